This design comes from an exercise in tuning for small area and a short achievable clock period on the open sky130 flow, not from production work. In this exercise RTL edits were held to simulation tests only and were not proved equivalent to the original. Order is by start time. A run may have started before the one above it ended, and the first run may already hold edits. Not every run is shown, and edits may drop behaviour that the tests do not exercise.

$ cat flow/design.v
`timescale 1ns / 1ps
module fm_mult (
    input                    CLK ,
    input      signed [15:0] A   ,
    input      signed [15:0] B   ,
    output reg signed [31:0] P
);
always @(posedge CLK)
    P <= A * B ;
endmodule
`timescale 1ns / 1ps
module conv2d#(
    parameter   CONV_WIDTH      = 'd8 ,
    parameter   CONV_HEIGHT     = 'd8 
)(
    input clk   ,
    input rst_n ,
    input                matrix_vsync ,
    input                matrix_href  ,
    input        [6:0]   matrix_h_cnt       ,
    input        [6:0]   matrix_v_cnt       ,
    input signed [15:0]   conv_bias   ,
    input        [143:0]  fm_data     ,
    input        [143:0]  conv_weight ,
    output reg        [6:0]  conv_h_cnt ,
    output reg        [6:0]  conv_v_cnt ,
    output reg               conv_href  ,
    output reg               conv_vsync ,
    output reg signed [31:0] conv_result 
);
wire    signed  [31:00] mult_result11 ;
wire    signed  [31:00] mult_result12 ;
wire    signed  [31:00] mult_result13 ;
wire    signed  [31:00] mult_result21 ;
wire    signed  [31:00] mult_result22 ;
wire    signed  [31:00] mult_result23 ;
wire    signed  [31:00] mult_result31 ;
wire    signed  [31:00] mult_result32 ;
wire    signed  [31:00] mult_result33 ;
reg                     matrix_vsync_r;
reg                     matrix_href_r ;
reg        [6:0]        conv_h_cnt_r  ;
reg        [6:0]        conv_v_cnt_r  ; 
always @(posedge clk or negedge rst_n)begin
    if(!rst_n)begin
        matrix_vsync_r <= 0 ;
        matrix_href_r  <= 0 ;
        conv_href      <= 0 ;
        conv_vsync     <= 0 ;
        conv_h_cnt_r   <= 0 ;
        conv_v_cnt_r   <= 0 ;
        conv_h_cnt     <= 0 ;
        conv_v_cnt     <= 0 ;
    end
    else begin
        matrix_vsync_r <= matrix_vsync   ;
        matrix_href_r  <= matrix_href    ;
        conv_href      <= matrix_href_r  ;
        conv_vsync     <= matrix_vsync_r ;
        conv_h_cnt_r   <= matrix_h_cnt   ;
        conv_v_cnt_r   <= matrix_v_cnt   ;
        conv_h_cnt     <= conv_h_cnt_r   ;
        conv_v_cnt     <= conv_v_cnt_r   ; 
    end
end
always @(posedge clk or negedge rst_n)begin
    if(!rst_n)
        conv_result <= 0 ;
    else
        conv_result <= mult_result11 + mult_result12 + mult_result13
                     + mult_result21 + mult_result22 + mult_result23
                     + mult_result31 + mult_result32 + mult_result33 + conv_bias ;
end
fm_mult mult11 (
  .CLK      (clk                  ),     
  .A        (conv_weight[143:128] ),     
  .B        (fm_data[143:128]     ),      
  .P        (mult_result11        )      
);
fm_mult mult12 (
  .CLK      (clk                  ),     
  .A        (conv_weight[127:112] ),     
  .B        (fm_data[127:112]     ),      
  .P        (mult_result12        )      
);
fm_mult mult13 (
  .CLK      (clk                  ),     
  .A        (conv_weight[111:96]  ),     
  .B        (fm_data[111:96]      ),      
  .P        (mult_result13        )      
);
fm_mult mult21 (
  .CLK      (clk                  ),     
  .A        (conv_weight[95:80]   ),      
  .B        (fm_data[95:80]       ),      
  .P        (mult_result21        )      
);
fm_mult mult22 (
  .CLK      (clk                  ),     
  .A        (conv_weight[79:64]   ),      
  .B        (fm_data[79:64]       ),      
  .P        (mult_result22        )      
);
fm_mult mult23 (
  .CLK      (clk                  ),     
  .A        (conv_weight[63:48]   ),      
  .B        (fm_data[63:48]       ),      
  .P        (mult_result23        )      
);
fm_mult mult31 (
  .CLK      (clk                  ),     
  .A        (conv_weight[47:32]   ),     
  .B        (fm_data[47:32]       ),      
  .P        (mult_result31        )      
);
fm_mult mult32 (
  .CLK      (clk                  ),     
  .A        (conv_weight[31:16]   ),     
  .B        (fm_data[31:16]       ),      
  .P        (mult_result32        )      
);
fm_mult mult33 (
  .CLK      (clk                  ),     
  .A        (conv_weight[15:0]    ),     
  .B        (fm_data[15:0]        ),      
  .P        (mult_result33        )      
);
endmodule
$ cat flow/run.sh
#!/bin/bash
# synth_recipe.tcl (not shown) runs the flow's synth.tcl, then flattens the netlist and writes it again
# the make line also repeats each setting of config.mk as NAME=value (left out here)
make -C /OpenROAD-flow-scripts/flow DESIGN_CONFIG=/design/flow/config.mk WORK_HOME=/design/flow/orfs CLKGATE_MAP_FILE= SYNTH_SCRIPT=/design/flow/synth_recipe.tcl finish
$ cat flow/config.mk
export PLATFORM = sky130hd
export DESIGN_NAME = conv2d
export DESIGN_NICKNAME = conv2d
export VERILOG_FILES = /design/flow/design.v
export SDC_FILE = /design/flow/constraint.sdc
export NUM_CORES = 4
export LEC_CHECK = 0
export CAP_MARGIN = 20
export CORE_MARGIN = 2
export CORE_UTILIZATION = 40
export SLEW_MARGIN = 20
$ cat flow/constraint.sdc
create_clock -name core_clock -period 10.0 [get_ports {clk}]
set_input_delay 2.0000 -clock core_clock [delete_from_list [all_inputs] [get_ports {clk}]]
set_output_delay 2.0000 -clock core_clock [all_outputs]
set_load 0.01 [all_outputs]
==> flow_metrics.py, run 1 <==
metrics = {
    "synthesis": {
        "synth_cell_types": 75,
        "syn_inst": 10761,
        "synth-seq-area-share": 0.0718,
        "syn_avg_cell_area_um2": 9.54,
        "synth_top_area_cell": "fa_1",
        "synth_edf_count": 0,
        "ys_warn_count": 2,
        "syn_area_mm2": 0.103,
        "synth_area_leaders": "fa_1 (51%), inv_1 (11%), ha_1 (9.4%)",
        "synth_seq_cells": 352,
        "ys_top_cells_by_count": "inv_1 (2881), fa_1 (2600), nand2_1 (1157), and2_1 (1104), ha_1 (773)",
        "synth.most_common_cell": "inv_1",
        "synth_ff_type": "dfxtp_1",
        "ys_async_sr_fraction": 0.182,
        "yosysTopAreaCellShare": 0.507,
    },
    "clock_network": {
        "cts_resized": 0,
        "postCtsSetupBuffers": 0,
        "cts_buffers": 44,
        "numClockSinks": 352,
        "h-tree-depth": 2,
        "clk_pin_slew_ns": 0.06,
        "cts_tree": "done",
        "hold_buffers": 0,
        "root_buffer": "clkbuf_16",
        "clock_latency_ns": 0.64,
        "clockBufferDepth": 3,
    },
    "route": {
        "routed_wl_um": 279000,
        "via_per_inst": 4.94,
        "wl_met2_um": 138000,
        "drc": 0,
        "wl_met3_um": 14200,
        "dr.pass1.iters": 7,
        "wl_met1_um": 118000,
        "avgRoutedWirePerCell_um": 19.4,
        "drtIter0Drc": 4408,
        "vias": 70963,
        "drtAntennaViolNets": 0,
        "top_layer": "met5",
    },
    "layout": {
        "finish.utilization": 0.438,
        "final_layout_size_suffix_gt1_frac": 0.0152,
        "fill_cells": 24742,
        "fin_nets": 14645,
        "synthToLayoutAreaGrowth_pct": 8.63,
        "final_cell_area_mm2": 0.112,
    },
    "die": {
        "die_area_mm2": 0.261,
        "rows": 185,
        "start_util": 0.403,
        "die_y_um": 511,
        "core_mm2": 0.255,
        "die_x_um": 511,
        "ioPinCount": 370,
    },
    "timing": {
        "fin_hold_ws_ns": 0.336,
        "maxSlewHeadroom": 0.316,
        "fin_tns_setup_ns": 0,
        "setup_viol": 0,
        "skew_ns": 0.0168,
        "slew_viol_final": 0,
        "clock.fmax_mhz": 116,
        "hold_violations": 0,
        "tightestPinTransition_ns": 1.02,
        "period_needed_ns": 8.62,
        "min_period_over_period": 0.862,
        "grt_setup_unrepaired": "false",
    },
    "placement": {
        "placed_cell_area_mm2": 0.110,
        "place.gp.congestion": 0.895,
        "dp_hpwl_um": 242000,
        "portBuffers": 369,
    },
    "critical_path": {
        "cp-start-kind": "input pin",
        "worstPathRequired_ns": 10.52,
        "path_max_fanout": 16,
        "cp.arrival_ns": 9.14,
        "timing.rr.end": "conv_result[31]",
        "path_common_cell": "fa_1",
        "worstSetupPathType": "in2reg",
        "crit_chain": "clkdlybuf4s50_1 > nand2_1 > inv_1 > fa_1 > inv_1 > fa_1 > inv_1 > fa_1 > inv_1 > fa_1 > fa_1 > fa_1 > inv_1 > ha_1 > a21o_1 > a21o_1 > a21oi_1 > a21o_1 > nand2_1 > a31o_2 > a211oi_1 > a21oi_1 > xor2_1",
        "slowest_stage": "clkdlybuf4s50_1",
        "r2r_cells": 19,
        "r2r_start": "mult31.P[8]",
        "cpPeakStageDelay_ns": 0.85,
        "ff2ff_setup_slack_ns": 4.07,
        "setup.worst_path.end_class": "flop",
    },
    "grt": {
        "antenna_found_initial": 17,
        "grt_pass1_vias": 79641,
        "grt_overflow_total": 0,
        "grt_pass1_wl_um": 451000,
        "grt_max_degree": 65,
        "grt_usage": 0.221,
    },
    "hold_path": {
        "hold_path_depth": 0,
        "min_to": "conv_vsync",
        "hp-class": "reg2reg",
        "min_from": "matrix_vsync_r",
    },
    "run": {
        "maxCapViolations": 0,
    },
    "outcome": {
        "status": "timing/DRC/antenna clean",
    },
}
-- placed cells by master (no fill, tap or decap), drive strengths merged, types with 71 or more instances in the layout --
| master | instances |
|---|---|
| buf | 71 |
| inv | 2885 |
| a21oi | 207 |
| xnor2 | 271 |
| dfxtp | 288 |
| clkdlybuf4s50 | 368 |
| ha | 773 |
| a21o | 130 |
| fa | 2600 |
| and2 | 1104 |
| o21ai | 113 |
| nand2 | 1157 |
| nor2 | 258 |
-- per-layer routing --
metal  GRT usage  vias to the layer above
met5           0                        -
li1            -                    31613
met3      0.0243                      302
met2       0.379                     1903
met1       0.295                    37137
met4      0.0625                        8
-- worst max-delay path by stage --
stage               slack, ns  depth (start not counted)           end        startpoint
floorplan                2.13                         22  mult11.P[30]  conv_weight[143]
detailed placement       0.78                         22  mult11.P[30]  conv_weight[137]
global placement         0.78                         22  mult11.P[30]  conv_weight[137]
finish                   1.38                         23  mult32.P[29]       fm_data[17]
CTS                      1.42                         22  mult11.P[30]  conv_weight[137]
global route             1.12                         22  mult31.P[27]   conv_weight[39]
-- metrics by stage --
stage	instances	setup WS [ns]
final	14361	1.38
after global routing	14355	1.12
after CTS	14347	1.42
after detailed placement	14270	0.777
after global placement	14270	0.776
after floorplan	10761	2.13
-- critical path, delay by kind of cell --
kind                       cells  cell delay [ns]
adders and majority gates      7             3.45
xor gates and xnor gates       1             0.18
buffers and inverters          6             1.18
and+or+nand+nor                2             0.41
AOI/OAI and AO/OA              7             1.89
-- kinds of logic (layout without fill, tap and decap cells) --
family,count (synthesis),after routing,synth area share
other,0,14,0
adder cells (fa/ha/maj),3373,3373,0.601
flip-flops,352,352,0.0718
buffers and inverters,3178,3398,0.116
XOR/XNOR,340,340,0.0290
AND/OR/NAND/NOR,2802,2802,0.136
AO/OA/AOI/OAI,710,710,0.0455
multiplexers,6,6,0.000585
-- area by class of cell --
type                       count  area, um2  area share
timing repair buffer         439       4210      0.0378
multi-input combinational   7231      83400       0.748
sequential                   352       7370      0.0661
clock inverter                17        251     0.00225
clock buffer                  60       1260      0.0113
antenna                       14       35.0    0.000314
tap                         3366       4210      0.0378
inverter                    2882      10800      0.0970
-- state kept, by name (all words and copies together), names as in the netlist --
name	flops
conv_h_cnt	7
mult12.P	32
mult11.P	32
mult23.P	32
matrix_href_r	1
conv_href	1
mult13.P	32
conv_v_cnt_r	7
matrix_vsync_r	1
mult31.P	32
conv_result	32
mult33.P	32
mult32.P	32
conv_v_cnt	7
mult21.P	32
mult22.P	32
conv_h_cnt_r	7
conv_vsync	1
Power of run 1 is not shown: default switching activity piles up to over one toggle a cycle in this logic, so the estimate is an artifact.
--- run 2: outline of the changes from run 1 ---
flow/design.v: 128 -> 4977 lines; modules unchanged: 1
  conv2d: edited, 117 -> 4966 lines, shown in part
==> module conv2d, changes in run 2, first 44 of 5010 lines <==
@@ -15,21 +15,12 @@
     output reg        [6:0]  conv_v_cnt ,
     output reg               conv_href  ,
     output reg               conv_vsync ,
-    output reg signed [31:0] conv_result 
+    output reg signed [31:0] conv_result
 );
-wire    signed  [31:00] mult_result11 ;
-wire    signed  [31:00] mult_result12 ;
-wire    signed  [31:00] mult_result13 ;
-wire    signed  [31:00] mult_result21 ;
-wire    signed  [31:00] mult_result22 ;
-wire    signed  [31:00] mult_result23 ;
-wire    signed  [31:00] mult_result31 ;
-wire    signed  [31:00] mult_result32 ;
-wire    signed  [31:00] mult_result33 ;
 reg                     matrix_vsync_r;
 reg                     matrix_href_r ;
 reg        [6:0]        conv_h_cnt_r  ;
-reg        [6:0]        conv_v_cnt_r  ; 
+reg        [6:0]        conv_v_cnt_r  ;
 always @(posedge clk or negedge rst_n)begin
     if(!rst_n)begin
         matrix_vsync_r <= 0 ;
@@ -49,69 +40,4927 @@
         conv_h_cnt_r   <= matrix_h_cnt   ;
         conv_v_cnt_r   <= matrix_v_cnt   ;
         conv_h_cnt     <= conv_h_cnt_r   ;
-        conv_v_cnt     <= conv_v_cnt_r   ; 
+        conv_v_cnt     <= conv_v_cnt_r   ;
     end
 end
+wire [16:0] a0 = {fm_data[143], fm_data[143:128]};
+wire [16:0] b0 = {conv_weight[143:128], 1'b0};
+wire [16:0] a0n = ~a0;
+wire one0_0 = b0[1] ^ b0[0];
+wire two0_0 = (b0[2] & ~b0[1] & ~b0[0]) | (~b0[2] & b0[1] & b0[0]);
+wire neg0_0 = b0[2] & ~(b0[1] & b0[0]);
+wire [16:0] x0_0 = a0 ^ {17{neg0_0}};
+wire pp0_0_0 = ((one0_0 & x0_0[0]) | (two0_0 & neg0_0));
+wire pp0_0_1 = ((one0_0 & x0_0[1]) | (two0_0 & x0_0[0]));
+wire pp0_0_2 = ((one0_0 & x0_0[2]) | (two0_0 & x0_0[1]));
+wire pp0_0_3 = ((one0_0 & x0_0[3]) | (two0_0 & x0_0[2]));
+wire pp0_0_4 = ((one0_0 & x0_0[4]) | (two0_0 & x0_0[3]));
==> run 2 against run 1 <==
  * Still clean on timing, DRC and antenna
  * Global-route usage rose by 14 points
  * Count of clock-buffer cells in the layout rose by 20
  * Register-to-register slack worse by 0.16 ns
  * Routed wire length grew 9.0%
  * Hold slack better by 0.014 ns
  * Core utilization up 1.4 points
  * Sequential share of layout area is 6.5 points higher
  * Die area is 36% lower
  * Area after synthesis down 36%
  * First-iteration DRC count up 55%
  * Largest cell class unchanged
==> flow_metrics.py, run 2 <==
metrics = {
    "timing": {
        "fin_ws_ns": 2.36,
        "slew_viol_final": 0,
        "skew_ns": 0.0352,
        "hold_violations": 0,
        "maxSlewHeadroom": 0.179,
        "fin_tns_setup_ns": 0,
        "grt_setup_unrepaired": "false",
        "clock.fmax_mhz": 131,
        "min_period_over_period": 0.764,
        "period_needed_ns": 7.64,
        "setup_viol": 0,
        "tightestPinTransition_ns": 1.22,
    },
    "synthesis": {
        "syn_avg_cell_area_um2": 9.52,
        "synth_edf_count": 0,
        "synth.most_common_cell": "fa_1",
        "synth_cell_types": 51,
        "synth_top_area_cell": "fa_1",
        "yosysTopAreaCellShare": 0.379,
        "synth_seq_cells": 464,
        "synth-seq-area-share": 0.147,
        "syn_inst": 6882,
        "ys_async_sr_fraction": 0.138,
        "synth_ff_type": "dfxtp_1",
        "ys_top_cells_by_count": "fa_1 (1240), inv_1 (1182), xor2_1 (686), a22oi_1 (627), xnor2_1 (416)",
        "syn_area_mm2": 0.0655,
        "ys_warn_count": 1,
        "synth_area_leaders": "fa_1 (38%), dfxtp_1 (12%), xor2_1 (9.2%)",
    },
    "critical_path": {
        "path_common_cell": "fa_1",
        "slowest_stage": "a211oi_1",
        "cp-start-kind": "input pin",
        "r2r_start": "cs_c2_0",
        "setup.worst_path.end_class": "flop",
        "worstSetupPathType": "in2reg",
        "cp_num_buf_inv": 3,
        "worstPathRequired_ns": 10.57,
        "crit_chain": "clkdlybuf4s50_1 > fa_1 > fa_1 > inv_1 > fa_1 > inv_1 > fa_1 > fa_1 > fa_1 > ha_1 > a21o_1 > o21bai_1 > o21ai_0 > a21oi_1 > a211oi_1 > o31ai_1 > xor2_1",
        "cpPeakStageDelay_ns": 0.69,
        "path_delay_family": "adder cells",
        "cp.arrival_ns": 8.21,
        "timing.rr.end": "conv_result[29]",
        "r2r_cells": 16,
        "path_max_fanout": 5,
        "ff2ff_setup_slack_ns": 3.91,
    },
    "placement": {
        "place.gp.congestion": 1.04,
        "dp_hpwl_um": 267000,
        "dp_slack_ns": 1.63,
        "portBuffers": 369,
        "placed_cells": 9092,
    },
    "layout": {
        "fin_nets": 8677,
        "synthToLayoutAreaGrowth_pct": 12.2,
        "final_layout_size_suffix_gt1_frac": 0.0447,
        "layout_commonest_cell": "fa_1",
        "finalNonFillerCells": 9210,
        "largest_reg_flops": 32,
        "layout_common_cells": "fa_1 (1240), inv_1 (1182), xor2_1 (686), a22oi_1 (627), xnor2_1 (416)",
        "regMostFlops": "conv_result",
    },
    "grt": {
        "antenna_found_initial": 14,
        "grt_overflow_total": 0,
        "grt_max_degree": 65,
        "grt_pass1_wl_um": 417000,
        "grt_pass1_vias": 52021,
        "grt_usage": 0.362,
    },
    "die": {
        "die_x_um": 409,
        "ioPinCount": 370,
        "core_mm2": 0.163,
        "die_area_mm2": 0.167,
        "rows": 148,
        "start_util": 0.402,
        "die_y_um": 409,
    },
    "outcome": {
        "status": "timing/DRC/antenna clean",
    },
    "clock_network": {
        "numClockSinks": 464,
        "clock_latency_ns": 0.69,
        "clk_pin_slew_ns": 0.08,
        "h-tree-depth": 2,
        "root_buffer": "clkbuf_16",
        "hold_buffers": 0,
        "clockBufferDepth": 3,
        "postCtsSetupBuffers": 0,
        "cts_resized": 0,
        "cts_buffers": 58,
        "cts_tree": "done",
    },
    "route": {
        "routed_wl_um": 304000,
        "drtAntennaViolNets": 0,
        "via_per_inst": 5.69,
        "vias": 52426,
        "dr.pass1.iters": 6,
        "drc": 0,
        "avgRoutedWirePerCell_um": 33.0,
        "drtIter0Drc": 6847,
    },
    "hold_path": {
        "hp-class": "reg2reg",
        "min_to": "conv_v_cnt[4]",
        "min_from": "conv_v_cnt_r[4]",
        "hold_path_depth": 0,
    },
    "run": {
        "maxCapViolations": 0,
    },
}
## run 2: worst max-delay path by stage
| stage | cells past startpoint | to | slack, ns | startpoint |
|---|---|---|---|---|
| finish | 17 | conv_result[29] | 2.36 | conv_bias[2] |
| global route | 17 | conv_result[29] | 2.10 | conv_bias[2] |
| CTS | 17 | conv_result[29] | 2.38 | conv_bias[2] |
| detailed placement | 17 | conv_result[29] | 1.63 | conv_bias[2] |
| global placement | 17 | conv_result[29] | 1.69 | conv_bias[2] |
| floorplan | 18 | conv_result[28] | 2.91 | conv_bias[6] |
## run 2: cells by family (layout without fill, tap and decap cells)
kind of cell,after synthesis,count (layout),synth area share
buffers and inverters,1657,1801,0.0951
AOI/OAI and AO/OA,1429,1429,0.142
adders and majority gates,1378,1378,0.405
xor gates and xnor gates,1102,1102,0.147
and+or+nand+nor,791,791,0.0547
DFF,464,464,0.147
muxes,61,61,0.00934
other,0,9,0
## run 2: final cells by class
type	count	area [um2]
fill	15724	89300
multi-input combinational	4761	49900
sequential	464	9610
timing repair buffer	493	4610
inverter	1199	4500
tap	2175	2720
clock buffer	80	1770
clock inverter	29	398
antenna	9	22.5
## run 2: metrics by stage
step / util / hold slack (ns) / area, um2
6_report: 0.452 / 0.350 / 73500
5_1_grt: 0.451 / 0.355 / 73500
4_1_cts: 0.451 / 0.351 / 73400
3_5_place_dp: 0.438 / 0.336 / 71300
3_3_place_gp: 0.438 / 0.331 / 71300
2_1_floorplan: - / 0.331 / 65500
## run 2: metal layers
| layer | GRT usage | part of all wire |
|---|---|---|
| met1 | 0.497 | 0.41 |
| met2 | 0.532 | 0.42 |
| met3 | 0.0790 | 0.10 |
| met4 | 0.194 | 0.067 |
| met5 | 0 | 0.00023 |
Power of run 2 is left out for the same reason.
==> run 3: too many edits to list; what changed since run 2 <==
flow/design.v: 4977 -> 4561 lines; modules unchanged: 1
  conv2d: edited, 4966 -> 4550 lines, shown in part
==> module conv2d, changes in run 3, first 34 of 2301 lines <==
@@ -3416,1425 +3416,1009 @@
 wire xc1832 = (pp0_7_15 & pp1_7_15) | (pp2_7_15 & (pp0_7_15 ^ pp1_7_15));
 wire xs1833 = pp3_7_15 ^ pp4_7_15 ^ pp5_7_15;
 wire xc1834 = (pp3_7_15 & pp4_7_15) | (pp5_7_15 & (pp3_7_15 ^ pp4_7_15));
+wire xs1835 = neg8_0 ^ xs1513 ^ xs1509;
+wire xc1836 = (neg8_0 & xs1513) | (xs1509 & (neg8_0 ^ xs1513));
+wire xs1837 = xs1511 ^ pp0_0_0 ^ pp1_0_0;
+wire xc1838 = (xs1511 & pp0_0_0) | (pp1_0_0 & (xs1511 ^ pp0_0_0));
+wire xs1839 = xc1514 ^ xc1510 ^ xc1512;
+wire xc1840 = (xc1514 & xc1510) | (xc1512 & (xc1514 ^ xc1510));
+wire xs1841 = pp0_0_1 ^ pp1_0_1 ^ pp2_0_1;
+wire xc1842 = (pp0_0_1 & pp1_0_1) | (pp2_0_1 & (pp0_0_1 ^ pp1_0_1));
+wire xs1843 = pp3_0_1 ^ pp4_0_1;
+wire xc1844 = pp3_0_1 & pp4_0_1;
+wire xs1845 = pp4_1_0 ^ pp5_0_2 ^ pp5_1_0;
+wire xc1846 = (pp4_1_0 & pp5_0_2) | (pp5_1_0 & (pp4_1_0 ^ pp5_0_2));
+wire xs1847 = pp6_0_2 ^ pp6_1_0 ^ pp7_0_2;
+wire xc1848 = (pp6_0_2 & pp6_1_0) | (pp7_0_2 & (pp6_0_2 ^ pp6_1_0));
+wire xs1849 = pp7_1_0 ^ pp8_0_2 ^ pp8_1_0;
+wire xc1850 = (pp7_1_0 & pp8_0_2) | (pp8_1_0 & (pp7_1_0 ^ pp8_0_2));
+wire xs1851 = xs1515 ^ xs1517;
+wire xc1852 = xs1515 & xs1517;
+wire xs1853 = pp8_0_3 ^ pp8_1_1 ^ xs1529;
+wire xc1854 = (pp8_0_3 & pp8_1_1) | (xs1529 & (pp8_0_3 ^ pp8_1_1));
+wire xs1855 = xs1087 ^ xc1516 ^ xs1521;
+wire xc1856 = (xs1087 & xc1516) | (xs1521 & (xs1087 ^ xc1516));
+wire xs1857 = xc1518 ^ xc1520 ^ xc1084;
+wire xc1858 = (xc1518 & xc1520) | (xc1084 & (xc1518 ^ xc1520));
+wire xs1859 = xs1523 ^ xs1525 ^ xs1527;
+wire xc1860 = (xs1523 & xs1525) | (xs1527 & (xs1523 ^ xs1525));
+wire xs1861 = xc1530 ^ xc1522 ^ xc1524;
+wire xc1862 = (xc1530 & xc1522) | (xc1524 & (xc1530 ^ xc1522));
+wire xs1863 = xc1526 ^ xc1528 ^ xs1531;
+wire xc1864 = (xc1526 & xc1528) | (xs1531 & (xc1526 ^ xc1528));
==> run 3 against run 2 <==
  * Still clean
  * Fmax grew 6.1%
  * Count of clock-buffer cells in the layout shrank 43
  * Non-clock buffer count shrank 1
  * Core utilization shrank 0.73 points
  * Critical endpoint is now cs_c19_5
==> flow_metrics.py, run 3 <==
metrics = {
    "grt": {
        "grt_pass1_vias": 47508,
        "grt_max_degree": 65,
        "grt_usage": 0.366,
        "grt_overflow_total": 0,
        "antenna_found_initial": 12,
        "grt_pass1_wl_um": 384000,
    },
    "timing": {
        "period_needed_ns": 7.20,
        "setup_viol": 0,
        "slew_viol_final": 0,
        "tightestPinTransition_ns": 1.22,
        "fin_tns_setup_ns": 0,
        "hold_violations": 0,
        "min_period_over_period": 0.720,
        "grt_setup_unrepaired": "false",
        "clock.fmax_mhz": 139,
        "skew_ns": 0.0294,
        "maxSlewHeadroom": 0.180,
    },
    "synthesis": {
        "synth.most_common_cell": "fa_1",
        "yosysTopAreaCellShare": 0.414,
        "synth_seq_cells": 256,
        "ys_warn_count": 1,
        "ys_top_cells_by_count": "fa_1 (1240), a22oi_1 (882), xor2_1 (843), inv_1 (806), clkbuf_1 (372)",
        "syn_inst": 6171,
        "syn_avg_cell_area_um2": 9.71,
        "synth-seq-area-share": 0.0908,
        "ys_async_sr_fraction": 0.250,
        "synth_edf_count": 0,
        "syn_area_mm2": 0.0599,
        "synth_ff_type": "dfxtp_1",
        "synth_cell_types": 56,
        "synth_area_leaders": "fa_1 (41%), xor2_1 (12%), a22oi_1 (11%)",
        "synth_top_area_cell": "fa_1",
    },
    "clock_network": {
        "cts_buffers": 31,
        "cts_tree": "done",
        "clk_pin_slew_ns": 0.07,
        "clockBufferDepth": 3,
        "root_buffer": "clkbuf_16",
        "h-tree-depth": 1,
        "numClockSinks": 256,
        "clock_latency_ns": 0.61,
        "hold_buffers": 0,
        "postCtsSetupBuffers": 0,
        "cts_resized": 0,
    },
    "route": {
        "drtIter0Drc": 6916,
        "drtAntennaViolNets": 0,
        "avgRoutedWirePerCell_um": 34.5,
        "dr.pass1.iters": 6,
        "routed_wl_um": 281000,
        "drc": 0,
        "via_per_inst": 5.91,
        "vias": 48200,
    },
    "outcome": {
        "status": "timing/DRC/antenna clean",
    },
    "critical_path": {
        "crit_chain": "clkdlybuf4s50_1 > ha_1 > nor2b_2 > xor2_1 > nand2_1 > o21ai_0 > fa_1 > inv_1 > fa_1 > fa_1 > fa_1 > inv_1 > fa_1 > inv_1 > fa_1 > inv_1 > fa_1",
        "cp-start-kind": "input pin",
        "path_common_cell": "fa_1",
        "ff2ff_setup_slack_ns": 4.83,
        "path_max_fanout": 18,
        "cp.arrival_ns": 7.68,
        "cpPeakStageDelay_ns": 0.86,
        "slowest_stage": "nor2b_2",
        "r2r_cells": 16,
        "setup.worst_path.end_class": "flop",
        "worstSetupPathType": "in2reg",
        "worstPathRequired_ns": 10.48,
    },
    "die": {
        "die_area_mm2": 0.153,
        "ioPinCount": 370,
        "core_mm2": 0.149,
        "rows": 142,
        "start_util": 0.402,
        "die_x_um": 391,
        "die_y_um": 391,
    },
    "placement": {
        "portBuffers": 369,
        "placed_cell_area_mm2": 0.0651,
        "placed_cells": 8099,
        "place.gp.congestion": 1.07,
        "dp_hpwl_um": 249000,
    },
    "hold_path": {
        "hold_path_depth": 0,
        "hp-class": "reg2reg",
    },
    "layout": {
        "layout_common_cells": "fa_1 (1240), a22oi_1 (882), xor2_1 (843), inv_1 (806), clkdlybuf4s50_1 (365)",
        "layout_commonest_cell": "fa_1",
        "final_layout_size_suffix_gt1_frac": 0.0409,
        "final_cell_area_mm2": 0.0663,
        "regMostFlops": "conv_result",
        "fin_nets": 7890,
        "synthToLayoutAreaGrowth_pct": 10.6,
        "finalNonFillerCells": 8160,
        "largest_reg_flops": 32,
        "finish.utilization": 0.444,
    },
    "run": {
        "maxCapViolations": 0,
    },
}
-- run 3: cell count changes after synthesis, sizes merged, moves of 92 or more --
cell   change
a21oi    -112
a22oi    +255
dfxtp    -208
inv      -381
o21ai     -93
o22ai     -92
xnor2    -204
xor2     +157
-- run 3: cell type report --
type | instances | area (um2)
timing repair buffer | 492 | 4600
inverter | 810 | 3040
clock inverter | 21 | 268
sequential | 256 | 5450
clock buffer | 37 | 850
multi-input combinational | 4599 | 49700
fill | 14401 | 82900
antenna | 1 | 2.50
tap | 1944 | 2430
-- run 3: stage by stage --
stage | hold slack [ns] | setup WS (ns)
floorplan | 0.331 | 3.31
global placement | 0.332 | 2.11
detailed placement | 0.335 | 2.13
CTS | 0.349 | 2.72
global route | 0.351 | 2.57
finish | 0.346 | 2.80
-- run 3: path summary, 6_finish.rpt --
kind	start	end
worst max register to register	cs_c2_0	conv_result[31]
max in group asynchronous	rst_n	conv_result[6]
worst min register to register	conv_v_cnt_r[1]	conv_v_cnt[1]
worst min-delay path	conv_v_cnt_r[1]	conv_v_cnt[1]
min in group asynchronous	rst_n	conv_v_cnt_r[2]
worst max-delay path	conv_weight[139]	cs_c19_5
-- run 3: worst max-delay path, delay by kind of cell --
kind / cells / cell delay, ns
simple gates: 2 / 0.98
xor+xnor: 1 / 0.19
buf+inv: 5 / 0.82
compound gates: 1 / 0.21
fa+ha+maj: 8 / 3.48
-- run 3: metal layers --
layer	share of wire	wire length (um)	global-route usage	vias up
li1	-	-	-	20068
met1	0.40	113000	0.491	24740
met2	0.44	123000	0.557	2858
met3	0.091	25500	0.0677	522
met4	0.072	20300	0.206	12
met5	0.00035	99	0	-
-- run 3: logic make-up after synthesis --
family                     count (synthesis)  share of synthesized area
DFF                                      256                     0.0908
adders and majority gates               1378                      0.443
buffers and inverters                   1316                     0.0839
xor gates and xnor gates                1055                      0.154
and+or+nand+nor                          654                     0.0485
muxes                                    113                     0.0189
AOI/OAI and AO/OA                       1399                      0.161
Power of run 3 is left out for the same reason.
==> run 4: changes to the inputs <==
--- a/flow/design.v
+++ b/flow/design.v
@@ -3667,767 +3667,947 @@
 wire xc2072 = (pp3_7_16 & pp4_7_16) | (pp5_7_16 & (pp3_7_16 ^ pp4_7_16));
 wire xs2073 = pp6_7_16 ^ pp7_7_16 ^ pp8_7_16;
 wire xc2074 = (pp6_7_16 & pp7_7_16) | (pp8_7_16 & (pp6_7_16 ^ pp7_7_16));
-wire xs2075 = pp2_0_0 ^ pp3_0_0 ^ pp4_0_0;
-wire xc2076 = (pp2_0_0 & pp3_0_0) | (pp4_0_0 & (pp2_0_0 ^ pp3_0_0));
-wire xs2077 = pp5_0_0 ^ pp6_0_0;
-wire xc2078 = pp5_0_0 & pp6_0_0;
-wire xs2079 = pp5_0_1 ^ pp6_0_1 ^ pp7_0_1;
-wire xc2080 = (pp5_0_1 & pp6_0_1) | (pp7_0_1 & (pp5_0_1 ^ pp6_0_1));
-wire xs2081 = pp8_0_1 ^ xs1843 ^ xc1836;
-wire xc2082 = (pp8_0_1 & xs1843) | (xc1836 & (pp8_0_1 ^ xs1843));
-wire xs2083 = xs1839 ^ xc1838;
-wire xc2084 = xs1839 & xc1838;
-wire xs2085 = xc1844 ^ xc1840 ^ xc1842;
-wire xc2086 = (xc1844 & xc1840) | (xc1842 & (xc1844 ^ xc1840));
-wire xs2087 = xs1845 ^ xs1847 ^ xs1849;
-wire xc2088 = (xs1845 & xs1847) | (xs1849 & (xs1845 ^ xs1847));
-wire xs2089 = xs1519 ^ xs1083 ^ xs1851;
-wire xc2090 = (xs1519 & xs1083) | (xs1851 & (xs1519 ^ xs1083));
-wire xs2091 = xc1846 ^ xc1848 ^ xc1850;
-wire xc2092 = (xc1846 & xc1848) | (xc1850 & (xc1846 ^ xc1848));
-wire xs2093 = xs1085 ^ xc1852 ^ xs1853;
-wire xc2094 = (xs1085 & xc1852) | (xs1853 & (xs1085 ^ xc1852));
-wire xs2095 = xs1855 ^ xs1857 ^ xs1859;
-wire xc2096 = (xs1855 & xs1857) | (xs1859 & (xs1855 ^ xs1857));
-wire xs2097 = xc1854 ^ xc1856 ^ xc1858;
-wire xc2098 = (xc1854 & xc1856) | (xc1858 & (xc1854 ^ xc1856));
-wire xs2099 = xc1860 ^ xs1861 ^ xs1863;
-wire xc2100 = (xc1860 & xs1861) | (xs1863 & (xc1860 ^ xs1861));
-wire xs2101 = xs1865 ^ xs1539 ^ xs1867;
-wire xc2102 = (xs1865 & xs1539) | (xs1867 & (xs1865 ^ xs1539));
-wire xs2103 = xc1862 ^ xc1864 ^ xc1866;
-wire xc2104 = (xc1862 & xc1864) | (xc1866 & (xc1862 ^ xc1864));
-wire xs2105 = xs1869 ^ xs1553 ^ xc1868;
-wire xc2106 = (xs1869 & xs1553) | (xc1868 & (xs1869 ^ xs1553));
-wire xs2107 = xs1871 ^ xs1873 ^ xs1875;
-wire xc2108 = (xs1871 & xs1873) | (xs1875 & (xs1871 ^ xs1873));
-wire xs2109 = xc1870 ^ xc1872 ^ xc1874;
-wire xc2110 = (xc1870 & xc1872) | (xc1874 & (xc1870 ^ xc1872));
-wire xs2111 = xs1877 ^ xc1876 ^ xs1879;
-wire xc2112 = (xs1877 & xc1876) | (xs1879 & (xs1877 ^ xc1876));
-wire xs2113 = xs1565 ^ xs1881 ^ xs1883;
-wire xc2114 = (xs1565 & xs1881) | (xs1883 & (xs1565 ^ xs1881));
-wire xs2115 = xc1878 ^ xc1880 ^ xc1882;
-wire xc2116 = (xc1878 & xc1880) | (xc1882 & (xc1878 ^ xc1880));
-wire xs2117 = xc1884 ^ xs1885 ^ xs1887;
-wire xc2118 = (xc1884 & xs1885) | (xs1887 & (xc1884 ^ xs1885));
-wire xs2119 = xs1889 ^ xs1577 ^ xs1891;
-wire xc2120 = (xs1889 & xs1577) | (xs1891 & (xs1889 ^ xs1577));
-wire xs2121 = xc1886 ^ xc1888 ^ xc1890;
-wire xc2122 = (xc1886 & xc1888) | (xc1890 & (xc1886 ^ xc1888));
-wire xs2123 = xs1893 ^ xs1895 ^ xs1589;
-wire xc2124 = (xs1893 & xs1895) | (xs1589 & (xs1893 ^ xs1895));
-wire xs2125 = xc1892 ^ xs1897 ^ xs1899;
-wire xc2126 = (xc1892 & xs1897) | (xs1899 & (xc1892 ^ xs1897));
-wire xs2127 = xc1894 ^ xc1896 ^ xs1601;
-wire xc2128 = (xc1894 & xc1896) | (xs1601 & (xc1894 ^ xc1896));
-wire xs2129 = xc1898 ^ xc1900 ^ xs1901;
-wire xc2130 = (xc1898 & xc1900) | (xs1901 & (xc1898 ^ xc1900));
-wire xs2131 = xs1903 ^ xs1905 ^ xs1907;
-wire xc2132 = (xs1903 & xs1905) | (xs1907 & (xs1903 ^ xs1905));
-wire xs2133 = xc1902 ^ xc1904 ^ xc1906;
-wire xc2134 = (xc1902 & xc1904) | (xc1906 & (xc1902 ^ xc1904));
-wire xs2135 = xs1909 ^ xc1908 ^ xs1911;
-wire xc2136 = (xs1909 & xc1908) | (xs1911 & (xs1909 ^ xc1908));
-wire xs2137 = xs1913 ^ xs1613 ^ xs1915;
-wire xc2138 = (xs1913 & xs1613) | (xs1915 & (xs1913 ^ xs1613));
-wire xs2139 = xc1910 ^ xc1912 ^ xc1914;
-wire xc2140 = (xc1910 & xc1912) | (xc1914 & (xc1910 ^ xc1912));
-wire xs2141 = xs1917 ^ xc1916 ^ xs1919;
-wire xc2142 = (xs1917 & xc1916) | (xs1919 & (xs1917 ^ xc1916));
-wire xs2143 = xs1625 ^ xs1921 ^ xs1923;
-wire xc2144 = (xs1625 & xs1921) | (xs1923 & (xs1625 ^ xs1921));
-wire xs2145 = xc1918 ^ xc1920 ^ xs1925;
-wire xc2146 = (xc1918 & xc1920) | (xs1925 & (xc1918 ^ xc1920));
-wire xs2147 = xc1922 ^ xs1927 ^ xs1637;
-wire xc2148 = (xc1922 & xs1927) | (xs1637 & (xc1922 ^ xs1927));
-wire xs2149 = xc1924 ^ xs1929 ^ xs1931;
-wire xc2150 = (xc1924 & xs1929) | (xs1931 & (xc1924 ^ xs1929));
-wire xs2151 = xc1926 ^ xc1928 ^ xs1933;
-wire xc2152 = (xc1926 & xc1928) | (xs1933 & (xc1926 ^ xc1928));
-wire xs2153 = xs1649 ^ xc1930 ^ xs1935;
-wire xc2154 = (xs1649 & xc1930) | (xs1935 & (xs1649 ^ xc1930));
-wire xs2155 = xc1932 ^ xs1937 ^ xs1939;
-wire xc2156 = (xc1932 & xs1937) | (xs1939 & (xc1932 ^ xs1937));
-wire xs2157 = xc1934 ^ xs1661 ^ xc1936;
-wire xc2158 = (xc1934 & xs1661) | (xc1936 & (xc1934 ^ xs1661));
-wire xs2159 = xs1941 ^ xc1938 ^ xc1940;
-wire xc2160 = (xs1941 & xc1938) | (xc1940 & (xs1941 ^ xc1938));
-wire xs2161 = xs1943 ^ xs1945 ^ xs1947;
-wire xc2162 = (xs1943 & xs1945) | (xs1947 & (xs1943 ^ xs1945));
-wire xs2163 = xc1942 ^ xs1673 ^ xc1944;
-wire xc2164 = (xc1942 & xs1673) | (xc1944 & (xc1942 ^ xs1673));
-wire xs2165 = xc1946 ^ xs1949 ^ xc1948;
-wire xc2166 = (xc1946 & xs1949) | (xc1948 & (xc1946 ^ xs1949));
-wire xs2167 = xs1951 ^ xs1953 ^ xs1955;
-wire xc2168 = (xs1951 & xs1953) | (xs1955 & (xs1951 ^ xs1953));
-wire xs2169 = xc1950 ^ xc1952 ^ xc1954;
-wire xc2170 = (xc1950 & xc1952) | (xc1954 & (xc1950 ^ xc1952));
-wire xs2171 = xc1956 ^ xs1957 ^ xs1959;
-wire xc2172 = (xc1956 & xs1957) | (xs1959 & (xc1956 ^ xs1957));
-wire xs2173 = xs1685 ^ xs1961 ^ xs1963;
-wire xc2174 = (xs1685 & xs1961) | (xs1963 & (xs1685 ^ xs1961));
-wire xs2175 = xc1958 ^ xc1960 ^ xs1965;
-wire xc2176 = (xc1958 & xc1960) | (xs1965 & (xc1958 ^ xc1960));
-wire xs2177 = xc1962 ^ xs1967 ^ xs1697;
-wire xc2178 = (xc1962 & xs1967) | (xs1697 & (xc1962 ^ xs1967));
-wire xs2179 = xs1969 ^ xc1964 ^ xs1971;
-wire xc2180 = (xs1969 & xc1964) | (xs1971 & (xs1969 ^ xc1964));
-wire xs2181 = xc1966 ^ xc1968 ^ xs1973;
-wire xc2182 = (xc1966 & xc1968) | (xs1973 & (xc1966 ^ xc1968));
-wire xs2183 = xs1709 ^ xc1970 ^ xs1975;
-wire xc2184 = (xs1709 & xc1970) | (xs1975 & (xs1709 ^ xc1970));
-wire xs2185 = xs1977 ^ xc1972 ^ xs1979;
-wire xc2186 = (xs1977 & xc1972) | (xs1979 & (xs1977 ^ xc1972));
-wire xs2187 = xc1974 ^ xc1976 ^ xs1981;
-wire xc2188 = (xc1974 & xc1976) | (xs1981 & (xc1974 ^ xc1976));
-wire xs2189 = xs1721 ^ xc1978 ^ xs1983;
-wire xc2190 = (xs1721 & xc1978) | (xs1983 & (xs1721 ^ xc1978));
-wire xs2191 = xs1985 ^ xc1980 ^ xs1987;
-wire xc2192 = (xs1985 & xc1980) | (xs1987 & (xs1985 ^ xc1980));
-wire xs2193 = xc1982 ^ xc1722 ^ xc1984;
-wire xc2194 = (xc1982 & xc1722) | (xc1984 & (xc1982 ^ xc1722));
-wire xs2195 = xc1986 ^ xs1989 ^ xs1991;
-wire xc2196 = (xc1986 & xs1989) | (xs1991 & (xc1986 ^ xs1989));
-wire xs2197 = xs1993 ^ xs1995 ^ xc1988;
-wire xc2198 = (xs1993 & xs1995) | (xc1988 & (xs1993 ^ xs1995));
-wire xs2199 = xs1745 ^ xc1990 ^ xc1992;
-wire xc2200 = (xs1745 & xc1990) | (xc1992 & (xs1745 ^ xc1990));
-wire xs2201 = xs1997 ^ xs1999 ^ xc1994;
-wire xc2202 = (xs1997 & xs1999) | (xc1994 & (xs1997 ^ xs1999));
-wire xs2203 = xs2001 ^ xc1996 ^ xs2003;
-wire xc2204 = (xs2001 & xc1996) | (xs2003 & (xs2001 ^ xc1996));
-wire xs2205 = xs1757 ^ xs2005 ^ xc1998;
-wire xc2206 = (xs1757 & xs2005) | (xc1998 & (xs1757 ^ xs2005));
-wire xs2207 = xc2000 ^ xs2007 ^ xc2002;
-wire xc2208 = (xc2000 & xs2007) | (xc2002 & (xc2000 ^ xs2007));
-wire xs2209 = xc2004 ^ xs2009 ^ xs2011;
-wire xc2210 = (xc2004 & xs2009) | (xs2011 & (xc2004 ^ xs2009));
-wire xs2211 = xc2006 ^ xs2013 ^ xs2015;
-wire xc2212 = (xc2006 & xs2013) | (xs2015 & (xc2006 ^ xs2013));
-wire xs2213 = xs1769 ^ xc2008 ^ xc2010;
-wire xc2214 = (xs1769 & xc2008) | (xc2010 & (xs1769 ^ xc2008));
-wire xs2215 = xs2017 ^ xc2012 ^ xs2019;
-wire xc2216 = (xs2017 & xc2012) | (xs2019 & (xs2017 ^ xc2012));
-wire xs2217 = xc2014 ^ xc2016 ^ xs2021;
-wire xc2218 = (xc2014 & xc2016) | (xs2021 & (xc2014 ^ xc2016));
-wire xs2219 = xs1781 ^ xs2023 ^ xs2025;
-wire xc2220 = (xs1781 & xs2023) | (xs2025 & (xs1781 ^ xs2023));
-wire xs2221 = xc2018 ^ xc2020 ^ xs2027;
-wire xc2222 = (xc2018 & xc2020) | (xs2027 & (xc2018 ^ xc2020));
-wire xs2223 = xc2022 ^ xs2029 ^ xc1782;
-wire xc2224 = (xc2022 & xs2029) | (xc1782 & (xc2022 ^ xs2029));
-wire xs2225 = xc2024 ^ xc2026 ^ xs2031;
-wire xc2226 = (xc2024 & xc2026) | (xs2031 & (xc2024 ^ xc2026));
-wire xs2227 = xs2033 ^ xs2035 ^ xc2028;
-wire xc2228 = (xs2033 & xs2035) | (xc2028 & (xs2033 ^ xs2035));
-wire xs2229 = xs2037 ^ xs1805 ^ xs2039;
-wire xc2230 = (xs2037 & xs1805) | (xs2039 & (xs2037 ^ xs1805));
-wire xs2231 = xc2030 ^ xc2032 ^ xc2034;
-wire xc2232 = (xc2030 & xc2032) | (xc2034 & (xc2030 ^ xc2032));
-wire xs2233 = xs2041 ^ xc2036 ^ xs2043;
-wire xc2234 = (xs2041 & xc2036) | (xs2043 & (xs2041 ^ xc2036));
-wire xs2235 = xc2038 ^ xs1817 ^ xc2040;
-wire xc2236 = (xc2038 & xs1817) | (xc2040 & (xc2038 ^ xs1817));
-wire xs2237 = xs2045 ^ xs2047 ^ xs2049;
-wire xc2238 = (xs2045 & xs2047) | (xs2049 & (xs2045 ^ xs2047));
-wire xs2239 = xc2042 ^ xc2044 ^ xs2051;
-wire xc2240 = (xc2042 & xc2044) | (xs2051 & (xc2042 ^ xc2044));
-wire xs2241 = xs2053 ^ xs2055 ^ xc1818;
-wire xc2242 = (xs2053 & xs2055) | (xc1818 & (xs2053 ^ xs2055));
-wire xs2243 = xc2046 ^ xc2048 ^ xc2050;
-wire xc2244 = (xc2046 & xc2048) | (xc2050 & (xc2046 ^ xc2048));
-wire xs2245 = xs2057 ^ xs2059 ^ xc2052;
-wire xc2246 = (xs2057 & xs2059) | (xc2052 & (xs2057 ^ xs2059));
-wire xs2247 = xs2061 ^ xc2054 ^ xc2056;
-wire xc2248 = (xs2061 & xc2054) | (xc2056 & (xs2061 ^ xc2054));
-wire xs2249 = xc1830 ^ xs2063 ^ xs2065;
-wire xc2250 = (xc1830 & xs2063) | (xs2065 & (xc1830 ^ xs2063));
-wire xs2251 = xc2058 ^ xs2067 ^ xc2060;
-wire xc2252 = (xc2058 & xs2067) | (xc2060 & (xc2058 ^ xs2067));
-wire xs2253 = xc2062 ^ xc1832 ^ xc1834;
-wire xc2254 = (xc2062 & xc1832) | (xc1834 & (xc2062 ^ xc1832));
-wire xs2255 = xs2069 ^ xs2071 ^ xs2073;
-wire xc2256 = (xs2069 & xs2071) | (xs2073 & (xs2069 ^ xs2071));
-wire xs2257 = xc2064 ^ xc2066 ^ xc2068;
-wire xc2258 = (xc2064 & xc2066) | (xc2068 & (xc2064 ^ xc2066));
 reg cs_c0_0;
 reg cs_c0_1;
 reg cs_c0_2;
 reg cs_c0_3;
 reg cs_c0_4;
 reg cs_c0_5;
+reg cs_c0_6;
+reg cs_c0_7;
+reg cs_c0_8;
 reg cs_c1_0;
 reg cs_c1_1;
 reg cs_c1_2;
 reg cs_c1_3;
 reg cs_c1_4;
 reg cs_c1_5;
+reg cs_c1_6;
+reg cs_c1_7;
+reg cs_c1_8;
 reg cs_c2_0;
 reg cs_c2_1;
 reg cs_c2_2;
 reg cs_c2_3;
 reg cs_c2_4;
 reg cs_c2_5;
+reg cs_c2_6;
+reg cs_c2_7;
+reg cs_c2_8;
 reg cs_c3_0;
 reg cs_c3_1;
 reg cs_c3_2;
 reg cs_c3_3;
 reg cs_c3_4;
 reg cs_c3_5;
+reg cs_c3_6;
+reg cs_c3_7;
+reg cs_c3_8;
 reg cs_c4_0;
 reg cs_c4_1;
 reg cs_c4_2;
 reg cs_c4_3;
 reg cs_c4_4;
 reg cs_c4_5;
+reg cs_c4_6;
+reg cs_c4_7;
+reg cs_c4_8;
 reg cs_c5_0;
 reg cs_c5_1;
 reg cs_c5_2;
 reg cs_c5_3;
 reg cs_c5_4;
 reg cs_c5_5;
+reg cs_c5_6;
+reg cs_c5_7;
+reg cs_c5_8;
 reg cs_c6_0;
 reg cs_c6_1;
 reg cs_c6_2;
 reg cs_c6_3;
 reg cs_c6_4;
 reg cs_c6_5;
+reg cs_c6_6;
+reg cs_c6_7;
+reg cs_c6_8;
 reg cs_c7_0;
 reg cs_c7_1;
 reg cs_c7_2;
 reg cs_c7_3;
 reg cs_c7_4;
 reg cs_c7_5;
+reg cs_c7_6;
+reg cs_c7_7;
+reg cs_c7_8;
 reg cs_c8_0;
 reg cs_c8_1;
 reg cs_c8_2;
 reg cs_c8_3;
 reg cs_c8_4;
 reg cs_c8_5;
+reg cs_c8_6;
+reg cs_c8_7;
+reg cs_c8_8;
 reg cs_c9_0;
 reg cs_c9_1;
 reg cs_c9_2;
 reg cs_c9_3;
 reg cs_c9_4;
 reg cs_c9_5;
+reg cs_c9_6;
+reg cs_c9_7;
+reg cs_c9_8;
 reg cs_c10_0;
 reg cs_c10_1;
 reg cs_c10_2;
 reg cs_c10_3;
 reg cs_c10_4;
 reg cs_c10_5;
+reg cs_c10_6;
+reg cs_c10_7;
+reg cs_c10_8;
 reg cs_c11_0;
 reg cs_c11_1;
 reg cs_c11_2;
 reg cs_c11_3;
 reg cs_c11_4;
 reg cs_c11_5;
+reg cs_c11_6;
+reg cs_c11_7;
+reg cs_c11_8;
 reg cs_c12_0;
 reg cs_c12_1;
 reg cs_c12_2;
 reg cs_c12_3;
 reg cs_c12_4;
 reg cs_c12_5;
+reg cs_c12_6;
+reg cs_c12_7;
+reg cs_c12_8;
 reg cs_c13_0;
 reg cs_c13_1;
 reg cs_c13_2;
 reg cs_c13_3;
 reg cs_c13_4;
 reg cs_c13_5;
+reg cs_c13_6;
+reg cs_c13_7;
+reg cs_c13_8;
 reg cs_c14_0;
 reg cs_c14_1;
 reg cs_c14_2;
 reg cs_c14_3;
 reg cs_c14_4;
 reg cs_c14_5;
+reg cs_c14_6;
+reg cs_c14_7;
+reg cs_c14_8;
 reg cs_c15_0;
 reg cs_c15_1;
 reg cs_c15_2;
 reg cs_c15_3;
 reg cs_c15_4;
 reg cs_c15_5;
+reg cs_c15_6;
+reg cs_c15_7;
+reg cs_c15_8;
 reg cs_c16_0;
 reg cs_c16_1;
 reg cs_c16_2;
 reg cs_c16_3;
 reg cs_c16_4;
 reg cs_c16_5;
+reg cs_c16_6;
+reg cs_c16_7;
+reg cs_c16_8;
 reg cs_c17_0;
 reg cs_c17_1;
 reg cs_c17_2;
 reg cs_c17_3;
 reg cs_c17_4;
 reg cs_c17_5;
+reg cs_c17_6;
+reg cs_c17_7;
+reg cs_c17_8;
 reg cs_c18_0;
 reg cs_c18_1;
 reg cs_c18_2;
 reg cs_c18_3;
 reg cs_c18_4;
 reg cs_c18_5;
+reg cs_c18_6;
+reg cs_c18_7;
+reg cs_c18_8;
 reg cs_c19_0;
 reg cs_c19_1;
 reg cs_c19_2;
 reg cs_c19_3;
 reg cs_c19_4;
 reg cs_c19_5;
+reg cs_c19_6;
+reg cs_c19_7;
+reg cs_c19_8;
 reg cs_c20_0;
 reg cs_c20_1;
 reg cs_c20_2;
 reg cs_c20_3;
 reg cs_c20_4;
 reg cs_c20_5;
+reg cs_c20_6;
+reg cs_c20_7;
+reg cs_c20_8;
 reg cs_c21_0;
 reg cs_c21_1;
 reg cs_c21_2;
 reg cs_c21_3;
 reg cs_c21_4;
 reg cs_c21_5;
+reg cs_c21_6;
+reg cs_c21_7;
+reg cs_c21_8;
 reg cs_c22_0;
 reg cs_c22_1;
 reg cs_c22_2;
 reg cs_c22_3;
 reg cs_c22_4;
 reg cs_c22_5;
+reg cs_c22_6;
+reg cs_c22_7;
+reg cs_c22_8;
 reg cs_c23_0;
 reg cs_c23_1;
 reg cs_c23_2;
 reg cs_c23_3;
 reg cs_c23_4;
 reg cs_c23_5;
+reg cs_c23_6;
+reg cs_c23_7;
+reg cs_c23_8;
 reg cs_c24_0;
 reg cs_c24_1;
 reg cs_c24_2;
 reg cs_c24_3;
 reg cs_c24_4;
 reg cs_c24_5;
+reg cs_c24_6;
+reg cs_c24_7;
+reg cs_c24_8;
 reg cs_c25_0;
 reg cs_c25_1;
 reg cs_c25_2;
 reg cs_c25_3;
 reg cs_c25_4;
 reg cs_c25_5;
+reg cs_c25_6;
+reg cs_c25_7;
+reg cs_c25_8;
 reg cs_c26_0;
 reg cs_c26_1;
 reg cs_c26_2;
 reg cs_c26_3;
 reg cs_c26_4;
 reg cs_c26_5;
+reg cs_c26_6;
+reg cs_c26_7;
+reg cs_c26_8;
 reg cs_c27_0;
 reg cs_c27_1;
 reg cs_c27_2;
 reg cs_c27_3;
 reg cs_c27_4;
 reg cs_c27_5;
+reg cs_c27_6;
+reg cs_c27_7;
+reg cs_c27_8;
 reg cs_c28_0;
 reg cs_c28_1;
 reg cs_c28_2;
 reg cs_c28_3;
 reg cs_c28_4;
 reg cs_c28_5;
+reg cs_c28_6;
+reg cs_c28_7;
+reg cs_c28_8;
 reg cs_c29_0;
 reg cs_c29_1;
 reg cs_c29_2;
 reg cs_c29_3;
 reg cs_c29_4;
 reg cs_c29_5;
+reg cs_c29_6;
+reg cs_c29_7;
+reg cs_c29_8;
 reg cs_c30_0;
 reg cs_c30_1;
 reg cs_c30_2;
 reg cs_c30_3;
 reg cs_c30_4;
 reg cs_c30_5;
+reg cs_c30_6;
+reg cs_c30_7;
+reg cs_c30_8;
 reg cs_c31_0;
 reg cs_c31_1;
 reg cs_c31_2;
-reg cs_c31_3;
-reg cs_c31_4;
-reg cs_c31_5;
 always @(posedge clk) begin
-    cs_c0_0 <= xs2075;
-    cs_c0_1 <= xs2077;
-    cs_c0_2 <= pp7_0_0;
-    cs_c0_3 <= pp8_0_0;
-    cs_c0_4 <= xs1835;
-    cs_c0_5 <= xs1837;
-    cs_c1_0 <= xc2076;
-    cs_c1_1 <= xc2078;
-    cs_c1_2 <= xs2079;
-    cs_c1_3 <= xs2081;
-    cs_c1_4 <= xs2083;
-    cs_c1_5 <= xs1841;
-    cs_c2_0 <= xc2080;
-    cs_c2_1 <= xc2082;
-    cs_c2_2 <= xc2084;
-    cs_c2_3 <= xs2085;
-    cs_c2_4 <= xs2087;
-    cs_c2_5 <= xs2089;
-    cs_c3_0 <= xc2086;
-    cs_c3_1 <= xc2088;
-    cs_c3_2 <= xc2090;
-    cs_c3_3 <= xs2091;
-    cs_c3_4 <= xs2093;
-    cs_c3_5 <= xs2095;
-    cs_c4_0 <= xc2092;
-    cs_c4_1 <= xc2094;
-    cs_c4_2 <= xc2096;
-    cs_c4_3 <= xs2097;
-    cs_c4_4 <= xs2099;
-    cs_c4_5 <= xs2101;
-    cs_c5_0 <= xc2098;
-    cs_c5_1 <= xc2100;
-    cs_c5_2 <= xc2102;
-    cs_c5_3 <= xs2103;
-    cs_c5_4 <= xs2105;
-    cs_c5_5 <= xs2107;
-    cs_c6_0 <= xc2104;
-    cs_c6_1 <= xc2106;
-    cs_c6_2 <= xc2108;
-    cs_c6_3 <= xs2109;
-    cs_c6_4 <= xs2111;
-    cs_c6_5 <= xs2113;
-    cs_c7_0 <= xc2110;
-    cs_c7_1 <= xc2112;
-    cs_c7_2 <= xc2114;
-    cs_c7_3 <= xs2115;
-    cs_c7_4 <= xs2117;
-    cs_c7_5 <= xs2119;
-    cs_c8_0 <= xc2116;
-    cs_c8_1 <= xc2118;
-    cs_c8_2 <= xc2120;
-    cs_c8_3 <= xs2121;
-    cs_c8_4 <= xs2123;
-    cs_c8_5 <= xs2125;
-    cs_c9_0 <= xc2122;
-    cs_c9_1 <= xc2124;
-    cs_c9_2 <= xc2126;
-    cs_c9_3 <= xs2127;
-    cs_c9_4 <= xs2129;
-    cs_c9_5 <= xs2131;
-    cs_c10_0 <= xc2128;
-    cs_c10_1 <= xc2130;
-    cs_c10_2 <= xc2132;
-    cs_c10_3 <= xs2133;
-    cs_c10_4 <= xs2135;
-    cs_c10_5 <= xs2137;
-    cs_c11_0 <= xc2134;
-    cs_c11_1 <= xc2136;
-    cs_c11_2 <= xc2138;
-    cs_c11_3 <= xs2139;
-    cs_c11_4 <= xs2141;
-    cs_c11_5 <= xs2143;
-    cs_c12_0 <= xc2140;
-    cs_c12_1 <= xc2142;
-    cs_c12_2 <= xc2144;
-    cs_c12_3 <= xs2145;
-    cs_c12_4 <= xs2147;
-    cs_c12_5 <= xs2149;
-    cs_c13_0 <= xc2146;
-    cs_c13_1 <= xc2148;
-    cs_c13_2 <= xc2150;
-    cs_c13_3 <= xs2151;
-    cs_c13_4 <= xs2153;
-    cs_c13_5 <= xs2155;
-    cs_c14_0 <= xc2152;
-    cs_c14_1 <= xc2154;
-    cs_c14_2 <= xc2156;
-    cs_c14_3 <= xs2157;
-    cs_c14_4 <= xs2159;
-    cs_c14_5 <= xs2161;
-    cs_c15_0 <= xc2158;
-    cs_c15_1 <= xc2160;
-    cs_c15_2 <= xc2162;
-    cs_c15_3 <= xs2163;
-    cs_c15_4 <= xs2165;
-    cs_c15_5 <= xs2167;
-    cs_c16_0 <= xc2164;
-    cs_c16_1 <= xc2166;
-    cs_c16_2 <= xc2168;
-    cs_c16_3 <= xs2169;
-    cs_c16_4 <= xs2171;
-    cs_c16_5 <= xs2173;
-    cs_c17_0 <= xc2170;
-    cs_c17_1 <= xc2172;
-    cs_c17_2 <= xc2174;
-    cs_c17_3 <= xs2175;
-    cs_c17_4 <= xs2177;
-    cs_c17_5 <= xs2179;
-    cs_c18_0 <= xc2176;
-    cs_c18_1 <= xc2178;
-    cs_c18_2 <= xc2180;
-    cs_c18_3 <= xs2181;
-    cs_c18_4 <= xs2183;
-    cs_c18_5 <= xs2185;
-    cs_c19_0 <= xc2182;
-    cs_c19_1 <= xc2184;
-    cs_c19_2 <= xc2186;
-    cs_c19_3 <= xs2187;
-    cs_c19_4 <= xs2189;
-    cs_c19_5 <= xs2191;
-    cs_c20_0 <= xc2188;
-    cs_c20_1 <= xc2190;
-    cs_c20_2 <= xc2192;
-    cs_c20_3 <= xs2193;
-    cs_c20_4 <= xs2195;
-    cs_c20_5 <= xs2197;
-    cs_c21_0 <= xc2194;
-    cs_c21_1 <= xc2196;
-    cs_c21_2 <= xc2198;
-    cs_c21_3 <= xs2199;
-    cs_c21_4 <= xs2201;
-    cs_c21_5 <= xs2203;
-    cs_c22_0 <= xc2200;
-    cs_c22_1 <= xc2202;
-    cs_c22_2 <= xc2204;
-    cs_c22_3 <= xs2205;
-    cs_c22_4 <= xs2207;
-    cs_c22_5 <= xs2209;
-    cs_c23_0 <= xc2206;
-    cs_c23_1 <= xc2208;
-    cs_c23_2 <= xc2210;
-    cs_c23_3 <= xs2211;
-    cs_c23_4 <= xs2213;
-    cs_c23_5 <= xs2215;
-    cs_c24_0 <= xc2212;
-    cs_c24_1 <= xc2214;
-    cs_c24_2 <= xc2216;
-    cs_c24_3 <= xs2217;
-    cs_c24_4 <= xs2219;
-    cs_c24_5 <= xs2221;
-    cs_c25_0 <= xc2218;
-    cs_c25_1 <= xc2220;
-    cs_c25_2 <= xc2222;
-    cs_c25_3 <= xs2223;
-    cs_c25_4 <= xs2225;
-    cs_c25_5 <= xs2227;
-    cs_c26_0 <= xc2224;
-    cs_c26_1 <= xc2226;
-    cs_c26_2 <= xc2228;
-    cs_c26_3 <= xs2229;
-    cs_c26_4 <= xs2231;
-    cs_c26_5 <= xs2233;
-    cs_c27_0 <= xc2230;
-    cs_c27_1 <= xc2232;
-    cs_c27_2 <= xc2234;
-    cs_c27_3 <= xs2235;
-    cs_c27_4 <= xs2237;
-    cs_c27_5 <= xs2239;
-    cs_c28_0 <= xc2236;
-    cs_c28_1 <= xc2238;
-    cs_c28_2 <= xc2240;
-    cs_c28_3 <= xs2241;
-    cs_c28_4 <= xs2243;
-    cs_c28_5 <= xs2245;
-    cs_c29_0 <= xc2242;
-    cs_c29_1 <= xc2244;
-    cs_c29_2 <= xc2246;
-    cs_c29_3 <= xs2247;
-    cs_c29_4 <= xs2249;
-    cs_c29_5 <= xs2251;
-    cs_c30_0 <= xc2248;
-    cs_c30_1 <= xc2250;
-    cs_c30_2 <= xc2252;
-    cs_c30_3 <= xs2253;
-    cs_c30_4 <= xs2255;
-    cs_c30_5 <= xs2257;
-    cs_c31_0 <= xc2254;
-    cs_c31_1 <= xc2256;
-    cs_c31_2 <= xc2258;
-    cs_c31_3 <= xc2070;
-    cs_c31_4 <= xc2072;
-    cs_c31_5 <= xc2074;
+    cs_c0_0 <= xs1835;
+    cs_c0_1 <= xs1837;
+    cs_c0_2 <= pp2_0_0;
+    cs_c0_3 <= pp3_0_0;
+    cs_c0_4 <= pp4_0_0;
+    cs_c0_5 <= pp5_0_0;
+    cs_c0_6 <= pp6_0_0;
+    cs_c0_7 <= pp7_0_0;
+    cs_c0_8 <= pp8_0_0;
+    cs_c1_0 <= xc1836;
+    cs_c1_1 <= xc1838;
+    cs_c1_2 <= xs1839;
+    cs_c1_3 <= xs1841;
+    cs_c1_4 <= xs1843;
+    cs_c1_5 <= pp5_0_1;
+    cs_c1_6 <= pp6_0_1;
+    cs_c1_7 <= pp7_0_1;
+    cs_c1_8 <= pp8_0_1;
+    cs_c2_0 <= xc1840;
+    cs_c2_1 <= xc1842;
+    cs_c2_2 <= xc1844;
+    cs_c2_3 <= xs1845;
+    cs_c2_4 <= xs1847;
+    cs_c2_5 <= xs1849;
+    cs_c2_6 <= xs1851;
+    cs_c2_7 <= xs1519;
+    cs_c2_8 <= xs1083;
+    cs_c3_0 <= xc1846;
+    cs_c3_1 <= xc1848;
+    cs_c3_2 <= xc1850;
+    cs_c3_3 <= xc1852;
+    cs_c3_4 <= xs1853;
+    cs_c3_5 <= xs1855;
+    cs_c3_6 <= xs1857;
+    cs_c3_7 <= xs1859;
+    cs_c3_8 <= xs1085;
+    cs_c4_0 <= xc1854;
+    cs_c4_1 <= xc1856;
+    cs_c4_2 <= xc1858;
+    cs_c4_3 <= xc1860;
+    cs_c4_4 <= xs1861;
+    cs_c4_5 <= xs1863;
+    cs_c4_6 <= xs1865;
+    cs_c4_7 <= xs1867;
+    cs_c4_8 <= xs1539;
+    cs_c5_0 <= xc1862;
+    cs_c5_1 <= xc1864;
+    cs_c5_2 <= xc1866;
+    cs_c5_3 <= xc1868;
+    cs_c5_4 <= xs1869;
+    cs_c5_5 <= xs1871;
+    cs_c5_6 <= xs1873;
+    cs_c5_7 <= xs1875;
+    cs_c5_8 <= xs1553;
+    cs_c6_0 <= xc1870;
+    cs_c6_1 <= xc1872;
+    cs_c6_2 <= xc1874;
+    cs_c6_3 <= xc1876;
+    cs_c6_4 <= xs1877;
+    cs_c6_5 <= xs1879;
+    cs_c6_6 <= xs1881;
+    cs_c6_7 <= xs1883;
+    cs_c6_8 <= xs1565;
+    cs_c7_0 <= xc1878;
+    cs_c7_1 <= xc1880;
+    cs_c7_2 <= xc1882;
+    cs_c7_3 <= xc1884;
+    cs_c7_4 <= xs1885;
+    cs_c7_5 <= xs1887;
+    cs_c7_6 <= xs1889;
+    cs_c7_7 <= xs1891;
+    cs_c7_8 <= xs1577;
+    cs_c8_0 <= xc1886;
+    cs_c8_1 <= xc1888;
+    cs_c8_2 <= xc1890;
+    cs_c8_3 <= xc1892;
+    cs_c8_4 <= xs1893;
+    cs_c8_5 <= xs1895;
+    cs_c8_6 <= xs1897;
+    cs_c8_7 <= xs1899;
+    cs_c8_8 <= xs1589;
+    cs_c9_0 <= xc1894;
+    cs_c9_1 <= xc1896;
+    cs_c9_2 <= xc1898;
+    cs_c9_3 <= xc1900;
+    cs_c9_4 <= xs1901;
+    cs_c9_5 <= xs1903;
+    cs_c9_6 <= xs1905;
+    cs_c9_7 <= xs1907;
+    cs_c9_8 <= xs1601;
+    cs_c10_0 <= xc1902;
+    cs_c10_1 <= xc1904;
+    cs_c10_2 <= xc1906;
+    cs_c10_3 <= xc1908;
+    cs_c10_4 <= xs1909;
+    cs_c10_5 <= xs1911;
+    cs_c10_6 <= xs1913;
+    cs_c10_7 <= xs1915;
+    cs_c10_8 <= xs1613;
+    cs_c11_0 <= xc1910;
+    cs_c11_1 <= xc1912;
+    cs_c11_2 <= xc1914;
+    cs_c11_3 <= xc1916;
+    cs_c11_4 <= xs1917;
+    cs_c11_5 <= xs1919;
+    cs_c11_6 <= xs1921;
+    cs_c11_7 <= xs1923;
+    cs_c11_8 <= xs1625;
+    cs_c12_0 <= xc1918;
+    cs_c12_1 <= xc1920;
+    cs_c12_2 <= xc1922;
+    cs_c12_3 <= xc1924;
+    cs_c12_4 <= xs1925;
+    cs_c12_5 <= xs1927;
+    cs_c12_6 <= xs1929;
+    cs_c12_7 <= xs1931;
+    cs_c12_8 <= xs1637;
+    cs_c13_0 <= xc1926;
+    cs_c13_1 <= xc1928;
+    cs_c13_2 <= xc1930;
+    cs_c13_3 <= xc1932;
+    cs_c13_4 <= xs1933;
+    cs_c13_5 <= xs1935;
+    cs_c13_6 <= xs1937;
+    cs_c13_7 <= xs1939;
+    cs_c13_8 <= xs1649;
+    cs_c14_0 <= xc1934;
+    cs_c14_1 <= xc1936;
+    cs_c14_2 <= xc1938;
+    cs_c14_3 <= xc1940;
+    cs_c14_4 <= xs1941;
+    cs_c14_5 <= xs1943;
+    cs_c14_6 <= xs1945;
+    cs_c14_7 <= xs1947;
+    cs_c14_8 <= xs1661;
+    cs_c15_0 <= xc1942;
+    cs_c15_1 <= xc1944;
+    cs_c15_2 <= xc1946;
+    cs_c15_3 <= xc1948;
+    cs_c15_4 <= xs1949;
+    cs_c15_5 <= xs1951;
+    cs_c15_6 <= xs1953;
+    cs_c15_7 <= xs1955;
+    cs_c15_8 <= xs1673;
+    cs_c16_0 <= xc1950;
+    cs_c16_1 <= xc1952;
+    cs_c16_2 <= xc1954;
+    cs_c16_3 <= xc1956;
+    cs_c16_4 <= xs1957;
+    cs_c16_5 <= xs1959;
+    cs_c16_6 <= xs1961;
+    cs_c16_7 <= xs1963;
+    cs_c16_8 <= xs1685;
+    cs_c17_0 <= xc1958;
+    cs_c17_1 <= xc1960;
+    cs_c17_2 <= xc1962;
+    cs_c17_3 <= xc1964;
+    cs_c17_4 <= xs1965;
+    cs_c17_5 <= xs1967;
+    cs_c17_6 <= xs1969;
+    cs_c17_7 <= xs1971;
+    cs_c17_8 <= xs1697;
+    cs_c18_0 <= xc1966;
+    cs_c18_1 <= xc1968;
+    cs_c18_2 <= xc1970;
+    cs_c18_3 <= xc1972;
+    cs_c18_4 <= xs1973;
+    cs_c18_5 <= xs1975;
+    cs_c18_6 <= xs1977;
+    cs_c18_7 <= xs1979;
+    cs_c18_8 <= xs1709;
+    cs_c19_0 <= xc1974;
+    cs_c19_1 <= xc1976;
+    cs_c19_2 <= xc1978;
+    cs_c19_3 <= xc1980;
+    cs_c19_4 <= xs1981;
+    cs_c19_5 <= xs1983;
+    cs_c19_6 <= xs1985;
+    cs_c19_7 <= xs1987;
+    cs_c19_8 <= xs1721;
+    cs_c20_0 <= xc1982;
+    cs_c20_1 <= xc1984;
+    cs_c20_2 <= xc1986;
+    cs_c20_3 <= xc1988;
+    cs_c20_4 <= xs1989;
+    cs_c20_5 <= xs1991;
+    cs_c20_6 <= xs1993;
+    cs_c20_7 <= xs1995;
+    cs_c20_8 <= xc1722;
+    cs_c21_0 <= xc1990;
+    cs_c21_1 <= xc1992;
+    cs_c21_2 <= xc1994;
+    cs_c21_3 <= xc1996;
+    cs_c21_4 <= xs1997;
+    cs_c21_5 <= xs1999;
+    cs_c21_6 <= xs2001;
+    cs_c21_7 <= xs2003;
+    cs_c21_8 <= xs1745;
+    cs_c22_0 <= xc1998;
+    cs_c22_1 <= xc2000;
+    cs_c22_2 <= xc2002;
+    cs_c22_3 <= xc2004;
+    cs_c22_4 <= xs2005;
+    cs_c22_5 <= xs2007;
+    cs_c22_6 <= xs2009;
+    cs_c22_7 <= xs2011;
+    cs_c22_8 <= xs1757;
+    cs_c23_0 <= xc2006;
+    cs_c23_1 <= xc2008;
+    cs_c23_2 <= xc2010;
+    cs_c23_3 <= xc2012;
+    cs_c23_4 <= xs2013;
+    cs_c23_5 <= xs2015;
+    cs_c23_6 <= xs2017;
+    cs_c23_7 <= xs2019;
+    cs_c23_8 <= xs1769;
+    cs_c24_0 <= xc2014;
+    cs_c24_1 <= xc2016;
+    cs_c24_2 <= xc2018;
+    cs_c24_3 <= xc2020;
+    cs_c24_4 <= xs2021;
+    cs_c24_5 <= xs2023;
+    cs_c24_6 <= xs2025;
+    cs_c24_7 <= xs2027;
+    cs_c24_8 <= xs1781;
+    cs_c25_0 <= xc2022;
+    cs_c25_1 <= xc2024;
+    cs_c25_2 <= xc2026;
+    cs_c25_3 <= xc2028;
+    cs_c25_4 <= xs2029;
+    cs_c25_5 <= xs2031;
+    cs_c25_6 <= xs2033;
+    cs_c25_7 <= xs2035;
+    cs_c25_8 <= xc1782;
+    cs_c26_0 <= xc2030;
+    cs_c26_1 <= xc2032;
+    cs_c26_2 <= xc2034;
+    cs_c26_3 <= xc2036;
+    cs_c26_4 <= xs2037;
+    cs_c26_5 <= xs2039;
+    cs_c26_6 <= xs2041;
+    cs_c26_7 <= xs2043;
+    cs_c26_8 <= xs1805;
+    cs_c27_0 <= xc2038;
+    cs_c27_1 <= xc2040;
+    cs_c27_2 <= xc2042;
+    cs_c27_3 <= xc2044;
+    cs_c27_4 <= xs2045;
+    cs_c27_5 <= xs2047;
+    cs_c27_6 <= xs2049;
+    cs_c27_7 <= xs2051;
+    cs_c27_8 <= xs1817;
+    cs_c28_0 <= xc2046;
+    cs_c28_1 <= xc2048;
+    cs_c28_2 <= xc2050;
+    cs_c28_3 <= xc2052;
+    cs_c28_4 <= xs2053;
+    cs_c28_5 <= xs2055;
+    cs_c28_6 <= xs2057;
+    cs_c28_7 <= xs2059;
+    cs_c28_8 <= xc1818;
+    cs_c29_0 <= xc2054;
+    cs_c29_1 <= xc2056;
+    cs_c29_2 <= xc2058;
+    cs_c29_3 <= xc2060;
+    cs_c29_4 <= xs2061;
+    cs_c29_5 <= xs2063;
+    cs_c29_6 <= xs2065;
+    cs_c29_7 <= xs2067;
+    cs_c29_8 <= xc1830;
+    cs_c30_0 <= xc2062;
+    cs_c30_1 <= xc2064;
+    cs_c30_2 <= xc2066;
+    cs_c30_3 <= xc2068;
+    cs_c30_4 <= xs2069;
+    cs_c30_5 <= xs2071;
+    cs_c30_6 <= xs2073;
+    cs_c30_7 <= xc1832;
+    cs_c30_8 <= xc1834;
+    cs_c31_0 <= xc2070;
+    cs_c31_1 <= xc2072;
+    cs_c31_2 <= xc2074;
 end
-wire ys2259 = conv_bias[0] ^ cs_c0_0;
-wire yc2260 = conv_bias[0] & cs_c0_0;
-wire ys2261 = conv_bias[1] ^ cs_c1_0 ^ cs_c1_1;
-wire yc2262 = (conv_bias[1] & cs_c1_0) | (cs_c1_1 & (conv_bias[1] ^ cs_c1_0));
-wire ys2263 = conv_bias[2] ^ cs_c2_0 ^ cs_c2_1;
-wire yc2264 = (conv_bias[2] & cs_c2_0) | (cs_c2_1 & (conv_bias[2] ^ cs_c2_0));
-wire ys2265 = conv_bias[3] ^ cs_c3_0 ^ cs_c3_1;
-wire yc2266 = (conv_bias[3] & cs_c3_0) | (cs_c3_1 & (conv_bias[3] ^ cs_c3_0));
-wire ys2267 = conv_bias[4] ^ cs_c4_0 ^ cs_c4_1;
-wire yc2268 = (conv_bias[4] & cs_c4_0) | (cs_c4_1 & (conv_bias[4] ^ cs_c4_0));
-wire ys2269 = conv_bias[5] ^ cs_c5_0 ^ cs_c5_1;
-wire yc2270 = (conv_bias[5] & cs_c5_0) | (cs_c5_1 & (conv_bias[5] ^ cs_c5_0));
-wire ys2271 = conv_bias[6] ^ cs_c6_0 ^ cs_c6_1;
-wire yc2272 = (conv_bias[6] & cs_c6_0) | (cs_c6_1 & (conv_bias[6] ^ cs_c6_0));
-wire ys2273 = conv_bias[7] ^ cs_c7_0 ^ cs_c7_1;
-wire yc2274 = (conv_bias[7] & cs_c7_0) | (cs_c7_1 & (conv_bias[7] ^ cs_c7_0));
-wire ys2275 = conv_bias[8] ^ cs_c8_0 ^ cs_c8_1;
-wire yc2276 = (conv_bias[8] & cs_c8_0) | (cs_c8_1 & (conv_bias[8] ^ cs_c8_0));
-wire ys2277 = conv_bias[9] ^ cs_c9_0 ^ cs_c9_1;
-wire yc2278 = (conv_bias[9] & cs_c9_0) | (cs_c9_1 & (conv_bias[9] ^ cs_c9_0));
-wire ys2279 = conv_bias[10] ^ cs_c10_0 ^ cs_c10_1;
-wire yc2280 = (conv_bias[10] & cs_c10_0) | (cs_c10_1 & (conv_bias[10] ^ cs_c10_0));
-wire ys2281 = conv_bias[11] ^ cs_c11_0 ^ cs_c11_1;
-wire yc2282 = (conv_bias[11] & cs_c11_0) | (cs_c11_1 & (conv_bias[11] ^ cs_c11_0));
-wire ys2283 = conv_bias[12] ^ cs_c12_0 ^ cs_c12_1;
-wire yc2284 = (conv_bias[12] & cs_c12_0) | (cs_c12_1 & (conv_bias[12] ^ cs_c12_0));
-wire ys2285 = conv_bias[13] ^ cs_c13_0 ^ cs_c13_1;
-wire yc2286 = (conv_bias[13] & cs_c13_0) | (cs_c13_1 & (conv_bias[13] ^ cs_c13_0));
-wire ys2287 = conv_bias[14] ^ cs_c14_0 ^ cs_c14_1;
-wire yc2288 = (conv_bias[14] & cs_c14_0) | (cs_c14_1 & (conv_bias[14] ^ cs_c14_0));
-wire ys2289 = ~conv_bias[15] ^ cs_c15_0 ^ cs_c15_1;
-wire yc2290 = (~conv_bias[15] & cs_c15_0) | (cs_c15_1 & (~conv_bias[15] ^ cs_c15_0));
-wire ys2291 = cs_c16_0 ^ cs_c16_1;
-wire yc2292 = cs_c16_0 & cs_c16_1;
-wire ys2293 = cs_c17_0 ^ cs_c17_1;
-wire yc2294 = cs_c17_0 & cs_c17_1;
-wire ys2295 = cs_c18_0 ^ cs_c18_1;
-wire yc2296 = cs_c18_0 & cs_c18_1;
-wire ys2297 = cs_c19_0 ^ cs_c19_1;
-wire yc2298 = cs_c19_0 & cs_c19_1;
-wire ys2299 = cs_c20_0 ^ cs_c20_1;
-wire yc2300 = cs_c20_0 & cs_c20_1;
-wire ys2301 = cs_c21_0 ^ cs_c21_1;
-wire yc2302 = cs_c21_0 & cs_c21_1;
-wire ys2303 = cs_c22_0 ^ cs_c22_1;
-wire yc2304 = cs_c22_0 & cs_c22_1;
-wire ys2305 = cs_c23_0 ^ cs_c23_1;
-wire yc2306 = cs_c23_0 & cs_c23_1;
-wire ys2307 = cs_c24_0 ^ cs_c24_1;
-wire yc2308 = cs_c24_0 & cs_c24_1;
-wire ys2309 = cs_c25_0 ^ cs_c25_1;
-wire yc2310 = cs_c25_0 & cs_c25_1;
-wire ys2311 = cs_c26_0 ^ cs_c26_1;
-wire yc2312 = cs_c26_0 & cs_c26_1;
-wire ys2313 = cs_c27_0 ^ cs_c27_1;
-wire yc2314 = cs_c27_0 & cs_c27_1;
-wire ys2315 = cs_c28_0 ^ cs_c28_1;
-wire yc2316 = cs_c28_0 & cs_c28_1;
-wire ys2317 = cs_c29_0 ^ cs_c29_1;
-wire yc2318 = cs_c29_0 & cs_c29_1;
-wire ys2319 = cs_c30_0 ^ cs_c30_1;
-wire yc2320 = cs_c30_0 & cs_c30_1;
+wire ys2075 = cs_c0_0 ^ cs_c0_1;
+wire yc2076 = cs_c0_0 & cs_c0_1;
+wire ys2077 = cs_c1_0 ^ cs_c1_1 ^ cs_c1_2;
+wire yc2078 = (cs_c1_0 & cs_c1_1) | (cs_c1_2 & (cs_c1_0 ^ cs_c1_1));
+wire ys2079 = cs_c2_0 ^ cs_c2_1 ^ cs_c2_2;
+wire yc2080 = (cs_c2_0 & cs_c2_1) | (cs_c2_2 & (cs_c2_0 ^ cs_c2_1));
+wire ys2081 = cs_c3_0 ^ cs_c3_1 ^ cs_c3_2;
+wire yc2082 = (cs_c3_0 & cs_c3_1) | (cs_c3_2 & (cs_c3_0 ^ cs_c3_1));
+wire ys2083 = cs_c4_0 ^ cs_c4_1 ^ cs_c4_2;
+wire yc2084 = (cs_c4_0 & cs_c4_1) | (cs_c4_2 & (cs_c4_0 ^ cs_c4_1));
+wire ys2085 = cs_c5_0 ^ cs_c5_1 ^ cs_c5_2;
+wire yc2086 = (cs_c5_0 & cs_c5_1) | (cs_c5_2 & (cs_c5_0 ^ cs_c5_1));
+wire ys2087 = cs_c6_0 ^ cs_c6_1 ^ cs_c6_2;
+wire yc2088 = (cs_c6_0 & cs_c6_1) | (cs_c6_2 & (cs_c6_0 ^ cs_c6_1));
+wire ys2089 = cs_c7_0 ^ cs_c7_1 ^ cs_c7_2;
+wire yc2090 = (cs_c7_0 & cs_c7_1) | (cs_c7_2 & (cs_c7_0 ^ cs_c7_1));
+wire ys2091 = cs_c8_0 ^ cs_c8_1 ^ cs_c8_2;
+wire yc2092 = (cs_c8_0 & cs_c8_1) | (cs_c8_2 & (cs_c8_0 ^ cs_c8_1));
+wire ys2093 = cs_c9_0 ^ cs_c9_1 ^ cs_c9_2;
+wire yc2094 = (cs_c9_0 & cs_c9_1) | (cs_c9_2 & (cs_c9_0 ^ cs_c9_1));
+wire ys2095 = cs_c10_0 ^ cs_c10_1 ^ cs_c10_2;
+wire yc2096 = (cs_c10_0 & cs_c10_1) | (cs_c10_2 & (cs_c10_0 ^ cs_c10_1));
+wire ys2097 = cs_c11_0 ^ cs_c11_1 ^ cs_c11_2;
+wire yc2098 = (cs_c11_0 & cs_c11_1) | (cs_c11_2 & (cs_c11_0 ^ cs_c11_1));
+wire ys2099 = cs_c12_0 ^ cs_c12_1 ^ cs_c12_2;
+wire yc2100 = (cs_c12_0 & cs_c12_1) | (cs_c12_2 & (cs_c12_0 ^ cs_c12_1));
+wire ys2101 = cs_c13_0 ^ cs_c13_1 ^ cs_c13_2;
+wire yc2102 = (cs_c13_0 & cs_c13_1) | (cs_c13_2 & (cs_c13_0 ^ cs_c13_1));
+wire ys2103 = cs_c14_0 ^ cs_c14_1 ^ cs_c14_2;
+wire yc2104 = (cs_c14_0 & cs_c14_1) | (cs_c14_2 & (cs_c14_0 ^ cs_c14_1));
+wire ys2105 = cs_c15_0 ^ cs_c15_1 ^ cs_c15_2;
+wire yc2106 = (cs_c15_0 & cs_c15_1) | (cs_c15_2 & (cs_c15_0 ^ cs_c15_1));
+wire ys2107 = cs_c16_0 ^ cs_c16_1;
+wire yc2108 = cs_c16_0 & cs_c16_1;
+wire ys2109 = cs_c17_0 ^ cs_c17_1;
+wire yc2110 = cs_c17_0 & cs_c17_1;
+wire ys2111 = cs_c18_0 ^ cs_c18_1;
+wire yc2112 = cs_c18_0 & cs_c18_1;
+wire ys2113 = cs_c19_0 ^ cs_c19_1;
+wire yc2114 = cs_c19_0 & cs_c19_1;
+wire ys2115 = cs_c20_0 ^ cs_c20_1;
+wire yc2116 = cs_c20_0 & cs_c20_1;
+wire ys2117 = cs_c21_0 ^ cs_c21_1;
+wire yc2118 = cs_c21_0 & cs_c21_1;
+wire ys2119 = cs_c22_0 ^ cs_c22_1;
+wire yc2120 = cs_c22_0 & cs_c22_1;
+wire ys2121 = cs_c23_0 ^ cs_c23_1;
+wire yc2122 = cs_c23_0 & cs_c23_1;
+wire ys2123 = cs_c24_0 ^ cs_c24_1;
+wire yc2124 = cs_c24_0 & cs_c24_1;
+wire ys2125 = cs_c25_0 ^ cs_c25_1;
+wire yc2126 = cs_c25_0 & cs_c25_1;
+wire ys2127 = cs_c26_0 ^ cs_c26_1;
+wire yc2128 = cs_c26_0 & cs_c26_1;
+wire ys2129 = cs_c27_0 ^ cs_c27_1;
+wire yc2130 = cs_c27_0 & cs_c27_1;
+wire ys2131 = cs_c28_0 ^ cs_c28_1;
+wire yc2132 = cs_c28_0 & cs_c28_1;
+wire ys2133 = cs_c29_0 ^ cs_c29_1;
+wire yc2134 = cs_c29_0 & cs_c29_1;
+wire ys2135 = cs_c30_0 ^ cs_c30_1;
+wire yc2136 = cs_c30_0 & cs_c30_1;
+wire ys2137 = cs_c0_2 ^ cs_c0_3 ^ cs_c0_4;
+wire yc2138 = (cs_c0_2 & cs_c0_3) | (cs_c0_4 & (cs_c0_2 ^ cs_c0_3));
+wire ys2139 = cs_c0_5 ^ cs_c0_6;
+wire yc2140 = cs_c0_5 & cs_c0_6;
+wire ys2141 = cs_c1_3 ^ cs_c1_4 ^ cs_c1_5;
+wire yc2142 = (cs_c1_3 & cs_c1_4) | (cs_c1_5 & (cs_c1_3 ^ cs_c1_4));
+wire ys2143 = cs_c1_6 ^ cs_c1_7 ^ cs_c1_8;
+wire yc2144 = (cs_c1_6 & cs_c1_7) | (cs_c1_8 & (cs_c1_6 ^ cs_c1_7));
+wire ys2145 = yc2076 ^ ys2077;
+wire yc2146 = yc2076 & ys2077;
+wire ys2147 = cs_c2_3 ^ cs_c2_4 ^ cs_c2_5;
+wire yc2148 = (cs_c2_3 & cs_c2_4) | (cs_c2_5 & (cs_c2_3 ^ cs_c2_4));
+wire ys2149 = cs_c2_6 ^ cs_c2_7 ^ cs_c2_8;
+wire yc2150 = (cs_c2_6 & cs_c2_7) | (cs_c2_8 & (cs_c2_6 ^ cs_c2_7));
+wire ys2151 = yc2078 ^ ys2079 ^ conv_bias[2];
+wire yc2152 = (yc2078 & ys2079) | (conv_bias[2] & (yc2078 ^ ys2079));
+wire ys2153 = cs_c3_3 ^ cs_c3_4 ^ cs_c3_5;
+wire yc2154 = (cs_c3_3 & cs_c3_4) | (cs_c3_5 & (cs_c3_3 ^ cs_c3_4));
+wire ys2155 = cs_c3_6 ^ cs_c3_7 ^ cs_c3_8;
+wire yc2156 = (cs_c3_6 & cs_c3_7) | (cs_c3_8 & (cs_c3_6 ^ cs_c3_7));
+wire ys2157 = yc2080 ^ ys2081 ^ conv_bias[3];
+wire yc2158 = (yc2080 & ys2081) | (conv_bias[3] & (yc2080 ^ ys2081));
+wire ys2159 = cs_c4_3 ^ cs_c4_4 ^ cs_c4_5;
+wire yc2160 = (cs_c4_3 & cs_c4_4) | (cs_c4_5 & (cs_c4_3 ^ cs_c4_4));
+wire ys2161 = cs_c4_6 ^ cs_c4_7 ^ cs_c4_8;
+wire yc2162 = (cs_c4_6 & cs_c4_7) | (cs_c4_8 & (cs_c4_6 ^ cs_c4_7));
+wire ys2163 = yc2082 ^ ys2083 ^ conv_bias[4];
+wire yc2164 = (yc2082 & ys2083) | (conv_bias[4] & (yc2082 ^ ys2083));
+wire ys2165 = cs_c5_3 ^ cs_c5_4 ^ cs_c5_5;
+wire yc2166 = (cs_c5_3 & cs_c5_4) | (cs_c5_5 & (cs_c5_3 ^ cs_c5_4));
+wire ys2167 = cs_c5_6 ^ cs_c5_7 ^ cs_c5_8;
+wire yc2168 = (cs_c5_6 & cs_c5_7) | (cs_c5_8 & (cs_c5_6 ^ cs_c5_7));
+wire ys2169 = yc2084 ^ ys2085 ^ conv_bias[5];
+wire yc2170 = (yc2084 & ys2085) | (conv_bias[5] & (yc2084 ^ ys2085));
+wire ys2171 = cs_c6_3 ^ cs_c6_4 ^ cs_c6_5;
+wire yc2172 = (cs_c6_3 & cs_c6_4) | (cs_c6_5 & (cs_c6_3 ^ cs_c6_4));
+wire ys2173 = cs_c6_6 ^ cs_c6_7 ^ cs_c6_8;
+wire yc2174 = (cs_c6_6 & cs_c6_7) | (cs_c6_8 & (cs_c6_6 ^ cs_c6_7));
+wire ys2175 = yc2086 ^ ys2087 ^ conv_bias[6];
+wire yc2176 = (yc2086 & ys2087) | (conv_bias[6] & (yc2086 ^ ys2087));
+wire ys2177 = cs_c7_3 ^ cs_c7_4 ^ cs_c7_5;
+wire yc2178 = (cs_c7_3 & cs_c7_4) | (cs_c7_5 & (cs_c7_3 ^ cs_c7_4));
+wire ys2179 = cs_c7_6 ^ cs_c7_7 ^ cs_c7_8;
+wire yc2180 = (cs_c7_6 & cs_c7_7) | (cs_c7_8 & (cs_c7_6 ^ cs_c7_7));
+wire ys2181 = yc2088 ^ ys2089 ^ conv_bias[7];
+wire yc2182 = (yc2088 & ys2089) | (conv_bias[7] & (yc2088 ^ ys2089));
+wire ys2183 = cs_c8_3 ^ cs_c8_4 ^ cs_c8_5;
+wire yc2184 = (cs_c8_3 & cs_c8_4) | (cs_c8_5 & (cs_c8_3 ^ cs_c8_4));
+wire ys2185 = cs_c8_6 ^ cs_c8_7 ^ cs_c8_8;
+wire yc2186 = (cs_c8_6 & cs_c8_7) | (cs_c8_8 & (cs_c8_6 ^ cs_c8_7));
+wire ys2187 = yc2090 ^ ys2091 ^ conv_bias[8];
+wire yc2188 = (yc2090 & ys2091) | (conv_bias[8] & (yc2090 ^ ys2091));
+wire ys2189 = cs_c9_3 ^ cs_c9_4 ^ cs_c9_5;
+wire yc2190 = (cs_c9_3 & cs_c9_4) | (cs_c9_5 & (cs_c9_3 ^ cs_c9_4));
+wire ys2191 = cs_c9_6 ^ cs_c9_7 ^ cs_c9_8;
+wire yc2192 = (cs_c9_6 & cs_c9_7) | (cs_c9_8 & (cs_c9_6 ^ cs_c9_7));
+wire ys2193 = yc2092 ^ ys2093 ^ conv_bias[9];
+wire yc2194 = (yc2092 & ys2093) | (conv_bias[9] & (yc2092 ^ ys2093));
+wire ys2195 = cs_c10_3 ^ cs_c10_4 ^ cs_c10_5;
+wire yc2196 = (cs_c10_3 & cs_c10_4) | (cs_c10_5 & (cs_c10_3 ^ cs_c10_4));
+wire ys2197 = cs_c10_6 ^ cs_c10_7 ^ cs_c10_8;
+wire yc2198 = (cs_c10_6 & cs_c10_7) | (cs_c10_8 & (cs_c10_6 ^ cs_c10_7));
+wire ys2199 = yc2094 ^ ys2095 ^ conv_bias[10];
+wire yc2200 = (yc2094 & ys2095) | (conv_bias[10] & (yc2094 ^ ys2095));
+wire ys2201 = cs_c11_3 ^ cs_c11_4 ^ cs_c11_5;
+wire yc2202 = (cs_c11_3 & cs_c11_4) | (cs_c11_5 & (cs_c11_3 ^ cs_c11_4));
+wire ys2203 = cs_c11_6 ^ cs_c11_7 ^ cs_c11_8;
+wire yc2204 = (cs_c11_6 & cs_c11_7) | (cs_c11_8 & (cs_c11_6 ^ cs_c11_7));
+wire ys2205 = yc2096 ^ ys2097 ^ conv_bias[11];
+wire yc2206 = (yc2096 & ys2097) | (conv_bias[11] & (yc2096 ^ ys2097));
+wire ys2207 = cs_c12_3 ^ cs_c12_4 ^ cs_c12_5;
+wire yc2208 = (cs_c12_3 & cs_c12_4) | (cs_c12_5 & (cs_c12_3 ^ cs_c12_4));
+wire ys2209 = cs_c12_6 ^ cs_c12_7 ^ cs_c12_8;
+wire yc2210 = (cs_c12_6 & cs_c12_7) | (cs_c12_8 & (cs_c12_6 ^ cs_c12_7));
+wire ys2211 = yc2098 ^ ys2099 ^ conv_bias[12];
+wire yc2212 = (yc2098 & ys2099) | (conv_bias[12] & (yc2098 ^ ys2099));
+wire ys2213 = cs_c13_3 ^ cs_c13_4 ^ cs_c13_5;
+wire yc2214 = (cs_c13_3 & cs_c13_4) | (cs_c13_5 & (cs_c13_3 ^ cs_c13_4));
+wire ys2215 = cs_c13_6 ^ cs_c13_7 ^ cs_c13_8;
+wire yc2216 = (cs_c13_6 & cs_c13_7) | (cs_c13_8 & (cs_c13_6 ^ cs_c13_7));
+wire ys2217 = yc2100 ^ ys2101 ^ conv_bias[13];
+wire yc2218 = (yc2100 & ys2101) | (conv_bias[13] & (yc2100 ^ ys2101));
+wire ys2219 = cs_c14_3 ^ cs_c14_4 ^ cs_c14_5;
+wire yc2220 = (cs_c14_3 & cs_c14_4) | (cs_c14_5 & (cs_c14_3 ^ cs_c14_4));
+wire ys2221 = cs_c14_6 ^ cs_c14_7 ^ cs_c14_8;
+wire yc2222 = (cs_c14_6 & cs_c14_7) | (cs_c14_8 & (cs_c14_6 ^ cs_c14_7));
+wire ys2223 = yc2102 ^ ys2103 ^ conv_bias[14];
+wire yc2224 = (yc2102 & ys2103) | (conv_bias[14] & (yc2102 ^ ys2103));
+wire ys2225 = cs_c15_3 ^ cs_c15_4 ^ cs_c15_5;
+wire yc2226 = (cs_c15_3 & cs_c15_4) | (cs_c15_5 & (cs_c15_3 ^ cs_c15_4));
+wire ys2227 = cs_c15_6 ^ cs_c15_7 ^ cs_c15_8;
+wire yc2228 = (cs_c15_6 & cs_c15_7) | (cs_c15_8 & (cs_c15_6 ^ cs_c15_7));
+wire ys2229 = yc2104 ^ ys2105 ^ ~conv_bias[15];
+wire yc2230 = (yc2104 & ys2105) | (~conv_bias[15] & (yc2104 ^ ys2105));
+wire ys2231 = cs_c16_2 ^ cs_c16_3 ^ cs_c16_4;
+wire yc2232 = (cs_c16_2 & cs_c16_3) | (cs_c16_4 & (cs_c16_2 ^ cs_c16_3));
+wire ys2233 = cs_c16_5 ^ cs_c16_6 ^ cs_c16_7;
+wire yc2234 = (cs_c16_5 & cs_c16_6) | (cs_c16_7 & (cs_c16_5 ^ cs_c16_6));
+wire ys2235 = cs_c16_8 ^ ys2107 ^ yc2106;
+wire yc2236 = (cs_c16_8 & ys2107) | (yc2106 & (cs_c16_8 ^ ys2107));
+wire ys2237 = cs_c17_2 ^ cs_c17_3 ^ cs_c17_4;
+wire yc2238 = (cs_c17_2 & cs_c17_3) | (cs_c17_4 & (cs_c17_2 ^ cs_c17_3));
+wire ys2239 = cs_c17_5 ^ cs_c17_6 ^ cs_c17_7;
+wire yc2240 = (cs_c17_5 & cs_c17_6) | (cs_c17_7 & (cs_c17_5 ^ cs_c17_6));
+wire ys2241 = cs_c17_8 ^ yc2108 ^ ys2109;
+wire yc2242 = (cs_c17_8 & yc2108) | (ys2109 & (cs_c17_8 ^ yc2108));
+wire ys2243 = cs_c18_2 ^ cs_c18_3 ^ cs_c18_4;
+wire yc2244 = (cs_c18_2 & cs_c18_3) | (cs_c18_4 & (cs_c18_2 ^ cs_c18_3));
+wire ys2245 = cs_c18_5 ^ cs_c18_6 ^ cs_c18_7;
+wire yc2246 = (cs_c18_5 & cs_c18_6) | (cs_c18_7 & (cs_c18_5 ^ cs_c18_6));
+wire ys2247 = cs_c18_8 ^ yc2110 ^ ys2111;
+wire yc2248 = (cs_c18_8 & yc2110) | (ys2111 & (cs_c18_8 ^ yc2110));
+wire ys2249 = cs_c19_2 ^ cs_c19_3 ^ cs_c19_4;
+wire yc2250 = (cs_c19_2 & cs_c19_3) | (cs_c19_4 & (cs_c19_2 ^ cs_c19_3));
+wire ys2251 = cs_c19_5 ^ cs_c19_6 ^ cs_c19_7;
+wire yc2252 = (cs_c19_5 & cs_c19_6) | (cs_c19_7 & (cs_c19_5 ^ cs_c19_6));
+wire ys2253 = cs_c19_8 ^ yc2112 ^ ys2113;
+wire yc2254 = (cs_c19_8 & yc2112) | (ys2113 & (cs_c19_8 ^ yc2112));
+wire ys2255 = cs_c20_2 ^ cs_c20_3 ^ cs_c20_4;
+wire yc2256 = (cs_c20_2 & cs_c20_3) | (cs_c20_4 & (cs_c20_2 ^ cs_c20_3));
+wire ys2257 = cs_c20_5 ^ cs_c20_6 ^ cs_c20_7;
+wire yc2258 = (cs_c20_5 & cs_c20_6) | (cs_c20_7 & (cs_c20_5 ^ cs_c20_6));
+wire ys2259 = cs_c20_8 ^ yc2114 ^ ys2115;
+wire yc2260 = (cs_c20_8 & yc2114) | (ys2115 & (cs_c20_8 ^ yc2114));
+wire ys2261 = cs_c21_2 ^ cs_c21_3 ^ cs_c21_4;
+wire yc2262 = (cs_c21_2 & cs_c21_3) | (cs_c21_4 & (cs_c21_2 ^ cs_c21_3));
+wire ys2263 = cs_c21_5 ^ cs_c21_6 ^ cs_c21_7;
+wire yc2264 = (cs_c21_5 & cs_c21_6) | (cs_c21_7 & (cs_c21_5 ^ cs_c21_6));
+wire ys2265 = cs_c21_8 ^ yc2116 ^ ys2117;
+wire yc2266 = (cs_c21_8 & yc2116) | (ys2117 & (cs_c21_8 ^ yc2116));
+wire ys2267 = cs_c22_2 ^ cs_c22_3 ^ cs_c22_4;
+wire yc2268 = (cs_c22_2 & cs_c22_3) | (cs_c22_4 & (cs_c22_2 ^ cs_c22_3));
+wire ys2269 = cs_c22_5 ^ cs_c22_6 ^ cs_c22_7;
+wire yc2270 = (cs_c22_5 & cs_c22_6) | (cs_c22_7 & (cs_c22_5 ^ cs_c22_6));
+wire ys2271 = cs_c22_8 ^ yc2118 ^ ys2119;
+wire yc2272 = (cs_c22_8 & yc2118) | (ys2119 & (cs_c22_8 ^ yc2118));
+wire ys2273 = cs_c23_2 ^ cs_c23_3 ^ cs_c23_4;
+wire yc2274 = (cs_c23_2 & cs_c23_3) | (cs_c23_4 & (cs_c23_2 ^ cs_c23_3));
+wire ys2275 = cs_c23_5 ^ cs_c23_6 ^ cs_c23_7;
+wire yc2276 = (cs_c23_5 & cs_c23_6) | (cs_c23_7 & (cs_c23_5 ^ cs_c23_6));
+wire ys2277 = cs_c23_8 ^ yc2120 ^ ys2121;
+wire yc2278 = (cs_c23_8 & yc2120) | (ys2121 & (cs_c23_8 ^ yc2120));
+wire ys2279 = cs_c24_2 ^ cs_c24_3 ^ cs_c24_4;
+wire yc2280 = (cs_c24_2 & cs_c24_3) | (cs_c24_4 & (cs_c24_2 ^ cs_c24_3));
+wire ys2281 = cs_c24_5 ^ cs_c24_6 ^ cs_c24_7;
+wire yc2282 = (cs_c24_5 & cs_c24_6) | (cs_c24_7 & (cs_c24_5 ^ cs_c24_6));
+wire ys2283 = cs_c24_8 ^ yc2122 ^ ys2123;
+wire yc2284 = (cs_c24_8 & yc2122) | (ys2123 & (cs_c24_8 ^ yc2122));
+wire ys2285 = cs_c25_2 ^ cs_c25_3 ^ cs_c25_4;
+wire yc2286 = (cs_c25_2 & cs_c25_3) | (cs_c25_4 & (cs_c25_2 ^ cs_c25_3));
+wire ys2287 = cs_c25_5 ^ cs_c25_6 ^ cs_c25_7;
+wire yc2288 = (cs_c25_5 & cs_c25_6) | (cs_c25_7 & (cs_c25_5 ^ cs_c25_6));
+wire ys2289 = cs_c25_8 ^ yc2124 ^ ys2125;
+wire yc2290 = (cs_c25_8 & yc2124) | (ys2125 & (cs_c25_8 ^ yc2124));
+wire ys2291 = cs_c26_2 ^ cs_c26_3 ^ cs_c26_4;
+wire yc2292 = (cs_c26_2 & cs_c26_3) | (cs_c26_4 & (cs_c26_2 ^ cs_c26_3));
+wire ys2293 = cs_c26_5 ^ cs_c26_6 ^ cs_c26_7;
+wire yc2294 = (cs_c26_5 & cs_c26_6) | (cs_c26_7 & (cs_c26_5 ^ cs_c26_6));
+wire ys2295 = cs_c26_8 ^ yc2126 ^ ys2127;
+wire yc2296 = (cs_c26_8 & yc2126) | (ys2127 & (cs_c26_8 ^ yc2126));
+wire ys2297 = cs_c27_2 ^ cs_c27_3 ^ cs_c27_4;
+wire yc2298 = (cs_c27_2 & cs_c27_3) | (cs_c27_4 & (cs_c27_2 ^ cs_c27_3));
+wire ys2299 = cs_c27_5 ^ cs_c27_6 ^ cs_c27_7;
+wire yc2300 = (cs_c27_5 & cs_c27_6) | (cs_c27_7 & (cs_c27_5 ^ cs_c27_6));
+wire ys2301 = cs_c27_8 ^ yc2128 ^ ys2129;
+wire yc2302 = (cs_c27_8 & yc2128) | (ys2129 & (cs_c27_8 ^ yc2128));
+wire ys2303 = cs_c28_2 ^ cs_c28_3 ^ cs_c28_4;
+wire yc2304 = (cs_c28_2 & cs_c28_3) | (cs_c28_4 & (cs_c28_2 ^ cs_c28_3));
+wire ys2305 = cs_c28_5 ^ cs_c28_6 ^ cs_c28_7;
+wire yc2306 = (cs_c28_5 & cs_c28_6) | (cs_c28_7 & (cs_c28_5 ^ cs_c28_6));
+wire ys2307 = cs_c28_8 ^ yc2130 ^ ys2131;
+wire yc2308 = (cs_c28_8 & yc2130) | (ys2131 & (cs_c28_8 ^ yc2130));
+wire ys2309 = cs_c29_2 ^ cs_c29_3 ^ cs_c29_4;
+wire yc2310 = (cs_c29_2 & cs_c29_3) | (cs_c29_4 & (cs_c29_2 ^ cs_c29_3));
+wire ys2311 = cs_c29_5 ^ cs_c29_6 ^ cs_c29_7;
+wire yc2312 = (cs_c29_5 & cs_c29_6) | (cs_c29_7 & (cs_c29_5 ^ cs_c29_6));
+wire ys2313 = cs_c29_8 ^ yc2132 ^ ys2133;
+wire yc2314 = (cs_c29_8 & yc2132) | (ys2133 & (cs_c29_8 ^ yc2132));
+wire ys2315 = cs_c30_2 ^ cs_c30_3 ^ cs_c30_4;
+wire yc2316 = (cs_c30_2 & cs_c30_3) | (cs_c30_4 & (cs_c30_2 ^ cs_c30_3));
+wire ys2317 = cs_c30_5 ^ cs_c30_6 ^ cs_c30_7;
+wire yc2318 = (cs_c30_5 & cs_c30_6) | (cs_c30_7 & (cs_c30_5 ^ cs_c30_6));
+wire ys2319 = cs_c30_8 ^ yc2134 ^ ys2135;
+wire yc2320 = (cs_c30_8 & yc2134) | (ys2135 & (cs_c30_8 ^ yc2134));
 wire ys2321 = cs_c31_0 ^ cs_c31_1;
-wire ys2323 = cs_c0_1 ^ cs_c0_2 ^ cs_c0_3;
-wire yc2324 = (cs_c0_1 & cs_c0_2) | (cs_c0_3 & (cs_c0_1 ^ cs_c0_2));
-wire ys2325 = cs_c1_2 ^ cs_c1_3 ^ cs_c1_4;
-wire yc2326 = (cs_c1_2 & cs_c1_3) | (cs_c1_4 & (cs_c1_2 ^ cs_c1_3));
-wire ys2327 = cs_c1_5 ^ yc2260;
-wire yc2328 = cs_c1_5 & yc2260;
-wire ys2329 = cs_c2_2 ^ cs_c2_3 ^ cs_c2_4;
-wire yc2330 = (cs_c2_2 & cs_c2_3) | (cs_c2_4 & (cs_c2_2 ^ cs_c2_3));
-wire ys2331 = cs_c2_5 ^ yc2262 ^ ys2263;
-wire yc2332 = (cs_c2_5 & yc2262) | (ys2263 & (cs_c2_5 ^ yc2262));
-wire ys2333 = cs_c3_2 ^ cs_c3_3 ^ cs_c3_4;
-wire yc2334 = (cs_c3_2 & cs_c3_3) | (cs_c3_4 & (cs_c3_2 ^ cs_c3_3));
-wire ys2335 = cs_c3_5 ^ yc2264 ^ ys2265;
-wire yc2336 = (cs_c3_5 & yc2264) | (ys2265 & (cs_c3_5 ^ yc2264));
-wire ys2337 = cs_c4_2 ^ cs_c4_3 ^ cs_c4_4;
-wire yc2338 = (cs_c4_2 & cs_c4_3) | (cs_c4_4 & (cs_c4_2 ^ cs_c4_3));
-wire ys2339 = cs_c4_5 ^ yc2266 ^ ys2267;
-wire yc2340 = (cs_c4_5 & yc2266) | (ys2267 & (cs_c4_5 ^ yc2266));
-wire ys2341 = cs_c5_2 ^ cs_c5_3 ^ cs_c5_4;
-wire yc2342 = (cs_c5_2 & cs_c5_3) | (cs_c5_4 & (cs_c5_2 ^ cs_c5_3));
-wire ys2343 = cs_c5_5 ^ yc2268 ^ ys2269;
-wire yc2344 = (cs_c5_5 & yc2268) | (ys2269 & (cs_c5_5 ^ yc2268));
-wire ys2345 = cs_c6_2 ^ cs_c6_3 ^ cs_c6_4;
-wire yc2346 = (cs_c6_2 & cs_c6_3) | (cs_c6_4 & (cs_c6_2 ^ cs_c6_3));
-wire ys2347 = cs_c6_5 ^ yc2270 ^ ys2271;
-wire yc2348 = (cs_c6_5 & yc2270) | (ys2271 & (cs_c6_5 ^ yc2270));
-wire ys2349 = cs_c7_2 ^ cs_c7_3 ^ cs_c7_4;
-wire yc2350 = (cs_c7_2 & cs_c7_3) | (cs_c7_4 & (cs_c7_2 ^ cs_c7_3));
-wire ys2351 = cs_c7_5 ^ yc2272 ^ ys2273;
-wire yc2352 = (cs_c7_5 & yc2272) | (ys2273 & (cs_c7_5 ^ yc2272));
-wire ys2353 = cs_c8_2 ^ cs_c8_3 ^ cs_c8_4;
-wire yc2354 = (cs_c8_2 & cs_c8_3) | (cs_c8_4 & (cs_c8_2 ^ cs_c8_3));
-wire ys2355 = cs_c8_5 ^ yc2274 ^ ys2275;
-wire yc2356 = (cs_c8_5 & yc2274) | (ys2275 & (cs_c8_5 ^ yc2274));
-wire ys2357 = cs_c9_2 ^ cs_c9_3 ^ cs_c9_4;
-wire yc2358 = (cs_c9_2 & cs_c9_3) | (cs_c9_4 & (cs_c9_2 ^ cs_c9_3));
-wire ys2359 = cs_c9_5 ^ yc2276 ^ ys2277;
-wire yc2360 = (cs_c9_5 & yc2276) | (ys2277 & (cs_c9_5 ^ yc2276));
-wire ys2361 = cs_c10_2 ^ cs_c10_3 ^ cs_c10_4;
-wire yc2362 = (cs_c10_2 & cs_c10_3) | (cs_c10_4 & (cs_c10_2 ^ cs_c10_3));
-wire ys2363 = cs_c10_5 ^ yc2278 ^ ys2279;
-wire yc2364 = (cs_c10_5 & yc2278) | (ys2279 & (cs_c10_5 ^ yc2278));
-wire ys2365 = cs_c11_2 ^ cs_c11_3 ^ cs_c11_4;
-wire yc2366 = (cs_c11_2 & cs_c11_3) | (cs_c11_4 & (cs_c11_2 ^ cs_c11_3));
-wire ys2367 = cs_c11_5 ^ yc2280 ^ ys2281;
-wire yc2368 = (cs_c11_5 & yc2280) | (ys2281 & (cs_c11_5 ^ yc2280));
-wire ys2369 = cs_c12_2 ^ cs_c12_3 ^ cs_c12_4;
-wire yc2370 = (cs_c12_2 & cs_c12_3) | (cs_c12_4 & (cs_c12_2 ^ cs_c12_3));
-wire ys2371 = cs_c12_5 ^ yc2282 ^ ys2283;
-wire yc2372 = (cs_c12_5 & yc2282) | (ys2283 & (cs_c12_5 ^ yc2282));
-wire ys2373 = cs_c13_2 ^ cs_c13_3 ^ cs_c13_4;
-wire yc2374 = (cs_c13_2 & cs_c13_3) | (cs_c13_4 & (cs_c13_2 ^ cs_c13_3));
-wire ys2375 = cs_c13_5 ^ yc2284 ^ ys2285;
-wire yc2376 = (cs_c13_5 & yc2284) | (ys2285 & (cs_c13_5 ^ yc2284));
-wire ys2377 = cs_c14_2 ^ cs_c14_3 ^ cs_c14_4;
-wire yc2378 = (cs_c14_2 & cs_c14_3) | (cs_c14_4 & (cs_c14_2 ^ cs_c14_3));
-wire ys2379 = cs_c14_5 ^ yc2286 ^ ys2287;
-wire yc2380 = (cs_c14_5 & yc2286) | (ys2287 & (cs_c14_5 ^ yc2286));
-wire ys2381 = cs_c15_2 ^ cs_c15_3 ^ cs_c15_4;
-wire yc2382 = (cs_c15_2 & cs_c15_3) | (cs_c15_4 & (cs_c15_2 ^ cs_c15_3));
-wire ys2383 = cs_c15_5 ^ yc2288 ^ ys2289;
-wire yc2384 = (cs_c15_5 & yc2288) | (ys2289 & (cs_c15_5 ^ yc2288));
-wire ys2385 = cs_c16_2 ^ cs_c16_3 ^ cs_c16_4;
-wire yc2386 = (cs_c16_2 & cs_c16_3) | (cs_c16_4 & (cs_c16_2 ^ cs_c16_3));
-wire ys2387 = cs_c16_5 ^ ys2291 ^ yc2290;
-wire yc2388 = (cs_c16_5 & ys2291) | (yc2290 & (cs_c16_5 ^ ys2291));
-wire ys2389 = cs_c17_2 ^ cs_c17_3 ^ cs_c17_4;
-wire yc2390 = (cs_c17_2 & cs_c17_3) | (cs_c17_4 & (cs_c17_2 ^ cs_c17_3));
-wire ys2391 = cs_c17_5 ^ yc2292 ^ ys2293;
-wire yc2392 = (cs_c17_5 & yc2292) | (ys2293 & (cs_c17_5 ^ yc2292));
-wire ys2393 = cs_c18_2 ^ cs_c18_3 ^ cs_c18_4;
-wire yc2394 = (cs_c18_2 & cs_c18_3) | (cs_c18_4 & (cs_c18_2 ^ cs_c18_3));
-wire ys2395 = cs_c18_5 ^ yc2294 ^ ys2295;
-wire yc2396 = (cs_c18_5 & yc2294) | (ys2295 & (cs_c18_5 ^ yc2294));
-wire ys2397 = cs_c19_2 ^ cs_c19_3 ^ cs_c19_4;
-wire yc2398 = (cs_c19_2 & cs_c19_3) | (cs_c19_4 & (cs_c19_2 ^ cs_c19_3));
-wire ys2399 = cs_c19_5 ^ yc2296 ^ ys2297;
-wire yc2400 = (cs_c19_5 & yc2296) | (ys2297 & (cs_c19_5 ^ yc2296));
-wire ys2401 = cs_c20_2 ^ cs_c20_3 ^ cs_c20_4;
-wire yc2402 = (cs_c20_2 & cs_c20_3) | (cs_c20_4 & (cs_c20_2 ^ cs_c20_3));
-wire ys2403 = cs_c20_5 ^ yc2298 ^ ys2299;
-wire yc2404 = (cs_c20_5 & yc2298) | (ys2299 & (cs_c20_5 ^ yc2298));
-wire ys2405 = cs_c21_2 ^ cs_c21_3 ^ cs_c21_4;
-wire yc2406 = (cs_c21_2 & cs_c21_3) | (cs_c21_4 & (cs_c21_2 ^ cs_c21_3));
-wire ys2407 = cs_c21_5 ^ yc2300 ^ ys2301;
-wire yc2408 = (cs_c21_5 & yc2300) | (ys2301 & (cs_c21_5 ^ yc2300));
-wire ys2409 = cs_c22_2 ^ cs_c22_3 ^ cs_c22_4;
-wire yc2410 = (cs_c22_2 & cs_c22_3) | (cs_c22_4 & (cs_c22_2 ^ cs_c22_3));
-wire ys2411 = cs_c22_5 ^ yc2302 ^ ys2303;
-wire yc2412 = (cs_c22_5 & yc2302) | (ys2303 & (cs_c22_5 ^ yc2302));
-wire ys2413 = cs_c23_2 ^ cs_c23_3 ^ cs_c23_4;
-wire yc2414 = (cs_c23_2 & cs_c23_3) | (cs_c23_4 & (cs_c23_2 ^ cs_c23_3));
-wire ys2415 = cs_c23_5 ^ yc2304 ^ ys2305;
-wire yc2416 = (cs_c23_5 & yc2304) | (ys2305 & (cs_c23_5 ^ yc2304));
-wire ys2417 = cs_c24_2 ^ cs_c24_3 ^ cs_c24_4;
-wire yc2418 = (cs_c24_2 & cs_c24_3) | (cs_c24_4 & (cs_c24_2 ^ cs_c24_3));
-wire ys2419 = cs_c24_5 ^ yc2306 ^ ys2307;
-wire yc2420 = (cs_c24_5 & yc2306) | (ys2307 & (cs_c24_5 ^ yc2306));
-wire ys2421 = cs_c25_2 ^ cs_c25_3 ^ cs_c25_4;
-wire yc2422 = (cs_c25_2 & cs_c25_3) | (cs_c25_4 & (cs_c25_2 ^ cs_c25_3));
-wire ys2423 = cs_c25_5 ^ yc2308 ^ ys2309;
-wire yc2424 = (cs_c25_5 & yc2308) | (ys2309 & (cs_c25_5 ^ yc2308));
-wire ys2425 = cs_c26_2 ^ cs_c26_3 ^ cs_c26_4;
-wire yc2426 = (cs_c26_2 & cs_c26_3) | (cs_c26_4 & (cs_c26_2 ^ cs_c26_3));
-wire ys2427 = cs_c26_5 ^ yc2310 ^ ys2311;
-wire yc2428 = (cs_c26_5 & yc2310) | (ys2311 & (cs_c26_5 ^ yc2310));
-wire ys2429 = cs_c27_2 ^ cs_c27_3 ^ cs_c27_4;
-wire yc2430 = (cs_c27_2 & cs_c27_3) | (cs_c27_4 & (cs_c27_2 ^ cs_c27_3));
-wire ys2431 = cs_c27_5 ^ yc2312 ^ ys2313;
-wire yc2432 = (cs_c27_5 & yc2312) | (ys2313 & (cs_c27_5 ^ yc2312));
-wire ys2433 = cs_c28_2 ^ cs_c28_3 ^ cs_c28_4;
-wire yc2434 = (cs_c28_2 & cs_c28_3) | (cs_c28_4 & (cs_c28_2 ^ cs_c28_3));
-wire ys2435 = cs_c28_5 ^ yc2314 ^ ys2315;
-wire yc2436 = (cs_c28_5 & yc2314) | (ys2315 & (cs_c28_5 ^ yc2314));
-wire ys2437 = cs_c29_2 ^ cs_c29_3 ^ cs_c29_4;
-wire yc2438 = (cs_c29_2 & cs_c29_3) | (cs_c29_4 & (cs_c29_2 ^ cs_c29_3));
-wire ys2439 = cs_c29_5 ^ yc2316 ^ ys2317;
-wire yc2440 = (cs_c29_5 & yc2316) | (ys2317 & (cs_c29_5 ^ yc2316));
-wire ys2441 = cs_c30_2 ^ cs_c30_3 ^ cs_c30_4;
-wire yc2442 = (cs_c30_2 & cs_c30_3) | (cs_c30_4 & (cs_c30_2 ^ cs_c30_3));
-wire ys2443 = cs_c30_5 ^ yc2318 ^ ys2319;
-wire yc2444 = (cs_c30_5 & yc2318) | (ys2319 & (cs_c30_5 ^ yc2318));
-wire ys2445 = cs_c31_2 ^ cs_c31_3 ^ cs_c31_4;
-wire ys2447 = cs_c31_5 ^ yc2320 ^ ys2321;
-wire ys2449 = cs_c0_4 ^ cs_c0_5;
-wire yc2450 = cs_c0_4 & cs_c0_5;
-wire ys2451 = yc2324 ^ ys2325 ^ ys2261;
-wire yc2452 = (yc2324 & ys2325) | (ys2261 & (yc2324 ^ ys2325));
+wire ys2323 = cs_c0_7 ^ cs_c0_8 ^ ys2139;
+wire yc2324 = (cs_c0_7 & cs_c0_8) | (ys2139 & (cs_c0_7 ^ cs_c0_8));
+wire ys2325 = yc2140 ^ yc2138 ^ ys2141;
+wire yc2326 = (yc2140 & yc2138) | (ys2141 & (yc2140 ^ yc2138));
+wire ys2327 = ys2143 ^ ys2145;
+wire yc2328 = ys2143 & ys2145;
+wire ys2329 = yc2142 ^ yc2144 ^ ys2147;
+wire yc2330 = (yc2142 & yc2144) | (ys2147 & (yc2142 ^ yc2144));
+wire ys2331 = ys2149 ^ yc2146 ^ ys2151;
+wire yc2332 = (ys2149 & yc2146) | (ys2151 & (ys2149 ^ yc2146));
+wire ys2333 = yc2148 ^ yc2150 ^ ys2153;
+wire yc2334 = (yc2148 & yc2150) | (ys2153 & (yc2148 ^ yc2150));
+wire ys2335 = ys2155 ^ yc2152 ^ ys2157;
+wire yc2336 = (ys2155 & yc2152) | (ys2157 & (ys2155 ^ yc2152));
+wire ys2337 = yc2154 ^ yc2156 ^ ys2159;
+wire yc2338 = (yc2154 & yc2156) | (ys2159 & (yc2154 ^ yc2156));
+wire ys2339 = ys2161 ^ yc2158 ^ ys2163;
+wire yc2340 = (ys2161 & yc2158) | (ys2163 & (ys2161 ^ yc2158));
+wire ys2341 = yc2160 ^ yc2162 ^ ys2165;
+wire yc2342 = (yc2160 & yc2162) | (ys2165 & (yc2160 ^ yc2162));
+wire ys2343 = ys2167 ^ yc2164 ^ ys2169;
+wire yc2344 = (ys2167 & yc2164) | (ys2169 & (ys2167 ^ yc2164));
+wire ys2345 = yc2166 ^ yc2168 ^ ys2171;
+wire yc2346 = (yc2166 & yc2168) | (ys2171 & (yc2166 ^ yc2168));
+wire ys2347 = ys2173 ^ yc2170 ^ ys2175;
+wire yc2348 = (ys2173 & yc2170) | (ys2175 & (ys2173 ^ yc2170));
+wire ys2349 = yc2172 ^ yc2174 ^ ys2177;
+wire yc2350 = (yc2172 & yc2174) | (ys2177 & (yc2172 ^ yc2174));
+wire ys2351 = ys2179 ^ yc2176 ^ ys2181;
+wire yc2352 = (ys2179 & yc2176) | (ys2181 & (ys2179 ^ yc2176));
+wire ys2353 = yc2178 ^ yc2180 ^ ys2183;
+wire yc2354 = (yc2178 & yc2180) | (ys2183 & (yc2178 ^ yc2180));
+wire ys2355 = ys2185 ^ yc2182 ^ ys2187;
+wire yc2356 = (ys2185 & yc2182) | (ys2187 & (ys2185 ^ yc2182));
+wire ys2357 = yc2184 ^ yc2186 ^ ys2189;
+wire yc2358 = (yc2184 & yc2186) | (ys2189 & (yc2184 ^ yc2186));
+wire ys2359 = ys2191 ^ yc2188 ^ ys2193;
+wire yc2360 = (ys2191 & yc2188) | (ys2193 & (ys2191 ^ yc2188));
+wire ys2361 = yc2190 ^ yc2192 ^ ys2195;
+wire yc2362 = (yc2190 & yc2192) | (ys2195 & (yc2190 ^ yc2192));
+wire ys2363 = ys2197 ^ yc2194 ^ ys2199;
+wire yc2364 = (ys2197 & yc2194) | (ys2199 & (ys2197 ^ yc2194));
+wire ys2365 = yc2196 ^ yc2198 ^ ys2201;
+wire yc2366 = (yc2196 & yc2198) | (ys2201 & (yc2196 ^ yc2198));
+wire ys2367 = ys2203 ^ yc2200 ^ ys2205;
+wire yc2368 = (ys2203 & yc2200) | (ys2205 & (ys2203 ^ yc2200));
+wire ys2369 = yc2202 ^ yc2204 ^ ys2207;
+wire yc2370 = (yc2202 & yc2204) | (ys2207 & (yc2202 ^ yc2204));
+wire ys2371 = ys2209 ^ yc2206 ^ ys2211;
+wire yc2372 = (ys2209 & yc2206) | (ys2211 & (ys2209 ^ yc2206));
+wire ys2373 = yc2208 ^ yc2210 ^ ys2213;
+wire yc2374 = (yc2208 & yc2210) | (ys2213 & (yc2208 ^ yc2210));
+wire ys2375 = ys2215 ^ yc2212 ^ ys2217;
+wire yc2376 = (ys2215 & yc2212) | (ys2217 & (ys2215 ^ yc2212));
+wire ys2377 = yc2214 ^ yc2216 ^ ys2219;
+wire yc2378 = (yc2214 & yc2216) | (ys2219 & (yc2214 ^ yc2216));
+wire ys2379 = ys2221 ^ yc2218 ^ ys2223;
+wire yc2380 = (ys2221 & yc2218) | (ys2223 & (ys2221 ^ yc2218));
+wire ys2381 = yc2220 ^ yc2222 ^ ys2225;
+wire yc2382 = (yc2220 & yc2222) | (ys2225 & (yc2220 ^ yc2222));
+wire ys2383 = ys2227 ^ yc2224 ^ ys2229;
+wire yc2384 = (ys2227 & yc2224) | (ys2229 & (ys2227 ^ yc2224));
+wire ys2385 = yc2226 ^ yc2228 ^ ys2231;
+wire yc2386 = (yc2226 & yc2228) | (ys2231 & (yc2226 ^ yc2228));
+wire ys2387 = ys2233 ^ ys2235 ^ yc2230;
+wire yc2388 = (ys2233 & ys2235) | (yc2230 & (ys2233 ^ ys2235));
+wire ys2389 = yc2232 ^ yc2234 ^ ys2237;
+wire yc2390 = (yc2232 & yc2234) | (ys2237 & (yc2232 ^ yc2234));
+wire ys2391 = ys2239 ^ ys2241 ^ yc2236;
+wire yc2392 = (ys2239 & ys2241) | (yc2236 & (ys2239 ^ ys2241));
+wire ys2393 = yc2238 ^ yc2240 ^ ys2243;
+wire yc2394 = (yc2238 & yc2240) | (ys2243 & (yc2238 ^ yc2240));
+wire ys2395 = ys2245 ^ yc2242 ^ ys2247;
+wire yc2396 = (ys2245 & yc2242) | (ys2247 & (ys2245 ^ yc2242));
+wire ys2397 = yc2244 ^ yc2246 ^ ys2249;
+wire yc2398 = (yc2244 & yc2246) | (ys2249 & (yc2244 ^ yc2246));
+wire ys2399 = ys2251 ^ yc2248 ^ ys2253;
+wire yc2400 = (ys2251 & yc2248) | (ys2253 & (ys2251 ^ yc2248));
+wire ys2401 = yc2250 ^ yc2252 ^ ys2255;
+wire yc2402 = (yc2250 & yc2252) | (ys2255 & (yc2250 ^ yc2252));
+wire ys2403 = ys2257 ^ yc2254 ^ ys2259;
+wire yc2404 = (ys2257 & yc2254) | (ys2259 & (ys2257 ^ yc2254));
+wire ys2405 = yc2256 ^ yc2258 ^ ys2261;
+wire yc2406 = (yc2256 & yc2258) | (ys2261 & (yc2256 ^ yc2258));
+wire ys2407 = ys2263 ^ yc2260 ^ ys2265;
+wire yc2408 = (ys2263 & yc2260) | (ys2265 & (ys2263 ^ yc2260));
+wire ys2409 = yc2262 ^ yc2264 ^ ys2267;
+wire yc2410 = (yc2262 & yc2264) | (ys2267 & (yc2262 ^ yc2264));
+wire ys2411 = ys2269 ^ yc2266 ^ ys2271;
+wire yc2412 = (ys2269 & yc2266) | (ys2271 & (ys2269 ^ yc2266));
+wire ys2413 = yc2268 ^ yc2270 ^ ys2273;
+wire yc2414 = (yc2268 & yc2270) | (ys2273 & (yc2268 ^ yc2270));
+wire ys2415 = ys2275 ^ yc2272 ^ ys2277;
+wire yc2416 = (ys2275 & yc2272) | (ys2277 & (ys2275 ^ yc2272));
+wire ys2417 = yc2274 ^ yc2276 ^ ys2279;
+wire yc2418 = (yc2274 & yc2276) | (ys2279 & (yc2274 ^ yc2276));
+wire ys2419 = ys2281 ^ yc2278 ^ ys2283;
+wire yc2420 = (ys2281 & yc2278) | (ys2283 & (ys2281 ^ yc2278));
+wire ys2421 = yc2280 ^ yc2282 ^ ys2285;
+wire yc2422 = (yc2280 & yc2282) | (ys2285 & (yc2280 ^ yc2282));
+wire ys2423 = ys2287 ^ yc2284 ^ ys2289;
+wire yc2424 = (ys2287 & yc2284) | (ys2289 & (ys2287 ^ yc2284));
+wire ys2425 = yc2286 ^ yc2288 ^ ys2291;
+wire yc2426 = (yc2286 & yc2288) | (ys2291 & (yc2286 ^ yc2288));
+wire ys2427 = ys2293 ^ yc2290 ^ ys2295;
+wire yc2428 = (ys2293 & yc2290) | (ys2295 & (ys2293 ^ yc2290));
+wire ys2429 = yc2292 ^ yc2294 ^ ys2297;
+wire yc2430 = (yc2292 & yc2294) | (ys2297 & (yc2292 ^ yc2294));
+wire ys2431 = ys2299 ^ yc2296 ^ ys2301;
+wire yc2432 = (ys2299 & yc2296) | (ys2301 & (ys2299 ^ yc2296));
+wire ys2433 = yc2298 ^ yc2300 ^ ys2303;
+wire yc2434 = (yc2298 & yc2300) | (ys2303 & (yc2298 ^ yc2300));
+wire ys2435 = ys2305 ^ yc2302 ^ ys2307;
+wire yc2436 = (ys2305 & yc2302) | (ys2307 & (ys2305 ^ yc2302));
+wire ys2437 = yc2304 ^ yc2306 ^ ys2309;
+wire yc2438 = (yc2304 & yc2306) | (ys2309 & (yc2304 ^ yc2306));
+wire ys2439 = ys2311 ^ yc2308 ^ ys2313;
+wire yc2440 = (ys2311 & yc2308) | (ys2313 & (ys2311 ^ yc2308));
+wire ys2441 = yc2310 ^ yc2312 ^ ys2315;
+wire yc2442 = (yc2310 & yc2312) | (ys2315 & (yc2310 ^ yc2312));
+wire ys2443 = ys2317 ^ yc2314 ^ ys2319;
+wire yc2444 = (ys2317 & yc2314) | (ys2319 & (ys2317 ^ yc2314));
+wire ys2445 = cs_c31_2 ^ ys2321 ^ yc2136;
+wire ys2447 = yc2316 ^ yc2318 ^ yc2320;
+wire ys2449 = ys2075 ^ ys2137;
+wire yc2450 = ys2075 & ys2137;
+wire ys2451 = yc2324 ^ ys2325 ^ ys2327;
+wire yc2452 = (yc2324 & ys2325) | (ys2327 & (yc2324 ^ ys2325));
 wire ys2453 = yc2326 ^ ys2329 ^ yc2328;
 wire yc2454 = (yc2326 & ys2329) | (yc2328 & (yc2326 ^ ys2329));
 wire ys2455 = yc2330 ^ ys2333 ^ yc2332;
@@ -4460,8 +4640,8 @@
 wire yc2482 = (yc2382 & ys2385) | (yc2384 & (yc2382 ^ ys2385));
 wire ys2483 = yc2386 ^ ys2389 ^ ys2391;
 wire yc2484 = (yc2386 & ys2389) | (ys2391 & (yc2386 ^ ys2389));
-wire ys2485 = yc2390 ^ ys2393 ^ yc2392;
-wire yc2486 = (yc2390 & ys2393) | (yc2392 & (yc2390 ^ ys2393));
+wire ys2485 = yc2390 ^ ys2393 ^ ys2395;
+wire yc2486 = (yc2390 & ys2393) | (ys2395 & (yc2390 ^ ys2393));
 wire ys2487 = yc2394 ^ ys2397 ^ yc2396;
 wire yc2488 = (yc2394 & ys2397) | (yc2396 & (yc2394 ^ ys2397));
 wire ys2489 = yc2398 ^ ys2401 ^ yc2400;
@@ -4486,13 +4666,13 @@
 wire yc2508 = (yc2434 & ys2437) | (yc2436 & (yc2434 ^ ys2437));
 wire ys2509 = yc2438 ^ ys2441 ^ yc2440;
 wire yc2510 = (yc2438 & ys2441) | (yc2440 & (yc2438 ^ ys2441));
-wire ys2511 = yc2442 ^ ys2445 ^ yc2444;
-wire ys2513 = ys2449 ^ ys2259;
-wire yc2514 = ys2449 & ys2259;
-wire ys2515 = yc2450 ^ ys2327 ^ ys2451;
-wire yc2516 = (yc2450 & ys2327) | (ys2451 & (yc2450 ^ ys2327));
-wire ys2517 = yc2452 ^ ys2331 ^ ys2453;
-wire yc2518 = (yc2452 & ys2331) | (ys2453 & (yc2452 ^ ys2331));
+wire ys2511 = ys2445 ^ yc2442 ^ yc2444;
+wire ys2513 = ys2449 ^ ys2323;
+wire yc2514 = ys2449 & ys2323;
+wire ys2515 = yc2450 ^ ys2451 ^ conv_bias[1];
+wire yc2516 = (yc2450 & ys2451) | (conv_bias[1] & (yc2450 ^ ys2451));
+wire ys2517 = yc2452 ^ ys2453 ^ ys2331;
+wire yc2518 = (yc2452 & ys2453) | (ys2331 & (yc2452 ^ ys2453));
 wire ys2519 = yc2454 ^ ys2335 ^ ys2455;
 wire yc2520 = (yc2454 & ys2335) | (ys2455 & (yc2454 ^ ys2335));
 wire ys2521 = ys2339 ^ yc2456 ^ ys2457;
@@ -4521,12 +4701,12 @@
 wire yc2544 = (ys2383 & yc2478) | (ys2479 & (ys2383 ^ yc2478));
 wire ys2545 = ys2387 ^ yc2480 ^ ys2481;
 wire yc2546 = (ys2387 & yc2480) | (ys2481 & (ys2387 ^ yc2480));
-wire ys2547 = yc2388 ^ ys2483 ^ yc2482;
-wire yc2548 = (yc2388 & ys2483) | (yc2482 & (yc2388 ^ ys2483));
-wire ys2549 = ys2395 ^ yc2484 ^ ys2485;
-wire yc2550 = (ys2395 & yc2484) | (ys2485 & (ys2395 ^ yc2484));
-wire ys2551 = ys2399 ^ yc2486 ^ ys2487;
-wire yc2552 = (ys2399 & yc2486) | (ys2487 & (ys2399 ^ yc2486));
+wire ys2547 = ys2483 ^ yc2388 ^ yc2482;
+wire yc2548 = (ys2483 & yc2388) | (yc2482 & (ys2483 ^ yc2388));
+wire ys2549 = yc2392 ^ ys2485 ^ yc2484;
+wire yc2550 = (yc2392 & ys2485) | (yc2484 & (yc2392 ^ ys2485));
+wire ys2551 = ys2399 ^ ys2487 ^ yc2486;
+wire yc2552 = (ys2399 & ys2487) | (yc2486 & (ys2399 ^ ys2487));
 wire ys2553 = ys2403 ^ yc2488 ^ ys2489;
 wire yc2554 = (ys2403 & yc2488) | (ys2489 & (ys2403 ^ yc2488));
 wire ys2555 = ys2407 ^ yc2490 ^ ys2491;
@@ -4551,7 +4731,7 @@
 wire yc2574 = (ys2443 & yc2508) | (ys2509 & (ys2443 ^ yc2508));
 wire ys2575 = ys2447 ^ yc2510 ^ ys2511;
 wire [31:0] row0 = {yc2574, yc2572, yc2570, yc2568, yc2566, yc2564, yc2562, yc2560, yc2558, yc2556, yc2554, yc2552, yc2550, yc2548, yc2546, yc2544, yc2542, yc2540, yc2538, yc2536, yc2534, yc2532, yc2530, yc2528, yc2526, yc2524, yc2522, yc2520, yc2518, yc2516, yc2514, ys2513};
-wire [31:0] row1 = {ys2575, ys2573, ys2571, ys2569, ys2567, ys2565, ys2563, ys2561, ys2559, ys2557, ys2555, ys2553, ys2551, ys2549, ys2547, ys2545, ys2543, ys2541, ys2539, ys2537, ys2535, ys2533, ys2531, ys2529, ys2527, ys2525, ys2523, ys2521, ys2519, ys2517, ys2515, ys2323};
+wire [31:0] row1 = {ys2575, ys2573, ys2571, ys2569, ys2567, ys2565, ys2563, ys2561, ys2559, ys2557, ys2555, ys2553, ys2551, ys2549, ys2547, ys2545, ys2543, ys2541, ys2539, ys2537, ys2535, ys2533, ys2531, ys2529, ys2527, ys2525, ys2523, ys2521, ys2519, ys2517, ys2515, conv_bias[0]};
 always @(posedge clk or negedge rst_n)begin
     if(!rst_n)
         conv_result <= 0 ;
==> run 4 against run 3 <==
  * Fmax increased by 5.8%
  * Area after synthesis grew 4.9%
  * Count of clock-buffer cells in the layout increased by 19
  * Design area increased by 5.5%
  * Hold slack hardly changed
  * Synthesized cell count increased by 7.7%
  * Non-clock buffer count fell by 4
  * Global-route usage fell by 1.1 points
  * Via count is 5.0% higher
  * Highest routed layer unchanged
==> flow_metrics.py, run 4 <==
metrics = {
    "outcome": {
        "status": "timing/DRC/antenna clean",
    },
    "critical_path": {
        "r2r_start": "cs_c2_0",
        "crit_end": "conv_result[31]",
        "path_max_fanout": 5,
        "timing.rr.end": "conv_result[31]",
        "worstSetupPathType": "in2reg",
        "critPathLaunch": "conv_bias[2]",
        "cp-start-kind": "input pin",
        "worstPathRequired_ns": 10.48,
        "r2r_cells": 17,
        "ff2ff_setup_slack_ns": 4.04,
        "cp.arrival_ns": 7.29,
        "setup.worst_path.end_class": "flop",
    },
    "clock_network": {
        "clk_pin_slew_ns": 0.06,
        "root_buffer": "clkbuf_16",
        "cts_resized": 0,
        "numClockSinks": 346,
        "cts_buffers": 43,
        "h-tree-depth": 2,
        "cts_tree": "done",
        "postCtsSetupBuffers": 0,
        "hold_buffers": 0,
        "clock_latency_ns": 0.68,
        "clockBufferDepth": 3,
    },
    "die": {
        "die_y_um": 401,
        "core_mm2": 0.156,
        "rows": 145,
        "ioPinCount": 370,
        "start_util": 0.403,
        "die_area_mm2": 0.160,
        "die_x_um": 401,
    },
    "timing": {
        "grt_setup_unrepaired": "false",
        "min_period_over_period": 0.680,
        "clock.fmax_mhz": 147,
        "slew_viol_final": 0,
        "setup_viol": 0,
        "hold_violations": 0,
        "fin_tns_setup_ns": 0,
        "period_needed_ns": 6.80,
        "skew_ns": 0.0616,
        "maxSlewHeadroom": 0.101,
        "tightestPinTransition_ns": 1.34,
    },
    "layout": {
        "largest_reg_flops": 32,
        "regMostFlops": "conv_result",
        "layout_common_cells": "fa_1 (1240), inv_1 (1087), xor2_1 (728), a22oi_1 (637), clkdlybuf4s50_1 (366)",
        "multi_input_area_mm2": 0.0499,
        "seqCellArea_mm2": 0.00725,
        "layout_commonest_cell": "fa_1",
        "fill_cells": 15073,
        "fin_nets": 8411,
        "synthToLayoutAreaGrowth_pct": 11.2,
        "final_layout_size_suffix_gt1_frac": 0.0422,
    },
    "synthesis": {
        "synth_top_area_cell": "fa_1",
        "ys_async_sr_fraction": 0.185,
        "yosysTopAreaCellShare": 0.395,
        "synth_edf_count": 0,
        "synth_ff_type": "dfxtp_1",
        "synth_area_leaders": "fa_1 (39%), xor2_1 (10%), dfxtp_1 (9.0%)",
        "syn_avg_cell_area_um2": 9.46,
        "synth_seq_cells": 346,
        "syn_inst": 6647,
        "synth_cell_types": 66,
        "ys_top_cells_by_count": "fa_1 (1240), inv_1 (1087), xor2_1 (728), a22oi_1 (637), clkbuf_1 (349)",
        "synth-seq-area-share": 0.115,
        "syn_area_mm2": 0.0629,
        "ys_warn_count": 1,
        "synth.most_common_cell": "fa_1",
    },
    "grt": {
        "grt_overflow_total": 0,
        "grt_pass1_vias": 50950,
        "antenna_found_initial": 14,
        "grt_usage": 0.355,
        "grt_pass1_wl_um": 397000,
        "grt_max_degree": 65,
    },
    "route": {
        "drtIter0Drc": 6497,
        "avgRoutedWirePerCell_um": 32.5,
        "dr.pass1.iters": 8,
        "via_per_inst": 5.74,
        "vias": 50619,
        "drc": 0,
        "routed_wl_um": 287000,
        "drtAntennaViolNets": 0,
    },
    "placement": {
        "portBuffers": 369,
        "place.gp.congestion": 1.06,
        "dp_hpwl_um": 252000,
    },
    "run": {
        "maxCapViolations": 0,
    },
    "hold_path": {
        "min_from": "conv_v_cnt_r[2]",
        "hp-class": "reg2reg",
    },
}
[run 4: changes by cell type after synthesis, moves of 50 or more]
cell	before	now
o21ai_0	97	202
inv_1	806	1087
o22ai_1	22	119
xor2_1	843	728
dfxtp_1	192	282
a22oi_1	882	637
xnor2_1	212	327
a21oi_1	192	242
[run 4: per-stage QoR]
stage	hold slack [ns]	util	worst slack (ns)	instance area [um2]	std cells
final	0.347	0.448	3.20	70000	8818
after global routing	0.355	0.448	3.06	69900	8807
after CTS	0.349	0.447	3.26	69900	8803
after detailed placement	0.336	0.438	2.62	68400	8723
after global placement	0.331	0.438	2.15	68400	8723
after floorplan	0.331	-	3.79	62900	6647
[run 4: worst min path at each step]
stage,to,cells past startpoint
3_3_place_gp,conv_vsync,0
6_report,conv_v_cnt[2],0
3_5_place_dp,conv_v_cnt[2],0
5_1_grt,conv_h_cnt[6],0
2_1_floorplan,conv_h_cnt[0],0
4_1_cts,conv_v_cnt[2],0
[run 4: critical path, stage by stage]
cell	delay (ns)
clkdlybuf4s50_1	0.43
fa_1	0.52
fa_1	0.47
fa_1	0.56
inv_1	0.06
fa_1	0.53
inv_1	0.05
ha_1	0.36
nand2_1	0.11
o311ai_2	0.33
or3b_4	0.46
o22ai_2	0.53
o22ai_1	0.37
a221oi_1	0.36
o211ai_1	0.13
[run 4: cells by family (layout without fill, tap and decap cells)]
kind of cell	count (synthesis)	after routing	synth area share
other cells	0	14	0
xor+xnor	1055	1055	0.147
fa+ha+maj	1378	1378	0.422
simple gates	775	775	0.0559
compound gates	1451	1451	0.153
mux	75	75	0.0120
flops	346	346	0.115
buf+inv	1567	1666	0.0948
[run 4: layer usage]
metal / part of all wire / global-route usage / routed length (um) / vias to the layer above
met5: 0.00023 / 0 / 65 / -
met4: 0.067 / 0.194 / 19300 / 10
met3: 0.11 / 0.101 / 31200 / 453
met2: 0.42 / 0.514 / 119000 / 2803
met1: 0.41 / 0.478 / 117000 / 26025
li1: - / - / - / 21328
[run 4: final cells by class]
type                            count  area share
Clock inverter                     24     0.00354
Clock buffer                       56      0.0177
Inverter                         1098      0.0589
Antenna cell                       14    0.000501
Tap cell                         2058      0.0368
Multi-Input combinational cell   4734       0.714
Timing Repair Buffer              488      0.0654
Sequential cell                   346       0.104
Power of run 4 is left out for the same reason.
==> run 5: changes to the inputs <==
--- a/flow/config.mk
+++ b/flow/config.mk
@@ -8,4 +8,5 @@
 export CAP_MARGIN = 20
 export CORE_MARGIN = 2
 export CORE_UTILIZATION = 40
+export SETUP_SLACK_MARGIN = 4.0
 export SLEW_MARGIN = 20
==> run 5 against run 4 <==
  * Cell count rose by 1.3%
  * Routed wire length rose by 1.8%
  * Via count rose by 1.7%
  * Count of clock-buffer cells in the layout rose by 2
  * Sequential share of layout area fell by 0.36 points
  * Non-clock buffer count rose by 110
  * Die area did not move
  * Hold slack barely moved
  * Sequential cell count did not move
  * Area after synthesis did not move
  * Synthesized cell count did not move
==> flow_metrics.py, run 5 <==
metrics = {
    "outcome": {
        "status": "timing/DRC/antenna clean",
    },
    "synthesis": {
        "ys_async_sr_fraction": 0.185,
        "synth_top_family_by_area": "adder cells",
        "synth-simple-area-share": 0.0559,
        "syn_area_mm2": 0.0629,
        "synth-seq-area-share": 0.115,
        "ys_warn_count": 1,
        "muxShareOfSynthArea": 0.0120,
        "synth_area_leaders": "fa_1 (39%), xor2_1 (10%), dfxtp_1 (9.0%)",
        "synthXorXnorAreaFrac": 0.147,
        "synth-adder-area-share": 0.422,
        "yosysTopAreaCellShare": 0.395,
        "synth_edf_count": 0,
        "synth_top_area_cell": "fa_1",
        "synth_seq_cells": 346,
        "synth_ff_type": "dfxtp_1",
        "synth-compound-area-share": 0.153,
        "syn_inst": 6647,
        "synth_cell_types": 66,
        "synth.most_common_cell": "fa_1",
        "ys_top_cells_by_count": "fa_1 (1240), inv_1 (1087), xor2_1 (728), a22oi_1 (637), clkbuf_1 (349)",
        "syn_avg_cell_area_um2": 9.46,
    },
    "hold_path": {
        "min_from": "conv_v_cnt_r[4]",
        "min_to": "conv_v_cnt[4]",
        "hold_path_depth": 0,
        "hp-class": "reg2reg",
    },
    "critical_path": {
        "cp.arrival_ns": 6.56,
        "cpPeakStageDelay_ns": 0.90,
        "path_delay_family": "adder cells",
        "cp_num_buf_inv": 3,
        "r2r_cells": 18,
        "crit_chain": "clkdlybuf4s50_1 > xnor2_2 > o21ai_2 > fa_1 > inv_1 > fa_1 > fa_1 > fa_1 > inv_1 > fa_1 > fa_1",
        "timing.rr.end": "conv_result[28]",
        "setup.worst_path.end_class": "flop",
        "critPathLaunch": "fm_data[117]",
        "path_max_fanout": 9,
        "cp-start-kind": "input pin",
        "slowest_stage": "clkdlybuf4s50_1",
        "worstSetupPathType": "in2reg",
        "ff2ff_setup_slack_ns": 4.74,
        "r2r_start": "cs_c14_0",
        "worstPathRequired_ns": 10.53,
        "path_common_cell": "fa_1",
    },
    "timing": {
        "tightestPinTransition_ns": 1.33,
        "fin_tns_setup_ns": 0,
        "setup_viol": 0,
        "min_period_over_period": 0.603,
        "grt_setup_unrepaired": "true",
        "period_needed_ns": 6.03,
        "clock.fmax_mhz": 166,
        "maxSlewHeadroom": 0.105,
        "hold_violations": 0,
        "slew_viol_final": 0,
        "skew_ns": 0.0497,
    },
    "clock_network": {
        "cts_tree": "done",
        "root_buffer": "clkbuf_16",
        "clockBufferDepth": 3,
        "numClockSinks": 346,
        "clk_pin_slew_ns": 0.07,
        "hold_buffers": 0,
        "h-tree-depth": 2,
        "cts_buffers": 45,
        "clock_latency_ns": 0.68,
    },
    "route": {
        "via_per_inst": 5.77,
        "drtIter0Drc": 6683,
        "drtAntennaViolNets": 0,
        "routed_wl_um": 292000,
        "dr.pass1.iters": 6,
        "avgRoutedWirePerCell_um": 32.7,
        "vias": 51498,
        "drc": 0,
    },
    "die": {
        "start_util": 0.403,
        "die_x_um": 401,
        "die_y_um": 401,
        "core_mm2": 0.156,
        "ioPinCount": 370,
        "rows": 145,
        "die_area_mm2": 0.160,
    },
    "layout": {
        "fill_cells": 14904,
        "layout_common_cells": "fa_1 (1214), inv_1 (1080), xor2_1 (716), a22oi_1 (626), xnor2_1 (322)",
        "final_layout_size_suffix_gt1_frac": 0.0813,
        "layout_commonest_cell": "fa_1",
        "fin_nets": 8525,
        "regMostFlops": "conv_result",
        "synthToLayoutAreaGrowth_pct": 15.2,
        "largest_reg_flops": 32,
    },
    "grt": {
        "grt_overflow_total": 0,
        "grt_max_degree": 65,
        "grt_pass1_vias": 51508,
        "antenna_found_initial": 26,
        "grt_usage": 0.360,
        "grt_pass1_wl_um": 402000,
    },
    "placement": {
        "dp_hpwl_um": 253000,
        "place.gp.congestion": 1.07,
        "portBuffers": 369,
    },
    "run": {
        "maxCapViolations": 0,
    },
}
-- run 5: cell count changes in the layout (fill, tap and decap cells not counted), sizes merged --
cell and change:
buf +108, clkdlybuf4s50 -69, inv -7, dlygate4sd2 +10
bufinv +4, clkbuf +5, clkdlybuf4s15 +1, clkinvlp +8
clkinv -3, dlymetal6s2s +57
-- run 5: worst max-delay path by stage --
stage | slack, ns | cells after the start | end
finish | 3.97 | 11 | cs_c17_7
global placement | 2.57 | 12 | cs_c18_7
CTS | 3.95 | 12 | cs_c17_7
global route | 3.90 | 11 | cs_c17_7
detailed placement | 2.57 | 14 | cs_c17_7
floorplan | 3.96 | 14 | cs_c17_7
-- run 5: area by class of cell --
cell class	count	area, um2	share of cell area
multi-input cells	4734	50800	0.701
flip-flops and latches	346	7250	0.100
repair buffers	598	6020	0.0831
inverters	1098	4150	0.0573
well taps	2058	2570	0.0355
clock buffers	58	1260	0.0173
clock inverters	24	340	0.00470
diodes	14	35.0	0.000483
repair inverters	2	10.0	0.000138
-- run 5: what timing repair did --
action,4_1_cts,5_1_grt
setup endpoints to repair,119,55
pin swaps,18,38
gates cloned,0,3
buffers inserted,86,17
gates resized for setup,153,246
-- run 5: cell families after synthesis --
family | count (synthesis)
compound gates | 1451
xor+xnor | 1055
fa+ha+maj | 1378
buf+inv | 1567
flops | 346
mux | 75
simple gates | 775
-- run 5: per-layer routing --
metal / part of all wire / track usage / wire length, um
met5: 0.00057 / 0 / 167
met1: 0.40 / 0.483 / 116000
met2: 0.42 / 0.527 / 123000
met3: 0.11 / 0.0941 / 32300
met4: 0.070 / 0.202 / 20600
-- run 5: per-stage QoR --
stage                     instances  hold WS, ns  setup WS (ns)  utilization  instance area [um2]
after floorplan                6647        0.331           3.96            -                63000
after global placement         8730        0.331           2.57        0.438                68400
final                          8932        0.347           3.97        0.464                72500
after CTS                      8898        0.349           3.95        0.457                71400
after global routing           8926        0.354           3.90        0.464                72500
after detailed placement       8730        0.335           2.57        0.438                68400
Power of run 5 is left out for the same reason.
==> run 6: too many edits to list; what changed since run 5 <==
flow/design.v: 4741 -> 4957 lines; modules unchanged: 1
  conv2d: edited, 4730 -> 4946 lines, shown in part
==> module conv2d as of run 6, first 52 of 4946 lines <==
module conv2d#(
    parameter   CONV_WIDTH      = 'd8 ,
    parameter   CONV_HEIGHT     = 'd8 
)(
    input clk   ,
    input rst_n ,
    input                matrix_vsync ,
    input                matrix_href  ,
    input        [6:0]   matrix_h_cnt       ,
    input        [6:0]   matrix_v_cnt       ,
    input signed [15:0]   conv_bias   ,
    input        [143:0]  fm_data     ,
    input        [143:0]  conv_weight ,
    output reg        [6:0]  conv_h_cnt ,
    output reg        [6:0]  conv_v_cnt ,
    output reg               conv_href  ,
    output reg               conv_vsync ,
    output reg signed [31:0] conv_result
);
reg                     matrix_vsync_r;
reg                     matrix_href_r ;
reg        [6:0]        conv_h_cnt_r  ;
reg        [6:0]        conv_v_cnt_r  ;
always @(posedge clk or negedge rst_n)begin
    if(!rst_n)begin
        matrix_vsync_r <= 0 ;
        matrix_href_r  <= 0 ;
        conv_href      <= 0 ;
        conv_vsync     <= 0 ;
        conv_h_cnt_r   <= 0 ;
        conv_v_cnt_r   <= 0 ;
        conv_h_cnt     <= 0 ;
        conv_v_cnt     <= 0 ;
    end
    else begin
        matrix_vsync_r <= matrix_vsync   ;
        matrix_href_r  <= matrix_href    ;
        conv_href      <= matrix_href_r  ;
        conv_vsync     <= matrix_vsync_r ;
        conv_h_cnt_r   <= matrix_h_cnt   ;
        conv_v_cnt_r   <= matrix_v_cnt   ;
        conv_h_cnt     <= conv_h_cnt_r   ;
        conv_v_cnt     <= conv_v_cnt_r   ;
    end
end
wire [16:0] a0 = {fm_data[143], fm_data[143:128]};
wire [16:0] b0 = {conv_weight[143:128], 1'b0};
wire [16:0] a0n = ~a0;
wire one0_0 = b0[1] ^ b0[0];
wire two0_0 = (b0[2] & ~b0[1] & ~b0[0]) | (~b0[2] & b0[1] & b0[0]);
wire neg0_0 = b0[2] & ~(b0[1] & b0[0]);
wire [16:0] x0_0 = a0 ^ {17{neg0_0}};
--- a/flow/config.mk
+++ b/flow/config.mk
@@ -8,5 +8,5 @@
 export CAP_MARGIN = 20
 export CORE_MARGIN = 2
 export CORE_UTILIZATION = 40
-export SETUP_SLACK_MARGIN = 4.0
+export SETUP_SLACK_MARGIN = 5.0
 export SLEW_MARGIN = 20
==> run 6 against run 5 <==
  * Design area grew 14%
  * Critical path depth increased by 8
  * Synthesized cell count increased by 6.6%
  * Cell count is 10% higher
  * Sequential share of layout area increased by 1.6 points
  * Non-clock buffer count grew 292
  * Routed wire length rose by 12%
  * Die area is 5.1% higher
  * Via count grew 7.2%
  * First-iteration DRC count about the same
  * Clock skew up 0.023 ns
  * Largest cell class unchanged
==> flow_metrics.py, run 6 <==
metrics = {
    "outcome": {
        "status": "timing/DRC/antenna clean",
    },
    "clock_network": {
        "cts_tree": "done",
        "numClockSinks": 464,
        "clockBufferDepth": 3,
        "root_buffer": "clkbuf_16",
        "hold_buffers": 0,
        "h-tree-depth": 2,
        "clk_pin_slew_ns": 0.07,
        "clock_latency_ns": 0.74,
        "cts_buffers": 60,
    },
    "synthesis": {
        "yosysTopAreaCellShare": 0.375,
        "synth.most_common_cell": "inv_1",
        "ys_async_sr_fraction": 0.138,
        "synth-seq-area-share": 0.145,
        "syn_inst": 7089,
        "syn_avg_cell_area_um2": 9.33,
        "syn_area_mm2": 0.0662,
        "synth_ff_type": "dfxtp_1",
        "muxShareOfSynthArea": 0.00726,
        "synth_cell_types": 59,
        "synth-simple-area-share": 0.0584,
        "synth-adder-area-share": 0.399,
        "ys_top_cells_by_count": "inv_1 (1340), fa_1 (1240), xor2_1 (573), a22oi_1 (539), xnor2_1 (526)",
        "synth_edf_count": 0,
        "ys_warn_count": 1,
        "synthXorXnorAreaFrac": 0.145,
        "synth-compound-area-share": 0.140,
        "synth_area_leaders": "fa_1 (38%), dfxtp_1 (12%), inv_1 (7.6%)",
        "synth_seq_cells": 464,
        "synth_top_area_cell": "fa_1",
        "synth_top_family_by_area": "adder cells",
    },
    "critical_path": {
        "cp-start-kind": "flop",
        "ff2ff_setup_slack_ns": 4.10,
        "worstPathRequired_ns": 10.57,
        "worstSetupPathType": "reg2reg",
        "cp.arrival_ns": 6.47,
        "path_max_fanout": 3,
        "setup.worst_path.end_class": "flop",
        "r2r_start": "cs_c1_3",
        "r2r_cells": 19,
        "timing.rr.end": "conv_result[28]",
    },
    "route": {
        "avgRoutedWirePerCell_um": 33.1,
        "via_per_inst": 5.61,
        "routed_wl_um": 326000,
        "drc": 0,
        "dr.pass1.iters": 6,
        "vias": 55217,
        "drtIter0Drc": 6681,
        "drtAntennaViolNets": 0,
    },
    "timing": {
        "period_needed_ns": 5.90,
        "grt_setup_unrepaired": "true",
        "min_period_over_period": 0.590,
        "clock.fmax_mhz": 169,
        "skew_ns": 0.0723,
        "slew_viol_final": 0,
        "tightestPinTransition_ns": 1.14,
        "fin_tns_setup_ns": 0,
        "setup_viol": 0,
        "hold_violations": 0,
        "maxSlewHeadroom": 0.240,
    },
    "hold_path": {
        "min_from": "conv_h_cnt_r[2]",
        "hold_path_depth": 0,
        "min_to": "conv_h_cnt[2]",
        "hp-class": "reg2reg",
    },
    "die": {
        "die_area_mm2": 0.169,
        "core_mm2": 0.165,
        "start_util": 0.402,
        "rows": 149,
        "die_y_um": 411,
        "ioPinCount": 370,
        "die_x_um": 411,
    },
    "grt": {
        "grt_pass1_wl_um": 439000,
        "antenna_found_initial": 12,
        "grt_overflow_total": 0,
        "grt_pass1_vias": 54319,
        "grt_usage": 0.380,
        "grt_max_degree": 65,
    },
    "layout": {
        "largest_reg_flops": 32,
        "final_layout_size_suffix_gt1_frac": 0.220,
        "finalNonFillerCells": 9850,
        "finish.utilization": 0.503,
        "synthToLayoutAreaGrowth_pct": 25.2,
        "regMostFlops": "conv_result",
        "fin_nets": 9289,
        "layout_common_cells": "inv_1 (1252), fa_1 (1015), xnor2_1 (461), a22oi_1 (452), xor2_1 (448)",
        "layout_commonest_cell": "inv_1",
    },
    "placement": {
        "dp_hpwl_um": 277000,
        "portBuffers": 369,
        "placed_cells": 9332,
        "place.gp.congestion": 1.06,
    },
    "run": {
        "maxCapViolations": 0,
    },
}
==> run 6: cell count changes in the layout (fill, tap and decap cells not counted), moves of 79 or more <==
| cell | change |
|---|---|
| fa_2 | +199 |
| xnor2_1 | +139 |
| clkbuf_2 | +79 |
| inv_1 | +172 |
| fa_1 | -199 |
| xor2_1 | -268 |
| dfxtp_1 | +103 |
| a22oi_1 | -174 |
| clkdlybuf4s50_1 | -187 |
| xor2_2 | +86 |
| buf_4 | +192 |
==> run 6: cells by family after synthesis <==
group	after synthesis
adders and majority gates	1368
DFF	464
xor gates and xnor gates	1099
AOI/OAI and AO/OA	1448
buffers and inverters	1813
and+or+nand+nor	849
muxes	48
==> run 6: routing by layer <==
layer  track usage  up-vias  routed length, um
li1              -    23142                  -
met1         0.512    28308             130000
met2         0.582     3083             143000
met3        0.0619      678              28400
met4         0.208        6              23900
met5             0        -                 31
==> run 6: critical path: stages, from the launching register on <==
cell and delay [ns]:
dfxtp_1 0.41, fa_1 0.48, inv_1 0.12, fa_1 0.60, inv_1 0.09, fa_1 0.49
fa_2 0.41, fa_1 0.51, inv_1 0.05, fa_1 0.52, inv_2 0.05, ha_4 0.24
a21o_1 0.20, a221oi_4 0.42, o211a_1 0.26, o21ai_4 0.08, buf_12 0.15, a41o_1 0.26
a21oi_2 0.18, xnor2_2 0.17
==> run 6: cell type report <==
type | count | area [um2]
Fill cell | 15353 | 81800
Clock inverter | 32 | 329
Inverter | 1370 | 5240
Tap cell | 2189 | 2740
Sequential cell | 464 | 9640
Timing Repair inverter | 1 | 8.76
Timing Repair Buffer | 890 | 8920
Multi-Input combinational cell | 4812 | 54200
Antenna cell | 13 | 32.5
Clock buffer | 79 | 1680
==> run 6: worst max path at each step <==
stage,start,to,slack [ns]
6_report,cs_c1_3,conv_result[28],4.10
3_5_place_dp,conv_weight[115],cs_c15_12,3.13
3_3_place_gp,conv_weight[115],cs_c15_12,3.12
5_1_grt,cs_c13_9,conv_result[29],4.07
4_1_cts,cs_c3_10,conv_result[25],4.12
2_1_floorplan,conv_weight[65],cs_c15_12,4.71
==> run 6: what timing repair did <==
| action | in CTS | in global routing |
|---|---|---|
| resized for setup | 1041 | 570 |
| pin swaps | 144 | 178 |
| setup buffers | 289 | 79 |
| gates cloned | 18 | 8 |
| endpoints found under the hold margin | 0 | 0 |
| setup endpoints to repair | 262 | 113 |
==> run 6: per-stage QoR <==
step,setup WS [ns],instance area [um2],hold WS (ns)
2_1_floorplan,4.71,68500,0.331
3_3_place_gp,3.12,73200,0.332
3_5_place_dp,3.13,73200,0.335
4_1_cts,4.12,80700,0.349
5_1_grt,4.07,82800,0.353
6_report,4.10,82800,0.347
Power of run 6 is left out for the same reason.
--- run 7: outline of the changes from run 6 ---
flow/design.v: 4957 -> 4721 lines; modules unchanged: 1
  conv2d: edited, 4946 -> 4710 lines, shown in part
==> module conv2d as of run 7, first 52 of 4710 lines <==
module conv2d#(
    parameter   CONV_WIDTH      = 'd8 ,
    parameter   CONV_HEIGHT     = 'd8 
)(
    input clk   ,
    input rst_n ,
    input                matrix_vsync ,
    input                matrix_href  ,
    input        [6:0]   matrix_h_cnt       ,
    input        [6:0]   matrix_v_cnt       ,
    input signed [15:0]   conv_bias   ,
    input        [143:0]  fm_data     ,
    input        [143:0]  conv_weight ,
    output reg        [6:0]  conv_h_cnt ,
    output reg        [6:0]  conv_v_cnt ,
    output reg               conv_href  ,
    output reg               conv_vsync ,
    output reg signed [31:0] conv_result
);
reg                     matrix_vsync_r;
reg                     matrix_href_r ;
reg        [6:0]        conv_h_cnt_r  ;
reg        [6:0]        conv_v_cnt_r  ;
always @(posedge clk or negedge rst_n)begin
    if(!rst_n)begin
        matrix_vsync_r <= 0 ;
        matrix_href_r  <= 0 ;
        conv_href      <= 0 ;
        conv_vsync     <= 0 ;
        conv_h_cnt_r   <= 0 ;
        conv_v_cnt_r   <= 0 ;
        conv_h_cnt     <= 0 ;
        conv_v_cnt     <= 0 ;
    end
    else begin
        matrix_vsync_r <= matrix_vsync   ;
        matrix_href_r  <= matrix_href    ;
        conv_href      <= matrix_href_r  ;
        conv_vsync     <= matrix_vsync_r ;
        conv_h_cnt_r   <= matrix_h_cnt   ;
        conv_v_cnt_r   <= matrix_v_cnt   ;
        conv_h_cnt     <= conv_h_cnt_r   ;
        conv_v_cnt     <= conv_v_cnt_r   ;
    end
end
wire [16:0] a0 = {fm_data[143], fm_data[143:128]};
wire [16:0] b0 = {conv_weight[143:128], 1'b0};
wire [16:0] a0n = ~a0;
wire one0_0 = b0[1] ^ b0[0];
wire two0_0 = (b0[2] & ~b0[1] & ~b0[0]) | (~b0[2] & b0[1] & b0[0]);
wire neg0_0 = b0[2] & ~(b0[1] & b0[0]);
wire [16:0] x0_0 = a0 ^ {17{neg0_0}};
==> run 7 against run 6 <==
  * Die area shrank 4.5%
  * Register-to-register slack improved by 1.0 ns
  * Count of clock-buffer cells in the layout is 23 lower
  * Global-route usage grew 1.2 points
  * Hold slack got worse by 0.00057 ns
  * Design area rose by 7.2%
  * Sequential share of layout area down 3.5 points
  * Non-clock buffer count is 140 higher
  * Sequential cell count fell by 118
  * Synthesized cell count decreased by 4.9%
  * Critical path depth shrank 5
  * Fmax rose by 8.0%
  * Critical path type is now in2reg
==> flow_metrics.py, run 7 <==
metrics = {
    "outcome": {
        "status": "timing/DRC/antenna clean",
    },
    "die": {
        "ioPinCount": 370,
        "rows": 145,
        "die_y_um": 401,
        "start_util": 0.404,
        "die_x_um": 401,
        "core_mm2": 0.157,
        "die_area_mm2": 0.161,
    },
    "layout": {
        "layout_common_cells": "inv_1 (880), fa_1 (635), fa_2 (605), buf_4 (379), nand2_1 (327)",
        "fill_cells": 13215,
        "layout_commonest_cell": "inv_1",
        "final_layout_size_suffix_gt1_frac": 0.412,
        "largest_reg_flops": 32,
        "fin_nets": 9043,
        "regMostFlops": "conv_result",
        "multi_input_area_mm2": 0.0609,
        "synthToLayoutAreaGrowth_pct": 40.5,
        "finish.utilization": 0.567,
        "seqCellArea_mm2": 0.00725,
    },
    "critical_path": {
        "cp.arrival_ns": 6.00,
        "worstSetupPathType": "in2reg",
        "path_delay_family": "adder cells",
        "setup.worst_path.end_class": "flop",
        "path_common_cell": "fa_2",
        "worstPathRequired_ns": 10.54,
        "crit_chain": "buf_8 > buf_12 > buf_4 > nand2_1 > o21ai_4 > buf_4 > a22oi_2 > fa_2 > fa_2 > fa_2 > fa_1 > inv_2 > fa_2 > fa_2",
        "slowest_stage": "fa_1",
        "path_max_fanout": 10,
        "cp_num_buf_inv": 5,
        "cp-start-kind": "input pin",
        "cpPeakStageDelay_ns": 0.55,
    },
    "placement": {
        "place.gp.congestion": 1.08,
        "dp_hpwl_um": 262000,
        "portBuffers": 369,
    },
    "hold_path": {
        "hp-class": "reg2reg",
    },
    "synthesis": {
        "synth_seq_cells": 346,
        "ys_async_sr_fraction": 0.185,
        "synth.most_common_cell": "fa_1",
        "ys_warn_count": 1,
        "syn_area_mm2": 0.0632,
        "synth_edf_count": 0,
        "synth-seq-area-share": 0.115,
        "synth_cell_types": 65,
        "syn_avg_cell_area_um2": 9.37,
        "synth_area_leaders": "fa_1 (39%), xor2_1 (9.2%), dfxtp_1 (8.9%)",
        "syn_inst": 6739,
        "ys_top_cells_by_count": "fa_1 (1240), inv_1 (1100), xor2_1 (665), a22oi_1 (634), xnor2_1 (389)",
        "synth_ff_type": "dfxtp_1",
        "synth_top_area_cell": "fa_1",
        "yosysTopAreaCellShare": 0.393,
    },
    "route": {
        "vias": 54892,
        "avgRoutedWirePerCell_um": 33.9,
        "drtAntennaViolNets": 0,
        "routed_wl_um": 321000,
        "via_per_inst": 5.80,
        "drtIter0Drc": 5945,
        "drc": 0,
        "dr.pass1.iters": 8,
    },
    "timing": {
        "fin_tns_setup_ns": 0,
        "grt_setup_unrepaired": "true",
        "period_needed_ns": 5.46,
        "maxSlewHeadroom": 0.251,
        "slew_viol_final": 0,
        "tightestPinTransition_ns": 1.12,
        "skew_ns": 0.0233,
        "setup_viol": 0,
        "hold_violations": 0,
        "min_period_over_period": 0.546,
        "clock.fmax_mhz": 183,
    },
    "clock_network": {
        "clock_latency_ns": 0.60,
        "hold_buffers": 0,
        "clk_pin_slew_ns": 0.06,
        "root_buffer": "clkbuf_16",
        "clockBufferDepth": 3,
        "h-tree-depth": 2,
        "numClockSinks": 346,
        "cts_tree": "done",
        "cts_buffers": 43,
    },
    "grt": {
        "grt_pass1_vias": 55852,
        "grt_overflow_total": 0,
        "grt_pass1_wl_um": 438000,
        "antenna_found_initial": 19,
        "grt_usage": 0.392,
        "grt_max_degree": 58,
    },
    "run": {
        "maxCapViolations": 0,
    },
}
## run 7: cell count changes after synthesis, sizes merged, moves of 56 or more
cell   before   now
xnor2     526   389
xor2      573   665
o22ai     135    79
a21oi     335   235
inv      1345  1109
buf       104   160
dfxtp     400   282
a22oi     539   634
## run 7: layout make-up
type | instances | share of cell area
Tap cell | 2058 | 0.0290
Clock inverter | 20 | 0.00281
Inverter | 1113 | 0.0487
Sequential cell | 346 | 0.0817
Timing Repair inverter | 2 | 0.000226
Clock buffer | 56 | 0.0142
Antenna cell | 15 | 0.000423
Timing Repair Buffer | 1030 | 0.136
Multi-Input combinational cell | 4817 | 0.687
## run 7: cell families (layout without fill, tap and decap cells)
logic type | Yosys count | after routing | share of synthesized area
AO/OA/AOI/OAI | 1453 | 1454 | 0.151
XOR/XNOR | 1054 | 1054 | 0.146
adder cells (fa/ha/maj) | 1368 | 1368 | 0.418
buffers and inverters | 1577 | 2221 | 0.0964
flip-flops | 346 | 346 | 0.115
multiplexers | 61 | 61 | 0.00966
other | 0 | 15 | 0
AND/OR/NAND/NOR | 880 | 880 | 0.0634
## run 7: path summary, 6_finish.rpt
check / slack, ns / end / start / cells after the start
min in group asynchronous: 1.24 / conv_result[4] / rst_n / 1
worst min register to register: 0.35 / conv_h_cnt[3] / conv_h_cnt_r[3] / 0
worst max register to register: 5.10 / conv_result[24] / cs_c11_6 / 14
worst min-delay path: 0.35 / conv_h_cnt[3] / conv_h_cnt_r[3] / 0
worst max-delay path: 4.54 / cs_c18_8 / conv_weight[65] / 14
max in group asynchronous: 7.86 / conv_h_cnt_r[5] / rst_n / 2
## run 7: per-stage QoR
stage / cell area [um2] / instances / hold slack (ns) / setup WS [ns]
global placement: 70600 / 8817 / 0.332 / 2.69
global route: 88700 / 9443 / 0.353 / 4.52
CTS: 84500 / 9333 / 0.345 / 4.65
detailed placement: 70600 / 8817 / 0.335 / 2.69
floorplan: 66200 / 6739 / 0.331 / 4.37
finish: 88700 / 9457 / 0.346 / 4.54
## run 7: worst register-to-register path: cells and delay by family, from the launching register on
kind / cells / cell delay [ns]
AND/OR/NAND/NOR: 2 / 0.64
XOR/XNOR: 1 / 0.25
buffers and inverters: 2 / 0.10
AO/OA/AOI/OAI: 3 / 0.51
flip-flops: 1 / 0.33
adder cells (fa/ha/maj): 6 / 2.97
## run 7: timing repair
| action | 4_1_cts | 5_1_grt |
|---|---|---|
| buffers inserted | 392 | 104 |
| gates resized for setup | 2768 | 698 |
| setup endpoints to repair | 230 | 149 |
| pin swaps | 509 | 361 |
| cloned | 48 | 5 |
## run 7: metal layers
layer / share of wire / global-route usage
met3: 0.099 / 0.0959
met5: 0.00032 / 0
met4: 0.096 / 0.266
met2: 0.44 / 0.605
met1: 0.37 / 0.485
Power of run 7 is left out for the same reason.
==> run 8: changes to the inputs <==
--- a/flow/config.mk
+++ b/flow/config.mk
@@ -8,5 +8,5 @@
 export CAP_MARGIN = 20
 export CORE_MARGIN = 2
 export CORE_UTILIZATION = 40
-export SETUP_SLACK_MARGIN = 5.0
+export SETUP_SLACK_MARGIN = 4.0
 export SLEW_MARGIN = 20
==> run 8 against run 7 <==
  * Die area did not move
  * Via count fell by 6.0%
  * Register-to-register slack got worse by 0.52 ns
  * Non-clock buffer count fell by 437
  * Worst setup slack got worse by 0.59 ns
  * Count of clock-buffer cells in the layout fell by 2
  * Highest routed layer unchanged
  * Core utilization fell by 10 points
  * Critical endpoint is now cs_c12_7
  * Hold slack improved by 0.00062 ns
  * First-iteration DRC count rose by 3.9%
  * Sequential cell count did not move
  * Routed wire length fell by 5.8%
==> flow_metrics.py, run 8 <==
metrics = {
    "outcome": {
        "status": "timing/DRC/antenna clean",
    },
    "synthesis": {
        "synth-adder-area-share": 0.418,
        "yosysTopAreaCellShare": 0.393,
        "synth_edf_count": 0,
        "synth_seq_cells": 346,
        "synth_cell_types": 65,
        "syn_inst": 6739,
        "synth-simple-area-share": 0.0634,
        "synth_top_area_cell": "fa_1",
        "synth_ff_type": "dfxtp_1",
        "synth_area_leaders": "fa_1 (39%), xor2_1 (9.2%), dfxtp_1 (8.9%)",
        "muxShareOfSynthArea": 0.00966,
        "syn_area_mm2": 0.0632,
        "synthXorXnorAreaFrac": 0.146,
        "ys_warn_count": 1,
        "synth_top_family_by_area": "adder cells",
        "ys_async_sr_fraction": 0.185,
        "synth-compound-area-share": 0.151,
        "synth.most_common_cell": "fa_1",
        "synth-seq-area-share": 0.115,
        "syn_avg_cell_area_um2": 9.37,
        "ys_top_cells_by_count": "fa_1 (1240), inv_1 (1100), xor2_1 (665), a22oi_1 (634), xnor2_1 (389)",
    },
    "die": {
        "core_mm2": 0.157,
        "ioPinCount": 370,
        "die_y_um": 401,
        "start_util": 0.404,
        "die_area_mm2": 0.161,
        "die_x_um": 401,
        "rows": 145,
    },
    "grt": {
        "grt_pass1_vias": 52011,
        "grt_pass1_wl_um": 414000,
        "antenna_found_initial": 27,
        "grt_usage": 0.372,
        "grt_overflow_total": 0,
        "grt_max_degree": 65,
    },
    "critical_path": {
        "cp.depth": 11,
        "worstSetupPathType": "in2reg",
        "path_common_cell": "fa_1",
        "cp.arrival_ns": 6.53,
        "worstPathRequired_ns": 10.48,
        "r2r_cells": 16,
        "cpPeakStageDelay_ns": 0.90,
        "setup.worst_path.end_class": "flop",
        "slowest_stage": "clkdlybuf4s50_1",
        "path_delay_family": "adder cells",
        "crit_chain": "clkdlybuf4s50_1 > xor2_1 > nand2_1 > o21ai_0 > fa_1 > fa_1 > fa_1 > inv_1 > fa_1 > inv_1 > fa_1",
        "cp_num_buf_inv": 3,
        "path_max_fanout": 9,
        "cp-start-kind": "input pin",
    },
    "route": {
        "drtAntennaViolNets": 0,
        "vias": 51621,
        "via_per_inst": 5.73,
        "wl_met2_um": 129000,
        "top_layer": "met5",
        "dr.pass1.iters": 6,
        "wl_met3_um": 28900,
        "drc": 0,
        "drtIter0Drc": 6174,
        "wl_met1_um": 117000,
        "routed_wl_um": 302000,
        "avgRoutedWirePerCell_um": 33.5,
    },
    "timing": {
        "hold_violations": 0,
        "skew_ns": 0.0432,
        "slew_viol_final": 0,
        "tightestPinTransition_ns": 1.28,
        "period_needed_ns": 6.05,
        "clock.fmax_mhz": 165,
        "maxSlewHeadroom": 0.139,
        "setup_viol": 0,
        "fin_tns_setup_ns": 0,
        "min_period_over_period": 0.605,
        "grt_setup_unrepaired": "true",
    },
    "clock_network": {
        "cts_tree": "done",
        "clockBufferDepth": 3,
        "hold_buffers": 0,
        "h-tree-depth": 2,
        "clock_latency_ns": 0.63,
        "clk_pin_slew_ns": 0.06,
        "root_buffer": "clkbuf_16",
        "cts_buffers": 43,
        "numClockSinks": 346,
    },
    "layout": {
        "fin_nets": 8603,
        "final_layout_size_suffix_gt1_frac": 0.0820,
        "synthToLayoutAreaGrowth_pct": 14.5,
        "largest_reg_flops": 32,
        "regMostFlops": "conv_result",
        "layout_commonest_cell": "fa_1",
        "layout_common_cells": "fa_1 (1177), inv_1 (1096), xor2_1 (643), a22oi_1 (593), xnor2_1 (378)",
        "fill_cells": 15059,
    },
    "placement": {
        "portBuffers": 369,
        "place.gp.congestion": 1.08,
        "dp_hpwl_um": 264000,
    },
    "hold_path": {
        "hold_path_depth": 0,
        "hp-class": "reg2reg",
    },
    "run": {
        "maxCapViolations": 0,
    },
}
## run 8: changes by cell type in the layout (fill, tap and decap cells not counted), sizes merged, moves of 4 or more
| cell | previous run | this run |
|---|---|---|
| inv | 1107 | 1113 |
| dlymetal6s2s | 0 | 50 |
| clkdlybuf4s50 | 85 | 301 |
| bufbuf | 16 | 0 |
| buf | 789 | 226 |
| diode | 15 | 11 |
| clkdlybuf4s15 | 112 | 1 |
| clkbuf | 64 | 57 |
| clkdlybuf4s18 | 6 | 0 |
| clkinvlp | 11 | 6 |
## run 8: cell type report
type,count,area (um2),area share
multi-input combinational,4816,50900,0.703
tap,2058,2570,0.0356
clock inverter,25,284,0.00393
sequential,346,7250,0.100
inverter,1113,4210,0.0581
timing repair buffer,593,5940,0.0821
antenna,11,27.5,0.000380
clock buffer,54,1210,0.0167
## run 8: kinds of logic after synthesis
logic type | count (synthesis)
AO/OA/AOI/OAI | 1453
flip-flops | 346
buffers and inverters | 1577
AND/OR/NAND/NOR | 880
adder cells (fa/ha/maj) | 1368
multiplexers | 61
XOR/XNOR | 1054
## run 8: path summary, 6_finish.rpt
| check | slack, ns | to | from |
|---|---|---|---|
| worst max-delay path | 3.95 | cs_c12_7 | fm_data[0] |
| worst min-delay path | 0.35 | conv_v_cnt[2] | conv_v_cnt_r[2] |
| worst max register to register | 4.58 | conv_result[24] | cs_c16_6 |
| worst min register to register | 0.35 | conv_v_cnt[2] | conv_v_cnt_r[2] |
| max in group asynchronous | 7.94 | conv_h_cnt_r[2] | rst_n |
| min in group asynchronous | 1.53 | conv_result[0] | rst_n |
## run 8: metrics by stage
stage | instances | hold slack [ns] | instance area [um2] | worst slack (ns) | util
4_1_cts | 8972 | 0.348 | 71200 | 3.93 | 0.455
5_1_grt | 9014 | 0.354 | 72400 | 3.92 | 0.462
3_5_place_dp | 8842 | 0.335 | 68700 | 2.26 | 0.439
6_report | 9016 | 0.347 | 72400 | 3.95 | 0.462
3_3_place_gp | 8842 | 0.332 | 68700 | 2.33 | 0.439
2_1_floorplan | 6739 | 0.331 | 63200 | 4.01 | -
## run 8: what timing repair did
| item | CTS | global route |
|---|---|---|
| gates cloned | 0 | 2 |
| pin swaps | 5 | 17 |
| setup buffers | 51 | 31 |
| endpoints found under the setup margin | 171 | 51 |
| gates resized for setup | 171 | 234 |
## run 8: metal layers
metal | up-vias | track usage
met3 | 621 | 0.0906
met2 | 2838 | 0.558
li1 | 21779 | -
met4 | 6 | 0.260
met1 | 26377 | 0.472
met5 | - | 0
Power of run 8 is left out for the same reason.
==> run 9: changes to the inputs <==
--- a/flow/config.mk
+++ b/flow/config.mk
@@ -5,8 +5,9 @@
 export SDC_FILE = /design/flow/constraint.sdc
 export NUM_CORES = 4
 export LEC_CHECK = 0
+export ABC_CLOCK_PERIOD_IN_PS = 5000
 export CAP_MARGIN = 20
 export CORE_MARGIN = 2
-export CORE_UTILIZATION = 40
+export CORE_UTILIZATION = 55
 export SETUP_SLACK_MARGIN = 4.0
 export SLEW_MARGIN = 20
==> run 9 against run 8 <==
  * Non-clock buffer count is 35 lower
  * First-iteration DRC count grew 6.0%
  * Sequential cell count unchanged
  * Area after synthesis unchanged
  * Core utilization rose by 16 points
  * Clock skew fell by 0.0021 ns
  * Critical path type unchanged
  * Critical endpoint is now cs_c18_8
  * Largest cell class unchanged
==> flow_metrics.py, run 9 <==
metrics = {
    "placement": {
        "portBuffers": 369,
        "place.gp.congestion": 1.12,
        "dp_hpwl_um": 240000,
    },
    "critical_path": {
        "path_common_cell": "fa_1",
        "cpPeakStageDelay_ns": 0.51,
        "r2r_cells": 16,
        "ff2ff_setup_slack_ns": 4.24,
        "cp.arrival_ns": 6.52,
        "worstPathRequired_ns": 10.53,
        "path_max_fanout": 36,
        "critPathLaunch": "conv_weight[17]",
        "r2r_start": "cs_c16_6",
        "slowest_stage": "fa_1",
        "crit_chain": "clkdlybuf4s50_1 > buf_12 > ha_1 > nor2b_4 > buf_4 > xor2_1 > a22oi_1 > fa_1 > fa_1 > fa_2 > fa_1 > inv_1 > fa_1 > fa_1",
        "timing.rr.end": "conv_result[24]",
        "worstSetupPathType": "in2reg",
        "cp-start-kind": "input pin",
        "crit_end": "cs_c18_8",
        "setup.worst_path.end_class": "flop",
    },
    "layout": {
        "fill_cells": 9843,
        "layout_common_cells": "fa_1 (1189), inv_1 (1097), xor2_1 (650), a22oi_1 (605), xnor2_1 (382)",
        "finish.utilization": 0.624,
        "largest_reg_flops": 32,
        "synthToLayoutAreaGrowth_pct": 12.8,
        "layout_commonest_cell": "fa_1",
        "regMostFlops": "conv_result",
        "final_layout_size_suffix_gt1_frac": 0.0719,
        "fin_nets": 8568,
    },
    "synthesis": {
        "synth_seq_cells": 346,
        "synth-simple-area-share": 0.0634,
        "synth_top_area_cell": "fa_1",
        "synth-seq-area-share": 0.115,
        "syn_inst": 6739,
        "syn_avg_cell_area_um2": 9.37,
        "synth_cell_types": 65,
        "yosysTopAreaCellShare": 0.393,
        "synth_top_family_by_area": "adder cells",
        "muxShareOfSynthArea": 0.00966,
        "synth-compound-area-share": 0.151,
        "ys_warn_count": 1,
        "ys_top_cells_by_count": "fa_1 (1240), inv_1 (1100), xor2_1 (665), a22oi_1 (634), xnor2_1 (389)",
        "syn_area_mm2": 0.0632,
        "synth.most_common_cell": "fa_1",
        "synth_area_leaders": "fa_1 (39%), xor2_1 (9.2%), dfxtp_1 (8.9%)",
        "synth-adder-area-share": 0.418,
        "synth_edf_count": 0,
        "synthXorXnorAreaFrac": 0.146,
        "ys_async_sr_fraction": 0.185,
        "synth_ff_type": "dfxtp_1",
    },
    "die": {
        "start_util": 0.553,
        "rows": 124,
        "core_mm2": 0.114,
        "ioPinCount": 370,
        "die_y_um": 343,
        "die_x_um": 343,
        "die_area_mm2": 0.118,
    },
    "route": {
        "routed_wl_um": 278000,
        "via_per_inst": 6.16,
        "vias": 51928,
        "drc": 0,
        "avgRoutedWirePerCell_um": 33.0,
        "dr.pass1.iters": 6,
        "drtIter0Drc": 6543,
        "drtAntennaViolNets": 0,
    },
    "grt": {
        "grt_pass1_wl_um": 383000,
        "antenna_found_initial": 10,
        "grt_pass1_vias": 51387,
        "grt_overflow_total": 0,
        "grt_usage": 0.473,
        "grt_max_degree": 65,
    },
    "timing": {
        "fin_tns_setup_ns": 0,
        "slew_viol_final": 0,
        "setup_viol": 0,
        "maxSlewHeadroom": 0.200,
        "period_needed_ns": 6.00,
        "tightestPinTransition_ns": 1.19,
        "min_period_over_period": 0.600,
        "hold_violations": 0,
        "fin_hold_ws_ns": 0.346,
        "grt_setup_unrepaired": "true",
        "clock.fmax_mhz": 167,
        "skew_ns": 0.0412,
    },
    "clock_network": {
        "cts_buffers": 43,
        "cts_tree": "done",
        "root_buffer": "clkbuf_16",
        "numClockSinks": 346,
        "clk_pin_slew_ns": 0.06,
        "clockBufferDepth": 3,
        "hold_buffers": 0,
        "clock_latency_ns": 0.66,
        "h-tree-depth": 2,
    },
    "outcome": {
        "status": "timing/DRC/antenna clean",
    },
    "run": {
        "maxCapViolations": 0,
    },
    "hold_path": {
        "hp-class": "reg2reg",
        "min_from": "conv_v_cnt_r[1]",
    },
}
[run 9: cell counts after synthesis]
No cell type changed its count.
[run 9: routing by layer]
layer / wire, um / global-route usage / vias to the layer above / share of wire
met4: 27200 / 0.357 / 6 / 0.098
li1: - / - / 21731 / -
met5: 37 / 0 / - / 0.00013
met1: 98800 / 0.588 / 25925 / 0.36
met2: 116000 / 0.684 / 3500 / 0.42
met3: 36100 / 0.158 / 766 / 0.13
[run 9: worst min path at each step]
stage	slack [ns]	endpoint	cells after the start
3_5_place_dp	0.33	conv_h_cnt[1]	0
2_1_floorplan	0.33	conv_h_cnt[0]	0
5_1_grt	0.36	conv_v_cnt[5]	0
4_1_cts	0.35	conv_h_cnt[2]	0
6_report	0.35	conv_v_cnt[1]	0
3_3_place_gp	0.33	conv_v_cnt[6]	0
[run 9: what timing repair did]
action | 4_1_cts | 5_1_grt
gates resized for setup | 140 | 195
pin swaps | 6 | 17
buffers inserted | 48 | 13
endpoints found under the hold margin | 0 | 0
setup endpoints to repair | 163 | 39
[run 9: critical path: cells and delay by family]
kind                     cells  cell delay, ns
AND/OR/NAND/NOR              1            0.22
AO/OA/AOI/OAI                1            0.16
adder cells (fa/ha/maj)      7            2.97
buffers and inverters        4            0.92
XOR/XNOR                     1            0.25
[run 9: logic make-up (layout without fill, tap and decap cells)]
logic type | Yosys count | in the layout
and+or+nand+nor | 880 | 880
adders and majority gates | 1368 | 1368
DFF | 346 | 346
xor gates and xnor gates | 1054 | 1054
other | 0 | 8
buffers and inverters | 1577 | 1751
AOI/OAI and AO/OA | 1453 | 1453
muxes | 61 | 61
[run 9: cell type report]
cell class | count | area (um2) | area share
tap | 1512 | 1890 | 0.0265
clock buffer | 52 | 1200 | 0.0169
antenna | 8 | 20.0 | 0.000281
sequential | 346 | 7250 | 0.102
clock inverter | 28 | 423 | 0.00593
inverter | 1113 | 4200 | 0.0589
multi-input combinational | 4816 | 50700 | 0.712
timing repair buffer | 558 | 5580 | 0.0782
[run 9: through the flow]
stage          area (um2)  setup slack (ns)  std cells
6_report            71300              4.00       8433
5_1_grt             71300              3.92       8428
4_1_cts             70500              3.95       8412
3_5_place_dp        68000              2.20       8284
3_3_place_gp        67900              2.36       8284
2_1_floorplan       63200              4.01       6739
Power of run 9 is left out for the same reason.
## Run 10: large edit since run 9, in outline
flow/design.v: 4721 -> 4725 lines; modules unchanged: 1
  conv2d: edited, 4710 -> 4710 lines, shown in part
  fa3: new, 4 lines
==> module conv2d, changes in run 10, first 40 of 5040 lines <==
@@ -1582,2070 +1582,2070 @@
 wire pp8_7_14 = ((one8_7 & x8_7[14]) | (two8_7 & x8_7[13]));
 wire pp8_7_15 = ((one8_7 & x8_7[15]) | (two8_7 & x8_7[14]));
 wire pp8_7_16 = ~((one8_7 & x8_7[16]) | (two8_7 & x8_7[15]));
-wire xs1 = neg0_0 ^ neg1_0 ^ neg2_0;
-wire xc2 = (neg0_0 & neg1_0) | (neg2_0 & (neg0_0 ^ neg1_0));
-wire xs3 = neg3_0 ^ neg4_0 ^ neg5_0;
-wire xc4 = (neg3_0 & neg4_0) | (neg5_0 & (neg3_0 ^ neg4_0));
-wire xs5 = neg6_0 ^ neg7_0 ^ neg8_0;
-wire xc6 = (neg6_0 & neg7_0) | (neg8_0 & (neg6_0 ^ neg7_0));
-wire xs7 = xs1 ^ xs3 ^ xs5;
-wire xc8 = (xs1 & xs3) | (xs5 & (xs1 ^ xs3));
+wire xs1, xc2;
+fa3 xs1_i (.a(neg0_0), .b(neg1_0), .c(neg2_0), .s(xs1), .co(xc2));
+wire xs3, xc4;
+fa3 xs3_i (.a(neg3_0), .b(neg4_0), .c(neg5_0), .s(xs3), .co(xc4));
+wire xs5, xc6;
+fa3 xs5_i (.a(neg6_0), .b(neg7_0), .c(neg8_0), .s(xs5), .co(xc6));
+wire xs7, xc8;
+fa3 xs7_i (.a(xs1), .b(xs3), .c(xs5), .s(xs7), .co(xc8));
 wire xs9 = pp0_0_0 ^ pp1_0_0;
 wire xc10 = pp0_0_0 & pp1_0_0;
-wire xs11 = xc2 ^ xc4 ^ xc6;
-wire xc12 = (xc2 & xc4) | (xc6 & (xc2 ^ xc4));
-wire xs13 = pp0_0_1 ^ pp1_0_1 ^ pp2_0_1;
-wire xc14 = (pp0_0_1 & pp1_0_1) | (pp2_0_1 & (pp0_0_1 ^ pp1_0_1));
+wire xs11, xc12;
+fa3 xs11_i (.a(xc2), .b(xc4), .c(xc6), .s(xs11), .co(xc12));
+wire xs13, xc14;
+fa3 xs13_i (.a(pp0_0_1), .b(pp1_0_1), .c(pp2_0_1), .s(xs13), .co(xc14));
 wire xs15 = pp3_0_1 ^ pp4_0_1;
 wire xc16 = pp3_0_1 & pp4_0_1;
-wire xs17 = neg0_1 ^ neg1_1 ^ neg2_1;
-wire xc18 = (neg0_1 & neg1_1) | (neg2_1 & (neg0_1 ^ neg1_1));
-wire xs19 = neg3_1 ^ neg4_1 ^ neg5_1;
-wire xc20 = (neg3_1 & neg4_1) | (neg5_1 & (neg3_1 ^ neg4_1));
-wire xs21 = neg6_1 ^ neg7_1 ^ neg8_1;
-wire xc22 = (neg6_1 & neg7_1) | (neg8_1 & (neg6_1 ^ neg7_1));
-wire xs23 = xs17 ^ xs19 ^ xs21;
-wire xc24 = (xs17 & xs19) | (xs21 & (xs17 ^ xs19));
==> module fa3 as of run 10 <==
module fa3 (input a, input b, input c, output s, output co);
assign s  = ~(~a ^ b ^ c);
assign co = ~((~a & ~b) | (~a & ~c) | (~b & ~c));
endmodule
--- a/flow/config.mk
+++ b/flow/config.mk
@@ -11,3 +11,4 @@
 export CORE_UTILIZATION = 55
 export SETUP_SLACK_MARGIN = 4.0
 export SLEW_MARGIN = 20
+export SYNTH_HIERARCHICAL = 1
==> run 10 against run 9 <==
  * Non-clock buffer count is 30 higher
  * Global-route usage increased by 3.3 points
  * Largest cell class unchanged
  * Sequential share of layout area increased by 0.85 points
  * Critical path type unchanged
  * Die area fell by 8.5%
  * Highest routed layer unchanged
==> flow_metrics.py, run 10 <==
metrics = {
    "route": {
        "avgRoutedWirePerCell_um": 38.6,
        "vias": 48124,
        "routed_wl_um": 273000,
        "drtIter0Drc": 6802,
        "drc": 0,
        "dr.pass1.iters": 8,
        "via_per_inst": 6.80,
        "drtAntennaViolNets": 0,
    },
    "timing": {
        "clock.fmax_mhz": 165,
        "fin_ws_ns": 3.96,
        "min_period_over_period": 0.604,
        "skew_ns": 0.0710,
        "fin_tns_setup_ns": 0,
        "period_needed_ns": 6.04,
        "hold_violations": 0,
        "slew_viol_final": 0,
        "fin_hold_ws_ns": 0.346,
        "setup_viol": 0,
        "tightestPinTransition_ns": 1.29,
        "grt_setup_unrepaired": "true",
        "maxSlewHeadroom": 0.128,
    },
    "die": {
        "die_area_mm2": 0.108,
        "die_y_um": 328,
        "start_util": 0.556,
        "core_mm2": 0.104,
        "die_x_um": 328,
        "rows": 118,
        "ioPinCount": 370,
    },
    "critical_path": {
        "path_max_fanout": 9,
        "crit_chain": "clkdlybuf4s50_1 > nand2_1 > o21ai_0 > fa_1 > fa_1 > fa_1 > fa_1 > fa_1 > ha_1",
        "cp.arrival_ns": 6.61,
        "path_common_cell": "fa_1",
        "slowest_stage": "clkdlybuf4s50_1",
        "worstSetupPathType": "in2reg",
        "cp-start-kind": "input pin",
        "worstPathRequired_ns": 10.56,
        "cpPeakStageDelay_ns": 1.00,
        "setup.worst_path.end_class": "flop",
    },
    "synthesis": {
        "ys_top_cells_by_count": "fa_1 (1242), xnor2_1 (997), o22ai_1 (882), clkbuf_1 (333), dfxtp_1 (282)",
        "yosysTopAreaCellShare": 0.431,
        "synth_top_area_cell": "fa_1",
        "syn_inst": 5498,
        "syn_avg_cell_area_um2": 10.5,
        "ys_async_sr_fraction": 0.185,
        "synth.most_common_cell": "fa_1",
        "syn_area_mm2": 0.0577,
        "synth-seq-area-share": 0.126,
        "synth_area_leaders": "fa_1 (43%), xnor2_1 (15%), dfxtp_1 (9.8%)",
        "synth_cell_types": 48,
        "synth_seq_cells": 346,
        "synth_edf_count": 0,
        "synth_ff_type": "dfxtp_1",
        "ys_warn_count": 7,
    },
    "clock_network": {
        "clk_pin_slew_ns": 0.07,
        "hold_buffers": 0,
        "clockBufferDepth": 3,
        "h-tree-depth": 2,
        "cts_buffers": 42,
        "numClockSinks": 346,
        "root_buffer": "clkbuf_16",
        "clock_latency_ns": 0.67,
        "cts_tree": "done",
    },
    "layout": {
        "multi_input_area_mm2": 0.0487,
        "fin_nets": 7356,
        "fill_cells": 8342,
        "final_layout_size_suffix_gt1_frac": 0.0880,
        "layout_common_cells": "fa_1 (1188), xnor2_1 (991), o22ai_1 (847), clkdlybuf4s50_1 (329), dfxtp_1 (282)",
        "synthToLayoutAreaGrowth_pct": 14.0,
        "seqCellArea_mm2": 0.00725,
        "largest_reg_flops": 32,
        "layout_commonest_cell": "fa_1",
        "regMostFlops": "conv_result",
    },
    "grt": {
        "antenna_found_initial": 15,
        "grt_overflow_total": 0,
        "grt_pass1_vias": 46825,
        "grt_usage": 0.506,
        "grt_pass1_wl_um": 369000,
        "grt_max_degree": 65,
    },
    "hold_path": {
        "hp-class": "reg2reg",
    },
    "placement": {
        "portBuffers": 369,
        "place.gp.congestion": 1.15,
        "dp_slack_ns": 2.26,
        "dp_hpwl_um": 237000,
    },
    "run": {
        "maxCapViolations": 0,
    },
    "outcome": {
        "status": "timing/DRC/antenna clean",
    },
}
-- run 10: cell count changes after synthesis, moves of 63 or more --
cell	change
inv_1	-946
o2bb2ai_1	+63
nor2_1	-232
o22ai_1	+803
xor2_1	-591
a21oi_1	-105
nand3_1	+71
nand2_1	-106
xnor2_1	+608
a22oi_1	-634
-- run 10: cell type report --
| class | instances | share of cell area |
|---|---|---|
| inverters | 154 | 0.00987 |
| clock inverters | 23 | 0.00514 |
| multi-input cells | 4532 | 0.741 |
| repair buffers | 588 | 0.0901 |
| flip-flops and latches | 346 | 0.110 |
| well taps | 1380 | 0.0262 |
| diodes | 4 | 0.000152 |
| clock buffers | 53 | 0.0175 |
-- run 10: cell families (layout without fill, tap and decap cells) --
kind of cell | count (synthesis) | in the layout | share of synthesized area
other | 1 | 6 | 0.0000650
and+or+nand+nor | 695 | 696 | 0.0627
AOI/OAI and AO/OA | 1385 | 1385 | 0.146
muxes | 8 | 8 | 0.00156
xor gates and xnor gates | 1071 | 1071 | 0.162
buffers and inverters | 622 | 818 | 0.0433
adders and majority gates | 1370 | 1370 | 0.458
DFF | 346 | 346 | 0.126
-- run 10: layer usage --
metal / global-route usage / vias to the layer above / wire, um
met1: 0.631 / 24370 / 94600
met4: 0.378 / 20 / 27100
li1: - / 19200 / -
met3: 0.193 / 872 / 39400
met5: 0 / - / 213
met2: 0.714 / 3662 / 112000
-- run 10: worst max-delay path, delay by kind of cell --
kind | cells | cell delay [ns]
AO/OA/AOI/OAI | 1 | 0.71
buffers and inverters | 1 | 1.00
AND/OR/NAND/NOR | 1 | 0.15
adder cells (fa/ha/maj) | 6 | 2.74
-- run 10: path summary, 6_finish.rpt --
kind                       slack (ns)              end             from  cells after the start
max in group asynchronous        7.93  conv_result[11]            rst_n                      2
min reg2reg                      0.35    conv_h_cnt[2]  conv_h_cnt_r[2]                      0
max reg2reg                      4.25  conv_result[30]          cs_c2_5                     13
max                              3.96         cs_c17_8      fm_data[13]                      9
min                              0.35    conv_h_cnt[2]  conv_h_cnt_r[2]                      0
min in group asynchronous        1.54   conv_result[9]            rst_n                      2
-- run 10: modules after synthesis (local to each module, per instance) --
module  flops+latches  area [um2]  copies in the design  cells inside
conv2d            346       32900                     1          4257
fa3                 0        20.0                  1241             1
-- run 10: per-stage QoR --
stage          area, um2  instances   util
2_1_floorplan      57700       5499      -
3_3_place_gp       62300       6902  0.600
3_5_place_dp       62300       6902  0.600
4_1_cts            64700       7027  0.623
5_1_grt            65800       7077  0.634
6_report           65800       7080  0.634
-- run 10: repair_timing --
action / in CTS / in global routing
buffers inserted: 49 / 48
endpoints found under the setup margin: 139 / 39
resized for setup: 122 / 191
gates cloned: 0 / 1
pin swaps: 0 / 11
Power of run 10 is left out for the same reason.
## Run 11: large edit since run 10, in outline
flow/design.v: 4725 -> 4961 lines; modules unchanged: 2
  conv2d: edited, 4710 -> 4946 lines, shown in part
==> module conv2d, changes in run 11, first 38 of 5020 lines <==
@@ -1586,982 +1586,982 @@
 fa3 xs1_i (.a(neg0_0), .b(neg1_0), .c(neg2_0), .s(xs1), .co(xc2));
 wire xs3, xc4;
 fa3 xs3_i (.a(neg3_0), .b(neg4_0), .c(neg5_0), .s(xs3), .co(xc4));
-wire xs5, xc6;
-fa3 xs5_i (.a(neg6_0), .b(neg7_0), .c(neg8_0), .s(xs5), .co(xc6));
+wire xs5 = neg6_0 ^ neg7_0;
+wire xc6 = neg6_0 & neg7_0;
 wire xs7, xc8;
-fa3 xs7_i (.a(xs1), .b(xs3), .c(xs5), .s(xs7), .co(xc8));
-wire xs9 = pp0_0_0 ^ pp1_0_0;
-wire xc10 = pp0_0_0 & pp1_0_0;
+fa3 xs7_i (.a(neg0_1), .b(neg1_1), .c(neg2_1), .s(xs7), .co(xc8));
+wire xs9, xc10;
+fa3 xs9_i (.a(neg3_1), .b(neg4_1), .c(neg5_1), .s(xs9), .co(xc10));
 wire xs11, xc12;
-fa3 xs11_i (.a(xc2), .b(xc4), .c(xc6), .s(xs11), .co(xc12));
+fa3 xs11_i (.a(neg6_1), .b(neg7_1), .c(neg8_1), .s(xs11), .co(xc12));
 wire xs13, xc14;
-fa3 xs13_i (.a(pp0_0_1), .b(pp1_0_1), .c(pp2_0_1), .s(xs13), .co(xc14));
-wire xs15 = pp3_0_1 ^ pp4_0_1;
-wire xc16 = pp3_0_1 & pp4_0_1;
+fa3 xs13_i (.a(xs7), .b(xs9), .c(xs11), .s(xs13), .co(xc14));
+wire xs15, xc16;
+fa3 xs15_i (.a(pp0_0_2), .b(pp0_1_0), .c(pp1_0_2), .s(xs15), .co(xc16));
 wire xs17, xc18;
-fa3 xs17_i (.a(neg0_1), .b(neg1_1), .c(neg2_1), .s(xs17), .co(xc18));
+fa3 xs17_i (.a(pp1_1_0), .b(pp2_0_2), .c(pp2_1_0), .s(xs17), .co(xc18));
 wire xs19, xc20;
-fa3 xs19_i (.a(neg3_1), .b(neg4_1), .c(neg5_1), .s(xs19), .co(xc20));
+fa3 xs19_i (.a(pp3_0_2), .b(pp3_1_0), .c(pp4_0_2), .s(xs19), .co(xc20));
 wire xs21, xc22;
-fa3 xs21_i (.a(neg6_1), .b(neg7_1), .c(neg8_1), .s(xs21), .co(xc22));
+fa3 xs21_i (.a(xc8), .b(xc10), .c(xc12), .s(xs21), .co(xc22));
 wire xs23, xc24;
-fa3 xs23_i (.a(xs17), .b(xs19), .c(xs21), .s(xs23), .co(xc24));
+fa3 xs23_i (.a(pp0_0_3), .b(pp0_1_1), .c(pp1_0_3), .s(xs23), .co(xc24));
 wire xs25, xc26;
==> run 11 against run 10 <==
  * Routed wire length decreased by 2.8%
  * First-iteration DRC count fell by 9.5%
  * Sequential cell count grew 118
  * Highest routed layer unchanged
  * Clock skew is 0.015 ns lower
  * Fmax increased by 1.9%
  * Non-clock buffer count down 72
  * Synthesized cell count grew 1.9%
  * Global-route usage shrank 3.1 points
  * Worst setup slack improved by 0.11 ns
  * Design area grew 1.7%
  * Largest cell class unchanged
  * Hold slack improved by 0.0015 ns
==> flow_metrics.py, run 11 <==
metrics = {
    "synthesis": {
        "syn_inst": 5602,
        "synth_edf_count": 0,
        "syn_area_mm2": 0.0600,
        "synth_seq_cells": 464,
        "synth-seq-area-share": 0.160,
        "ys_top_cells_by_count": "fa_1 (1242), xnor2_1 (976), o22ai_1 (882), dfxtp_1 (400), clkbuf_1 (340)",
        "ys_async_sr_fraction": 0.138,
        "syn_avg_cell_area_um2": 10.7,
        "ys_warn_count": 7,
        "synth_cell_types": 47,
        "synth_ff_type": "dfxtp_1",
        "synth.most_common_cell": "fa_1",
        "synth_top_area_cell": "fa_1",
        "yosysTopAreaCellShare": 0.415,
        "synth_area_leaders": "fa_1 (41%), xnor2_1 (14%), dfxtp_1 (13%)",
    },
    "placement": {
        "portBuffers": 369,
        "place.gp.congestion": 1.11,
        "dp_hpwl_um": 229000,
    },
    "layout": {
        "seqCellArea_mm2": 0.00961,
        "synthToLayoutAreaGrowth_pct": 11.6,
        "fin_nets": 7403,
        "finish.utilization": 0.616,
        "largest_reg_flops": 32,
        "layout_commonest_cell": "fa_1",
        "fill_cells": 8837,
        "final_layout_size_suffix_gt1_frac": 0.0587,
        "layout_common_cells": "fa_1 (1242), xnor2_1 (976), o22ai_1 (882), dfxtp_1 (400), clkdlybuf4s50_1 (366)",
        "regMostFlops": "conv_result",
        "multi_input_area_mm2": 0.0482,
    },
    "clock_network": {
        "cts_tree": "done",
        "clock_latency_ns": 0.69,
        "hold_buffers": 0,
        "numClockSinks": 464,
        "cts_buffers": 55,
        "clk_pin_slew_ns": 0.07,
        "h-tree-depth": 2,
        "root_buffer": "clkbuf_16",
        "clockBufferDepth": 3,
    },
    "route": {
        "avgRoutedWirePerCell_um": 36.8,
        "via_per_inst": 6.63,
        "drc": 0,
        "dr.pass1.iters": 6,
        "drtAntennaViolNets": 0,
        "vias": 47755,
        "routed_wl_um": 265000,
        "drtIter0Drc": 6159,
    },
    "timing": {
        "hold_violations": 0,
        "period_needed_ns": 5.93,
        "fin_tns_setup_ns": 0,
        "grt_setup_unrepaired": "false",
        "tightestPinTransition_ns": 1.05,
        "maxSlewHeadroom": 0.300,
        "min_period_over_period": 0.593,
        "skew_ns": 0.0556,
        "slew_viol_final": 0,
        "fin_hold_ws_ns": 0.347,
        "setup_viol": 0,
        "clock.fmax_mhz": 169,
    },
    "critical_path": {
        "path_max_fanout": 6,
        "cp.arrival_ns": 6.52,
        "cp-start-kind": "flop",
        "setup.worst_path.end_class": "flop",
        "worstSetupPathType": "reg2reg",
        "worstPathRequired_ns": 10.59,
    },
    "die": {
        "ioPinCount": 370,
        "die_y_um": 334,
        "die_x_um": 334,
        "die_area_mm2": 0.112,
        "rows": 121,
        "start_util": 0.552,
        "core_mm2": 0.109,
    },
    "grt": {
        "grt_overflow_total": 0,
        "grt_pass1_wl_um": 364000,
        "grt_max_degree": 65,
        "antenna_found_initial": 33,
        "grt_pass1_vias": 47351,
        "grt_usage": 0.475,
    },
    "hold_path": {
        "hp-class": "reg2reg",
    },
    "run": {
        "maxCapViolations": 0,
    },
    "outcome": {
        "status": "timing/DRC/antenna clean",
    },
}
## run 11: cell types whose count changed after synthesis, sizes merged, moves of 6 or more
cell	previous run	this run
a21oi	129	100
nand2b	120	137
nand2	225	243
dfxtp	282	400
xnor2	997	976
buf	134	123
inv	154	137
clkbuf	334	340
o21ai	267	285
nand3	130	139
## run 11: per-layer routing
layer,GRT usage,part of all wire,vias up
met5,0,0.00047,-
met4,0.340,0.091,18
met1,0.598,0.36,24310
li1,-,-,19430
met3,0.167,0.13,715
met2,0.681,0.42,3282
## run 11: critical path, stage by stage, from the launching register on
cell	delay (ns)
dfxtp_1	0.50
fa_1	0.66
fa_1	0.50
fa_1	0.45
fa_1	0.50
fa_1	0.44
fa_1	0.52
ha_1	0.39
a21oi_1	0.39
o21ai_0	0.20
or2_2	0.32
o21ai_2	0.21
a211o_2	0.38
nand2_1	0.15
a211oi_2	0.24
## run 11: kinds of logic (layout without fill, tap and decap cells)
group                      count (synthesis)  in the layout  synth area share
adders and majority gates               1368           1368             0.441
AOI/OAI and AO/OA                       1366           1366             0.139
xor gates and xnor gates                1055           1055             0.154
and+or+nand+nor                          738            738            0.0640
buffers and inverters                    600            755            0.0401
DFF                                      464            464             0.160
muxes                                     10             10           0.00188
other                                      1             34         0.0000625
## run 11: layout make-up
cell class / instances / area share
diodes: 32 / 0.00120
well taps: 1414 / 0.0264
clock buffers: 71 / 0.0225
repair buffers: 516 / 0.0719
clock inverters: 31 / 0.00559
multi-input cells: 4539 / 0.721
inverters: 137 / 0.00774
flip-flops and latches: 464 / 0.144
## run 11: metrics by stage
step | cell area (um2) | setup WS [ns] | std cells
after floorplan | 60000 | 4.21 | 5603
after global placement | 64700 | 3.15 | 7053
after detailed placement | 64700 | 3.08 | 7053
after CTS | 66600 | 3.98 | 7155
after global routing | 66900 | 3.99 | 7200
final | 66900 | 4.07 | 7204
## run 11: worst paths after layout
| path | start | to | slack [ns] | depth (start not counted) |
|---|---|---|---|---|
| worst max-delay path | cs_c5_0 | conv_result[26] | 4.07 | 14 |
| worst min-delay path | conv_h_cnt_r[3] | conv_h_cnt[3] | 0.35 | 0 |
| worst max register to register | cs_c5_0 | conv_result[26] | 4.07 | 14 |
| worst min register to register | conv_h_cnt_r[3] | conv_h_cnt[3] | 0.35 | 0 |
| max in group asynchronous | rst_n | conv_result[7] | 7.97 | 1 |
| min in group asynchronous | rst_n | conv_v_cnt_r[5] | 1.43 | 1 |
## run 11: modules after synthesis, one instance, submodules excluded
| module | flip-flops and latches | copies in the design |
|---|---|---|
| fa3 | 0 | 1241 |
| conv2d | 464 | 1 |
## run 11: what timing repair did
action	in CTS	in global routing
resized for setup	15	5
endpoints found under the hold margin	0	0
setup buffers	0	17
setup endpoints to repair	23	14
pin swaps	1	1
Power of run 11 is left out for the same reason.
==> run 12: changes to the inputs <==
==> flow/design.v: back to that of run 10 <==
==> flow/flow/run.sh (new file) <==
#!/bin/bash
# The standard layout (standard.sh: standard synthesis, floorplan, place, CTS, route,
# finish), except that the port buffers that buffer_ports inserts are
# sky130_fd_sc_hd__buf_2 instead of the delay buffer it picks by default.
# The full make output goes to standard.log here; ORFS's per-step logs stay in orfs/logs/.
set -uo pipefail
export BUFFER_PORTS_ARGS="-buffer_cell sky130_fd_sc_hd__buf_2"
bash standard.sh > standard.log 2>&1
==> flow/standard.sh (new file) <==
#!/bin/bash
# synth_recipe.tcl (not shown) runs the flow's synth.tcl, then flattens the netlist and writes it again
# the make line also repeats each setting of config.mk as NAME=value (left out here)
make -C /OpenROAD-flow-scripts/flow DESIGN_CONFIG=/design/flow/config.mk WORK_HOME=/design/flow/orfs CLKGATE_MAP_FILE= SYNTH_SCRIPT=/design/flow/synth_recipe.tcl "${@:-finish}"
--- a/flow/config.mk
+++ b/flow/config.mk
@@ -9,6 +9,6 @@
 export CAP_MARGIN = 20
 export CORE_MARGIN = 2
 export CORE_UTILIZATION = 55
-export SETUP_SLACK_MARGIN = 4.0
+export SETUP_SLACK_MARGIN = 4
 export SLEW_MARGIN = 20
 export SYNTH_HIERARCHICAL = 1
removed: flow/run.sh
==> run 12 against run 11 <==
  * Still clean on timing, DRC and antenna
  * Routed wire length is 1.2% higher
  * Hold slack worse by 0.0034 ns
  * Register-to-register slack better by 0.35 ns
  * Count of clock-buffer cells in the layout is 18 lower
  * First-iteration DRC count is 13% higher
  * Die area is 3.7% lower
  * Sequential share of layout area is 2.8 points lower
  * Worst setup slack worse by 0.066 ns
==> flow_metrics.py, run 12 <==
metrics = {
    "die": {
        "core_mm2": 0.104,
        "die_x_um": 328,
        "ioPinCount": 370,
        "rows": 118,
        "die_area_mm2": 0.108,
        "start_util": 0.556,
        "die_y_um": 328,
    },
    "timing": {
        "tightestPinTransition_ns": 1.19,
        "fin_ws_ns": 4.00,
        "fin_tns_setup_ns": 0,
        "min_period_over_period": 0.600,
        "period_needed_ns": 6.00,
        "clock.fmax_mhz": 167,
        "slew_viol_final": 0,
        "skew_ns": 0.0388,
        "grt_setup_unrepaired": "true",
        "hold_violations": 0,
        "setup_viol": 0,
        "maxSlewHeadroom": 0.204,
    },
    "synthesis": {
        "ys_warn_count": 7,
        "yosysTopAreaCellShare": 0.431,
        "synth_ff_type": "dfxtp_1",
        "synth_top_area_cell": "fa_1",
        "synth_edf_count": 0,
        "synth-seq-area-share": 0.126,
        "synth_area_leaders": "fa_1 (43%), xnor2_1 (15%), dfxtp_1 (9.8%)",
        "syn_avg_cell_area_um2": 10.5,
        "ys_async_sr_fraction": 0.185,
        "synth.most_common_cell": "fa_1",
        "synth_seq_cells": 346,
        "synth_cell_types": 48,
        "ys_top_cells_by_count": "fa_1 (1242), xnor2_1 (997), o22ai_1 (882), clkbuf_1 (333), dfxtp_1 (282)",
        "syn_inst": 5498,
        "syn_area_mm2": 0.0577,
    },
    "outcome": {
        "status": "timing/DRC/antenna clean",
    },
    "layout": {
        "synthToLayoutAreaGrowth_pct": 8.52,
        "fill_cells": 8939,
        "layout_commonest_cell": "fa_1",
        "regMostFlops": "conv_result",
        "finalNonFillerCells": 7039,
        "final_layout_size_suffix_gt1_frac": 0.126,
        "fin_nets": 7314,
        "largest_reg_flops": 32,
        "layout_common_cells": "fa_1 (1242), xnor2_1 (997), o22ai_1 (880), buf_2 (362), dfxtp_1 (282)",
        "final_cell_area_mm2": 0.0626,
    },
    "critical_path": {
        "crit_chain": "buf_2 > buf_4 > ha_1 > nor2b_4 > buf_6 > xnor2_1 > o21ai_0 > fa_1 > fa_1 > fa_1 > fa_1 > fa_1",
        "worstPathRequired_ns": 10.49,
        "r2r_cells": 13,
        "path_delay_family": "adder cells",
        "cp_num_buf_inv": 3,
        "worstSetupPathType": "in2reg",
        "path_max_fanout": 36,
        "setup.worst_path.end_class": "flop",
        "cp-start-kind": "input pin",
        "cpPeakStageDelay_ns": 0.70,
        "ff2ff_setup_slack_ns": 4.42,
        "r2r_start": "cs_c2_4",
        "timing.rr.end": "conv_result[31]",
        "path_common_cell": "fa_1",
        "slowest_stage": "fa_1",
        "cp.arrival_ns": 6.49,
    },
    "hold_path": {
        "hold_path_depth": 0,
        "hp-class": "reg2reg",
        "min_from": "conv_v_cnt_r[4]",
        "min_to": "conv_v_cnt[4]",
    },
    "route": {
        "via_per_inst": 6.71,
        "drtAntennaViolNets": 0,
        "drc": 0,
        "avgRoutedWirePerCell_um": 38.2,
        "vias": 47248,
        "routed_wl_um": 269000,
        "drtIter0Drc": 6937,
        "dr.pass1.iters": 6,
    },
    "clock_network": {
        "cts_buffers": 42,
        "root_buffer": "clkbuf_16",
        "clock_latency_ns": 0.65,
        "cts_tree": "done",
        "clockBufferDepth": 3,
        "numClockSinks": 346,
        "clk_pin_slew_ns": 0.06,
        "hold_buffers": 0,
        "h-tree-depth": 2,
    },
    "grt": {
        "grt_usage": 0.499,
        "grt_pass1_wl_um": 362000,
        "antenna_found_initial": 16,
        "grt_max_degree": 37,
        "grt_pass1_vias": 45713,
        "grt_overflow_total": 0,
    },
    "placement": {
        "portBuffers": 369,
        "placed_cell_area_mm2": 0.0603,
        "placed_cells": 6881,
        "dp_hpwl_um": 234000,
        "dp_slack_ns": 3.00,
        "place.gp.congestion": 1.14,
    },
    "run": {
        "maxCapViolations": 0,
    },
}
run 12: layer usage:
metal | vias up | routed length [um] | track usage
met2 | 3333 | 111000 | 0.711
met5 | - | 134 | 0
met1 | 24057 | 96600 | 0.647
li1 | 19140 | - | -
met4 | 20 | 23900 | 0.339
met3 | 698 | 37000 | 0.165
run 12: layout make-up:
cell class	instances	area (um2)	area share
diodes	3	7.51	0.000120
flip-flops and latches	346	7250	0.116
repair buffers	547	3300	0.0527
well taps	1380	1730	0.0276
clock inverters	25	295	0.00471
multi-input cells	4531	48300	0.772
inverters	154	578	0.00923
clock buffers	53	1150	0.0184
run 12: worst register-to-register path: cells and delay by family (launching register included):
kind / cells / cell delay [ns]
xor+xnor: 1 / 0.11
flops: 1 / 0.54
compound gates: 6 / 1.99
fa+ha+maj: 6 / 2.83
run 12: logic make-up (layout without fill, tap and decap cells):
logic type               after synthesis  in the layout  share of synthesized area
flip-flops                           346            346                      0.126
XOR/XNOR                            1071           1071                      0.162
other                                  1              5                  0.0000650
adder cells (fa/ha/maj)             1370           1370                      0.458
multiplexers                           8              8                    0.00156
AO/OA/AOI/OAI                       1385           1385                      0.146
buffers and inverters                622            779                     0.0433
AND/OR/NAND/NOR                      695            695                     0.0627
run 12: stage by stage:
stage | hold slack [ns] | utilization
after global routing | 0.354 | 0.603
after global placement | 0.332 | 0.581
final | 0.344 | 0.604
after CTS | 0.345 | 0.596
after floorplan | 0.331 | -
after detailed placement | 0.335 | 0.581
run 12: modules after synthesis, one instance, submodules excluded:
module	area (um2)	cells	flops+latches
conv2d	32900	4257	346
fa3	20.0	1	0
run 12: what timing repair did:
action / in CTS / in global routing
pin swaps: 0 / 0
endpoints found under the setup margin: 38 / 16
gates cloned: 0 / 0
setup buffers: 3 / 74
gates resized for setup: 27 / 19
run 12: worst max path at each step:
stage,startpoint,endpoint,slack [ns],cells past startpoint
3_5_place_dp,conv_weight[97],cs_c18_8,3.00,11
2_1_floorplan,conv_weight[29],cs_c17_7,4.01,11
6_report,conv_weight[17],cs_c18_8,4.00,12
4_1_cts,conv_weight[126],cs_c18_8,3.94,11
5_1_grt,conv_weight[81],cs_c18_8,3.96,12
3_3_place_gp,conv_weight[33],cs_c18_8,2.96,10
Power of run 12 is left out for the same reason.
==> run 13: changes to the inputs <==
--- a/flow/config.mk
+++ b/flow/config.mk
@@ -9,6 +9,6 @@
 export CAP_MARGIN = 20
 export CORE_MARGIN = 2
 export CORE_UTILIZATION = 55
-export SETUP_SLACK_MARGIN = 4
+export SETUP_SLACK_MARGIN = 4.5
 export SLEW_MARGIN = 20
 export SYNTH_HIERARCHICAL = 1
==> run 13 against run 12 <==
  * Still clean
  * Die area unchanged
  * Design area is 1.5% higher
  * First-iteration DRC count is 11% lower
  * Count of clock-buffer cells in the layout down 2
  * Clock skew decreased by 0.0010 ns
  * Area after synthesis is the same
  * Routed wire length down 3.6%
  * Hold slack better by 0.0036 ns
  * Worst setup slack better by 0.49 ns
  * Non-clock buffer count is 1 lower
  * Critical endpoint unchanged
==> flow_metrics.py, run 13 <==
metrics = {
    "clock_network": {
        "clk_pin_slew_ns": 0.06,
        "clockBufferDepth": 3,
        "cts_tree": "done",
        "cts_buffers": 43,
        "h-tree-depth": 2,
        "numClockSinks": 346,
        "clock_latency_ns": 0.65,
        "root_buffer": "clkbuf_16",
    },
    "critical_path": {
        "path_delay_family": "adder cells",
        "worstSetupPathType": "in2reg",
        "path_common_cell": "fa_2",
        "cp.depth": 9,
        "cp-start-kind": "input pin",
        "worstPathRequired_ns": 10.51,
        "r2r_cells": 13,
        "slowest_stage": "o21ai_0",
        "crit_chain": "buf_2 > nand2_1 > o21ai_0 > fa_1 > fa_2 > fa_2 > fa_2 > fa_2 > fa_1",
        "path_max_fanout": 31,
        "cp.arrival_ns": 6.02,
        "cp_num_buf_inv": 1,
        "setup.worst_path.end_class": "flop",
        "cpPeakStageDelay_ns": 0.81,
    },
    "route": {
        "drtAntennaViolNets": 0,
        "avgRoutedWirePerCell_um": 36.7,
        "routed_wl_um": 259000,
        "drc": 0,
        "dr.pass1.iters": 8,
        "via_per_inst": 6.66,
        "vias": 46952,
        "drtIter0Drc": 6167,
    },
    "die": {
        "ioPinCount": 370,
        "core_mm2": 0.104,
        "die_area_mm2": 0.108,
        "die_y_um": 328,
        "rows": 118,
        "start_util": 0.556,
        "die_x_um": 328,
    },
    "synthesis": {
        "synth_cell_types": 48,
        "synth_edf_count": 0,
        "ys_async_sr_fraction": 0.185,
        "syn_inst": 5498,
        "synth_area_leaders": "fa_1 (43%), xnor2_1 (15%), dfxtp_1 (9.8%)",
        "synth_ff_type": "dfxtp_1",
        "synth.most_common_cell": "fa_1",
        "syn_avg_cell_area_um2": 10.5,
        "syn_area_mm2": 0.0577,
        "synth_top_area_cell": "fa_1",
        "ys_top_cells_by_count": "fa_1 (1242), xnor2_1 (997), o22ai_1 (882), clkbuf_1 (333), dfxtp_1 (282)",
        "synth_seq_cells": 346,
        "ys_warn_count": 7,
        "synth-seq-area-share": 0.126,
        "yosysTopAreaCellShare": 0.431,
    },
    "layout": {
        "fin_nets": 7314,
        "finish.utilization": 0.613,
        "synthToLayoutAreaGrowth_pct": 10.2,
        "largest_reg_flops": 32,
        "fill_cells": 8767,
        "seqCellArea_mm2": 0.00725,
        "multi_input_area_mm2": 0.0489,
        "layout_common_cells": "fa_1 (1124), xnor2_1 (991), o22ai_1 (865), buf_2 (361), dfxtp_1 (282)",
        "layout_commonest_cell": "fa_1",
        "regMostFlops": "conv_result",
        "final_layout_size_suffix_gt1_frac": 0.156,
    },
    "timing": {
        "skew_ns": 0.0378,
        "slew_viol_final": 0,
        "period_needed_ns": 5.51,
        "fin_tns_setup_ns": 0,
        "clock.fmax_mhz": 182,
        "setup_viol": 0,
        "hold_violations": 0,
        "min_period_over_period": 0.551,
        "maxSlewHeadroom": 0.291,
        "tightestPinTransition_ns": 1.05,
        "grt_setup_unrepaired": "true",
    },
    "run": {
        "maxCapViolations": 0,
    },
    "placement": {
        "place.gp.congestion": 1.13,
        "dp_hpwl_um": 226000,
        "portBuffers": 369,
    },
    "outcome": {
        "status": "timing/DRC/antenna clean",
    },
    "grt": {
        "grt_overflow_total": 0,
        "grt_max_degree": 65,
        "grt_pass1_vias": 46451,
        "antenna_found_initial": 15,
        "grt_pass1_wl_um": 357000,
        "grt_usage": 0.483,
    },
    "hold_path": {
        "hp-class": "reg2reg",
        "hold_path_depth": 0,
    },
}
run 13: cell counts after synthesis:
No cell type changed its count.
run 13: timing repair:
item | in CTS | in global routing
gates cloned | 0 | 0
buffers inserted | 27 | 41
resized for setup | 57 | 138
pin swaps | 3 | 6
setup endpoints to repair | 105 | 45
hold buffers | 0 | 0
run 13: cells by family after synthesis:
| kind of cell | Yosys count | share of synthesized area |
|---|---|---|
| muxes | 8 | 0.00156 |
| xor gates and xnor gates | 1071 | 0.162 |
| other | 1 | 0.0000650 |
| AOI/OAI and AO/OA | 1385 | 0.146 |
| and+or+nand+nor | 695 | 0.0627 |
| adders and majority gates | 1370 | 0.458 |
| DFF | 346 | 0.126 |
| buffers and inverters | 622 | 0.0433 |
run 13: modules after synthesis (local to each module, per instance):
module,flops+latches,copies in the design,cell area (um2)
fa3,0,1241,20.0
conv2d,346,1,32900
run 13: layout make-up:
cell class	instances	area share
clock buffer	51	0.0177
multi-input combinational	4531	0.769
clock inverter	28	0.00468
timing repair buffer	546	0.0568
sequential	346	0.114
tap	1380	0.0272
inverter	154	0.0103
antenna	15	0.000590
run 13: worst paths after layout:
check / slack (ns) / end / start
max reg2reg: 4.65 / conv_result[31] / cs_c1_1
min reg2reg: 0.35 / conv_h_cnt[0] / conv_h_cnt_r[0]
min in group asynchronous: 1.52 / conv_vsync / rst_n
max in group asynchronous: 7.93 / conv_result[6] / rst_n
min: 0.35 / conv_h_cnt[0] / conv_h_cnt_r[0]
max: 4.49 / cs_c18_8 / conv_weight[128]
run 13: through the flow:
stage          hold slack (ns)  area (um2)  instances  setup WS (ns)
3_3_place_gp             0.331       60700       6889           3.05
4_1_cts                  0.348       62600       6995           4.48
3_5_place_dp             0.335       60700       6889           3.08
2_1_floorplan            0.331       58800       5499           4.39
5_1_grt                  0.353       63600       7046           4.49
6_report                 0.347       63600       7051           4.49
run 13: layer usage:
layer,share of wire,track usage,vias to the layer above,wire length [um]
met5,0.00031,0.000887,-,81
li1,-,-,19122,-
met2,0.42,0.693,3175,108000
met3,0.13,0.138,775,33400
met4,0.098,0.372,14,25400
met1,0.36,0.617,23866,92200
Power of run 13 is left out for the same reason.
## Run 14: large edit since run 13, in outline
flow/design.v: 4725 -> 4845 lines; modules unchanged: 2
  conv2d: edited, 4710 -> 4830 lines, shown in part
==> module conv2d, changes in run 14, first 38 of 4854 lines <==
@@ -1588,2064 +1588,1942 @@
 fa3 xs3_i (.a(neg3_0), .b(neg4_0), .c(neg5_0), .s(xs3), .co(xc4));
 wire xs5, xc6;
 fa3 xs5_i (.a(neg6_0), .b(neg7_0), .c(neg8_0), .s(xs5), .co(xc6));
-wire xs7, xc8;
-fa3 xs7_i (.a(xs1), .b(xs3), .c(xs5), .s(xs7), .co(xc8));
-wire xs9 = pp0_0_0 ^ pp1_0_0;
-wire xc10 = pp0_0_0 & pp1_0_0;
+wire xs7 = xs1 ^ xs3;
+wire xc8 = xs1 & xs3;
+wire xs9, xc10;
+fa3 xs9_i (.a(xc2), .b(xc4), .c(xc6), .s(xs9), .co(xc10));
 wire xs11, xc12;
-fa3 xs11_i (.a(xc2), .b(xc4), .c(xc6), .s(xs11), .co(xc12));
+fa3 xs11_i (.a(neg0_1), .b(neg1_1), .c(neg2_1), .s(xs11), .co(xc12));
 wire xs13, xc14;
-fa3 xs13_i (.a(pp0_0_1), .b(pp1_0_1), .c(pp2_0_1), .s(xs13), .co(xc14));
-wire xs15 = pp3_0_1 ^ pp4_0_1;
-wire xc16 = pp3_0_1 & pp4_0_1;
+fa3 xs13_i (.a(neg3_1), .b(neg4_1), .c(neg5_1), .s(xs13), .co(xc14));
+wire xs15, xc16;
+fa3 xs15_i (.a(neg6_1), .b(neg7_1), .c(neg8_1), .s(xs15), .co(xc16));
 wire xs17, xc18;
-fa3 xs17_i (.a(neg0_1), .b(neg1_1), .c(neg2_1), .s(xs17), .co(xc18));
+fa3 xs17_i (.a(xs11), .b(xs13), .c(xs15), .s(xs17), .co(xc18));
 wire xs19, xc20;
-fa3 xs19_i (.a(neg3_1), .b(neg4_1), .c(neg5_1), .s(xs19), .co(xc20));
+fa3 xs19_i (.a(pp0_0_2), .b(pp0_1_0), .c(pp1_0_2), .s(xs19), .co(xc20));
 wire xs21, xc22;
-fa3 xs21_i (.a(neg6_1), .b(neg7_1), .c(neg8_1), .s(xs21), .co(xc22));
+fa3 xs21_i (.a(pp1_1_0), .b(pp2_0_2), .c(pp2_1_0), .s(xs21), .co(xc22));
 wire xs23, xc24;
-fa3 xs23_i (.a(xs17), .b(xs19), .c(xs21), .s(xs23), .co(xc24));
+fa3 xs23_i (.a(pp3_0_2), .b(pp3_1_0), .c(pp4_0_2), .s(xs23), .co(xc24));
 wire xs25, xc26;
-fa3 xs25_i (.a(pp0_0_2), .b(pp0_1_0), .c(pp1_0_2), .s(xs25), .co(xc26));
-wire xs27, xc28;
-fa3 xs27_i (.a(pp1_1_0), .b(pp2_0_2), .c(pp2_1_0), .s(xs27), .co(xc28));
==> flow/config.mk (replaced) <==
export PLATFORM = sky130hd
export DESIGN_NAME = conv2d
export DESIGN_NICKNAME = conv2d
export VERILOG_FILES = /design/flow/design.v
export SDC_FILE = /design/flow/constraint.sdc
export NUM_CORES = 4
export LEC_CHECK = 0
export CAP_MARGIN = 20
export CORE_MARGIN = 2
export CORE_UTILIZATION = 55
export SETUP_SLACK_MARGIN = 5.0
export SLEW_MARGIN = 20
export SYNTH_HIERARCHICAL = 1
==> run 14 against run 13 <==
  * Worst setup slack improved by 0.061 ns
  * Register-to-register slack got worse by 0.098 ns
  * Synthesized cell count increased by 0.95%
  * Core utilization increased by 8.3 points
  * Area after synthesis up 2.1%
  * Clock skew down 0.020 ns
  * Routed wire length grew 12%
  * Design area increased by 17%
  * Critical path depth rose by 6
  * Count of clock-buffer cells in the layout increased by 12
  * Sequential share of layout area barely moved
  * First-iteration DRC count is 16% higher
  * Largest cell class unchanged
==> flow_metrics.py, run 14 <==
metrics = {
    "grt": {
        "use_met3": 0.163,
        "grt_overflow_total": 0,
        "grt_pass1_vias": 49815,
        "grt_max_degree": 65,
        "met1_usage": 0.629,
        "use_met2": 0.743,
        "grt_usage": 0.515,
        "antenna_found_initial": 16,
        "busiest_layer": "met2",
        "grt_pass1_wl_um": 388000,
    },
    "critical_path": {
        "cp-start-kind": "flop",
        "setup.worst_path.end_class": "flop",
        "worstSetupPathType": "reg2reg",
        "worstPathRequired_ns": 10.51,
        "path_max_fanout": 4,
        "cp.arrival_ns": 5.96,
    },
    "die": {
        "die_y_um": 331,
        "die_area_mm2": 0.110,
        "ioPinCount": 370,
        "rows": 120,
        "core_mm2": 0.107,
        "die_x_um": 331,
        "start_util": 0.553,
    },
    "timing": {
        "maxSlewHeadroom": 0.175,
        "min_period_over_period": 0.545,
        "clock.fmax_mhz": 184,
        "tightestPinTransition_ns": 1.24,
        "hold_violations": 0,
        "period_needed_ns": 5.45,
        "skew_ns": 0.0183,
        "fin_tns_setup_ns": 0,
        "setup_viol": 0,
        "slew_viol_final": 0,
        "grt_setup_unrepaired": "true",
    },
    "clock_network": {
        "clockBufferDepth": 3,
        "root_buffer": "clkbuf_16",
        "numClockSinks": 406,
        "h-tree-depth": 2,
        "clk_pin_slew_ns": 0.06,
        "cts_tree": "done",
        "cts_buffers": 47,
        "hold_buffers": 0,
        "clock_latency_ns": 0.65,
    },
    "layout": {
        "multi_input_area_mm2": 0.0537,
        "synthToLayoutAreaGrowth_pct": 25.9,
        "seqCellArea_mm2": 0.00846,
        "largest_reg_flops": 32,
        "regMostFlops": "conv_result",
        "finalNonFillerCells": 7503,
        "layout_commonest_cell": "fa_1",
        "fin_nets": 7735,
        "layout_common_cells": "fa_1 (851), xnor2_1 (814), o22ai_1 (691), buf_4 (406), fa_2 (391)",
        "final_layout_size_suffix_gt1_frac": 0.338,
        "fill_cells": 7761,
    },
    "synthesis": {
        "synth-seq-area-share": 0.143,
        "synth_seq_cells": 406,
        "syn_inst": 5550,
        "ys_async_sr_fraction": 0.158,
        "synth_ff_type": "dfxtp_1",
        "syn_area_mm2": 0.0589,
        "syn_avg_cell_area_um2": 10.6,
        "ys_warn_count": 7,
        "synth_edf_count": 0,
        "synth_area_leaders": "fa_1 (42%), xnor2_1 (15%), dfxtp_1 (12%)",
        "ys_top_cells_by_count": "fa_1 (1242), xnor2_1 (983), o22ai_1 (882), dfxtp_1 (342), clkbuf_1 (333)",
        "synth_top_area_cell": "fa_1",
        "synth.most_common_cell": "fa_1",
        "yosysTopAreaCellShare": 0.422,
        "synth_cell_types": 56,
    },
    "route": {
        "vias": 50921,
        "drtIter0Drc": 7180,
        "drc": 0,
        "via_per_inst": 6.79,
        "dr.pass1.iters": 8,
        "drtAntennaViolNets": 0,
        "routed_wl_um": 291000,
        "avgRoutedWirePerCell_um": 38.8,
    },
    "placement": {
        "portBuffers": 369,
        "placed_cells": 6955,
        "place.gp.congestion": 1.10,
        "dp_hpwl_um": 239000,
    },
    "hold_path": {
        "hp-class": "reg2reg",
    },
    "outcome": {
        "status": "timing/DRC/antenna clean",
    },
    "run": {
        "maxCapViolations": 0,
    },
}
run 14: cell count changes after synthesis, moves of 11 or more:
cell,delta
inv_1,-21
xnor2_1,-14
dfxtp_1,+60
nand2b_1,+15
o21ai_0,+12
nand2_1,+14
a21oi_1,-36
nand3_1,+11
run 14: kinds of logic after synthesis:
group	count (synthesis)	synth area share
xor gates and xnor gates	1057	0.157
muxes	9	0.00172
and+or+nand+nor	739	0.0655
buffers and inverters	603	0.0413
adders and majority gates	1370	0.449
DFF	406	0.143
other	1	0.0000637
AOI/OAI and AO/OA	1365	0.142
run 14: Yosys stat by module, one instance, submodules excluded:
module / area (um2) / flops+latches / times used / cells
conv2d: 34100 / 406 / 1 / 4309
fa3: 20.0 / 0 / 1241 / 1
run 14: stage by stage:
stage	utilization	cell area [um2]	setup WS, ns	hold WS (ns)
after CTS	0.655	69800	4.72	0.349
final	0.696	74200	4.55	0.349
after global routing	0.696	74100	4.51	0.356
after detailed placement	0.602	64200	3.22	0.336
after floorplan	-	62500	4.61	0.331
after global placement	0.602	64200	3.24	0.331
run 14: worst paths after layout:
kind	start	end	slack, ns	depth (start not counted)
setup / recovery	cs_c1_6	conv_result[30]	4.55	15
hold / removal	matrix_href_r	conv_href	0.35	0
setup reg to reg	cs_c1_6	conv_result[30]	4.55	15
hold reg to reg	matrix_href_r	conv_href	0.35	0
max in group asynchronous	rst_n	conv_result[3]	7.94	1
min in group asynchronous	rst_n	conv_v_cnt_r[0]	1.48	1
run 14: timing repair:
action,in CTS,in global routing
endpoints found under the setup margin,180,82
setup buffers,199,228
cloned,4,11
resized for setup,464,436
pin swaps,104,232
run 14: cell type report:
class,instances,share of cell area
inverter,134,0.00967
clock buffer,63,0.0180
antenna,19,0.000641
tap,1403,0.0237
multi-input combinational,4542,0.724
sequential,406,0.114
timing repair inverter,2,0.000202
clock inverter,24,0.00454
timing repair buffer,910,0.105
run 14: per-layer routing:
metal	wire [um]	part of all wire
met4	34200	0.12
met3	38000	0.13
met2	120000	0.41
met1	98100	0.34
met5	235	0.00081
run 14: critical path, cell delays in order (launching register included):
cell and delay (ns):
dfxtp_1 0.32, fa_1 0.64, fa_2 0.48, fa_2 0.41, fa_1 0.51, fa_1 0.57, fa_2 0.48, ha_4 0.33
nand4_1 0.21, a21oi_4 0.33, nor2_4 0.08, o31a_4 0.32, nor4_4 0.16, buf_6 0.22, o32ai_1 0.12, xnor2_1 0.14
Power of run 14 is left out for the same reason.
==> run 15: changes to the inputs <==
==> flow/design.v: back to that of run 10 <==
==> run 15 against run 14 <==
  * Critical path depth shrank 6
  * Synthesized cell count down 0.94%
  * Highest routed layer unchanged
  * Global-route usage is essentially flat
  * Largest cell class unchanged
  * Still clean
  * Clock skew increased by 0.012 ns
  * First-iteration DRC count increased by 4.1%
  * Fmax up 0.67%
  * Area after synthesis is 2.0% lower
  * Worst setup slack better by 0.036 ns
==> flow_metrics.py, run 15 <==
metrics = {
    "critical_path": {
        "setup.worst_path.end_class": "flop",
        "path_max_fanout": 31,
        "cp-start-kind": "input pin",
        "slowest_stage": "fa_2",
        "cpPeakStageDelay_ns": 0.59,
        "path_common_cell": "fa_2",
        "worstPathRequired_ns": 10.56,
        "path_delay_family": "adder cells",
        "crit_chain": "buf_2 > nand2_1 > o21ai_1 > fa_2 > fa_2 > fa_2 > fa_2 > fa_2 > fa_2",
        "cp_num_buf_inv": 1,
        "cp.arrival_ns": 5.97,
        "worstSetupPathType": "in2reg",
    },
    "synthesis": {
        "syn_inst": 5498,
        "synth_seq_cells": 346,
        "ys_top_cells_by_count": "fa_1 (1242), xnor2_1 (997), o22ai_1 (882), clkbuf_1 (333), dfxtp_1 (282)",
        "synth_top_area_cell": "fa_1",
        "synth-seq-area-share": 0.126,
        "synth.most_common_cell": "fa_1",
        "yosysTopAreaCellShare": 0.431,
        "ys_warn_count": 7,
        "synth_ff_type": "dfxtp_1",
        "syn_area_mm2": 0.0577,
        "synth_edf_count": 0,
        "synth_cell_types": 48,
        "synth_area_leaders": "fa_1 (43%), xnor2_1 (15%), dfxtp_1 (9.8%)",
        "syn_avg_cell_area_um2": 10.5,
        "ys_async_sr_fraction": 0.185,
    },
    "route": {
        "drc": 0,
        "drtAntennaViolNets": 0,
        "dr.pass1.iters": 10,
        "drtIter0Drc": 7475,
        "avgRoutedWirePerCell_um": 38.5,
        "via_per_inst": 6.91,
        "vias": 52227,
        "routed_wl_um": 291000,
    },
    "timing": {
        "tightestPinTransition_ns": 1.05,
        "setup_viol": 0,
        "fin_tns_setup_ns": 0,
        "clock.fmax_mhz": 185,
        "skew_ns": 0.0305,
        "min_period_over_period": 0.541,
        "grt_setup_unrepaired": "true",
        "period_needed_ns": 5.41,
        "hold_violations": 0,
        "slew_viol_final": 0,
        "maxSlewHeadroom": 0.291,
    },
    "clock_network": {
        "root_buffer": "clkbuf_16",
        "clock_latency_ns": 0.63,
        "h-tree-depth": 2,
        "cts_tree": "done",
        "hold_buffers": 0,
        "clockBufferDepth": 3,
        "clk_pin_slew_ns": 0.06,
        "numClockSinks": 346,
        "cts_buffers": 40,
    },
    "layout": {
        "seqCellArea_mm2": 0.00725,
        "fin_nets": 7823,
        "multi_input_area_mm2": 0.0562,
        "regMostFlops": "conv_result",
        "largest_reg_flops": 32,
        "layout_common_cells": "xnor2_1 (740), fa_1 (630), fa_2 (612), o22ai_1 (603), buf_4 (476)",
        "synthToLayoutAreaGrowth_pct": 33.8,
        "final_layout_size_suffix_gt1_frac": 0.426,
        "layout_commonest_cell": "xnor2_1",
        "fill_cells": 6807,
    },
    "placement": {
        "dp_hpwl_um": 230000,
        "portBuffers": 369,
        "place.gp.congestion": 1.09,
    },
    "grt": {
        "antenna_found_initial": 16,
        "grt_usage": 0.515,
        "grt_max_degree": 65,
        "grt_pass1_wl_um": 379000,
        "grt_overflow_total": 0,
        "grt_pass1_vias": 50174,
    },
    "die": {
        "rows": 118,
        "die_area_mm2": 0.108,
        "ioPinCount": 370,
        "start_util": 0.556,
        "die_x_um": 328,
        "core_mm2": 0.104,
        "die_y_um": 328,
    },
    "outcome": {
        "status": "timing/DRC/antenna clean",
    },
    "run": {
        "maxCapViolations": 0,
    },
    "hold_path": {
        "hp-class": "reg2reg",
    },
}
-- run 15: cell families (layout without fill, tap and decap cells) --
| group | after synthesis | count (layout) | synth area share |
|---|---|---|---|
| other | 1 | 15 | 0.0000650 |
| AO/OA/AOI/OAI | 1385 | 1386 | 0.146 |
| flip-flops | 346 | 346 | 0.126 |
| buffers and inverters | 622 | 1282 | 0.0433 |
| AND/OR/NAND/NOR | 695 | 695 | 0.0627 |
| XOR/XNOR | 1071 | 1071 | 0.162 |
| adder cells (fa/ha/maj) | 1370 | 1370 | 0.458 |
| multiplexers | 8 | 8 | 0.00156 |
-- run 15: path summary, 6_finish.rpt --
path                                  from  slack, ns  cells past startpoint              end
max                        conv_weight[32]       4.59                      9         cs_c18_8
min                          matrix_href_r       0.35                      0        conv_href
max reg2reg                       cs_c24_0       4.99                     13  conv_result[29]
min reg2reg                  matrix_href_r       0.35                      0        conv_href
max in group asynchronous            rst_n       7.89                      2   conv_result[9]
min in group asynchronous            rst_n       1.58                      2  conv_h_cnt_r[5]
-- run 15: timing repair --
| action | CTS | global route |
|---|---|---|
| setup buffers | 357 | 219 |
| cloned | 17 | 14 |
| setup endpoints to repair | 185 | 107 |
| pin swaps | 272 | 340 |
| gates resized for setup | 791 | 704 |
-- run 15: layout make-up --
cell class              count  area share
multi-input cells        4532       0.727
well taps                1380      0.0224
repair buffers           1055       0.128
inverters                 154      0.0106
repair inverters            2    0.000162
diodes                     13    0.000421
clock inverters            22     0.00377
flip-flops and latches    346      0.0939
clock buffers              49      0.0138
-- run 15: Yosys stat by module, one instance, submodules excluded --
module | area, um2 | times used
conv2d | 32900 | 1
fa3 | 20.0 | 1241
-- run 15: stage by stage --
stage | hold slack (ns) | area, um2 | cells | setup slack (ns) | util
2_1_floorplan | 0.331 | 61500 | 5499 | 4.39 | -
3_3_place_gp | 0.332 | 62900 | 6862 | 3.11 | 0.606
3_5_place_dp | 0.337 | 63000 | 6862 | 3.10 | 0.607
4_1_cts | 0.348 | 71300 | 7307 | 4.75 | 0.687
5_1_grt | 0.357 | 77200 | 7546 | 4.61 | 0.744
6_report | 0.347 | 77200 | 7553 | 4.59 | 0.744
-- run 15: worst reg2reg max path, delay by kind of cell, from the launching register on --
family / cells / cell delay (ns)
simple gates: 4 / 0.82
xor+xnor: 1 / 0.15
fa+ha+maj: 6 / 2.91
flops: 1 / 0.31
compound gates: 2 / 0.66
-- run 15: metal layers --
layer  vias to the layer above  part of all wire  GRT usage
li1                      20217                 -          -
met1                     26150              0.33      0.635
met2                      4518              0.40      0.721
met3                      1320              0.15      0.206
met4                        22              0.11      0.394
met5                         -            0.0011    0.00843
Power of run 15 is left out for the same reason.
==> run 16: changes to the inputs <==
==> flow/design.v: back to that of run 14 <==
--- a/flow/config.mk
+++ b/flow/config.mk
@@ -8,6 +8,6 @@
 export CAP_MARGIN = 20
 export CORE_MARGIN = 2
 export CORE_UTILIZATION = 55
-export SETUP_SLACK_MARGIN = 5.0
+export SETUP_SLACK_MARGIN = 4.5
 export SLEW_MARGIN = 20
 export SYNTH_HIERARCHICAL = 1
==> run 16 against run 15 <==
  * Critical path depth up 4
  * Global-route usage is 2.4 points lower
  * Still clean on timing, DRC and antenna
  * Count of clock-buffer cells in the layout is 12 higher
  * Worst setup slack got worse by 0.13 ns
  * Hold slack improved by 0.00077 ns
  * Non-clock buffer count shrank 536
  * Design area shrank 17%
  * Die area up 2.0%
  * Critical path type is now reg2reg
  * Synthesized cell count grew 0.95%
  * Routed wire length down 7.4%
==> flow_metrics.py, run 16 <==
metrics = {
    "layout": {
        "regMostFlops": "conv_result",
        "layout_commonest_cell": "fa_1",
        "layout_common_cells": "fa_1 (1229), xnor2_1 (982), o22ai_1 (880), buf_2 (360), dfxtp_1 (342)",
        "fill_cells": 9158,
        "final_layout_size_suffix_gt1_frac": 0.129,
        "multi_input_area_mm2": 0.0485,
        "fin_nets": 7342,
        "largest_reg_flops": 32,
        "synthToLayoutAreaGrowth_pct": 8.78,
        "seqCellArea_mm2": 0.00845,
    },
    "critical_path": {
        "r2r_cells": 13,
        "ff2ff_setup_slack_ns": 4.46,
        "slowest_stage": "fa_1",
        "cp.arrival_ns": 6.13,
        "crit_end": "conv_result[29]",
        "r2r_start": "cs_c20_6",
        "cp.depth": 13,
        "timing.rr.end": "conv_result[29]",
        "path_common_cell": "fa_1",
        "path_max_fanout": 6,
        "crit_chain": "fa_1 > fa_1 > fa_1 > fa_1 > fa_1 > ha_1 > ha_1 > a21o_1 > o21bai_1 > a221oi_2 > nand3_2 > a21oi_1 > xnor2_1",
        "path_delay_family": "adder cells",
        "worstSetupPathType": "reg2reg",
        "cpPeakStageDelay_ns": 0.70,
        "cp-start-kind": "flop",
        "setup.worst_path.end_class": "flop",
        "worstPathRequired_ns": 10.59,
        "cp_num_buf_inv": 0,
        "critPathLaunch": "cs_c20_6",
    },
    "clock_network": {
        "cts_buffers": 47,
        "clockBufferDepth": 3,
        "cts_tree": "done",
        "clk_pin_slew_ns": 0.06,
        "numClockSinks": 406,
        "h-tree-depth": 2,
        "root_buffer": "clkbuf_16",
        "clock_latency_ns": 0.68,
        "hold_buffers": 0,
    },
    "timing": {
        "min_period_over_period": 0.554,
        "maxSlewHeadroom": 0.187,
        "grt_setup_unrepaired": "true",
        "slew_viol_final": 0,
        "tightestPinTransition_ns": 1.21,
        "fin_tns_setup_ns": 0,
        "period_needed_ns": 5.54,
        "setup_viol": 0,
        "clock.fmax_mhz": 180,
        "hold_violations": 0,
        "skew_ns": 0.0378,
    },
    "run": {
        "maxCapViolations": 0,
    },
    "synthesis": {
        "synth_cell_types": 56,
        "synth_ff_type": "dfxtp_1",
        "synth_edf_count": 0,
        "ys_warn_count": 7,
        "syn_area_mm2": 0.0589,
        "synth_top_area_cell": "fa_1",
        "synth_area_leaders": "fa_1 (42%), xnor2_1 (15%), dfxtp_1 (12%)",
        "synth-seq-area-share": 0.143,
        "synth.most_common_cell": "fa_1",
        "syn_avg_cell_area_um2": 10.6,
        "synth_seq_cells": 406,
        "syn_inst": 5550,
        "ys_async_sr_fraction": 0.158,
        "yosysTopAreaCellShare": 0.422,
        "ys_top_cells_by_count": "fa_1 (1242), xnor2_1 (983), o22ai_1 (882), dfxtp_1 (342), clkbuf_1 (333)",
    },
    "route": {
        "drtAntennaViolNets": 0,
        "routed_wl_um": 269000,
        "drc": 0,
        "avgRoutedWirePerCell_um": 37.8,
        "dr.pass1.iters": 8,
        "vias": 47659,
        "via_per_inst": 6.69,
        "drtIter0Drc": 6335,
    },
    "grt": {
        "grt_max_degree": 53,
        "grt_pass1_wl_um": 370000,
        "antenna_found_initial": 20,
        "grt_pass1_vias": 47024,
        "grt_overflow_total": 0,
        "grt_usage": 0.490,
    },
    "die": {
        "ioPinCount": 370,
        "rows": 120,
        "start_util": 0.553,
        "core_mm2": 0.107,
        "die_area_mm2": 0.110,
        "die_x_um": 331,
        "die_y_um": 331,
    },
    "hold_path": {
        "min_from": "conv_h_cnt_r[6]",
        "hp-class": "reg2reg",
    },
    "placement": {
        "dp_hpwl_um": 234000,
        "place.gp.congestion": 1.12,
        "portBuffers": 369,
    },
    "outcome": {
        "status": "timing/DRC/antenna clean",
    },
}
==> run 16: cell count changes in the layout (fill, tap and decap cells not counted), moves of 64 or more <==
| cell | before | now |
|---|---|---|
| buf_4 | 476 | 142 |
| buf_6 | 87 | 2 |
| xnor2_2 | 199 | 1 |
| clkinvlp_4 | 70 | 6 |
| buf_12 | 126 | 6 |
| xnor2_1 | 740 | 982 |
| fa_1 | 630 | 1229 |
| o22ai_1 | 603 | 880 |
| ha_1 | 55 | 122 |
| o22ai_2 | 264 | 2 |
| fa_2 | 612 | 13 |
==> run 16: modules after synthesis (local to each module, per instance) <==
module,cells inside,cell area (um2)
fa3,1,20.0
conv2d,4309,34100
==> run 16: worst reg2reg max path, delay by kind of cell, from the launching register on <==
kind / cells / cell delay, ns
xor+xnor: 1 / 0.13
simple gates: 1 / 0.29
fa+ha+maj: 7 / 3.44
compound gates: 4 / 1.29
flops: 1 / 0.32
==> run 16: final cells by class <==
class / count / area share
multi-input combinational: 4542 / 0.757
sequential: 406 / 0.132
timing repair buffer: 519 / 0.0484
tap: 1403 / 0.0274
clock buffer: 61 / 0.0206
inverter: 134 / 0.00802
clock inverter: 27 / 0.00592
antenna: 31 / 0.00121
==> run 16: how the worst min path moves through the flow <==
| stage | slack (ns) | cells past startpoint | endpoint |
|---|---|---|---|
| after floorplan | 0.33 | 0 | conv_h_cnt[0] |
| after global placement | 0.33 | 0 | conv_v_cnt[1] |
| after detailed placement | 0.33 | 0 | conv_h_cnt[0] |
| after CTS | 0.35 | 0 | conv_v_cnt[1] |
| after global routing | 0.36 | 0 | conv_h_cnt[0] |
| final | 0.35 | 0 | conv_h_cnt[6] |
==> run 16: repair_timing <==
action / CTS / global route
pin swaps: 3 / 11
hold endpoints to repair: 0 / 0
setup buffers: 20 / 19
endpoints found under the setup margin: 81 / 46
gates resized for setup: 35 / 52
==> run 16: kinds of logic (layout without fill, tap and decap cells) <==
kind of cell               count (synthesis)  after routing  share of synthesized area
buffers and inverters                    603            741                     0.0413
muxes                                      9              9                    0.00172
DFF                                      406            406                      0.143
xor gates and xnor gates                1057           1057                      0.157
adders and majority gates               1370           1370                      0.449
other                                      1             33                  0.0000637
and+or+nand+nor                          739            739                     0.0655
AOI/OAI and AO/OA                       1365           1365                      0.142
==> run 16: per-stage QoR <==
step / instance area (um2) / std cells / util / hold WS [ns] / setup WS [ns]
after floorplan: 59100 / 5551 / - / 0.331 / 4.46
after CTS: 63600 / 7073 / 0.597 / 0.348 / 4.50
after global routing: 64100 / 7116 / 0.601 / 0.355 / 4.46
after detailed placement: 61600 / 6965 / 0.578 / 0.335 / 3.26
after global placement: 61600 / 6963 / 0.578 / 0.331 / 3.31
final: 64100 / 7123 / 0.601 / 0.347 / 4.46
==> run 16: per-layer routing <==
| layer | routed length (um) | global-route usage | up-vias |
|---|---|---|---|
| li1 | - | - | 19262 |
| met1 | 96700 | 0.621 | 24406 |
| met2 | 111000 | 0.697 | 3264 |
| met3 | 36200 | 0.169 | 719 |
| met4 | 25200 | 0.361 | 8 |
| met5 | 51 | 0 | - |
Power of run 16 is left out for the same reason.
==> run 17: changes to the inputs <==
--- a/flow/config.mk
+++ b/flow/config.mk
@@ -8,6 +8,7 @@
 export CAP_MARGIN = 20
 export CORE_MARGIN = 2
 export CORE_UTILIZATION = 55
-export SETUP_SLACK_MARGIN = 4.5
+export SETUP_SLACK_MARGIN = 4.7
 export SLEW_MARGIN = 20
 export SYNTH_HIERARCHICAL = 1
+export TNS_END_PERCENT = 10
==> run 17 against run 16 <==
  * Cell count increased by 0.15%
  * Synthesized cell count unchanged
  * Register-to-register slack improved by 0.16 ns
  * Core utilization increased by 0.72 points
  * Largest cell class unchanged
  * Via count increased by 0.59%
  * Area after synthesis unchanged
  * Count of clock-buffer cells in the layout increased by 11
  * Still clean
  * Die area unchanged
  * Critical path type is now in2reg
  * Sequential cell count unchanged
  * Non-clock buffer count increased by 22
==> flow_metrics.py, run 17 <==
metrics = {
    "timing": {
        "tightestPinTransition_ns": 1.13,
        "grt_setup_unrepaired": "true",
        "fin_tns_setup_ns": 0,
        "setup_viol": 0,
        "hold_violations": 0,
        "slew_viol_final": 0,
        "maxSlewHeadroom": 0.237,
        "clock.fmax_mhz": 185,
        "min_period_over_period": 0.541,
        "period_needed_ns": 5.41,
        "skew_ns": 0.0486,
    },
    "synthesis": {
        "synth.most_common_cell": "fa_1",
        "ys_async_sr_fraction": 0.158,
        "synth_edf_count": 0,
        "synth_cell_types": 56,
        "yosysTopAreaCellShare": 0.422,
        "synth_ff_type": "dfxtp_1",
        "syn_inst": 5550,
        "ys_warn_count": 7,
        "synth_area_leaders": "fa_1 (42%), xnor2_1 (15%), dfxtp_1 (12%)",
        "syn_avg_cell_area_um2": 10.6,
        "syn_area_mm2": 0.0589,
        "synth-seq-area-share": 0.143,
        "synth_seq_cells": 406,
        "ys_top_cells_by_count": "fa_1 (1242), xnor2_1 (983), o22ai_1 (882), dfxtp_1 (342), clkbuf_1 (333)",
        "synth_top_area_cell": "fa_1",
    },
    "layout": {
        "fin_nets": 7367,
        "final_layout_size_suffix_gt1_frac": 0.150,
        "layout_common_cells": "fa_1 (1190), xnor2_1 (981), o22ai_1 (866), buf_2 (361), dfxtp_1 (341)",
        "synthToLayoutAreaGrowth_pct": 10.1,
        "layout_commonest_cell": "fa_1",
        "largest_reg_flops": 32,
        "regMostFlops": "conv_result",
    },
    "grt": {
        "grt_max_degree": 65,
        "grt_usage": 0.493,
        "antenna_found_initial": 21,
        "grt_pass1_wl_um": 372000,
        "grt_pass1_vias": 47256,
        "grt_overflow_total": 0,
    },
    "route": {
        "routed_wl_um": 272000,
        "drc": 0,
        "avgRoutedWirePerCell_um": 38.1,
        "drtAntennaViolNets": 0,
        "vias": 47941,
        "dr.pass1.iters": 6,
        "via_per_inst": 6.72,
        "drtIter0Drc": 6733,
    },
    "die": {
        "die_x_um": 331,
        "ioPinCount": 370,
        "rows": 120,
        "die_y_um": 331,
        "die_area_mm2": 0.110,
        "start_util": 0.553,
        "core_mm2": 0.107,
    },
    "placement": {
        "portBuffers": 369,
        "place.gp.congestion": 1.09,
        "dp_hpwl_um": 235000,
    },
    "outcome": {
        "status": "timing/DRC/antenna clean",
    },
    "clock_network": {
        "cts_tree": "done",
        "clockBufferDepth": 3,
        "h-tree-depth": 2,
        "hold_buffers": 0,
        "clk_pin_slew_ns": 0.06,
        "numClockSinks": 406,
        "root_buffer": "clkbuf_16",
        "cts_buffers": 50,
        "clock_latency_ns": 0.68,
    },
    "critical_path": {
        "cp.arrival_ns": 5.96,
        "worstSetupPathType": "in2reg",
        "worstPathRequired_ns": 10.55,
        "path_max_fanout": 18,
        "setup.worst_path.end_class": "flop",
        "cp-start-kind": "input pin",
    },
    "run": {
        "maxCapViolations": 0,
    },
    "hold_path": {
        "hp-class": "reg2reg",
    },
}
## run 17: cell counts after synthesis
No cell type changed its count.
## run 17: area by class of cell
| cell class | count | area [um2] |
|---|---|---|
| repair buffers | 541 | 3400 |
| clock buffers | 72 | 1460 |
| well taps | 1403 | 1760 |
| diodes | 15 | 37.5 |
| multi-input cells | 4542 | 48900 |
| flip-flops and latches | 406 | 8450 |
| clock inverters | 21 | 292 |
| fillers | 8781 | 41800 |
| inverters | 134 | 529 |
## run 17: final timing paths
kind | slack (ns) | cells after the start | from | to
worst max-delay path | 4.59 | 11 | conv_weight[29] | cs_c17_9
worst min-delay path | 0.35 | 0 | conv_v_cnt_r[3] | conv_v_cnt[3]
worst max register to register | 4.62 | 16 | cs_c4_0 | conv_result[30]
worst min register to register | 0.35 | 0 | conv_v_cnt_r[3] | conv_v_cnt[3]
max in group asynchronous | 7.90 | 2 | rst_n | conv_result[1]
min in group asynchronous | 1.54 | 2 | rst_n | conv_v_cnt[0]
## run 17: cells by family after synthesis
| logic type | Yosys count | synth area share |
|---|---|---|
| muxes | 9 | 0.00172 |
| DFF | 406 | 0.143 |
| AOI/OAI and AO/OA | 1365 | 0.142 |
| adders and majority gates | 1370 | 0.449 |
| other | 1 | 0.0000637 |
| xor gates and xnor gates | 1057 | 0.157 |
| buffers and inverters | 603 | 0.0413 |
| and+or+nand+nor | 739 | 0.0655 |
## run 17: per-module statistics from Yosys, one instance, submodules excluded
module  cells  flops+latches  copies in the design  area [um2]
fa3         1              0                  1241        20.0
conv2d   4309            406                     1       34100
## run 17: per-layer routing
layer,global-route usage,wire (um),vias up,share of wire
li1,-,-,19295,-
met1,0.631,97700,24529,0.36
met2,0.715,114000,3348,0.42
met3,0.149,34800,751,0.13
met4,0.353,25200,18,0.093
met5,0,119,-,0.00044
## run 17: through the flow
step | utilization | hold slack (ns) | area (um2) | setup WS [ns] | std cells
CTS | 0.601 | 0.344 | 64100 | 4.65 | 7080
global route | 0.608 | 0.352 | 64800 | 4.57 | 7130
finish | 0.608 | 0.348 | 64900 | 4.59 | 7134
detailed placement | 0.578 | 0.336 | 61600 | 3.31 | 6960
floorplan | - | 0.331 | 59500 | 4.61 | 5551
global placement | 0.578 | 0.332 | 61600 | 3.32 | 6960
## run 17: what timing repair did
action	CTS	global route
pin swaps	13	17
setup buffers	27	39
resized for setup	109	102
endpoints found under the setup margin	148	54
## run 17: worst max-delay path: stages
cell and delay [ns]:
buf_2 0.15, ha_4 0.17, nor2b_2 0.09, buf_4 0.30, xnor2_1 0.15, o22ai_1 0.52
fa_1 0.55, fa_1 0.54, fa_1 0.50, fa_1 0.56, fa_1 0.41
Power of run 17 is left out for the same reason.
==> run 18: changes to the inputs <==
--- a/flow/config.mk
+++ b/flow/config.mk
@@ -8,7 +8,7 @@
 export CAP_MARGIN = 20
 export CORE_MARGIN = 2
 export CORE_UTILIZATION = 55
-export SETUP_SLACK_MARGIN = 4.7
+export PLACE_DENSITY = 0.8
+export SETUP_SLACK_MARGIN = 4.6
 export SLEW_MARGIN = 20
 export SYNTH_HIERARCHICAL = 1
-export TNS_END_PERCENT = 10
==> run 18 against run 17 <==
  * Core utilization fell by 0.097 points
  * Register-to-register slack lost 0.14 ns
  * Cell count up 0.20%
  * Sequential share of layout area is essentially flat
  * Via count up 2.8%
  * Area after synthesis unchanged
  * Hold slack gained 0.0010 ns
  * Sequential cell count did not move
  * Worst setup slack lost 0.11 ns
  * Routed wire length is 6.9% higher
  * Count of clock-buffer cells in the layout down 12
  * Critical path type is now reg2reg
==> flow_metrics.py, run 18 <==
metrics = {
    "outcome": {
        "status": "timing/DRC/antenna clean",
    },
    "placement": {
        "dp_slack_ns": 3.35,
        "dp_hpwl_um": 247000,
        "portBuffers": 369,
        "place.gp.congestion": 1.10,
    },
    "timing": {
        "min_period_over_period": 0.552,
        "period_needed_ns": 5.52,
        "clock.fmax_mhz": 181,
        "tightestPinTransition_ns": 1.32,
        "hold_violations": 0,
        "setup_viol": 0,
        "fin_tns_setup_ns": 0,
        "maxSlewHeadroom": 0.109,
        "slew_viol_final": 0,
        "grt_setup_unrepaired": "true",
        "fin_ws_ns": 4.48,
        "skew_ns": 0.0585,
    },
    "hold_path": {
        "min_to": "conv_v_cnt[3]",
        "hp-class": "reg2reg",
        "min_from": "conv_v_cnt_r[3]",
        "hold_path_depth": 0,
    },
    "synthesis": {
        "synth_area_leaders": "fa_1 (42%), xnor2_1 (15%), dfxtp_1 (12%)",
        "synth_edf_count": 0,
        "synth.most_common_cell": "fa_1",
        "syn_inst": 5550,
        "ys_top_cells_by_count": "fa_1 (1242), xnor2_1 (983), o22ai_1 (882), dfxtp_1 (342), clkbuf_1 (333)",
        "yosysTopAreaCellShare": 0.422,
        "synth_ff_type": "dfxtp_1",
        "synth-seq-area-share": 0.143,
        "synth_seq_cells": 406,
        "ys_async_sr_fraction": 0.158,
        "synth_top_area_cell": "fa_1",
        "syn_avg_cell_area_um2": 10.6,
        "synth_cell_types": 56,
        "syn_area_mm2": 0.0589,
        "ys_warn_count": 7,
    },
    "critical_path": {
        "worstSetupPathType": "reg2reg",
        "slowest_stage": "fa_1",
        "ff2ff_setup_slack_ns": 4.48,
        "path_common_cell": "fa_1",
        "timing.rr.end": "conv_result[29]",
        "cp-start-kind": "flop",
        "setup.worst_path.end_class": "flop",
        "cpPeakStageDelay_ns": 0.63,
        "cp.arrival_ns": 6.11,
        "worstPathRequired_ns": 10.59,
        "path_max_fanout": 6,
        "crit_chain": "fa_1 > fa_1 > fa_1 > fa_1 > fa_1 > ha_1 > ha_1 > a21o_1 > a21oi_2 > o21bai_1 > a221oi_4 > nand3_2 > a21oi_1 > xnor2_1",
        "r2r_start": "cs_c17_0",
        "r2r_cells": 14,
    },
    "die": {
        "ioPinCount": 370,
        "die_y_um": 331,
        "start_util": 0.553,
        "rows": 120,
        "core_mm2": 0.107,
        "die_area_mm2": 0.110,
        "die_x_um": 331,
    },
    "clock_network": {
        "numClockSinks": 406,
        "cts_tree": "done",
        "clock_latency_ns": 0.68,
        "clk_pin_slew_ns": 0.06,
        "h-tree-depth": 2,
        "root_buffer": "clkbuf_16",
        "clockBufferDepth": 3,
        "hold_buffers": 0,
        "cts_buffers": 48,
    },
    "grt": {
        "grt_usage": 0.524,
        "grt_pass1_vias": 48297,
        "grt_max_degree": 65,
        "use_met2": 0.731,
        "antenna_found_initial": 25,
        "grt_overflow_total": 0,
        "met1_usage": 0.662,
        "use_met3": 0.192,
        "busiest_layer": "met2",
        "grt_pass1_wl_um": 392000,
    },
    "layout": {
        "synthToLayoutAreaGrowth_pct": 9.90,
        "final_layout_size_suffix_gt1_frac": 0.144,
        "finish.utilization": 0.607,
        "largest_reg_flops": 32,
        "layout_common_cells": "fa_1 (1208), xnor2_1 (982), o22ai_1 (858), buf_2 (361), dfxtp_1 (342)",
        "regMostFlops": "conv_result",
        "fin_nets": 7372,
        "layout_commonest_cell": "fa_1",
    },
    "route": {
        "dr.pass1.iters": 12,
        "routed_wl_um": 290000,
        "avgRoutedWirePerCell_um": 40.6,
        "via_per_inst": 6.89,
        "drtIter0Drc": 7234,
        "drtAntennaViolNets": 0,
        "drc": 0,
        "vias": 49284,
    },
    "run": {
        "maxCapViolations": 0,
    },
}
==> run 18: cell types whose count changed in the layout (fill, tap and decap cells not counted), sizes merged <==
cell and delta:
bufinv -2, diode +14, inv -2, clkinv +2, clkinvlp +7, buf +7, clkbuf -12
==> run 18: critical path, delay by kind of cell, from the launching register on <==
family	cells	cell delay [ns]
simple gates	1	0.29
fa+ha+maj	7	3.25
xor+xnor	1	0.15
compound gates	5	1.42
flops	1	0.32
==> run 18: logic make-up after synthesis <==
kind of cell,Yosys count,synth area share
AOI/OAI and AO/OA,1365,0.142
xor gates and xnor gates,1057,0.157
adders and majority gates,1370,0.449
buffers and inverters,603,0.0413
DFF,406,0.143
muxes,9,0.00172
other,1,0.0000637
and+or+nand+nor,739,0.0655
==> run 18: metal layers <==
layer  up-vias  wire length [um]
met1     25086            102000
met2      3840            117000
met5         -               452
met3      1009             41100
li1      19327                 -
met4        22             29300
==> run 18: per-module statistics from Yosys, one instance, submodules excluded <==
module  cells  flip-flops and latches  area, um2
conv2d   4309                     406      34100
fa3         1                       0       20.0
==> run 18: what timing repair did <==
item / in CTS / in global routing
cloned: 0 / 0
pin swaps: 6 / 14
buffers inserted: 29 / 41
endpoints found under the setup margin: 113 / 51
gates resized for setup: 79 / 102
==> run 18: per-stage QoR <==
step,hold WS (ns),cell area (um2),std cells
6_report,0.349,64700,7148
5_1_grt,0.356,64700,7142
4_1_cts,0.348,63900,7077
3_5_place_dp,0.337,61600,6962
3_3_place_gp,0.334,61600,6962
2_1_floorplan,0.331,59300,5551
==> run 18: how the worst max path moves through the flow <==
stage,start,end,slack (ns),depth (start not counted)
after floorplan,conv_weight[115],cs_c15_10,4.56,11
after CTS,conv_weight[35],cs_c18_9,4.61,10
after global placement,conv_weight[17],cs_c20_10,3.34,10
final,cs_c17_0,conv_result[29],4.48,14
after detailed placement,conv_weight[113],cs_c19_10,3.35,10
after global routing,cs_c4_0,conv_result[29],4.46,14
==> run 18: area by class of cell <==
class	instances	area [um2]
tap	1403	1760
fill	8800	41900
multi-input combinational	4542	48800
clock buffer	60	1310
timing repair buffer	548	3510
antenna	29	72.6
sequential	406	8450
clock inverter	26	314
inverter	134	537
Power of run 18 is left out for the same reason.
==> run 19: too many edits to list; what changed since run 18 <==
flow/design.v: 4845 -> 5439 lines; modules unchanged: 2
  conv2d: edited, 4830 -> 5424 lines, shown in part
==> module conv2d, changes in run 19, first 40 of 5709 lines <==
@@ -15,7 +15,7 @@
     output reg        [6:0]  conv_v_cnt ,
     output reg               conv_href  ,
     output reg               conv_vsync ,
-    output reg signed [31:0] conv_result
+    output  signed [31:0] conv_result
 );
 reg                     matrix_vsync_r;
 reg                     matrix_href_r ;
@@ -1583,1947 +1583,1353 @@
 wire pp8_7_15 = ((one8_7 & x8_7[15]) | (two8_7 & x8_7[14]));
 wire pp8_7_16 = ~((one8_7 & x8_7[16]) | (two8_7 & x8_7[15]));
 wire xs1, xc2;
-fa3 xs1_i (.a(neg0_0), .b(neg1_0), .c(neg2_0), .s(xs1), .co(xc2));
+fa3 xs1_i (.a(neg0_1), .b(neg1_1), .c(neg2_1), .s(xs1), .co(xc2));
 wire xs3, xc4;
-fa3 xs3_i (.a(neg3_0), .b(neg4_0), .c(neg5_0), .s(xs3), .co(xc4));
-wire xs5, xc6;
-fa3 xs5_i (.a(neg6_0), .b(neg7_0), .c(neg8_0), .s(xs5), .co(xc6));
-wire xs7 = xs1 ^ xs3;
-wire xc8 = xs1 & xs3;
+fa3 xs3_i (.a(neg3_1), .b(neg4_1), .c(neg5_1), .s(xs3), .co(xc4));
+wire xs5 = neg6_1 ^ neg7_1;
+wire xc6 = neg6_1 & neg7_1;
+wire xs7, xc8;
+fa3 xs7_i (.a(neg0_2), .b(neg1_2), .c(neg2_2), .s(xs7), .co(xc8));
 wire xs9, xc10;
-fa3 xs9_i (.a(xc2), .b(xc4), .c(xc6), .s(xs9), .co(xc10));
+fa3 xs9_i (.a(neg3_2), .b(neg4_2), .c(neg5_2), .s(xs9), .co(xc10));
 wire xs11, xc12;
-fa3 xs11_i (.a(neg0_1), .b(neg1_1), .c(neg2_1), .s(xs11), .co(xc12));
+fa3 xs11_i (.a(neg6_2), .b(neg7_2), .c(neg8_2), .s(xs11), .co(xc12));
 wire xs13, xc14;
-fa3 xs13_i (.a(neg3_1), .b(neg4_1), .c(neg5_1), .s(xs13), .co(xc14));
+fa3 xs13_i (.a(xs7), .b(xs9), .c(xs11), .s(xs13), .co(xc14));
 wire xs15, xc16;
-fa3 xs15_i (.a(neg6_1), .b(neg7_1), .c(neg8_1), .s(xs15), .co(xc16));
+fa3 xs15_i (.a(pp0_0_4), .b(pp0_1_2), .c(pp0_2_0), .s(xs15), .co(xc16));
 wire xs17, xc18;
-fa3 xs17_i (.a(xs11), .b(xs13), .c(xs15), .s(xs17), .co(xc18));
--- a/flow/config.mk
+++ b/flow/config.mk
@@ -8,7 +8,6 @@
 export CAP_MARGIN = 20
 export CORE_MARGIN = 2
 export CORE_UTILIZATION = 55
-export PLACE_DENSITY = 0.8
-export SETUP_SLACK_MARGIN = 4.6
+export SETUP_SLACK_MARGIN = 4.8
 export SLEW_MARGIN = 20
 export SYNTH_HIERARCHICAL = 1
==> run 19 against run 18 <==
  * Worst setup slack gained 0.091 ns
  * First-iteration DRC count shrank 4.1%
  * Global-route usage shrank 4.7 points
  * Synthesized cell count grew 5.9%
  * Core utilization is essentially flat
  * Clock skew shrank 0.030 ns
  * Non-clock buffer count shrank 65
  * Area after synthesis grew 11%
  * Hold slack lost 0.0023 ns
  * Critical endpoint is now conv_result[31]
  * Largest cell class unchanged
==> flow_metrics.py, run 19 <==
metrics = {
    "critical_path": {
        "cp-start-kind": "flop",
        "setup.worst_path.end_class": "output port",
        "cp.arrival_ns": 3.43,
        "worstPathRequired_ns": 8.00,
        "path_max_fanout": 5,
        "worstSetupPathType": "reg2out",
        "ff2ff_setup_slack_ns": 5.24,
    },
    "layout": {
        "fill_cells": 9820,
        "fin_nets": 7672,
        "final_layout_size_suffix_gt1_frac": 0.123,
        "synthToLayoutAreaGrowth_pct": 9.35,
        "layout_commonest_cell": "fa_1",
        "layout_common_cells": "fa_1 (1241), xnor2_1 (984), o22ai_1 (882), dfxtp_1 (636), buf_2 (368)",
        "top_regs": "res_c x32, res_s x32",
    },
    "grt": {
        "grt_usage": 0.477,
        "grt_overflow_total": 0,
        "use_met3": 0.163,
        "grt_pass1_wl_um": 392000,
        "grt_max_degree": 63,
        "busiest_layer": "met2",
        "grt_pass1_vias": 49591,
        "antenna_found_initial": 25,
        "use_met2": 0.703,
        "met1_usage": 0.598,
    },
    "placement": {
        "dp_slack_ns": 4.12,
        "portBuffers": 369,
        "dp_hpwl_um": 248000,
        "place.gp.congestion": 1.06,
    },
    "synthesis": {
        "ys_top_cells_by_count": "fa_1 (1242), xnor2_1 (984), o22ai_1 (883), dfxtp_1 (636), clkbuf_1 (340)",
        "syn_avg_cell_area_um2": 11.2,
        "ys_async_sr_fraction": 0.131,
        "yosysTopAreaCellShare": 0.379,
        "synth_cell_types": 51,
        "synth_top_area_cell": "fa_1",
        "synth_ff_type": "dfxtp_1",
        "synth.most_common_cell": "fa_1",
        "syn_area_mm2": 0.0656,
        "synth_edf_count": 0,
        "ys_warn_count": 7,
        "syn_inst": 5875,
        "synth-seq-area-share": 0.231,
        "synth_area_leaders": "fa_1 (38%), dfxtp_1 (19%), xnor2_1 (13%)",
        "synth_seq_cells": 732,
    },
    "timing": {
        "grt_setup_unrepaired": "true",
        "maxSlewHeadroom": 0.247,
        "hold_violations": 0,
        "period_needed_ns": 5.43,
        "slew_viol_final": 0,
        "skew_ns": 0.0288,
        "tightestPinTransition_ns": 1.13,
        "min_period_over_period": 0.543,
        "clock.fmax_mhz": 184,
        "setup_viol": 0,
        "fin_ws_ns": 4.57,
        "fin_tns_setup_ns": 0,
    },
    "clock_network": {
        "cts_tree": "done",
        "clock_latency_ns": 0.68,
        "root_buffer": "clkbuf_16",
        "h-tree-depth": 3,
        "clk_pin_slew_ns": 0.06,
        "clockBufferDepth": 3,
        "hold_buffers": 0,
        "numClockSinks": 732,
        "cts_buffers": 85,
    },
    "die": {
        "ioPinCount": 370,
        "die_x_um": 349,
        "start_util": 0.555,
        "die_area_mm2": 0.122,
        "rows": 126,
        "core_mm2": 0.118,
        "die_y_um": 349,
    },
    "route": {
        "drtIter0Drc": 6938,
        "routed_wl_um": 289000,
        "vias": 49840,
        "via_per_inst": 6.56,
        "avgRoutedWirePerCell_um": 38.0,
        "drtAntennaViolNets": 0,
        "dr.pass1.iters": 10,
        "drc": 0,
    },
    "run": {
        "maxCapViolations": 0,
    },
    "outcome": {
        "status": "timing/DRC/antenna clean",
    },
    "hold_path": {
        "hp-class": "reg2reg",
    },
}
run 19: cell count changes after synthesis, moves of 3 or more:
cell      before  now
dfxtp_1      342  636
dfrtp_1       64   96
buf_2        136  117
clkbuf_1     333  340
nand2_1      239  245
nor2_1        30   36
a21o_1         8   12
inv_1        133  137
o21ai_1        3    7
a21oi_1       93   90
a31oi_1        8    5
run 19: per-layer routing:
layer	wire length (um)	up-vias	share of wire
li1	-	20267	-
met2	123000	3429	0.43
met5	360	-	0.0012
met3	36500	758	0.13
met4	23600	22	0.082
met1	105000	25364	0.36
run 19: metrics by stage:
step	hold WS [ns]	area, um2	util	std cells
after detailed placement	0.335	68400	0.579	7421
after floorplan	0.331	65600	-	5876
after global routing	0.351	71700	0.607	7595
after CTS	0.347	71600	0.606	7582
after global placement	0.332	68300	0.579	7419
final	0.347	71700	0.607	7601
run 19: critical path: stages, from the launching register on:
cell	delay (ns)
dfrtp_1	0.41
ha_4	0.28
buf_4	0.13
a21oi_1	0.10
o2111ai_1	0.26
a21boi_2	0.17
a2111oi_4	0.50
o21bai_2	0.19
a21oi_4	0.39
xnor2_1	0.16
buf_2	0.18
run 19: area by class of cell:
class                   instances  area [um2]  area share
inverters                     137         514     0.00717
clock buffers                 117        2460      0.0343
multi-input cells            4543       48500       0.676
diodes                         15        37.5    0.000524
clock inverters                38         463     0.00646
flip-flops and latches        732       15100       0.211
repair buffers                483        2710      0.0377
well taps                    1536        1920      0.0268
run 19: path summary, 6_finish.rpt:
| kind | from | to | depth (start not counted) |
|---|---|---|---|
| setup / recovery | res_c[8] | conv_result[31] | 10 |
| hold / removal | conv_v_cnt_r[3] | conv_v_cnt[3] | 0 |
| setup reg to reg | cs_c26_5 | res_c[29] | 8 |
| hold reg to reg | conv_v_cnt_r[3] | conv_v_cnt[3] | 0 |
| max in group asynchronous | rst_n | conv_h_cnt[3] | 2 |
| min in group asynchronous | rst_n | conv_v_cnt[5] | 1 |
run 19: logic make-up (layout without fill, tap and decap cells):
| family | Yosys count | in the layout | synth area share |
|---|---|---|---|
| buf+inv | 601 | 775 | 0.0372 |
| flops | 732 | 732 | 0.231 |
| simple gates | 742 | 742 | 0.0584 |
| compound gates | 1365 | 1365 | 0.128 |
| mux | 9 | 9 | 0.00155 |
| xor+xnor | 1057 | 1057 | 0.141 |
| other cells | 1 | 17 | 0.0000572 |
| fa+ha+maj | 1368 | 1368 | 0.403 |
run 19: timing repair:
item / CTS / global route
endpoints found under the setup margin: 11 / 9
setup buffers: 6 / 4
pin swaps: 15 / 16
gates resized for setup: 37 / 3
run 19: per-module statistics from Yosys, one instance, submodules excluded:
module / copies in the design / flip-flops and latches / cells inside
conv2d: 1 / 732 / 4634
fa3: 1241 / 0 / 1
Power of run 19 is left out for the same reason.
==> run 20: changes to the inputs <==
--- a/flow/config.mk
+++ b/flow/config.mk
@@ -8,6 +8,6 @@
 export CAP_MARGIN = 20
 export CORE_MARGIN = 2
 export CORE_UTILIZATION = 55
-export SETUP_SLACK_MARGIN = 4.8
+export SETUP_SLACK_MARGIN = 5.0
 export SLEW_MARGIN = 20
 export SYNTH_HIERARCHICAL = 1
==> run 20 against run 19 <==
  * Still clean on timing, DRC and antenna
  * Worst setup slack gained 0.039 ns
  * Die area is the same
  * Non-clock buffer count grew 22
  * Core utilization grew 0.37 points
  * Design area grew 0.61%
  * Critical endpoint unchanged
==> flow_metrics.py, run 20 <==
metrics = {
    "run": {
        "maxCapViolations": 0,
    },
    "grt": {
        "grt_usage": 0.470,
        "grt_overflow_total": 0,
        "grt_pass1_vias": 49272,
        "grt_pass1_wl_um": 388000,
        "antenna_found_initial": 22,
        "grt_max_degree": 68,
    },
    "route": {
        "via_per_inst": 6.56,
        "routed_wl_um": 285000,
        "drc": 0,
        "vias": 49899,
        "drtAntennaViolNets": 0,
        "drtIter0Drc": 6708,
        "dr.pass1.iters": 6,
        "avgRoutedWirePerCell_um": 37.4,
    },
    "timing": {
        "period_needed_ns": 5.39,
        "slew_viol_final": 0,
        "setup_viol": 0,
        "fin_tns_setup_ns": 0,
        "maxSlewHeadroom": 0.147,
        "skew_ns": 0.0267,
        "grt_setup_unrepaired": "true",
        "tightestPinTransition_ns": 1.27,
        "hold_violations": 0,
        "clock.fmax_mhz": 186,
        "min_period_over_period": 0.539,
    },
    "placement": {
        "portBuffers": 369,
        "place.gp.congestion": 1.10,
        "dp_hpwl_um": 244000,
        "placed_cell_area_mm2": 0.0684,
        "placed_cells": 7427,
    },
    "die": {
        "die_x_um": 349,
        "core_mm2": 0.118,
        "ioPinCount": 370,
        "die_y_um": 349,
        "rows": 126,
        "die_area_mm2": 0.122,
        "start_util": 0.555,
    },
    "clock_network": {
        "clockBufferDepth": 3,
        "numClockSinks": 732,
        "clk_pin_slew_ns": 0.06,
        "h-tree-depth": 3,
        "cts_buffers": 82,
        "cts_tree": "done",
        "root_buffer": "clkbuf_16",
        "clock_latency_ns": 0.72,
        "hold_buffers": 0,
    },
    "synthesis": {
        "synth_cell_types": 51,
        "synth_ff_type": "dfxtp_1",
        "ys_top_cells_by_count": "fa_1 (1242), xnor2_1 (984), o22ai_1 (883), dfxtp_1 (636), clkbuf_1 (340)",
        "synth_area_leaders": "fa_1 (38%), dfxtp_1 (19%), xnor2_1 (13%)",
        "synth.most_common_cell": "fa_1",
        "synth_seq_cells": 732,
        "syn_inst": 5875,
        "synth_top_area_cell": "fa_1",
        "syn_area_mm2": 0.0656,
        "syn_avg_cell_area_um2": 11.2,
        "ys_warn_count": 7,
        "synth-seq-area-share": 0.231,
        "ys_async_sr_fraction": 0.131,
        "synth_edf_count": 0,
        "yosysTopAreaCellShare": 0.379,
    },
    "layout": {
        "synthToLayoutAreaGrowth_pct": 10.0,
        "finalNonFillerCells": 7611,
        "fill_cells": 9744,
        "layout_commonest_cell": "fa_1",
        "layout_common_cells": "fa_1 (1241), xnor2_1 (982), o22ai_1 (882), dfxtp_1 (636), buf_2 (368)",
        "final_layout_size_suffix_gt1_frac": 0.128,
        "final_cell_area_mm2": 0.0721,
        "top_regs": "res_c x32, res_s x32",
        "fin_nets": 7691,
    },
    "critical_path": {
        "slowest_stage": "a2111oi_4",
        "cp-start-kind": "flop",
        "setup.worst_path.end_class": "output port",
        "worstPathRequired_ns": 8.00,
        "path_common_cell": "a2111oi_4",
        "crit_end": "conv_result[31]",
        "path_delay_family": "compound AO/OA/AOI/OAI gates",
        "ff2ff_setup_slack_ns": 5.02,
        "cpPeakStageDelay_ns": 0.48,
        "critPathLaunch": "res_c[10]",
        "path_max_fanout": 2,
        "cp.arrival_ns": 3.39,
        "cp.depth": 9,
        "crit_chain": "ha_4 > nand2_4 > a2111oi_4 > o21ai_4 > a2111oi_4 > o21bai_4 > a21oi_4 > xnor2_2 > buf_2",
        "timing.rr.end": "res_c[31]",
        "worstSetupPathType": "reg2out",
        "r2r_start": "cs_c26_5",
        "cp_num_buf_inv": 1,
        "r2r_cells": 11,
    },
    "outcome": {
        "status": "timing/DRC/antenna clean",
    },
    "hold_path": {
        "hp-class": "reg2reg",
    },
}
run 20: modules after synthesis (local to each module, per instance):
module	cells inside	area (um2)	times used
fa3	1	20.0	1241
conv2d	4634	40700	1
run 20: cell families after synthesis:
| logic type | count (synthesis) | synth area share |
|---|---|---|
| adder cells (fa/ha/maj) | 1368 | 0.403 |
| AO/OA/AOI/OAI | 1365 | 0.128 |
| XOR/XNOR | 1057 | 0.141 |
| AND/OR/NAND/NOR | 742 | 0.0584 |
| flip-flops | 732 | 0.231 |
| buffers and inverters | 601 | 0.0372 |
| multiplexers | 9 | 0.00155 |
| other | 1 | 0.0000572 |
run 20: area by class of cell:
cell class                 count  area (um2)  share of cell area
timing repair buffer         505        2890              0.0400
sequential                   732       15100               0.210
tap                         1536        1920              0.0266
clock inverter                47         731              0.0101
clock buffer                 104        2280              0.0316
inverter                     137         514             0.00713
multi-input combinational   4543       48700               0.674
antenna                        7        17.5            0.000243
run 20: layer usage:
| layer | GRT usage | share of wire |
|---|---|---|
| met3 | 0.165 | 0.13 |
| met4 | 0.283 | 0.076 |
| met2 | 0.693 | 0.43 |
| met1 | 0.597 | 0.37 |
| met5 | 0 | 0.00030 |
run 20: worst reg2reg max path, cell delays in order, from the launching register on:
cell	delay, ns
dfxtp_1	0.41
fa_1	0.68
fa_1	0.54
fa_1	0.48
fa_1	0.42
fa_1	0.44
fa_1	0.49
fa_1	0.39
xnor2_1	0.30
xnor2_1	0.14
xnor2_1	0.15
xnor2_1	0.40
run 20: stage by stage:
stage               hold slack, ns   util  setup slack, ns
finish                       0.346  0.611             4.61
global route                 0.352  0.611             4.55
CTS                          0.349  0.609             4.65
detailed placement           0.336  0.579             4.19
global placement             0.333  0.579             4.24
floorplan                    0.331      -             5.01
run 20: worst min-delay path by stage:
stage	cells after the start	start	to
4_1_cts	0	conv_h_cnt_r[0]	conv_h_cnt[0]
6_report	0	conv_h_cnt_r[0]	conv_h_cnt[0]
2_1_floorplan	0	conv_h_cnt_r[0]	conv_h_cnt[0]
5_1_grt	0	conv_v_cnt_r[0]	conv_v_cnt[0]
3_3_place_gp	0	conv_v_cnt_r[0]	conv_v_cnt[0]
3_5_place_dp	0	conv_v_cnt_r[0]	conv_v_cnt[0]
run 20: timing repair:
action / CTS / global route
endpoints found under the setup margin: 23 / 23
setup buffers: 15 / 11
hold endpoints to repair: 0 / 0
resized for setup: 66 / 14
pin swaps: 29 / 17
Power of run 20 is left out for the same reason.
--- run 21: outline of the changes from run 20 ---
flow/design.v: 5439 -> 4665 lines; modules unchanged: 2
  conv2d: edited, 5424 -> 4650 lines, shown in part
==> module conv2d, changes in run 21, first 39 of 5789 lines <==
@@ -15,7 +15,7 @@
     output reg        [6:0]  conv_v_cnt ,
     output reg               conv_href  ,
     output reg               conv_vsync ,
-    output  signed [31:0] conv_result
+    output reg signed [31:0] conv_result
 );
 reg                     matrix_vsync_r;
 reg                     matrix_href_r ;
@@ -1583,1031 +1583,1031 @@
 wire pp8_7_15 = ((one8_7 & x8_7[15]) | (two8_7 & x8_7[14]));
 wire pp8_7_16 = ~((one8_7 & x8_7[16]) | (two8_7 & x8_7[15]));
 wire xs1, xc2;
-fa3 xs1_i (.a(neg0_1), .b(neg1_1), .c(neg2_1), .s(xs1), .co(xc2));
+fa3 xs1_i (.a(neg0_0), .b(neg1_0), .c(neg2_0), .s(xs1), .co(xc2));
 wire xs3, xc4;
-fa3 xs3_i (.a(neg3_1), .b(neg4_1), .c(neg5_1), .s(xs3), .co(xc4));
-wire xs5 = neg6_1 ^ neg7_1;
-wire xc6 = neg6_1 & neg7_1;
+fa3 xs3_i (.a(neg3_0), .b(neg4_0), .c(neg5_0), .s(xs3), .co(xc4));
+wire xs5, xc6;
+fa3 xs5_i (.a(neg6_0), .b(neg7_0), .c(neg8_0), .s(xs5), .co(xc6));
 wire xs7, xc8;
-fa3 xs7_i (.a(neg0_2), .b(neg1_2), .c(neg2_2), .s(xs7), .co(xc8));
+fa3 xs7_i (.a(xs1), .b(xs3), .c(xs5), .s(xs7), .co(xc8));
 wire xs9, xc10;
-fa3 xs9_i (.a(neg3_2), .b(neg4_2), .c(neg5_2), .s(xs9), .co(xc10));
+fa3 xs9_i (.a(pp0_0_0), .b(pp1_0_0), .c(pp2_0_0), .s(xs9), .co(xc10));
 wire xs11, xc12;
-fa3 xs11_i (.a(neg6_2), .b(neg7_2), .c(neg8_2), .s(xs11), .co(xc12));
+fa3 xs11_i (.a(xc2), .b(xc4), .c(xc6), .s(xs11), .co(xc12));
 wire xs13, xc14;
-fa3 xs13_i (.a(xs7), .b(xs9), .c(xs11), .s(xs13), .co(xc14));
+fa3 xs13_i (.a(pp0_0_1), .b(pp1_0_1), .c(pp2_0_1), .s(xs13), .co(xc14));
 wire xs15, xc16;
-fa3 xs15_i (.a(pp0_0_4), .b(pp0_1_2), .c(pp0_2_0), .s(xs15), .co(xc16));
+fa3 xs15_i (.a(pp3_0_1), .b(pp4_0_1), .c(pp5_0_1), .s(xs15), .co(xc16));
 wire xs17, xc18;
-fa3 xs17_i (.a(pp1_0_4), .b(pp1_1_2), .c(pp1_2_0), .s(xs17), .co(xc18));
--- a/flow/config.mk
+++ b/flow/config.mk
@@ -8,6 +8,6 @@
 export CAP_MARGIN = 20
 export CORE_MARGIN = 2
 export CORE_UTILIZATION = 55
-export SETUP_SLACK_MARGIN = 5.0
+export SETUP_SLACK_MARGIN = 4.5
 export SLEW_MARGIN = 20
 export SYNTH_HIERARCHICAL = 1
==> run 21 against run 20 <==
  * Sequential share of layout area shrank 11 points
  * Die area shrank 13%
  * Design area shrank 9.1%
  * Core utilization grew 2.3 points
  * Routed wire length shrank 3.1%
  * Via count shrank 3.0%
  * Largest cell class unchanged
  * Still clean
  * Clock skew grew 0.013 ns
  * Hold slack is essentially flat
  * Fmax shrank 4.0%
  * Area after synthesis shrank 13%
  * Worst setup slack lost 0.22 ns
  * Sequential cell count shrank 416
==> flow_metrics.py, run 21 <==
metrics = {
    "outcome": {
        "status": "timing/DRC/antenna clean",
    },
    "critical_path": {
        "cp_num_buf_inv": 2,
        "cpPeakStageDelay_ns": 0.91,
        "setup.worst_path.end_class": "flop",
        "path_delay_family": "adder cells",
        "cp.arrival_ns": 6.07,
        "cp-start-kind": "input pin",
        "worstPathRequired_ns": 10.46,
        "path_max_fanout": 14,
        "path_common_cell": "fa_1",
        "slowest_stage": "fa_1",
        "crit_chain": "buf_2 > ha_1 > nor2b_4 > buf_12 > xnor2_1 > o21ai_0 > fa_1 > fa_1 > fa_1 > fa_1",
        "worstSetupPathType": "in2reg",
    },
    "timing": {
        "grt_setup_unrepaired": "true",
        "fin_tns_setup_ns": 0,
        "skew_ns": 0.0395,
        "tightestPinTransition_ns": 0.921,
        "maxSlewHeadroom": 0.380,
        "period_needed_ns": 5.61,
        "clock.fmax_mhz": 178,
        "setup_viol": 0,
        "slew_viol_final": 0,
        "fin_ws_ns": 4.39,
        "min_period_over_period": 0.561,
        "fin_hold_ws_ns": 0.346,
        "hold_violations": 0,
    },
    "grt": {
        "grt_pass1_wl_um": 376000,
        "antenna_found_initial": 13,
        "grt_max_degree": 65,
        "grt_overflow_total": 0,
        "grt_pass1_vias": 47945,
        "grt_usage": 0.516,
    },
    "route": {
        "wl_met1_um": 96700,
        "drtAntennaViolNets": 0,
        "wl_met3_um": 38300,
        "wl_met2_um": 113000,
        "routed_wl_um": 276000,
        "vias": 48413,
        "drc": 0,
        "top_layer": "met5",
        "avgRoutedWirePerCell_um": 38.8,
        "dr.pass1.iters": 7,
        "drtIter0Drc": 7186,
        "via_per_inst": 6.81,
    },
    "layout": {
        "synthToLayoutAreaGrowth_pct": 14.5,
        "largest_reg_flops": 32,
        "final_layout_size_suffix_gt1_frac": 0.223,
        "fill_cells": 8224,
        "layout_common_cells": "fa_1 (978), xnor2_1 (927), o22ai_1 (807), buf_2 (359), fa_2 (264)",
        "regMostFlops": "conv_result",
        "fin_nets": 7377,
        "final_cell_area_mm2": 0.0655,
        "layout_commonest_cell": "fa_1",
    },
    "synthesis": {
        "ys_async_sr_fraction": 0.203,
        "synth_top_area_cell": "fa_1",
        "synth_seq_cells": 316,
        "ys_top_cells_by_count": "fa_1 (1242), xnor2_1 (978), o22ai_1 (883), clkbuf_1 (342), o21ai_0 (277)",
        "synth_area_leaders": "fa_1 (43%), xnor2_1 (15%), o22ai_1 (9.7%)",
        "syn_avg_cell_area_um2": 10.4,
        "yosysTopAreaCellShare": 0.434,
        "synth_ff_type": "dfxtp_1",
        "syn_inst": 5489,
        "synth.most_common_cell": "fa_1",
        "syn_area_mm2": 0.0572,
        "synth_cell_types": 61,
        "synth-seq-area-share": 0.116,
        "synth_edf_count": 0,
        "ys_warn_count": 7,
    },
    "hold_path": {
        "hp-class": "reg2reg",
    },
    "die": {
        "ioPinCount": 370,
        "die_x_um": 327,
        "die_area_mm2": 0.107,
        "core_mm2": 0.103,
        "start_util": 0.554,
        "rows": 118,
        "die_y_um": 327,
    },
    "clock_network": {
        "hold_buffers": 0,
        "numClockSinks": 316,
        "cts_tree": "done",
        "cts_buffers": 37,
        "clk_pin_slew_ns": 0.06,
        "h-tree-depth": 2,
        "root_buffer": "clkbuf_16",
        "clockBufferDepth": 3,
        "clock_latency_ns": 0.63,
    },
    "placement": {
        "dp_hpwl_um": 236000,
        "placed_cell_area_mm2": 0.0608,
        "place.gp.congestion": 1.12,
        "portBuffers": 369,
        "dp_slack_ns": 2.93,
    },
    "run": {
        "maxCapViolations": 0,
    },
}
[run 21: cell count changes after synthesis, sizes merged, moves of 7 or more]
cell | previous run | this run
buf | 120 | 130
nor3 | 4 | 11
dfxtp | 636 | 252
nor2 | 37 | 45
nand2 | 245 | 237
dfrtp | 96 | 64
[run 21: cells by family after synthesis]
group                    Yosys count  share of synthesized area
multiplexers                      10                    0.00195
XOR/XNOR                        1051                      0.161
AO/OA/AOI/OAI                   1367                      0.146
flip-flops                       316                      0.116
AND/OR/NAND/NOR                  766                     0.0701
adder cells (fa/ha/maj)         1368                      0.462
other                              1                  0.0000655
buffers and inverters            610                     0.0431
[run 21: final timing paths]
kind / startpoint / slack (ns) / end / cells after the start
max in group asynchronous: rst_n / 7.89 / conv_result[11] / 2
min: conv_h_cnt_r[1] / 0.35 / conv_h_cnt[1] / 0
min reg2reg: conv_h_cnt_r[1] / 0.35 / conv_h_cnt[1] / 0
max: conv_weight[135] / 4.39 / cs_c23_3 / 10
min in group asynchronous: rst_n / 1.57 / conv_h_cnt_r[4] / 2
max reg2reg: cs_c6_3 / 4.57 / conv_result[27] / 13
[run 21: repair_timing]
action	CTS	global route
resized for setup	195	235
cloned	2	3
pin swaps	15	34
setup buffers	71	93
setup endpoints to repair	151	61
[run 21: area by class of cell]
type,count,area (um2),share of cell area
timing repair inverter,2,10.0,0.000153
multi-input combinational,4567,50600,0.771
inverter,136,687,0.0105
antenna,12,30.0,0.000458
clock inverter,18,285,0.00435
clock buffer,49,1060,0.0162
tap,1380,1730,0.0263
sequential,316,6650,0.101
timing repair buffer,627,4530,0.0691
[run 21: routing by layer]
layer	track usage	vias up
li1	-	19266
met1	0.650	24707
met2	0.730	3576
met3	0.183	856
met4	0.387	8
met5	0	-
[run 21: per-stage QoR]
stage,cells,utilization
after floorplan,5490,-
after global placement,6858,0.588
after detailed placement,6859,0.588
after CTS,6999,0.616
after global routing,7104,0.634
final,7107,0.634
[run 21: Yosys stat by module (local to each module, per instance)]
module  cells  flip-flops and latches  times used  area (um2)
conv2d   4248                     316           1       32400
fa3         1                       0        1241        20.0
Power of run 21 is left out for the same reason.
## Run 22: large edit since run 21, in outline
flow/design.v: 4665 -> 5154 lines; modules unchanged: 2
  conv2d: edited, 4650 -> 5139 lines, shown in part
==> module conv2d, changes in run 22, first 39 of 5360 lines <==
@@ -15,7 +15,7 @@
     output reg        [6:0]  conv_v_cnt ,
     output reg               conv_href  ,
     output reg               conv_vsync ,
-    output reg signed [31:0] conv_result
+    output  signed [31:0] conv_result
 );
 reg                     matrix_vsync_r;
 reg                     matrix_href_r ;
@@ -1585,2123 +1585,1663 @@
 wire xs1, xc2;
 fa3 xs1_i (.a(neg0_0), .b(neg1_0), .c(neg2_0), .s(xs1), .co(xc2));
 wire xs3, xc4;
-fa3 xs3_i (.a(neg3_0), .b(neg4_0), .c(neg5_0), .s(xs3), .co(xc4));
+fa3 xs3_i (.a(neg0_1), .b(neg1_1), .c(neg2_1), .s(xs3), .co(xc4));
 wire xs5, xc6;
-fa3 xs5_i (.a(neg6_0), .b(neg7_0), .c(neg8_0), .s(xs5), .co(xc6));
+fa3 xs5_i (.a(neg3_1), .b(neg4_1), .c(neg5_1), .s(xs5), .co(xc6));
 wire xs7, xc8;
-fa3 xs7_i (.a(xs1), .b(xs3), .c(xs5), .s(xs7), .co(xc8));
+fa3 xs7_i (.a(neg6_1), .b(neg7_1), .c(neg8_1), .s(xs7), .co(xc8));
 wire xs9, xc10;
-fa3 xs9_i (.a(pp0_0_0), .b(pp1_0_0), .c(pp2_0_0), .s(xs9), .co(xc10));
+fa3 xs9_i (.a(xs3), .b(xs5), .c(xs7), .s(xs9), .co(xc10));
 wire xs11, xc12;
-fa3 xs11_i (.a(xc2), .b(xc4), .c(xc6), .s(xs11), .co(xc12));
-wire xs13, xc14;
-fa3 xs13_i (.a(pp0_0_1), .b(pp1_0_1), .c(pp2_0_1), .s(xs13), .co(xc14));
+fa3 xs11_i (.a(pp0_0_2), .b(pp0_1_0), .c(pp1_0_2), .s(xs11), .co(xc12));
+wire xs13 = pp1_1_0 ^ pp2_0_2;
+wire xc14 = pp1_1_0 & pp2_0_2;
 wire xs15, xc16;
-fa3 xs15_i (.a(pp3_0_1), .b(pp4_0_1), .c(pp5_0_1), .s(xs15), .co(xc16));
+fa3 xs15_i (.a(xc4), .b(xc6), .c(xc8), .s(xs15), .co(xc16));
 wire xs17, xc18;
-fa3 xs17_i (.a(neg0_1), .b(neg1_1), .c(neg2_1), .s(xs17), .co(xc18));
+fa3 xs17_i (.a(pp0_0_3), .b(pp0_1_1), .c(pp1_0_3), .s(xs17), .co(xc18));
 wire xs19, xc20;
-fa3 xs19_i (.a(neg3_1), .b(neg4_1), .c(neg5_1), .s(xs19), .co(xc20));
--- a/flow/config.mk
+++ b/flow/config.mk
@@ -8,6 +8,6 @@
 export CAP_MARGIN = 20
 export CORE_MARGIN = 2
 export CORE_UTILIZATION = 55
-export SETUP_SLACK_MARGIN = 4.5
+export SETUP_SLACK_MARGIN = 4.7
 export SLEW_MARGIN = 20
 export SYNTH_HIERARCHICAL = 1
==> run 22 against run 21 <==
  * Non-clock buffer count shrank 143
  * Sequential cell count grew 270
  * Critical path depth grew 2
  * Count of clock-buffer cells in the layout grew 45
  * First-iteration DRC count shrank 7.4%
  * Largest cell class unchanged
  * Design area grew 4.0%
  * Routed wire length grew 2.6%
  * Highest routed layer unchanged
  * Clock skew grew 0.0019 ns
  * Via count grew 1.5%
  * Register-to-register slack gained 0.12 ns
  * Critical endpoint is now res_s1[30]
==> flow_metrics.py, run 22 <==
metrics = {
    "timing": {
        "skew_ns": 0.0414,
        "slew_viol_final": 0,
        "setup_viol": 0,
        "hold_violations": 0,
        "fin_tns_setup_ns": 0,
        "maxSlewHeadroom": 0.228,
        "tightestPinTransition_ns": 1.15,
        "min_period_over_period": 0.531,
        "period_needed_ns": 5.31,
        "clock.fmax_mhz": 188,
        "grt_setup_unrepaired": "true",
    },
    "route": {
        "avgRoutedWirePerCell_um": 38.3,
        "vias": 49126,
        "top_layer": "met5",
        "routed_wl_um": 283000,
        "dr.pass1.iters": 6,
        "drtAntennaViolNets": 0,
        "wl_met1_um": 103000,
        "drc": 0,
        "wl_met2_um": 120000,
        "wl_met3_um": 36800,
        "via_per_inst": 6.66,
        "drtIter0Drc": 6652,
    },
    "layout": {
        "fill_cells": 9381,
        "multi_input_area_mm2": 0.0482,
        "synthToLayoutAreaGrowth_pct": 8.55,
        "fin_nets": 7493,
        "regMostFlops": "res_s0",
        "largest_reg_flops": 32,
        "layout_common_cells": "fa_1 (1249), xnor2_1 (997), o22ai_1 (882), dfxtp_1 (480), buf_2 (365)",
        "top_regs": "res_s0 x32, res_s1 x28",
        "seqCellArea_mm2": 0.0123,
        "final_layout_size_suffix_gt1_frac": 0.121,
        "layout_commonest_cell": "fa_1",
    },
    "clock_network": {
        "postCtsSetupBuffers": 0,
        "numClockSinks": 586,
        "clockBufferDepth": 3,
        "h-tree-depth": 3,
        "cts_buffers": 69,
        "hold_buffers": 0,
        "cts_tree": "done",
        "clk_pin_slew_ns": 0.06,
        "root_buffer": "clkbuf_16",
        "clock_latency_ns": 0.67,
    },
    "die": {
        "start_util": 0.556,
        "die_area_mm2": 0.117,
        "rows": 123,
        "ioPinCount": 370,
        "core_mm2": 0.113,
        "die_x_um": 342,
        "die_y_um": 342,
    },
    "critical_path": {
        "worstPathRequired_ns": 10.54,
        "cp-start-kind": "flop",
        "worstSetupPathType": "reg2reg",
        "cp.arrival_ns": 5.85,
        "path_max_fanout": 3,
        "setup.worst_path.end_class": "flop",
    },
    "synthesis": {
        "synth_seq_cells": 586,
        "yosysTopAreaCellShare": 0.398,
        "ys_top_cells_by_count": "fa_1 (1249), xnor2_1 (998), o22ai_1 (882), dfxtp_1 (481), clkbuf_1 (330)",
        "ys_async_sr_fraction": 0.179,
        "synth.most_common_cell": "fa_1",
        "synth_edf_count": 0,
        "synth_top_area_cell": "fa_1",
        "synth_cell_types": 32,
        "syn_area_mm2": 0.0628,
        "ys_warn_count": 7,
        "synth-seq-area-share": 0.195,
        "synth_area_leaders": "fa_1 (40%), dfxtp_1 (15%), xnor2_1 (14%)",
        "synth_ff_type": "dfxtp_1",
        "syn_inst": 5696,
        "syn_avg_cell_area_um2": 11.0,
    },
    "outcome": {
        "status": "timing/DRC/antenna clean",
    },
    "grt": {
        "grt_overflow_total": 0,
        "grt_pass1_wl_um": 383000,
        "antenna_found_initial": 33,
        "grt_usage": 0.483,
        "grt_max_degree": 64,
        "grt_pass1_vias": 48994,
    },
    "hold_path": {
        "hp-class": "reg2reg",
    },
    "placement": {
        "dp_hpwl_um": 240000,
        "place.gp.congestion": 1.06,
        "portBuffers": 369,
    },
    "run": {
        "maxCapViolations": 0,
    },
}
## run 22: changes by cell type after synthesis, moves of 9 or more
cell	before	now
clkbuf_1	342	330
a21oi_1	88	105
dfxtp_1	252	481
nand2_1	237	214
mux2_2	9	24
nor3_1	10	1
nor2_1	43	19
nand3_1	142	127
o21ai_0	277	251
xnor2_1	978	998
nand2b_1	136	124
inv_1	136	169
dfrtp_1	64	105
## run 22: logic make-up after synthesis
group                      share of synthesized area
AOI/OAI and AO/OA                              0.128
adders and majority gates                      0.425
muxes                                        0.00621
and+or+nand+nor                               0.0561
DFF                                            0.195
other                                      0.0000597
buffers and inverters                         0.0405
xor gates and xnor gates                       0.149
## run 22: worst paths after layout
check                                start             to  slack [ns]  depth (start not counted)
min in group asynchronous            rst_n  conv_v_cnt[2]        1.30                          1
setup reg to reg                  cs_c28_0     res_s1[30]        4.69                         12
hold reg to reg            conv_v_cnt_r[6]  conv_v_cnt[6]        0.35                          0
hold / removal             conv_v_cnt_r[6]  conv_v_cnt[6]        0.35                          0
setup / recovery                  cs_c28_0     res_s1[30]        4.69                         12
max in group asynchronous            rst_n     res_s0[31]        7.40                          2
## run 22: timing repair
action / 4_1_cts / 5_1_grt
gates resized for setup: 2 / 7
gates cloned: 0 / 0
setup endpoints to repair: 4 / 8
endpoints found under the hold margin: 0 / 0
## run 22: modules after synthesis, one instance, submodules excluded
module  cell area [um2]  flops+latches
conv2d            38000            586
fa3                20.0              0
## run 22: layout make-up
type	count	area share
Clock buffer	94	0.0283
Inverter	169	0.00930
Clock inverter	32	0.00642
Timing Repair Buffer	484	0.0399
Multi-Input combinational cell	4479	0.707
Tap cell	1500	0.0275
Antenna cell	37	0.00136
Sequential cell	586	0.180
## run 22: critical path, cell delays in order (launching register included)
cell and delay, ns:
dfxtp_1 0.32, fa_1 0.97, fa_1 0.56, fa_1 0.72, fa_1 0.49, fa_1 0.46, ha_1 0.30, ha_1 0.21
inv_1 0.08, fa_1 0.56, inv_1 0.10, ha_1 0.23, xor2_1 0.17
## run 22: metal layers
metal  up-vias  GRT usage
met1     25152      0.623
met2      3566      0.695
met3       772      0.159
met5         -          0
met4        18      0.321
li1      19618          -
## run 22: metrics by stage
step	cells	area, um2	hold slack [ns]	utilization	worst slack (ns)
floorplan	5697	62800	0.331	-	4.72
CTS	7344	68000	0.351	0.602	4.72
finish	7381	68200	0.349	0.604	4.69
detailed placement	7218	65700	0.337	0.581	3.95
global route	7373	68200	0.353	0.603	4.63
global placement	7218	65700	0.332	0.581	3.94
Power of run 22 is left out for the same reason.
==> run 23: too many edits to list; what changed since run 22 <==
flow/design.v: 5154 -> 4785 lines; modules unchanged: 2
  conv2d: edited, 5139 -> 4770 lines, shown in part
==> module conv2d, changes in run 23, first 41 of 5293 lines <==
@@ -15,7 +15,7 @@
     output reg        [6:0]  conv_v_cnt ,
     output reg               conv_href  ,
     output reg               conv_vsync ,
-    output  signed [31:0] conv_result
+    output reg signed [31:0] conv_result
 );
 reg                     matrix_vsync_r;
 reg                     matrix_href_r ;
@@ -1585,1663 +1585,2005 @@
 wire xs1, xc2;
 fa3 xs1_i (.a(neg0_0), .b(neg1_0), .c(neg2_0), .s(xs1), .co(xc2));
 wire xs3, xc4;
-fa3 xs3_i (.a(neg0_1), .b(neg1_1), .c(neg2_1), .s(xs3), .co(xc4));
+fa3 xs3_i (.a(neg3_0), .b(neg4_0), .c(neg5_0), .s(xs3), .co(xc4));
 wire xs5, xc6;
-fa3 xs5_i (.a(neg3_1), .b(neg4_1), .c(neg5_1), .s(xs5), .co(xc6));
+fa3 xs5_i (.a(neg6_0), .b(neg7_0), .c(neg8_0), .s(xs5), .co(xc6));
 wire xs7, xc8;
-fa3 xs7_i (.a(neg6_1), .b(neg7_1), .c(neg8_1), .s(xs7), .co(xc8));
+fa3 xs7_i (.a(xs1), .b(xs3), .c(xs5), .s(xs7), .co(xc8));
 wire xs9, xc10;
-fa3 xs9_i (.a(xs3), .b(xs5), .c(xs7), .s(xs9), .co(xc10));
-wire xs11, xc12;
-fa3 xs11_i (.a(pp0_0_2), .b(pp0_1_0), .c(pp1_0_2), .s(xs11), .co(xc12));
-wire xs13 = pp1_1_0 ^ pp2_0_2;
-wire xc14 = pp1_1_0 & pp2_0_2;
+fa3 xs9_i (.a(xc2), .b(xc4), .c(xc6), .s(xs9), .co(xc10));
+wire xs11 = pp0_0_1 ^ pp1_0_1;
+wire xc12 = pp0_0_1 & pp1_0_1;
+wire xs13, xc14;
+fa3 xs13_i (.a(neg0_1), .b(neg1_1), .c(neg2_1), .s(xs13), .co(xc14));
 wire xs15, xc16;
-fa3 xs15_i (.a(xc4), .b(xc6), .c(xc8), .s(xs15), .co(xc16));
+fa3 xs15_i (.a(neg3_1), .b(neg4_1), .c(neg5_1), .s(xs15), .co(xc16));
 wire xs17, xc18;
-fa3 xs17_i (.a(pp0_0_3), .b(pp0_1_1), .c(pp1_0_3), .s(xs17), .co(xc18));
+fa3 xs17_i (.a(neg6_1), .b(neg7_1), .c(neg8_1), .s(xs17), .co(xc18));
 wire xs19, xc20;
-fa3 xs19_i (.a(pp1_1_1), .b(pp2_0_3), .c(pp2_1_1), .s(xs19), .co(xc20));
+fa3 xs19_i (.a(xs13), .b(xs15), .c(xs17), .s(xs19), .co(xc20));
--- a/flow/config.mk
+++ b/flow/config.mk
@@ -8,6 +8,6 @@
 export CAP_MARGIN = 20
 export CORE_MARGIN = 2
 export CORE_UTILIZATION = 55
-export SETUP_SLACK_MARGIN = 4.7
+export SETUP_SLACK_MARGIN = 4.6
 export SLEW_MARGIN = 20
 export SYNTH_HIERARCHICAL = 1
==> run 23 against run 22 <==
  * Design area shrank 5.9%
  * Fmax shrank 1.7%
  * First-iteration DRC count is 6.0% lower
  * Non-clock buffer count up 69
  * Die area is 7.0% lower
  * Critical path depth rose by 3
  * Routed wire length decreased by 7.0%
  * Core utilization grew 0.61 points
  * Area after synthesis is 7.1% lower
  * Critical path type unchanged
  * Still clean
  * Count of clock-buffer cells in the layout down 40
  * Hold slack worse by 0.0027 ns
  * Highest routed layer unchanged
==> flow_metrics.py, run 23 <==
metrics = {
    "clock_network": {
        "root_buffer": "clkbuf_16",
        "numClockSinks": 376,
        "h-tree-depth": 2,
        "hold_buffers": 0,
        "clock_latency_ns": 0.65,
        "cts_tree": "done",
        "clk_pin_slew_ns": 0.06,
        "cts_buffers": 45,
        "clockBufferDepth": 3,
    },
    "synthesis": {
        "syn_inst": 5518,
        "yosysTopAreaCellShare": 0.426,
        "synth_seq_cells": 376,
        "ys_warn_count": 7,
        "synth.most_common_cell": "fa_1",
        "ys_top_cells_by_count": "fa_1 (1242), xnor2_1 (1007), o22ai_1 (883), clkbuf_1 (332), dfxtp_1 (312)",
        "ys_async_sr_fraction": 0.170,
        "synth_cell_types": 58,
        "synth-seq-area-share": 0.134,
        "synth_edf_count": 0,
        "syn_avg_cell_area_um2": 10.6,
        "synth_top_area_cell": "fa_1",
        "synth_area_leaders": "fa_1 (43%), xnor2_1 (15%), dfxtp_1 (11%)",
        "synth_ff_type": "dfxtp_1",
        "syn_area_mm2": 0.0584,
    },
    "placement": {
        "portBuffers": 369,
        "dp_hpwl_um": 229000,
        "place.gp.congestion": 1.14,
    },
    "grt": {
        "grt_pass1_vias": 46534,
        "grt_overflow_total": 0,
        "antenna_found_initial": 12,
        "grt_pass1_wl_um": 360000,
        "grt_usage": 0.486,
        "grt_max_degree": 65,
    },
    "route": {
        "drtIter0Drc": 6250,
        "dr.pass1.iters": 9,
        "drc": 0,
        "routed_wl_um": 263000,
        "via_per_inst": 6.68,
        "drtAntennaViolNets": 0,
        "vias": 47277,
        "avgRoutedWirePerCell_um": 37.2,
    },
    "die": {
        "rows": 119,
        "die_y_um": 330,
        "ioPinCount": 370,
        "start_util": 0.554,
        "core_mm2": 0.105,
        "die_x_um": 330,
        "die_area_mm2": 0.109,
    },
    "timing": {
        "hold_violations": 0,
        "fin_hold_ws_ns": 0.346,
        "min_period_over_period": 0.540,
        "grt_setup_unrepaired": "true",
        "clock.fmax_mhz": 185,
        "period_needed_ns": 5.40,
        "tightestPinTransition_ns": 1.26,
        "fin_tns_setup_ns": 0,
        "setup_viol": 0,
        "slew_viol_final": 0,
        "maxSlewHeadroom": 0.150,
        "skew_ns": 0.0458,
    },
    "run": {
        "maxCapViolations": 0,
    },
    "layout": {
        "largest_reg_flops": 32,
        "layout_commonest_cell": "fa_1",
        "final_layout_size_suffix_gt1_frac": 0.146,
        "seqCellArea_mm2": 0.00785,
        "fin_nets": 7343,
        "fill_cells": 8920,
        "synthToLayoutAreaGrowth_pct": 9.97,
        "multi_input_area_mm2": 0.0487,
        "finish.utilization": 0.610,
        "regMostFlops": "conv_result",
        "layout_common_cells": "fa_1 (1193), xnor2_1 (1007), o22ai_1 (866), buf_2 (360), dfxtp_1 (312)",
    },
    "critical_path": {
        "slowest_stage": "fa_1",
        "worstSetupPathType": "reg2reg",
        "crit_chain": "fa_1 > fa_1 > fa_1 > fa_1 > fa_1 > ha_1 > ha_2 > and4_2 > nand2_1 > nor2_2 > a311oi_2 > o31ai_2 > buf_6 > mux2_1 > o2111ai_1",
        "cp-start-kind": "flop",
        "cp.arrival_ns": 5.93,
        "setup.worst_path.end_class": "flop",
        "worstPathRequired_ns": 10.52,
        "path_delay_family": "adder cells",
        "cp_num_buf_inv": 1,
        "cpPeakStageDelay_ns": 0.66,
        "path_common_cell": "fa_1",
        "path_max_fanout": 8,
    },
    "hold_path": {
        "hp-class": "reg2reg",
    },
    "outcome": {
        "status": "timing/DRC/antenna clean",
    },
}
-- run 23: cells by family (layout without fill, tap and decap cells) --
| kind of cell | after synthesis | after routing | synth area share |
|---|---|---|---|
| AO/OA/AOI/OAI | 1391 | 1391 | 0.145 |
| adder cells (fa/ha/maj) | 1370 | 1370 | 0.453 |
| XOR/XNOR | 1083 | 1083 | 0.163 |
| AND/OR/NAND/NOR | 657 | 657 | 0.0592 |
| buffers and inverters | 631 | 796 | 0.0434 |
| flip-flops | 376 | 376 | 0.134 |
| multiplexers | 9 | 9 | 0.00172 |
| other | 1 | 6 | 0.0000642 |
-- run 23: cell type report --
| class | instances | area share |
|---|---|---|
| sequential | 376 | 0.122 |
| clock buffer | 54 | 0.0195 |
| inverter | 163 | 0.0101 |
| timing repair buffer | 553 | 0.0564 |
| clock inverter | 26 | 0.00517 |
| multi-input combinational | 4512 | 0.759 |
| antenna | 4 | 0.000156 |
| tap | 1391 | 0.0271 |
-- run 23: modules after synthesis, one instance, submodules excluded --
| module | area (um2) | copies in the design | flip-flops and latches |
|---|---|---|---|
| conv2d | 33500 | 1 | 376 |
| fa3 | 20.0 | 1241 | 0 |
-- run 23: what timing repair did --
item                                    4_1_cts  5_1_grt
setup buffers                                49       31
resized for setup                            67       99
cloned                                        0        0
pin swaps                                     5       16
endpoints found under the setup margin      123       68
-- run 23: layer usage --
metal | GRT usage | wire [um] | share of wire
met4 | 0.389 | 26300 | 0.10
met2 | 0.694 | 110000 | 0.42
met3 | 0.162 | 33400 | 0.13
met5 | 0 | 58 | 0.00022
met1 | 0.605 | 93400 | 0.36
-- run 23: per-stage QoR --
stage / setup WS [ns] / instances / area (um2)
floorplan: 4.54 / 5519 / 59000
global placement: 3.18 / 6915 / 61100
detailed placement: 3.15 / 6915 / 61100
CTS: 4.56 / 7044 / 63400
global route: 4.53 / 7078 / 64200
finish: 4.60 / 7079 / 64200
-- run 23: worst paths after layout --
kind / startpoint / endpoint / slack (ns) / depth (start not counted)
setup / recovery: cs_c17_2 / conv_result[29] / 4.60 / 15
hold / removal: conv_v_cnt_r[4] / conv_v_cnt[4] / 0.35 / 0
setup reg to reg: cs_c17_2 / conv_result[29] / 4.60 / 15
hold reg to reg: conv_v_cnt_r[4] / conv_v_cnt[4] / 0.35 / 0
max in group asynchronous: rst_n / conv_result[3] / 7.89 / 1
min in group asynchronous: rst_n / conv_h_cnt_r[0] / 1.48 / 1
Power of run 23 is left out for the same reason.
==> run 24: changes to the inputs <==
==> flow/design.v: back to that of run 10 <==
==> run 24 against run 23 <==
  * Worst setup slack got worse by 0.074 ns
  * Hold slack got worse by 0.00093 ns
  * Cell count increased by 0.45%
  * Non-clock buffer count increased by 56
  * Still clean on timing, DRC and antenna
  * Clock skew decreased by 0.0044 ns
  * Area after synthesis decreased by 1.1%
  * Design area increased by 0.56%
  * Core utilization increased by 1.2 points
  * Routed wire length decreased by 0.32%
==> flow_metrics.py, run 24 <==
metrics = {
    "synthesis": {
        "synth_seq_cells": 346,
        "synth-compound-area-share": 0.146,
        "ys_top_cells_by_count": "fa_1 (1242), xnor2_1 (997), o22ai_1 (882), clkbuf_1 (333), dfxtp_1 (282)",
        "syn_avg_cell_area_um2": 10.5,
        "synth_edf_count": 0,
        "ys_async_sr_fraction": 0.185,
        "yosysTopAreaCellShare": 0.431,
        "synthXorXnorAreaFrac": 0.162,
        "synth-adder-area-share": 0.458,
        "muxShareOfSynthArea": 0.00156,
        "synth.most_common_cell": "fa_1",
        "synth-seq-area-share": 0.126,
        "synth_top_area_cell": "fa_1",
        "syn_inst": 5498,
        "ys_warn_count": 7,
        "synth_cell_types": 48,
        "synth_area_leaders": "fa_1 (43%), xnor2_1 (15%), dfxtp_1 (9.8%)",
        "synth_top_family_by_area": "adder cells",
        "synth_ff_type": "dfxtp_1",
        "synth-simple-area-share": 0.0627,
        "syn_area_mm2": 0.0577,
    },
    "die": {
        "core_mm2": 0.104,
        "rows": 118,
        "die_area_mm2": 0.108,
        "die_x_um": 328,
        "die_y_um": 328,
        "start_util": 0.556,
        "ioPinCount": 370,
    },
    "timing": {
        "skew_ns": 0.0414,
        "hold_violations": 0,
        "slew_viol_final": 0,
        "clock.fmax_mhz": 183,
        "tightestPinTransition_ns": 1.40,
        "maxSlewHeadroom": 0.0612,
        "period_needed_ns": 5.47,
        "setup_viol": 0,
        "grt_setup_unrepaired": "true",
        "fin_ws_ns": 4.53,
        "fin_tns_setup_ns": 0,
        "min_period_over_period": 0.547,
    },
    "grt": {
        "grt_pass1_wl_um": 359000,
        "grt_pass1_vias": 46823,
        "grt_overflow_total": 0,
        "antenna_found_initial": 14,
        "grt_max_degree": 55,
        "grt_usage": 0.487,
    },
    "route": {
        "dr.pass1.iters": 8,
        "routed_wl_um": 262000,
        "via_per_inst": 6.68,
        "avgRoutedWirePerCell_um": 36.9,
        "drtAntennaViolNets": 0,
        "drc": 0,
        "drtIter0Drc": 6321,
        "vias": 47485,
    },
    "placement": {
        "place.gp.congestion": 1.10,
        "dp_slack_ns": 3.10,
        "dp_hpwl_um": 226000,
        "portBuffers": 369,
    },
    "clock_network": {
        "root_buffer": "clkbuf_16",
        "clk_pin_slew_ns": 0.06,
        "numClockSinks": 346,
        "clock_latency_ns": 0.66,
        "cts_tree": "done",
        "cts_buffers": 42,
        "clockBufferDepth": 3,
        "h-tree-depth": 2,
    },
    "layout": {
        "regMostFlops": "conv_result",
        "largest_reg_flops": 32,
        "fill_cells": 8593,
        "final_layout_size_suffix_gt1_frac": 0.180,
        "layout_commonest_cell": "fa_1",
        "layout_common_cells": "fa_1 (1075), xnor2_1 (986), o22ai_1 (851), buf_2 (360), dfxtp_1 (282)",
        "fin_nets": 7379,
        "synthToLayoutAreaGrowth_pct": 11.8,
        "finish.utilization": 0.622,
    },
    "critical_path": {
        "slowest_stage": "fa_1",
        "worstSetupPathType": "in2reg",
        "setup.worst_path.end_class": "flop",
        "crit_chain": "buf_4 > ha_1 > nor2b_4 > buf_4 > xnor2_1 > o22ai_1 > fa_1 > fa_2 > fa_1 > fa_2 > fa_2 > fa_1",
        "worstPathRequired_ns": 10.50,
        "cp-start-kind": "input pin",
        "cp.arrival_ns": 5.98,
        "cpPeakStageDelay_ns": 0.57,
        "path_max_fanout": 36,
    },
    "run": {
        "maxCapViolations": 0,
    },
    "hold_path": {
        "hp-class": "reg2reg",
    },
    "outcome": {
        "status": "timing/DRC/antenna clean",
    },
}
==> run 24: cell types whose count changed in the layout (fill, tap and decap cells not counted), moves of 14 or more <==
| cell | previous run | this run |
|---|---|---|
| a21oi_1 | 135 | 115 |
| buf_4 | 147 | 188 |
| clkinvlp_4 | 14 | 36 |
| dfxtp_1 | 312 | 282 |
| fa_1 | 1193 | 1075 |
| fa_2 | 49 | 167 |
| inv_1 | 153 | 120 |
| nand2_1 | 211 | 225 |
| nand3_1 | 112 | 130 |
| o21ai_0 | 232 | 248 |
| o22ai_1 | 866 | 851 |
| o22ai_2 | 15 | 31 |
| xnor2_1 | 1007 | 986 |
==> run 24: critical path: cells and delay by family <==
family,cells,cell delay [ns]
fa+ha+maj,7,3.03
buf+inv,2,0.44
xor+xnor,1,0.25
simple gates,1,0.08
compound gates,1,0.17
==> run 24: final cells by class <==
class,count,area [um2],share of cell area
Multi-Input combinational cell,4533,49300,0.763
Timing Repair inverter,1,5.00,0.0000775
Clock inverter,16,225,0.00349
Tap cell,1380,1730,0.0268
Timing Repair Buffer,609,4160,0.0645
Inverter,154,706,0.0109
Antenna cell,13,32.5,0.000504
Clock buffer,59,1180,0.0182
Sequential cell,346,7250,0.112
==> run 24: logic make-up after synthesis <==
family / count (synthesis)
AOI/OAI and AO/OA: 1385
adders and majority gates: 1370
other: 1
DFF: 346
and+or+nand+nor: 695
xor gates and xnor gates: 1071
buffers and inverters: 622
muxes: 8
==> run 24: repair_timing <==
action / 4_1_cts / 5_1_grt
hold buffers: 0 / 0
gates cloned: 0 / 3
endpoints found under the hold margin: 0 / 0
pin swaps: 6 / 9
setup endpoints to repair: 144 / 60
buffers inserted: 68 / 70
gates resized for setup: 124 / 154
==> run 24: per-layer routing <==
layer | GRT usage | up-vias | wire (um)
li1 | - | 19254 | -
met1 | 0.609 | 24169 | 93500
met2 | 0.715 | 3222 | 111000
met3 | 0.161 | 826 | 34000
met4 | 0.339 | 14 | 24000
met5 | 0 | - | 92
==> run 24: worst paths after layout <==
path	from	end	slack, ns	cells past startpoint
worst min register to register	conv_v_cnt_r[1]	conv_v_cnt[1]	0.35	0
max in group asynchronous	rst_n	conv_result[0]	7.82	2
worst max-delay path	conv_weight[1]	cs_c19_8	4.53	12
min in group asynchronous	rst_n	conv_v_cnt[5]	1.23	1
worst max register to register	cs_c3_2	conv_result[31]	4.68	13
worst min-delay path	conv_v_cnt_r[1]	conv_v_cnt[1]	0.35	0
==> run 24: per-module statistics from Yosys, one instance, submodules excluded <==
module / flops+latches / area, um2 / cells
conv2d: 346 / 32900 / 4257
fa3: 0 / 20.0 / 1
==> run 24: through the flow <==
step / hold WS [ns] / cells / cell area (um2)
after floorplan: 0.331 / 5499 / 59000
after CTS: 0.347 / 7025 / 63300
after global placement: 0.331 / 6881 / 60800
final: 0.345 / 7111 / 64500
after detailed placement: 0.335 / 6882 / 60900
after global routing: 0.343 / 7105 / 64500
Power of run 24 is left out for the same reason.
==> run 25: changes to the inputs <==
==> flow/design.v: back to that of run 23 <==
--- a/flow/config.mk
+++ b/flow/config.mk
@@ -11,3 +11,4 @@
 export SETUP_SLACK_MARGIN = 4.6
 export SLEW_MARGIN = 20
 export SYNTH_HIERARCHICAL = 1
+export TNS_END_PERCENT = 0
==> run 25 against run 24 <==
  * Still clean on timing, DRC and antenna
  * Worst setup slack improved by 0.0091 ns
  * Cell count hardly changed
  * Routed wire length grew 4.3%
  * Global-route usage grew 1.7 points
  * Critical endpoint is now cs_c15_9
==> flow_metrics.py, run 25 <==
metrics = {
    "layout": {
        "finalNonFillerCells": 7107,
        "fill_cells": 8665,
        "fin_nets": 7336,
        "final_layout_size_suffix_gt1_frac": 0.141,
        "layout_common_cells": "fa_1 (1218), xnor2_1 (1005), o22ai_1 (868), buf_2 (361), dfxtp_1 (312)",
        "regMostFlops": "conv_result",
        "layout_commonest_cell": "fa_1",
        "largest_reg_flops": 32,
        "synthToLayoutAreaGrowth_pct": 9.74,
    },
    "grt": {
        "grt_max_degree": 65,
        "grt_pass1_vias": 47075,
        "grt_pass1_wl_um": 370000,
        "antenna_found_initial": 19,
        "grt_usage": 0.504,
        "grt_overflow_total": 0,
    },
    "timing": {
        "hold_violations": 0,
        "fin_tns_setup_ns": 0,
        "slew_viol_final": 0,
        "grt_setup_unrepaired": "true",
        "tightestPinTransition_ns": 1.21,
        "fin_ws_ns": 4.53,
        "period_needed_ns": 5.47,
        "setup_viol": 0,
        "maxSlewHeadroom": 0.187,
        "min_period_over_period": 0.547,
        "skew_ns": 0.0480,
        "clock.fmax_mhz": 183,
    },
    "clock_network": {
        "hold_buffers": 0,
        "cts_tree": "done",
        "numClockSinks": 376,
        "clockBufferDepth": 3,
        "h-tree-depth": 2,
        "root_buffer": "clkbuf_16",
        "cts_buffers": 45,
        "clock_latency_ns": 0.66,
        "clk_pin_slew_ns": 0.06,
    },
    "synthesis": {
        "ys_top_cells_by_count": "fa_1 (1242), xnor2_1 (1007), o22ai_1 (883), clkbuf_1 (332), dfxtp_1 (312)",
        "synth_ff_type": "dfxtp_1",
        "syn_avg_cell_area_um2": 10.6,
        "synth_cell_types": 58,
        "synth_top_area_cell": "fa_1",
        "synth_area_leaders": "fa_1 (43%), xnor2_1 (15%), dfxtp_1 (11%)",
        "ys_warn_count": 7,
        "yosysTopAreaCellShare": 0.426,
        "synth_seq_cells": 376,
        "synth_edf_count": 0,
        "syn_inst": 5518,
        "synth.most_common_cell": "fa_1",
        "syn_area_mm2": 0.0584,
        "ys_async_sr_fraction": 0.170,
        "synth-seq-area-share": 0.134,
    },
    "route": {
        "drtAntennaViolNets": 0,
        "avgRoutedWirePerCell_um": 38.5,
        "vias": 48156,
        "routed_wl_um": 273000,
        "via_per_inst": 6.78,
        "dr.pass1.iters": 8,
        "drc": 0,
        "drtIter0Drc": 6820,
    },
    "critical_path": {
        "slowest_stage": "fa_1",
        "crit_chain": "buf_2 > ha_1 > nor2b_2 > buf_4 > xnor2_1 > o22ai_1 > fa_1 > fa_1 > fa_1 > fa_1 > fa_1",
        "cp.arrival_ns": 6.00,
        "worstSetupPathType": "in2reg",
        "setup.worst_path.end_class": "flop",
        "worstPathRequired_ns": 10.53,
        "path_common_cell": "fa_1",
        "cpPeakStageDelay_ns": 0.61,
        "path_max_fanout": 18,
        "cp-start-kind": "input pin",
    },
    "die": {
        "die_x_um": 330,
        "core_mm2": 0.105,
        "die_area_mm2": 0.109,
        "die_y_um": 330,
        "start_util": 0.554,
        "ioPinCount": 370,
        "rows": 119,
    },
    "run": {
        "maxCapViolations": 0,
    },
    "placement": {
        "dp_hpwl_um": 237000,
        "portBuffers": 369,
        "place.gp.congestion": 1.12,
        "placed_cells": 6912,
        "dp_slack_ns": 3.06,
    },
    "hold_path": {
        "hp-class": "reg2reg",
    },
    "outcome": {
        "status": "timing/DRC/antenna clean",
    },
}
## run 25: cells by family (layout without fill, tap and decap cells)
family          after synthesis  count (layout)  share of synthesized area
xor+xnor                   1083            1083                      0.163
buf+inv                     631             789                     0.0434
simple gates                657             658                     0.0592
flops                       376             376                      0.134
mux                           9               9                    0.00172
compound gates             1391            1391                      0.145
fa+ha+maj                  1370            1370                      0.453
other cells                   1              40                  0.0000642
## run 25: worst paths after layout
check | to | slack, ns | startpoint | cells past startpoint
min in group asynchronous | conv_h_cnt[3] | 1.47 | rst_n | 1
max reg2reg | conv_result[27] | 4.61 | cs_c4_1 | 16
max | cs_c15_9 | 4.53 | conv_weight[103] | 11
min reg2reg | conv_h_cnt[6] | 0.35 | conv_h_cnt_r[6] | 0
max in group asynchronous | conv_result[0] | 7.90 | rst_n | 1
min | conv_h_cnt[6] | 0.35 | conv_h_cnt_r[6] | 0
## run 25: repair_timing
| action | CTS | global route |
|---|---|---|
| pin swaps | 6 | 17 |
| resized for setup | 82 | 68 |
| setup buffers | 40 | 35 |
| setup endpoints to repair | 137 | 74 |
| cloned | 0 | 1 |
## run 25: per-module statistics from Yosys (local to each module, per instance)
module,times used,cell area [um2],flip-flops and latches
conv2d,1,33500,376
fa3,1241,20.0,0
## run 25: metrics by stage
step / utilization / instance area [um2] / hold WS, ns
after floorplan: - / 58700 / 0.331
after global placement: 0.579 / 61000 / 0.331
after detailed placement: 0.579 / 61000 / 0.335
after CTS: 0.602 / 63300 / 0.348
after global routing: 0.608 / 64000 / 0.355
final: 0.608 / 64100 / 0.348
## run 25: worst max-delay path, delay by kind of cell
kind	cells	cell delay (ns)
AND/OR/NAND/NOR	1	0.10
AO/OA/AOI/OAI	1	0.38
adder cells (fa/ha/maj)	6	2.85
XOR/XNOR	1	0.19
buffers and inverters	2	0.46
## run 25: cell type report
class	instances	area, um2	area share
repair buffers	545	3450	0.0539
clock buffers	58	1270	0.0198
inverters	163	649	0.0101
clock inverters	23	278	0.00434
multi-input cells	4513	48700	0.761
diodes	38	95.1	0.00148
flip-flops and latches	376	7850	0.123
well taps	1391	1740	0.0272
## run 25: layer usage
| metal | routed length, um | track usage | vias up | share of wire |
|---|---|---|---|---|
| met5 | 168 | 0.000435 | - | 0.00061 |
| met4 | 26900 | 0.376 | 8 | 0.099 |
| met3 | 35200 | 0.162 | 777 | 0.13 |
| met2 | 113000 | 0.721 | 3690 | 0.41 |
| met1 | 97800 | 0.641 | 24446 | 0.36 |
| li1 | - | - | 19235 | - |
Power of run 25 is left out for the same reason.
==> run 26: changes to the inputs <==
--- a/flow/config.mk
+++ b/flow/config.mk
@@ -7,8 +7,7 @@
 export LEC_CHECK = 0
 export CAP_MARGIN = 20
 export CORE_MARGIN = 2
-export CORE_UTILIZATION = 55
+export CORE_UTILIZATION = 62
 export SETUP_SLACK_MARGIN = 4.6
 export SLEW_MARGIN = 20
 export SYNTH_HIERARCHICAL = 1
-export TNS_END_PERCENT = 0
==> run 26 against run 25 <==
  * Still clean
  * Area after synthesis unchanged
  * Critical path depth is the same
  * Sequential share of layout area is essentially flat
==> flow_metrics.py, run 26 <==
metrics = {
    "outcome": {
        "status": "timing/DRC/antenna clean",
    },
    "synthesis": {
        "synth_seq_cells": 376,
        "synthXorXnorAreaFrac": 0.163,
        "synth-seq-area-share": 0.134,
        "synth-compound-area-share": 0.145,
        "synth_ff_type": "dfxtp_1",
        "synth_cell_types": 58,
        "ys_async_sr_fraction": 0.170,
        "synth_edf_count": 0,
        "ys_top_cells_by_count": "fa_1 (1242), xnor2_1 (1007), o22ai_1 (883), clkbuf_1 (332), dfxtp_1 (312)",
        "synth-simple-area-share": 0.0592,
        "syn_area_mm2": 0.0584,
        "ys_warn_count": 7,
        "muxShareOfSynthArea": 0.00171,
        "synth.most_common_cell": "fa_1",
        "synth_top_family_by_area": "adder cells",
        "synth_top_area_cell": "fa_1",
        "synth_area_leaders": "fa_1 (43%), xnor2_1 (15%), dfxtp_1 (11%)",
        "synth-adder-area-share": 0.453,
        "yosysTopAreaCellShare": 0.426,
        "syn_inst": 5518,
        "syn_avg_cell_area_um2": 10.6,
    },
    "die": {
        "start_util": 0.625,
        "ioPinCount": 370,
        "die_y_um": 311,
        "rows": 112,
        "die_x_um": 311,
        "core_mm2": 0.0933,
        "die_area_mm2": 0.0966,
    },
    "layout": {
        "final_layout_size_suffix_gt1_frac": 0.152,
        "largest_reg_flops": 32,
        "fin_nets": 7365,
        "regMostFlops": "conv_result",
        "fill_cells": 6821,
        "final_cell_area_mm2": 0.0643,
        "layout_commonest_cell": "fa_1",
        "layout_common_cells": "fa_1 (1191), xnor2_1 (1007), o22ai_1 (865), buf_2 (361), dfxtp_1 (312)",
        "synthToLayoutAreaGrowth_pct": 10.1,
        "finish.utilization": 0.689,
    },
    "critical_path": {
        "cp_num_buf_inv": 3,
        "cpPeakStageDelay_ns": 0.62,
        "crit_chain": "buf_4 > nor2_1 > a21oi_2 > buf_4 > inv_1 > o21ai_0 > fa_1 > fa_1 > fa_1 > fa_1 > fa_1",
        "worstPathRequired_ns": 10.50,
        "worstSetupPathType": "in2reg",
        "path_common_cell": "fa_1",
        "slowest_stage": "fa_1",
        "setup.worst_path.end_class": "flop",
        "path_max_fanout": 36,
        "cp.arrival_ns": 5.98,
        "ff2ff_setup_slack_ns": 4.61,
        "path_delay_family": "adder cells",
        "cp-start-kind": "input pin",
    },
    "clock_network": {
        "numClockSinks": 376,
        "hold_buffers": 0,
        "root_buffer": "clkbuf_16",
        "cts_tree": "done",
        "h-tree-depth": 2,
        "clockBufferDepth": 3,
        "clk_pin_slew_ns": 0.06,
        "cts_buffers": 44,
        "clock_latency_ns": 0.65,
    },
    "timing": {
        "period_needed_ns": 5.47,
        "maxSlewHeadroom": 0.145,
        "min_period_over_period": 0.547,
        "clock.fmax_mhz": 183,
        "grt_setup_unrepaired": "true",
        "fin_tns_setup_ns": 0,
        "setup_viol": 0,
        "skew_ns": 0.0300,
        "slew_viol_final": 0,
        "hold_violations": 0,
        "tightestPinTransition_ns": 1.28,
    },
    "route": {
        "dr.pass1.iters": 10,
        "drtAntennaViolNets": 0,
        "routed_wl_um": 271000,
        "avgRoutedWirePerCell_um": 38.8,
        "via_per_inst": 7.15,
        "drtIter0Drc": 7671,
        "vias": 49906,
        "drc": 0,
    },
    "run": {
        "maxCapViolations": 0,
    },
    "grt": {
        "grt_max_degree": 65,
        "grt_overflow_total": 0,
        "grt_usage": 0.554,
        "grt_pass1_wl_um": 371000,
        "antenna_found_initial": 33,
        "grt_pass1_vias": 49149,
    },
    "placement": {
        "dp_hpwl_um": 225000,
        "portBuffers": 369,
        "placed_cell_area_mm2": 0.0609,
        "place.gp.congestion": 1.19,
    },
    "hold_path": {
        "hp-class": "reg2reg",
    },
}
## run 26: cell types whose count changed in the layout (fill, tap and decap cells not counted), moves of 7 or more
cell	previous run	this run
fa_1	1218	1191
fa_2	24	51
diode_2	38	23
buf_4	153	167
buf_6	11	21
ha_2	5	14
o21ai_0	235	226
o21ai_1	9	18
buf_12	16	23
ha_1	119	112
## run 26: per-module statistics from Yosys, one instance, submodules excluded
| module | copies in the design | cell area [um2] | cells inside |
|---|---|---|---|
| fa3 | 1241 | 20.0 | 1 |
| conv2d | 1 | 33500 | 4277 |
## run 26: what timing repair did
action	4_1_cts	5_1_grt
endpoints found under the setup margin	144	74
resized for setup	81	113
cloned	0	1
pin swaps	6	20
setup buffers	59	48
## run 26: final cells by class
class,count,area [um2],area share
multi-input combinational,4512,48800,0.760
sequential,376,7850,0.122
timing repair buffer,575,3800,0.0592
tap,1254,1570,0.0244
clock buffer,60,1280,0.0200
inverter,163,664,0.0103
clock inverter,18,221,0.00345
antenna,23,57.6,0.000895
timing repair inverter,1,5.00,0.0000779
## run 26: path summary, 6_finish.rpt
check / from / endpoint / cells past startpoint
max: conv_weight[49] / cs_c19_9 / 11
min: conv_h_cnt_r[4] / conv_h_cnt[4] / 0
max reg2reg: cs_c4_1 / conv_result[29] / 14
min reg2reg: conv_h_cnt_r[4] / conv_h_cnt[4] / 0
max in group asynchronous: rst_n / conv_result[12] / 1
min in group asynchronous: rst_n / conv_h_cnt_r[5] / 1
## run 26: metal layers
layer | track usage | up-vias | part of all wire
li1 | - | 19221 | -
met5 | 0.00642 | - | 0.00075
met3 | 0.246 | 1334 | 0.16
met2 | 0.785 | 4685 | 0.41
met4 | 0.483 | 18 | 0.12
met1 | 0.636 | 24648 | 0.32
## run 26: stage by stage
stage	hold slack (ns)	setup slack, ns	std cells
finish	0.350	4.53	6982
global route	0.355	4.52	6969
CTS	0.349	4.53	6910
detailed placement	0.335	3.04	6773
global placement	0.332	3.13	6773
floorplan	0.331	4.54	5519
## run 26: logic make-up (layout without fill, tap and decap cells)
| group | count (synthesis) | in the layout |
|---|---|---|
| buffers and inverters | 631 | 817 |
| muxes | 9 | 9 |
| other | 1 | 25 |
| and+or+nand+nor | 657 | 657 |
| AOI/OAI and AO/OA | 1391 | 1391 |
| DFF | 376 | 376 |
| adders and majority gates | 1370 | 1370 |
| xor gates and xnor gates | 1083 | 1083 |
Power of run 26 is left out for the same reason.
==> run 27: changes to the inputs <==
--- a/flow/config.mk
+++ b/flow/config.mk
@@ -7,7 +7,8 @@
 export LEC_CHECK = 0
 export CAP_MARGIN = 20
 export CORE_MARGIN = 2
-export CORE_UTILIZATION = 62
+export CORE_UTILIZATION = 55
+export CTS_BUF_LIST = sky130_fd_sc_hd__clkbuf_4 sky130_fd_sc_hd__clkbuf_8
 export SETUP_SLACK_MARGIN = 4.6
 export SLEW_MARGIN = 20
 export SYNTH_HIERARCHICAL = 1
==> run 27 against run 26 <==
  * Critical path depth is 4 higher
  * Fmax is 0.43% lower
  * Area after synthesis unchanged
  * Cell count increased by 2.0%
  * Highest routed layer unchanged
  * Still clean
  * Hold slack worse by 0.0098 ns
  * Non-clock buffer count down 32
  * Register-to-register slack worse by 0.11 ns
==> flow_metrics.py, run 27 <==
metrics = {
    "die": {
        "rows": 119,
        "die_area_mm2": 0.109,
        "start_util": 0.554,
        "ioPinCount": 370,
        "core_mm2": 0.105,
        "die_x_um": 330,
        "die_y_um": 330,
    },
    "grt": {
        "busiest_layer": "met2",
        "grt_overflow_total": 0,
        "grt_pass1_vias": 46376,
        "grt_max_degree": 65,
        "grt_usage": 0.484,
        "use_met3": 0.158,
        "use_met2": 0.694,
        "grt_pass1_wl_um": 358000,
        "antenna_found_initial": 16,
        "met1_usage": 0.608,
    },
    "hold_path": {
        "hp-class": "reg2reg",
    },
    "critical_path": {
        "cp_num_buf_inv": 1,
        "path_delay_family": "adder cells",
        "worstSetupPathType": "reg2reg",
        "worstPathRequired_ns": 10.59,
        "cp-start-kind": "flop",
        "path_max_fanout": 8,
        "cpPeakStageDelay_ns": 0.64,
        "cp.arrival_ns": 6.09,
        "crit_chain": "fa_1 > fa_1 > fa_1 > fa_1 > fa_2 > ha_1 > ha_2 > and4_2 > nand2_1 > nor2_2 > a311oi_4 > o31ai_2 > buf_4 > mux2_1 > o2111ai_1",
        "path_common_cell": "fa_1",
        "ff2ff_setup_slack_ns": 4.50,
        "setup.worst_path.end_class": "flop",
        "slowest_stage": "fa_2",
    },
    "clock_network": {
        "clock_latency_ns": 0.74,
        "h-tree-depth": 3,
        "hold_buffers": 0,
        "cts_tree": "done",
        "cts_buffers": 69,
        "clockBufferDepth": 3,
        "numClockSinks": 376,
        "clk_pin_slew_ns": 0.08,
        "root_buffer": "clkbuf_8",
    },
    "layout": {
        "fin_nets": 7357,
        "largest_reg_flops": 32,
        "layout_common_cells": "fa_1 (1209), xnor2_1 (1007), o22ai_1 (875), buf_2 (361), dfxtp_1 (312)",
        "regMostFlops": "conv_result",
        "layout_commonest_cell": "fa_1",
        "final_layout_size_suffix_gt1_frac": 0.146,
        "synthToLayoutAreaGrowth_pct": 9.39,
        "fill_cells": 8964,
    },
    "synthesis": {
        "ys_async_sr_fraction": 0.170,
        "syn_inst": 5518,
        "synth-compound-area-share": 0.145,
        "synth_top_family_by_area": "adder cells",
        "syn_area_mm2": 0.0584,
        "yosysTopAreaCellShare": 0.426,
        "synth_cell_types": 58,
        "synth_seq_cells": 376,
        "muxShareOfSynthArea": 0.00171,
        "synth_ff_type": "dfxtp_1",
        "synth-adder-area-share": 0.453,
        "ys_top_cells_by_count": "fa_1 (1242), xnor2_1 (1007), o22ai_1 (883), clkbuf_1 (332), dfxtp_1 (312)",
        "ys_warn_count": 7,
        "synth_area_leaders": "fa_1 (43%), xnor2_1 (15%), dfxtp_1 (11%)",
        "syn_avg_cell_area_um2": 10.6,
        "synth_edf_count": 0,
        "synth-simple-area-share": 0.0592,
        "synthXorXnorAreaFrac": 0.163,
        "synth.most_common_cell": "fa_1",
        "synth_top_area_cell": "fa_1",
        "synth-seq-area-share": 0.134,
    },
    "outcome": {
        "status": "timing/DRC/antenna clean",
    },
    "route": {
        "vias": 47235,
        "dr.pass1.iters": 6,
        "drtAntennaViolNets": 0,
        "via_per_inst": 6.63,
        "routed_wl_um": 261000,
        "avgRoutedWirePerCell_um": 36.7,
        "drc": 0,
        "drtIter0Drc": 6259,
    },
    "timing": {
        "min_period_over_period": 0.550,
        "tightestPinTransition_ns": 1.30,
        "hold_violations": 0,
        "setup_viol": 0,
        "fin_tns_setup_ns": 0,
        "skew_ns": 0.0773,
        "grt_setup_unrepaired": "true",
        "clock.fmax_mhz": 182,
        "slew_viol_final": 0,
        "maxSlewHeadroom": 0.133,
        "period_needed_ns": 5.50,
    },
    "placement": {
        "dp_hpwl_um": 229000,
        "portBuffers": 369,
        "place.gp.congestion": 1.14,
    },
    "run": {
        "maxCapViolations": 0,
    },
}
-- run 27: cell count changes in the layout (fill, tap and decap cells not counted), moves of 7 or more --
cell       change
fa_1          +18
clkbuf_4      +19
o22ai_1       +10
o22ai_2        -9
clkbuf_16     -46
fa_2          -18
clkinv_2       +7
buf_4         -18
clkbuf_8      +73
ha_2           -8
inv_1          +8
ha_1           +7
diode_2       -12
-- run 27: cell type report --
cell class                      count  area [um2]  area share
Multi-Input combinational cell   4512       48600       0.762
Antenna cell                       11        27.5    0.000431
Timing Repair Buffer              543        3450      0.0541
Sequential cell                   376        7850       0.123
Inverter                          163         634     0.00994
Clock inverter                     26         250     0.00392
Tap cell                         1391        1740      0.0273
Clock buffer                      100        1260      0.0197
-- run 27: routing by layer --
layer  vias up  share of wire
li1      19245              -
met1     23989           0.35
met2      3312           0.42
met3       675           0.13
met4        14           0.10
met5         -        0.00037
-- run 27: kinds of logic after synthesis --
| kind of cell | after synthesis |
|---|---|
| AOI/OAI and AO/OA | 1391 |
| adders and majority gates | 1370 |
| xor gates and xnor gates | 1083 |
| and+or+nand+nor | 657 |
| buffers and inverters | 631 |
| DFF | 376 |
| muxes | 9 |
| other | 1 |
-- run 27: path summary, 6_finish.rpt --
| path | cells past startpoint | to | from |
|---|---|---|---|
| min reg2reg | 0 | conv_v_cnt[4] | conv_v_cnt_r[4] |
| min | 0 | conv_v_cnt[4] | conv_v_cnt_r[4] |
| max | 15 | conv_result[29] | cs_c17_0 |
| max reg2reg | 15 | conv_result[29] | cs_c17_0 |
| max in group asynchronous | 1 | conv_result[14] | rst_n |
| min in group asynchronous | 1 | conv_result[11] | rst_n |
-- run 27: per-stage QoR --
| stage | area (um2) | cells | worst slack, ns | util | hold WS, ns |
|---|---|---|---|---|---|
| final | 63800 | 7122 | 4.50 | 0.607 | 0.340 |
| after global placement | 61100 | 6915 | 3.18 | 0.580 | 0.331 |
| after CTS | 63200 | 7074 | 4.53 | 0.600 | 0.344 |
| after detailed placement | 61100 | 6915 | 3.15 | 0.580 | 0.335 |
| after global routing | 63800 | 7116 | 4.51 | 0.606 | 0.353 |
| after floorplan | 59000 | 5519 | 4.54 | - | 0.331 |
-- run 27: per-module statistics from Yosys (local to each module, per instance) --
module,cells inside,times used,cell area [um2]
fa3,1,1241,20.0
conv2d,4277,1,33500
-- run 27: timing repair --
action,4_1_cts,5_1_grt
endpoints found under the setup margin,108,58
buffers inserted,33,37
pin swaps,4,10
gates resized for setup,58,59
Power of run 27 is left out for the same reason.
==> run 28: too many edits to list; what changed since run 27 <==
flow/design.v: 4785 -> 4797 lines; modules unchanged: 2
  conv2d: edited, 4770 -> 4782 lines, shown in part
==> module conv2d, changes in run 28, first 38 of 4556 lines <==
@@ -1583,2007 +1583,2019 @@
 wire pp8_7_15 = ((one8_7 & x8_7[15]) | (two8_7 & x8_7[14]));
 wire pp8_7_16 = ~((one8_7 & x8_7[16]) | (two8_7 & x8_7[15]));
 wire xs1, xc2;
-fa3 xs1_i (.a(neg0_0), .b(neg1_0), .c(neg2_0), .s(xs1), .co(xc2));
+fa3 xs1_i (.a(neg0_6), .b(neg1_6), .c(neg2_6), .s(xs1), .co(xc2));
 wire xs3, xc4;
-fa3 xs3_i (.a(neg3_0), .b(neg4_0), .c(neg5_0), .s(xs3), .co(xc4));
+fa3 xs3_i (.a(neg3_6), .b(neg4_6), .c(neg5_6), .s(xs3), .co(xc4));
 wire xs5, xc6;
-fa3 xs5_i (.a(neg6_0), .b(neg7_0), .c(neg8_0), .s(xs5), .co(xc6));
+fa3 xs5_i (.a(neg6_6), .b(neg7_6), .c(neg8_6), .s(xs5), .co(xc6));
 wire xs7, xc8;
-fa3 xs7_i (.a(xs1), .b(xs3), .c(xs5), .s(xs7), .co(xc8));
-wire xs9, xc10;
-fa3 xs9_i (.a(xc2), .b(xc4), .c(xc6), .s(xs9), .co(xc10));
-wire xs11 = pp0_0_1 ^ pp1_0_1;
-wire xc12 = pp0_0_1 & pp1_0_1;
+fa3 xs7_i (.a(pp0_0_12), .b(pp0_1_10), .c(pp0_2_8), .s(xs7), .co(xc8));
+wire xs9 = pp0_3_6 ^ pp0_4_4;
+wire xc10 = pp0_3_6 & pp0_4_4;
+wire xs11, xc12;
+fa3 xs11_i (.a(pp0_0_13), .b(pp0_1_11), .c(pp0_2_9), .s(xs11), .co(xc12));
 wire xs13, xc14;
-fa3 xs13_i (.a(neg0_1), .b(neg1_1), .c(neg2_1), .s(xs13), .co(xc14));
-wire xs15, xc16;
-fa3 xs15_i (.a(neg3_1), .b(neg4_1), .c(neg5_1), .s(xs15), .co(xc16));
+fa3 xs13_i (.a(pp0_3_7), .b(pp0_4_5), .c(pp0_5_3), .s(xs13), .co(xc14));
+wire xs15 = pp0_6_1 ^ pp1_0_13;
+wire xc16 = pp0_6_1 & pp1_0_13;
 wire xs17, xc18;
-fa3 xs17_i (.a(neg6_1), .b(neg7_1), .c(neg8_1), .s(xs17), .co(xc18));
+fa3 xs17_i (.a(neg0_7), .b(neg1_7), .c(neg2_7), .s(xs17), .co(xc18));
 wire xs19, xc20;
-fa3 xs19_i (.a(xs13), .b(xs15), .c(xs17), .s(xs19), .co(xc20));
+fa3 xs19_i (.a(neg3_7), .b(neg4_7), .c(neg5_7), .s(xs19), .co(xc20));
 wire xs21, xc22;
-fa3 xs21_i (.a(pp0_0_2), .b(pp0_1_0), .c(pp1_0_2), .s(xs21), .co(xc22));
--- a/flow/config.mk
+++ b/flow/config.mk
@@ -8,7 +8,6 @@
 export CAP_MARGIN = 20
 export CORE_MARGIN = 2
 export CORE_UTILIZATION = 55
-export CTS_BUF_LIST = sky130_fd_sc_hd__clkbuf_4 sky130_fd_sc_hd__clkbuf_8
 export SETUP_SLACK_MARGIN = 4.6
 export SLEW_MARGIN = 20
 export SYNTH_HIERARCHICAL = 1
==> run 28 against run 27 <==
  * Hold slack better by 0.0058 ns
  * Clock skew down 0.041 ns
  * Area after synthesis about the same
  * Sequential share of layout area down 0.054 points
  * Core utilization up 0.41 points
  * Global-route usage down 0.54 points
  * First-iteration DRC count up 3.1%
  * Routed wire length down 0.45%
  * Register-to-register slack better by 0.16 ns
  * Worst setup slack worse by 0.012 ns
  * Design area up 0.68%
  * Critical endpoint is now cs_c20_4
  * Highest routed layer unchanged
==> flow_metrics.py, run 28 <==
metrics = {
    "clock_network": {
        "numClockSinks": 376,
        "clockBufferDepth": 3,
        "clk_pin_slew_ns": 0.06,
        "cts_buffers": 49,
        "cts_tree": "done",
        "root_buffer": "clkbuf_16",
        "hold_buffers": 0,
        "clock_latency_ns": 0.68,
        "h-tree-depth": 2,
    },
    "timing": {
        "grt_setup_unrepaired": "true",
        "maxSlewHeadroom": 0.239,
        "setup_viol": 0,
        "skew_ns": 0.0364,
        "period_needed_ns": 5.51,
        "clock.fmax_mhz": 182,
        "tightestPinTransition_ns": 1.13,
        "fin_tns_setup_ns": 0,
        "min_period_over_period": 0.551,
        "slew_viol_final": 0,
        "hold_violations": 0,
    },
    "route": {
        "drtAntennaViolNets": 0,
        "dr.pass1.iters": 9,
        "drc": 0,
        "via_per_inst": 6.76,
        "avgRoutedWirePerCell_um": 36.9,
        "drtIter0Drc": 6455,
        "vias": 47618,
        "routed_wl_um": 260000,
    },
    "layout": {
        "synthToLayoutAreaGrowth_pct": 10.0,
        "layout_common_cells": "fa_1 (1210), xnor2_1 (997), o22ai_1 (850), buf_2 (360), dfxtp_1 (303)",
        "regMostFlops": "conv_result",
        "largest_reg_flops": 32,
        "layout_commonest_cell": "fa_1",
        "fin_nets": 7307,
        "final_layout_size_suffix_gt1_frac": 0.150,
    },
    "synthesis": {
        "synth_area_leaders": "fa_1 (43%), xnor2_1 (15%), dfxtp_1 (11%)",
        "syn_inst": 5494,
        "ys_warn_count": 7,
        "ys_async_sr_fraction": 0.170,
        "synth-compound-area-share": 0.146,
        "synth_seq_cells": 376,
        "synth_top_area_cell": "fa_1",
        "synthXorXnorAreaFrac": 0.162,
        "synth.most_common_cell": "fa_1",
        "syn_avg_cell_area_um2": 10.6,
        "synth-simple-area-share": 0.0561,
        "synth_ff_type": "dfxtp_1",
        "yosysTopAreaCellShare": 0.426,
        "syn_area_mm2": 0.0584,
        "muxShareOfSynthArea": 0.00403,
        "synth_top_family_by_area": "adder cells",
        "synth-seq-area-share": 0.134,
        "synth-adder-area-share": 0.454,
        "ys_top_cells_by_count": "fa_1 (1242), xnor2_1 (1008), o22ai_1 (882), clkbuf_1 (327), dfxtp_1 (312)",
        "synth_edf_count": 0,
        "synth_cell_types": 61,
    },
    "critical_path": {
        "cp.arrival_ns": 6.04,
        "r2r_cells": 14,
        "ff2ff_setup_slack_ns": 4.66,
        "crit_chain": "buf_2 > nor3b_1 > a21oi_1 > buf_4 > inv_1 > o21ai_0 > fa_1 > fa_1 > fa_1 > fa_1",
        "cp-start-kind": "input pin",
        "worstSetupPathType": "in2reg",
        "worstPathRequired_ns": 10.54,
        "setup.worst_path.end_class": "flop",
        "slowest_stage": "o21ai_0",
        "r2r_start": "cs_c10_7",
        "path_common_cell": "fa_1",
        "cpPeakStageDelay_ns": 0.88,
        "path_max_fanout": 16,
        "timing.rr.end": "conv_result[30]",
    },
    "grt": {
        "grt_usage": 0.478,
        "antenna_found_initial": 12,
        "grt_pass1_vias": 47267,
        "grt_pass1_wl_um": 355000,
        "grt_overflow_total": 0,
        "grt_max_degree": 65,
    },
    "hold_path": {
        "min_from": "conv_v_cnt_r[0]",
        "hold_path_depth": 0,
        "hp-class": "reg2reg",
        "min_to": "conv_v_cnt[0]",
    },
    "die": {
        "core_mm2": 0.105,
        "rows": 119,
        "ioPinCount": 370,
        "start_util": 0.555,
        "die_x_um": 330,
        "die_y_um": 330,
        "die_area_mm2": 0.109,
    },
    "placement": {
        "place.gp.congestion": 1.08,
        "portBuffers": 369,
        "dp_hpwl_um": 226000,
    },
    "outcome": {
        "status": "timing/DRC/antenna clean",
    },
    "run": {
        "maxCapViolations": 0,
    },
}
[run 28: changes by cell type after synthesis, moves of 14 or more]
| cell | before | now |
|---|---|---|
| buf_1 | 6 | 20 |
| mux2i_1 | 1 | 19 |
| a22o_1 | 0 | 16 |
| nand2_1 | 211 | 188 |
| nand2b_1 | 107 | 89 |
| o21ai_0 | 243 | 228 |
[run 28: how the worst max path moves through the flow]
stage	from	to	slack, ns	cells after the start
after floorplan	conv_weight[29]	cs_c15_5	4.56	10
after global placement	conv_weight[129]	cs_c18_5	2.94	10
after detailed placement	conv_weight[129]	cs_c18_5	2.92	10
after CTS	conv_weight[3]	cs_c18_5	4.58	11
after global routing	conv_weight[113]	cs_c18_5	4.54	13
final	conv_weight[5]	cs_c20_4	4.49	10
[run 28: metal layers]
metal | wire length (um) | GRT usage | vias up
li1 | - | - | 19171
met1 | 96500 | 0.622 | 24010
met2 | 103000 | 0.649 | 3640
met3 | 34900 | 0.176 | 787
met4 | 25900 | 0.361 | 10
met5 | 61 | 0 | -
[run 28: critical path, delay by kind of cell]
family,cells,cell delay (ns)
AO/OA/AOI/OAI,2,1.00
adder cells (fa/ha/maj),4,2.39
buffers and inverters,3,0.48
AND/OR/NAND/NOR,1,0.14
[run 28: kinds of logic (layout without fill, tap and decap cells)]
logic type,Yosys count,after routing
compound gates,1389,1389
fa+ha+maj,1376,1376
xor+xnor,1081,1081
buf+inv,627,779
simple gates,621,621
flops,376,376
mux,23,23
other cells,1,10
[run 28: layout make-up]
class                   count  area [um2]
flip-flops and latches    376        7870
repair buffers            530        3230
well taps                1391        1740
inverters                 160         642
clock buffers              58        1310
clock inverters            31         437
fillers                  8900       41000
diodes                      8        20.0
multi-input cells        4492       49000
[run 28: Yosys stat by module (local to each module, per instance)]
module	times used	flip-flops and latches	cells inside
conv2d	1	376	4253
fa3	1241	0	1
[run 28: repair_timing]
action                     CTS  global route
gates resized for setup     80           120
setup endpoints to repair  111            61
hold endpoints to repair     0             0
gates cloned                 0             0
setup buffers               23            23
pin swaps                    6            14
[run 28: metrics by stage]
| stage | worst slack, ns | cells | utilization | area [um2] | hold slack, ns |
|---|---|---|---|---|---|
| 5_1_grt | 4.54 | 7041 | 0.611 | 64300 | 0.359 |
| 2_1_floorplan | 4.56 | 5495 | - | 59200 | 0.331 |
| 3_3_place_gp | 2.94 | 6903 | 0.582 | 61300 | 0.332 |
| 6_report | 4.49 | 7046 | 0.611 | 64300 | 0.346 |
| 4_1_cts | 4.58 | 7015 | 0.604 | 63500 | 0.348 |
| 3_5_place_dp | 2.92 | 6903 | 0.582 | 61300 | 0.335 |
Power of run 28 is left out for the same reason.

==> static timing again, ports no longer ideal <==
The results above use ideal ports. As a check the final layouts listed here were re-extracted and re-timed, cells and wires unchanged. Step 1 sets driving cells, clkbuf_16 on the clock port and buf_2 on the other inputs (assumed; they add their load-dependent delay and slew). Step 2 times the ports against the registers' clock, not the clock port: input delays grow and output delays shrink by t, the midpoint of the rising clock arrivals with the driver on. a / b / c = ideal ports / drivers / drivers and shift; a / b = the first two.
run	t, ns	slack for setup (ns)	worst hold slack (ns)
run 1	0.704	1.381 / 1.393 / 0.689	0.336 / 0.336 / 0.336
run 2	0.764	2.360 / 2.426 / 1.663	0.350 / 0.350 / 0.350
run 3	0.665	2.800 / 2.838 / 2.173	0.346 / 0.346 / 0.346
run 4	0.722	3.195 / 3.249 / 2.527	0.347 / 0.347 / 0.347
run 5	0.736	3.973 / 4.033 / 3.297	0.347 / 0.347 / 0.347
run 6	0.792	4.100 / 4.100 / 4.100	0.347 / 0.347 / 0.347
run 7	0.663	4.535 / 4.539 / 3.876	0.346 / 0.346 / 0.346
run 8	0.686	3.950 / 3.998 / 3.312	0.347 / 0.347 / 0.347
run 9	0.726	4.004 / 4.054 / 3.328	0.346 / 0.346 / 0.346
run 10	0.712	3.956 / 3.969 / 3.258	0.346 / 0.346 / 0.346
run 11	0.736	4.069 / 4.069 / 3.392	0.347 / 0.347 / 0.347
run 12	0.711	4.003 / 4.060 / 3.349	0.344 / 0.344 / 0.344
run 13	0.706	4.491 / 4.547 / 3.841	0.347 / 0.347 / 0.347
run 14	0.727	4.552 / 4.552 / 4.246	0.349 / 0.349 / 0.349
run 15	0.691	4.588 / 4.637 / 3.946	0.347 / 0.347 / 0.347
run 16	0.737	4.456 / 4.456 / 3.854	0.347 / 0.347 / 0.347
run 17	0.734	4.594 / 4.620 / 3.918	0.348 / 0.348 / 0.348
run 18	0.736	4.482 / 4.482 / 3.857	0.349 / 0.349 / 0.349
run 19	0.754	4.573 / 4.487 / 4.339	0.347 / 0.347 / 0.347
run 20	0.791	4.611 / 4.525 / 4.400	0.346 / 0.346 / 0.346
run 21	0.688	4.387 / 4.426 / 3.738	0.346 / 0.346 / 0.346
run 22	0.731	4.692 / 4.692 / 4.052	0.349 / 0.349 / 0.349
run 23	0.690	4.599 / 4.599 / 3.967	0.346 / 0.346 / 0.346
run 24	0.714	4.525 / 4.562 / 3.848	0.345 / 0.345 / 0.345
run 25	0.715	4.534 / 4.569 / 3.854	0.348 / 0.348 / 0.348
run 26	0.711	4.527 / 4.583 / 3.872	0.350 / 0.350 / 0.350
run 27	0.772	4.503 / 4.503 / 3.882	0.340 / 0.340 / 0.340
run 28	0.744	4.491 / 4.518 / 3.773	0.346 / 0.346 / 0.346
After both steps every run listed still meets setup and hold. For run 28, which loses most, drivers alone change the setup slack by +0.027 ns; drivers and shift together by -0.718 ns.
